Source: an optimization exercise on an open RTL-to-GDS flow (aim: small area). Production flows keep margins and buffers that such runs may drop. At most, simulation tests tie the RTL to the original design; equivalence was not proved. Runs are listed by start time; runs that overlapped did not see each other's results, and the first one shown may already differ from the original design. Not every run is shown, and edits may drop behaviour that the tests do not exercise. Only the layout flow was run in runs 3, 13 and 22 to 24; the RTL was not checked for function there. Power figures rest on the tool's default switching activity, not on a simulated workload.

==> design/flow/design.v <==
`timescale 1ns / 1ps
module opl3_log_sine_lut (
    input wire clk,
    input wire reset,
    input wire [7:0] theta,
    output reg [11:0] out
);
    always @(posedge clk)
        if (reset)
            out <= 0;
        else case(theta) 
            8'h0: out <= 2137;
            8'h1: out <= 1731;
            8'h2: out <= 1543;
            8'h3: out <= 1419;
            8'h4: out <= 1326;
            8'h5: out <= 1252;
            8'h6: out <= 1190;
            8'h7: out <= 1137;
            8'h8: out <= 1091;
            8'h9: out <= 1050;
            8'ha: out <= 1013;
            8'hb: out <= 979;
            8'hc: out <= 949;
            8'hd: out <= 920;
            8'he: out <= 894;
            8'hf: out <= 869;
            8'h10: out <= 846;
            8'h11: out <= 825;
            8'h12: out <= 804;
            8'h13: out <= 785;
            8'h14: out <= 767;
            8'h15: out <= 749;
            8'h16: out <= 732;
            8'h17: out <= 717;
            8'h18: out <= 701;
            8'h19: out <= 687;
            8'h1a: out <= 672;
            8'h1b: out <= 659;
            8'h1c: out <= 646;
            8'h1d: out <= 633;
            8'h1e: out <= 621;
            8'h1f: out <= 609;
            8'h20: out <= 598;
            8'h21: out <= 587;
            8'h22: out <= 576;
            8'h23: out <= 566;
            8'h24: out <= 556;
            8'h25: out <= 546;
            8'h26: out <= 536;
            8'h27: out <= 527;
            8'h28: out <= 518;
            8'h29: out <= 509;
            8'h2a: out <= 501;
            8'h2b: out <= 492;
            8'h2c: out <= 484;
            8'h2d: out <= 476;
            8'h2e: out <= 468;
            8'h2f: out <= 461;
            8'h30: out <= 453;
            8'h31: out <= 446;
            8'h32: out <= 439;
            8'h33: out <= 432;
            8'h34: out <= 425;
            8'h35: out <= 418;
            8'h36: out <= 411;
            8'h37: out <= 405;
            8'h38: out <= 399;
            8'h39: out <= 392;
            8'h3a: out <= 386;
            8'h3b: out <= 380;
            8'h3c: out <= 375;
            8'h3d: out <= 369;
            8'h3e: out <= 363;
            8'h3f: out <= 358;
            8'h40: out <= 352;
            8'h41: out <= 347;
            8'h42: out <= 341;
            8'h43: out <= 336;
            8'h44: out <= 331;
            8'h45: out <= 326;
            8'h46: out <= 321;
            8'h47: out <= 316;
            8'h48: out <= 311;
            8'h49: out <= 307;
            8'h4a: out <= 302;
            8'h4b: out <= 297;
            8'h4c: out <= 293;
            8'h4d: out <= 289;
            8'h4e: out <= 284;
            8'h4f: out <= 280;
            8'h50: out <= 276;
            8'h51: out <= 271;
            8'h52: out <= 267;
            8'h53: out <= 263;
            8'h54: out <= 259;
            8'h55: out <= 255;
            8'h56: out <= 251;
            8'h57: out <= 248;
            8'h58: out <= 244;
            8'h59: out <= 240;
            8'h5a: out <= 236;
            8'h5b: out <= 233;
            8'h5c: out <= 229;
            8'h5d: out <= 226;
            8'h5e: out <= 222;
            8'h5f: out <= 219;
            8'h60: out <= 215;
            8'h61: out <= 212;
            8'h62: out <= 209;
            8'h63: out <= 205;
            8'h64: out <= 202;
            8'h65: out <= 199;
            8'h66: out <= 196;
            8'h67: out <= 193;
            8'h68: out <= 190;
            8'h69: out <= 187;
            8'h6a: out <= 184;
            8'h6b: out <= 181;
            8'h6c: out <= 178;
            8'h6d: out <= 175;
            8'h6e: out <= 172;
            8'h6f: out <= 169;
            8'h70: out <= 167;
            8'h71: out <= 164;
            8'h72: out <= 161;
            8'h73: out <= 159;
            8'h74: out <= 156;
            8'h75: out <= 153;
            8'h76: out <= 151;
            8'h77: out <= 148;
            8'h78: out <= 146;
            8'h79: out <= 143;
            8'h7a: out <= 141;
            8'h7b: out <= 138;
            8'h7c: out <= 136;
            8'h7d: out <= 134;
            8'h7e: out <= 131;
            8'h7f: out <= 129;
            8'h80: out <= 127;
            8'h81: out <= 125;
            8'h82: out <= 122;
            8'h83: out <= 120;
            8'h84: out <= 118;
            8'h85: out <= 116;
            8'h86: out <= 114;
            8'h87: out <= 112;
            8'h88: out <= 110;
            8'h89: out <= 108;
            8'h8a: out <= 106;
            8'h8b: out <= 104;
            8'h8c: out <= 102;
            8'h8d: out <= 100;
            8'h8e: out <= 98;
            8'h8f: out <= 96;
            8'h90: out <= 94;
            8'h91: out <= 92;
            8'h92: out <= 91;
            8'h93: out <= 89;
            8'h94: out <= 87;
            8'h95: out <= 85;
            8'h96: out <= 83;
            8'h97: out <= 82;
            8'h98: out <= 80;
            8'h99: out <= 78;
            8'h9a: out <= 77;
            8'h9b: out <= 75;
            8'h9c: out <= 74;
            8'h9d: out <= 72;
            8'h9e: out <= 70;
            8'h9f: out <= 69;
            8'ha0: out <= 67;
            8'ha1: out <= 66;
            8'ha2: out <= 64;
            8'ha3: out <= 63;
            8'ha4: out <= 62;
            8'ha5: out <= 60;
            8'ha6: out <= 59;
            8'ha7: out <= 57;
            8'ha8: out <= 56;
            8'ha9: out <= 55;
            8'haa: out <= 53;
            8'hab: out <= 52;
            8'hac: out <= 51;
            8'had: out <= 49;
            8'hae: out <= 48;
            8'haf: out <= 47;
            8'hb0: out <= 46;
            8'hb1: out <= 45;
            8'hb2: out <= 43;
            8'hb3: out <= 42;
            8'hb4: out <= 41;
            8'hb5: out <= 40;
            8'hb6: out <= 39;
            8'hb7: out <= 38;
            8'hb8: out <= 37;
            8'hb9: out <= 36;
            8'hba: out <= 35;
            8'hbb: out <= 34;
            8'hbc: out <= 33;
            8'hbd: out <= 32;
            8'hbe: out <= 31;
            8'hbf: out <= 30;
            8'hc0: out <= 29;
            8'hc1: out <= 28;
            8'hc2: out <= 27;
            8'hc3: out <= 26;
            8'hc4: out <= 25;
            8'hc5: out <= 24;
            8'hc6: out <= 23;
            8'hc7: out <= 23;
            8'hc8: out <= 22;
            8'hc9: out <= 21;
            8'hca: out <= 20;
            8'hcb: out <= 20;
            8'hcc: out <= 19;
            8'hcd: out <= 18;
            8'hce: out <= 17;
            8'hcf: out <= 17;
            8'hd0: out <= 16;
            8'hd1: out <= 15;
            8'hd2: out <= 15;
            8'hd3: out <= 14;
            8'hd4: out <= 13;
            8'hd5: out <= 13;
            8'hd6: out <= 12;
            8'hd7: out <= 12;
            8'hd8: out <= 11;
            8'hd9: out <= 10;
            8'hda: out <= 10;
            8'hdb: out <= 9;
            8'hdc: out <= 9;
            8'hdd: out <= 8;
            8'hde: out <= 8;
            8'hdf: out <= 7;
            8'he0: out <= 7;
            8'he1: out <= 7;
            8'he2: out <= 6;
            8'he3: out <= 6;
            8'he4: out <= 5;
            8'he5: out <= 5;
            8'he6: out <= 5;
            8'he7: out <= 4;
            8'he8: out <= 4;
            8'he9: out <= 4;
            8'hea: out <= 3;
            8'heb: out <= 3;
            8'hec: out <= 3;
            8'hed: out <= 2;
            8'hee: out <= 2;
            8'hef: out <= 2;
            8'hf0: out <= 2;
            8'hf1: out <= 1;
            8'hf2: out <= 1;
            8'hf3: out <= 1;
            8'hf4: out <= 1;
            8'hf5: out <= 1;
            8'hf6: out <= 1;
            8'hf7: out <= 1;
            8'hf8: out <= 0;
            8'hf9: out <= 0;
            8'hfa: out <= 0;
            8'hfb: out <= 0;
            8'hfc: out <= 0;
            8'hfd: out <= 0;
            8'hfe: out <= 0;
            8'hff: out <= 0;
            endcase
endmodule
`timescale 1ns / 1ps
module opl3_exp_lut (
    input wire clk,
    input wire reset,
    input wire [7:0] in,
    output reg [9:0] out
);
    always @(posedge clk)
        if (reset)
            out <= 0;
        else case(in)
            8'h0: out <= 0;
            8'h1: out <= 3;
            8'h2: out <= 6;
            8'h3: out <= 8;
            8'h4: out <= 11;
            8'h5: out <= 14;
            8'h6: out <= 17;
            8'h7: out <= 20;
            8'h8: out <= 22;
            8'h9: out <= 25;
            8'ha: out <= 28;
            8'hb: out <= 31;
            8'hc: out <= 34;
            8'hd: out <= 37;
            8'he: out <= 40;
            8'hf: out <= 42;
            8'h10: out <= 45;
            8'h11: out <= 48;
            8'h12: out <= 51;
            8'h13: out <= 54;
            8'h14: out <= 57;
            8'h15: out <= 60;
            8'h16: out <= 63;
            8'h17: out <= 66;
            8'h18: out <= 69;
            8'h19: out <= 72;
            8'h1a: out <= 75;
            8'h1b: out <= 78;
            8'h1c: out <= 81;
            8'h1d: out <= 84;
            8'h1e: out <= 87;
            8'h1f: out <= 90;
            8'h20: out <= 93;
            8'h21: out <= 96;
            8'h22: out <= 99;
            8'h23: out <= 102;
            8'h24: out <= 105;
            8'h25: out <= 108;
            8'h26: out <= 111;
            8'h27: out <= 114;
            8'h28: out <= 117;
            8'h29: out <= 120;
            8'h2a: out <= 123;
            8'h2b: out <= 126;
            8'h2c: out <= 130;
            8'h2d: out <= 133;
            8'h2e: out <= 136;
            8'h2f: out <= 139;
            8'h30: out <= 142;
            8'h31: out <= 145;
            8'h32: out <= 148;
            8'h33: out <= 152;
            8'h34: out <= 155;
            8'h35: out <= 158;
            8'h36: out <= 161;
            8'h37: out <= 164;
            8'h38: out <= 168;
            8'h39: out <= 171;
            8'h3a: out <= 174;
            8'h3b: out <= 177;
            8'h3c: out <= 181;
            8'h3d: out <= 184;
            8'h3e: out <= 187;
            8'h3f: out <= 190;
            8'h40: out <= 194;
            8'h41: out <= 197;
            8'h42: out <= 200;
            8'h43: out <= 204;
            8'h44: out <= 207;
            8'h45: out <= 210;
            8'h46: out <= 214;
            8'h47: out <= 217;
            8'h48: out <= 220;
            8'h49: out <= 224;
            8'h4a: out <= 227;
            8'h4b: out <= 231;
            8'h4c: out <= 234;
            8'h4d: out <= 237;
            8'h4e: out <= 241;
            8'h4f: out <= 244;
            8'h50: out <= 248;
            8'h51: out <= 251;
            8'h52: out <= 255;
            8'h53: out <= 258;
            8'h54: out <= 262;
            8'h55: out <= 265;
            8'h56: out <= 268;
            8'h57: out <= 272;
            8'h58: out <= 276;
            8'h59: out <= 279;
            8'h5a: out <= 283;
            8'h5b: out <= 286;
            8'h5c: out <= 290;
            8'h5d: out <= 293;
            8'h5e: out <= 297;
            8'h5f: out <= 300;
            8'h60: out <= 304;
            8'h61: out <= 308;
            8'h62: out <= 311;
            8'h63: out <= 315;
            8'h64: out <= 318;
            8'h65: out <= 322;
            8'h66: out <= 326;
            8'h67: out <= 329;
            8'h68: out <= 333;
            8'h69: out <= 337;
            8'h6a: out <= 340;
            8'h6b: out <= 344;
            8'h6c: out <= 348;
            8'h6d: out <= 352;
            8'h6e: out <= 355;
            8'h6f: out <= 359;
            8'h70: out <= 363;
            8'h71: out <= 367;
            8'h72: out <= 370;
            8'h73: out <= 374;
            8'h74: out <= 378;
            8'h75: out <= 382;
            8'h76: out <= 385;
            8'h77: out <= 389;
            8'h78: out <= 393;
            8'h79: out <= 397;
            8'h7a: out <= 401;
            8'h7b: out <= 405;
            8'h7c: out <= 409;
            8'h7d: out <= 412;
            8'h7e: out <= 416;
            8'h7f: out <= 420;
            8'h80: out <= 424;
            8'h81: out <= 428;
            8'h82: out <= 432;
            8'h83: out <= 436;
            8'h84: out <= 440;
            8'h85: out <= 444;
            8'h86: out <= 448;
            8'h87: out <= 452;
            8'h88: out <= 456;
            8'h89: out <= 460;
            8'h8a: out <= 464;
            8'h8b: out <= 468;
            8'h8c: out <= 472;
            8'h8d: out <= 476;
            8'h8e: out <= 480;
            8'h8f: out <= 484;
            8'h90: out <= 488;
            8'h91: out <= 492;
            8'h92: out <= 496;
            8'h93: out <= 501;
            8'h94: out <= 505;
            8'h95: out <= 509;
            8'h96: out <= 513;
            8'h97: out <= 517;
            8'h98: out <= 521;
            8'h99: out <= 526;
            8'h9a: out <= 530;
            8'h9b: out <= 534;
            8'h9c: out <= 538;
            8'h9d: out <= 542;
            8'h9e: out <= 547;
            8'h9f: out <= 551;
            8'ha0: out <= 555;
            8'ha1: out <= 560;
            8'ha2: out <= 564;
            8'ha3: out <= 568;
            8'ha4: out <= 572;
            8'ha5: out <= 577;
            8'ha6: out <= 581;
            8'ha7: out <= 585;
            8'ha8: out <= 590;
            8'ha9: out <= 594;
            8'haa: out <= 599;
            8'hab: out <= 603;
            8'hac: out <= 607;
            8'had: out <= 612;
            8'hae: out <= 616;
            8'haf: out <= 621;
            8'hb0: out <= 625;
            8'hb1: out <= 630;
            8'hb2: out <= 634;
            8'hb3: out <= 639;
            8'hb4: out <= 643;
            8'hb5: out <= 648;
            8'hb6: out <= 652;
            8'hb7: out <= 657;
            8'hb8: out <= 661;
            8'hb9: out <= 666;
            8'hba: out <= 670;
            8'hbb: out <= 675;
            8'hbc: out <= 680;
            8'hbd: out <= 684;
            8'hbe: out <= 689;
            8'hbf: out <= 693;
            8'hc0: out <= 698;
            8'hc1: out <= 703;
            8'hc2: out <= 708;
            8'hc3: out <= 712;
            8'hc4: out <= 717;
            8'hc5: out <= 722;
            8'hc6: out <= 726;
            8'hc7: out <= 731;
            8'hc8: out <= 736;
            8'hc9: out <= 741;
            8'hca: out <= 745;
            8'hcb: out <= 750;
            8'hcc: out <= 755;
            8'hcd: out <= 760;
            8'hce: out <= 765;
            8'hcf: out <= 770;
            8'hd0: out <= 774;
            8'hd1: out <= 779;
            8'hd2: out <= 784;
            8'hd3: out <= 789;
            8'hd4: out <= 794;
            8'hd5: out <= 799;
            8'hd6: out <= 804;
            8'hd7: out <= 809;
            8'hd8: out <= 814;
            8'hd9: out <= 819;
            8'hda: out <= 824;
            8'hdb: out <= 829;
            8'hdc: out <= 834;
            8'hdd: out <= 839;
            8'hde: out <= 844;
            8'hdf: out <= 849;
            8'he0: out <= 854;
            8'he1: out <= 859;
            8'he2: out <= 864;
            8'he3: out <= 869;
            8'he4: out <= 874;
            8'he5: out <= 880;
            8'he6: out <= 885;
            8'he7: out <= 890;
            8'he8: out <= 895;
            8'he9: out <= 900;
            8'hea: out <= 906;
            8'heb: out <= 911;
            8'hec: out <= 916;
            8'hed: out <= 921;
            8'hee: out <= 927;
            8'hef: out <= 932;
            8'hf0: out <= 937;
            8'hf1: out <= 942;
            8'hf2: out <= 948;
            8'hf3: out <= 953;
            8'hf4: out <= 959;
            8'hf5: out <= 964;
            8'hf6: out <= 969;
            8'hf7: out <= 975;
            8'hf8: out <= 980;
            8'hf9: out <= 986;
            8'hfa: out <= 991;
            8'hfb: out <= 996;
            8'hfc: out <= 1002;
            8'hfd: out <= 1007;
            8'hfe: out <= 1013;
            8'hff: out <= 1018;
            endcase
endmodule
`timescale 1ns / 1ps
module edge_detector #(
    parameter EDGE_LEVEL = 1,  
    parameter CLK_DLY = 0,  
    parameter INITIAL_INPUT_LEVEL = 0
) (
    input wire clk,
    input wire reset,
    input wire clk_en,
    input wire in, 
    output reg edge_detected
);
    reg in_r0;
    reg in_r1;
    always @(posedge clk)
        if (reset) begin
            in_r0 <= INITIAL_INPUT_LEVEL;
            in_r1 <= INITIAL_INPUT_LEVEL;
        end else if (!CLK_DLY)
            in_r0 <= in;
        else if (clk_en) begin
            in_r0 <= in;
            in_r1 <= in_r0;
        end
    always @ *
        if (EDGE_LEVEL)
            if (!CLK_DLY)
                edge_detected = in && !in_r0;
            else
                edge_detected = in_r0 && !in_r1;
        else
            if (!CLK_DLY)
                edge_detected = !in && in_r0;
            else 
                edge_detected = !in_r0 && in_r1;        
endmodule
`timescale 1ns / 1ps
module vibrato (
    input wire clk,
    input wire reset,
    input wire sample_clk_en,   
    input wire [10-1:0] fnum,
    input wire dvb,    
    output reg [10-1:0] vib_val
);
    localparam VIBRATO_INDEX_WIDTH = 13;
    reg [VIBRATO_INDEX_WIDTH-1:0] vibrato_index;
    wire [10-1:0] delta0;
    wire [10-1:0] delta1;
    wire [10-1:0] delta2;
    always @(posedge clk)
        if (reset)
            vibrato_index <= 0;
        else if (sample_clk_en)
            vibrato_index <= vibrato_index + 1;
    assign delta0 = fnum >> 7;
    assign delta1 = ((vibrato_index >> 10) & 3) == 3 ? delta0 >> 1 : delta0;
    assign delta2 = !dvb ? delta1 >> 1 : delta1;
    always @(posedge clk)
        if (reset)
            vib_val <= 0;
        else
            vib_val <= ((vibrato_index >> 10) & 4) != 0 ? ~delta2 : delta2;
endmodule
`timescale 1ns / 1ps
module calc_phase_inc (
    input wire clk,
    input wire reset,
    input wire sample_clk_en,     
    input wire [10-1:0] fnum,
    input wire [4-1:0] mult,
    input wire [3-1:0] block,
    input wire vib,
    input wire dvb,
    output reg signed [20-1:0] phase_inc
);   
    wire signed [20-1:0] pre_mult;
    reg signed [20-1:0] post_mult;
    wire signed [10-1:0] vib_val;
    assign pre_mult = fnum << block;
    reg signed [4:0] pre_mult_adj;
    always @(*) begin
        case (mult)
        'h0: pre_mult_adj <= 1;
        'h1: pre_mult_adj <= 1;
        'h2: pre_mult_adj <= 2;
        'h3: pre_mult_adj <= 3;
        'h4: pre_mult_adj <= 4;
        'h5: pre_mult_adj <= 5;
        'h6: pre_mult_adj <= 6;
        'h7: pre_mult_adj <= 7;
        'h8: pre_mult_adj <= 8;
        'h9: pre_mult_adj <= 9;
        'hA: pre_mult_adj <= 10;
        'hB: pre_mult_adj <= 10;
        'hC: pre_mult_adj <= 12;
        'hD: pre_mult_adj <= 12;
        'hE: pre_mult_adj <= 15;
        'hF: pre_mult_adj <= 15;
        default: pre_mult_adj <= 1;
        endcase
    end
    always @(posedge clk)
        if (reset)
            post_mult <= 0;
        else
            case (mult)
            'h0: post_mult <= pre_mult >> 1;
            default: post_mult <= pre_mult * pre_mult_adj;
            endcase
    always @ *
        if (vib)
            phase_inc = post_mult + vib_val;
        else
            phase_inc = post_mult;
    vibrato vibrato (
        .clk(clk),
        .reset(reset),
        .sample_clk_en(sample_clk_en),
        .fnum(fnum),
        .dvb(dvb),
        .vib_val(vib_val)
    );
endmodule
`timescale 1ns / 1ps
module tremolo (
    input wire clk,
    input wire reset,
    input wire sample_clk_en,
    input wire [5-1:0] op_num,            
    input wire dam,  
    output reg [5-1:0] am_val
);
    localparam TREMOLO_MAX_COUNT = 13*1024;
    localparam TREMOLO_INDEX_WIDTH = 14;
    reg [TREMOLO_INDEX_WIDTH-1:0] tremolo_index;
    wire [TREMOLO_INDEX_WIDTH-8-1:0] am_val_tmp0;
    wire [TREMOLO_INDEX_WIDTH-8-1:0] am_val_tmp1;
    always @(posedge clk)
        if (reset)
            tremolo_index <= 0;
        else if (sample_clk_en && op_num == 0)
            if (tremolo_index == TREMOLO_MAX_COUNT - 1)
                tremolo_index <= 0;
            else
                tremolo_index <= tremolo_index + 1;
    assign am_val_tmp0 = tremolo_index >> 8;
    assign am_val_tmp1 = (am_val_tmp0 > 26) ? (2*26 + ~am_val_tmp0) : am_val_tmp0;
    always @(posedge clk)
        if (reset)
            am_val <= 0;
        else if (dam)
            am_val <= am_val_tmp1;
        else
            am_val <= am_val_tmp1 >> 2;
endmodule
`timescale 1ns / 1ps
module ksl_add_rom # (
    parameter integer KSL_ADD_WIDTH = 8  
) (
    input wire clk,
    input wire reset,
    input wire [10-1:0] fnum,
    input wire [3-1:0] block,
    input wire [2-1:0] ksl,
    output reg [KSL_ADD_WIDTH-1:0] ksl_add
);
    reg [6:0] rom_out;
    wire signed [KSL_ADD_WIDTH-1:0] tmp0;
    wire signed [KSL_ADD_WIDTH-1:0] tmp1;
    wire [10-6-1:0] fnum_shifted;
    assign fnum_shifted = fnum >> 6;
    always @(posedge clk)
        if (reset)
            rom_out <= 0;
        else
            case (fnum_shifted)
            0: rom_out <= 0;
            1: rom_out <= 32;
            2: rom_out <= 40;
            3: rom_out <= 45;
            4: rom_out <= 48;
            5: rom_out <= 51;
            6: rom_out <= 53;
            7: rom_out <= 55;
            8: rom_out <= 56;
            9: rom_out <= 58;
            10: rom_out <= 59;
            11: rom_out <= 60;
            12: rom_out <= 61;
            13: rom_out <= 62;
            14: rom_out <= 63;
            15: rom_out <= 64;
            endcase
    assign tmp0 = block - 8;            
    assign tmp1 = rom_out + (tmp0 << 3);
    always @(posedge clk)
        if (reset)
            ksl_add <= 0;
        else
            case (ksl)
            0: ksl_add <= 0;
            1: ksl_add <= tmp1 <= 0 ? 0 : tmp1 << 1;
            2: ksl_add <= tmp1 <= 0 ? 0 : tmp1;
            3: ksl_add <= tmp1 <= 0 ? 0 : tmp1 << 2;
            endcase
endmodule
`timescale 1ns / 1ps
module env_rate_counter (
    input wire clk,
    input wire reset,
    input wire sample_clk_en,
    input wire [5-1:0] op_num,                  
    input wire ksr,  
    input wire nts,  
    input wire [10-1:0] fnum,    
    input wire [3-1:0] block,    
    input wire [4-1:0] requested_rate,
    output wire [8-1:0] rate_counter_overflow
);
    localparam COUNTER_WIDTH = 15;
    localparam OVERFLOW_TMP_MAX_VALUE = 7<<15;
    wire [8-1:0] rate_tmp0;
    wire [8-1:0] rate_tmp1;
    wire [8-1:0] rate_tmp2;
    wire [8-1:0] effective_rate;
    wire [8-1:0] rate_value;
    wire [8-1:0] requested_rate_shifted;
    wire [1:0] rof;
    reg [COUNTER_WIDTH-1:0] counter [0:18-1];
    wire [
   (OVERFLOW_TMP_MAX_VALUE <= 2) ? 1 : (
   (OVERFLOW_TMP_MAX_VALUE <= 4) ? 2 : (
   (OVERFLOW_TMP_MAX_VALUE <= 8) ? 3 : (
   (OVERFLOW_TMP_MAX_VALUE <= 16) ? 4 : (
   (OVERFLOW_TMP_MAX_VALUE <= 32) ? 5 : (
   (OVERFLOW_TMP_MAX_VALUE <= 64) ? 6 : (
   (OVERFLOW_TMP_MAX_VALUE <= 128) ? 7 : (
   (OVERFLOW_TMP_MAX_VALUE <= 256) ? 8 : (
   (OVERFLOW_TMP_MAX_VALUE <= 512) ? 9 : (
   (OVERFLOW_TMP_MAX_VALUE <= 1024) ? 10 : (
   (OVERFLOW_TMP_MAX_VALUE <= 2048) ? 11 : (
   (OVERFLOW_TMP_MAX_VALUE <= 4196) ? 12 : (
   (OVERFLOW_TMP_MAX_VALUE <= 8192) ? 13 : (
   (OVERFLOW_TMP_MAX_VALUE <= 16384) ? 14 : (
   (OVERFLOW_TMP_MAX_VALUE <= 32768) ? 15 : (
   (OVERFLOW_TMP_MAX_VALUE <= 32768) ? 16 : (
   (OVERFLOW_TMP_MAX_VALUE <= 131072) ? 17 : (
   (OVERFLOW_TMP_MAX_VALUE <= 262144) ? 18 : (
   (OVERFLOW_TMP_MAX_VALUE <= 524288) ? 19 : (
   (OVERFLOW_TMP_MAX_VALUE <= 1048576) ? 20 : (
   (OVERFLOW_TMP_MAX_VALUE <= 2097152) ? 21 : (
   (OVERFLOW_TMP_MAX_VALUE <= 4194304) ? 22 : (
   (OVERFLOW_TMP_MAX_VALUE <= 8388608) ? 23 : (
   (OVERFLOW_TMP_MAX_VALUE <= 4194304) ? 24 : (
   (OVERFLOW_TMP_MAX_VALUE <= 16777216) ? 25 : (
   (OVERFLOW_TMP_MAX_VALUE <= 33554432) ? 26 : (
   -1))))))))))))))))))))))))))-1:0] overflow_tmp;
    reg sample_clk_en_d0;
    assign rate_tmp0 = nts ? fnum[8] : fnum[9];
    assign rate_tmp1 = rate_tmp0 | (block << 1);
    assign rate_tmp2 = ksr ? rate_tmp1 : rate_tmp1 >> 2;
    assign requested_rate_shifted = requested_rate << 2;
    assign effective_rate = (rate_tmp2 + requested_rate_shifted > 60) ? 
     60 : rate_tmp2 + requested_rate_shifted;
    assign rate_value = effective_rate >> 2;
    assign rof = effective_rate[1:0];
    always @(posedge clk)
        if (reset)
            sample_clk_en_d0 <= 0;
        else
            sample_clk_en_d0 <= sample_clk_en;
    genvar i;
    generate
        for (i = 0; i < 18; i = i + 1) begin: named
            always @(posedge clk) begin
                if (reset)
                    counter[i] <= 0;
                else if (sample_clk_en_d0 && requested_rate != 0 && (op_num == i))
                    counter[i] <= counter[i] + ((4 | rof) << rate_value);
            end
        end
    endgenerate
    assign overflow_tmp = counter[op_num] + ((4 | rof) << rate_value);
    assign
        rate_counter_overflow = overflow_tmp >> 15;
endmodule
`timescale 1ns / 1ps
module envelope_generator #(
    parameter SILENCE = 511
)(
    input wire clk,
    input wire reset,
    input wire sample_clk_en,
    input wire [5-1:0] op_num,        
    input wire [4-1:0] ar,  
    input wire [4-1:0] dr,  
    input wire [4-1:0] sl,  
    input wire [4-1:0] rr,  
    input wire [6-1:0] tl,   
    input wire ksr,                     
    input wire [2-1:0] ksl,  
    input wire egt,                      
    input wire am,                       
    input wire dam,                      
    input wire nts,                      
    input wire [10-1:0] fnum,
    input wire [3-1:0] block,
    input wire key_on_pulse,
    input wire key_off_pulse,
    output reg [9-1:0] env
);
    localparam KSL_ADD_WIDTH = 8;
    localparam PIPELINE_DELAY = 2;
    localparam [1:0]
        RELEASE   = 2'b00,
        ATTACK    = 2'b01,
        DECAY     = 2'b10,
        SUSTAIN   = 2'b11;
    reg [1:0] state [18-1:0];
    reg [1:0] next_state;    
    wire [KSL_ADD_WIDTH-1:0] ksl_add;
    reg [9-1:0] env_int [0:18-1];
    wire [5-1:0] am_val;
    reg [4-1:0] requested_rate;
    wire [8-1:0] rate_counter_overflow;
    reg signed [9+1:0] env_tmp;  
    reg [PIPELINE_DELAY-1:0] sample_clk_en_delayed;
    ksl_add_rom ksl_add_rom (
        .clk(clk),
        .reset(reset),
        .fnum(fnum),
        .block(block),
        .ksl(ksl),
        .ksl_add(ksl_add)
    );
    genvar i;
    generate
        for (i = 0; i < 18; i = i + 1) begin: named
            always @(posedge clk) begin
                if (reset)
                    state[i] <= RELEASE;
                else if (key_on_pulse && (op_num == i))
                    state[i] <= ATTACK;
                else if (key_off_pulse && (op_num == i))
                    state[i] <= RELEASE;
                else if (sample_clk_en && (op_num == i))
                    state[i] <= next_state;
            end
        end
    endgenerate
    always @ *
        case (state[op_num])
        ATTACK: next_state = env_int[op_num] == 0 ? DECAY : ATTACK;
        DECAY: next_state = (env_int[op_num] >> 4) >= sl ? SUSTAIN : DECAY;
        SUSTAIN: next_state = !egt ? RELEASE : SUSTAIN;
        RELEASE: next_state = RELEASE;
        default: next_state = RELEASE;
        endcase
    always @ *
        case (state[op_num])
        ATTACK: requested_rate = ar;
        DECAY: requested_rate = dr;
        SUSTAIN: requested_rate = 0;
        RELEASE: requested_rate = rr;
        default: requested_rate = rr;
        endcase
    env_rate_counter env_rate_counter (
        .clk(clk),
        .reset(reset),
        .sample_clk_en(sample_clk_en),
        .op_num(op_num),      
        .ksr(ksr),
        .nts(nts),
        .fnum(fnum),
        .block(block),
        .requested_rate(requested_rate),
        .rate_counter_overflow(rate_counter_overflow)
    );
    always @(posedge clk) begin
        if (reset)
            sample_clk_en_delayed <= 0;
        else begin
            sample_clk_en_delayed <= sample_clk_en_delayed << 1;
            sample_clk_en_delayed[0] <= sample_clk_en;
        end
    end        
    generate
    for (i = 0; i < 18; i = i + 1) begin: named1
        always @(posedge clk) begin
            if (reset)
                env_int[i] <= SILENCE;
            else if (sample_clk_en_delayed[PIPELINE_DELAY-1] && (op_num == i))
                if (state[i] == ATTACK && rate_counter_overflow != 0 && env_int[i] != 0)
                    env_int[i] <= env_int[i] - (((env_int[i]*rate_counter_overflow) >> 3) + 1);
                else if (state[i] == DECAY || state[i] == RELEASE)
                    if (env_int[i] + rate_counter_overflow > SILENCE)
                        env_int[i] <= SILENCE;
                    else
                        env_int[i] <= env_int[i] + rate_counter_overflow;     
        end
    end
    endgenerate
    tremolo tremolo (
        .clk(clk),
        .reset(reset),
        .sample_clk_en(sample_clk_en),
        .op_num(op_num),      
        .dam(dam),
        .am_val(am_val)
    );
    always @ *
        if (am)
            env_tmp = env_int[op_num] + (tl << 2) + ksl_add + am_val;
        else
            env_tmp = env_int[op_num] + (tl << 2) + ksl_add;
    always @(posedge clk)
        if (reset)
            env <= 0;
        else if (env_tmp < 0)
            env <= 0;
        else if (env_tmp > SILENCE) 
            env <= SILENCE;
        else
            env <= env_tmp;
endmodule
`timescale 1ns / 1ps
module calc_rhythm_phase (
    input wire clk,
    input wire reset,
    input wire sample_clk_en,
    input wire [5-1:0] op_num,          
    input wire [20-1:0] phase_acc,
    input wire [20-1:0] phase_acc_17,
    input wire [20-1:0] phase_acc_13,
    input wire [2:0] op_type,    
    output reg [20-1:0] rhythm_phase
);	
    localparam RAND_POLYNOMIAL = 'h800302;  
    localparam RAND_NUM_WIDTH = 24;
    reg [20-10-1:0] friend_phase;
    wire [20-10-1:0] phase_bit;
    wire [20-10-1:0] upper_current_phase;
    reg [20-10-1:0] noise_bit;    
    reg [RAND_NUM_WIDTH-1:0] rand_num;
    assign upper_current_phase = phase_acc >> 10;
    always @ *
        case (op_type)
        2:     friend_phase = phase_acc_17 >> 10;
        5: friend_phase = phase_acc_13 >> 10;
        default:        friend_phase = 0;
        endcase
    assign
        phase_bit = (((upper_current_phase & 'h88) ^ ((upper_current_phase << 5) & 'h80)) |
         ((friend_phase ^ (friend_phase << 2)) & 'h20)) ? 'h02 : 'h00;
    always @ *
        case (op_type)
        2:     noise_bit = rand_num[0] << 1;
        4: noise_bit = rand_num[0] << 8;
        default:        noise_bit = 0;
        endcase
    always @ *
        case (op_type)
        0:     rhythm_phase = phase_acc;
        1:  rhythm_phase = phase_acc;
        2:     rhythm_phase = ((phase_bit << 8) | ('h34 << (phase_bit ^ noise_bit))) << 10;
        3:    rhythm_phase = phase_acc;
        4: rhythm_phase = (('h100 + (upper_current_phase & 'h100)) ^ noise_bit) << 10;
        5: rhythm_phase = ((1 + phase_bit) << 8) << 10;
        default:        rhythm_phase = phase_acc;
        endcase
    always @(posedge clk)
        if (reset)
            rand_num <= 1;
        else if (sample_clk_en && op_num == 0)
            if (rand_num & 1)
                rand_num <= (rand_num ^ RAND_POLYNOMIAL) >> 1;
            else
                rand_num <= rand_num >> 1;  
endmodule
`timescale 1ns / 1ps
module phase_generator (
    input wire clk,
    input wire reset,
    input wire sample_clk_en,
    input wire [5-1:0] op_num,  
    input wire [20-1:0] phase_inc,
    input wire [2-1:0] ws,
    input wire [9-1:0] env,
    input wire key_on_pulse,
    input wire [13-1:0] modulation,
    input wire [2:0] op_type,    
    output reg signed [13-1:0] out
);	
    localparam LOG_SIN_OUT_WIDTH = 12;
    localparam EXP_OUT_WIDTH = 10;
    localparam LOG_SIN_PLUS_GAIN_WIDTH = 13;
    localparam PIPELINE_DELAY = 2;     
    reg [PIPELINE_DELAY-1:0] sample_clk_en_delayed;
    reg [20-1:0] phase_acc [0:18-1];
    reg [20-1:0] final_phase [0:18-1];
    wire [20-1:0] rhythm_phase;
    wire [LOG_SIN_OUT_WIDTH-1:0] log_sin_out; 
    wire [LOG_SIN_PLUS_GAIN_WIDTH-1:0] log_sin_plus_gain;     
    wire [EXP_OUT_WIDTH-1:0] exp_out;
    wire [13-1:0] tmp_out0;
    reg signed [13-1:0] tmp_out1;
    reg signed [13-1:0] tmp_out2;    
    wire signed [13-1:0] tmp_ws2;
    always @(posedge clk) begin
        if (reset)
            sample_clk_en_delayed <= 0;
        else begin
            sample_clk_en_delayed <= sample_clk_en_delayed << 1;
            sample_clk_en_delayed[0] <= sample_clk_en;
        end
    end
    calc_rhythm_phase calc_rhythm_phase (
        .clk(clk),
        .reset(reset),
        .sample_clk_en(sample_clk_en),
        .op_num(op_num),
        .phase_acc(phase_acc[op_num]),
        .phase_acc_17(phase_acc[17]),
        .phase_acc_13(phase_acc[13]),
        .op_type(op_type),    
        .rhythm_phase(rhythm_phase)
    );
    genvar k;
    generate
        for (k = 0; k < 18; k = k + 1) begin: phase_regs
            always @(posedge clk)
                if (reset) begin
                    phase_acc[k] <= 0;
                    final_phase[k] <= 0;
                end else if (sample_clk_en_delayed[PIPELINE_DELAY-1] && op_num == k)
                    if (key_on_pulse) begin
                        phase_acc[k] <= 0;
                        final_phase[k] <= 0;
                    end else begin
                        phase_acc[k] <= phase_acc[k] + phase_inc;
                        final_phase[k] <= rhythm_phase + phase_inc
                         + (modulation << 10);
                    end
        end
    endgenerate
    assign tmp_ws2 = tmp_out1 < 0 ? ~tmp_out1 : tmp_out1;
    opl3_log_sine_lut log_sine_lut_inst (
        .theta(final_phase[op_num][18] ? ~final_phase[op_num][17:10]
         : final_phase[op_num][17:10]),
        .out(log_sin_out),
        .clk(clk),
        .reset(reset)
    );      
    assign log_sin_plus_gain = (log_sin_out) + (env << 3);
    opl3_exp_lut exp_lut_inst (
        .in(~log_sin_plus_gain[7:0]),
        .out(exp_out),
        .clk(clk),
        .reset(reset)
    );
    assign tmp_out0 = (2**10 + exp_out) << 1;
    always @ *
        if (final_phase[op_num][19])
            tmp_out1 = ~(tmp_out0 >> log_sin_plus_gain[LOG_SIN_PLUS_GAIN_WIDTH-1:8]);
        else
            tmp_out1 = tmp_out0 >> log_sin_plus_gain[LOG_SIN_PLUS_GAIN_WIDTH-1:8]; 
    always @ *
        case (ws)
        0: tmp_out2 = tmp_out1;
        1: tmp_out2 = tmp_out1 < 0 ? 0 : tmp_out1;
        2: tmp_out2 = tmp_ws2;
        3: tmp_out2 = final_phase[op_num][20-2] ? 0 : tmp_ws2;
        endcase 
    always @(posedge clk)
        if (reset)
            out <= 0;
        else
            case (op_type)
            0:    out <= tmp_out2;
            1: out <= tmp_out2;
            default:      out <= tmp_out2 << 1;
            endcase      
endmodule
`timescale 1ns / 1ps
module operator (
    input wire clk,
    input wire reset,
    input wire sample_clk_en,
    input wire [5-1:0] op_num,              
    input wire [10-1:0] fnum,
    input wire [4-1:0] mult,
    input wire [3-1:0] block,
    input wire [2-1:0] ws,
    input wire vib,
    input wire dvb,
    input wire [18-1:0] kon,  
    input wire [4-1:0] ar,  
    input wire [4-1:0] dr,  
    input wire [4-1:0] sl,  
    input wire [4-1:0] rr,  
    input wire [6-1:0] tl,   
    input wire ksr,                     
    input wire [2-1:0] ksl,  
    input wire egt,                      
    input wire am,                       
    input wire dam,                      
    input wire nts,                      
    input wire bd,
    input wire sd,
    input wire tom,
    input wire tc,
    input wire hh,        
    input wire use_feedback,
    input wire [3-1:0] fb,
    input wire [13-1:0] modulation,
    input wire latch_feedback_pulse,
    input wire [2:0] op_type,
    output wire signed [13-1:0] out
);
    wire [18-1:0] key_on_pulse_array;
    wire [18-1:0] key_off_pulse_array;
    wire bd_on_pulse;
    wire sd_on_pulse;
    wire tom_on_pulse;
    wire tc_on_pulse;
    wire hh_on_pulse;
    wire key_on_pulse;
    wire key_off_pulse;
    wire [20-1:0] phase_inc;
    wire [9-1:0] env;
    reg signed [13-1:0] feedback1 [0:18-1];
    reg signed [13-1:0] feedback2 [0:18-1];
    wire signed [13-1:0] feedback_result;
    reg signed [13+1+2**3-1:0] feedback_result_p0;
    wire rhythm_kon_pulse;
    genvar j;
    generate
        for (j = 0; j < 18; j = j + 1) begin: detect
            edge_detector #(
                .EDGE_LEVEL(1), 
                .CLK_DLY(1)
            ) key_on_edge_detect (
                .clk_en(j == op_num && sample_clk_en),
                .in(kon[j]), 
                .edge_detected(key_on_pulse_array[j]),
                .clk(clk),
                .reset(reset)
            );
            edge_detector #(
                .EDGE_LEVEL(0), 
                .CLK_DLY(1)
            ) key_off_edge_detect (
                .clk_en(j == op_num && sample_clk_en && op_type == 0),
                .in(kon[j]), 
                .edge_detected(key_off_pulse_array[j]),
                .clk(clk),
                .reset(reset)
            );                                   
        end
    endgenerate  
    edge_detector #(
        .EDGE_LEVEL(1), 
        .CLK_DLY(1)
    ) bd_edge_detect (
        .clk_en(op_type == 1 && sample_clk_en),
        .in(bd), 
        .edge_detected(bd_on_pulse),
        .clk(clk),
        .reset(reset)
    );
    edge_detector #(
        .EDGE_LEVEL(1), 
        .CLK_DLY(1)
    ) sd_edge_detect (
        .clk_en(op_type == 4 && sample_clk_en),
        .in(sd), 
        .edge_detected(sd_on_pulse),
        .clk(clk),
        .reset(reset)
    );
    edge_detector #(
        .EDGE_LEVEL(1), 
        .CLK_DLY(1)
    ) tom_edge_detect (
        .clk_en(op_type == 3 && sample_clk_en),
        .in(tom), 
        .edge_detected(tom_on_pulse),
        .clk(clk),
        .reset(reset)
    );       
    edge_detector #(
        .EDGE_LEVEL(1), 
        .CLK_DLY(1)
    ) tc_edge_detect (
        .clk_en(op_type == 5 && sample_clk_en),
        .in(tc), 
        .edge_detected(tc_on_pulse),
        .clk(clk),
        .reset(reset)
    );
    edge_detector #(
        .EDGE_LEVEL(1), 
        .CLK_DLY(1)
    ) hh_edge_detect (
        .clk_en(op_type == 2 && sample_clk_en),
        .in(hh), 
        .edge_detected(hh_on_pulse),
        .clk(clk),
        .reset(reset)
    ); 
    assign rhythm_kon_pulse =
     (op_type == 1 && bd_on_pulse) ||
     (op_type == 4 && sd_on_pulse) ||
     (op_type == 3 && tom_on_pulse) ||
     (op_type == 5 && tc_on_pulse) ||
     (op_type == 2 && hh_on_pulse);
    assign key_on_pulse = key_on_pulse_array[op_num] || rhythm_kon_pulse;
    assign key_off_pulse = key_off_pulse_array[op_num];
    generate
        for (j = 0; j < 18; j = j + 1) begin: named
            always @(posedge clk) begin
                if (reset) begin
                    feedback1[j] <= 0;
                    feedback2[j] <= 0;
                end else if (latch_feedback_pulse && (op_num == j)) begin
                    feedback1[j] <= out;
                    feedback2[j] <= feedback1[j];
                end
            end
        end
    endgenerate
    always @ *
        if (fb == 0)
            feedback_result_p0 = 0;
        else
            feedback_result_p0 = ((feedback1[op_num] +
             feedback2[op_num]) <<< fb);
    assign feedback_result = feedback_result_p0 >>> 9;
    calc_phase_inc calc_phase_inc (
        .clk(clk),
        .reset(reset),
        .sample_clk_en(sample_clk_en),  
        .fnum(fnum),
        .mult(mult),
        .block(block),
        .vib(vib),
        .dvb(dvb),
        .phase_inc(phase_inc)
    ); 
    envelope_generator envelope_generator (
        .clk(clk),
        .reset(reset),
        .sample_clk_en(sample_clk_en),
        .op_num(op_num),
        .ar(ar),
        .dr(dr),
        .sl(sl),
        .rr(rr),
        .tl(tl),
        .ksr(ksr),
        .ksl(ksl),
        .egt(egt),
        .am(am),
        .dam(dam),
        .nts(nts),
        .fnum(fnum),
        .block(block),
        .key_on_pulse(key_on_pulse),
        .key_off_pulse(key_off_pulse),
        .env(env)
    );
    phase_generator phase_generator (
        .clk(clk),
        .reset(reset),
        .sample_clk_en(sample_clk_en),
        .op_num(op_num),
        .phase_inc(phase_inc),
        .ws(ws),
        .env(env),
        .key_on_pulse(key_on_pulse),
        .modulation(use_feedback ? feedback_result : modulation),
        .op_type(op_type),
        .out(out)
    );
endmodule
`timescale 1ns / 1ps
module opl2(
  clk,        
  reset,      
  opl2_we,    
  opl2_data,  
  opl2_adr,   
  kon,        
  channel_a,  
  channel_b,  
  sample_clk,
  sample_clk_128    
  );
  input         clk;
  input         reset;
  input         opl2_we;
  input [7:0]   opl2_data;
  input [7:0]   opl2_adr;
  output [8:0]  kon;
  output signed [15:0] channel_a;
  output signed [15:0] channel_b;
  output sample_clk;
  output sample_clk_128;
  localparam OPERATOR_PIPELINE_DELAY = 7; 
  localparam NUM_OPERATOR_UPDATE_STATES = 18 + 1;
  localparam
    IDLE = 0,
    CALC_OUTPUTS = 1;
  reg [7:0] opl2_reg[255:0];
  reg [9:0] cntr;
  reg sample_clk_en;
  reg nts;
  reg [17:0] am;
  reg [17:0] vib;
  reg [17:0] egt;
  reg [17:0] ksr;
  reg [3:0] mult[17:0];
  reg [1:0] ksl[17:0];
  reg [5:0] tl[17:0];
  reg [3:0] ar[17:0];
  reg [3:0] dr[17:0];
  reg [3:0] sl[17:0];
  reg [3:0] rr[17:0];
  reg [9:0] fnum[8:0];
  reg [8:0] kon;
  reg [2:0] block[8:0];
  reg sample_clk;
  reg sample_clk_128;
  reg dam;
  reg dvb;
  reg ryt;
  reg bd;
  reg sd;
  reg tom;
  reg tc;
  reg hh;
  reg [8:0] chb;
  reg [8:0] cha;
  reg [2:0] fb[8:0];
  reg [8:0] cnt;
  reg [1:0] ws[17:0];
  reg [9:0] fnum_tmp[17:0];
  reg [2:0] block_tmp[17:0];
  reg [2:0] fb_tmp[17:0];
  reg [2:0] op_type_tmp[17:0];
  reg [17:0] kon_tmp;
  reg [17:0] use_feedback;
  reg signed [12:0] modulation[17:0];
  reg [
   (OPERATOR_PIPELINE_DELAY <= 2) ? 1 : (
   (OPERATOR_PIPELINE_DELAY <= 4) ? 2 : (
   (OPERATOR_PIPELINE_DELAY <= 8) ? 3 : (
   (OPERATOR_PIPELINE_DELAY <= 16) ? 4 : (
   (OPERATOR_PIPELINE_DELAY <= 32) ? 5 : (
   (OPERATOR_PIPELINE_DELAY <= 64) ? 6 : (
   (OPERATOR_PIPELINE_DELAY <= 128) ? 7 : (
   (OPERATOR_PIPELINE_DELAY <= 256) ? 8 : (
   (OPERATOR_PIPELINE_DELAY <= 512) ? 9 : (
   (OPERATOR_PIPELINE_DELAY <= 1024) ? 10 : (
   (OPERATOR_PIPELINE_DELAY <= 2048) ? 11 : (
   (OPERATOR_PIPELINE_DELAY <= 4196) ? 12 : (
   (OPERATOR_PIPELINE_DELAY <= 8192) ? 13 : (
   (OPERATOR_PIPELINE_DELAY <= 16384) ? 14 : (
   (OPERATOR_PIPELINE_DELAY <= 32768) ? 15 : (
   (OPERATOR_PIPELINE_DELAY <= 32768) ? 16 : (
   (OPERATOR_PIPELINE_DELAY <= 131072) ? 17 : (
   (OPERATOR_PIPELINE_DELAY <= 262144) ? 18 : (
   (OPERATOR_PIPELINE_DELAY <= 524288) ? 19 : (
   (OPERATOR_PIPELINE_DELAY <= 1048576) ? 20 : (
   (OPERATOR_PIPELINE_DELAY <= 2097152) ? 21 : (
   (OPERATOR_PIPELINE_DELAY <= 4194304) ? 22 : (
   (OPERATOR_PIPELINE_DELAY <= 8388608) ? 23 : (
   (OPERATOR_PIPELINE_DELAY <= 4194304) ? 24 : (
   (OPERATOR_PIPELINE_DELAY <= 16777216) ? 25 : (
   (OPERATOR_PIPELINE_DELAY <= 33554432) ? 26 : (
   -1))))))))))))))))))))))))))-1:0] delay_counter;
  reg [
   (NUM_OPERATOR_UPDATE_STATES <= 2) ? 1 : (
   (NUM_OPERATOR_UPDATE_STATES <= 4) ? 2 : (
   (NUM_OPERATOR_UPDATE_STATES <= 8) ? 3 : (
   (NUM_OPERATOR_UPDATE_STATES <= 16) ? 4 : (
   (NUM_OPERATOR_UPDATE_STATES <= 32) ? 5 : (
   (NUM_OPERATOR_UPDATE_STATES <= 64) ? 6 : (
   (NUM_OPERATOR_UPDATE_STATES <= 128) ? 7 : (
   (NUM_OPERATOR_UPDATE_STATES <= 256) ? 8 : (
   (NUM_OPERATOR_UPDATE_STATES <= 512) ? 9 : (
   (NUM_OPERATOR_UPDATE_STATES <= 1024) ? 10 : (
   (NUM_OPERATOR_UPDATE_STATES <= 2048) ? 11 : (
   (NUM_OPERATOR_UPDATE_STATES <= 4196) ? 12 : (
   (NUM_OPERATOR_UPDATE_STATES <= 8192) ? 13 : (
   (NUM_OPERATOR_UPDATE_STATES <= 16384) ? 14 : (
   (NUM_OPERATOR_UPDATE_STATES <= 32768) ? 15 : (
   (NUM_OPERATOR_UPDATE_STATES <= 32768) ? 16 : (
   (NUM_OPERATOR_UPDATE_STATES <= 131072) ? 17 : (
   (NUM_OPERATOR_UPDATE_STATES <= 262144) ? 18 : (
   (NUM_OPERATOR_UPDATE_STATES <= 524288) ? 19 : (
   (NUM_OPERATOR_UPDATE_STATES <= 1048576) ? 20 : (
   (NUM_OPERATOR_UPDATE_STATES <= 2097152) ? 21 : (
   (NUM_OPERATOR_UPDATE_STATES <= 4194304) ? 22 : (
   (NUM_OPERATOR_UPDATE_STATES <= 8388608) ? 23 : (
   (NUM_OPERATOR_UPDATE_STATES <= 4194304) ? 24 : (
   (NUM_OPERATOR_UPDATE_STATES <= 16777216) ? 25 : (
   (NUM_OPERATOR_UPDATE_STATES <= 33554432) ? 26 : (
   -1))))))))))))))))))))))))))-1:0] delay_state;
  reg [
   (NUM_OPERATOR_UPDATE_STATES <= 2) ? 1 : (
   (NUM_OPERATOR_UPDATE_STATES <= 4) ? 2 : (
   (NUM_OPERATOR_UPDATE_STATES <= 8) ? 3 : (
   (NUM_OPERATOR_UPDATE_STATES <= 16) ? 4 : (
   (NUM_OPERATOR_UPDATE_STATES <= 32) ? 5 : (
   (NUM_OPERATOR_UPDATE_STATES <= 64) ? 6 : (
   (NUM_OPERATOR_UPDATE_STATES <= 128) ? 7 : (
   (NUM_OPERATOR_UPDATE_STATES <= 256) ? 8 : (
   (NUM_OPERATOR_UPDATE_STATES <= 512) ? 9 : (
   (NUM_OPERATOR_UPDATE_STATES <= 1024) ? 10 : (
   (NUM_OPERATOR_UPDATE_STATES <= 2048) ? 11 : (
   (NUM_OPERATOR_UPDATE_STATES <= 4196) ? 12 : (
   (NUM_OPERATOR_UPDATE_STATES <= 8192) ? 13 : (
   (NUM_OPERATOR_UPDATE_STATES <= 16384) ? 14 : (
   (NUM_OPERATOR_UPDATE_STATES <= 32768) ? 15 : (
   (NUM_OPERATOR_UPDATE_STATES <= 32768) ? 16 : (
   (NUM_OPERATOR_UPDATE_STATES <= 131072) ? 17 : (
   (NUM_OPERATOR_UPDATE_STATES <= 262144) ? 18 : (
   (NUM_OPERATOR_UPDATE_STATES <= 524288) ? 19 : (
   (NUM_OPERATOR_UPDATE_STATES <= 1048576) ? 20 : (
   (NUM_OPERATOR_UPDATE_STATES <= 2097152) ? 21 : (
   (NUM_OPERATOR_UPDATE_STATES <= 4194304) ? 22 : (
   (NUM_OPERATOR_UPDATE_STATES <= 8388608) ? 23 : (
   (NUM_OPERATOR_UPDATE_STATES <= 4194304) ? 24 : (
   (NUM_OPERATOR_UPDATE_STATES <= 16777216) ? 25 : (
   (NUM_OPERATOR_UPDATE_STATES <= 33554432) ? 26 : (
   -1))))))))))))))))))))))))))-1:0] next_delay_state;
  reg [
   (18 <= 2) ? 1 : (
   (18 <= 4) ? 2 : (
   (18 <= 8) ? 3 : (
   (18 <= 16) ? 4 : (
   (18 <= 32) ? 5 : (
   (18 <= 64) ? 6 : (
   (18 <= 128) ? 7 : (
   (18 <= 256) ? 8 : (
   (18 <= 512) ? 9 : (
   (18 <= 1024) ? 10 : (
   (18 <= 2048) ? 11 : (
   (18 <= 4196) ? 12 : (
   (18 <= 8192) ? 13 : (
   (18 <= 16384) ? 14 : (
   (18 <= 32768) ? 15 : (
   (18 <= 32768) ? 16 : (
   (18 <= 131072) ? 17 : (
   (18 <= 262144) ? 18 : (
   (18 <= 524288) ? 19 : (
   (18 <= 1048576) ? 20 : (
   (18 <= 2097152) ? 21 : (
   (18 <= 4194304) ? 22 : (
   (18 <= 8388608) ? 23 : (
   (18 <= 4194304) ? 24 : (
   (18 <= 16777216) ? 25 : (
   (18 <= 33554432) ? 26 : (
   -1))))))))))))))))))))))))))-1:0] op_num;
  wire signed [12:0] operator_out_tmp;
  reg signed [12:0] operator_out[17:0];
  wire latch_feedback_pulse;
  reg calc_state;
  reg next_calc_state;
  reg [3:0] channel;
  reg signed [16-1:0] channel_2_op[8:0];
  reg signed [19-1:0] channel_a_acc_pre_clamp;
  reg signed [19-1:0] channel_a_acc_pre_clamp_p[8:0];    
  reg signed [19-1:0] channel_b_acc_pre_clamp;
  reg signed [19-1:0] channel_b_acc_pre_clamp_p[8:0];
  reg signed [16-1:0] channel_a;
  reg signed [16-1:0] channel_b;
  genvar i;
  generate
    for (i = 0; i < 256; i = i + 1) begin: named
      always @ (posedge clk) begin
        if (reset)
          opl2_reg[i] <= 8'd0;
        else if (opl2_we && (opl2_adr == i))
          opl2_reg[i] <= opl2_data;
      end
    end
  endgenerate
  always @(posedge clk)
    if (reset) begin
      cntr <= 10'd0;
      sample_clk_en <= 1'b0;
      sample_clk <= 1'b0;
    end else begin
      cntr <= cntr == 10'd813 ? 9'd0 : cntr + 1'b1;
      sample_clk_en <= cntr == 10'd0;
      sample_clk <= ~cntr[9];
      sample_clk_128 <= ~cntr[0];
    end
  always @(posedge clk)
    if (reset) begin
      nts <= 1'b0;
      dam <= 1'b0;
      dvb <= 1'b0;
      ryt <= 1'b0;
      bd  <= 1'b0;
      sd  <= 1'b0;
      tom <= 1'b0;
      tc  <= 1'b0;
      hh  <= 1'b0;
    end else if (sample_clk_en) begin
      nts <= opl2_reg[8][6];
      dam <= opl2_reg['hBD][7];
      dvb <= opl2_reg['hBD][6];
      ryt <= opl2_reg['hBD][5];
      bd  <= opl2_reg['hBD][4];
      sd  <= opl2_reg['hBD][3];
      tom <= opl2_reg['hBD][2];
      tc  <= opl2_reg['hBD][1];
      hh  <= opl2_reg['hBD][0];                 
    end
  generate
    for (i = 0; i < 6; i = i + 1) begin: name1
      always @(posedge clk) begin
        if (reset) begin
          am[i]   <= 1'b0;
          vib[i]  <= 1'b0;
          egt[i]  <= 1'b0;
          ksr[i]  <= 1'b0;
          mult[i] <= 4'd0;
          ksl[i] <= 2'd0;
          tl[i]  <= 6'd0;
          ar[i] <= 4'd0;
          dr[i] <= 4'd0;
          sl[i] <= 4'd0;
          rr[i] <= 4'd0;
          ws[i] <= 2'd0;        
        end else if (sample_clk_en) begin
          am[i]   <= opl2_reg['h20+i][7];
          vib[i]  <= opl2_reg['h20+i][6];
          egt[i]  <= opl2_reg['h20+i][5];
          ksr[i]  <= opl2_reg['h20+i][4];
          mult[i] <= opl2_reg['h20+i][3:0];
          ksl[i] <= opl2_reg['h40+i][7:6];
          tl[i]  <= opl2_reg['h40+i][5:0];
          ar[i] <= opl2_reg['h60+i][7:4];
          dr[i] <= opl2_reg['h60+i][3:0]; 
          sl[i] <= opl2_reg['h80+i][7:4];
          rr[i] <= opl2_reg['h80+i][3:0];
          ws[i] <= opl2_reg['hE0+i][1:0];           
        end
        end
      end
    endgenerate
    generate    
    for (i = 6; i < 12; i = i + 1) begin: name2
      always @(posedge clk) begin
        if (reset) begin
          am[i]   <= 1'b0;
          vib[i]  <= 1'b0;
          egt[i]  <= 1'b0;
          ksr[i]  <= 1'b0;
          mult[i] <= 4'd0;
          ksl[i] <= 2'd0;
          tl[i]  <= 6'd0;
          ar[i] <= 4'd0;
          dr[i] <= 4'd0;
          sl[i] <= 4'd0;
          rr[i] <= 4'd0;
          ws[i] <= 2'd0;        
        end else if (sample_clk_en) begin         
          am[i]   <= opl2_reg['h22+i][7];
          vib[i]  <= opl2_reg['h22+i][6];
          egt[i]  <= opl2_reg['h22+i][5];
          ksr[i]  <= opl2_reg['h22+i][4];
          mult[i] <= opl2_reg['h22+i][3:0];
          ksl[i] <= opl2_reg['h42+i][7:6];
          tl[i]  <= opl2_reg['h42+i][5:0];
          ar[i] <= opl2_reg['h62+i][7:4];
          dr[i] <= opl2_reg['h62+i][3:0];
          sl[i] <= opl2_reg['h82+i][7:4];
          rr[i] <= opl2_reg['h82+i][3:0];            
          ws[i] <= opl2_reg['hE2+i][1:0];         
        end
        end
      end
    endgenerate
    generate
    for (i = 12; i < 18; i = i + 1) begin: name3
      always @(posedge clk) begin
        if (reset) begin
          am[i]   <= 1'b0;
          vib[i]  <= 1'b0;
          egt[i]  <= 1'b0;
          ksr[i]  <= 1'b0;
          mult[i] <= 4'd0;
          ksl[i] <= 2'd0;
          tl[i]  <= 6'd0;
          ar[i] <= 4'd0;
          dr[i] <= 4'd0;
          sl[i] <= 4'd0;
          rr[i] <= 4'd0;
          ws[i] <= 2'd0;        
        end else if (sample_clk_en) begin            
          am[i]   <= opl2_reg['h24+i][7];
          vib[i]  <= opl2_reg['h24+i][6];
          egt[i]  <= opl2_reg['h24+i][5];
          ksr[i]  <= opl2_reg['h24+i][4];
          mult[i] <= opl2_reg['h24+i][3:0];
          ksl[i] <= opl2_reg['h44+i][7:6];
          tl[i]  <= opl2_reg['h44+i][5:0];
          ar[i] <= opl2_reg['h64+i][7:4];
          dr[i] <= opl2_reg['h64+i][3:0];
          sl[i] <= opl2_reg['h84+i][7:4];
          rr[i] <= opl2_reg['h84+i][3:0];
          ws[i] <= opl2_reg['hE4+i][1:0];         
        end
        end
      end
    endgenerate    
    generate
    for (i = 0; i < 9; i = i + 1) begin: name4
      always @(posedge clk) begin
        if (reset) begin
          fnum[i] <= 10'd0;
          kon[i] <= 1'b0;
          block[i] <= 3'd0;
          chb[i] <= 1'b0;
          cha[i] <= 1'b0;
          fb[i]  <= 3'd0;
          cnt[i] <= 1'b0;
        end else if (sample_clk_en) begin
          fnum[i][7:0] <= opl2_reg['hA0+i];
          fnum[i][9:8] <= opl2_reg['hB0+i][1:0];
          kon[i] <= opl2_reg['hB0+i][5];
          block[i] <= opl2_reg['hB0+i][4:2];
          chb[i] <= opl2_reg['hC0+i][5];
          cha[i] <= opl2_reg['hC0+i][4];
          fb[i]  <= opl2_reg['hC0+i][3:1];
          cnt[i] <= opl2_reg['hC0+i][0];                
        end
        end
      end
    endgenerate   
  always @ (*) begin
    fnum_tmp[0] = fnum[0];
    block_tmp[0] = block[0];
    kon_tmp[0] = kon[0];
    fb_tmp[0] = fb[0];
    op_type_tmp[0] = 0;
    use_feedback[0] = 1;
    modulation[0] = 0;
    fnum_tmp[3] = fnum[0];
    block_tmp[3] = block[0];
    kon_tmp[3] = kon[0];
    fb_tmp[3] = 0;
    op_type_tmp[3] = 0;
    use_feedback[3] = 0;
    modulation[3] = cnt[0] ? 0 : operator_out[0];
    fnum_tmp[1] = fnum[1];
    block_tmp[1] = block[1];
    kon_tmp[1] = kon[1];
    fb_tmp[1] = fb[1];
    op_type_tmp[1] = 0;
    use_feedback[1] = 1;
    modulation[1] = 0;
    fnum_tmp[4] = fnum[1];
    block_tmp[4] = block[1];
    kon_tmp[4] = kon[1];
    fb_tmp[4] = 0;
    op_type_tmp[4] = 0;
    use_feedback[4] = 0;
    modulation[4] = cnt[1] ? 0 : operator_out[1];
    fnum_tmp[2] = fnum[2];
    block_tmp[2] = block[2];
    kon_tmp[2] = kon[2];
    fb_tmp[2] = fb[2];
    op_type_tmp[2] = 0;
    use_feedback[2] = 1;
    modulation[2] = 0;
    fnum_tmp[5] = fnum[2];
    block_tmp[5] = block[2];
    kon_tmp[5] = kon[2];
    fb_tmp[5] = 0;
    op_type_tmp[5] = 0;
    use_feedback[5] = 0;
    modulation[5] = cnt[2] ? 0 : operator_out[2];
    fnum_tmp[6] = fnum[3];
    block_tmp[6] = block[3];
    kon_tmp[6] = kon[3];
    fb_tmp[6] = fb[3];
    op_type_tmp[6] = 0;
    use_feedback[6] = 1;
    modulation[6] = 0;
    fnum_tmp[9] = fnum[3];
    block_tmp[9] = block[3];
    kon_tmp[9] = kon[3];
    fb_tmp[9] = 0; 
    op_type_tmp[9] = 0;
    use_feedback[9] = 0;
    modulation[9] = cnt[3] ? 0 : operator_out[6];
    fnum_tmp[7] = fnum[4];
    block_tmp[7] = block[4];
    kon_tmp[7] = kon[4];
    fb_tmp[7] = fb[4];
    op_type_tmp[7] = 0;
    use_feedback[7] = 1;
    modulation[7] = 0;
    fnum_tmp[10] = fnum[4];
    block_tmp[10] = block[4];
    kon_tmp[10] = kon[4];
    fb_tmp[10] = 0;
    op_type_tmp[10] = 0;
    use_feedback[10] = 0;
    modulation[10] = cnt[4] ? 0 : operator_out[7];
    fnum_tmp[8] = fnum[5];
    block_tmp[8] = block[5];
    kon_tmp[8] = kon[5];
    fb_tmp[8] = fb[5];
    op_type_tmp[8] = 0;
    use_feedback[8] = 1;
    modulation[8] = 0;
    fnum_tmp[11] = fnum[5];
    block_tmp[11] = block[5];
    kon_tmp[11] = kon[5];
    fb_tmp[11] = 0;   
    op_type_tmp[11] = 0;
    use_feedback[11] = 0;
    modulation[11] = cnt[5] ? 0 : operator_out[8];
    fnum_tmp[12] = fnum[6];
    block_tmp[12] = block[6];
    kon_tmp[12] = kon[6];
    fb_tmp[12] = fb[6];
    op_type_tmp[12] = ryt ? 1 : 0;
    use_feedback[12] = 1;
    modulation[12] = 0;
    fnum_tmp[15] = fnum[6];
    block_tmp[15] = block[6];
    kon_tmp[15] = kon[6];
    fb_tmp[15] = 0;
    op_type_tmp[15] = ryt ? 1 : 0;
    use_feedback[15] = 0;
    modulation[15] = cnt[6] ? 0 : operator_out[12];
    fnum_tmp[13] = fnum[7];
    block_tmp[13] = block[7];
    kon_tmp[13] = kon[7];
    fb_tmp[13] = ryt ? 0 : fb[7];
    op_type_tmp[13] = ryt ? 2 : 0;
    use_feedback[13] = ryt ? 0 : 1;
    modulation[13] = 0;
    fnum_tmp[16] = fnum[7];
    block_tmp[16] = block[7];
    kon_tmp[16] = kon[7];
    fb_tmp[16] = 0;
    op_type_tmp[16] = ryt ? 4 : 0;        
    use_feedback[16] = 0;
    modulation[16] = cnt[7] || ryt ? 0 : operator_out[13];
    fnum_tmp[14] = fnum[8];
    block_tmp[14] = block[8];
    kon_tmp[14] = kon[8];
    fb_tmp[14] = ryt ? 0 : fb[8];
    op_type_tmp[14] = ryt ? 3 : 0;        
    use_feedback[14] = ryt ? 0 : 1;
    modulation[14] = 0;
    fnum_tmp[17] = fnum[8];
    block_tmp[17] = block[8];
    kon_tmp[17] = kon[8];
    fb_tmp[17] = 0;
    op_type_tmp[17] = ryt ? 5 : 0;
    use_feedback[17] = 0;
    modulation[17] = cnt[8] || ryt ? 0 : operator_out[14];
  end
  always @(posedge clk)
    if (reset)
      delay_state <= 5'd0;
    else
      delay_state <= next_delay_state;
  always @ (*)
    if (delay_state == 0)
      next_delay_state = sample_clk_en ? 1 : 0;
    else if (delay_counter == OPERATOR_PIPELINE_DELAY - 1)
      if (delay_state == NUM_OPERATOR_UPDATE_STATES - 1)
        next_delay_state = 0;
      else
        next_delay_state = delay_state + 1;
    else
      next_delay_state = delay_state;
  always @(posedge clk)
    if (reset)
      delay_counter <= 0;
    else begin
      if (next_delay_state != delay_state)
        delay_counter <= 0;
      else if (delay_counter == OPERATOR_PIPELINE_DELAY - 1)
        delay_counter <= 0;
      else
        delay_counter <= delay_counter + 1;
    end
  always @ (*) 
    if (delay_state == 0)
      op_num = 0;
    else
      op_num = delay_state - 1;
  operator operator_inst(
    .clk(clk),
    .reset(reset),
    .sample_clk_en(delay_state != 0 && delay_counter == 0),
    .op_num(op_num),              
    .fnum(fnum_tmp[op_num]),
    .mult(mult[op_num]),
    .block(block_tmp[op_num]),
    .ws(ws[op_num]),
    .vib(vib[op_num]),
    .kon(kon_tmp),  
    .ar(ar[op_num]),
    .dr(dr[op_num]),
    .sl(sl[op_num]),
    .rr(rr[op_num]),
    .tl(tl[op_num]),
    .ksr(ksr[op_num]),
    .ksl(ksl[op_num]),
    .egt(egt[op_num]),
    .am(am[op_num]),
    .dam(dam),
    .dvb(dvb),
    .nts(nts),
    .bd(bd),
    .sd(sd),
    .tom(tom),
    .tc(tc),
    .hh(hh),        
    .use_feedback(use_feedback[op_num]),
    .fb(fb_tmp[op_num]),
    .modulation(modulation[op_num]),
    .op_type(op_type_tmp[op_num]),
    .latch_feedback_pulse(latch_feedback_pulse),
    .out(operator_out_tmp)
  );   
  always @(posedge clk) begin
    if (delay_counter == OPERATOR_PIPELINE_DELAY - 1)
      operator_out[op_num] <= operator_out_tmp;
  end
  assign
    latch_feedback_pulse = delay_counter == OPERATOR_PIPELINE_DELAY - 1;     
  always @(posedge clk)
    if (reset)
      calc_state <= IDLE;
    else
      calc_state <= next_calc_state;
  always @ (*)
    case (calc_state)
    IDLE: next_calc_state = sample_clk_en ? CALC_OUTPUTS : IDLE;
    CALC_OUTPUTS: next_calc_state = channel == 8 ? IDLE : CALC_OUTPUTS;
    endcase
  always @(posedge clk) begin
    if (calc_state == IDLE || channel == 8)
      channel <= 0;
    else
      channel <= channel + 1;
    end
  always @ (*) begin
    channel_2_op[0] = cnt[0] ? operator_out[0] + operator_out[3]
     : operator_out[3];
    channel_2_op[1] = cnt[1] ? operator_out[1] + operator_out[4]
     : operator_out[4];
    channel_2_op[2] = cnt[2] ? operator_out[2] + operator_out[5]
     : operator_out[5];        
    channel_2_op[3] = cnt[3] ? operator_out[6] + operator_out[9]
     : operator_out[9];
    channel_2_op[4] = cnt[4] ? operator_out[7] + operator_out[10]
     : operator_out[10];
    channel_2_op[5] = cnt[5] ? operator_out[8] + operator_out[11]
     : operator_out[11];
    if (ryt)               
      channel_2_op[6] = cnt[6] ? operator_out[15] : operator_out[12];
    else
      channel_2_op[6] = cnt[6] ? operator_out[12] + operator_out[15]
       : operator_out[15];
    channel_2_op[7] = cnt[7] || (ryt) ? operator_out[13] + operator_out[16]
     : operator_out[16];   
    channel_2_op[8] = cnt[8] || (ryt)  ? operator_out[14] + operator_out[17]
     : operator_out[17];
  end
  always @(posedge clk) begin
    channel_a_acc_pre_clamp_p[0] <= cha[0] ? channel_2_op[0] : 0;
    channel_a_acc_pre_clamp_p[1] <= cha[1] ? channel_2_op[1] : 0;
    channel_a_acc_pre_clamp_p[2] <= cha[2] ? channel_2_op[2] : 0;
    channel_a_acc_pre_clamp_p[3] <= cha[3] ? channel_2_op[3] : 0;
    channel_a_acc_pre_clamp_p[4] <= cha[4] ? channel_2_op[4] : 0;
    channel_a_acc_pre_clamp_p[5] <= cha[5] ? channel_2_op[5] : 0;
    channel_a_acc_pre_clamp_p[6] <= cha[6] ? channel_2_op[6] : 0;
    channel_a_acc_pre_clamp_p[7] <= cha[7] ? channel_2_op[7] : 0;
    channel_a_acc_pre_clamp_p[8] <= cha[8] ? channel_2_op[8] : 0;
    channel_b_acc_pre_clamp_p[0] <= chb[0] ? channel_2_op[0] : 0;
    channel_b_acc_pre_clamp_p[1] <= chb[1] ? channel_2_op[1] : 0;
    channel_b_acc_pre_clamp_p[2] <= chb[2] ? channel_2_op[2] : 0;
    channel_b_acc_pre_clamp_p[3] <= chb[3] ? channel_2_op[3] : 0;
    channel_b_acc_pre_clamp_p[4] <= chb[4] ? channel_2_op[4] : 0;
    channel_b_acc_pre_clamp_p[5] <= chb[5] ? channel_2_op[5] : 0;
    channel_b_acc_pre_clamp_p[6] <= chb[6] ? channel_2_op[6] : 0;
    channel_b_acc_pre_clamp_p[7] <= chb[7] ? channel_2_op[7] : 0;
    channel_b_acc_pre_clamp_p[8] <= chb[8] ? channel_2_op[8] : 0;
  end
  always @(posedge clk)
    if (sample_clk_en)
      channel_a_acc_pre_clamp <= 0;
    else if (calc_state == CALC_OUTPUTS)
      channel_a_acc_pre_clamp <= channel_a_acc_pre_clamp + 
       channel_a_acc_pre_clamp_p[channel];
  always @(posedge clk)
    if (sample_clk_en)
      channel_b_acc_pre_clamp <= 0;
    else if (calc_state == CALC_OUTPUTS)
      channel_b_acc_pre_clamp <= channel_b_acc_pre_clamp + 
       channel_b_acc_pre_clamp_p[channel];
  always @(posedge clk)
    if (sample_clk_en) begin
      if (channel_a_acc_pre_clamp > 2**15 - 1)
        channel_a <= 2**15 - 1;
      else if (channel_a_acc_pre_clamp < -2**15)
        channel_a <= -2**15;
      else
        channel_a <= channel_a_acc_pre_clamp;
      if (channel_b_acc_pre_clamp > 2**15 - 1)
        channel_b <= 2**15 - 1;
      else if (channel_b_acc_pre_clamp < -2**15)
        channel_b <= -2**15;
      else
        channel_b <= channel_b_acc_pre_clamp;
    end
endmodule
==> design/flow/run.sh <==
#!/bin/bash
# synth_recipe.tcl (not shown) runs the flow's synth.tcl, then flattens the netlist and writes it again
# the make line also repeats each setting of config.mk as NAME=value (left out here)
make -C /OpenROAD-flow-scripts/flow DESIGN_CONFIG=/design/flow/config.mk WORK_HOME=/design/flow/orfs CLKGATE_MAP_FILE= SYNTH_SCRIPT=/design/flow/synth_recipe.tcl finish
==> design/flow/config.mk <==
export PLATFORM = sky130hd
export DESIGN_NAME = opl2
export DESIGN_NICKNAME = opl2
export VERILOG_FILES = /design/flow/design.v
export SDC_FILE = /design/flow/constraint.sdc
export NUM_CORES = 8
export LEC_CHECK = 0
export CAP_MARGIN = 20
export CORE_MARGIN = 2
export CORE_UTILIZATION = 40
export SLEW_MARGIN = 20
==> design/flow/constraint.sdc <==
create_clock -name core_clock -period 15.0 [get_ports {clk}]
set_input_delay 3.0000 -clock core_clock [delete_from_list [all_inputs] [get_ports {clk}]]
set_output_delay 3.0000 -clock core_clock [all_outputs]
set_load 0.01 [all_outputs]
==> results of run 1 <==
[what timing repair did]
item | in CTS | in global routing
gates resized for setup | 0 | 9
hold endpoints to repair | 0 | 0
setup endpoints to repair | 0 | 39
setup buffers | 0 | 4
[cells in the final DEF, fill, tap and decap left out, drive strengths merged, types with 105 or more instances in the layout]
| cell type | n |
|---|---|
| a22o | 132 |
| xnor2 | 673 |
| nand2b | 109 |
| o21ai | 772 |
| nand4 | 156 |
| dfxtp | 3615 |
| a211oi | 143 |
| a21o | 240 |
| and2 | 222 |
| nor2 | 2592 |
| a22oi | 436 |
| a21oi | 2963 |
| a221oi | 223 |
| xor2 | 288 |
| a21boi | 119 |
| o21bai | 352 |
| nor2b | 280 |
| inv | 1135 |
| edfxtp | 267 |
| a31oi | 177 |
| nand2 | 3823 |
| clkinv | 117 |
| ha | 1315 |
| a222oi | 228 |
| clkbuf | 626 |
| nor4 | 105 |
| nand3 | 1017 |
| buf | 492 |
| fa | 285 |
| nor3 | 289 |
| mux2i | 1252 |
| o211ai | 192 |
[layout make-up]
cell class              instances  area [um^2]
clock buffers                 625        12610
flip-flops and latches       3882        80390
inverters                    1144         4305
well taps                    7181         8985
multi-input cells           19386       124900
diodes                         30        75.07
repair buffers                545         4544
fillers                     52932       298700
clock inverters               158         2056
[layer usage]
metal | GRT usage (%) | up-vias | routed length (um)
met2 | 43.41 | 7853 | 346000
met5 | 0 | - | 103
li1 | - | 90078 | -
met3 | 4.760 | 1570 | 66920
met4 | 12.68 | 16 | 40100
met1 | 36.95 | 93216 | 333500
[power by group through the flow]
stage	Clock, mW	Combinational (mW)	Sequential [mW]
floorplan	0	2.81	10.9
finish	11.1	4.22	10.7
global route	11.6	4.55	10.7
global placement	0	4.10	10.9
CTS	11.2	4.15	10.7
detailed placement	0	4.13	10.9
[worst max-delay path: cells and delay by family (launching register included)]
kind                       cells  cell delay, ns
AOI/OAI and AO/OA             28            7.12
and+or+nand+nor               10            2.22
xor gates and xnor gates       3            0.45
DFF                            1            0.88
buffers and inverters          8            1.24
adders and majority gates      6            1.96
[per-stage QoR]
step	power (mW)	instances	instance area (um^2)	setup WS, ns
after global routing	26.83	32927	237800	0.08112
after floorplan	13.72	26175	215300	1.125
final	25.98	32951	237800	0.8745
after detailed placement	15.05	32134	223000	0.4603
after CTS	26.03	32917	237700	0.3964
after global placement	15.02	32132	222900	0.4687
[worst paths after layout]
check / from / end / slack, ns / cells past startpoint
worst max-delay path: delay_state[4] / operator_inst.envelope_generator.env_int[6][8] / 0.87 / 55
worst min-delay path: flop / flop / 0.41 / 2
worst min register to register: flop / flop / 0.41 / 2
worst max register to register: delay_state[4] / operator_inst.envelope_generator.env_int[6][8] / 0.87 / 55
[cell families after synthesis]
family / after synthesis / share of synthesized area, %
flops: 3882 / 37.33
buf+inv: 2907 / 5.150
compound gates: 6543 / 19.15
simple gates: 8984 / 18.07
xor+xnor: 961 / 3.916
fa+ha+maj: 1600 / 10.29
mux: 1298 / 6.099
==> key figures, run 1 <==
Critical path
  – Slowest stage delay, CP: 0.88 ns
  – CP max-delay cell: dfxtp_1
  – Element type at the critical path end: flop
  – Peak fanout along the critical path: 49
  – Crit path kind: reg2reg
  – Top cell by count, worst path: a21oi_1
  – CP startpoint kind: flop
  – Crit path arrival time: 15.06 ns
  – Critical Path RT: 15.94 ns

Final layout
  – P&R area growth vs syn: 10.46%
  – Final core occ: 44.33%
  – Largest register FFs: 801
  – Ratio of cells with drive above 1 in the final layout: 5.796%
  – Nets: 27006

Timing
  – Final Hold Fails: 0
  – Worst Tran Pin Value: 1.246 ns
  – Max Fclk: 70.79 MHz
  – Worst Hold Slack: 0.4095 ns
  – Fin Setup TNS: 0 ns
  – Slew HR: 16.95%
  – Max Slew Vio Count: 0
  – Final setup fails: 0
  – Clock skew: 0.1332 ns
  – Unrepaired setup endpoints after global routing: false
  – Final min period: 14.13 ns
  – Final period utilization: 94.17%

Yosys
  – Synth Warn #: 75
  – Post-synth EDFFs: 267
  – Mapped Cells: 26175
  – Dominant cells by area after synthesis: dfxtp_1, ha_1, a21oi_1, nand2_1, mux2i_1
  – Yosys top cell by area: dfxtp_1
  – Synth Net Count: 27794
  – Count of cell types in the netlist: 114
  – Most frequent cells after synthesis: nand2_1, dfxtp_1, a21oi_1
  – Top FF cell, synth: dfxtp_1
  – Yosys reg bits: 3882
  – Synth Area per Inst: 8.226 um^2
  – Area share of the largest cell type after synthesis: 33.61%
  – Netlist Area Pre-Place: 0.2153 mm^2
  – Sequential area share after synthesis: 37.33%
  – Most numerous cell in the Yosys netlist: nand2_1
  – Share of flip-flops with an asynchronous set or reset: 0%

Detailed routing
  – First-pass DRT Iterations: 10
  – Avg Vias per Cell: 5.849
  – Vias post-DR: 192733
  – Initial DRC count: 21987
  – # DRC: 0
  – Routed WL: 786700 um
  – Final ANT Viol Nets: 0
  – Routed WL per cell: 23.87 um

CTS
  – CTS Root Cell: clkbuf_16
  – Clock Sinks: 3882
  – CTS tree: built
  – Clk pin slew, worst setup/hold paths: 0.06 ns
  – Htree depth: 5
  – CTS Buffer Depth: 4
  – CTS Buf Count: 428
  – Clock latency (worst-skew pair): 1.11 ns
  – Hold-fix buffers, CTS: 0

Pwr
  – Internal Pwr Total: 18.34 mW
  – Combinational power share: 16.2%
  – P_leak: 89.59 nW
  – P_sw: 7.645 mW
  – Net Sw Frac: 29.43%
  – Worst VDD drop: 0.0001053 V
  – Flop pwr share: 41.2%
  – Clock power frac: 42.6%
  – Pwr/cell area: 109.2 mW/mm^2

GRT
  – Number of global-route vias before repair: 178915
  – Initial antenna violation count: 53
  – GRT Total Usage: 27.61%
  – First-pass GRT wire length: 1162000 um
  – Total gr overflow: 0
  – Pin count of the biggest net entering global routing: 239

Job
  – Max-cap check violation count: 0

Run status
  – Status: complete, no violations

Floorplan
  – Die width: 737.7 um
  – I/O Pins: 62
  – Initial Util: 40.14%
  – FP Rows: 269
  – CORE AREA: 0.5365 mm^2
  – DIE AREA: 0.5442 mm^2
  – Chip Height: 737.7 um

Place
  – Port bufs: 61
  – Gpl congestion: 0.9404
  – Detailed Place HPWL: 539800 um

Hold path
  – Min-Delay Path Class: reg2reg
==> run 2: changes to the inputs <==
==> design/flow/design.v (replaced) <==
`timescale 1ns / 1ps
module opl3_log_sine_lut (
    input wire [7:0] theta,
    output reg [11:0] out
);
    always @*
        case (theta)
            8'h0: out = 2137;
            8'h1: out = 1731;
            8'h2: out = 1543;
            8'h3: out = 1419;
            8'h4: out = 1326;
            8'h5: out = 1252;
            8'h6: out = 1190;
            8'h7: out = 1137;
            8'h8: out = 1091;
            8'h9: out = 1050;
            8'ha: out = 1013;
            8'hb: out = 979;
            8'hc: out = 949;
            8'hd: out = 920;
            8'he: out = 894;
            8'hf: out = 869;
            8'h10: out = 846;
            8'h11: out = 825;
            8'h12: out = 804;
            8'h13: out = 785;
            8'h14: out = 767;
            8'h15: out = 749;
            8'h16: out = 732;
            8'h17: out = 717;
            8'h18: out = 701;
            8'h19: out = 687;
            8'h1a: out = 672;
            8'h1b: out = 659;
            8'h1c: out = 646;
            8'h1d: out = 633;
            8'h1e: out = 621;
            8'h1f: out = 609;
            8'h20: out = 598;
            8'h21: out = 587;
            8'h22: out = 576;
            8'h23: out = 566;
            8'h24: out = 556;
            8'h25: out = 546;
            8'h26: out = 536;
            8'h27: out = 527;
            8'h28: out = 518;
            8'h29: out = 509;
            8'h2a: out = 501;
            8'h2b: out = 492;
            8'h2c: out = 484;
            8'h2d: out = 476;
            8'h2e: out = 468;
            8'h2f: out = 461;
            8'h30: out = 453;
            8'h31: out = 446;
            8'h32: out = 439;
            8'h33: out = 432;
            8'h34: out = 425;
            8'h35: out = 418;
            8'h36: out = 411;
            8'h37: out = 405;
            8'h38: out = 399;
            8'h39: out = 392;
            8'h3a: out = 386;
            8'h3b: out = 380;
            8'h3c: out = 375;
            8'h3d: out = 369;
            8'h3e: out = 363;
            8'h3f: out = 358;
            8'h40: out = 352;
            8'h41: out = 347;
            8'h42: out = 341;
            8'h43: out = 336;
            8'h44: out = 331;
            8'h45: out = 326;
            8'h46: out = 321;
            8'h47: out = 316;
            8'h48: out = 311;
            8'h49: out = 307;
            8'h4a: out = 302;
            8'h4b: out = 297;
            8'h4c: out = 293;
            8'h4d: out = 289;
            8'h4e: out = 284;
            8'h4f: out = 280;
            8'h50: out = 276;
            8'h51: out = 271;
            8'h52: out = 267;
            8'h53: out = 263;
            8'h54: out = 259;
            8'h55: out = 255;
            8'h56: out = 251;
            8'h57: out = 248;
            8'h58: out = 244;
            8'h59: out = 240;
            8'h5a: out = 236;
            8'h5b: out = 233;
            8'h5c: out = 229;
            8'h5d: out = 226;
            8'h5e: out = 222;
            8'h5f: out = 219;
            8'h60: out = 215;
            8'h61: out = 212;
            8'h62: out = 209;
            8'h63: out = 205;
            8'h64: out = 202;
            8'h65: out = 199;
            8'h66: out = 196;
            8'h67: out = 193;
            8'h68: out = 190;
            8'h69: out = 187;
            8'h6a: out = 184;
            8'h6b: out = 181;
            8'h6c: out = 178;
            8'h6d: out = 175;
            8'h6e: out = 172;
            8'h6f: out = 169;
            8'h70: out = 167;
            8'h71: out = 164;
            8'h72: out = 161;
            8'h73: out = 159;
            8'h74: out = 156;
            8'h75: out = 153;
            8'h76: out = 151;
            8'h77: out = 148;
            8'h78: out = 146;
            8'h79: out = 143;
            8'h7a: out = 141;
            8'h7b: out = 138;
            8'h7c: out = 136;
            8'h7d: out = 134;
            8'h7e: out = 131;
            8'h7f: out = 129;
            8'h80: out = 127;
            8'h81: out = 125;
            8'h82: out = 122;
            8'h83: out = 120;
            8'h84: out = 118;
            8'h85: out = 116;
            8'h86: out = 114;
            8'h87: out = 112;
            8'h88: out = 110;
            8'h89: out = 108;
            8'h8a: out = 106;
            8'h8b: out = 104;
            8'h8c: out = 102;
            8'h8d: out = 100;
            8'h8e: out = 98;
            8'h8f: out = 96;
            8'h90: out = 94;
            8'h91: out = 92;
            8'h92: out = 91;
            8'h93: out = 89;
            8'h94: out = 87;
            8'h95: out = 85;
            8'h96: out = 83;
            8'h97: out = 82;
            8'h98: out = 80;
            8'h99: out = 78;
            8'h9a: out = 77;
            8'h9b: out = 75;
            8'h9c: out = 74;
            8'h9d: out = 72;
            8'h9e: out = 70;
            8'h9f: out = 69;
            8'ha0: out = 67;
            8'ha1: out = 66;
            8'ha2: out = 64;
            8'ha3: out = 63;
            8'ha4: out = 62;
            8'ha5: out = 60;
            8'ha6: out = 59;
            8'ha7: out = 57;
            8'ha8: out = 56;
            8'ha9: out = 55;
            8'haa: out = 53;
            8'hab: out = 52;
            8'hac: out = 51;
            8'had: out = 49;
            8'hae: out = 48;
            8'haf: out = 47;
            8'hb0: out = 46;
            8'hb1: out = 45;
            8'hb2: out = 43;
            8'hb3: out = 42;
            8'hb4: out = 41;
            8'hb5: out = 40;
            8'hb6: out = 39;
            8'hb7: out = 38;
            8'hb8: out = 37;
            8'hb9: out = 36;
            8'hba: out = 35;
            8'hbb: out = 34;
            8'hbc: out = 33;
            8'hbd: out = 32;
            8'hbe: out = 31;
            8'hbf: out = 30;
            8'hc0: out = 29;
            8'hc1: out = 28;
            8'hc2: out = 27;
            8'hc3: out = 26;
            8'hc4: out = 25;
            8'hc5: out = 24;
            8'hc6: out = 23;
            8'hc7: out = 23;
            8'hc8: out = 22;
            8'hc9: out = 21;
            8'hca: out = 20;
            8'hcb: out = 20;
            8'hcc: out = 19;
            8'hcd: out = 18;
            8'hce: out = 17;
            8'hcf: out = 17;
            8'hd0: out = 16;
            8'hd1: out = 15;
            8'hd2: out = 15;
            8'hd3: out = 14;
            8'hd4: out = 13;
            8'hd5: out = 13;
            8'hd6: out = 12;
            8'hd7: out = 12;
            8'hd8: out = 11;
            8'hd9: out = 10;
            8'hda: out = 10;
            8'hdb: out = 9;
            8'hdc: out = 9;
            8'hdd: out = 8;
            8'hde: out = 8;
            8'hdf: out = 7;
            8'he0: out = 7;
            8'he1: out = 7;
            8'he2: out = 6;
            8'he3: out = 6;
            8'he4: out = 5;
            8'he5: out = 5;
            8'he6: out = 5;
            8'he7: out = 4;
            8'he8: out = 4;
            8'he9: out = 4;
            8'hea: out = 3;
            8'heb: out = 3;
            8'hec: out = 3;
            8'hed: out = 2;
            8'hee: out = 2;
            8'hef: out = 2;
            8'hf0: out = 2;
            8'hf1: out = 1;
            8'hf2: out = 1;
            8'hf3: out = 1;
            8'hf4: out = 1;
            8'hf5: out = 1;
            8'hf6: out = 1;
            8'hf7: out = 1;
            8'hf8: out = 0;
            8'hf9: out = 0;
            8'hfa: out = 0;
            8'hfb: out = 0;
            8'hfc: out = 0;
            8'hfd: out = 0;
            8'hfe: out = 0;
            8'hff: out = 0;
            default: out = 0;
        endcase
endmodule
`timescale 1ns / 1ps
module opl3_exp_lut (
    input wire [7:0] in,
    output reg [9:0] out
);
    always @*
        case (in)
            8'h0: out = 0;
            8'h1: out = 3;
            8'h2: out = 6;
            8'h3: out = 8;
            8'h4: out = 11;
            8'h5: out = 14;
            8'h6: out = 17;
            8'h7: out = 20;
            8'h8: out = 22;
            8'h9: out = 25;
            8'ha: out = 28;
            8'hb: out = 31;
            8'hc: out = 34;
            8'hd: out = 37;
            8'he: out = 40;
            8'hf: out = 42;
            8'h10: out = 45;
            8'h11: out = 48;
            8'h12: out = 51;
            8'h13: out = 54;
            8'h14: out = 57;
            8'h15: out = 60;
            8'h16: out = 63;
            8'h17: out = 66;
            8'h18: out = 69;
            8'h19: out = 72;
            8'h1a: out = 75;
            8'h1b: out = 78;
            8'h1c: out = 81;
            8'h1d: out = 84;
            8'h1e: out = 87;
            8'h1f: out = 90;
            8'h20: out = 93;
            8'h21: out = 96;
            8'h22: out = 99;
            8'h23: out = 102;
            8'h24: out = 105;
            8'h25: out = 108;
            8'h26: out = 111;
            8'h27: out = 114;
            8'h28: out = 117;
            8'h29: out = 120;
            8'h2a: out = 123;
            8'h2b: out = 126;
            8'h2c: out = 130;
            8'h2d: out = 133;
            8'h2e: out = 136;
            8'h2f: out = 139;
            8'h30: out = 142;
            8'h31: out = 145;
            8'h32: out = 148;
            8'h33: out = 152;
            8'h34: out = 155;
            8'h35: out = 158;
            8'h36: out = 161;
            8'h37: out = 164;
            8'h38: out = 168;
            8'h39: out = 171;
            8'h3a: out = 174;
            8'h3b: out = 177;
            8'h3c: out = 181;
            8'h3d: out = 184;
            8'h3e: out = 187;
            8'h3f: out = 190;
            8'h40: out = 194;
            8'h41: out = 197;
            8'h42: out = 200;
            8'h43: out = 204;
            8'h44: out = 207;
            8'h45: out = 210;
            8'h46: out = 214;
            8'h47: out = 217;
            8'h48: out = 220;
            8'h49: out = 224;
            8'h4a: out = 227;
            8'h4b: out = 231;
            8'h4c: out = 234;
            8'h4d: out = 237;
            8'h4e: out = 241;
            8'h4f: out = 244;
            8'h50: out = 248;
            8'h51: out = 251;
            8'h52: out = 255;
            8'h53: out = 258;
            8'h54: out = 262;
            8'h55: out = 265;
            8'h56: out = 268;
            8'h57: out = 272;
            8'h58: out = 276;
            8'h59: out = 279;
            8'h5a: out = 283;
            8'h5b: out = 286;
            8'h5c: out = 290;
            8'h5d: out = 293;
            8'h5e: out = 297;
            8'h5f: out = 300;
            8'h60: out = 304;
            8'h61: out = 308;
            8'h62: out = 311;
            8'h63: out = 315;
            8'h64: out = 318;
            8'h65: out = 322;
            8'h66: out = 326;
            8'h67: out = 329;
            8'h68: out = 333;
            8'h69: out = 337;
            8'h6a: out = 340;
            8'h6b: out = 344;
            8'h6c: out = 348;
            8'h6d: out = 352;
            8'h6e: out = 355;
            8'h6f: out = 359;
            8'h70: out = 363;
            8'h71: out = 367;
            8'h72: out = 370;
            8'h73: out = 374;
            8'h74: out = 378;
            8'h75: out = 382;
            8'h76: out = 385;
            8'h77: out = 389;
            8'h78: out = 393;
            8'h79: out = 397;
            8'h7a: out = 401;
            8'h7b: out = 405;
            8'h7c: out = 409;
            8'h7d: out = 412;
            8'h7e: out = 416;
            8'h7f: out = 420;
            8'h80: out = 424;
            8'h81: out = 428;
            8'h82: out = 432;
            8'h83: out = 436;
            8'h84: out = 440;
            8'h85: out = 444;
            8'h86: out = 448;
            8'h87: out = 452;
            8'h88: out = 456;
            8'h89: out = 460;
            8'h8a: out = 464;
            8'h8b: out = 468;
            8'h8c: out = 472;
            8'h8d: out = 476;
            8'h8e: out = 480;
            8'h8f: out = 484;
            8'h90: out = 488;
            8'h91: out = 492;
            8'h92: out = 496;
            8'h93: out = 501;
            8'h94: out = 505;
            8'h95: out = 509;
            8'h96: out = 513;
            8'h97: out = 517;
            8'h98: out = 521;
            8'h99: out = 526;
            8'h9a: out = 530;
            8'h9b: out = 534;
            8'h9c: out = 538;
            8'h9d: out = 542;
            8'h9e: out = 547;
            8'h9f: out = 551;
            8'ha0: out = 555;
            8'ha1: out = 560;
            8'ha2: out = 564;
            8'ha3: out = 568;
            8'ha4: out = 572;
            8'ha5: out = 577;
            8'ha6: out = 581;
            8'ha7: out = 585;
            8'ha8: out = 590;
            8'ha9: out = 594;
            8'haa: out = 599;
            8'hab: out = 603;
            8'hac: out = 607;
            8'had: out = 612;
            8'hae: out = 616;
            8'haf: out = 621;
            8'hb0: out = 625;
            8'hb1: out = 630;
            8'hb2: out = 634;
            8'hb3: out = 639;
            8'hb4: out = 643;
            8'hb5: out = 648;
            8'hb6: out = 652;
            8'hb7: out = 657;
            8'hb8: out = 661;
            8'hb9: out = 666;
            8'hba: out = 670;
            8'hbb: out = 675;
            8'hbc: out = 680;
            8'hbd: out = 684;
            8'hbe: out = 689;
            8'hbf: out = 693;
            8'hc0: out = 698;
            8'hc1: out = 703;
            8'hc2: out = 708;
            8'hc3: out = 712;
            8'hc4: out = 717;
            8'hc5: out = 722;
            8'hc6: out = 726;
            8'hc7: out = 731;
            8'hc8: out = 736;
            8'hc9: out = 741;
            8'hca: out = 745;
            8'hcb: out = 750;
            8'hcc: out = 755;
            8'hcd: out = 760;
            8'hce: out = 765;
            8'hcf: out = 770;
            8'hd0: out = 774;
            8'hd1: out = 779;
            8'hd2: out = 784;
            8'hd3: out = 789;
            8'hd4: out = 794;
            8'hd5: out = 799;
            8'hd6: out = 804;
            8'hd7: out = 809;
            8'hd8: out = 814;
            8'hd9: out = 819;
            8'hda: out = 824;
            8'hdb: out = 829;
            8'hdc: out = 834;
            8'hdd: out = 839;
            8'hde: out = 844;
            8'hdf: out = 849;
            8'he0: out = 854;
            8'he1: out = 859;
            8'he2: out = 864;
            8'he3: out = 869;
            8'he4: out = 874;
            8'he5: out = 880;
            8'he6: out = 885;
            8'he7: out = 890;
            8'he8: out = 895;
            8'he9: out = 900;
            8'hea: out = 906;
            8'heb: out = 911;
            8'hec: out = 916;
            8'hed: out = 921;
            8'hee: out = 927;
            8'hef: out = 932;
            8'hf0: out = 937;
            8'hf1: out = 942;
            8'hf2: out = 948;
            8'hf3: out = 953;
            8'hf4: out = 959;
            8'hf5: out = 964;
            8'hf6: out = 969;
            8'hf7: out = 975;
            8'hf8: out = 980;
            8'hf9: out = 986;
            8'hfa: out = 991;
            8'hfb: out = 996;
            8'hfc: out = 1002;
            8'hfd: out = 1007;
            8'hfe: out = 1013;
            8'hff: out = 1018;
            default: out = 0;
        endcase
endmodule
`timescale 1ns / 1ps
module opl2(
  clk,
  reset,
  opl2_we,
  opl2_data,
  opl2_adr,
  kon,
  channel_a,
  channel_b,
  sample_clk,
  sample_clk_128
  );
  input         clk;
  input         reset;
  input         opl2_we;
  input [7:0]   opl2_data;
  input [7:0]   opl2_adr;
  output [8:0]  kon;
  output signed [15:0] channel_a;
  output signed [15:0] channel_b;
  output sample_clk;
  output sample_clk_128;
  localparam [1:0]
    RELEASE = 2'b00,
    ATTACK  = 2'b01,
    DECAY   = 2'b10,
    SUSTAIN = 2'b11;
  localparam RAND_POLYNOMIAL = 'h800302;
  localparam TREMOLO_MAX_COUNT = 13*1024;
  reg [8:0] kon;
  reg signed [15:0] channel_a;
  reg signed [15:0] channel_b;
  reg sample_clk;
  reg sample_clk_128;
  genvar i;
  reg [9:0] cntr;
  reg sample_clk_en;
  always @(posedge clk)
    if (reset) begin
      cntr <= 10'd0;
      sample_clk_en <= 1'b0;
      sample_clk <= 1'b0;
    end else begin
      cntr <= cntr == 10'd813 ? 10'd0 : cntr + 1'b1;
      sample_clk_en <= cntr == 10'd0;
      sample_clk <= ~cntr[9];
      sample_clk_128 <= ~cntr[0];
    end
  reg [7:0] m20 [0:17];
  reg [7:0] m40 [0:17];
  reg [7:0] m60 [0:17];
  reg [7:0] m80 [0:17];
  reg [1:0] me0 [0:17];
  reg [7:0] ma0 [0:8];
  reg [5:0] mb0 [0:8];
  reg [5:0] mc0 [0:8];
  reg [7:0] mbd;
  reg       m08;
  generate
    for (i = 0; i < 18; i = i + 1) begin: mop
      localparam [7:0] OFF = (i < 6) ? i : (i < 12) ? i + 2 : i + 4;
      always @(posedge clk)
        if (reset) begin
          m20[i] <= 8'd0;
          m40[i] <= 8'd0;
          m60[i] <= 8'd0;
          m80[i] <= 8'd0;
          me0[i] <= 2'd0;
        end else if (opl2_we) begin
          if (opl2_adr == 8'h20 + OFF) m20[i] <= opl2_data;
          if (opl2_adr == 8'h40 + OFF) m40[i] <= opl2_data;
          if (opl2_adr == 8'h60 + OFF) m60[i] <= opl2_data;
          if (opl2_adr == 8'h80 + OFF) m80[i] <= opl2_data;
          if (opl2_adr == 8'he0 + OFF) me0[i] <= opl2_data[1:0];
        end
    end
    for (i = 0; i < 9; i = i + 1) begin: mch
      always @(posedge clk)
        if (reset) begin
          ma0[i] <= 8'd0;
          mb0[i] <= 6'd0;
          mc0[i] <= 6'd0;
        end else if (opl2_we) begin
          if (opl2_adr == 8'ha0 + i) ma0[i] <= opl2_data;
          if (opl2_adr == 8'hb0 + i) mb0[i] <= opl2_data[5:0];
          if (opl2_adr == 8'hc0 + i) mc0[i] <= opl2_data[5:0];
        end
    end
  endgenerate
  always @(posedge clk)
    if (reset) begin
      mbd <= 8'd0;
      m08 <= 1'b0;
    end else if (opl2_we) begin
      if (opl2_adr == 8'hbd) mbd <= opl2_data;
      if (opl2_adr == 8'h08) m08 <= opl2_data[6];
    end
  reg [7:0] s20 [0:17];
  reg [7:0] s40 [0:17];
  reg [7:0] s60 [0:17];
  reg [7:0] s80 [0:17];
  reg [1:0] se0 [0:17];
  reg [9:0] sfnum [0:8];
  reg [2:0] sblock [0:8];
  reg [8:0] scha;
  reg [8:0] schb;
  reg [2:0] sfb [0:8];
  reg [8:0] scnt;
  reg [7:0] sbd;
  reg       nts;
  reg [2:0] ch0_old;    
  generate
    for (i = 0; i < 18; i = i + 1) begin: sop
      always @(posedge clk)
        if (sample_clk_en) begin
          s20[i] <= m20[i];
          s40[i] <= m40[i];
          s60[i] <= m60[i];
          s80[i] <= m80[i];
          se0[i] <= me0[i];
        end
    end
    for (i = 0; i < 9; i = i + 1) begin: sch
      always @(posedge clk)
        if (sample_clk_en) begin
          sfnum[i] <= {mb0[i][1:0], ma0[i]};
          sblock[i] <= mb0[i][4:2];
          schb[i] <= mc0[i][5];
          scha[i] <= mc0[i][4];
          sfb[i] <= mc0[i][3:1];
          scnt[i] <= mc0[i][0];
        end
      always @(posedge clk)
        if (reset)
          kon[i] <= 1'b0;
        else if (sample_clk_en)
          kon[i] <= mb0[i][5];
    end
  endgenerate
  always @(posedge clk)
    if (sample_clk_en) begin
      sbd <= mbd;
      nts <= m08;
      ch0_old <= {scha[0], schb[0], scnt[0]};
    end
  wire dam = sbd[7];
  wire dvb = sbd[6];
  wire ryt = sbd[5];
  wire bd  = sbd[4];
  wire sd  = sbd[3];
  wire tom = sbd[2];
  wire tc  = sbd[1];
  wire hh  = sbd[0];
  reg [4:0] rpos;        
  reg req;               
  reg act;               
  reg vB;
  reg vC;
  reg fresh;             
  wire start = (sample_clk_en | req) & (rpos == 5'd17);
  wire fin = act & (rpos == 5'd17);
  always @(posedge clk)
    if (reset) begin
      rpos <= 5'd0;
      req <= 1'b0;
      act <= 1'b0;
      vB <= 1'b0;
      vC <= 1'b0;
      fresh <= 1'b1;
    end else begin
      rpos <= (rpos == 5'd17) ? 5'd0 : rpos + 1'b1;
      req <= start ? 1'b0 : (req | sample_clk_en);
      if (start)
        act <= 1'b1;
      else if (fin)
        act <= 1'b0;
      vB <= act;
      vC <= vB;
      if (fin)
        fresh <= 1'b0;
    end
  reg [13:0] tremolo_index;
  reg [12:0] vibrato_index;    
  reg [23:0] rand_num;
  always @(posedge clk)
    if (reset) begin
      tremolo_index <= 14'd0;
      vibrato_index <= 13'd1;
      rand_num <= 24'd1;
    end else begin
      if (start) begin
        if (tremolo_index == TREMOLO_MAX_COUNT - 1)
          tremolo_index <= 0;
        else
          tremolo_index <= tremolo_index + 1'b1;
        if (rand_num & 1)
          rand_num <= (rand_num ^ RAND_POLYNOMIAL) >> 1;
        else
          rand_num <= rand_num >> 1;
      end
      if (act)
        vibrato_index <= vibrato_index + 1'b1;
    end
  wire [5:0] am_val_tmp0 = tremolo_index >> 8;
  wire [5:0] am_val_tmp1 = (am_val_tmp0 > 26) ? (2*26 + ~am_val_tmp0) : am_val_tmp0;
  wire [4:0] am_val = dam ? am_val_tmp1 : am_val_tmp1 >> 2;
  reg [8:0] k1;          
  reg [8:0] k2;          
  reg [2:0] q0;          
  reg [2:0] q1;
  reg bd0;
  reg hh0, hh1, sd0, sd1, tom0, tom1, tc0, tc1;
  always @(posedge clk)
    if (reset) begin
      k1 <= 9'd0;
      k2 <= 9'd0;
      q0 <= 3'd0;
      q1 <= 3'd0;
      bd0 <= 1'b0;
      hh0 <= 1'b0; hh1 <= 1'b0;
      sd0 <= 1'b0; sd1 <= 1'b0;
      tom0 <= 1'b0; tom1 <= 1'b0;
      tc0 <= 1'b0; tc1 <= 1'b0;
    end else if (fin) begin
      k1 <= kon;
      k2 <= k1;
      if (!ryt) begin
        q0 <= kon[8:6];
        q1 <= q0;
      end else begin
        bd0 <= bd;
        hh0 <= hh; hh1 <= hh0;
        sd0 <= sd; sd1 <= sd0;
        tom0 <= tom; tom1 <= tom0;
        tc0 <= tc; tc1 <= tc0;
      end
    end
  reg [1:0]  r_st  [0:17];
  reg [8:0]  r_env [0:17];
  reg [14:0] r_cnt [0:17];
  reg [19:0] r_pa  [0:17];
  reg [12:0] r_out [0:17];
  reg [12:0] r_fb2 [0:8];
  wire [4:0] op = rpos;
  reg [3:0] ch;
  reg is_mod;
  always @ *
    case (op)
    5'd0:  begin ch = 4'd0; is_mod = 1'b1; end
    5'd1:  begin ch = 4'd1; is_mod = 1'b1; end
    5'd2:  begin ch = 4'd2; is_mod = 1'b1; end
    5'd3:  begin ch = 4'd0; is_mod = 1'b0; end
    5'd4:  begin ch = 4'd1; is_mod = 1'b0; end
    5'd5:  begin ch = 4'd2; is_mod = 1'b0; end
    5'd6:  begin ch = 4'd3; is_mod = 1'b1; end
    5'd7:  begin ch = 4'd4; is_mod = 1'b1; end
    5'd8:  begin ch = 4'd5; is_mod = 1'b1; end
    5'd9:  begin ch = 4'd3; is_mod = 1'b0; end
    5'd10: begin ch = 4'd4; is_mod = 1'b0; end
    5'd11: begin ch = 4'd5; is_mod = 1'b0; end
    5'd12: begin ch = 4'd6; is_mod = 1'b1; end
    5'd13: begin ch = 4'd7; is_mod = 1'b1; end
    5'd14: begin ch = 4'd8; is_mod = 1'b1; end
    5'd15: begin ch = 4'd6; is_mod = 1'b0; end
    5'd16: begin ch = 4'd7; is_mod = 1'b0; end
    default: begin ch = 4'd8; is_mod = 1'b0; end
    endcase
  wire [7:0] p20 = s20[op];
  wire [7:0] p40 = s40[op];
  wire [7:0] p60 = s60[op];
  wire [7:0] p80 = s80[op];
  wire [1:0] ws = se0[op];
  wire am   = p20[7];
  wire vib  = p20[6];
  wire egt  = p20[5];
  wire ksr  = p20[4];
  wire [3:0] mult = p20[3:0];
  wire [1:0] ksl = p40[7:6];
  wire [5:0] tl  = p40[5:0];
  wire [3:0] ar = p60[7:4];
  wire [3:0] dr = p60[3:0];
  wire [3:0] sl = p80[7:4];
  wire [3:0] rr = p80[3:0];
  wire [9:0] fnum = sfnum[ch];
  wire [2:0] block = sblock[ch];
  wire [2:0] fb = sfb[ch];
  wire cnt_c = scnt[ch];
  wire kon_c = kon[ch];
  wire k1_c = k1[ch];
  wire k2_c = k2[ch];
  wire op_bd = ryt && (op == 5'd12 || op == 5'd15);
  wire op_hh = ryt && op == 5'd13;
  wire op_tt = ryt && op == 5'd14;
  wire op_sd = ryt && op == 5'd16;
  wire op_tc = ryt && op == 5'd17;
  wire [1:0]  st0  = fresh ? RELEASE : r_st[0];
  wire [8:0]  env0 = fresh ? 9'd511 : r_env[0];
  wire [14:0] cnt0 = fresh ? 15'd0 : r_cnt[0];
  wire [19:0] pa0  = fresh ? 20'd0 : r_pa[0];
  wire [12:0] out_old = fresh ? 13'd0 : r_out[0];
  wire [12:0] fb2_old = fresh ? 13'd0 : r_fb2[0];
  wire [19:0] pa17 = fresh ? 20'd0 : r_pa[14];   
  wire [19:0] pa13 = r_pa[4];                    
  reg off_old, off_new, rhy_old, rhy_new;
  always @ * begin
    if (ch < 4'd6) begin
      off_old = !k1_c && k2_c;
      off_new = !kon_c && k1_c;
    end else begin
      off_old = !q0[ch - 4'd6] && q1[ch - 4'd6];
      off_new = ryt ? off_old : (!kon_c && q0[ch - 4'd6]);
    end
    rhy_old = 1'b0;
    rhy_new = 1'b0;
    if (ryt)
      case (op)
      5'd12: rhy_new = bd && !bd0;
      5'd15: rhy_old = bd && !bd0;
      5'd13: begin rhy_old = hh0 && !hh1; rhy_new = hh && !hh0; end
      5'd14: begin rhy_old = tom0 && !tom1; rhy_new = tom && !tom0; end
      5'd16: begin rhy_old = sd0 && !sd1; rhy_new = sd && !sd0; end
      5'd17: begin rhy_old = tc0 && !tc1; rhy_new = tc && !tc0; end
      default: ;
      endcase
  end
  wire kon_old = (k1_c && !k2_c) || rhy_old;
  wire kon_new = (kon_c && !k1_c) || rhy_new;
  reg [1:0] next_state;
  always @ *
    case (st0)
    ATTACK: next_state = env0 == 0 ? DECAY : ATTACK;
    DECAY: next_state = (env0 >> 4) >= sl ? SUSTAIN : DECAY;
    SUSTAIN: next_state = !egt ? RELEASE : SUSTAIN;
    default: next_state = RELEASE;
    endcase
  wire [1:0] s1 = kon_old ? ATTACK : off_old ? RELEASE : next_state;
  wire [1:0] s2 = kon_new ? ATTACK : off_new ? RELEASE : s1;
  function [3:0] req_rate;
    input [1:0] s;
    input [3:0] ar, dr, rr;
    case (s)
    ATTACK: req_rate = ar;
    DECAY: req_rate = dr;
    SUSTAIN: req_rate = 0;
    default: req_rate = rr;
    endcase
  endfunction
  wire [7:0] rate_tmp0 = nts ? fnum[8] : fnum[9];
  wire [7:0] rate_tmp1 = rate_tmp0 | (block << 1);
  wire [7:0] rate_tmp2 = ksr ? rate_tmp1 : rate_tmp1 >> 2;
  function [17:0] rate_inc;
    input [3:0] requested_rate;
    input [7:0] rate_tmp2;
    reg [7:0] requested_rate_shifted;
    reg [7:0] effective_rate;
    reg [7:0] rate_value;
    reg [1:0] rof;
    begin
      requested_rate_shifted = requested_rate << 2;
      effective_rate = (rate_tmp2 + requested_rate_shifted > 60) ?
       60 : rate_tmp2 + requested_rate_shifted;
      rate_value = effective_rate >> 2;
      rof = effective_rate[1:0];
      rate_inc = (4 | rof) << rate_value;
    end
  endfunction
  wire [3:0] rate1 = req_rate(s1, ar, dr, rr);
  wire [3:0] rate2 = req_rate(s2, ar, dr, rr);
  wire [17:0] inc1 = rate_inc(rate1, rate_tmp2);
  wire [17:0] inc2 = rate_inc(rate2, rate_tmp2);
  wire [14:0] cnt1 = (rate1 != 0) ? cnt0 + inc1[14:0] : cnt0;
  wire [17:0] overflow_tmp = cnt1 + inc2;
  wire [7:0] rate_counter_overflow = overflow_tmp >> 15;
  reg [8:0] env1;
  always @ *
    if (s2 == ATTACK && rate_counter_overflow != 0 && env0 != 0)
      env1 = env0 - (((env0 * rate_counter_overflow) >> 3) + 1);
    else if (s2 == DECAY || s2 == RELEASE)
      if (env0 + rate_counter_overflow > 511)
        env1 = 511;
      else
        env1 = env0 + rate_counter_overflow;
    else
      env1 = env0;
  wire signed [19:0] pre_mult = fnum << block;
  reg signed [4:0] pre_mult_adj;
  always @ *
    case (mult)
    'h0: pre_mult_adj = 1;
    'h1: pre_mult_adj = 1;
    'h2: pre_mult_adj = 2;
    'h3: pre_mult_adj = 3;
    'h4: pre_mult_adj = 4;
    'h5: pre_mult_adj = 5;
    'h6: pre_mult_adj = 6;
    'h7: pre_mult_adj = 7;
    'h8: pre_mult_adj = 8;
    'h9: pre_mult_adj = 9;
    'hA: pre_mult_adj = 10;
    'hB: pre_mult_adj = 10;
    'hC: pre_mult_adj = 12;
    'hD: pre_mult_adj = 12;
    'hE: pre_mult_adj = 15;
    default: pre_mult_adj = 15;
    endcase
  reg signed [19:0] post_mult;
  always @ *
    if (mult == 0)
      post_mult = pre_mult >> 1;
    else
      post_mult = pre_mult * pre_mult_adj;
  wire [9:0] delta0 = fnum >> 7;
  wire [9:0] delta1 = ((vibrato_index >> 10) & 3) == 3 ? delta0 >> 1 : delta0;
  wire [9:0] delta2 = !dvb ? delta1 >> 1 : delta1;
  wire signed [9:0] vib_val = ((vibrato_index >> 10) & 4) != 0 ? ~delta2 : delta2;
  wire signed [19:0] phase_inc = vib ? post_mult + vib_val : post_mult;
  wire [9:0] upper_current_phase = pa0 >> 10;
  reg [9:0] friend_phase;
  always @ *
    if (op_hh)
      friend_phase = pa17 >> 10;
    else if (op_tc)
      friend_phase = pa13 >> 10;
    else
      friend_phase = 0;
  wire [9:0] phase_bit =
   (((upper_current_phase & 'h88) ^ ((upper_current_phase << 5) & 'h80)) |
   ((friend_phase ^ (friend_phase << 2)) & 'h20)) ? 'h02 : 'h00;
  reg [9:0] noise_bit;
  always @ *
    if (op_hh)
      noise_bit = rand_num[0] << 1;
    else if (op_sd)
      noise_bit = rand_num[0] << 8;
    else
      noise_bit = 0;
  reg [19:0] rhythm_phase;
  always @ *
    if (op_hh)
      rhythm_phase = ((phase_bit << 8) | ('h34 << (phase_bit ^ noise_bit))) << 10;
    else if (op_sd)
      rhythm_phase = (('h100 + (upper_current_phase & 'h100)) ^ noise_bit) << 10;
    else if (op_tc)
      rhythm_phase = ((1 + phase_bit) << 8) << 10;
    else
      rhythm_phase = pa0;
  wire use_feedback = is_mod && !((op == 5'd13 || op == 5'd14) && ryt);
  wire signed [12:0] fb1_s = out_old;
  wire signed [12:0] fb2_s = (op == 5'd0) ? out_old : fb2_old;
  reg signed [21:0] feedback_result_p0;
  always @ *
    if (fb == 0)
      feedback_result_p0 = 0;
    else
      feedback_result_p0 = ((fb1_s + fb2_s) <<< fb);
  wire signed [12:0] feedback_result = feedback_result_p0 >>> 9;
  wire carrier_mod_off = cnt_c || (ryt && (op == 5'd16 || op == 5'd17));
  wire [12:0] modulation = use_feedback ? feedback_result :
   (!is_mod && !carrier_mod_off) ? r_out[3] : 13'd0;
  wire [19:0] pa1 = kon_new ? 20'd0 : pa0 + phase_inc;
  wire [19:0] final_phase = kon_new ? 20'd0 :
   rhythm_phase + phase_inc + (modulation << 10);
  reg [6:0] rom_out;
  always @ *
    case (fnum >> 6)
    0: rom_out = 0;
    1: rom_out = 32;
    2: rom_out = 40;
    3: rom_out = 45;
    4: rom_out = 48;
    5: rom_out = 51;
    6: rom_out = 53;
    7: rom_out = 55;
    8: rom_out = 56;
    9: rom_out = 58;
    10: rom_out = 59;
    11: rom_out = 60;
    12: rom_out = 61;
    13: rom_out = 62;
    14: rom_out = 63;
    default: rom_out = 64;
    endcase
  wire signed [7:0] ksl_tmp0 = block - 8;
  wire signed [7:0] ksl_tmp1 = rom_out + (ksl_tmp0 << 3);
  reg [7:0] ksl_add;
  always @ *
    case (ksl)
    0: ksl_add = 0;
    1: ksl_add = ksl_tmp1 <= 0 ? 0 : ksl_tmp1 << 1;
    2: ksl_add = ksl_tmp1 <= 0 ? 0 : ksl_tmp1;
    default: ksl_add = ksl_tmp1 <= 0 ? 0 : ksl_tmp1 << 2;
    endcase
  wire [10:0] env_offs = (tl << 2) + ksl_add + (am ? am_val : 5'd0);
  reg incl;
  always @ *
    if (op == 5'd15)
      incl = ryt ? cnt_c : 1'b1;
    else if (op == 5'd12)
      incl = ryt ? !cnt_c : cnt_c;
    else if (op == 5'd13 || op == 5'd14)
      incl = cnt_c || ryt;
    else if (op == 5'd0)
      incl = ch0_old[0];
    else
      incl = is_mod ? cnt_c : 1'b1;
  wire cha_c = (ch == 4'd0) ? ch0_old[2] : scha[ch];
  wire chb_c = (ch == 4'd0) ? ch0_old[1] : schb[ch];
  wire signed [18:0] out_old_ext = fb1_s;
  reg signed [18:0] acc_a;
  reg signed [18:0] acc_b;
  always @(posedge clk)
    if (start) begin
      acc_a <= 0;
      acc_b <= 0;
    end else if (act) begin
      if (incl && cha_c)
        acc_a <= acc_a + out_old_ext;
      if (incl && chb_c)
        acc_b <= acc_b + out_old_ext;
    end
  always @(posedge clk)
    if (sample_clk_en) begin
      if (acc_a > 2**15 - 1)
        channel_a <= 2**15 - 1;
      else if (acc_a < -2**15)
        channel_a <= -2**15;
      else
        channel_a <= acc_a;
      if (acc_b > 2**15 - 1)
        channel_b <= 2**15 - 1;
      else if (acc_b < -2**15)
        channel_b <= -2**15;
      else
        channel_b <= acc_b;
    end
  reg [9:0] b_phase;       
  reg [9:0] b_offs;
  reg [1:0] b_ws;
  reg b_shl;
  always @(posedge clk) begin
    b_phase <= final_phase[19:10];
    b_offs <= env_offs[9:0];
    b_ws <= ws;
    b_shl <= op_hh || op_tt || op_sd || op_tc;
  end
  wire [11:0] log_sin_out;
  opl3_log_sine_lut log_sine_lut_inst (
    .theta(b_phase[8] ? ~b_phase[7:0] : b_phase[7:0]),
    .out(log_sin_out)
  );
  wire signed [10:0] env_tmp = r_env[1] + b_offs;
  reg [8:0] env;
  always @ *
    if (env_tmp < 0)
      env = 0;
    else if (env_tmp > 511)
      env = 511;
    else
      env = env_tmp;
  wire [12:0] log_sin_plus_gain = log_sin_out + (env << 3);
  reg [12:0] c_lsg;
  reg c_sign;
  reg c_half;
  reg [1:0] c_ws;
  reg c_shl;
  always @(posedge clk) begin
    c_lsg <= log_sin_plus_gain;
    c_sign <= b_phase[9];
    c_half <= b_phase[8];
    c_ws <= b_ws;
    c_shl <= b_shl;
  end
  wire [9:0] exp_out;
  opl3_exp_lut exp_lut_inst (
    .in(~c_lsg[7:0]),
    .out(exp_out)
  );
  wire [12:0] tmp_out0 = (2**10 + exp_out) << 1;
  reg signed [12:0] tmp_out1;
  always @ *
    if (c_sign)
      tmp_out1 = ~(tmp_out0 >> c_lsg[12:8]);
    else
      tmp_out1 = tmp_out0 >> c_lsg[12:8];
  wire signed [12:0] tmp_ws2 = tmp_out1 < 0 ? ~tmp_out1 : tmp_out1;
  reg signed [12:0] tmp_out2;
  always @ *
    case (c_ws)
    0: tmp_out2 = tmp_out1;
    1: tmp_out2 = tmp_out1 < 0 ? 0 : tmp_out1;
    2: tmp_out2 = tmp_ws2;
    default: tmp_out2 = c_half ? 0 : tmp_ws2;
    endcase
  wire [12:0] op_out = c_shl ? tmp_out2 << 1 : tmp_out2;
  always @(posedge clk) begin
    r_st[1]  <= act ? s2 : r_st[0];
    r_env[1] <= act ? env1 : r_env[0];
    r_cnt[1] <= act ? cnt1 : r_cnt[0];
    r_pa[1]  <= act ? pa1 : r_pa[0];
    r_out[1] <= r_out[0];
    r_fb2[1] <= (act && is_mod) ? out_old : r_fb2[0];
    r_st[0]  <= r_st[17];
    r_env[0] <= r_env[17];
    r_cnt[0] <= r_cnt[17];
    r_pa[0]  <= r_pa[17];
    r_out[0] <= r_out[17];
    r_fb2[0] <= r_fb2[8];
    r_out[2] <= r_out[1];
    r_out[3] <= vC ? op_out : r_out[2];
  end
  generate
    for (i = 2; i < 18; i = i + 1) begin: ring
      always @(posedge clk) begin
        r_st[i]  <= r_st[i-1];
        r_env[i] <= r_env[i-1];
        r_cnt[i] <= r_cnt[i-1];
        r_pa[i]  <= r_pa[i-1];
      end
      if (i > 3) begin: ro
        always @(posedge clk)
          r_out[i] <= r_out[i-1];
      end
    end
    for (i = 2; i < 9; i = i + 1) begin: fring
      always @(posedge clk)
        r_fb2[i] <= r_fb2[i-1];
    end
  endgenerate
endmodule
==> run 2 against run 1 <==
  * Clock-buffer cell count fell by 193
  * Worst setup slack worse by 0.064 ns
  * Via count shrank 59%
  * Sequential power shrank 17%
  * Routed wire length fell by 58%
  * Still clean
  * Synthesized area is 48% lower
  * Synthesized cell count is 61% lower
  * Maximum frequency fell by 0.45%
  * Global-route usage decreased by 5.1 points
==> key figures, run 2 <==
Run status
  – Status: complete, no violations

Yosys
  – Synth Net Count: 10670
  – Sequential area share after synthesis: 61.49%
  – Post-synth EDFFs: 828
  – Mapped Cells: 10281
  – Top FF cell, synth: dfxtp_1
  – Synth Area per Inst: 10.83 um^2
  – Netlist Area Pre-Place: 0.1113 mm^2
  – Most frequent cells after synthesis: dfxtp_1, nand2_1, a21oi_1
  – Area share of the largest cell type after synthesis: 39.16%
  – Mux cell area share after synthesis: 4.744%
  – Post-synthesis compound-gate area fraction: 12.39%
  – Synth Area in Simple Gates: 12.02%
  – Count of cell types in the netlist: 99
  – Synth Warn #: 25
  – Yosys top cell by area: dfxtp_1
  – XOR/XNOR share of the synthesized area: 1.605%
  – Adder-cell share of the synthesized area: 4.576%
  – Largest family of logic cells by synthesized area: compound AO/OA/AOI/OAI gates
  – Most numerous cell in the Yosys netlist: dfxtp_1
  – Yosys reg bits: 3006
  – Dominant cells by area after synthesis: dfxtp_1, edfxtp_1, a21oi_1, nand2_1, mux2i_1
  – Share of flip-flops with an asynchronous set or reset: 0%

Timing
  – Final min period: 14.19 ns
  – Final Hold Fails: 0
  – Fin Setup TNS: 0 ns
  – Fin worst setup slack: 0.8107 ns
  – Clock skew: 0.1046 ns
  – Final setup fails: 0
  – Worst Tran Pin Value: 1.232 ns
  – Final period utilization: 94.60%
  – Max Fclk: 70.48 MHz
  – Worst Hold Slack: 0.2939 ns
  – Slew HR: 17.51%
  – Max Slew Vio Count: 0

Detailed routing
  – Avg Vias per Cell: 5.502
  – Vias post-DR: 78074
  – # DRC: 0
  – Initial DRC count: 8415
  – Routed WL per cell: 23.18 um
  – Routed WL: 329000 um
  – Final ANT Viol Nets: 0
  – First-pass DRT Iterations: 7

Place
  – Detailed Place HPWL: 215800 um
  – DP Area: 0.1161 mm^2
  – Port bufs: 61
  – Gpl congestion: 0.8980
  – Pre-CTS WS: 0.3572 ns

Final layout
  – Fill count: 25250
  – Ratio of cells with drive above 1 in the final layout: 9.224%
  – P&R area growth vs syn: 13.99%
  – Largest register FFs: 360
  – Nets: 10619
  – Most frequent cells in the layout: dfxtp_1, nand2_1, a21oi_1
  – Commonest non-fill, non-tap cell in the layout: dfxtp_1
  – Final instance area: 0.1269 mm^2

Critical path
  – Top cell by count, worst path: a21oi_1
  – CP startpoint kind: flop
  – Critical Path RT: 15.78 ns
  – Crit path kind: reg2reg
  – Crit path max-delay family: compound AO/OA/AOI/OAI gates
  – Crit path arrival time: 14.97 ns
  – Slowest stage delay, CP: 0.66 ns
  – Element type at the critical path end: flop
  – Peak fanout along the critical path: 17
  – Buf/Inv on CP: 4
  – CP max-delay cell: dfxtp_2

GRT
  – Pin count of the biggest net entering global routing: 183
  – First-pass GRT wire length: 488900 um
  – GRT Total Usage: 22.53%
  – Number of global-route vias before repair: 75066
  – Total gr overflow: 0
  – Initial antenna violation count: 9

Floorplan
  – FP Rows: 193
  – Die width: 531.6 um
  – I/O Pins: 62
  – Chip Height: 531.6 um
  – Initial Util: 40.24%
  – CORE AREA: 0.2767 mm^2
  – DIE AREA: 0.2826 mm^2

Hold path
  – Min-Delay Path Class: reg2reg

Pwr
  – Pwr/cell area: 183.9 mW/mm^2
  – P_leak: 46.85 nW
  – Worst VDD drop: 0.0001862 V
  – Power Total: 23.34 mW

CTS
  – CTS Buf Count: 310
  – CTS tree: built
  – Hold-fix buffers, CTS: 0
  – Htree depth: 5
  – CTS Buffer Depth: 4
  – CTS Root Cell: clkbuf_16
  – Clock Sinks: 3006
  – Clock latency (worst-skew pair): 0.94 ns
  – Clk pin slew, worst setup/hold paths: 0.06 ns

Job
  – Max-cap check violation count: 0
[run 2: changes by cell type after synthesis, sizes merged, moves of 550 or more]
| cell | change |
|---|---|
| a21oi | -2007 |
| nand2 | -2707 |
| mux2i | -866 |
| clkbuf | -837 |
| ha | -1007 |
| inv | -849 |
| edfxtp | +561 |
| dfxtp | -1437 |
| nor2 | -1691 |
| xnor2 | -550 |
[run 2: repair_timing]
item | in CTS | in global routing
gates resized for setup | 0 | 18
setup endpoints to repair | 0 | 6
buffers inserted | 0 | 11
[run 2: logic make-up (layout without fill, tap and decap cells)]
logic type	Yosys count	count (layout)
fa+ha+maj	370	370
flops	3006	3006
compound gates	2260	2260
mux	492	492
simple gates	3022	3022
xor+xnor	204	204
buf+inv	927	1130
other cells	0	2
[run 2: final cells by class]
cell class                      count  area [um^2]  share of cell area, %
Antenna cell                        2        5.005               0.003943
Tap cell                         3705         4636                  3.652
Multi-Input combinational cell   6348        39760                  31.32
Clock buffer                      432         8836                  6.962
Inverter                          275         1032                 0.8133
Clock inverter                    134         1755                  1.383
Timing Repair Buffer              289         2410                  1.899
Sequential cell                  3006        68490                  53.96
[run 2: through the flow]
stage                     utilization (%)  instances
after floorplan                         -      10281
after global placement              41.95      13610
after detailed placement            41.96      13611
after CTS                           45.78      14177
after global routing                45.86      14190
final                               45.86      14191
[run 2: power by group]
part	internal, mW	switching [mW]	total, mW
logic	2.39	4.20	6.58
registers	8.65	0.200	8.85
clock network	4.61	3.29	7.90
[run 2: routing by layer]
metal	track usage, %	wire [um]
met1	31.07	142600
met2	35.17	147000
met3	4.082	26210
met4	8.456	13140
met5	0	13
[run 2: final timing paths]
check                                    to         from  depth (start not counted)  slack (ns)
worst max-delay path            r_env[1][8]      rpos[4]                         72        0.81
worst min-delay path            r_pa[16][6]  r_pa[15][6]                          0        0.29
worst max register to register  r_env[1][8]      rpos[4]                         72        0.81
worst min register to register  r_pa[16][6]  r_pa[15][6]                          0        0.29
==> run 3: changes to the inputs <==
--- a/design/flow/design.v
+++ b/design/flow/design.v
@@ -589,45 +589,30 @@
   reg [5:0] mc0 [0:8];
   reg [7:0] mbd;
   reg       m08;
+  wire [7:0] wdata = reset ? 8'd0 : opl2_data;
   generate
     for (i = 0; i < 18; i = i + 1) begin: mop
       localparam [7:0] OFF = (i < 6) ? i : (i < 12) ? i + 2 : i + 4;
-      always @(posedge clk)
-        if (reset) begin
-          m20[i] <= 8'd0;
-          m40[i] <= 8'd0;
-          m60[i] <= 8'd0;
-          m80[i] <= 8'd0;
-          me0[i] <= 2'd0;
-        end else if (opl2_we) begin
-          if (opl2_adr == 8'h20 + OFF) m20[i] <= opl2_data;
-          if (opl2_adr == 8'h40 + OFF) m40[i] <= opl2_data;
-          if (opl2_adr == 8'h60 + OFF) m60[i] <= opl2_data;
-          if (opl2_adr == 8'h80 + OFF) m80[i] <= opl2_data;
-          if (opl2_adr == 8'he0 + OFF) me0[i] <= opl2_data[1:0];
-        end
+      always @(posedge clk) begin
+        if (reset || (opl2_we && opl2_adr == 8'h20 + OFF)) m20[i] <= wdata;
+        if (reset || (opl2_we && opl2_adr == 8'h40 + OFF)) m40[i] <= wdata;
+        if (reset || (opl2_we && opl2_adr == 8'h60 + OFF)) m60[i] <= wdata;
+        if (reset || (opl2_we && opl2_adr == 8'h80 + OFF)) m80[i] <= wdata;
+        if (reset || (opl2_we && opl2_adr == 8'he0 + OFF)) me0[i] <= wdata[1:0];
+      end
     end
     for (i = 0; i < 9; i = i + 1) begin: mch
-      always @(posedge clk)
-        if (reset) begin
-          ma0[i] <= 8'd0;
-          mb0[i] <= 6'd0;
-          mc0[i] <= 6'd0;
-        end else if (opl2_we) begin
-          if (opl2_adr == 8'ha0 + i) ma0[i] <= opl2_data;
-          if (opl2_adr == 8'hb0 + i) mb0[i] <= opl2_data[5:0];
-          if (opl2_adr == 8'hc0 + i) mc0[i] <= opl2_data[5:0];
-        end
+      always @(posedge clk) begin
+        if (reset || (opl2_we && opl2_adr == 8'ha0 + i)) ma0[i] <= wdata;
+        if (reset || (opl2_we && opl2_adr == 8'hb0 + i)) mb0[i] <= wdata[5:0];
+        if (reset || (opl2_we && opl2_adr == 8'hc0 + i)) mc0[i] <= wdata[5:0];
+      end
     end
   endgenerate
-  always @(posedge clk)
-    if (reset) begin
-      mbd <= 8'd0;
-      m08 <= 1'b0;
-    end else if (opl2_we) begin
-      if (opl2_adr == 8'hbd) mbd <= opl2_data;
-      if (opl2_adr == 8'h08) m08 <= opl2_data[6];
-    end
+  always @(posedge clk) begin
+    if (reset || (opl2_we && opl2_adr == 8'hbd)) mbd <= wdata;
+    if (reset || (opl2_we && opl2_adr == 8'h08)) m08 <= wdata[6];
+  end
   reg [7:0] s20 [0:17];
   reg [7:0] s40 [0:17];
   reg [7:0] s60 [0:17];
@@ -915,33 +900,29 @@
         env1 = env0 + rate_counter_overflow;
     else
       env1 = env0;
-  wire signed [19:0] pre_mult = fnum << block;
-  reg signed [4:0] pre_mult_adj;
+  reg [3:0] mult_adj;
   always @ *
     case (mult)
-    'h0: pre_mult_adj = 1;
-    'h1: pre_mult_adj = 1;
-    'h2: pre_mult_adj = 2;
-    'h3: pre_mult_adj = 3;
-    'h4: pre_mult_adj = 4;
-    'h5: pre_mult_adj = 5;
-    'h6: pre_mult_adj = 6;
-    'h7: pre_mult_adj = 7;
-    'h8: pre_mult_adj = 8;
-    'h9: pre_mult_adj = 9;
-    'hA: pre_mult_adj = 10;
-    'hB: pre_mult_adj = 10;
-    'hC: pre_mult_adj = 12;
-    'hD: pre_mult_adj = 12;
-    'hE: pre_mult_adj = 15;
-    default: pre_mult_adj = 15;
+    'h0: mult_adj = 1;
+    'h1: mult_adj = 1;
+    'h2: mult_adj = 2;
+    'h3: mult_adj = 3;
+    'h4: mult_adj = 4;
+    'h5: mult_adj = 5;
+    'h6: mult_adj = 6;
+    'h7: mult_adj = 7;
+    'h8: mult_adj = 8;
+    'h9: mult_adj = 9;
+    'hA: mult_adj = 10;
+    'hB: mult_adj = 10;
+    'hC: mult_adj = 12;
+    'hD: mult_adj = 12;
+    'hE: mult_adj = 15;
+    default: mult_adj = 15;
     endcase
-  reg signed [19:0] post_mult;
-  always @ *
-    if (mult == 0)
-      post_mult = pre_mult >> 1;
-    else
-      post_mult = pre_mult * pre_mult_adj;
+  wire [13:0] fnum_mult = fnum * mult_adj;
+  wire [19:0] fnum_mult_sh = fnum_mult << block;
+  wire signed [19:0] post_mult = (mult == 0) ? fnum_mult_sh >> 1 : fnum_mult_sh;
   wire [9:0] delta0 = fnum >> 7;
   wire [9:0] delta1 = ((vibrato_index >> 10) & 3) == 3 ? delta0 >> 1 : delta0;
   wire [9:0] delta2 = !dvb ? delta1 >> 1 : delta1;
@@ -990,9 +971,11 @@
   wire carrier_mod_off = cnt_c || (ryt && (op == 5'd16 || op == 5'd17));
   wire [12:0] modulation = use_feedback ? feedback_result :
    (!is_mod && !carrier_mod_off) ? r_out[3] : 13'd0;
-  wire [19:0] pa1 = kon_new ? 20'd0 : pa0 + phase_inc;
-  wire [19:0] final_phase = kon_new ? 20'd0 :
-   rhythm_phase + phase_inc + (modulation << 10);
+  wire rhythmic = op_hh || op_sd || op_tc;
+  wire [19:0] pa_sum = pa0 + phase_inc;
+  wire [9:0] fp_base = rhythmic ? rhythm_phase[19:10] + phase_inc[19:10] : pa_sum[19:10];
+  wire [19:0] pa1 = kon_new ? 20'd0 : pa_sum;
+  wire [9:0] final_phase_hi = kon_new ? 10'd0 : fp_base + modulation[9:0];
   reg [6:0] rom_out;
   always @ *
     case (fnum >> 6)
@@ -1038,9 +1021,9 @@
       incl = is_mod ? cnt_c : 1'b1;
   wire cha_c = (ch == 4'd0) ? ch0_old[2] : scha[ch];
   wire chb_c = (ch == 4'd0) ? ch0_old[1] : schb[ch];
-  wire signed [18:0] out_old_ext = fb1_s;
-  reg signed [18:0] acc_a;
-  reg signed [18:0] acc_b;
+  wire signed [17:0] out_old_ext = fb1_s;
+  reg signed [17:0] acc_a;
+  reg signed [17:0] acc_b;
   always @(posedge clk)
     if (start) begin
       acc_a <= 0;
@@ -1071,7 +1054,7 @@
   reg [1:0] b_ws;
   reg b_shl;
   always @(posedge clk) begin
-    b_phase <= final_phase[19:10];
+    b_phase <= final_phase_hi;
     b_offs <= env_offs[9:0];
     b_ws <= ws;
     b_shl <= op_hh || op_tt || op_sd || op_tc;
--- a/design/flow/config.mk
+++ b/design/flow/config.mk
@@ -5,6 +5,7 @@
 export SDC_FILE = /design/flow/constraint.sdc
 export NUM_CORES = 8
 export LEC_CHECK = 0
+export ABC_AREA = 1
 export CAP_MARGIN = 20
 export CORE_MARGIN = 2
 export CORE_UTILIZATION = 40
==> run 3 against run 2 <==
  * Highest routed layer unchanged
  * Global-route usage shrank 3.9 points
  * Critical endpoint unchanged
  * Clock skew shrank 0.017 ns
  * Synthesized cell count fell by 21%
  * Still clean on timing, DRC and antenna
  * Sequential cell count down 2
  * Clock-buffer cell count decreased by 41
  * Utilization grew 0.24 points
==> key figures, run 3 <==
Critical path
  – Crit path arrival time: 14.76 ns
  – CP max-delay cell: fa_1
  – CP startpoint kind: flop
  – Slowest stage delay, CP: 0.55 ns
  – Element type at the critical path end: flop
  – Critical Path RT: 15.85 ns
  – Peak fanout along the critical path: 16
  – Top cell by count, worst path: nand2_1
  – Crit path kind: reg2reg

Final layout
  – Nets: 8767
  – Most frequent cells in the layout: edfxtp_1, dfxtp_1, nand2_1
  – Final instance area: 0.1195 mm^2
  – P&R area growth vs syn: 14.77%
  – Largest register FFs: 360
  – Fill count: 22847
  – Commonest non-fill, non-tap cell in the layout: edfxtp_1
  – Ratio of cells with drive above 1 in the final layout: 9.192%

Yosys
  – Area share of the largest cell type after synthesis: 46.97%
  – Synth Area per Inst: 12.85 um^2
  – Synth Net Count: 8442
  – Top FF cell, synth: edfxtp_1
  – Yosys reg bits: 3004
  – Dominant cells by area after synthesis: edfxtp_1, dfxtp_1, nand2_1, ha_1, o21ai_0
  – Share of flip-flops with an asynchronous set or reset: 0%
  – Post-synth EDFFs: 1629
  – Netlist Area Pre-Place: 0.1041 mm^2
  – Yosys top cell by area: edfxtp_1
  – Most frequent cells after synthesis: edfxtp_1, dfxtp_1, nand2_1
  – Sequential area share after synthesis: 73.40%
  – Most numerous cell in the Yosys netlist: edfxtp_1
  – Mapped Cells: 8105
  – Count of cell types in the netlist: 71
  – Synth Warn #: 25

Run status
  – Status: complete, no violations

CTS
  – Htree depth: 5
  – CTS Buf Count: 309
  – Clk pin slew, worst setup/hold paths: 0.06 ns
  – Clock Sinks: 3004
  – CTS Buffer Depth: 4
  – CTS tree: built
  – CTS Root Cell: clkbuf_16
  – Hold-fix buffers, CTS: 0
  – Clock latency (worst-skew pair): 0.95 ns

Detailed routing
  – Final ANT Viol Nets: 0
  – First-pass DRT Iterations: 6
  – Routed WL: 250800 um
  – Initial DRC count: 5840
  – Vias post-DR: 61580
  – Routed WL per cell: 20.80 um
  – Avg Vias per Cell: 5.108
  – # DRC: 0

Place
  – Gpl congestion: 0.8912
  – Detailed Place HPWL: 168500 um
  – DP Area: 0.1096 mm^2
  – Port bufs: 61

Floorplan
  – Initial Util: 40.17%
  – Die width: 514.3 um
  – DIE AREA: 0.2645 mm^2
  – Chip Height: 514.3 um
  – I/O Pins: 62
  – FP Rows: 187
  – CORE AREA: 0.2592 mm^2

Timing
  – Final min period: 13.92 ns
  – Max Slew Vio Count: 0
  – Fin Setup TNS: 0 ns
  – Max Fclk: 71.86 MHz
  – Final Hold Fails: 0
  – Clock skew: 0.08811 ns
  – Final period utilization: 92.77%
  – Worst Tran Pin Value: 1.099 ns
  – Final setup fails: 0
  – Slew HR: 26.24%

GRT
  – GRT Total Usage: 18.66%
  – Total gr overflow: 0
  – Pin count of the biggest net entering global routing: 171
  – First-pass GRT wire length: 374900 um
  – Number of global-route vias before repair: 60262
  – Initial antenna violation count: 8

Pwr
  – Clock power frac: 32.7%
  – Combinational power share: 25.4%
  – Net Sw Frac: 31.89%
  – P_sw: 7.238 mW
  – Pwr/cell area: 189.9 mW/mm^2
  – Worst VDD drop: 0.0001362 V
  – P_leak: 46.01 nW
  – Flop pwr share: 41.9%
  – Internal Pwr Total: 15.46 mW

Hold path
  – Min-Delay Path Class: reg2reg

Job
  – Max-cap check violation count: 0
## run 3: final timing paths
| check | cells after the start | to | startpoint | slack [ns] |
|---|---|---|---|---|
| max | 87 | r_env[1][8] | rpos[0] | 1.08 |
| min | 0 | r_pa[17][9] | r_pa[16][9] | 0.27 |
| max reg2reg | 87 | r_env[1][8] | rpos[0] | 1.08 |
| min reg2reg | 0 | r_pa[17][9] | r_pa[16][9] | 0.27 |
## run 3: final cells by class
cell class / instances / area, um^2 / share of cell area (%)
Antenna cell: 4 / 10.01 / 0.008374
Clock buffer: 391 / 8392 / 7.021
Clock inverter: 139 / 1424 / 1.191
Inverter: 648 / 2444 / 2.044
Multi-Input combinational cell: 4217 / 24480 / 20.48
Sequential cell: 3004 / 76450 / 63.96
Tap cell: 3402 / 4257 / 3.561
Timing Repair Buffer: 250 / 2067 / 1.729
## run 3: per-stage QoR
step / worst slack, ns / hold slack [ns] / instances / util, % / total power, mW
after floorplan: 2.348 / 0.3096 / 8105 / - / 13.49
after global placement: 0.9089 / 0.3097 / 11515 / 42.27 / 15.33
after detailed placement: 0.7276 / 0.3121 / 11516 / 42.28 / 15.35
after CTS: 0.6860 / 0.2681 / 12046 / 46.07 / 22.80
after global routing: -0.09160 / 0.2678 / 12053 / 46.10 / 23.83
final: 1.085 / 0.2651 / 12055 / 46.11 / 22.70
## run 3: routing by layer
layer | wire length [um] | track usage [%] | vias up | part of all wire, %
li1 | - | - | 29095 | -
met1 | 112000 | 25.92 | 30024 | 45
met2 | 115900 | 29.90 | 2037 | 46
met3 | 15480 | 3.104 | 420 | 6.2
met4 | 7334 | 5.783 | 4 | 2.9
met5 | 25 | 0 | - | 0.010
## run 3: kinds of logic after synthesis
group | count (synthesis) | share of synthesized area, %
buffers and inverters | 884 | 3.234
XOR/XNOR | 160 | 1.346
flip-flops | 3004 | 73.40
AO/OA/AOI/OAI | 1511 | 8.897
AND/OR/NAND/NOR | 2227 | 8.988
adder cells (fa/ha/maj) | 318 | 4.123
multiplexers | 1 | 0.009612
## run 3: worst max-delay path: cells and delay by family (launching register included)
kind,cells,cell delay (ns)
xor gates and xnor gates,3,0.52
AOI/OAI and AO/OA,23,3.99
buffers and inverters,10,0.95
adders and majority gates,10,3.33
DFF,1,0.38
and+or+nand+nor,41,4.64
## run 3: repair_timing
action,4_1_cts,5_1_grt
endpoints found under the setup margin,0,4
setup buffers,0,2
gates resized for setup,0,11
## run 3: power by group through the flow
stage                     Clock, mW  Sequential, mW  Combinational [mW]
after floorplan                   0            9.72                3.78
after global placement            0            9.67                5.66
after detailed placement          0            9.69                5.67
after CTS                      7.58            9.51                5.70
after global routing           7.91            9.56                6.37
final                          7.42            9.51                5.76
==> run 4: changes to the inputs <==
--- a/design/flow/design.v
+++ b/design/flow/design.v
@@ -673,7 +673,6 @@
   reg req;               
   reg act;               
   reg vB;
-  reg vC;
   reg fresh;             
   wire start = (sample_clk_en | req) & (rpos == 5'd17);
   wire fin = act & (rpos == 5'd17);
@@ -683,7 +682,6 @@
       req <= 1'b0;
       act <= 1'b0;
       vB <= 1'b0;
-      vC <= 1'b0;
       fresh <= 1'b1;
     end else begin
       rpos <= (rpos == 5'd17) ? 5'd0 : rpos + 1'b1;
@@ -693,7 +691,6 @@
       else if (fin)
         act <= 1'b0;
       vB <= act;
-      vC <= vB;
       if (fin)
         fresh <= 1'b0;
     end
@@ -1074,46 +1071,35 @@
     else
       env = env_tmp;
   wire [12:0] log_sin_plus_gain = log_sin_out + (env << 3);
-  reg [12:0] c_lsg;
-  reg c_sign;
-  reg c_half;
-  reg [1:0] c_ws;
-  reg c_shl;
-  always @(posedge clk) begin
-    c_lsg <= log_sin_plus_gain;
-    c_sign <= b_phase[9];
-    c_half <= b_phase[8];
-    c_ws <= b_ws;
-    c_shl <= b_shl;
-  end
   wire [9:0] exp_out;
   opl3_exp_lut exp_lut_inst (
-    .in(~c_lsg[7:0]),
+    .in(~log_sin_plus_gain[7:0]),
     .out(exp_out)
   );
   wire [12:0] tmp_out0 = (2**10 + exp_out) << 1;
   reg signed [12:0] tmp_out1;
   always @ *
-    if (c_sign)
-      tmp_out1 = ~(tmp_out0 >> c_lsg[12:8]);
+    if (b_phase[9])
+      tmp_out1 = ~(tmp_out0 >> log_sin_plus_gain[12:8]);
     else
-      tmp_out1 = tmp_out0 >> c_lsg[12:8];
+      tmp_out1 = tmp_out0 >> log_sin_plus_gain[12:8];
   wire signed [12:0] tmp_ws2 = tmp_out1 < 0 ? ~tmp_out1 : tmp_out1;
   reg signed [12:0] tmp_out2;
   always @ *
-    case (c_ws)
+    case (b_ws)
     0: tmp_out2 = tmp_out1;
     1: tmp_out2 = tmp_out1 < 0 ? 0 : tmp_out1;
     2: tmp_out2 = tmp_ws2;
-    default: tmp_out2 = c_half ? 0 : tmp_ws2;
+    default: tmp_out2 = b_phase[8] ? 0 : tmp_ws2;
     endcase
-  wire [12:0] op_out = c_shl ? tmp_out2 << 1 : tmp_out2;
+  wire [12:0] op_out = b_shl ? tmp_out2 << 1 : tmp_out2;
   always @(posedge clk) begin
     r_st[1]  <= act ? s2 : r_st[0];
     r_env[1] <= act ? env1 : r_env[0];
     r_cnt[1] <= act ? cnt1 : r_cnt[0];
     r_pa[1]  <= act ? pa1 : r_pa[0];
     r_out[1] <= r_out[0];
+    r_out[2] <= vB ? op_out : r_out[1];
     r_fb2[1] <= (act && is_mod) ? out_old : r_fb2[0];
     r_st[0]  <= r_st[17];
     r_env[0] <= r_env[17];
@@ -1121,8 +1107,7 @@
     r_pa[0]  <= r_pa[17];
     r_out[0] <= r_out[17];
     r_fb2[0] <= r_fb2[8];
-    r_out[2] <= r_out[1];
-    r_out[3] <= vC ? op_out : r_out[2];
+    r_out[3] <= r_out[2];
   end
   generate
     for (i = 2; i < 18; i = i + 1) begin: ring
==> run 4 against run 3 <==
  * Still clean
  * Routed wire length rose by 4.8%
  * First-iteration DRC count rose by 9.5%
  * Maximum frequency rose by 0.67%
  * Sequential cell count fell by 19
  * Non-clock buffer count fell by 24
  * Worst setup slack improved by 0.093 ns
  * Sequential share of layout area fell by 0.056 points
  * Synthesized cell count rose by 0.31%
  * Utilization fell by 0.15 points
  * Critical endpoint unchanged
==> key figures, run 4 <==
Run status
  – Status: complete, no violations

Timing
  – Final period utilization: 92.15%
  – Slew HR: 22.16%
  – Worst Tran Pin Value: 1.160 ns
  – Worst Hold Slack: 0.2721 ns
  – Final setup fails: 0
  – Clock skew: 0.09591 ns
  – Final min period: 13.82 ns
  – Final Hold Fails: 0
  – Max Fclk: 72.35 MHz
  – Max Slew Vio Count: 0

Yosys
  – Most numerous cell in the Yosys netlist: edfxtp_1
  – Yosys reg bits: 2985
  – Synth Area per Inst: 12.78 um^2
  – Most frequent cells after synthesis: edfxtp_1, dfxtp_1, nand2_1
  – Dominant cells by area after synthesis: edfxtp_1, dfxtp_1, nand2_1, ha_1, o21ai_0
  – Area share of the largest cell type after synthesis: 47.10%
  – Sequential area share after synthesis: 73.23%
  – Post-synth EDFFs: 1629
  – Synth Net Count: 8470
  – Synth Warn #: 25
  – Yosys top cell by area: edfxtp_1
  – Netlist Area Pre-Place: 0.1039 mm^2
  – Mapped Cells: 8130
  – Share of flip-flops with an asynchronous set or reset: 0%
  – Count of cell types in the netlist: 69
  – Top FF cell, synth: edfxtp_1

Floorplan
  – CORE AREA: 0.2590 mm^2
  – Initial Util: 40.10%
  – DIE AREA: 0.2638 mm^2
  – FP Rows: 187
  – Die width: 513.6 um
  – I/O Pins: 62
  – Chip Height: 513.6 um

Place
  – Detailed Place HPWL: 173400 um
  – Port bufs: 61
  – DP Area: 0.1092 mm^2
  – Gpl congestion: 0.8929

Critical path
  – Critical Path RT: 15.81 ns
  – FF-to-FF path depth: 83
  – Crit path kind: reg2reg
  – CP startpoint kind: flop
  – Crit path arrival time: 14.63 ns
  – Element type at the critical path end: flop
  – Slowest stage delay, CP: 0.56 ns
  – CP max-delay cell: fa_1
  – Peak fanout along the critical path: 13

CTS
  – CTS Buf Count: 310
  – Clock latency (worst-skew pair): 0.98 ns
  – CTS tree: built
  – Clock Sinks: 2985
  – CTS Root Cell: clkbuf_16
  – Clk pin slew, worst setup/hold paths: 0.06 ns
  – Post-CTS Setup Bufs: 0
  – Hold-fix buffers, CTS: 0
  – Htree depth: 5
  – CTS Buffer Depth: 4

Detailed routing
  – Routed WL per cell: 21.82 um
  – Vias post-DR: 62901
  – # DRC: 0
  – Final ANT Viol Nets: 0
  – Avg Vias per Cell: 5.223
  – Initial DRC count: 6395
  – Routed WL: 262800 um
  – First-pass DRT Iterations: 6

Final layout
  – Nets: 8752
  – Final instance area: 0.1190 mm^2
  – P&R area growth vs syn: 14.60%
  – Commonest non-fill, non-tap cell in the layout: edfxtp_1
  – Ratio of cells with drive above 1 in the final layout: 8.801%
  – Most frequent cells in the layout: edfxtp_1, dfxtp_1, nand2_1
  – Largest register FFs: 360

Job
  – Max-cap check violation count: 0

GRT
  – Initial antenna violation count: 14
  – Number of global-route vias before repair: 61138
  – Pin count of the biggest net entering global routing: 156
  – Total gr overflow: 0
  – GRT Total Usage: 19.53%
  – First-pass GRT wire length: 388700 um

Hold path
  – Min-Delay Path Class: reg2reg
  – Hold Path Depth: 0
-- run 4: changes by cell type after synthesis, sizes merged, moves of 13 or more --
| cell | change |
|---|---|
| nor2 | -63 |
| nand2 | +26 |
| inv | -46 |
| a31oi | +22 |
| dfxtp | -19 |
| o21bai | -13 |
| or2 | -14 |
| buf | +45 |
| a221oi | -22 |
| a22o | -31 |
| a21oi | +17 |
| clkbuf | -25 |
| nand3 | +124 |
-- run 4: critical path, delay by kind of cell, from the launching register on --
| family | cells | cell delay, ns |
|---|---|---|
| compound gates | 22 | 3.73 |
| simple gates | 37 | 4.64 |
| buf+inv | 11 | 1.10 |
| xor+xnor | 3 | 0.42 |
| fa+ha+maj | 10 | 3.44 |
| flops | 1 | 0.37 |
-- run 4: timing repair --
action / 4_1_cts / 5_1_grt
gates resized for setup: 0 / 13
endpoints found under the setup margin: 0 / 4
hold endpoints to repair: 0 / 0
-- run 4: cells by family (layout without fill, tap and decap cells) --
family / count (synthesis) / count (layout) / synth area share (%)
DFF: 2985 / 2985 / 73.23
and+or+nand+nor: 2294 / 2294 / 9.254
AOI/OAI and AO/OA: 1495 / 1495 / 8.664
buffers and inverters: 857 / 1362 / 3.169
adders and majority gates: 321 / 321 / 4.170
xor gates and xnor gates: 168 / 168 / 1.417
muxes: 10 / 10 / 0.09637
other: 0 / 7 / 0
-- run 4: stage by stage --
step	worst slack, ns	TNS, ns	utilization (%)	instances
2_1_floorplan	2.791	0	-	8130
3_3_place_gp	0.7458	0	42.14	11499
3_5_place_dp	0.8119	0	42.16	11501
4_1_cts	0.7575	0	45.93	12036
5_1_grt	-0.03275	-0.03275	45.95	12040
6_report	1.177	0	45.96	12044
-- run 4: cell type report --
cell class / instances / area [um^2]
multi-input combinational: 4288 / 24810
inverter: 601 / 2261
tap: 3402 / 4257
antenna: 7 / 17.52
clock inverter: 136 / 1346
clock buffer: 399 / 8418
timing repair buffer: 226 / 1857
sequential: 2985 / 76070
fill: 22714 / 140000
-- run 4: routing by layer --
layer	part of all wire (%)	vias up	global-route usage (%)	wire length, um
met5	0.11	-	0	294
met4	2.8	12	6.071	7386
met3	6.6	452	3.262	17440
met2	46	2332	31.15	120900
met1	44	30925	27.25	116700
li1	-	29180	-	-
-- run 4: final timing paths --
path,from,end,slack (ns)
min reg2reg,r_fb2[3][5],r_fb2[4][5],0.27
max,rpos[0],r_env[1][8],1.18
max reg2reg,rpos[0],r_env[1][8],1.18
min,r_fb2[3][5],r_fb2[4][5],0.27
Power of run 4 is not shown: the default activity estimate is doubtful for this run.
==> run 5: changes to the inputs <==
--- a/design/flow/config.mk
+++ b/design/flow/config.mk
@@ -9,4 +9,5 @@
 export CAP_MARGIN = 20
 export CORE_MARGIN = 2
 export CORE_UTILIZATION = 40
+export CTS_BUF_LIST = sky130_fd_sc_hd__clkbuf_4 sky130_fd_sc_hd__clkbuf_8
 export SLEW_MARGIN = 20
==> run 5 against run 4 <==
  * Still clean on timing, DRC and antenna
  * Non-clock buffer count up 1
  * Synthesized area unchanged
  * Sequential cell count stayed put
  * Register-to-register slack gained 0.11 ns
  * Cell count is 2.3% higher
  * Synthesized cell count did not move
  * Critical path depth did not move
  * Global-route usage rose by 0.057 points
  * Hold slack got worse by 0.026 ns
  * Via count increased by 0.97%
  * Critical endpoint unchanged
  * Highest routed layer unchanged
==> key figures, run 5 <==
Critical path
  – Peak fanout along the critical path: 13
  – R2r endpoint: r_env[1][8]
  – R2r setup slk: 1.28 ns
  – CP Launch Point: rpos[0]
  – Slowest stage delay, CP: 0.56 ns
  – CP startpoint kind: flop
  – Crit path arrival time: 14.73 ns
  – R2R Path Start: rpos[0]
  – FF-to-FF path depth: 83
  – CP max-delay cell: fa_1
  – Critical Path RT: 16.02 ns
  – Top cell by count, worst path: nand2_1
  – Crit path kind: reg2reg
  – Element type at the critical path end: flop

Yosys
  – Share of flip-flops with an asynchronous set or reset: 0%
  – Synth Net Count: 8470
  – Netlist Area Pre-Place: 0.1039 mm^2
  – Post-synth EDFFs: 1629
  – Top FF cell, synth: edfxtp_1
  – Count of cell types in the netlist: 69
  – Area share of the largest cell type after synthesis: 47.10%
  – Dominant cells by area after synthesis: edfxtp_1, dfxtp_1, nand2_1, ha_1, o21ai_0
  – Sequential area share after synthesis: 73.23%
  – Yosys reg bits: 2985
  – Yosys top cell by area: edfxtp_1
  – Most frequent cells after synthesis: edfxtp_1, dfxtp_1, nand2_1
  – Synth Area per Inst: 12.78 um^2
  – Most numerous cell in the Yosys netlist: edfxtp_1
  – Mapped Cells: 8130
  – Synth Warn #: 25

Detailed routing
  – DR WL met2: 120200 um
  – # DRC: 0
  – DRT met1 WL: 116200 um
  – Initial DRC count: 6095
  – Final ANT Viol Nets: 0
  – DR top layer: met5
  – WL met3: 18470 um
  – Routed WL per cell: 21.39 um
  – Avg Vias per Cell: 5.153
  – Routed WL: 263600 um
  – Vias post-DR: 63510
  – First-pass DRT Iterations: 8

GRT
  – GRT Total Usage: 19.59%
  – Total gr overflow: 0
  – Number of global-route vias before repair: 62488
  – Initial antenna violation count: 13
  – Pin count of the biggest net entering global routing: 156
  – First-pass GRT wire length: 390600 um

Timing
  – Slew HR: 21.38%
  – Worst Hold Slack: 0.2464 ns
  – Final min period: 13.72 ns
  – Worst Tran Pin Value: 1.164 ns
  – Final Hold Fails: 0
  – Final period utilization: 91.44%
  – Max Slew Vio Count: 0
  – Max Fclk: 72.91 MHz
  – Clock skew: 0.09148 ns
  – Final setup fails: 0
  – Unrepaired setup endpoints after global routing: false
  – Fin Setup TNS: 0 ns

Floorplan
  – Chip Height: 513.6 um
  – FP Rows: 187
  – Die width: 513.6 um
  – CORE AREA: 0.2590 mm^2
  – DIE AREA: 0.2638 mm^2
  – Initial Util: 40.10%
  – I/O Pins: 62

Final layout
  – Commonest non-fill, non-tap cell in the layout: edfxtp_1
  – Most frequent cells in the layout: edfxtp_1, dfxtp_1, nand2_1
  – Final core occ: 45.87%
  – Ratio of cells with drive above 1 in the final layout: 12.11%
  – P&R area growth vs syn: 14.38%
  – Nets: 8906
  – Largest register FFs: 360
  – Fill count: 22877

CTS
  – Clk pin slew, worst setup/hold paths: 0.06 ns
  – Hold-fix buffers, CTS: 0
  – CTS Buffer Depth: 4
  – CTS Root Cell: clkbuf_8
  – Clock latency (worst-skew pair): 1.12 ns
  – CTS Buf Count: 463
  – Htree depth: 5
  – Clock Sinks: 2985
  – CTS tree: built

Job
  – Max-cap check violation count: 0

Hold path
  – Hold Path Depth: 0
  – Hold endpoint: r_cnt[8][8]
  – Min-delay src: r_cnt[7][8]
  – Min-Delay Path Class: reg2reg

Run status
  – Status: complete, no violations

Place
  – Detailed Place HPWL: 173400 um
  – Gpl congestion: 0.8929
  – Port bufs: 61
[run 5: changes by cell type in the layout (fill, tap and decap cells not counted), sizes merged]
cell,change
clkbuf,+265
buf,+2
inv,-8
clkinvlp,-5
clkinv,+30
bufinv,-2
diode,-1
[run 5: worst max-delay path: cells and delay by family (launching register included)]
kind / cells / cell delay [ns]
xor gates and xnor gates: 3 / 0.42
adders and majority gates: 10 / 3.49
AOI/OAI and AO/OA: 22 / 3.83
and+or+nand+nor: 37 / 4.39
DFF: 1 / 0.44
buffers and inverters: 11 / 1.09
[run 5: metal layers]
layer | vias up | track usage [%]
met5 | - | 0
met1 | 31038 | 26.96
met4 | 12 | 7.032
li1 | 29571 | -
met3 | 512 | 3.681
met2 | 2377 | 30.92
[run 5: layout make-up]
type                       instances  area, um^2  area share [%]
antenna                            6       15.01         0.01264
clock buffer                     665        8245           6.941
clock inverter                   151        1264           1.064
inverter                         601        2261           1.903
multi-input combinational       4288       24830           20.90
sequential                      2985       76070           64.03
tap                             3402        4257           3.583
timing repair buffer             227        1864           1.569
[run 5: worst max-delay path by stage]
stage | end | depth (start not counted)
6_report | r_env[1][8] | 83
3_3_place_gp | r_env[1][8] | 84
3_5_place_dp | r_env[1][8] | 82
2_1_floorplan | tremolo_index[13] | 11
5_1_grt | r_env[1][8] | 84
4_1_cts | r_env[1][8] | 83
[run 5: cell families (layout without fill, tap and decap cells)]
logic type      count (synthesis)  count (layout)  synth area share [%]
xor+xnor                      168             168                 1.417
mux                            10              10               0.09637
buf+inv                       857            1644                 3.169
compound gates               1495            1495                 8.664
other cells                     0               6                     0
fa+ha+maj                     321             321                 4.170
simple gates                 2294            2294                 9.254
flops                        2985            2985                 73.23
[run 5: through the flow]
step                area [um^2]  instances  setup WS (ns)
global placement         109200      11499         0.7458
finish                   118800      12325          1.284
CTS                      118700      12317         0.7584
global route             118800      12322        0.02373
floorplan                103900       8130          2.791
detailed placement       109200      11501         0.8119
[run 5: what timing repair did]
| action | CTS | global route |
|---|---|---|
| buffers inserted | 0 | 0 |
| endpoints found under the setup margin | 0 | 4 |
| gates resized for setup | 0 | 15 |
Power of run 5 is not shown: the default activity estimate is doubtful for this run.
==> run 6: changes to the inputs <==
--- a/design/flow/config.mk
+++ b/design/flow/config.mk
@@ -8,6 +8,5 @@
 export ABC_AREA = 1
 export CAP_MARGIN = 20
 export CORE_MARGIN = 2
-export CORE_UTILIZATION = 40
-export CTS_BUF_LIST = sky130_fd_sc_hd__clkbuf_4 sky130_fd_sc_hd__clkbuf_8
+export CORE_UTILIZATION = 65
 export SLEW_MARGIN = 20
==> run 6 against run 5 <==
  * Routed wire length is 0.94% lower
  * Cell count is 14% lower
  * Hold slack better by 0.018 ns
  * Register-to-register slack worse by 0.26 ns
  * Worst setup slack worse by 0.26 ns
  * Utilization is 28 points higher
  * Critical path type unchanged
  * Sequential share of layout area is 1.0 points higher
  * Highest routed layer unchanged
  * Maximum frequency is 1.9% lower
==> key figures, run 6 <==
CTS
  – Clock Sinks: 2985
  – Clk pin slew, worst setup/hold paths: 0.06 ns
  – CTS tree: built
  – Htree depth: 5
  – CTS Root Cell: clkbuf_16
  – Clock latency (worst-skew pair): 0.94 ns
  – CTS Buffer Depth: 4
  – CTS Buf Count: 290

Timing
  – Final Hold Fails: 0
  – Worst Hold Slack: 0.2646 ns
  – Unrepaired setup endpoints after global routing: false
  – Clock skew: 0.07957 ns
  – Slew HR: 20.93%
  – Final min period: 13.98 ns
  – Max Fclk: 71.54 MHz
  – Worst Tran Pin Value: 1.181 ns
  – Fin Setup TNS: 0 ns
  – Max Slew Vio Count: 0
  – Final period utilization: 93.19%
  – Final setup fails: 0
  – Fin worst setup slack: 1.022 ns

Final layout
  – Most frequent cells in the layout: edfxtp_1, dfxtp_1, nand2_1
  – Largest register FFs: 360
  – P&R area growth vs syn: 12.54%
  – Commonest non-fill, non-tap cell in the layout: edfxtp_1
  – Final core occ: 73.72%
  – Fill count: 10012
  – Ratio of cells with drive above 1 in the final layout: 8.464%
  – Nets: 8709

Critical path
  – R2r setup slk: 1.02 ns
  – Element type at the critical path end: flop
  – Buf/Inv on CP: 10
  – Top cell by count, worst path: nand2_1
  – FF-to-FF path depth: 83
  – R2r endpoint: r_env[1][8]
  – Peak fanout along the critical path: 14
  – Crit path max-delay family: compound AO/OA/AOI/OAI gates
  – Crit path arrival time: 14.80 ns
  – CP max-delay cell: a2111oi_1
  – Crit path kind: reg2reg
  – Critical Path RT: 15.82 ns
  – CP startpoint kind: flop
  – Slowest stage delay, CP: 0.62 ns
  – R2R Path Start: rpos[0]

Detailed routing
  – Routed WL per cell: 24.51 um
  – Routed WL: 261100 um
  – Vias post-DR: 63774
  – Initial DRC count: 8133
  – # DRC: 0
  – Final ANT Viol Nets: 0
  – Avg Vias per Cell: 5.986
  – First-pass DRT Iterations: 8

Yosys
  – Top FF cell, synth: edfxtp_1
  – Netlist Area Pre-Place: 0.1039 mm^2
  – Dominant cells by area after synthesis: edfxtp_1, dfxtp_1, nand2_1, ha_1, o21ai_0
  – Synth Warn #: 25
  – Yosys reg bits: 2985
  – Area share of the largest cell type after synthesis: 47.10%
  – Yosys top cell by area: edfxtp_1
  – Synth Net Count: 8470
  – Sequential area share after synthesis: 73.23%
  – Share of flip-flops with an asynchronous set or reset: 0%
  – Count of cell types in the netlist: 69
  – Post-synth EDFFs: 1629
  – Most numerous cell in the Yosys netlist: edfxtp_1
  – Most frequent cells after synthesis: edfxtp_1, dfxtp_1, nand2_1
  – Synth Area per Inst: 12.78 um^2
  – Mapped Cells: 8130

GRT
  – GRT Total Usage: 31.87%
  – Initial antenna violation count: 8
  – Number of global-route vias before repair: 62481
  – Pin count of the biggest net entering global routing: 174
  – First-pass GRT wire length: 386900 um
  – Total gr overflow: 0

Hold path
  – Min-Delay Path Class: reg2reg
  – Min-delay src: r_pa[5][9]
  – Hold Path Depth: 0
  – Hold endpoint: r_pa[6][9]

Floorplan
  – DIE AREA: 0.1630 mm^2
  – CORE AREA: 0.1586 mm^2
  – Initial Util: 65.51%
  – FP Rows: 146
  – Die width: 403.7 um
  – Chip Height: 403.7 um
  – I/O Pins: 62

Job
  – Max-cap check violation count: 0

Run status
  – Status: complete, no violations

Place
  – Gpl congestion: 0.9125
  – Detailed Place HPWL: 164800 um
  – Port bufs: 61
  – Pre-CTS WS: 0.9665 ns
-- run 6: stage by stage --
| stage | cell area (um^2) | cells |
|---|---|---|
| after floorplan | 103900 | 8130 |
| after global placement | 107300 | 10147 |
| after detailed placement | 107300 | 10148 |
| after CTS | 116800 | 10649 |
| after global routing | 116900 | 10650 |
| final | 116900 | 10653 |
-- run 6: cell families (layout without fill, tap and decap cells) --
family                   count (synthesis)  count (layout)  share of synthesized area (%)
AND/OR/NAND/NOR                       2294            2294                          9.254
AO/OA/AOI/OAI                         1495            1495                          8.664
other                                    0               3                              0
multiplexers                            10              10                        0.09637
XOR/XNOR                               168             168                          1.417
adder cells (fa/ha/maj)                321             321                          4.170
flip-flops                            2985            2985                          73.23
buffers and inverters                  857            1305                          3.169
-- run 6: final cells by class --
type	count	area, um^2	area share [%]
inverters	601	2258	1.932
well taps	2072	2592	2.218
flip-flops and latches	2985	76070	65.07
repair buffers	203	1692	1.447
clock buffers	384	8130	6.955
multi-input cells	4288	24830	21.24
clock inverters	117	1315	1.125
diodes	3	7.507	0.006422
-- run 6: per-layer routing --
metal	GRT usage (%)	routed length, um	vias to the layer above
met4	12.16	9908	8
met1	44.36	106400	30881
met3	5.580	22310	591
met5	0	49	-
li1	-	-	29037
met2	50.69	122400	3257
-- run 6: worst max-delay path by stage --
stage / start / end / slack (ns) / cells past startpoint
after floorplan: sample_clk_en / tremolo_index[13] / 2.79 / 11
after global routing: rpos[0] / r_env[1][8] / 0.07 / 83
final: rpos[0] / r_env[1][8] / 1.02 / 83
after CTS: rpos[0] / r_env[1][8] / 0.97 / 83
after detailed placement: rpos[0] / r_env[1][8] / 0.97 / 83
after global placement: rpos[0] / r_env[1][8] / 1.09 / 83
-- run 6: what timing repair did --
action,in CTS,in global routing
gates resized for setup,0,1
hold buffers,0,0
setup endpoints to repair,0,1
buffers inserted,0,0
Power of run 6 is not shown: the default activity estimate is doubtful for this run.
==> run 7: changes to the inputs <==
--- a/design/flow/config.mk
+++ b/design/flow/config.mk
@@ -8,5 +8,8 @@
 export ABC_AREA = 1
 export CAP_MARGIN = 20
 export CORE_MARGIN = 2
-export CORE_UTILIZATION = 65
+export CORE_UTILIZATION = 40
+export CTS_BUF_LIST = sky130_fd_sc_hd__clkbuf_16
+export CTS_CLUSTER_DIAMETER = 100
+export CTS_CLUSTER_SIZE = 30
 export SLEW_MARGIN = 20
==> run 7 against run 6 <==
  * Utilization down 30 points
  * Global-route usage shrank 13 points
  * Via count is 3.8% lower
  * Hold slack better by 0.031 ns
  * Routed wire length shrank 1.5%
  * Highest routed layer unchanged
==> key figures, run 7 <==
Run status
  – Status: complete, no violations

Detailed routing
  – Initial DRC count: 6423
  – # DRC: 0
  – Routed WL: 257300 um
  – First-pass DRT Iterations: 8
  – Final ANT Viol Nets: 0
  – Vias post-DR: 61327
  – Routed WL per cell: 21.98 um
  – Avg Vias per Cell: 5.239

CTS
  – CTS Buf Count: 120
  – Clock Sinks: 2985
  – CTS tree: built
  – Post-CTS Setup Bufs: 0
  – CTS Buffer Depth: 3
  – CTS Root Cell: clkbuf_16
  – Clock latency (worst-skew pair): 0.85 ns
  – Clk pin slew, worst setup/hold paths: 0.11 ns
  – Htree depth: 3

Floorplan
  – FP Rows: 187
  – DIE AREA: 0.2638 mm^2
  – Die width: 513.6 um
  – Chip Height: 513.6 um
  – I/O Pins: 62
  – Initial Util: 40.10%
  – CORE AREA: 0.2590 mm^2

Place
  – Port bufs: 61
  – Gpl congestion: 0.8929
  – Detailed Place HPWL: 173400 um

Critical path
  – Top cell by count, worst path: nand2_1
  – CP max-delay cell: fa_1
  – R2r setup slk: 1.22 ns
  – Element type at the critical path end: flop
  – FF-to-FF path depth: 82
  – Critical Path RT: 15.71 ns
  – Slowest stage delay, CP: 0.56 ns
  – Crit path arrival time: 14.50 ns
  – CP startpoint kind: flop
  – Peak fanout along the critical path: 13
  – Crit path kind: reg2reg

Yosys
  – Synth Warn #: 25
  – Mapped Cells: 8130
  – Dominant cells by area after synthesis: edfxtp_1, dfxtp_1, nand2_1, ha_1, o21ai_0
  – Post-synth EDFFs: 1629
  – Most frequent cells after synthesis: edfxtp_1, dfxtp_1, nand2_1
  – Yosys reg bits: 2985
  – Share of flip-flops with an asynchronous set or reset: 0%
  – Top FF cell, synth: edfxtp_1
  – Netlist Area Pre-Place: 0.1039 mm^2
  – Synth Net Count: 8470
  – Yosys top cell by area: edfxtp_1
  – Area share of the largest cell type after synthesis: 47.10%
  – Count of cell types in the netlist: 69
  – Synth Area per Inst: 12.78 um^2
  – Most numerous cell in the Yosys netlist: edfxtp_1
  – Sequential area share after synthesis: 73.23%

Timing
  – Final setup fails: 0
  – Max Fclk: 72.54 MHz
  – Worst Tran Pin Value: 1.151 ns
  – Slew HR: 22.75%
  – Unrepaired setup endpoints after global routing: false
  – Clock skew: 0.06158 ns
  – Final Hold Fails: 0
  – Fin Setup TNS: 0 ns
  – Max Slew Vio Count: 0
  – Final min period: 13.78 ns
  – Final period utilization: 91.90%

GRT
  – First-pass GRT wire length: 379800 um
  – GRT Total Usage: 19.05%
  – Total gr overflow: 0
  – Pin count of the biggest net entering global routing: 156
  – Initial antenna violation count: 12
  – Number of global-route vias before repair: 59031

Hold path
  – Min-Delay Path Class: reg2reg
  – Hold Path Depth: 0

Final layout
  – P&R area growth vs syn: 8.763%
  – Nets: 8562
  – Commonest non-fill, non-tap cell in the layout: edfxtp_1
  – Ratio of cells with drive above 1 in the final layout: 5.701%
  – Most frequent cells in the layout: edfxtp_1, dfxtp_1, nand2_1
  – Largest register FFs: 360

Job
  – Max-cap check violation count: 0
[run 7: cell counts after synthesis]
Identical to the previous run, type by type.
[run 7: path summary, 6_finish.rpt]
path                                     to        start
worst max-delay path            r_env[1][8]      rpos[0]
worst min-delay path            r_cnt[5][3]  r_cnt[4][3]
worst max register to register  r_env[1][8]      rpos[0]
worst min register to register  r_cnt[5][3]  r_cnt[4][3]
[run 7: critical path, delay by kind of cell (launching register included)]
kind | cells | cell delay, ns
AND/OR/NAND/NOR | 38 | 4.66
adder cells (fa/ha/maj) | 10 | 3.51
AO/OA/AOI/OAI | 21 | 3.48
buffers and inverters | 10 | 1.10
XOR/XNOR | 3 | 0.47
flip-flops | 1 | 0.46
[run 7: kinds of logic (layout without fill, tap and decap cells)]
| kind of cell | after synthesis | after routing | share of synthesized area (%) |
|---|---|---|---|
| AOI/OAI and AO/OA | 1495 | 1495 | 8.664 |
| DFF | 2985 | 2985 | 73.23 |
| and+or+nand+nor | 2294 | 2294 | 9.254 |
| xor gates and xnor gates | 168 | 168 | 1.417 |
| adders and majority gates | 321 | 321 | 4.170 |
| buffers and inverters | 857 | 1024 | 3.169 |
| muxes | 10 | 10 | 0.09637 |
| other | 0 | 7 | 0 |
[run 7: final cells by class]
type,instances,area (um^2)
tap,3402,4257
multi-input combinational,4288,24820
clock inverter,75,639.4
fill,23273,146000
antenna,7,17.52
timing repair buffer,226,1857
clock buffer,122,3053
sequential,2985,76070
inverter,601,2261
[run 7: repair_timing]
action	CTS	global route
hold buffers	0	0
setup endpoints to repair	0	4
gates resized for setup	0	16
[run 7: routing by layer]
metal,wire length (um),vias up,GRT usage [%]
met2,118500,2040,30.67
met3,15800,340,2.399
met5,80,-,0
li1,-,28603,-
met1,115700,30334,27.00
met4,7175,10,5.524
[run 7: metrics by stage]
| stage | hold slack (ns) | utilization (%) | cells | cell area (um^2) | worst slack [ns] |
|---|---|---|---|---|---|
| final | 0.2955 | 43.62 | 11706 | 113000 | 1.215 |
| after global routing | 0.3028 | 43.61 | 11702 | 113000 | 0.06681 |
| after CTS | 0.2975 | 43.58 | 11698 | 112900 | 0.6822 |
| after detailed placement | 0.3121 | 42.16 | 11501 | 109200 | 0.8119 |
| after global placement | 0.3096 | 42.14 | 11499 | 109200 | 0.7458 |
| after floorplan | 0.3096 | - | 8130 | 103900 | 2.791 |
Power of run 7 is not shown: the default activity estimate is doubtful for this run.
==> run 8: changes to the inputs <==
--- a/design/flow/config.mk
+++ b/design/flow/config.mk
@@ -8,8 +8,8 @@
 export ABC_AREA = 1
 export CAP_MARGIN = 20
 export CORE_MARGIN = 2
-export CORE_UTILIZATION = 40
+export CORE_UTILIZATION = 60
 export CTS_BUF_LIST = sky130_fd_sc_hd__clkbuf_16
-export CTS_CLUSTER_DIAMETER = 100
+export CTS_CLUSTER_DIAMETER = 80
 export CTS_CLUSTER_SIZE = 30
 export SLEW_MARGIN = 20
==> run 8 against run 7 <==
  * Maximum frequency hardly changed
  * Worst setup slack improved by 0.0037 ns
  * Utilization increased by 21 points
  * Global-route usage up 8.7 points
  * Critical path depth stayed put
  * Hold slack lost 0.037 ns
  * Highest routed layer is now met4
==> key figures, run 8 <==
CTS
  – CTS tree: built
  – Clock Sinks: 2985
  – CTS Root Cell: clkbuf_16
  – CTS Buf Count: 121
  – Hold-fix buffers, CTS: 0
  – CTS Buffer Depth: 3
  – Clock latency (worst-skew pair): 0.85 ns
  – Clk pin slew, worst setup/hold paths: 0.11 ns
  – Htree depth: 3

Detailed routing
  – Initial DRC count: 6311
  – Routed WL per cell: 23.22 um
  – Routed WL: 246100 um
  – Avg Vias per Cell: 5.779
  – # DRC: 0
  – Final ANT Viol Nets: 0
  – Vias post-DR: 61249
  – First-pass DRT Iterations: 8

Job
  – Max-cap check violation count: 0

Yosys
  – Mapped Cells: 8130
  – Area share of the largest cell type after synthesis: 47.10%
  – Sequential area share after synthesis: 73.23%
  – Post-synth EDFFs: 1629
  – Top FF cell, synth: edfxtp_1
  – Synth Net Count: 8470
  – Dominant cells by area after synthesis: edfxtp_1, dfxtp_1, nand2_1, ha_1, o21ai_0
  – Yosys top cell by area: edfxtp_1
  – Synth Area per Inst: 12.78 um^2
  – Synth Warn #: 25
  – Netlist Area Pre-Place: 0.1039 mm^2
  – Most numerous cell in the Yosys netlist: edfxtp_1
  – Yosys reg bits: 2985
  – Most frequent cells after synthesis: edfxtp_1, dfxtp_1, nand2_1
  – Count of cell types in the netlist: 69
  – Share of flip-flops with an asynchronous set or reset: 0%

Final layout
  – Ratio of cells with drive above 1 in the final layout: 5.816%
  – P&R area growth vs syn: 7.523%
  – Largest register FFs: 360
  – Commonest non-fill, non-tap cell in the layout: edfxtp_1
  – Nets: 8559
  – Most frequent cells in the layout: edfxtp_1, dfxtp_1, nand2_1

GRT
  – GRT Total Usage: 27.78%
  – Total gr overflow: 0
  – Pin count of the biggest net entering global routing: 110
  – Number of global-route vias before repair: 57789
  – Initial antenna violation count: 4
  – First-pass GRT wire length: 364700 um

Critical path
  – Slowest stage delay, CP: 0.55 ns
  – CP startpoint kind: flop
  – Top cell by count, worst path: nand2_1
  – Crit path kind: reg2reg
  – Element type at the critical path end: flop
  – Crit path max-delay family: compound AO/OA/AOI/OAI gates
  – Crit path arrival time: 14.52 ns
  – Peak fanout along the critical path: 16
  – Buf/Inv on CP: 10
  – Critical Path RT: 15.74 ns
  – CP max-delay cell: fa_1

Timing
  – Unrepaired setup endpoints after global routing: false
  – Clock skew: 0.1210 ns
  – Max Slew Vio Count: 0
  – Final Hold Fails: 0
  – Final min period: 13.78 ns
  – Max Fclk: 72.56 MHz
  – Worst Tran Pin Value: 1.198 ns
  – Fin Setup TNS: 0 ns
  – Final period utilization: 91.87%
  – Final setup fails: 0
  – Slew HR: 19.96%

Hold path
  – Min-Delay Path Class: reg2reg

Place
  – Port bufs: 61
  – Gpl congestion: 0.9326
  – Detailed Place HPWL: 165600 um

Floorplan
  – FP Rows: 152
  – CORE AREA: 0.1717 mm^2
  – Initial Util: 60.48%
  – Chip Height: 420.1 um
  – I/O Pins: 62
  – DIE AREA: 0.1765 mm^2
  – Die width: 420.1 um

Run status
  – Status: complete, no violations
-- run 8: changes by cell type in the layout (fill, tap and decap cells not counted), sizes merged --
cell      change
inv          -15
clkinv        +8
diode         -6
buf           -4
bufinv        +2
clkbuf        -1
clkinvlp      +1
-- run 8: logic make-up after synthesis --
kind of cell / count (synthesis) / share of synthesized area (%)
compound gates: 1495 / 8.664
xor+xnor: 168 / 1.417
fa+ha+maj: 321 / 4.170
buf+inv: 857 / 3.169
flops: 2985 / 73.23
mux: 10 / 0.09637
simple gates: 2294 / 9.254
-- run 8: per-layer routing --
metal	wire length, um	track usage [%]	part of all wire, %
met1	105700	40.25	43
met2	115100	44.65	47
met5	0	0	0
met4	6931	7.688	2.8
met3	18490	3.431	7.5
-- run 8: per-stage QoR --
stage | utilization, % | worst slack, ns | area, um^2 | hold WS [ns] | std cells
2_1_floorplan | - | 2.791 | 103900 | 0.3096 | 8130
3_3_place_gp | 62.74 | 1.434 | 107700 | 0.3095 | 10401
3_5_place_dp | 62.76 | 1.232 | 107800 | 0.3121 | 10402
4_1_cts | 64.97 | 1.114 | 111600 | 0.2427 | 10594
5_1_grt | 65.03 | 0.04368 | 111700 | 0.2440 | 10598
6_report | 65.03 | 1.219 | 111700 | 0.2583 | 10599
-- run 8: cell type report --
| cell class | instances | area (um^2) |
|---|---|---|
| clock buffers | 121 | 3028 |
| flip-flops and latches | 2985 | 76070 |
| diodes | 1 | 2.502 |
| inverters | 601 | 2265 |
| well taps | 2310 | 2890 |
| repair buffers | 222 | 1822 |
| fillers | 12771 | 60050 |
| clock inverters | 71 | 778.2 |
| multi-input cells | 4288 | 24830 |
-- run 8: path summary, 6_finish.rpt --
path / from / depth (start not counted) / endpoint / slack [ns]
worst max-delay path: rpos[0] / 82 / r_env[1][8] / 1.22
worst min-delay path: r_pa[12][19] / 0 / r_pa[13][19] / 0.26
worst max register to register: rpos[0] / 82 / r_env[1][8] / 1.22
worst min register to register: r_pa[12][19] / 0 / r_pa[13][19] / 0.26
-- run 8: worst register-to-register path: cells and delay by family (launching register included) --
kind                       cells  cell delay (ns)
adders and majority gates     10             3.53
DFF                            1             0.38
and+or+nand+nor               36             4.19
buffers and inverters         10             0.84
AOI/OAI and AO/OA             23             4.33
xor gates and xnor gates       3             0.44
-- run 8: timing repair --
item	in CTS	in global routing
endpoints found under the hold margin	0	0
setup buffers	0	3
gates resized for setup	0	7
endpoints found under the setup margin	0	1
Power of run 8 is not shown: the default activity estimate is doubtful for this run.
==> run 9: changes to the inputs <==
--- a/design/flow/config.mk
+++ b/design/flow/config.mk
@@ -10,6 +10,6 @@
 export CORE_MARGIN = 2
 export CORE_UTILIZATION = 60
 export CTS_BUF_LIST = sky130_fd_sc_hd__clkbuf_16
-export CTS_CLUSTER_DIAMETER = 80
-export CTS_CLUSTER_SIZE = 30
+export CTS_CLUSTER_DIAMETER = 60
+export CTS_CLUSTER_SIZE = 26
 export SLEW_MARGIN = 20
==> run 9 against run 8 <==
  * Synthesized area did not move
  * Die area unchanged
  * Maximum frequency is 0.34% higher
  * Synthesized cell count stayed put
  * Register-to-register slack better by 0.05 ns
  * Worst setup slack better by 0.047 ns
  * Non-clock buffer count rose by 2
  * Design area is 1.6% higher
  * Utilization up 1.0 points
  * First-iteration DRC count increased by 3.1%
  * Critical path type unchanged
  * Still clean on timing, DRC and antenna
  * Global-route usage is 0.28 points higher
==> key figures, run 9 <==
CTS
  – Clk pin slew, worst setup/hold paths: 0.09 ns
  – Clock latency (worst-skew pair): 0.84 ns
  – CTS Buffer Depth: 3
  – Htree depth: 4
  – Hold-fix buffers, CTS: 0
  – Clock Sinks: 2985
  – CTS Root Cell: clkbuf_16
  – CTS Buf Count: 165
  – CTS tree: built

GRT
  – Total gr overflow: 0
  – Pin count of the biggest net entering global routing: 110
  – GRT Total Usage: 28.06%
  – First-pass GRT wire length: 367900 um
  – Initial antenna violation count: 7
  – Number of global-route vias before repair: 58643

Yosys
  – Most frequent cells after synthesis: edfxtp_1, dfxtp_1, nand2_1
  – Share of flip-flops with an asynchronous set or reset: 0%
  – Top FF cell, synth: edfxtp_1
  – Most numerous cell in the Yosys netlist: edfxtp_1
  – Yosys reg bits: 2985
  – Count of cell types in the netlist: 69
  – Synth Net Count: 8470
  – Yosys top cell by area: edfxtp_1
  – Synth Area per Inst: 12.78 um^2
  – Post-synth EDFFs: 1629
  – Area share of the largest cell type after synthesis: 47.10%
  – Synth Warn #: 25
  – Netlist Area Pre-Place: 0.1039 mm^2
  – Mapped Cells: 8130
  – Dominant cells by area after synthesis: edfxtp_1, dfxtp_1, nand2_1, ha_1, o21ai_0
  – Sequential area share after synthesis: 73.23%

Final layout
  – Nets: 8605
  – Commonest non-fill, non-tap cell in the layout: edfxtp_1
  – Most frequent cells in the layout: edfxtp_1, dfxtp_1, nand2_1
  – Largest register FFs: 360
  – Ratio of cells with drive above 1 in the final layout: 7.008%
  – P&R area growth vs syn: 9.247%

Timing
  – Final setup fails: 0
  – Worst Tran Pin Value: 1.189 ns
  – Clock skew: 0.04318 ns
  – Fin Setup TNS: 0 ns
  – Slew HR: 20.26%
  – Final Hold Fails: 0
  – Max Fclk: 72.81 MHz
  – Unrepaired setup endpoints after global routing: false
  – Max Slew Vio Count: 0
  – Final period utilization: 91.56%
  – Final min period: 13.73 ns

Place
  – Port bufs: 61
  – Gpl congestion: 0.9326
  – Detailed Place HPWL: 165600 um

Critical path
  – R2r setup slk: 1.27 ns
  – FF-to-FF path depth: 81
  – Critical Path RT: 15.74 ns
  – Slowest stage delay, CP: 0.62 ns
  – Element type at the critical path end: flop
  – Peak fanout along the critical path: 29
  – CP max-delay cell: dfxtp_1
  – R2R Path Start: rpos[2]
  – Crit path arrival time: 14.47 ns
  – Crit path kind: reg2reg
  – R2r endpoint: r_env[1][8]
  – CP startpoint kind: flop
  – Top cell by count, worst path: nand2_1

Floorplan
  – Initial Util: 60.48%
  – DIE AREA: 0.1765 mm^2
  – Die width: 420.1 um
  – I/O Pins: 62
  – FP Rows: 152
  – CORE AREA: 0.1717 mm^2
  – Chip Height: 420.1 um

Hold path
  – Hold Path Depth: 0
  – Min-delay src: r_pa[3][17]
  – Hold endpoint: r_pa[4][17]
  – Min-Delay Path Class: reg2reg

Detailed routing
  – # DRC: 0
  – Routed WL per cell: 23.14 um
  – Final ANT Viol Nets: 0
  – Avg Vias per Cell: 5.745
  – Routed WL: 247400 um
  – Initial DRC count: 6506
  – First-pass DRT Iterations: 6
  – Vias post-DR: 61416

Job
  – Max-cap check violation count: 0

Run status
  – Status: complete, no violations
run 9: cell counts after synthesis:
No cell type changed its count.
run 9: layer usage:
layer  routed length, um  track usage, %
met5                  11               0
met4                7469           8.706
met3               18200           4.069
met2              115700           44.87
met1              106000           40.06
run 9: timing repair:
item / in CTS / in global routing
setup endpoints to repair: 0 / 1
endpoints found under the hold margin: 0 / 0
gates resized for setup: 0 / 8
setup buffers: 0 / 4
run 9: critical path: cells and delay by family, from the launching register on:
| family | cells | cell delay (ns) |
|---|---|---|
| simple gates | 37 | 4.67 |
| compound gates | 23 | 3.73 |
| xor+xnor | 3 | 0.44 |
| fa+ha+maj | 9 | 3.22 |
| buf+inv | 9 | 0.91 |
| flops | 1 | 0.62 |
run 9: worst max-delay path by stage:
stage	from	depth (start not counted)	endpoint	slack, ns
2_1_floorplan	sample_clk_en	11	tremolo_index[13]	2.79
3_3_place_gp	rpos[0]	83	r_env[1][8]	1.43
3_5_place_dp	rpos[0]	83	r_env[1][8]	1.23
4_1_cts	rpos[0]	83	r_env[1][8]	1.14
5_1_grt	rpos[0]	82	r_env[1][8]	0.06
6_report	rpos[2]	81	r_env[1][8]	1.27
run 9: cells by family after synthesis:
logic type,Yosys count,synth area share [%]
flops,2985,73.23
fa+ha+maj,321,4.170
compound gates,1495,8.664
simple gates,2294,9.254
buf+inv,857,3.169
xor+xnor,168,1.417
mux,10,0.09637
run 9: final cells by class:
type,instances,area [um^2]
inverters,601,2265
fillers,12573,58260
multi-input cells,4288,24830
flip-flops and latches,2985,76070
well taps,2310,2890
repair buffers,224,1837
clock buffers,167,4179
diodes,4,10.01
clock inverters,111,1398
run 9: stage by stage:
step / hold slack, ns / instance area, um^2 / util [%] / cells / setup WS (ns)
floorplan: 0.3096 / 103900 / - / 8130 / 2.791
global placement: 0.3095 / 107700 / 62.74 / 10401 / 1.434
detailed placement: 0.3121 / 107800 / 62.76 / 10402 / 1.232
CTS: 0.3116 / 113400 / 66.00 / 10680 / 1.144
global route: 0.3034 / 113500 / 66.07 / 10688 / 0.06091
finish: 0.3093 / 113500 / 66.07 / 10690 / 1.266
Power of run 9 is not shown: the default activity estimate is doubtful for this run.
==> run 10: changes to the inputs <==
--- a/design/flow/config.mk
+++ b/design/flow/config.mk
@@ -8,8 +8,8 @@
 export ABC_AREA = 1
 export CAP_MARGIN = 20
 export CORE_MARGIN = 2
-export CORE_UTILIZATION = 60
+export CORE_UTILIZATION = 40
 export CTS_BUF_LIST = sky130_fd_sc_hd__clkbuf_16
-export CTS_CLUSTER_DIAMETER = 60
-export CTS_CLUSTER_SIZE = 26
+export CTS_CLUSTER_DIAMETER = 100
+export CTS_CLUSTER_SIZE = 24
 export SLEW_MARGIN = 20
==> run 10 against run 9 <==
  * Still clean on timing, DRC and antenna
  * Clock-buffer cell count fell by 17
  * Sequential cell count stayed put
  * First-iteration DRC count rose by 3.6%
  * Synthesized cell count did not move
  * Design area increased by 0.20%
  * Critical path depth is 1 higher
  * Synthesized area did not move
  * Die area rose by 49%
  * Routed wire length increased by 4.3%
  * Utilization is 22 points lower
  * Non-clock buffer count grew 2
  * Global-route usage down 8.9 points
==> key figures, run 10 <==
Place
  – Port bufs: 61
  – Detailed Place HPWL: 173400 um
  – Gpl congestion: 0.8929

Critical path
  – R2R Path Start: rpos[0]
  – Critical Path RT: 15.76 ns
  – CP Launch Point: rpos[0]
  – Slowest stage delay, CP: 0.56 ns
  – Element type at the critical path end: flop
  – Crit path kind: reg2reg
  – Peak fanout along the critical path: 13
  – CP max-delay cell: fa_1
  – Top cell by count, worst path: nand2_1
  – Crit path arrival time: 14.60 ns
  – CP startpoint kind: flop

CTS
  – CTS Buf Count: 149
  – Htree depth: 4
  – CTS tree: built
  – Post_cts resized: 0
  – CTS Buffer Depth: 3
  – Post-CTS Setup Bufs: 0
  – Clock latency (worst-skew pair): 0.90 ns
  – CTS Root Cell: clkbuf_16
  – Hold-fix buffers, CTS: 0
  – Clock Sinks: 2985
  – Clk pin slew, worst setup/hold paths: 0.10 ns

Final layout
  – P&R area growth vs syn: 9.463%
  – Ratio of cells with drive above 1 in the final layout: 6.036%
  – Fill count: 23192
  – Largest register FFs: 360
  – Commonest non-fill, non-tap cell in the layout: edfxtp_1
  – Nets: 8591
  – Most frequent cells in the layout: edfxtp_1, dfxtp_1, nand2_1

Detailed routing
  – First-pass DRT Iterations: 6
  – Routed WL per cell: 22.00 um
  – Initial DRC count: 6740
  – Avg Vias per Cell: 5.259
  – # DRC: 0
  – Routed WL: 258000 um
  – Final ANT Viol Nets: 0
  – Vias post-DR: 61658
  – DR WL met2: 118300 um
  – WL met3: 16920 um
  – DRT met1 WL: 115400 um
  – DR top layer: met5

Floorplan
  – I/O Pins: 62
  – DIE AREA: 0.2638 mm^2
  – Initial Util: 40.10%
  – FP Rows: 187
  – Chip Height: 513.6 um
  – CORE AREA: 0.2590 mm^2
  – Die width: 513.6 um

GRT
  – Initial antenna violation count: 11
  – Pin count of the biggest net entering global routing: 156
  – GRT Total Usage: 19.17%
  – Number of global-route vias before repair: 59311
  – First-pass GRT wire length: 381100 um
  – Total gr overflow: 0

Yosys
  – Share of flip-flops with an asynchronous set or reset: 0%
  – Mapped Cells: 8130
  – Count of cell types in the netlist: 69
  – Area share of the largest cell type after synthesis: 47.10%
  – Synth Net Count: 8470
  – Post-synth EDFFs: 1629
  – Most frequent cells after synthesis: edfxtp_1, dfxtp_1, nand2_1
  – Netlist Area Pre-Place: 0.1039 mm^2
  – Synth Warn #: 25
  – Synth Area per Inst: 12.78 um^2
  – Yosys reg bits: 2985
  – Yosys top cell by area: edfxtp_1
  – Top FF cell, synth: edfxtp_1
  – Sequential area share after synthesis: 73.23%
  – Dominant cells by area after synthesis: edfxtp_1, dfxtp_1, nand2_1, ha_1, o21ai_0
  – Most numerous cell in the Yosys netlist: edfxtp_1

Timing
  – Final Hold Fails: 0
  – Clock skew: 0.05899 ns
  – Worst Tran Pin Value: 1.184 ns
  – Fin Setup TNS: 0 ns
  – Final min period: 13.83 ns
  – Final period utilization: 92.22%
  – Max Fclk: 72.29 MHz
  – Max Slew Vio Count: 0
  – Final setup fails: 0
  – Slew HR: 20.00%
  – Unrepaired setup endpoints after global routing: false

Run status
  – Status: complete, no violations

Job
  – Max-cap check violation count: 0

Hold path
  – Min-Delay Path Class: reg2reg
  – Min-delay src: r_out[2][7]
-- run 10: cell counts after synthesis --
No cell type changed its count.
-- run 10: metrics by stage --
stage | cells | hold WS (ns) | area (um^2) | utilization, % | worst slack, ns
5_1_grt | 11721 | 0.2988 | 113700 | 43.89 | 0.005787
3_5_place_dp | 11501 | 0.3121 | 109200 | 42.16 | 0.8119
6_report | 11724 | 0.2972 | 113700 | 43.90 | 1.167
4_1_cts | 11718 | 0.2908 | 113600 | 43.86 | 0.7041
3_3_place_gp | 11499 | 0.3096 | 109200 | 42.14 | 0.7458
2_1_floorplan | 8130 | 0.3096 | 103900 | - | 2.791
-- run 10: cell type report --
cell class	instances	area, um^2	share of cell area (%)
sequential	2985	76070	66.91
timing repair buffer	226	1857	1.633
clock inverter	67	670.6	0.5899
antenna	5	12.51	0.01100
tap	3402	4257	3.744
clock buffer	150	3754	3.301
multi-input combinational	4288	24820	21.83
inverter	601	2261	1.989
-- run 10: worst paths after layout --
path                 endpoint  slack, ns  depth (start not counted)
hold reg to reg   r_out[3][7]       0.30                          0
hold / removal    r_out[3][7]       0.30                          0
setup reg to reg  r_env[1][8]       1.17                         82
setup / recovery  r_env[1][8]       1.17                         82
-- run 10: cells by family after synthesis --
| family | synth area share [%] |
|---|---|
| flops | 73.23 |
| fa+ha+maj | 4.170 |
| buf+inv | 3.169 |
| xor+xnor | 1.417 |
| mux | 0.09637 |
| simple gates | 9.254 |
| compound gates | 8.664 |
-- run 10: critical path: cells and delay by family, from the launching register on --
| kind | cells | cell delay [ns] |
|---|---|---|
| buffers and inverters | 10 | 1.05 |
| XOR/XNOR | 3 | 0.42 |
| flip-flops | 1 | 0.44 |
| AO/OA/AOI/OAI | 22 | 3.76 |
| adder cells (fa/ha/maj) | 10 | 3.48 |
| AND/OR/NAND/NOR | 37 | 4.52 |
-- run 10: metal layers --
metal / GRT usage, % / up-vias
met2: 30.64 / 2192
met4: 5.796 / 8
met1: 27.13 / 30445
met5: 0 / -
li1: - / 28645
met3: 2.635 / 368
Power of run 10 is not shown: the default activity estimate is doubtful for this run.
==> run 11: changes to the inputs <==
--- a/design/flow/config.mk
+++ b/design/flow/config.mk
@@ -12,4 +12,6 @@
 export CTS_BUF_LIST = sky130_fd_sc_hd__clkbuf_16
 export CTS_CLUSTER_DIAMETER = 100
 export CTS_CLUSTER_SIZE = 24
+export GPL_ROUTABILITY_DRIVEN = 0
+export GPL_TIMING_DRIVEN = 0
 export SLEW_MARGIN = 20
==> run 11 against run 10 <==
  * Maximum frequency fell by 1.5%
  * Synthesized cell count unchanged
  * Routed wire length shrank 1.6%
  * Synthesized area is the same
  * Sequential share of layout area down 1.1 points
  * Die area unchanged
  * Global-route usage decreased by 0.28 points
  * Utilization grew 0.74 points
  * First-iteration DRC count up 20%
  * Worst setup slack got worse by 0.22 ns
  * Critical path type unchanged
==> key figures, run 11 <==
Run status
  – Status: complete, no violations

Yosys
  – Sequential area share after synthesis: 73.23%
  – Area share of the largest cell type after synthesis: 47.10%
  – Post-synth EDFFs: 1629
  – Synth Net Count: 8470
  – Synth Area per Inst: 12.78 um^2
  – Yosys reg bits: 2985
  – Mapped Cells: 8130
  – Dominant cells by area after synthesis: edfxtp_1, dfxtp_1, nand2_1, ha_1, o21ai_0
  – Synth Warn #: 25
  – Most frequent cells after synthesis: edfxtp_1, dfxtp_1, nand2_1
  – Count of cell types in the netlist: 69
  – Yosys top cell by area: edfxtp_1
  – Most numerous cell in the Yosys netlist: edfxtp_1
  – Top FF cell, synth: edfxtp_1
  – Share of flip-flops with an asynchronous set or reset: 0%
  – Netlist Area Pre-Place: 0.1039 mm^2

Final layout
  – Final core occ: 44.63%
  – Ratio of cells with drive above 1 in the final layout: 6.494%
  – Commonest non-fill, non-tap cell in the layout: edfxtp_1
  – Largest register FFs: 360
  – P&R area growth vs syn: 11.30%
  – Nets: 8780
  – Final instance area: 0.1156 mm^2
  – Fill count: 22894
  – Most frequent cells in the layout: edfxtp_1, dfxtp_1, nand2_1

Critical path
  – Crit path arrival time: 14.81 ns
  – CP startpoint kind: flop
  – Slowest stage delay, CP: 0.55 ns
  – CP max-delay cell: fa_1
  – Crit path kind: reg2reg
  – Critical Path RT: 15.77 ns
  – Peak fanout along the critical path: 19
  – Element type at the critical path end: flop
  – Top cell by count, worst path: nand2_1
  – R2r endpoint: r_env[1][8]
  – FF-to-FF path depth: 82
  – R2r setup slk: 0.95 ns
  – R2R Path Start: rpos[3]

Detailed routing
  – Routed WL: 253900 um
  – Final ANT Viol Nets: 0
  – Initial DRC count: 8105
  – # DRC: 0
  – Avg Vias per Cell: 5.281
  – Vias post-DR: 62871
  – First-pass DRT Iterations: 12
  – Routed WL per cell: 21.33 um

GRT
  – First-pass GRT wire length: 376400 um
  – Initial antenna violation count: 6
  – GRT Total Usage: 18.89%
  – Pin count of the biggest net entering global routing: 62
  – Number of global-route vias before repair: 59965
  – Total gr overflow: 0

CTS
  – CTS tree: built
  – CTS Buffer Depth: 3
  – CTS Root Cell: clkbuf_16
  – CTS Buf Count: 148
  – Htree depth: 4
  – Clock Sinks: 2985
  – Clock latency (worst-skew pair): 0.87 ns
  – Clk pin slew, worst setup/hold paths: 0.10 ns
  – Hold-fix buffers, CTS: 0

Timing
  – Clock skew: 0.05916 ns
  – Final Hold Fails: 0
  – Max Slew Vio Count: 0
  – Final period utilization: 93.66%
  – Final min period: 14.05 ns
  – Worst Tran Pin Value: 1.179 ns
  – Max Fclk: 71.18 MHz
  – Final setup fails: 0
  – Slew HR: 21.39%
  – Fin Setup TNS: 0 ns

Place
  – DP Area: 0.1107 mm^2
  – Port bufs: 60
  – Detailed Place HPWL: 181600 um

Floorplan
  – DIE AREA: 0.2638 mm^2
  – FP Rows: 187
  – Chip Height: 513.6 um
  – I/O Pins: 62
  – Die width: 513.6 um
  – Initial Util: 40.10%
  – CORE AREA: 0.2590 mm^2

Hold path
  – Hold Path Depth: 0
  – Hold endpoint: r_pa[17][10]
  – Min-delay src: r_pa[16][10]
  – Min-Delay Path Class: reg2reg

Job
  – Max-cap check violation count: 0
==> run 11: cell counts after synthesis <==
No cell type changed its count.
==> run 11: kinds of logic after synthesis <==
group,after synthesis,synth area share (%)
AOI/OAI and AO/OA,1495,8.664
xor gates and xnor gates,168,1.417
DFF,2985,73.23
and+or+nand+nor,2294,9.254
muxes,10,0.09637
buffers and inverters,857,3.169
adders and majority gates,321,4.170
==> run 11: how the worst max path moves through the flow <==
stage	from	to	slack (ns)	cells after the start
after floorplan	sample_clk_en	tremolo_index[13]	2.79	11
after global placement	sample_clk_en	acc_b[14]	-2.71	7
after detailed placement	rpos[0]	r_env[1][8]	-2.05	88
after CTS	rpos[0]	r_env[1][8]	0.002	85
after global routing	rpos[0]	r_env[1][8]	-0.06	84
final	rpos[3]	r_env[1][8]	0.95	82
==> run 11: critical path: cells and delay by family, from the launching register on <==
kind	cells	cell delay, ns
buffers and inverters	10	1.59
and+or+nand+nor	36	4.32
adders and majority gates	9	3.39
DFF	1	0.43
xor gates and xnor gates	3	0.41
AOI/OAI and AO/OA	24	3.72
==> run 11: area by class of cell <==
cell class	instances	area (um^2)	area share, %
sequential	2985	76070	65.80
tap	3402	4257	3.682
timing repair buffer	181	2341	2.025
clock buffer	149	3729	3.225
inverter	601	2267	1.961
buffer	235	1112	0.9622
antenna	4	10.01	0.008659
multi-input combinational	4288	25150	21.76
clock inverter	61	665.6	0.5758
==> run 11: timing repair <==
item | 4_1_cts | 5_1_grt
endpoints found under the setup margin | 9 | 8
pin swaps | 1 | 11
buffers inserted | 2 | 10
gates resized for setup | 73 | 103
==> run 11: through the flow <==
stage	hold WS (ns)	worst slack (ns)	instances
after floorplan	0.3096	2.791	8130
final	0.2907	0.9506	11906
after detailed placement	0.3121	-2.047	11701
after CTS	0.2931	0.001831	11898
after global placement	0.3096	-2.707	11592
after global routing	0.3015	-0.06075	11905
==> run 11: layer usage <==
layer	track usage, %	wire, um	vias up
met2	30.17	115200	2710
met5	0	62	-
li1	-	-	29066
met3	3.017	19110	621
met4	7.396	11240	8
met1	25.80	108300	30466
Power of run 11 is not shown: the default activity estimate is doubtful for this run.
==> run 12: changes to the inputs <==
--- a/design/flow/config.mk
+++ b/design/flow/config.mk
@@ -8,10 +8,9 @@
 export ABC_AREA = 1
 export CAP_MARGIN = 20
 export CORE_MARGIN = 2
-export CORE_UTILIZATION = 40
+export CORE_UTILIZATION = 55
 export CTS_BUF_LIST = sky130_fd_sc_hd__clkbuf_16
 export CTS_CLUSTER_DIAMETER = 100
 export CTS_CLUSTER_SIZE = 24
-export GPL_ROUTABILITY_DRIVEN = 0
-export GPL_TIMING_DRIVEN = 0
+export PLACE_DENSITY = 0.7
 export SLEW_MARGIN = 20
==> run 12 against run 11 <==
  * Hold slack improved by 0.015 ns
  * Sequential share of layout area grew 2.0 points
  * Register-to-register slack better by 0.26 ns
==> key figures, run 12 <==
CTS
  – CTS Root Cell: clkbuf_16
  – Clk pin slew, worst setup/hold paths: 0.09 ns
  – Hold-fix buffers, CTS: 0
  – CTS Buf Count: 144
  – Htree depth: 4
  – Clock latency (worst-skew pair): 0.84 ns
  – Clock Sinks: 2985
  – Post-CTS Setup Bufs: 0
  – Post_cts resized: 0
  – CTS tree: built
  – CTS Buffer Depth: 3

Critical path
  – Crit path capture: r_env[1][8]
  – Element type at the critical path end: flop
  – R2r setup slk: 1.21 ns
  – CP startpoint kind: flop
  – FF-to-FF path depth: 83
  – Critical Path RT: 15.70 ns
  – Peak fanout along the critical path: 13
  – CP Launch Point: rpos[0]
  – R2r endpoint: r_env[1][8]
  – CP max-delay cell: fa_1
  – Slowest stage delay, CP: 0.54 ns
  – R2R Path Start: rpos[0]
  – Top cell by count, worst path: nand2_1
  – Crit path kind: reg2reg
  – Crit path arrival time: 14.49 ns

Yosys
  – Top FF cell, synth: edfxtp_1
  – Share of flip-flops with an asynchronous set or reset: 0%
  – Most numerous cell in the Yosys netlist: edfxtp_1
  – Yosys top cell by area: edfxtp_1
  – Sequential area share after synthesis: 73.23%
  – Mapped Cells: 8130
  – Area share of the largest cell type after synthesis: 47.10%
  – Yosys reg bits: 2985
  – Netlist Area Pre-Place: 0.1039 mm^2
  – Synth Net Count: 8470
  – Most frequent cells after synthesis: edfxtp_1, dfxtp_1, nand2_1
  – Synth Area per Inst: 12.78 um^2
  – Synth Warn #: 25
  – Count of cell types in the netlist: 69
  – Post-synth EDFFs: 1629
  – Dominant cells by area after synthesis: edfxtp_1, dfxtp_1, nand2_1, ha_1, o21ai_0

GRT
  – Total gr overflow: 0
  – Pin count of the biggest net entering global routing: 173
  – Initial antenna violation count: 3
  – Number of global-route vias before repair: 58851
  – GRT Total Usage: 25.26%
  – First-pass GRT wire length: 366000 um

Place
  – Port bufs: 61
  – Detailed Place HPWL: 166100 um
  – Pre-CTS WS: 1.101 ns
  – Gpl congestion: 0.9158

Floorplan
  – CORE AREA: 0.1878 mm^2
  – FP Rows: 159
  – DIE AREA: 0.1923 mm^2
  – Chip Height: 438.6 um
  – Initial Util: 55.31%
  – Die width: 438.6 um
  – I/O Pins: 62

Run status
  – Status: complete, no violations

Timing
  – Final Hold Fails: 0
  – Max Fclk: 72.53 MHz
  – Fin worst setup slack: 1.213 ns
  – Fin Setup TNS: 0 ns
  – Worst Tran Pin Value: 1.169 ns
  – Final min period: 13.79 ns
  – Slew HR: 21.26%
  – Final setup fails: 0
  – Unrepaired setup endpoints after global routing: false
  – Clock skew: 0.05206 ns
  – Max Slew Vio Count: 0
  – Final period utilization: 91.91%

Detailed routing
  – Final ANT Viol Nets: 0
  – Routed WL: 245000 um
  – Avg Vias per Cell: 5.692
  – Routed WL per cell: 22.67 um
  – First-pass DRT Iterations: 8
  – Initial DRC count: 6911
  – Vias post-DR: 61516
  – # DRC: 0

Final layout
  – Nets: 8592
  – Total inserted antenna cells: 0
  – Fill count: 14627
  – Most frequent cells in the layout: edfxtp_1, dfxtp_1, nand2_1
  – Ratio of cells with drive above 1 in the final layout: 5.834%
  – Commonest non-fill, non-tap cell in the layout: edfxtp_1
  – Largest register FFs: 360
  – P&R area growth vs syn: 8.089%

Job
  – Max-cap check violation count: 0

Hold path
  – Hold Path Depth: 0
  – Min-Delay Path Class: reg2reg
-- run 12: kinds of logic after synthesis --
kind of cell / after synthesis / synth area share (%)
and+or+nand+nor: 2294 / 9.254
AOI/OAI and AO/OA: 1495 / 8.664
xor gates and xnor gates: 168 / 1.417
muxes: 10 / 0.09637
adders and majority gates: 321 / 4.170
DFF: 2985 / 73.23
buffers and inverters: 857 / 3.169
-- run 12: worst min-delay path by stage --
stage                            start           to
after floorplan           r_cnt[17][0]  r_cnt[0][0]
after global placement     r_fb2[8][1]  r_fb2[0][1]
after detailed placement   r_out[7][4]  r_out[8][4]
after CTS                   r_pa[2][8]   r_pa[3][8]
after global routing       r_pa[14][6]  r_pa[15][6]
final                      r_pa[5][17]  r_pa[6][17]
-- run 12: through the flow --
step	util [%]	cell area, um^2	hold slack, ns	cells
floorplan	-	103900	0.3096	8130
global placement	57.53	108000	0.3097	10598
detailed placement	57.55	108100	0.3121	10600
CTS	59.76	112200	0.3096	10807
global route	59.78	112300	0.3119	10808
finish	59.78	112300	0.3053	10808
-- run 12: worst max-delay path, delay by kind of cell (launching register included) --
family | cells | cell delay, ns
AND/OR/NAND/NOR | 36 | 4.10
buffers and inverters | 10 | 0.96
adder cells (fa/ha/maj) | 10 | 3.48
AO/OA/AOI/OAI | 24 | 4.24
flip-flops | 1 | 0.38
XOR/XNOR | 3 | 0.45
-- run 12: final cells by class --
class	instances	area (um^2)	area share (%)
clock inverter	61	485.5	0.4324
inverter	601	2258	2.012
timing repair buffer	232	1906	1.697
multi-input combinational	4288	24780	22.07
clock buffer	146	3654	3.254
sequential	2985	76070	67.76
tap	2495	3122	2.781
-- run 12: per-layer routing --
metal / GRT usage (%) / routed length (um) / up-vias
li1: - / - / 28647
met1: 36.01 / 105000 / 29938
met2: 40.57 / 114100 / 2549
met3: 3.765 / 18820 / 382
met4: 7.216 / 7049 / 0
met5: 0 / 0 / -
Power of run 12 is not shown: the default activity estimate is doubtful for this run.
==> run 13: changes to the inputs <==
--- a/design/flow/design.v
+++ b/design/flow/design.v
@@ -970,7 +970,7 @@
    (!is_mod && !carrier_mod_off) ? r_out[3] : 13'd0;
   wire rhythmic = op_hh || op_sd || op_tc;
   wire [19:0] pa_sum = pa0 + phase_inc;
-  wire [9:0] fp_base = rhythmic ? rhythm_phase[19:10] + phase_inc[19:10] : pa_sum[19:10];
+  wire [9:0] fp_base = (rhythmic ? rhythm_phase[19:10] : pa_sum[19:10]) + (rhythmic ? phase_inc[19:10] : 10'd0);
   wire [19:0] pa1 = kon_new ? 20'd0 : pa_sum;
   wire [9:0] final_phase_hi = kon_new ? 10'd0 : fp_base + modulation[9:0];
   reg [6:0] rom_out;
@@ -1021,16 +1021,12 @@
   wire signed [17:0] out_old_ext = fb1_s;
   reg signed [17:0] acc_a;
   reg signed [17:0] acc_b;
-  always @(posedge clk)
-    if (start) begin
-      acc_a <= 0;
-      acc_b <= 0;
-    end else if (act) begin
-      if (incl && cha_c)
-        acc_a <= acc_a + out_old_ext;
-      if (incl && chb_c)
-        acc_b <= acc_b + out_old_ext;
-    end
+  wire signed [17:0] add_a = (act && incl && cha_c) ? out_old_ext : 18'sd0;
+  wire signed [17:0] add_b = (act && incl && chb_c) ? out_old_ext : 18'sd0;
+  always @(posedge clk) begin
+    acc_a <= (start ? 18'sd0 : acc_a) + add_a;
+    acc_b <= (start ? 18'sd0 : acc_b) + add_b;
+  end
   always @(posedge clk)
     if (sample_clk_en) begin
       if (acc_a > 2**15 - 1)
==> run 13 against run 12 <==
  * Critical endpoint unchanged
  * Utilization down 0.19 points
  * Sequential share of layout area rose by 0.36 points
  * First-iteration DRC count is 1.6% lower
  * Worst setup slack improved by 0.13 ns
  * Register-to-register slack better by 0.13 ns
  * Highest routed layer is now met5
  * Sequential cell count unchanged
  * Design area down 0.53%
  * Cell count down 0.99%
  * Critical path type unchanged
  * Synthesized cell count is 1.4% lower
==> key figures, run 13 <==
Yosys
  – Sequential area share after synthesis: 73.47%
  – Most frequent cells after synthesis: edfxtp_1, dfxtp_1, nand2_1
  – Synth Area per Inst: 12.91 um^2
  – Mapped Cells: 8016
  – Share of flip-flops with an asynchronous set or reset: 0%
  – Dominant cells by area after synthesis: edfxtp_1, dfxtp_1, nand2_1, ha_1, o21ai_0
  – Post-synth EDFFs: 1629
  – Area share of the largest cell type after synthesis: 47.25%
  – Synth Net Count: 8354
  – Top FF cell, synth: edfxtp_1
  – Most numerous cell in the Yosys netlist: edfxtp_1
  – Yosys top cell by area: edfxtp_1
  – Netlist Area Pre-Place: 0.1035 mm^2
  – Yosys reg bits: 2985
  – Synth Warn #: 25
  – Count of cell types in the netlist: 70

Timing
  – Clock skew: 0.03213 ns
  – Final min period: 13.66 ns
  – Max Fclk: 73.21 MHz
  – Worst Tran Pin Value: 1.135 ns
  – Slew HR: 23.81%
  – Max Slew Vio Count: 0
  – Fin Setup TNS: 0 ns
  – Worst Hold Slack: 0.3149 ns
  – Unrepaired setup endpoints after global routing: false
  – Final period utilization: 91.07%
  – Final setup fails: 0
  – Final Hold Fails: 0

Place
  – Gpl congestion: 0.8910
  – Detailed Place HPWL: 160500 um
  – Port bufs: 61
  – DP Area: 0.1076 mm^2

GRT
  – Pin count of the biggest net entering global routing: 158
  – Number of global-route vias before repair: 58616
  – Initial antenna violation count: 6
  – First-pass GRT wire length: 355400 um
  – GRT Total Usage: 24.44%
  – Total gr overflow: 0

Final layout
  – Ratio of cells with drive above 1 in the final layout: 5.801%
  – Commonest non-fill, non-tap cell in the layout: edfxtp_1
  – P&R area growth vs syn: 7.869%
  – Nets: 8478
  – Largest register FFs: 360
  – Most frequent cells in the layout: edfxtp_1, dfxtp_1, nand2_1
  – Final instance area: 0.1117 mm^2
  – Fill count: 14478

CTS
  – CTS Buf Count: 144
  – Hold-fix buffers, CTS: 0
  – Clock Sinks: 2985
  – Clock latency (worst-skew pair): 0.83 ns
  – Htree depth: 4
  – CTS tree: built
  – CTS Buffer Depth: 3
  – CTS Root Cell: clkbuf_16
  – Post-CTS Setup Bufs: 0
  – Clk pin slew, worst setup/hold paths: 0.10 ns

Critical path
  – R2R Path Start: rpos[0]
  – Slowest stage delay, CP: 0.72 ns
  – Buf/Inv on CP: 13
  – Critical Path RT: 15.75 ns
  – Crit path kind: reg2reg
  – Top cell by count, worst path: nand2_1
  – Crit path arrival time: 14.41 ns
  – Crit path max-delay family: simple AND/OR/NAND/NOR gates
  – Peak fanout along the critical path: 21
  – CP startpoint kind: flop
  – CP Launch Point: rpos[0]
  – Element type at the critical path end: flop
  – CP max-delay cell: nor2_2

Detailed routing
  – Initial DRC count: 6801
  – Routed WL per cell: 22.14 um
  – First-pass DRT Iterations: 6
  – Routed WL: 236900 um
  – Vias post-DR: 60229
  – # DRC: 0
  – Final ANT Viol Nets: 0
  – Avg Vias per Cell: 5.628

Floorplan
  – Initial Util: 55.24%
  – Chip Height: 437.9 um
  – I/O Pins: 62
  – FP Rows: 159
  – CORE AREA: 0.1874 mm^2
  – DIE AREA: 0.1917 mm^2
  – Die width: 437.9 um

Hold path
  – Min-Delay Path Class: reg2reg
  – Min-delay src: r_pa[8][12]

Run status
  – Status: complete, no violations

Job
  – Max-cap check violation count: 0
## run 13: cell types whose count changed after synthesis, moves of 12 or more
cell,delta
buf_2,-13
or2_2,+12
buf_1,-13
inv_1,+53
o21ai_1,+19
a221oi_1,+38
a21oi_1,-61
o21ai_0,-64
a22o_1,+13
a31oi_1,-34
nand3_1,-59
## run 13: cells by family after synthesis
family                     share of synthesized area [%]
and+or+nand+nor                                    9.185
xor gates and xnor gates                           1.371
buffers and inverters                              3.315
AOI/OAI and AO/OA                                  8.409
DFF                                                73.47
adders and majority gates                          4.218
muxes                                            0.02901
## run 13: worst paths after layout
kind                 end  slack, ns  cells after the start
max          r_env[1][8]       1.34                     83
min          r_pa[9][12]       0.31                      0
max reg2reg  r_env[1][8]       1.34                     83
min reg2reg  r_pa[9][12]       0.31                      0
## run 13: worst reg2reg max path, delay by kind of cell, from the launching register on
family / cells / cell delay [ns]
DFF: 1 / 0.38
adders and majority gates: 10 / 3.34
AOI/OAI and AO/OA: 25 / 3.91
buffers and inverters: 13 / 1.43
and+or+nand+nor: 32 / 4.02
xor gates and xnor gates: 3 / 0.52
## run 13: what timing repair did
item | CTS | global route
hold endpoints to repair | 0 | 0
setup endpoints to repair | 0 | 2
gates resized for setup | 0 | 3
## run 13: area by class of cell
| cell class | count | area, um^2 | area share, % |
|---|---|---|---|
| flip-flops and latches | 2985 | 76070 | 68.12 |
| multi-input cells | 4140 | 24200 | 21.67 |
| clock buffers | 145 | 3628 | 3.249 |
| well taps | 2495 | 3122 | 2.795 |
| inverters | 654 | 2467 | 2.209 |
| repair buffers | 215 | 1767 | 1.582 |
| clock inverters | 66 | 419.2 | 0.3753 |
| diodes | 1 | 2.502 | 0.002241 |
## run 13: per-layer routing
layer	vias to the layer above	GRT usage, %	wire, um
met4	6	7.742	7666
met1	29273	32.62	97200
met2	2331	41.04	114300
met5	-	0	41
li1	28181	-	-
met3	438	4.064	17660
## run 13: per-stage QoR
| step | util (%) | setup WS (ns) | instances |
|---|---|---|---|
| floorplan | - | 1.353 | 8016 |
| global placement | 57.39 | 1.457 | 10486 |
| detailed placement | 57.40 | 1.363 | 10488 |
| CTS | 59.56 | 1.300 | 10699 |
| global route | 59.59 | 0.01995 | 10700 |
| finish | 59.59 | 1.340 | 10701 |
Power of run 13 is not shown: the default activity estimate is doubtful for this run.
==> run 14: changes to the inputs <==
--- a/design/flow/design.v
+++ b/design/flow/design.v
@@ -579,11 +579,6 @@
       sample_clk <= ~cntr[9];
       sample_clk_128 <= ~cntr[0];
     end
-  reg [7:0] m20 [0:17];
-  reg [7:0] m40 [0:17];
-  reg [7:0] m60 [0:17];
-  reg [7:0] m80 [0:17];
-  reg [1:0] me0 [0:17];
   reg [7:0] ma0 [0:8];
   reg [5:0] mb0 [0:8];
   reg [5:0] mc0 [0:8];
@@ -591,16 +586,6 @@
   reg       m08;
   wire [7:0] wdata = reset ? 8'd0 : opl2_data;
   generate
-    for (i = 0; i < 18; i = i + 1) begin: mop
-      localparam [7:0] OFF = (i < 6) ? i : (i < 12) ? i + 2 : i + 4;
-      always @(posedge clk) begin
-        if (reset || (opl2_we && opl2_adr == 8'h20 + OFF)) m20[i] <= wdata;
-        if (reset || (opl2_we && opl2_adr == 8'h40 + OFF)) m40[i] <= wdata;
-        if (reset || (opl2_we && opl2_adr == 8'h60 + OFF)) m60[i] <= wdata;
-        if (reset || (opl2_we && opl2_adr == 8'h80 + OFF)) m80[i] <= wdata;
-        if (reset || (opl2_we && opl2_adr == 8'he0 + OFF)) me0[i] <= wdata[1:0];
-      end
-    end
     for (i = 0; i < 9; i = i + 1) begin: mch
       always @(posedge clk) begin
         if (reset || (opl2_we && opl2_adr == 8'ha0 + i)) ma0[i] <= wdata;
@@ -613,11 +598,6 @@
     if (reset || (opl2_we && opl2_adr == 8'hbd)) mbd <= wdata;
     if (reset || (opl2_we && opl2_adr == 8'h08)) m08 <= wdata[6];
   end
-  reg [7:0] s20 [0:17];
-  reg [7:0] s40 [0:17];
-  reg [7:0] s60 [0:17];
-  reg [7:0] s80 [0:17];
-  reg [1:0] se0 [0:17];
   reg [9:0] sfnum [0:8];
   reg [2:0] sblock [0:8];
   reg [8:0] scha;
@@ -628,16 +608,6 @@
   reg       nts;
   reg [2:0] ch0_old;    
   generate
-    for (i = 0; i < 18; i = i + 1) begin: sop
-      always @(posedge clk)
-        if (sample_clk_en) begin
-          s20[i] <= m20[i];
-          s40[i] <= m40[i];
-          s60[i] <= m60[i];
-          s80[i] <= m80[i];
-          se0[i] <= me0[i];
-        end
-    end
     for (i = 0; i < 9; i = i + 1) begin: sch
       always @(posedge clk)
         if (sample_clk_en) begin
@@ -694,6 +664,38 @@
       if (fin)
         fresh <= 1'b0;
     end
+  reg [33:0] mr [0:17];
+  reg [33:0] sr [0:17];
+  wire [4:0] w_off = opl2_adr[4:0];
+  wire [4:0] w_op = w_off - {2'b00, w_off[4:3], 1'b0};
+  wire w_valid = opl2_we && (w_off[2:0] <= 3'd5) && (w_off[4:3] != 2'd3);
+  reg [4:0] w_fld;
+  always @ *
+    case (opl2_adr[7:5])
+    3'd1: w_fld = 5'b00001;
+    3'd2: w_fld = 5'b00010;
+    3'd3: w_fld = 5'b00100;
+    3'd4: w_fld = 5'b01000;
+    3'd7: w_fld = 5'b10000;
+    default: w_fld = 5'b00000;
+    endcase
+  wire [5:0] w_d = {1'b0, rpos} + 6'd1 - {1'b0, w_op};
+  wire [5:0] w_pos = w_d[5] ? w_d + 6'd18 : (w_d == 6'd18 ? 6'd0 : w_d);
+  generate
+    for (i = 0; i < 18; i = i + 1) begin: opring
+      localparam PREV = (i + 17) % 18;
+      wire hit = w_valid && w_pos == i;
+      wire [4:0] wen = {5{reset}} | ({5{hit}} & w_fld);
+      always @(posedge clk) begin
+        mr[i][7:0]   <= wen[0] ? wdata : mr[PREV][7:0];
+        mr[i][15:8]  <= wen[1] ? wdata : mr[PREV][15:8];
+        mr[i][23:16] <= wen[2] ? wdata : mr[PREV][23:16];
+        mr[i][31:24] <= wen[3] ? wdata : mr[PREV][31:24];
+        mr[i][33:32] <= wen[4] ? wdata[1:0] : mr[PREV][33:32];
+        sr[i] <= sample_clk_en ? mr[PREV] : sr[PREV];
+      end
+    end
+  endgenerate
   reg [13:0] tremolo_index;
   reg [12:0] vibrato_index;    
   reg [23:0] rand_num;
@@ -780,11 +782,11 @@
     5'd16: begin ch = 4'd7; is_mod = 1'b0; end
     default: begin ch = 4'd8; is_mod = 1'b0; end
     endcase
-  wire [7:0] p20 = s20[op];
-  wire [7:0] p40 = s40[op];
-  wire [7:0] p60 = s60[op];
-  wire [7:0] p80 = s80[op];
-  wire [1:0] ws = se0[op];
+  wire [7:0] p20 = sr[0][7:0];
+  wire [7:0] p40 = sr[0][15:8];
+  wire [7:0] p60 = sr[0][23:16];
+  wire [7:0] p80 = sr[0][31:24];
+  wire [1:0] ws = sr[0][33:32];
   wire am   = p20[7];
   wire vib  = p20[6];
   wire egt  = p20[5];
==> run 14 against run 13 <==
  * Still clean on timing, DRC and antenna
  * Clock-buffer cell count up 2
  * Critical path depth is 17 lower
  * Routed wire length rose by 0.90%
  * Design area fell by 2.8%
  * Sequential cell count is 1 higher
  * Global-route usage is 0.80 points higher
  * Sequential share of layout area fell by 9.3 points
  * Synthesized cell count is 35% higher
  * Clock skew is 0.013 ns higher
  * Register-to-register slack gained 0.60 ns
  * First-iteration DRC count fell by 11%
  * Utilization is 0.34 points lower
  * Critical path type unchanged
  * Highest routed layer unchanged
==> key figures, run 14 <==
Run status
  – Status: complete, no violations

Detailed routing
  – Final ANT Viol Nets: 0
  – Initial DRC count: 6051
  – # DRC: 0
  – First-pass DRT Iterations: 7
  – Routed WL: 239000 um
  – Routed WL per cell: 18.14 um
  – Avg Vias per Cell: 5.266
  – Vias post-DR: 69401

CTS
  – Post_cts resized: 0
  – CTS tree: built
  – CTS Buf Count: 143
  – CTS Buffer Depth: 3
  – Clock Sinks: 2986
  – Hold-fix buffers, CTS: 0
  – CTS Root Cell: clkbuf_16
  – Htree depth: 4
  – Clk pin slew, worst setup/hold paths: 0.10 ns
  – Clock latency (worst-skew pair): 0.85 ns
  – Post-CTS Setup Bufs: 0

Timing
  – Final Hold Fails: 0
  – Max Fclk: 76.55 MHz
  – Slew HR: 20.05%
  – Final min period: 13.06 ns
  – Final setup fails: 0
  – Fin Setup TNS: 0 ns
  – Clock skew: 0.04495 ns
  – Worst Tran Pin Value: 1.198 ns
  – Unrepaired setup endpoints after global routing: false
  – Max Slew Vio Count: 0
  – Final period utilization: 87.09%

Critical path
  – CP startpoint kind: flop
  – Buf/Inv on CP: 8
  – Crit path max-delay family: simple AND/OR/NAND/NOR gates
  – Element type at the critical path end: flop
  – CP max-delay cell: dfxtp_1
  – Peak fanout along the critical path: 17
  – Slowest stage delay, CP: 0.80 ns
  – Crit path arrival time: 13.74 ns
  – Crit path kind: reg2reg
  – Critical Path RT: 15.68 ns

Yosys
  – Mapped Cells: 10792
  – Post-synth EDFFs: 405
  – Synth Area per Inst: 9.408 um^2
  – Top FF cell, synth: dfxtp_1
  – Synth Net Count: 11142
  – Most frequent cells after synthesis: nand2_1, dfxtp_1, o21ai_0
  – Count of cell types in the netlist: 78
  – Yosys reg bits: 2986
  – Dominant cells by area after synthesis: dfxtp_1, edfxtp_1, nand2_1, o21ai_0, ha_1
  – Synth Warn #: 17
  – Share of flip-flops with an asynchronous set or reset: 0%
  – Most numerous cell in the Yosys netlist: nand2_1
  – Area share of the largest cell type after synthesis: 50.89%
  – Sequential area share after synthesis: 62.87%
  – Yosys top cell by area: dfxtp_1
  – Netlist Area Pre-Place: 0.1015 mm^2

Floorplan
  – Die width: 433.7 um
  – Chip Height: 433.7 um
  – CORE AREA: 0.1833 mm^2
  – I/O Pins: 62
  – Initial Util: 55.40%
  – FP Rows: 157
  – DIE AREA: 0.1881 mm^2

Place
  – Port bufs: 61
  – Detailed Place HPWL: 162800 um
  – Gpl congestion: 0.8943
  – Dpl cells: 12989

Pwr
  – P_sw: 9.648 mW
  – Clock power frac: 18.0%
  – Internal Pwr Total: 13.64 mW
  – Worst VDD drop: 0.0003958 V
  – Power Total: 23.29 mW
  – Pwr/cell area: 214.5 mW/mm^2
  – Flop pwr share: 38.5%
  – P_leak: 46.60 nW
  – Net Sw Frac: 41.43%
  – Combinational power share: 43.5%

Final layout
  – Nets: 11020
  – P&R area growth vs syn: 6.953%
  – Final core occ: 59.25%
  – Ratio of cells with drive above 1 in the final layout: 3.986%
  – Most frequent cells in the layout: nand2_1, dfxtp_1, o21ai_0
  – Commonest non-fill, non-tap cell in the layout: nand2_1
  – Finished Layout Cells: 13179

Hold path
  – Min-Delay Path Class: reg2reg

GRT
  – Pin count of the biggest net entering global routing: 199
  – Busiest metal layer after global routing: met2
  – Initial antenna violation count: 6
  – Met1 usage: 35.31%
  – Number of global-route vias before repair: 66269
  – GRT Total Usage: 25.25%
  – GR Util met3: 3.252%
  – Total gr overflow: 0
  – First-pass GRT wire length: 373800 um
  – GR Layer Usage met2: 40.75%

Job
  – Max-cap check violation count: 0
## run 14: cell count changes after synthesis, sizes merged, moves of 101 or more
cell / before / now
clkbuf: 161 / 403
dfxtp: 1356 / 2581
edfxtp: 1629 / 405
inv: 643 / 744
nand2: 1212 / 3197
o21ai: 548 / 1184
## run 14: logic make-up after synthesis
group / share of synthesized area, %
simple gates: 16.58
flops: 62.87
compound gates: 10.08
buf+inv: 4.489
fa+ha+maj: 4.463
xor+xnor: 1.458
mux: 0.06901
## run 14: power groups by stage
stage | sequential, mW | clock, mW | combinational [mW]
finish | 8.97 | 4.18 | 10.1
global route | 9.02 | 4.56 | 11.3
CTS | 8.97 | 4.28 | 9.97
detailed placement | 9.14 | 0 | 9.91
global placement | 9.14 | 0 | 9.96
floorplan | 9.06 | 0 | 7.06
## run 14: final cells by class
cell class              instances  area (um^2)
fillers                     15586        74680
flip-flops and latches       2986        63840
multi-input cells            6604        33350
clock buffers                 147         3679
well taps                    2464         3083
inverters                     763         2882
repair buffers                172         1453
clock inverters                41        305.3
diodes                          2        5.005
## run 14: layer usage
layer	vias up	part of all wire (%)
met5	-	0.011
met4	4	3.1
met3	382	5.2
met2	1835	45
met1	32640	46
li1	34540	-
## run 14: metrics by stage
| step | instance area, um^2 | setup slack [ns] | hold slack (ns) |
|---|---|---|---|
| finish | 108600 | 1.936 | 0.3108 |
| global route | 108600 | 0.5213 | 0.3045 |
| CTS | 108500 | 1.897 | 0.3090 |
| detailed placement | 104600 | 1.968 | 0.3121 |
| global placement | 104500 | 2.097 | 0.3097 |
| floorplan | 101500 | 4.454 | 0.3096 |
## run 14: final timing paths
kind / end / slack, ns / startpoint / cells past startpoint
min reg2reg: r_out[4][11] / 0.31 / r_out[3][11] / 0
max reg2reg: r_env[1][7] / 1.94 / ch[0] / 66
max: r_env[1][7] / 1.94 / ch[0] / 66
min: r_out[4][11] / 0.31 / r_out[3][11] / 0
## run 14: worst reg2reg max path: cells and delay by family, from the launching register on
family / cells / cell delay [ns]
AND/OR/NAND/NOR: 30 / 3.90
AO/OA/AOI/OAI: 16 / 3.17
XOR/XNOR: 3 / 0.56
flip-flops: 1 / 0.80
adder cells (fa/ha/maj): 9 / 3.09
buffers and inverters: 8 / 1.37
==> run 15: changes to the inputs <==
--- a/design/flow/config.mk
+++ b/design/flow/config.mk
@@ -10,7 +10,7 @@
 export CORE_MARGIN = 2
 export CORE_UTILIZATION = 55
 export CTS_BUF_LIST = sky130_fd_sc_hd__clkbuf_16
-export CTS_CLUSTER_DIAMETER = 100
-export CTS_CLUSTER_SIZE = 24
+export CTS_CLUSTER_DIAMETER = 120
+export CTS_CLUSTER_SIZE = 28
 export PLACE_DENSITY = 0.7
 export SLEW_MARGIN = 20
==> run 15 against run 14 <==
  * Clock-buffer cell count fell by 30
  * Sequential share of layout area rose by 0.45 points
  * Register-to-register slack got worse by 0.08 ns
  * Power fell by 2.0%
  * Clock skew rose by 0.022 ns
  * Global-route usage fell by 0.14 points
  * Hold slack got worse by 0.010 ns
  * Critical path depth did not move
  * Routed wire length fell by 0.30%
  * Non-clock buffer count did not move
  * Worst setup slack got worse by 0.081 ns
  * Largest cell class unchanged
  * Highest routed layer is now met4
==> key figures, run 15 <==
Job
  – Max-cap check violation count: 0

Yosys
  – Yosys top cell by area: dfxtp_1
  – Top FF cell, synth: dfxtp_1
  – Post-synth EDFFs: 405
  – Most frequent cells after synthesis: nand2_1, dfxtp_1, o21ai_0
  – Sequential area share after synthesis: 62.87%
  – Yosys reg bits: 2986
  – Count of cell types in the netlist: 78
  – Synth Warn #: 17
  – Dominant cells by area after synthesis: dfxtp_1, edfxtp_1, nand2_1, o21ai_0, ha_1
  – Synth Net Count: 11142
  – Most numerous cell in the Yosys netlist: nand2_1
  – Share of flip-flops with an asynchronous set or reset: 0%
  – Mapped Cells: 10792
  – Synth Area per Inst: 9.408 um^2
  – Area share of the largest cell type after synthesis: 50.89%
  – Netlist Area Pre-Place: 0.1015 mm^2

Pwr
  – Pwr/cell area: 211.8 mW/mm^2
  – P_leak: 46.19 nW
  – Worst VDD drop: 0.0003960 V
  – Power Total: 22.82 mW

Detailed routing
  – Avg Vias per Cell: 5.260
  – Final ANT Viol Nets: 0
  – DR top layer: met4
  – First-pass DRT Iterations: 8
  – DR WL met2: 108300 um
  – Routed WL per cell: 18.13 um
  – # DRC: 0
  – WL met3: 11940 um
  – Routed WL: 238300 um
  – Vias post-DR: 69126
  – Initial DRC count: 6044
  – DRT met1 WL: 111200 um

CTS
  – Post-CTS Setup Bufs: 0
  – CTS Buf Count: 117
  – CTS Root Cell: clkbuf_16
  – Post_cts resized: 0
  – Clock Sinks: 2986
  – CTS tree: built
  – Clk pin slew, worst setup/hold paths: 0.11 ns
  – Clock latency (worst-skew pair): 0.86 ns
  – CTS Buffer Depth: 3
  – Hold-fix buffers, CTS: 0
  – Htree depth: 3

Critical path
  – CP max-delay cell: dfxtp_1
  – Crit path kind: reg2reg
  – CP startpoint kind: flop
  – Crit path arrival time: 13.82 ns
  – Element type at the critical path end: flop
  – Crit path max-delay family: simple AND/OR/NAND/NOR gates
  – Buf/Inv on CP: 8
  – Critical Path RT: 15.68 ns
  – Peak fanout along the critical path: 17
  – Slowest stage delay, CP: 0.81 ns

Timing
  – Final min period: 13.14 ns
  – Worst Hold Slack: 0.3007 ns
  – Slew HR: 19.91%
  – Final setup fails: 0
  – Worst Tran Pin Value: 1.200 ns
  – Final Hold Fails: 0
  – Fin Setup TNS: 0 ns
  – Clock skew: 0.06732 ns
  – Final period utilization: 87.63%
  – Max Slew Vio Count: 0
  – Max Fclk: 76.08 MHz
  – Unrepaired setup endpoints after global routing: false

GRT
  – First-pass GRT wire length: 372500 um
  – GRT Total Usage: 25.11%
  – Number of global-route vias before repair: 65789
  – Total gr overflow: 0
  – Initial antenna violation count: 5
  – Pin count of the biggest net entering global routing: 199

Floorplan
  – Die width: 433.7 um
  – Chip Height: 433.7 um
  – CORE AREA: 0.1833 mm^2
  – I/O Pins: 62
  – Initial Util: 55.40%
  – DIE AREA: 0.1881 mm^2
  – FP Rows: 157

Hold path
  – Min-Delay Path Class: reg2reg

Final layout
  – P&R area growth vs syn: 6.142%
  – Nets: 10994
  – Fill count: 15753
  – Ratio of cells with drive above 1 in the final layout: 3.691%
  – Commonest non-fill, non-tap cell in the layout: nand2_1
  – Final instance area: 0.1078 mm^2
  – Most frequent cells in the layout: nand2_1, dfxtp_1, o21ai_0

Run status
  – Status: complete, no violations

Place
  – Detailed Place HPWL: 162800 um
  – DP Area: 0.1046 mm^2
  – Gpl congestion: 0.8943
  – Port bufs: 61
run 15: cell types whose count changed in the layout (fill, tap and decap cells not counted), sizes merged:
cell / change
clkinv: -1
inv: -6
clkbuf: -30
diode: -1
run 15: per-stage QoR:
stage | instances | setup WS, ns | util (%)
4_1_cts | 13140 | 1.890 | 58.78
2_1_floorplan | 10792 | 4.454 | -
6_report | 13141 | 1.855 | 58.80
3_5_place_dp | 12989 | 1.968 | 57.05
3_3_place_gp | 12987 | 2.097 | 57.01
5_1_grt | 13141 | 0.5555 | 58.80
run 15: worst paths after layout:
kind	start	slack, ns	depth (start not counted)	endpoint
worst max-delay path	ch[0]	1.86	66	r_env[1][7]
worst max register to register	ch[0]	1.86	66	r_env[1][7]
worst min register to register	r_st[6][1]	0.30	0	r_st[7][1]
worst min-delay path	r_st[6][1]	0.30	0	r_st[7][1]
run 15: area by class of cell:
class	instances	area [um^2]	area share (%)
diodes	1	2.502	0.002322
clock buffers	117	2928	2.717
clock inverters	34	235.2	0.2183
inverters	763	2882	2.674
multi-input cells	6604	33350	30.95
flip-flops and latches	2986	63840	59.23
well taps	2464	3083	2.861
repair buffers	172	1453	1.348
run 15: cell families after synthesis:
family,count (synthesis),share of synthesized area [%]
and+or+nand+nor,4233,16.58
DFF,2986,62.87
AOI/OAI and AO/OA,1864,10.08
buffers and inverters,1202,4.489
adders and majority gates,331,4.463
xor gates and xnor gates,169,1.458
muxes,7,0.06901
run 15: where the power goes:
part           total, mW  internal [mW]  switching, mW
sequential          8.97           8.72          0.255
combinational       10.1           3.14           6.98
clock               3.73           1.43           2.31
run 15: metal layers:
metal	up-vias	track usage [%]
met5	-	0
met3	364	3.131
met4	0	7.106
met1	32593	35.36
met2	1708	40.73
li1	34461	-
==> run 16: changes to the inputs <==
--- a/design/flow/config.mk
+++ b/design/flow/config.mk
@@ -10,7 +10,7 @@
 export CORE_MARGIN = 2
 export CORE_UTILIZATION = 55
 export CTS_BUF_LIST = sky130_fd_sc_hd__clkbuf_16
-export CTS_CLUSTER_DIAMETER = 120
-export CTS_CLUSTER_SIZE = 28
+export CTS_CLUSTER_DIAMETER = 100
+export CTS_CLUSTER_SIZE = 30
 export PLACE_DENSITY = 0.7
 export SLEW_MARGIN = 20
==> run 16 against run 15 <==
  * Power about the same
  * Utilization about the same
  * Design area about the same
  * Non-clock buffer count is the same
  * Still clean
  * Cell count hardly changed
  * Critical path type unchanged
  * Worst setup slack improved by 0.065 ns
  * Largest power group unchanged
  * Clock-buffer cell count shrank 5
  * Combinational power hardly changed
  * Highest routed layer unchanged
  * Synthesized area unchanged
  * First-iteration DRC count down 0.63%
  * Sequential cell count unchanged
  * Maximum frequency increased by 0.49%
==> key figures, run 16 <==
Run status
  – Status: complete, no violations

Yosys
  – Yosys top cell by area: dfxtp_1
  – Mapped Cells: 10792
  – Most frequent cells after synthesis: nand2_1, dfxtp_1, o21ai_0
  – Dominant cells by area after synthesis: dfxtp_1, edfxtp_1, nand2_1, o21ai_0, ha_1
  – Area share of the largest cell type after synthesis: 50.89%
  – Synth Warn #: 17
  – Post-synth EDFFs: 405
  – Synth Net Count: 11142
  – XOR/XNOR share of the synthesized area: 1.458%
  – Synth Area per Inst: 9.408 um^2
  – Netlist Area Pre-Place: 0.1015 mm^2
  – Count of cell types in the netlist: 78
  – Most numerous cell in the Yosys netlist: nand2_1
  – Largest family of logic cells by synthesized area: simple AND/OR/NAND/NOR gates
  – Yosys reg bits: 2986
  – Synth Area in Simple Gates: 16.58%
  – Post-synthesis compound-gate area fraction: 10.08%
  – Mux cell area share after synthesis: 0.06901%
  – Share of flip-flops with an asynchronous set or reset: 0%
  – Adder-cell share of the synthesized area: 4.463%
  – Top FF cell, synth: dfxtp_1
  – Sequential area share after synthesis: 62.87%

GRT
  – Busiest metal layer after global routing: met2
  – First-pass GRT wire length: 371800 um
  – Initial antenna violation count: 4
  – Met1 usage: 35.45%
  – GR Util met3: 2.887%
  – GRT Total Usage: 25.06%
  – GR Layer Usage met2: 40.61%
  – Number of global-route vias before repair: 65604
  – Total gr overflow: 0
  – Pin count of the biggest net entering global routing: 199

Pwr
  – Pwr/cell area: 211.6 mW/mm^2
  – Flop pwr share: 39.3%
  – Clock power frac: 16.3%
  – Net Sw Frac: 41.88%
  – P_sw: 9.550 mW
  – Combinational power share: 44.4%
  – Internal Pwr Total: 13.26 mW
  – P_leak: 46.17 nW
  – Worst VDD drop: 0.0003985 V

Timing
  – Max Fclk: 76.45 MHz
  – Final period utilization: 87.20%
  – Final min period: 13.08 ns
  – Final setup fails: 0
  – Final Hold Fails: 0
  – Worst Tran Pin Value: 1.286 ns
  – Clock skew: 0.05185 ns
  – Unrepaired setup endpoints after global routing: false
  – Slew HR: 13.34%
  – Fin Setup TNS: 0 ns
  – Max Slew Vio Count: 0

Critical path
  – FF-to-FF path depth: 66
  – Element type at the critical path end: flop
  – Crit path kind: reg2reg
  – R2r setup slk: 1.92 ns
  – Peak fanout along the critical path: 17
  – CP max-delay cell: dfxtp_1
  – R2R Path Start: ch[0]
  – R2r endpoint: r_env[1][7]
  – Crit path arrival time: 13.77 ns
  – CP Launch Point: ch[0]
  – CP startpoint kind: flop
  – Slowest stage delay, CP: 0.81 ns
  – Crit path capture: r_env[1][7]
  – Critical Path RT: 15.69 ns

CTS
  – CTS Buffer Depth: 3
  – Post-CTS Setup Bufs: 0
  – CTS Buf Count: 112
  – CTS tree: built
  – Htree depth: 3
  – CTS Root Cell: clkbuf_16
  – Clock Sinks: 2986
  – Clk pin slew, worst setup/hold paths: 0.11 ns
  – Clock latency (worst-skew pair): 0.84 ns
  – Post_cts resized: 0
  – Hold-fix buffers, CTS: 0

Hold path
  – Min-Delay Path Class: reg2reg

Place
  – Dpl cells: 12989
  – Gpl congestion: 0.8943
  – Port bufs: 61
  – Detailed Place HPWL: 162800 um

Final layout
  – Ratio of cells with drive above 1 in the final layout: 3.683%
  – Finished Layout Cells: 13138
  – P&R area growth vs syn: 6.134%
  – Commonest non-fill, non-tap cell in the layout: nand2_1
  – Most frequent cells in the layout: nand2_1, dfxtp_1, o21ai_0
  – Nets: 10989

Detailed routing
  – Initial DRC count: 6006
  – Final ANT Viol Nets: 0
  – First-pass DRT Iterations: 7
  – Routed WL: 237900 um
  – Routed WL per cell: 18.11 um
  – Avg Vias per Cell: 5.263
  – Vias post-DR: 69143
  – # DRC: 0

Floorplan
  – CORE AREA: 0.1833 mm^2
  – FP Rows: 157
  – Die width: 433.7 um
  – I/O Pins: 62
  – Chip Height: 433.7 um
  – DIE AREA: 0.1881 mm^2
  – Initial Util: 55.40%

Job
  – Max-cap check violation count: 0
-- run 16: cells by family (layout without fill, tap and decap cells) --
group / after synthesis / after routing
multiplexers: 7 / 7
AND/OR/NAND/NOR: 4233 / 4233
flip-flops: 2986 / 2986
AO/OA/AOI/OAI: 1864 / 1864
adder cells (fa/ha/maj): 331 / 331
buffers and inverters: 1202 / 1082
other: 0 / 2
XOR/XNOR: 169 / 169
-- run 16: power by group through the flow --
stage | sequential [mW] | clock [mW] | combinational, mW
3_3_place_gp | 9.14 | 0 | 9.96
4_1_cts | 8.97 | 3.81 | 9.97
6_report | 8.97 | 3.72 | 10.1
3_5_place_dp | 9.14 | 0 | 9.91
2_1_floorplan | 9.06 | 0 | 7.06
5_1_grt | 9.03 | 4.08 | 11.3
-- run 16: worst min-delay path by stage --
stage / from / to / depth (start not counted)
2_1_floorplan: r_cnt[17][0] / r_cnt[0][0] / 0
3_3_place_gp: r_out[2][2] / r_out[3][2] / 0
3_5_place_dp: r_pa[17][1] / r_pa[0][1] / 0
4_1_cts: r_env[5][4] / r_env[6][4] / 0
5_1_grt: r_env[3][7] / r_env[4][7] / 0
6_report: r_env[3][7] / r_env[4][7] / 0
-- run 16: per-stage QoR --
step                      util [%]  total power, mW  hold WS [ns]  setup WS, ns  area (um^2)
final                        58.80            22.81        0.3246         1.920       107800
after global routing         58.79            24.38        0.3255        0.5508       107800
after CTS                    58.77            22.75        0.3237         1.920       107700
after global placement       57.01            19.10        0.3097         2.097       104500
after floorplan                  -            16.12        0.3096         4.454       101500
after detailed placement     57.05            19.05        0.3121         1.968       104600
-- run 16: cell type report --
class                           count  area (um^2)
Antenna cell                        2        5.005
Clock buffer                      112         2803
Clock inverter                     35        350.3
Fill cell                       15739        75510
Inverter                          763         2882
Multi-Input combinational cell   6604        33350
Sequential cell                  2986        63840
Tap cell                         2464         3083
Timing Repair Buffer              172         1453
-- run 16: critical path, delay by kind of cell (launching register included) --
kind	cells	cell delay, ns
fa+ha+maj	9	3.10
flops	1	0.81
buf+inv	8	1.36
simple gates	30	3.92
xor+xnor	3	0.56
compound gates	16	3.18
-- run 16: metal layers --
metal,wire [um],vias to the layer above
met1,110900,32536
met4,6913,0
met2,108100,1806
li1,-,34458
met3,11920,343
met5,0,-
==> run 17: changes to the inputs <==
--- a/design/flow/config.mk
+++ b/design/flow/config.mk
@@ -5,7 +5,6 @@
 export SDC_FILE = /design/flow/constraint.sdc
 export NUM_CORES = 8
 export LEC_CHECK = 0
-export ABC_AREA = 1
 export CAP_MARGIN = 20
 export CORE_MARGIN = 2
 export CORE_UTILIZATION = 55
==> run 17 against run 16 <==
  * Global-route usage decreased by 0.31 points
  * Clock skew grew 0.012 ns
  * Utilization is 0.32 points lower
  * Combinational power fell by 21%
  * Hold slack worse by 0.0077 ns
  * Cell count decreased by 9.9%
  * Synthesized area up 5.8%
  * Clock-buffer cell count increased by 8
  * First-iteration DRC count decreased by 11%
  * Critical path type unchanged
  * Clock power up 3%
==> key figures, run 17 <==
Critical path
  – Top cell by count, worst path: o21ai_0
  – Crit path arrival time: 14.38 ns
  – Crit path max-delay family: compound AO/OA/AOI/OAI gates
  – FF-to-FF path depth: 59
  – R2r endpoint: r_env[1][8]
  – R2R Path Start: ch[0]
  – CP max-delay cell: dfxtp_2
  – Buf/Inv on CP: 5
  – Critical Path RT: 15.68 ns
  – Slowest stage delay, CP: 0.88 ns
  – CP startpoint kind: flop
  – Peak fanout along the critical path: 28
  – Crit path kind: reg2reg
  – R2r setup slk: 1.30 ns
  – Element type at the critical path end: flop

Yosys
  – Dominant cells by area after synthesis: dfxtp_1, edfxtp_1, mux2_2, mux2i_1, nor2_1
  – Synth Warn #: 17
  – Area share of the largest cell type after synthesis: 48.09%
  – Most frequent cells after synthesis: dfxtp_1, nor2_1, mux2i_1
  – Most numerous cell in the Yosys netlist: dfxtp_1
  – Mapped Cells: 9465
  – Post-synth EDFFs: 405
  – Sequential area share after synthesis: 59.41%
  – Count of cell types in the netlist: 109
  – Yosys reg bits: 2986
  – Yosys top cell by area: dfxtp_1
  – Netlist Area Pre-Place: 0.1074 mm^2
  – Synth Net Count: 9815
  – Synth Area per Inst: 11.35 um^2
  – Share of flip-flops with an asynchronous set or reset: 0%
  – Top FF cell, synth: dfxtp_1

Detailed routing
  – Routed WL per cell: 21.18 um
  – # DRC: 0
  – WL met3: 10870 um
  – DR top layer: met5
  – First-pass DRT Iterations: 7
  – Final ANT Viol Nets: 0
  – Routed WL: 250700 um
  – Vias post-DR: 66350
  – Initial DRC count: 5347
  – DRT met1 WL: 115100 um
  – Avg Vias per Cell: 5.606
  – DR WL met2: 116400 um

Pwr
  – Pwr/cell area: 177.0 mW/mm^2
  – Net Sw Frac: 38.61%
  – Internal Pwr Total: 12.36 mW
  – Clock power frac: 19.0%
  – Flop pwr share: 41.4%
  – P_leak: 44.60 nW
  – Combinational power share: 39.6%
  – P_sw: 7.775 mW
  – Worst VDD drop: 0.0002632 V

Final layout
  – Final core occ: 58.48%
  – Seq. cell area: 0.06384 mm^2
  – Area of the multi-input gates: 0.04083 mm^2
  – Fill count: 16018
  – Most frequent cells in the layout: dfxtp_1, nor2_1, mux2i_1
  – Ratio of cells with drive above 1 in the final layout: 11.39%
  – Finished Layout Cells: 11836
  – Nets: 9608
  – Commonest non-fill, non-tap cell in the layout: dfxtp_1
  – P&R area growth vs syn: 5.903%

Floorplan
  – Chip Height: 446.0 um
  – FP Rows: 162
  – I/O Pins: 62
  – DIE AREA: 0.1989 mm^2
  – CORE AREA: 0.1946 mm^2
  – Die width: 446.0 um
  – Initial Util: 55.22%

CTS
  – Clock latency (worst-skew pair): 0.85 ns
  – CTS Root Cell: clkbuf_16
  – Post-CTS Setup Bufs: 0
  – Htree depth: 3
  – Clk pin slew, worst setup/hold paths: 0.11 ns
  – CTS Buffer Depth: 3
  – Hold-fix buffers, CTS: 0
  – CTS tree: built
  – Post_cts resized: 0
  – CTS Buf Count: 114
  – Clock Sinks: 2986

Timing
  – Max Slew Vio Count: 0
  – Final min period: 13.70 ns
  – Clock skew: 0.06390 ns
  – Unrepaired setup endpoints after global routing: false
  – Fin Setup TNS: 0 ns
  – Final period utilization: 91.36%
  – Worst Tran Pin Value: 1.164 ns
  – Max Fclk: 72.97 MHz
  – Final Hold Fails: 0
  – Final setup fails: 0
  – Slew HR: 20.41%

GRT
  – Pin count of the biggest net entering global routing: 236
  – Initial antenna violation count: 5
  – GRT Total Usage: 24.74%
  – Total gr overflow: 0
  – Number of global-route vias before repair: 65193
  – First-pass GRT wire length: 386600 um

Hold path
  – Hold Path Depth: 0
  – Min-delay src: r_pa[5][2]
  – Hold endpoint: r_pa[6][2]
  – Min-Delay Path Class: reg2reg

Place
  – Port bufs: 61
  – Dpl cells: 11682
  – Gpl congestion: 0.9445
  – Detailed Place HPWL: 168400 um

Run status
  – Status: complete, no violations

Job
  – Max-cap check violation count: 0
==> run 17: changes by cell type after synthesis, moves of 51 or more <==
| cell | change |
|---|---|
| nor2b_1 | +96 |
| and2_1 | +69 |
| a21o_1 | +54 |
| inv_1 | -457 |
| xor2_1 | -51 |
| xnor2_1 | +95 |
| nand2_1 | -2555 |
| o21ai_0 | -844 |
| mux2_2 | +653 |
| nor2_1 | +598 |
| mux2i_1 | +721 |
| nand3_1 | -145 |
==> run 17: stage by stage <==
step / setup slack, ns / hold WS (ns) / area [um^2] / total power, mW
2_1_floorplan: 3.296 / 0.3096 / 107400 / 13.94
3_3_place_gp: 1.702 / 0.3095 / 110400 / 16.35
6_report: 1.296 / 0.3169 / 113800 / 20.14
5_1_grt: 0.04489 / 0.3226 / 113800 / 21.14
3_5_place_dp: 1.515 / 0.3121 / 110400 / 16.29
4_1_cts: 1.386 / 0.3222 / 113700 / 20.05
==> run 17: cell families (layout without fill, tap and decap cells) <==
kind of cell	after synthesis	after routing	synth area share, %
flip-flops	2986	2986	59.41
AND/OR/NAND/NOR	2409	2409	9.707
multiplexers	1404	1404	14.09
AO/OA/AOI/OAI	1333	1333	8.018
buffers and inverters	789	616	2.820
adder cells (fa/ha/maj)	331	331	4.218
XOR/XNOR	213	213	1.736
other	0	2	0
==> run 17: cell type report <==
type | count | area share (%)
Tap cell | 2542 | 2.795
Sequential cell | 2986 | 56.11
Antenna cell | 2 | 0.004398
Inverter | 285 | 0.9402
Clock inverter | 30 | 0.2738
Multi-Input combinational cell | 5690 | 35.89
Clock buffer | 120 | 2.639
Timing Repair Buffer | 181 | 1.355
==> run 17: worst reg2reg max path, delay by kind of cell, from the launching register on <==
kind / cells / cell delay (ns)
AO/OA/AOI/OAI: 21 / 4.43
flip-flops: 1 / 0.88
multiplexers: 3 / 1.32
XOR/XNOR: 3 / 0.69
adder cells (fa/ha/maj): 9 / 2.72
AND/OR/NAND/NOR: 18 / 2.97
buffers and inverters: 5 / 0.53
==> run 17: power groups by stage <==
stage                     combinational, mW  clock, mW  sequential [mW]
after floorplan                        5.45          0             8.49
after global placement                 7.83          0             8.52
after detailed placement               7.76          0             8.52
after CTS                              7.80       3.91             8.34
after global routing                   8.61       4.17             8.36
final                                  7.98       3.82             8.34
==> run 17: worst max path at each step <==
stage	startpoint	end	slack (ns)	cells after the start
6_report	ch[0]	r_env[1][8]	1.30	59
5_1_grt	ch[0]	r_env[1][8]	0.04	60
4_1_cts	ch[0]	r_env[1][8]	1.39	59
3_5_place_dp	ch[0]	r_env[1][8]	1.51	59
3_3_place_gp	ch[0]	r_env[1][8]	1.70	60
2_1_floorplan	fresh	r_env[1][8]	3.30	67
==> run 17: routing by layer <==
| metal | GRT usage, % | up-vias |
|---|---|---|
| met5 | 0 | - |
| met4 | 7.942 | 2 |
| met3 | 2.825 | 374 |
| met2 | 40.74 | 1646 |
| met1 | 34.10 | 32321 |
| li1 | - | 32007 |
==> run 18: changes to the inputs <==
==> design/flow/config.mk (replaced) <==
export PLATFORM = sky130hd
export DESIGN_NAME = opl2
export DESIGN_NICKNAME = opl2
export VERILOG_FILES = /design/flow/design.v
export SDC_FILE = /design/flow/constraint.sdc
export NUM_CORES = 8
export LEC_CHECK = 0
export ABC_AREA = 1
export CAP_MARGIN = 20
export CORE_MARGIN = 2
export CORE_UTILIZATION = 65
export CTS_BUF_LIST = sky130_fd_sc_hd__clkbuf_16
export CTS_CLUSTER_DIAMETER = 70
export CTS_CLUSTER_SIZE = 30
export PLACE_DENSITY = 0.75
export SLEW_MARGIN = 20
==> run 18 against run 17 <==
  * Sequential power increased by 7.6%
  * Critical path type unchanged
  * Synthesized area decreased by 5.5%
  * Highest routed layer unchanged
  * Global-route usage increased by 4.7 points
  * Still clean on timing, DRC and antenna
  * Design area decreased by 4.6%
==> key figures, run 18 <==
CTS
  – Clk pin slew, worst setup/hold paths: 0.11 ns
  – CTS Buf Count: 135
  – Clock Sinks: 2986
  – Htree depth: 4
  – CTS Buffer Depth: 3
  – Hold-fix buffers, CTS: 0
  – CTS Root Cell: clkbuf_16
  – Post-CTS Setup Bufs: 0
  – Post_cts resized: 0
  – Clock latency (worst-skew pair): 0.84 ns
  – CTS tree: built

Detailed routing
  – First-pass DRT Iterations: 6
  – Initial DRC count: 6685
  – Vias post-DR: 69838
  – Final ANT Viol Nets: 0
  – Routed WL per cell: 18.53 um
  – # DRC: 0
  – Routed WL: 237000 um
  – Avg Vias per Cell: 5.460

Floorplan
  – FP Rows: 145
  – I/O Pins: 62
  – Initial Util: 65.23%
  – DIE AREA: 0.1594 mm^2
  – Die width: 399.2 um
  – Chip Height: 399.2 um
  – CORE AREA: 0.1557 mm^2

Pwr
  – P_sw: 9.730 mW
  – Worst VDD drop: 0.0004021 V
  – Pwr/cell area: 216.4 mW/mm^2
  – Internal Pwr Total: 13.75 mW
  – Combinational power share: 43.0%
  – P_leak: 46.73 nW
  – Net Sw Frac: 41.43%
  – Power Total: 23.48 mW
  – Clock power frac: 18.9%
  – Flop pwr share: 38.2%

Critical path
  – Crit path kind: reg2reg
  – Peak fanout along the critical path: 23
  – CP max-delay cell: fa_1
  – Critical Path RT: 15.76 ns
  – CP startpoint kind: flop
  – Slowest stage delay, CP: 0.57 ns
  – Element type at the critical path end: flop
  – Crit path arrival time: 13.96 ns
  – Top cell by count, worst path: nand2_1

Yosys
  – Synth Net Count: 11142
  – Sequential area share after synthesis: 62.87%
  – Dominant cells by area after synthesis: dfxtp_1, edfxtp_1, nand2_1, o21ai_0, ha_1
  – Synth Warn #: 17
  – Share of flip-flops with an asynchronous set or reset: 0%
  – Yosys reg bits: 2986
  – Synth Area per Inst: 9.408 um^2
  – Post-synth EDFFs: 405
  – Most frequent cells after synthesis: nand2_1, dfxtp_1, o21ai_0
  – Most numerous cell in the Yosys netlist: nand2_1
  – Count of cell types in the netlist: 78
  – Yosys top cell by area: dfxtp_1
  – Top FF cell, synth: dfxtp_1
  – Netlist Area Pre-Place: 0.1015 mm^2
  – Mapped Cells: 10792
  – Area share of the largest cell type after synthesis: 50.89%

Place
  – Gpl congestion: 0.9156
  – Dpl cells: 12573
  – Port bufs: 61
  – DP Area: 0.1039 mm^2
  – Detailed Place HPWL: 158000 um
  – Pre-CTS WS: 1.786 ns

Timing
  – Slew HR: 25.03%
  – Fin Setup TNS: 0 ns
  – Unrepaired setup endpoints after global routing: false
  – Final Hold Fails: 0
  – Fin worst setup slack: 1.802 ns
  – Worst Tran Pin Value: 1.120 ns
  – Final setup fails: 0
  – Final period utilization: 87.99%
  – Clock skew: 0.04695 ns
  – Final min period: 13.20 ns
  – Max Fclk: 75.77 MHz
  – Max Slew Vio Count: 0

Final layout
  – Finished Layout Cells: 12792
  – Most frequent cells in the layout: nand2_1, dfxtp_1, o21ai_0
  – Final instance area: 0.1085 mm^2
  – Ratio of cells with drive above 1 in the final layout: 4.183%
  – Fill count: 11696
  – P&R area growth vs syn: 6.888%
  – Seq. cell area: 0.06384 mm^2
  – Area of the multi-input gates: 0.03331 mm^2
  – Commonest non-fill, non-tap cell in the layout: nand2_1
  – Nets: 11005

GRT
  – Pin count of the biggest net entering global routing: 211
  – Total gr overflow: 0
  – Number of global-route vias before repair: 66653
  – First-pass GRT wire length: 369200 um
  – Initial antenna violation count: 9
  – GRT Total Usage: 29.45%

Hold path
  – Min-Delay Path Class: reg2reg

Job
  – Max-cap check violation count: 0

Run status
  – Status: complete, no violations
[run 18: changes by cell type in the layout (fill, tap and decap cells not counted), moves of 47 or more]
cell     delta
xor2_1     +55
xnor2_1    -91
a21o_1     -54
mux2i_1   -721
a21oi_1    -47
nor2_1    -585
o21ai_0   +841
nor3_1     -52
nand2_1  +2547
inv_1     +451
nor2b_1    -90
nand3_1   +145
and2_1     -69
mux2_2    -653
[run 18: power groups by stage]
stage          sequential [mW]  combinational, mW  clock (mW)
3_5_place_dp              9.14               9.86           0
2_1_floorplan             9.06               7.06           0
6_report                  8.97               10.1        4.43
5_1_grt                   9.02               11.2        4.75
3_3_place_gp              9.13               9.95           0
4_1_cts                   8.96               9.93        4.49
[run 18: per-layer routing]
metal  track usage [%]  vias to the layer above  share of wire, %
li1                  -                    34569                 -
met1             40.83                    32550                44
met2             47.54                     2265                46
met3             4.178                      446               6.5
met4             10.27                        8               3.4
met5                 0                        -             0.022
[run 18: critical path: cells and delay by family (launching register included)]
family / cells / cell delay (ns)
buffers and inverters: 7 / 1.29
adders and majority gates: 8 / 2.89
xor gates and xnor gates: 2 / 0.37
AOI/OAI and AO/OA: 17 / 3.29
and+or+nand+nor: 33 / 4.71
DFF: 1 / 0.55
[run 18: cell type report]
type                       count  share of cell area [%]
inverter                     763                   2.655
sequential                  2986                   58.82
clock inverter                76                  0.8912
tap                         2058                   2.373
timing repair buffer         165                   1.356
multi-input combinational   6604                   30.70
antenna                        1                0.002306
clock buffer                 139                   3.205
[run 18: worst paths after layout]
check | end | slack [ns] | cells past startpoint | startpoint
worst min-delay path | r_out[5][2] | 0.30 | 0 | r_out[4][2]
worst max-delay path | r_env[1][8] | 1.80 | 67 | ch[0]
worst max register to register | r_env[1][8] | 1.80 | 67 | ch[0]
worst min register to register | r_out[5][2] | 0.30 | 0 | r_out[4][2]
[run 18: cells by family after synthesis]
logic type,after synthesis,synth area share [%]
AND/OR/NAND/NOR,4233,16.58
flip-flops,2986,62.87
AO/OA/AOI/OAI,1864,10.08
buffers and inverters,1202,4.489
adder cells (fa/ha/maj),331,4.463
XOR/XNOR,169,1.458
multiplexers,7,0.06901
[run 18: metrics by stage]
stage	hold WS, ns	utilization [%]
2_1_floorplan	0.3096	-
3_3_place_gp	0.3095	66.76
3_5_place_dp	0.3121	66.78
5_1_grt	0.3050	69.72
6_report	0.2965	69.72
4_1_cts	0.2896	69.63
==> run 19: changes to the inputs <==
--- a/design/flow/config.mk
+++ b/design/flow/config.mk
@@ -10,7 +10,7 @@
 export CORE_MARGIN = 2
 export CORE_UTILIZATION = 65
 export CTS_BUF_LIST = sky130_fd_sc_hd__clkbuf_16
-export CTS_CLUSTER_DIAMETER = 70
-export CTS_CLUSTER_SIZE = 30
+export CTS_CLUSTER_DIAMETER = 100
+export CTS_CLUSTER_SIZE = 27
 export PLACE_DENSITY = 0.75
 export SLEW_MARGIN = 20
==> run 19 against run 18 <==
  * Hold slack gained 0.0088 ns
  * Synthesized cell count is the same
  * Clock power shrank 8.6%
  * Still clean
  * Utilization shrank 0.47 points
  * Via count is essentially flat
  * Critical path type unchanged
  * Power shrank 1.5%
  * Critical endpoint unchanged
  * Design area shrank 0.68%
==> key figures, run 19 <==
GRT
  – Pin count of the biggest net entering global routing: 211
  – Total gr overflow: 0
  – Initial antenna violation count: 9
  – GRT Total Usage: 29.54%
  – First-pass GRT wire length: 370200 um
  – Number of global-route vias before repair: 66491

Hold path
  – Min-delay src: r_pa[2][19]
  – Min-Delay Path Class: reg2reg

Floorplan
  – Chip Height: 399.2 um
  – DIE AREA: 0.1594 mm^2
  – Initial Util: 65.23%
  – CORE AREA: 0.1557 mm^2
  – I/O Pins: 62
  – FP Rows: 145
  – Die width: 399.2 um

Yosys
  – Synth Warn #: 17
  – Post-synth EDFFs: 405
  – Synth Net Count: 11142
  – Mapped Cells: 10792
  – Area share of the largest cell type after synthesis: 50.89%
  – Top FF cell, synth: dfxtp_1
  – Synth Area per Inst: 9.408 um^2
  – Most numerous cell in the Yosys netlist: nand2_1
  – Count of cell types in the netlist: 78
  – Yosys reg bits: 2986
  – Share of flip-flops with an asynchronous set or reset: 0%
  – Netlist Area Pre-Place: 0.1015 mm^2
  – Dominant cells by area after synthesis: dfxtp_1, edfxtp_1, nand2_1, o21ai_0, ha_1
  – Sequential area share after synthesis: 62.87%
  – Most frequent cells after synthesis: nand2_1, dfxtp_1, o21ai_0
  – Yosys top cell by area: dfxtp_1

Final layout
  – Commonest non-fill, non-tap cell in the layout: nand2_1
  – Ratio of cells with drive above 1 in the final layout: 3.732%
  – Fill count: 11783
  – Most frequent cells in the layout: nand2_1, dfxtp_1, o21ai_0
  – Nets: 10999
  – P&R area growth vs syn: 6.165%
  – Finished Layout Cells: 12750

Timing
  – Max Slew Vio Count: 0
  – Slew HR: 23.81%
  – Unrepaired setup endpoints after global routing: false
  – Max Fclk: 75.25 MHz
  – Worst Hold Slack: 0.3053 ns
  – Final Hold Fails: 0
  – Final period utilization: 88.59%
  – Clock skew: 0.05247 ns
  – Fin Setup TNS: 0 ns
  – Final min period: 13.29 ns
  – Final setup fails: 0
  – Worst Tran Pin Value: 1.139 ns

CTS
  – CTS Buffer Depth: 3
  – CTS Root Cell: clkbuf_16
  – Post_cts resized: 0
  – Clock Sinks: 2986
  – Hold-fix buffers, CTS: 0
  – CTS tree: built
  – CTS Buf Count: 130
  – Clk pin slew, worst setup/hold paths: 0.10 ns
  – Clock latency (worst-skew pair): 0.80 ns
  – Htree depth: 4
  – Post-CTS Setup Bufs: 0

Pwr
  – Worst VDD drop: 0.0004047 V
  – Pwr/cell area: 214.5 mW/mm^2
  – P_leak: 46.42 nW

Detailed routing
  – Vias post-DR: 69874
  – # DRC: 0
  – First-pass DRT Iterations: 8
  – Avg Vias per Cell: 5.480
  – Final ANT Viol Nets: 0
  – Routed WL per cell: 18.63 um
  – Routed WL: 237500 um
  – Initial DRC count: 6737

Place
  – Gpl congestion: 0.9156
  – Dpl cells: 12573
  – Port bufs: 61
  – Detailed Place HPWL: 158000 um

Critical path
  – Element type at the critical path end: flop
  – Crit path kind: reg2reg
  – Critical Path RT: 15.75 ns
  – Peak fanout along the critical path: 23
  – Slowest stage delay, CP: 0.57 ns
  – CP max-delay cell: inv_1
  – CP startpoint kind: flop
  – Crit path arrival time: 14.04 ns
  – R2R Path Start: ch[0]
  – Top cell by count, worst path: nand2_1
  – CP Launch Point: ch[0]

Job
  – Max-cap check violation count: 0

Run status
  – Status: complete, no violations
run 19: final timing paths:
path                 end  slack [ns]  cells after the start
min          r_pa[3][19]        0.31                      0
max reg2reg  r_env[1][8]        1.71                     67
min reg2reg  r_pa[3][19]        0.31                      0
max          r_env[1][8]        1.71                     67
run 19: cell type report:
type	count	area (um^2)	share of cell area, %
multi-input combinational	6604	33310	30.90
antenna	2	5.005	0.004643
timing repair buffer	164	1444	1.339
inverter	763	2882	2.673
clock inverter	41	434.2	0.4028
tap	2058	2575	2.389
sequential	2986	63840	59.22
clock buffer	132	3303	3.064
run 19: routing by layer:
| metal | vias up | global-route usage [%] | part of all wire, % |
|---|---|---|---|
| met4 | 10 | 9.875 | 3.4 |
| li1 | 34494 | - | - |
| met2 | 2356 | 47.87 | 46 |
| met1 | 32569 | 41.07 | 44 |
| met3 | 445 | 3.987 | 6.5 |
| met5 | - | 0 | 0.027 |
run 19: worst max-delay path, delay by kind of cell (launching register included):
family / cells / cell delay (ns)
xor gates and xnor gates: 2 / 0.37
DFF: 1 / 0.55
and+or+nand+nor: 33 / 4.76
AOI/OAI and AO/OA: 17 / 3.32
adders and majority gates: 8 / 2.89
buffers and inverters: 7 / 1.29
run 19: logic make-up (layout without fill, tap and decap cells):
logic type	after synthesis	after routing	synth area share (%)
simple gates	4233	4233	16.58
flops	2986	2986	62.87
compound gates	1864	1864	10.08
buf+inv	1202	1100	4.489
fa+ha+maj	331	331	4.463
xor+xnor	169	169	1.458
mux	7	7	0.06901
other cells	0	2	0
run 19: stage by stage:
stage | power (mW) | worst slack [ns] | utilization (%) | area (um^2)
6_report | 23.13 | 1.711 | 69.25 | 107800
5_1_grt | 24.65 | 0.2396 | 69.25 | 107800
4_1_cts | 23.00 | 1.689 | 69.18 | 107700
3_5_place_dp | 19.00 | 1.786 | 66.78 | 103900
3_3_place_gp | 19.08 | 1.850 | 66.76 | 103900
2_1_floorplan | 16.12 | 4.454 | - | 101500
run 19: power by group:
| part | total [mW] | switching [mW] | internal, mW |
|---|---|---|---|
| registers | 8.97 | 0.253 | 8.72 |
| clock network | 4.05 | 2.40 | 1.65 |
| logic | 10.1 | 6.94 | 3.17 |
==> run 20: changes to the inputs <==
--- a/design/flow/config.mk
+++ b/design/flow/config.mk
@@ -11,6 +11,6 @@
 export CORE_UTILIZATION = 65
 export CTS_BUF_LIST = sky130_fd_sc_hd__clkbuf_16
 export CTS_CLUSTER_DIAMETER = 100
-export CTS_CLUSTER_SIZE = 27
+export CTS_CLUSTER_SIZE = 30
 export PLACE_DENSITY = 0.75
 export SLEW_MARGIN = 20
==> run 20 against run 19 <==
  * Non-clock buffer count fell by 1
  * Largest cell class unchanged
  * Combinational power about the same
  * Design area decreased by 0.58%
  * Largest power group unchanged
  * Sequential share of layout area rose by 0.34 points
  * Sequential power hardly changed
  * Highest routed layer unchanged
==> key figures, run 20 <==
Timing
  – Final setup fails: 0
  – Clock skew: 0.08009 ns
  – Worst Tran Pin Value: 1.197 ns
  – Final period utilization: 88.48%
  – Unrepaired setup endpoints after global routing: false
  – Worst Hold Slack: 0.2895 ns
  – Final min period: 13.27 ns
  – Slew HR: 19.88%
  – Final Hold Fails: 0
  – Max Fclk: 75.35 MHz
  – Fin Setup TNS: 0 ns
  – Max Slew Vio Count: 0

Pwr
  – Worst VDD drop: 0.0004023 V
  – Pwr/cell area: 212.3 mW/mm^2
  – P_leak: 46.12 nW
  – Power Total: 22.75 mW

Yosys
  – Yosys top cell by area: dfxtp_1
  – Yosys reg bits: 2986
  – Top FF cell, synth: dfxtp_1
  – Synth Area per Inst: 9.408 um^2
  – Count of cell types in the netlist: 78
  – Post-synth EDFFs: 405
  – Dominant cells by area after synthesis: dfxtp_1, edfxtp_1, nand2_1, o21ai_0, ha_1
  – Synth Net Count: 11142
  – Sequential area share after synthesis: 62.87%
  – Area share of the largest cell type after synthesis: 50.89%
  – Most numerous cell in the Yosys netlist: nand2_1
  – Share of flip-flops with an asynchronous set or reset: 0%
  – Most frequent cells after synthesis: nand2_1, dfxtp_1, o21ai_0
  – Netlist Area Pre-Place: 0.1015 mm^2
  – Mapped Cells: 10792
  – Synth Warn #: 17

CTS
  – CTS tree: built
  – Clock Sinks: 2986
  – Clk pin slew, worst setup/hold paths: 0.11 ns
  – CTS Buffer Depth: 3
  – Htree depth: 3
  – CTS Root Cell: clkbuf_16
  – Post-CTS Setup Bufs: 0
  – Post_cts resized: 0
  – Hold-fix buffers, CTS: 0
  – CTS Buf Count: 111
  – Clock latency (worst-skew pair): 0.81 ns

Detailed routing
  – Final ANT Viol Nets: 0
  – WL met3: 14230 um
  – DRT met1 WL: 105400 um
  – Initial DRC count: 6656
  – DR top layer: met5
  – Routed WL: 235500 um
  – DR WL met2: 108300 um
  – Routed WL per cell: 18.51 um
  – First-pass DRT Iterations: 6
  – Avg Vias per Cell: 5.470
  – Vias post-DR: 69590
  – # DRC: 0

Floorplan
  – DIE AREA: 0.1594 mm^2
  – FP Rows: 145
  – I/O Pins: 62
  – Chip Height: 399.2 um
  – Initial Util: 65.23%
  – Die width: 399.2 um
  – CORE AREA: 0.1557 mm^2

Hold path
  – Min-Delay Path Class: reg2reg
  – Hold Path Depth: 0

Final layout
  – Fill count: 11890
  – Seq. cell area: 0.06384 mm^2
  – Area of the multi-input gates: 0.03331 mm^2
  – P&R area growth vs syn: 5.551%
  – Most frequent cells in the layout: nand2_1, dfxtp_1, o21ai_0
  – Commonest non-fill, non-tap cell in the layout: nand2_1
  – Nets: 10979
  – Ratio of cells with drive above 1 in the final layout: 3.499%

GRT
  – First-pass GRT wire length: 367500 um
  – Pin count of the biggest net entering global routing: 211
  – Number of global-route vias before repair: 66188
  – Initial antenna violation count: 9
  – GRT Total Usage: 29.20%
  – Total gr overflow: 0

Critical path
  – Crit path kind: reg2reg
  – CP startpoint kind: flop
  – Crit path arrival time: 13.94 ns
  – Peak fanout along the critical path: 23
  – CP max-delay cell: inv_1
  – Slowest stage delay, CP: 0.57 ns
  – FF-to-FF path depth: 65
  – Critical Path RT: 15.66 ns
  – Element type at the critical path end: flop

Place
  – Port bufs: 61
  – Gpl congestion: 0.9156
  – Detailed Place HPWL: 158000 um

Run status
  – Status: complete, no violations

Job
  – Max-cap check violation count: 0
run 20: final cells by class:
cell class	count	share of cell area (%)
clock inverter	32	0.2720
tap	2058	2.403
clock buffer	113	2.639
antenna	2	0.004670
multi-input combinational	6604	31.08
timing repair buffer	163	1.343
inverter	763	2.689
sequential	2986	59.57
run 20: where the power goes:
part	internal [mW]	switching (mW)
Sequential	8.72	0.252
Clock	1.39	2.31
Combinational	3.17	6.92
Total	13.3	9.48
run 20: layer usage:
layer	up-vias	GRT usage, %
met4	8	8.935
met5	-	0
met1	32521	41.06
li1	34450	-
met3	410	3.535
met2	2201	47.50
run 20: worst paths after layout:
| check | start | endpoint | slack (ns) |
|---|---|---|---|
| setup reg to reg | ch[0] | r_env[1][7] | 1.73 |
| hold reg to reg | r_pa[13][11] | r_pa[14][11] | 0.29 |
| setup / recovery | ch[0] | r_env[1][7] | 1.73 |
| hold / removal | r_pa[13][11] | r_pa[14][11] | 0.29 |
run 20: stage by stage:
step	instance area (um^2)	worst slack, ns	std cells	util [%]
5_1_grt	107200	0.2605	12719	68.84
3_5_place_dp	103900	1.786	12573	66.78
3_3_place_gp	103900	1.850	12572	66.76
6_report	107200	1.728	12721	68.85
4_1_cts	107100	1.723	12718	68.78
2_1_floorplan	101500	4.454	10792	-
run 20: worst max-delay path: cells and delay by family, from the launching register on:
family / cells / cell delay (ns)
AND/OR/NAND/NOR: 29 / 4.56
XOR/XNOR: 3 / 0.48
AO/OA/AOI/OAI: 17 / 3.21
buffers and inverters: 8 / 1.50
adder cells (fa/ha/maj): 8 / 2.82
flip-flops: 1 / 0.56
run 20: cell families after synthesis:
| group | after synthesis | share of synthesized area, % |
|---|---|---|
| mux | 7 | 0.06901 |
| buf+inv | 1202 | 4.489 |
| flops | 2986 | 62.87 |
| simple gates | 4233 | 16.58 |
| fa+ha+maj | 331 | 4.463 |
| compound gates | 1864 | 10.08 |
| xor+xnor | 169 | 1.458 |
==> run 21: changes to the inputs <==
==> design/flow/flow/run.sh (new file) <==
#!/bin/bash
# Layout flow: the standard synthesis, then the combinational logic of the
# synthesized netlist is remapped for area (the flip-flops are left exactly as
# the standard synthesis made them), then the standard layout steps.
set -euo pipefail
W=$PWD
R=$W/orfs/results/$FLOW_PLATFORM/opl2/base
LIB=$FLOW_HOME/platforms/$FLOW_PLATFORM/lib/sky130_fd_sc_hd__tt_025C_1v80.lib

bash standard.sh synth > $W/std_synth.log 2>&1

python3 $W/flow/splitlib.py $LIB $W/seq.lib $W/comb.lib > $W/splitlib.log 2>&1
cp $R/1_2_yosys.v $W/std_1_2_yosys.v
DU=""
for c in $(cat $W/flow/dont_use.txt); do DU="$DU -dont_use $c"; done
cat > $W/remap.ys <<EOS
read_liberty -lib $W/seq.lib
read_liberty -ignore_miss_func $W/comb.lib
read_verilog $W/std_1_2_yosys.v
hierarchy -top $FLOW_TOP
flatten
opt_clean
abc -script $W/flow/abc_area.scr -liberty $LIB $DU
opt_clean -purge
read_liberty -lib -ignore_redef $LIB
hilomap -singleton -hicell sky130_fd_sc_hd__conb_1 HI -locell sky130_fd_sc_hd__conb_1 LO
insbuf -buf sky130_fd_sc_hd__buf_4 A X
opt_clean -purge
tee -o $W/remap_stat.txt stat -liberty $LIB
check -assert -mapped
write_verilog -noattr -nohex -nodec $W/remap_1_2_yosys.v
EOS
yosys -s $W/remap.ys > $W/remap.log 2>&1
cp $W/remap_1_2_yosys.v $R/1_2_yosys.v
touch $R/1_2_yosys.v

bash standard.sh > $W/std_layout.log 2>&1
==> design/flow/flow/abc_area.scr (new file) <==
strash
dch
amap
topo
==> design/flow/flow/dont_use.txt (new file) <==
sky130_fd_sc_hd__probe_p_8
sky130_fd_sc_hd__probec_p_8
sky130_fd_sc_hd__lpflow_bleeder_1
sky130_fd_sc_hd__lpflow_clkbufkapwr_1
sky130_fd_sc_hd__lpflow_clkbufkapwr_16
sky130_fd_sc_hd__lpflow_clkbufkapwr_2
sky130_fd_sc_hd__lpflow_clkbufkapwr_4
sky130_fd_sc_hd__lpflow_clkbufkapwr_8
sky130_fd_sc_hd__lpflow_clkinvkapwr_1
sky130_fd_sc_hd__lpflow_clkinvkapwr_16
sky130_fd_sc_hd__lpflow_clkinvkapwr_2
sky130_fd_sc_hd__lpflow_clkinvkapwr_4
sky130_fd_sc_hd__lpflow_clkinvkapwr_8
sky130_fd_sc_hd__lpflow_decapkapwr_12
sky130_fd_sc_hd__lpflow_decapkapwr_3
sky130_fd_sc_hd__lpflow_decapkapwr_4
sky130_fd_sc_hd__lpflow_decapkapwr_6
sky130_fd_sc_hd__lpflow_decapkapwr_8
sky130_fd_sc_hd__lpflow_inputiso0n_1
sky130_fd_sc_hd__lpflow_inputiso0p_1
sky130_fd_sc_hd__lpflow_inputiso1n_1
sky130_fd_sc_hd__lpflow_inputiso1p_1
sky130_fd_sc_hd__lpflow_inputisolatch_1
sky130_fd_sc_hd__lpflow_isobufsrc_1
sky130_fd_sc_hd__lpflow_isobufsrc_16
sky130_fd_sc_hd__lpflow_isobufsrc_2
sky130_fd_sc_hd__lpflow_isobufsrc_4
sky130_fd_sc_hd__lpflow_isobufsrc_8
sky130_fd_sc_hd__lpflow_isobufsrckapwr_16
sky130_fd_sc_hd__lpflow_lsbuf_lh_hl_isowell_tap_1
sky130_fd_sc_hd__lpflow_lsbuf_lh_hl_isowell_tap_2
sky130_fd_sc_hd__lpflow_lsbuf_lh_hl_isowell_tap_4
sky130_fd_sc_hd__lpflow_lsbuf_lh_isowell_4
sky130_fd_sc_hd__lpflow_lsbuf_lh_isowell_tap_1
sky130_fd_sc_hd__lpflow_lsbuf_lh_isowell_tap_2
sky130_fd_sc_hd__lpflow_lsbuf_lh_isowell_tap_4
==> design/flow/flow/splitlib.py (new file) <==
# Split a Liberty file into its sequential cells (ff/latch/statetable) and its
# combinational cells, so that the combinational part of a mapped netlist can be
# read as logic and remapped while the flip-flops stay as they are.
import re, sys
lib = open(sys.argv[1]).read()
first = lib.index('cell (')
hdr = lib[:first]
cells = []
i = first
while True:
    j = lib.find('cell (', i)
    if j < 0:
        break
    p = lib.index('{', j)
    depth = 0
    while True:
        if lib[p] == '{':
            depth += 1
        elif lib[p] == '}':
            depth -= 1
            if depth == 0:
                break
        p += 1
    cells.append(lib[j:p + 1])
    i = p + 1
seq = [c for c in cells if re.search(r'\b(ff|latch|statetable)\s*\(', c)]
comb = [c for c in cells if not re.search(r'\b(ff|latch|statetable)\s*\(', c)]
open(sys.argv[2], 'w').write(hdr + '\n'.join(seq) + '\n}\n')
open(sys.argv[3], 'w').write(hdr + '\n'.join(comb) + '\n}\n')
print(len(seq), 'sequential cells,', len(comb), 'combinational cells')
==> design/flow/standard.sh (new file) <==
#!/bin/bash
# synth_recipe.tcl (not shown) runs the flow's synth.tcl, then flattens the netlist and writes it again
# the make line also repeats each setting of config.mk as NAME=value (left out here)
make -C /OpenROAD-flow-scripts/flow DESIGN_CONFIG=/design/flow/config.mk WORK_HOME=/design/flow/orfs CLKGATE_MAP_FILE= SYNTH_SCRIPT=/design/flow/synth_recipe.tcl "${@:-finish}"
removed: design/flow/run.sh
==> run 21 against run 20 <==
  * Die area shrank 7.4%
  * Synthesized cell count shrank 15%
  * Critical path depth grew 17
  * Register-to-register slack gained 0.03 ns
  * Combinational power shrank 28%
  * Global-route usage grew 0.44 points
  * Synthesized area shrank 7.5%
  * Cell count shrank 11%
  * Via count shrank 4.9%
  * Worst setup slack gained 0.030 ns
  * Clock-buffer cell count shrank 3
  * Utilization grew 1.5 points
  * Largest cell class unchanged
==> key figures, run 21 <==
Run status
  – Status: complete, no violations

GRT
  – GRT Total Usage: 29.63%
  – Pin count of the biggest net entering global routing: 183
  – First-pass GRT wire length: 345400 um
  – Total gr overflow: 0
  – Number of global-route vias before repair: 62065
  – Initial antenna violation count: 3

CTS
  – Clock latency (worst-skew pair): 0.80 ns
  – Clock Sinks: 2986
  – CTS tree: built
  – Clk pin slew, worst setup/hold paths: 0.11 ns
  – CTS Root Cell: clkbuf_16
  – CTS Buffer Depth: 3
  – Htree depth: 3
  – CTS Buf Count: 110

Detailed routing
  – Avg Vias per Cell: 5.831
  – First-pass DRT Iterations: 9
  – Routed WL: 223800 um
  – # DRC: 0
  – Final ANT Viol Nets: 0
  – Vias post-DR: 66214
  – Routed WL per cell: 19.71 um
  – Initial DRC count: 6434

Floorplan
  – FP Rows: 139
  – Die width: 384.1 um
  – Initial Util: 65.44%
  – Chip Height: 384.1 um
  – I/O Pins: 62
  – DIE AREA: 0.1475 mm^2
  – CORE AREA: 0.1435 mm^2

Critical path
  – R2r endpoint: r_env[1][8]
  – CP max-delay cell: dfxtp_1
  – Crit path arrival time: 13.96 ns
  – Top cell by count, worst path: nor2_1
  – Crit path capture: r_env[1][8]
  – FF-to-FF path depth: 82
  – R2r setup slk: 1.76 ns
  – Crit path kind: reg2reg
  – CP startpoint kind: flop
  – Critical Path RT: 15.72 ns
  – Element type at the critical path end: flop
  – Peak fanout along the critical path: 13
  – R2R Path Start: rpos[0]
  – CP Launch Point: rpos[0]
  – Slowest stage delay, CP: 0.42 ns

Final layout
  – Total inserted antenna cells: 0
  – Most frequent cells in the layout: dfxtp_1, clkinv_1, nand2_1
  – Final core occ: 70.38%
  – Nets: 9441
  – Commonest non-fill, non-tap cell in the layout: dfxtp_1
  – P&R area growth vs syn: 7.543%
  – Ratio of cells with drive above 1 in the final layout: 3.121%
  – Fill count: 10603
  – Final instance area: 0.1010 mm^2

Yosys
  – Netlist Area Pre-Place: 0.09390 mm^2
  – Synth Area per Inst: 10.27 um^2
  – Synth Net Count: 9161
  – Synth Warn #: 17
  – Mapped Cells: 9142

Timing
  – Worst Tran Pin Value: 1.153 ns
  – Clock skew: 0.03591 ns
  – Final Hold Fails: 0
  – Max Fclk: 75.52 MHz
  – Unrepaired setup endpoints after global routing: false
  – Final setup fails: 0
  – Final period utilization: 88.28%
  – Final min period: 13.24 ns
  – Max Slew Vio Count: 0
  – Slew HR: 22.62%

Pwr
  – Worst VDD drop: 0.0003817 V
  – P_leak: 36.46 nW
  – Pwr/cell area: 198.0 mW/mm^2

Place
  – Detailed Place HPWL: 150200 um
  – Gpl congestion: 0.9433
  – DP Area: 0.09781 mm^2
  – Port bufs: 61

Job
  – Max-cap check violation count: 0

Hold path
  – Min-Delay Path Class: reg2reg
run 21: routing by layer:
layer	vias to the layer above	wire length [um]	part of all wire [%]	GRT usage, %
met3	456	13670	6.1	3.800
li1	32274	-	-	-
met5	-	0	0	0
met1	31157	99370	44	41.37
met2	2327	102800	46	48.11
met4	0	7896	3.5	9.826
run 21: area by class of cell:
| cell class | instances | area [um^2] | share of cell area [%] |
|---|---|---|---|
| Inverter | 1072 | 4038 | 3.998 |
| Multi-Input combinational cell | 5075 | 26210 | 25.95 |
| Clock buffer | 110 | 2753 | 2.726 |
| Clock inverter | 32 | 231.5 | 0.2292 |
| Tap cell | 1903 | 2381 | 2.358 |
| Sequential cell | 2986 | 63840 | 63.22 |
| Timing Repair Buffer | 177 | 1533 | 1.518 |
run 21: timing repair:
action                     CTS  global route
buffers inserted             0             3
hold buffers                 0             0
setup endpoints to repair    0             9
gates resized for setup      0            35
run 21: metrics by stage:
stage	setup TNS, ns	worst slack [ns]	hold slack (ns)	cells	power [mW]
after global placement	0	0.6483	0.3097	11203	16.23
after floorplan	-3191.81	-5.840	0.3096	9142	14.19
after CTS	0	0.3111	0.3208	11349	19.81
final	0	1.758	0.3222	11355	19.99
after global routing	0	0.008731	0.3234	11355	21.02
after detailed placement	0	0.3656	0.3121	11207	16.25
run 21: worst min path at each step:
stage	slack [ns]	from	depth (start not counted)	end
finish	0.32	r_env[8][1]	0	r_env[9][1]
global route	0.32	r_st[13][1]	0	r_st[14][1]
CTS	0.32	r_env[8][1]	0	r_env[9][1]
detailed placement	0.31	r_cnt[9][12]	0	r_cnt[10][12]
global placement	0.31	r_cnt[4][14]	0	r_cnt[5][14]
floorplan	0.31	r_cnt[17][0]	0	r_cnt[0][0]
run 21: critical path, delay by kind of cell, from the launching register on:
| kind | cells | cell delay (ns) |
|---|---|---|
| buf+inv | 13 | 2.16 |
| flops | 1 | 0.42 |
| simple gates | 35 | 4.77 |
| compound gates | 34 | 5.81 |
run 21: power breakdown:
group          total (mW)  internal, mW  switching (mW)
Sequential           9.10          8.84           0.262
Clock                3.63          1.35            2.28
Combinational        7.26          2.21            5.05
==> run 22: changes to the inputs <==
--- a/design/flow/design.v
+++ b/design/flow/design.v
@@ -684,15 +684,17 @@
   generate
     for (i = 0; i < 18; i = i + 1) begin: opring
       localparam PREV = (i + 17) % 18;
+      localparam [7:0] INV = (i % 2 == 1) ? 8'hff : 8'h00;
       wire hit = w_valid && w_pos == i;
       wire [4:0] wen = {5{reset}} | ({5{hit}} & w_fld);
+      wire [7:0] wd = wdata ^ INV;
       always @(posedge clk) begin
-        mr[i][7:0]   <= wen[0] ? wdata : mr[PREV][7:0];
-        mr[i][15:8]  <= wen[1] ? wdata : mr[PREV][15:8];
-        mr[i][23:16] <= wen[2] ? wdata : mr[PREV][23:16];
-        mr[i][31:24] <= wen[3] ? wdata : mr[PREV][31:24];
-        mr[i][33:32] <= wen[4] ? wdata[1:0] : mr[PREV][33:32];
-        sr[i] <= sample_clk_en ? mr[PREV] : sr[PREV];
+        mr[i][7:0]   <= wen[0] ? wd : ~mr[PREV][7:0];
+        mr[i][15:8]  <= wen[1] ? wd : ~mr[PREV][15:8];
+        mr[i][23:16] <= wen[2] ? wd : ~mr[PREV][23:16];
+        mr[i][31:24] <= wen[3] ? wd : ~mr[PREV][31:24];
+        mr[i][33:32] <= wen[4] ? wd[1:0] : ~mr[PREV][33:32];
+        sr[i] <= sample_clk_en ? ~mr[PREV] : ~sr[PREV];
       end
     end
   endgenerate
==> run 22 against run 21 <==
  * Sequential cell count is the same
  * Synthesized area decreased by 4.1%
  * Worst setup slack worse by 0.24 ns
  * Largest cell class unchanged
  * Largest power group unchanged
==> key figures, run 22 <==
Detailed routing
  – Final ANT Viol Nets: 0
  – Avg Vias per Cell: 6.280
  – Initial DRC count: 6908
  – # DRC: 0
  – First-pass DRT Iterations: 8
  – Routed WL per cell: 22.94 um
  – Routed WL: 229900 um
  – Vias post-DR: 62923

Place
  – Detailed Place HPWL: 149600 um
  – Port bufs: 61
  – Gpl congestion: 0.9503
  – Dpl cells: 9868
  – DP Area: 0.09383 mm^2

Floorplan
  – CORE AREA: 0.1375 mm^2
  – FP Rows: 136
  – DIE AREA: 0.1416 mm^2
  – Initial Util: 65.52%
  – I/O Pins: 62
  – Die width: 376.3 um
  – Chip Height: 376.3 um

Critical path
  – Critical Path RT: 15.70 ns
  – Buf/Inv on CP: 9
  – CP startpoint kind: flop
  – Slowest stage delay, CP: 0.43 ns
  – CP max-delay cell: o31ai_4
  – Peak fanout along the critical path: 23
  – Crit path arrival time: 14.18 ns
  – Crit path kind: reg2reg
  – Crit path max-delay family: compound AO/OA/AOI/OAI gates
  – Element type at the critical path end: flop
  – Top cell by count, worst path: a21oi_1

Timing
  – Worst Hold Slack: 0.2963 ns
  – Max Fclk: 74.16 MHz
  – Clock skew: 0.08850 ns
  – Worst Tran Pin Value: 1.340 ns
  – Unrepaired setup endpoints after global routing: false
  – Max Slew Vio Count: 0
  – Final Hold Fails: 0
  – Slew HR: 10.67%
  – Final min period: 13.48 ns
  – Final setup fails: 0
  – Final period utilization: 89.89%
  – Fin Setup TNS: 0 ns

Yosys
  – Synth Area per Inst: 11.38 um^2
  – Mapped Cells: 7916
  – Synth Warn #: 17
  – Synth Net Count: 7935
  – Netlist Area Pre-Place: 0.09009 mm^2

Final layout
  – Most frequent cells in the layout: dfxtp_1, o22ai_1, nor2_1
  – Ratio of cells with drive above 1 in the final layout: 3.404%
  – Final instance area: 0.09708 mm^2
  – Commonest non-fill, non-tap cell in the layout: dfxtp_1
  – Finished Layout Cells: 10020
  – Fill count: 9565
  – Nets: 8209
  – P&R area growth vs syn: 7.761%

Pwr
  – P_leak: 35.07 nW
  – Pwr/cell area: 218.5 mW/mm^2
  – Worst VDD drop: 0.0002809 V

GRT
  – Initial antenna violation count: 1
  – Pin count of the biggest net entering global routing: 235
  – GRT Total Usage: 31.58%
  – Number of global-route vias before repair: 59086
  – First-pass GRT wire length: 346900 um
  – Total gr overflow: 0

CTS
  – CTS Root Cell: clkbuf_16
  – Clk pin slew, worst setup/hold paths: 0.11 ns
  – CTS Buffer Depth: 3
  – Clock latency (worst-skew pair): 0.83 ns
  – Htree depth: 3
  – Clock Sinks: 2986
  – Post-CTS Setup Bufs: 0
  – CTS tree: built
  – CTS Buf Count: 112

Hold path
  – Min-Delay Path Class: reg2reg

Job
  – Max-cap check violation count: 0

Run status
  – Status: complete, no violations
## run 22: routing by layer
layer / wire length [um] / vias up / track usage (%)
li1: - / 29812 / -
met3: 14860 / 551 / 3.459
met1: 97250 / 29900 / 43.14
met5: 0 / - / 0
met2: 107400 / 2660 / 51.76
met4: 10350 / 0 / 12.86
## run 22: path summary, 6_finish.rpt
check	from	end	slack [ns]	depth (start not counted)
max	ch[0]	r_env[1][8]	1.52	77
min	r_fb2[7][7]	r_fb2[8][7]	0.30	0
max reg2reg	ch[0]	r_env[1][8]	1.52	77
min reg2reg	r_fb2[7][7]	r_fb2[8][7]	0.30	0
## run 22: what timing repair did
| item | CTS | global route |
|---|---|---|
| hold buffers | 0 | 0 |
| resized for setup | 0 | 8 |
| endpoints found under the setup margin | 0 | 4 |
## run 22: through the flow
| stage | total power [mW] | utilization [%] | worst slack [ns] |
|---|---|---|---|
| CTS | 21.00 | 70.55 | 0.7237 |
| finish | 21.21 | 70.61 | 1.516 |
| global route | 22.22 | 70.61 | 0.04339 |
| detailed placement | 17.38 | 68.25 | 0.8096 |
| global placement | 17.49 | 68.24 | 0.8912 |
| floorplan | 14.70 | - | -2.864 |
## run 22: layout make-up
cell class | instances | area [um^2] | share of cell area (%)
antenna | 1 | 2.502 | 0.002578
tap | 1794 | 2245 | 2.312
clock inverter | 37 | 369.1 | 0.3802
inverter | 476 | 1799 | 1.853
timing repair buffer | 169 | 1461 | 1.505
clock buffer | 112 | 2803 | 2.887
multi-input combinational | 4445 | 24560 | 25.30
sequential | 2986 | 63840 | 65.76
## run 22: worst reg2reg max path: cells and delay by family (launching register included)
kind | cells | cell delay, ns
buffers and inverters | 9 | 1.69
and+or+nand+nor | 29 | 4.19
AOI/OAI and AO/OA | 38 | 6.81
xor gates and xnor gates | 1 | 0.33
DFF | 1 | 0.41
## run 22: power breakdown
| part | total, mW | internal [mW] | switching [mW] |
|---|---|---|---|
| Sequential | 9.43 | 8.99 | 0.434 |
| Clock | 3.70 | 1.39 | 2.31 |
| Combinational | 8.09 | 2.50 | 5.58 |
| Total | 21.2 | 12.9 | 8.32 |
==> run 23: changes to the inputs <==
--- a/design/flow/config.mk
+++ b/design/flow/config.mk
@@ -11,6 +11,6 @@
 export CORE_UTILIZATION = 65
 export CTS_BUF_LIST = sky130_fd_sc_hd__clkbuf_16
 export CTS_CLUSTER_DIAMETER = 100
-export CTS_CLUSTER_SIZE = 30
+export CTS_CLUSTER_SIZE = 22
 export PLACE_DENSITY = 0.75
 export SLEW_MARGIN = 20
==> run 23 against run 22 <==
  * Synthesized cell count did not move
  * Still clean on timing, DRC and antenna
  * Critical endpoint unchanged
  * Register-to-register slack improved by 0.05 ns
  * Non-clock buffer count did not move
  * Design area rose by 1.2%
  * Largest cell class unchanged
  * Critical path depth fell by 1
  * Clock power rose by 18%
  * Worst setup slack improved by 0.053 ns
==> key figures, run 23 <==
Run status
  – Status: complete, no violations

Place
  – Pre-CTS WS: 0.8096 ns
  – Gpl congestion: 0.9503
  – Detailed Place HPWL: 149600 um
  – Port bufs: 61

Critical path
  – CP startpoint kind: flop
  – Element type at the critical path end: flop
  – Crit path max-delay family: compound AO/OA/AOI/OAI gates
  – Crit path kind: reg2reg
  – Crit path arrival time: 14.12 ns
  – Slowest stage delay, CP: 0.42 ns
  – Buf/Inv on CP: 10
  – Top cell by count, worst path: nor2_1
  – Peak fanout along the critical path: 23
  – Critical Path RT: 15.69 ns
  – CP max-delay cell: a21oi_2

Floorplan
  – Initial Util: 65.52%
  – Chip Height: 376.3 um
  – Die width: 376.3 um
  – DIE AREA: 0.1416 mm^2
  – FP Rows: 136
  – I/O Pins: 62
  – CORE AREA: 0.1375 mm^2

Timing
  – Unrepaired setup endpoints after global routing: false
  – Max Slew Vio Count: 0
  – Fin worst setup slack: 1.569 ns
  – Final setup fails: 0
  – Slew HR: 5.831%
  – Final min period: 13.43 ns
  – Fin Setup TNS: 0 ns
  – Final Hold Fails: 0
  – Final period utilization: 89.54%
  – Max Fclk: 74.45 MHz
  – Clock skew: 0.04796 ns
  – Worst Tran Pin Value: 1.413 ns

Pwr
  – P_leak: 35.67 nW
  – P_sw: 8.451 mW
  – Net Sw Frac: 38.67%
  – Worst VDD drop: 0.0002811 V
  – Pwr/cell area: 222.4 mW/mm^2
  – Internal Pwr Total: 13.40 mW
  – Flop pwr share: 43.1%
  – Combinational power share: 37.0%
  – Clock power frac: 19.9%

CTS
  – Clock Sinks: 2986
  – Clock latency (worst-skew pair): 0.83 ns
  – CTS Buffer Depth: 3
  – Clk pin slew, worst setup/hold paths: 0.09 ns
  – CTS tree: built
  – Post-CTS Setup Bufs: 0
  – CTS Buf Count: 155
  – Htree depth: 4
  – CTS Root Cell: clkbuf_16

GRT
  – Pin count of the biggest net entering global routing: 235
  – GRT Total Usage: 32.10%
  – Number of global-route vias before repair: 60018
  – First-pass GRT wire length: 351700 um
  – Initial antenna violation count: 0
  – Total gr overflow: 0

Detailed routing
  – # DRC: 0
  – Routed WL per cell: 23.12 um
  – Final ANT Viol Nets: 0
  – Vias post-DR: 63348
  – First-pass DRT Iterations: 6
  – Avg Vias per Cell: 6.288
  – Initial DRC count: 7035
  – Routed WL: 232900 um

Final layout
  – Most frequent cells in the layout: dfxtp_1, o22ai_1, nor2_1
  – P&R area growth vs syn: 9.072%
  – Final core occ: 71.47%
  – Commonest non-fill, non-tap cell in the layout: dfxtp_1
  – Ratio of cells with drive above 1 in the final layout: 3.985%
  – Nets: 8252
  – Total inserted antenna cells: 0

Job
  – Max-cap check violation count: 0

Yosys
  – Netlist Area Pre-Place: 0.09009 mm^2
  – Mapped Cells: 7916
  – Synth Net Count: 7935
  – Synth Warn #: 17
  – Synth Area per Inst: 11.38 um^2

Hold path
  – Min-Delay Path Class: reg2reg
run 23: cell types whose count changed in the layout (fill, tap and decap cells not counted), moves of 2 or more:
cell,before,now
clkinv_8,0,6
clkbuf_16,112,156
inv_6,1,3
inv_1,25,31
inv_16,5,2
run 23: worst paths after layout:
| kind | startpoint | to | slack (ns) | depth (start not counted) |
|---|---|---|---|---|
| worst max-delay path | ch[0] | r_env[1][8] | 1.57 | 76 |
| worst max register to register | ch[0] | r_env[1][8] | 1.57 | 76 |
| worst min register to register | r_env[10][4] | r_env[11][4] | 0.32 | 0 |
| worst min-delay path | r_env[10][4] | r_env[11][4] | 0.32 | 0 |
run 23: final cells by class:
type,instances,area (um^2)
sequential,2986,63840
fill,9410,39230
multi-input combinational,4445,24560
clock buffer,156,3904
tap,1794,2245
inverter,476,1799
timing repair buffer,169,1461
clock inverter,49,451.7
run 23: power by group through the flow:
stage	combinational [mW]	sequential (mW)	clock, mW
2_1_floorplan	5.25	9.45	0
3_3_place_gp	7.92	9.57	0
3_5_place_dp	7.80	9.58	0
4_1_cts	7.85	9.42	4.40
5_1_grt	8.71	9.50	4.69
6_report	8.08	9.43	4.35
run 23: stage by stage:
stage	std cells	hold slack, ns	area [um^2]	total power, mW
floorplan	7916	0.3096	90090	14.70
global placement	9867	0.3096	93820	17.49
detailed placement	9868	0.3121	93830	17.38
CTS	10073	0.3157	98190	21.67
global route	10075	0.3208	98260	22.89
finish	10075	0.3187	98260	21.85
run 23: worst reg2reg max path: cells and delay by family (launching register included):
| family | cells | cell delay, ns |
|---|---|---|
| XOR/XNOR | 1 | 0.33 |
| AND/OR/NAND/NOR | 28 | 3.95 |
| flip-flops | 1 | 0.40 |
| AO/OA/AOI/OAI | 37 | 6.82 |
| buffers and inverters | 10 | 1.83 |
run 23: routing by layer:
| metal | up-vias | GRT usage, % | share of wire [%] |
|---|---|---|---|
| met5 | - | 0 | 0 |
| met4 | 0 | 13.68 | 4.4 |
| met3 | 572 | 3.980 | 7.0 |
| met2 | 2830 | 52.55 | 47 |
| met1 | 30011 | 43.35 | 42 |
| li1 | 29935 | - | - |
run 23: repair_timing:
item / 4_1_cts / 5_1_grt
resized for setup: 0 / 8
hold buffers: 0 / 0
setup endpoints to repair: 0 / 4
==> run 24: changes to the inputs <==
--- a/design/flow/config.mk
+++ b/design/flow/config.mk
@@ -11,6 +11,6 @@
 export CORE_UTILIZATION = 65
 export CTS_BUF_LIST = sky130_fd_sc_hd__clkbuf_16
 export CTS_CLUSTER_DIAMETER = 100
-export CTS_CLUSTER_SIZE = 22
+export CTS_CLUSTER_SIZE = 26
 export PLACE_DENSITY = 0.75
 export SLEW_MARGIN = 20
==> run 24 against run 23 <==
  * Still clean on timing, DRC and antenna
  * Die area unchanged
  * Design area down 0.58%
  * Synthesized area unchanged
  * Worst setup slack worse by 0.058 ns
  * Routed wire length down 1.1%
  * Hold slack better by 0.0073 ns
==> key figures, run 24 <==
Pwr
  – Power Total: 21.55 mW
  – Internal Pwr Total: 13.17 mW
  – Clock power frac: 18.7%
  – Pwr/cell area: 220.6 mW/mm^2
  – Net Sw Frac: 38.89%
  – P_sw: 8.383 mW
  – Worst VDD drop: 0.0002776 V
  – P_leak: 35.38 nW
  – Combinational power share: 37.5%
  – Flop pwr share: 43.7%

CTS
  – Htree depth: 4
  – Post-CTS Setup Bufs: 0
  – CTS Buffer Depth: 3
  – CTS Buf Count: 134
  – CTS tree: built
  – Clk pin slew, worst setup/hold paths: 0.10 ns
  – CTS Root Cell: clkbuf_16
  – Clock latency (worst-skew pair): 0.81 ns
  – Clock Sinks: 2986

Floorplan
  – Die width: 376.3 um
  – Initial Util: 65.52%
  – I/O Pins: 62
  – DIE AREA: 0.1416 mm^2
  – FP Rows: 136
  – CORE AREA: 0.1375 mm^2
  – Chip Height: 376.3 um

Yosys
  – Synth Warn #: 17
  – Mapped Cells: 7916
  – Synth Net Count: 7935
  – Synth Area per Inst: 11.38 um^2
  – Netlist Area Pre-Place: 0.09009 mm^2

Critical path
  – FF-to-FF path depth: 77
  – CP max-delay cell: o31ai_4
  – Slowest stage delay, CP: 0.42 ns
  – Crit path capture: r_env[1][8]
  – Peak fanout along the critical path: 23
  – Crit path kind: reg2reg
  – R2r endpoint: r_env[1][8]
  – Critical Path RT: 15.69 ns
  – Top cell by count, worst path: nor2_1
  – CP startpoint kind: flop
  – Crit path arrival time: 14.18 ns
  – Element type at the critical path end: flop
  – R2R Path Start: ch[0]
  – R2r setup slk: 1.51 ns
  – CP Launch Point: ch[0]

Detailed routing
  – DRT met1 WL: 96830 um
  – Final ANT Viol Nets: 0
  – DR WL met2: 107300 um
  – DR top layer: met5
  – Vias post-DR: 63184
  – WL met3: 16270 um
  – Routed WL per cell: 22.93 um
  – Routed WL: 230400 um
  – Avg Vias per Cell: 6.288
  – First-pass DRT Iterations: 7
  – # DRC: 0
  – Initial DRC count: 7068

GRT
  – Total gr overflow: 0
  – Pin count of the biggest net entering global routing: 235
  – GRT Total Usage: 31.67%
  – First-pass GRT wire length: 347500 um
  – Number of global-route vias before repair: 59378
  – Initial antenna violation count: 2

Place
  – Dpl cells: 9868
  – Gpl congestion: 0.9503
  – Pre-CTS WS: 0.8096 ns
  – Port bufs: 61
  – Detailed Place HPWL: 149600 um

Final layout
  – Finished Layout Cells: 10048
  – Commonest non-fill, non-tap cell in the layout: dfxtp_1
  – Total inserted antenna cells: 0
  – Fill count: 9475
  – Ratio of cells with drive above 1 in the final layout: 3.732%
  – Nets: 8231
  – Most frequent cells in the layout: dfxtp_1, o22ai_1, nor2_1
  – P&R area growth vs syn: 8.436%

Timing
  – Worst Tran Pin Value: 1.188 ns
  – Fin worst setup slack: 1.511 ns
  – Clock skew: 0.03750 ns
  – Final setup fails: 0
  – Max Slew Vio Count: 0
  – Unrepaired setup endpoints after global routing: false
  – Final period utilization: 89.93%
  – Slew HR: 20.30%
  – Final min period: 13.49 ns
  – Final Hold Fails: 0
  – Max Fclk: 74.14 MHz
  – Worst Hold Slack: 0.3260 ns

Run status
  – Status: complete, no violations

Hold path
  – Min-Delay Path Class: reg2reg

Job
  – Max-cap check violation count: 0
[run 24: how the worst min path moves through the flow]
stage	start	end	slack (ns)	cells after the start
after floorplan	r_cnt[17][0]	r_cnt[0][0]	0.31	0
after detailed placement	r_env[14][3]	r_env[15][3]	0.31	0
after CTS	r_fb2[7][7]	r_fb2[8][7]	0.32	0
after global routing	r_pa[7][10]	r_pa[8][10]	0.32	0
after global placement	r_cnt[7][11]	r_cnt[8][11]	0.31	0
final	r_fb2[6][12]	r_fb2[7][12]	0.33	0
[run 24: critical path: cells and delay by family (launching register included)]
| family | cells | cell delay [ns] |
|---|---|---|
| compound gates | 37 | 6.62 |
| simple gates | 29 | 4.20 |
| buf+inv | 10 | 1.83 |
| flops | 1 | 0.40 |
| xor+xnor | 1 | 0.32 |
[run 24: power groups by stage]
| stage | clock network (mW) | logic, mW | registers, mW |
|---|---|---|---|
| floorplan | 0 | 5.25 | 9.45 |
| global placement | 0 | 7.92 | 9.57 |
| global route | 4.35 | 8.72 | 9.49 |
| finish | 4.04 | 8.09 | 9.43 |
| CTS | 4.08 | 7.85 | 9.42 |
| detailed placement | 0 | 7.80 | 9.58 |
[run 24: routing by layer]
layer,vias to the layer above,GRT usage [%]
met5,-,0
met4,2,13.08
met3,547,3.788
met2,2832,51.54
met1,29926,43.29
li1,29877,-
[run 24: cell type report]
class,count,area [um^2],area share (%)
multi-input combinational,4445,24560,25.15
sequential,2986,63840,65.35
inverter,476,1799,1.842
clock buffer,136,3403,3.484
clock inverter,42,379.1,0.3881
timing repair buffer,169,1461,1.496
tap,1794,2245,2.298
[run 24: repair_timing]
action                                 4_1_cts  5_1_grt
setup endpoints to repair                    0        5
gates resized for setup                      0        8
hold buffers                                 0        0
endpoints found under the hold margin        0        0
[run 24: stage by stage]
stage / utilization (%) / area [um^2] / TNS (ns)
2_1_floorplan: - / 90090 / -1429.77
3_3_place_gp: 68.24 / 93820 / 0
3_5_place_dp: 68.25 / 93830 / 0
4_1_cts: 71.00 / 97620 / 0
5_1_grt: 71.05 / 97690 / 0
6_report: 71.05 / 97690 / 0
==> run 25: changes to the inputs <==
--- a/design/flow/design.v
+++ b/design/flow/design.v
@@ -579,57 +579,38 @@
       sample_clk <= ~cntr[9];
       sample_clk_128 <= ~cntr[0];
     end
-  reg [7:0] ma0 [0:8];
-  reg [5:0] mb0 [0:8];
-  reg [5:0] mc0 [0:8];
+  reg       mkon [0:8];     
   reg [7:0] mbd;
   reg       m08;
   wire [7:0] wdata = reset ? 8'd0 : opl2_data;
   generate
     for (i = 0; i < 9; i = i + 1) begin: mch
-      always @(posedge clk) begin
-        if (reset || (opl2_we && opl2_adr == 8'ha0 + i)) ma0[i] <= wdata;
-        if (reset || (opl2_we && opl2_adr == 8'hb0 + i)) mb0[i] <= wdata[5:0];
-        if (reset || (opl2_we && opl2_adr == 8'hc0 + i)) mc0[i] <= wdata[5:0];
-      end
+      always @(posedge clk)
+        if (reset || (opl2_we && opl2_adr == 8'hb0 + i)) mkon[i] <= wdata[5];
     end
   endgenerate
   always @(posedge clk) begin
     if (reset || (opl2_we && opl2_adr == 8'hbd)) mbd <= wdata;
     if (reset || (opl2_we && opl2_adr == 8'h08)) m08 <= wdata[6];
   end
-  reg [9:0] sfnum [0:8];
-  reg [2:0] sblock [0:8];
-  reg [8:0] scha;
-  reg [8:0] schb;
-  reg [2:0] sfb [0:8];
-  reg [8:0] scnt;
   reg [7:0] sbd;
   reg       nts;
   reg [2:0] ch0_old;    
+  wire [2:0] ch0_now;   
   generate
     for (i = 0; i < 9; i = i + 1) begin: sch
       always @(posedge clk)
-        if (sample_clk_en) begin
-          sfnum[i] <= {mb0[i][1:0], ma0[i]};
-          sblock[i] <= mb0[i][4:2];
-          schb[i] <= mc0[i][5];
-          scha[i] <= mc0[i][4];
-          sfb[i] <= mc0[i][3:1];
-          scnt[i] <= mc0[i][0];
-        end
-      always @(posedge clk)
         if (reset)
           kon[i] <= 1'b0;
         else if (sample_clk_en)
-          kon[i] <= mb0[i][5];
+          kon[i] <= mkon[i];
     end
   endgenerate
   always @(posedge clk)
     if (sample_clk_en) begin
       sbd <= mbd;
       nts <= m08;
-      ch0_old <= {scha[0], schb[0], scnt[0]};
+      ch0_old <= ch0_now;
     end
   wire dam = sbd[7];
   wire dvb = sbd[6];
@@ -698,6 +679,46 @@
       end
     end
   endgenerate
+  reg [18:0] mcr [0:8];
+  reg [18:0] scr [0:8];
+  wire [4:0] r9 = (rpos >= 5'd9) ? rpos - 5'd9 : rpos;
+  wire c_valid = opl2_we && opl2_adr[3:0] <= 4'd8 &&
+   (opl2_adr[7:4] == 4'ha || opl2_adr[7:4] == 4'hb || opl2_adr[7:4] == 4'hc);
+  wire [5:0] c_d = {1'b0, r9} + 6'd1 - {2'b00, opl2_adr[3:0]};
+  wire [5:0] c_pos = c_d[5] ? c_d + 6'd9 : (c_d == 6'd9 ? 6'd0 : c_d);
+  generate
+    for (i = 0; i < 9; i = i + 1) begin: chring
+      localparam PREV = (i + 8) % 9;
+      localparam [18:0] INV = (i % 2 == 1) ? 19'h7ffff : 19'h0;
+      localparam [18:0] FLIP = ((i % 2) != (PREV % 2)) ? 19'h7ffff : 19'h0;
+      wire hit = c_valid && c_pos == i;
+      wire wa = reset || (hit && opl2_adr[7:4] == 4'ha);
+      wire wb = reset || (hit && opl2_adr[7:4] == 4'hb);
+      wire wc = reset || (hit && opl2_adr[7:4] == 4'hc);
+      wire [18:0] wd = {wdata[5:0], wdata[4:0], wdata[7:0]} ^ INV;
+      wire [18:0] mprev = mcr[PREV] ^ FLIP;
+      always @(posedge clk) begin
+        mcr[i][7:0]   <= wa ? wd[7:0] : mprev[7:0];
+        mcr[i][12:8]  <= wb ? wd[12:8] : mprev[12:8];
+        mcr[i][18:13] <= wc ? wd[18:13] : mprev[18:13];
+        scr[i] <= sample_clk_en ? mprev : scr[PREV] ^ FLIP;
+      end
+    end
+  endgenerate
+  reg [18:0] scr_ch0;
+  always @ *
+    case (r9)
+    5'd0: scr_ch0 = scr[0];
+    5'd1: scr_ch0 = ~scr[1];
+    5'd2: scr_ch0 = scr[2];
+    5'd3: scr_ch0 = ~scr[3];
+    5'd4: scr_ch0 = scr[4];
+    5'd5: scr_ch0 = ~scr[5];
+    5'd6: scr_ch0 = scr[6];
+    5'd7: scr_ch0 = ~scr[7];
+    default: scr_ch0 = scr[8];
+    endcase
+  assign ch0_now = {scr_ch0[17], scr_ch0[18], scr_ch0[13]};
   reg [13:0] tremolo_index;
   reg [12:0] vibrato_index;    
   reg [23:0] rand_num;
@@ -800,10 +821,12 @@
   wire [3:0] dr = p60[3:0];
   wire [3:0] sl = p80[7:4];
   wire [3:0] rr = p80[3:0];
-  wire [9:0] fnum = sfnum[ch];
-  wire [2:0] block = sblock[ch];
-  wire [2:0] fb = sfb[ch];
-  wire cnt_c = scnt[ch];
+  wire [18:0] chw = (rpos >= 5'd3 && rpos <= 5'd8) ? ~scr[3] :
+   (rpos >= 5'd9 && rpos <= 5'd14) ? scr[6] : scr[0];
+  wire [9:0] fnum = chw[9:0];
+  wire [2:0] block = chw[12:10];
+  wire [2:0] fb = chw[16:14];
+  wire cnt_c = chw[13];
   wire kon_c = kon[ch];
   wire k1_c = k1[ch];
   wire k2_c = k2[ch];
@@ -1020,8 +1043,8 @@
       incl = ch0_old[0];
     else
       incl = is_mod ? cnt_c : 1'b1;
-  wire cha_c = (ch == 4'd0) ? ch0_old[2] : scha[ch];
-  wire chb_c = (ch == 4'd0) ? ch0_old[1] : schb[ch];
+  wire cha_c = (ch == 4'd0) ? ch0_old[2] : chw[17];
+  wire chb_c = (ch == 4'd0) ? ch0_old[1] : chw[18];
   wire signed [17:0] out_old_ext = fb1_s;
   reg signed [17:0] acc_a;
   reg signed [17:0] acc_b;
==> design/flow/flow/abc_area.scr (replaced) <==
strash
dch
amap
strash
dch
amap
strash
dch
amap
topo
==> run 25 against run 24 <==
  * First-iteration DRC count decreased by 0.83%
  * Non-clock buffer count decreased by 22
  * Power decreased by 0.25%
  * Die area decreased by 1.6%
  * Critical path type unchanged
  * Largest cell class unchanged
  * Largest power group unchanged
==> key figures, run 25 <==
Run status
  – Status: complete, no violations

Hold path
  – Min-delay src: r_env[13][5]
  – Hold endpoint: r_env[14][5]
  – Min-Delay Path Class: reg2reg
  – Hold Path Depth: 0

Detailed routing
  – # DRC: 0
  – Routed WL: 231200 um
  – Vias post-DR: 65623
  – Initial DRC count: 7009
  – Avg Vias per Cell: 6.314
  – First-pass DRT Iterations: 8
  – Final ANT Viol Nets: 0
  – Routed WL per cell: 22.25 um

Timing
  – Worst Tran Pin Value: 1.127 ns
  – Final min period: 13.48 ns
  – Max Fclk: 74.18 MHz
  – Fin worst setup slack: 1.520 ns
  – Final period utilization: 89.87%
  – Final Hold Fails: 0
  – Final setup fails: 0
  – Clock skew: 0.05194 ns
  – Slew HR: 24.83%
  – Unrepaired setup endpoints after global routing: false
  – Max Slew Vio Count: 0

Place
  – Detailed Place HPWL: 149700 um
  – DP Area: 0.09220 mm^2
  – Gpl congestion: 0.9947
  – Port bufs: 61
  – Pre-CTS WS: 1.594 ns

CTS
  – CTS Buffer Depth: 3
  – Clk pin slew, worst setup/hold paths: 0.11 ns
  – CTS Buf Count: 134
  – Clock latency (worst-skew pair): 0.80 ns
  – CTS tree: built
  – Hold-fix buffers, CTS: 0
  – Clock Sinks: 2986
  – Htree depth: 4
  – CTS Root Cell: clkbuf_16

Yosys
  – Synth Net Count: 8328
  – Netlist Area Pre-Place: 0.08859 mm^2
  – Mapped Cells: 8309
  – Synth Area per Inst: 10.66 um^2
  – Synth Warn #: 14

GRT
  – First-pass GRT wire length: 354500 um
  – GR Layer Usage met2: 51.28%
  – Total gr overflow: 0
  – Initial antenna violation count: 2
  – Number of global-route vias before repair: 61944
  – Pin count of the biggest net entering global routing: 221
  – GR Util met3: 5.104%
  – Met1 usage: 43.80%
  – GRT Total Usage: 32.19%
  – Busiest metal layer after global routing: met2

Pwr
  – Pwr/cell area: 224.0 mW/mm^2
  – Internal Pwr Total: 13.27 mW
  – Worst VDD drop: 0.0002607 V
  – P_leak: 35.40 nW
  – P_sw: 8.234 mW
  – Net Sw Frac: 38.30%
  – Combinational power share: 36.1%
  – Clock power frac: 18.9%
  – Flop pwr share: 45.0%

Critical path
  – Top cell by count, worst path: nor2_1
  – CP startpoint kind: flop
  – Critical Path RT: 15.71 ns
  – CP max-delay cell: o21ai_0
  – R2R Path Start: rpos[1]
  – FF-to-FF path depth: 73
  – R2r setup slk: 1.52 ns
  – Slowest stage delay, CP: 0.58 ns
  – Element type at the critical path end: flop
  – R2r endpoint: r_env[1][7]
  – Crit path arrival time: 14.19 ns
  – Crit path kind: reg2reg
  – Peak fanout along the critical path: 20

Final layout
  – Final instance area: 0.09598 mm^2
  – Seq. cell area: 0.06041 mm^2
  – Fill count: 9879
  – Ratio of cells with drive above 1 in the final layout: 3.240%
  – Nets: 8602
  – Area of the multi-input gates: 0.02641 mm^2
  – Total inserted antenna cells: 0
  – Commonest non-fill, non-tap cell in the layout: dfxtp_1
  – Most frequent cells in the layout: dfxtp_1, o22ai_1, nor2_1
  – P&R area growth vs syn: 8.341%

Floorplan
  – I/O Pins: 62
  – CORE AREA: 0.1353 mm^2
  – Initial Util: 65.48%
  – Die width: 373.2 um
  – FP Rows: 135
  – Chip Height: 373.2 um
  – DIE AREA: 0.1393 mm^2

Job
  – Max-cap check violation count: 0
## run 25: timing repair
| item | in CTS | in global routing |
|---|---|---|
| setup buffers | 0 | 0 |
| endpoints found under the setup margin | 0 | 2 |
| resized for setup | 0 | 1 |
## run 25: cell type report
class,instances,area share (%)
Inverter,491,1.937
Timing Repair Buffer,147,1.358
Sequential cell,2986,62.94
Clock inverter,27,0.3272
Clock buffer,138,3.598
Tap cell,1781,2.322
Multi-Input combinational cell,4823,27.52
## run 25: critical path, delay by kind of cell (launching register included)
family	cells	cell delay (ns)
DFF	1	0.48
and+or+nand+nor	31	4.84
AOI/OAI and AO/OA	29	5.30
buffers and inverters	13	2.75
## run 25: power groups by stage
stage	registers, mW	logic [mW]	clock network (mW)
6_report	9.67	7.76	4.06
5_1_grt	9.76	8.43	4.39
4_1_cts	9.66	7.53	4.11
3_5_place_dp	9.82	7.48	0
3_3_place_gp	9.81	7.49	0
2_1_floorplan	9.63	5.30	0
## run 25: worst max-delay path by stage
| stage | startpoint | endpoint | slack [ns] | cells past startpoint |
|---|---|---|---|---|
| 6_report | rpos[1] | r_env[1][7] | 1.52 | 73 |
| 3_5_place_dp | ch[0] | r_env[1][7] | 1.59 | 71 |
| 4_1_cts | ch[0] | r_env[1][7] | 1.51 | 71 |
| 3_3_place_gp | ch[0] | r_env[1][8] | 1.84 | 70 |
| 2_1_floorplan | sample_clk_en | mult_adj[0] | -5.31 | 6 |
| 5_1_grt | rpos[1] | r_env[1][7] | 0.18 | 75 |
## run 25: per-layer routing
layer | share of wire (%) | vias to the layer above | routed length, um
met5 | 0.0086 | - | 20
met4 | 4.4 | 2 | 10280
met3 | 7.4 | 651 | 17160
met2 | 46 | 2953 | 105800
met1 | 42 | 30892 | 97910
li1 | - | 31125 | -
## run 25: metrics by stage
| step | TNS [ns] | hold slack, ns | total power [mW] | instances | util [%] |
|---|---|---|---|---|---|
| 6_report | 0 | 0.3093 | 21.50 | 10393 | 70.94 |
| 5_1_grt | 0 | 0.3214 | 22.59 | 10393 | 70.94 |
| 4_1_cts | 0 | 0.3021 | 21.30 | 10393 | 70.93 |
| 3_5_place_dp | 0 | 0.3121 | 17.30 | 10228 | 68.15 |
| 3_3_place_gp | 0 | 0.3096 | 17.30 | 10228 | 68.14 |
| 2_1_floorplan | -3638.35 | 0.3096 | 14.93 | 8309 | - |
==> run 26: changes to the inputs <==
--- a/design/flow/config.mk
+++ b/design/flow/config.mk
@@ -8,9 +8,9 @@
 export ABC_AREA = 1
 export CAP_MARGIN = 20
 export CORE_MARGIN = 2
-export CORE_UTILIZATION = 65
+export CORE_UTILIZATION = 72
 export CTS_BUF_LIST = sky130_fd_sc_hd__clkbuf_16
 export CTS_CLUSTER_DIAMETER = 100
 export CTS_CLUSTER_SIZE = 26
-export PLACE_DENSITY = 0.75
+export PLACE_DENSITY = 0.8
 export SLEW_MARGIN = 20
==> run 26 against run 25 <==
  * Utilization grew 7.6 points
  * Critical path type unchanged
  * Design area shrank 0.32%
  * Die area shrank 9.6%
==> key figures, run 26 <==
Place
  – Gpl congestion: 0.9624
  – Port bufs: 61
  – Detailed Place HPWL: 158800 um
  – DP Area: 0.09195 mm^2

Job
  – Max-cap check violation count: 0

Critical path
  – CP max-delay cell: or3_1
  – Crit path capture: r_env[1][8]
  – CP Launch Point: rpos[1]
  – Top cell by count, worst path: nor2_1
  – Crit path arrival time: 14.42 ns
  – Peak fanout along the critical path: 20
  – CP startpoint kind: flop
  – R2r endpoint: r_env[1][8]
  – FF-to-FF path depth: 72
  – Critical Path RT: 15.74 ns
  – Element type at the critical path end: flop
  – Slowest stage delay, CP: 0.48 ns
  – R2R Path Start: rpos[1]
  – Crit path kind: reg2reg
  – R2r setup slk: 1.31 ns

CTS
  – Clock Sinks: 2986
  – CTS Buffer Depth: 3
  – CTS Buf Count: 133
  – Clock latency (worst-skew pair): 0.84 ns
  – Clk pin slew, worst setup/hold paths: 0.11 ns
  – CTS Root Cell: clkbuf_16
  – CTS tree: built
  – Htree depth: 4

Floorplan
  – Chip Height: 354.8 um
  – FP Rows: 128
  – I/O Pins: 62
  – DIE AREA: 0.1259 mm^2
  – CORE AREA: 0.1219 mm^2
  – Die width: 354.8 um
  – Initial Util: 72.69%

Timing
  – Final setup fails: 0
  – Max Fclk: 73.05 MHz
  – Worst Tran Pin Value: 1.339 ns
  – Final Hold Fails: 0
  – Unrepaired setup endpoints after global routing: false
  – Slew HR: 10.76%
  – Worst Hold Slack: 0.3121 ns
  – Final period utilization: 91.26%
  – Max Slew Vio Count: 0
  – Clock skew: 0.05533 ns
  – Final min period: 13.69 ns

GRT
  – GR Util met3: 7.631%
  – GRT Total Usage: 39.47%
  – First-pass GRT wire length: 386800 um
  – Initial antenna violation count: 7
  – GR Layer Usage met2: 63.23%
  – Pin count of the biggest net entering global routing: 218
  – Busiest metal layer after global routing: met2
  – Number of global-route vias before repair: 66870
  – Total gr overflow: 0
  – Met1 usage: 50.03%

Final layout
  – Seq. cell area: 0.06041 mm^2
  – Final instance area: 0.09568 mm^2
  – Most frequent cells in the layout: dfxtp_1, o22ai_1, nor2_1
  – Nets: 8607
  – Fill count: 7268
  – P&R area growth vs syn: 7.995%
  – Commonest non-fill, non-tap cell in the layout: dfxtp_1
  – Area of the multi-input gates: 0.02638 mm^2
  – Ratio of cells with drive above 1 in the final layout: 3.228%
  – Final core occ: 78.50%

Pwr
  – Power Total: 21.76 mW
  – P_leak: 35.35 nW
  – Pwr/cell area: 227.5 mW/mm^2
  – Worst VDD drop: 0.0003005 V

Yosys
  – Synth Area per Inst: 10.66 um^2
  – Synth Net Count: 8328
  – Synth Warn #: 14
  – Netlist Area Pre-Place: 0.08859 mm^2
  – Mapped Cells: 8309

Detailed routing
  – Routed WL: 255700 um
  – # DRC: 0
  – Final ANT Viol Nets: 0
  – Vias post-DR: 69684
  – First-pass DRT Iterations: 9
  – Initial DRC count: 9440
  – Routed WL per cell: 24.97 um
  – Avg Vias per Cell: 6.805

Run status
  – Status: complete, no violations

Hold path
  – Min-Delay Path Class: reg2reg
## run 26: cell type report
| type | count | share of cell area [%] |
|---|---|---|
| Antenna cell | 2 | 0.005231 |
| Clock buffer | 135 | 3.531 |
| Clock inverter | 25 | 0.3008 |
| Inverter | 491 | 1.946 |
| Multi-Input combinational cell | 4823 | 27.57 |
| Sequential cell | 2986 | 63.14 |
| Tap cell | 1625 | 2.125 |
| Timing Repair Buffer | 152 | 1.376 |
| Timing Repair inverter | 1 | 0.005231 |
## run 26: what timing repair did
action | 4_1_cts | 5_1_grt
resized for setup | 0 | 6
hold buffers | 0 | 0
hold endpoints to repair | 0 | 0
setup endpoints to repair | 0 | 9
setup buffers | 0 | 3
## run 26: report_power, final
part | leakage (nW) | total [mW] | switching (mW) | internal [mW]
sequential | 24.7 | 9.74 | 0.653 | 9.09
combinational | 8.81 | 7.94 | 5.45 | 2.49
clock | 1.82 | 4.08 | 2.42 | 1.66
## run 26: worst min-delay path by stage
stage / startpoint / endpoint / slack (ns) / cells after the start
3_5_place_dp: r_env[3][4] / r_env[4][4] / 0.31 / 0
2_1_floorplan: r_cnt[17][0] / r_cnt[0][0] / 0.31 / 0
5_1_grt: r_pa[10][13] / r_pa[11][13] / 0.31 / 0
3_3_place_gp: r_env[8][7] / r_env[9][7] / 0.31 / 0
4_1_cts: r_pa[1][10] / r_pa[2][10] / 0.30 / 0
6_report: r_pa[1][10] / r_pa[2][10] / 0.31 / 0
## run 26: metal layers
| metal | vias to the layer above | routed length [um] |
|---|---|---|
| met3 | 1262 | 25360 |
| met1 | 32629 | 95400 |
| li1 | 31144 | - |
| met2 | 4645 | 117000 |
| met5 | - | 27 |
| met4 | 4 | 17950 |
## run 26: metrics by stage
step / TNS [ns] / setup WS [ns] / instances
after detailed placement: 0 / 0.8293 / 10074
after global placement: 0 / 1.468 / 10074
final: 0 / 1.311 / 10240
after floorplan: -3638.35 / -5.313 / 8309
after global routing: 0 / 0.04989 / 10238
after CTS: 0 / 0.5932 / 10234
## run 26: critical path, delay by kind of cell, from the launching register on
family / cells / cell delay, ns
AO/OA/AOI/OAI: 32 / 5.80
AND/OR/NAND/NOR: 29 / 5.02
buffers and inverters: 11 / 2.30
flip-flops: 1 / 0.40
==> run 27: changes to the inputs <==
--- a/design/flow/config.mk
+++ b/design/flow/config.mk
@@ -8,9 +8,9 @@
 export ABC_AREA = 1
 export CAP_MARGIN = 20
 export CORE_MARGIN = 2
-export CORE_UTILIZATION = 72
+export CORE_UTILIZATION = 65
 export CTS_BUF_LIST = sky130_fd_sc_hd__clkbuf_16
 export CTS_CLUSTER_DIAMETER = 100
-export CTS_CLUSTER_SIZE = 26
-export PLACE_DENSITY = 0.8
+export CTS_CLUSTER_SIZE = 28
+export PLACE_DENSITY = 0.75
 export SLEW_MARGIN = 20
==> run 27 against run 26 <==
  * Clock-buffer cell count decreased by 15
  * Via count shrank 6.3%
  * Sequential share of layout area grew 0.18 points
  * Sequential cell count did not move
  * Routed wire length fell by 9.9%
  * Global-route usage decreased by 7.5 points
  * Critical endpoint is now r_env[1][7]
  * Power decreased by 2.8%
  * Synthesized area did not move
  * Cell count increased by 1.2%
  * Combinational power decreased by 3%
  * Maximum frequency grew 1.4%
==> key figures, run 27 <==
Final layout
  – Total inserted antenna cells: 0
  – Fill count: 9963
  – Nets: 8585
  – Seq. cell area: 0.06041 mm^2
  – Area of the multi-input gates: 0.02641 mm^2
  – Final core occ: 70.52%
  – Most frequent cells in the layout: dfxtp_1, o22ai_1, nor2_1
  – Ratio of cells with drive above 1 in the final layout: 2.948%
  – P&R area growth vs syn: 7.690%
  – Finished Layout Cells: 10364
  – Commonest non-fill, non-tap cell in the layout: dfxtp_1

Timing
  – Fin worst setup slack: 1.497 ns
  – Slew HR: 24.11%
  – Max Slew Vio Count: 0
  – Final setup fails: 0
  – Final Hold Fails: 0
  – Clock skew: 0.08445 ns
  – Final min period: 13.50 ns
  – Max Fclk: 74.06 MHz
  – Worst Hold Slack: 0.2772 ns
  – Final period utilization: 90.02%
  – Worst Tran Pin Value: 1.138 ns
  – Unrepaired setup endpoints after global routing: false

Floorplan
  – Chip Height: 373.2 um
  – FP Rows: 135
  – I/O Pins: 62
  – Die width: 373.2 um
  – Initial Util: 65.48%
  – DIE AREA: 0.1393 mm^2
  – CORE AREA: 0.1353 mm^2

Pwr
  – P_leak: 35.12 nW
  – Power Total: 21.15 mW
  – Pwr/cell area: 221.7 mW/mm^2
  – Worst VDD drop: 0.0002627 V

GRT
  – Total gr overflow: 0
  – First-pass GRT wire length: 353200 um
  – Pin count of the biggest net entering global routing: 221
  – Number of global-route vias before repair: 61677
  – GRT Total Usage: 31.99%
  – Initial antenna violation count: 4

CTS
  – CTS Buf Count: 117
  – Post_cts resized: 0
  – Clock latency (worst-skew pair): 0.82 ns
  – CTS Root Cell: clkbuf_16
  – Clk pin slew, worst setup/hold paths: 0.10 ns
  – Hold-fix buffers, CTS: 0
  – CTS tree: built
  – Post-CTS Setup Bufs: 0
  – Htree depth: 3
  – Clock Sinks: 2986
  – CTS Buffer Depth: 3

Critical path
  – CP max-delay cell: o21ai_0
  – Element type at the critical path end: flop
  – Crit path kind: reg2reg
  – Critical Path RT: 15.66 ns
  – Crit path max-delay family: compound AO/OA/AOI/OAI gates
  – Buf/Inv on CP: 13
  – Peak fanout along the critical path: 20
  – Top cell by count, worst path: nor2_1
  – Crit path arrival time: 14.16 ns
  – Slowest stage delay, CP: 0.59 ns
  – CP startpoint kind: flop

Yosys
  – Mapped Cells: 8309
  – Netlist Area Pre-Place: 0.08859 mm^2
  – Synth Area per Inst: 10.66 um^2
  – Synth Warn #: 14
  – Synth Net Count: 8328

Detailed routing
  – Vias post-DR: 65307
  – Avg Vias per Cell: 6.301
  – # DRC: 0
  – Initial DRC count: 6815
  – Final ANT Viol Nets: 0
  – Routed WL: 230400 um
  – Routed WL per cell: 22.23 um
  – First-pass DRT Iterations: 8

Job
  – Max-cap check violation count: 0

Place
  – Port bufs: 61
  – Detailed Place HPWL: 149700 um
  – Gpl congestion: 0.9947
  – Dpl cells: 10228
  – Pre-CTS WS: 1.594 ns

Run status
  – Status: complete, no violations

Hold path
  – Min-Delay Path Class: reg2reg
run 27: layer usage:
metal,up-vias,part of all wire [%],GRT usage [%]
li1,31101,-,-
met1,30790,42,43.66
met2,2792,46,51.25
met3,622,7.3,4.460
met4,2,4.7,13.84
met5,-,0.0056,0
run 27: where the power goes:
| group | switching, mW | internal, mW | leakage, nW |
|---|---|---|---|
| registers | 0.583 | 9.09 | 24.7 |
| clock network | 2.28 | 1.45 | 1.59 |
| logic | 5.26 | 2.48 | 8.80 |
| total | 8.13 | 13.0 | 35.1 |
run 27: path summary, 6_finish.rpt:
path / from / end / slack, ns / cells past startpoint
worst max-delay path: rpos[1] / r_env[1][7] / 1.50 / 73
worst min register to register: r_env[14][1] / r_env[15][1] / 0.28 / 0
worst min-delay path: r_env[14][1] / r_env[15][1] / 0.28 / 0
worst max register to register: rpos[1] / r_env[1][7] / 1.50 / 73
run 27: stage by stage:
stage,area (um^2),TNS (ns)
after floorplan,88600,-3638.35
after global placement,92190,0
after detailed placement,92200,0
after CTS,95390,0
after global routing,95410,0
final,95410,0
run 27: layout make-up:
class | count | share of cell area [%]
clock buffer | 120 | 3.147
clock inverter | 16 | 0.1967
inverter | 491 | 1.949
multi-input combinational | 4823 | 27.68
sequential | 2986 | 63.32
tap | 1781 | 2.336
timing repair buffer | 147 | 1.367
run 27: worst reg2reg max path, delay by kind of cell, from the launching register on:
kind                   cells  cell delay [ns]
AO/OA/AOI/OAI             29             5.26
AND/OR/NAND/NOR           31             4.82
buffers and inverters     13             2.78
flip-flops                 1             0.48

## afterwards: timing with drivers on the ports
The results above use ideal ports. As a check the final layouts listed here were re-extracted and re-timed, cells and wires unchanged.
Step 1 (the two cells are an assumption about what drives the block):
set clk [get_ports {clk}]
set_driving_cell -lib_cell sky130_fd_sc_hd__clkbuf_16 $clk
set_driving_cell -lib_cell sky130_fd_sc_hd__buf_2 [delete_from_list [all_inputs] $clk]
Step 2 also shifts input and output timing later by t, the mid clock arrival at the registers, as if the neighbouring blocks saw the same clock.
Slacks: ideal / step 1 / step 2; pairs: ideal / step 1.
run	t (ns)	slack for setup (ns)	worst hold slack (ns)
run 1	1.176	0.875 / 0.875 / 0.875	0.409 / 0.409 / 0.409
run 2	0.988	0.811 / 0.811 / 0.811	0.294 / 0.294 / 0.294
run 3	0.998	1.085 / 1.085 / 1.085	0.265 / 0.265 / 0.265
run 4	1.018	1.177 / 1.177 / 1.177	0.272 / 0.272 / 0.272
run 5	1.159	1.284 / 1.284 / 1.284	0.246 / 0.246 / 0.246
run 6	0.990	1.022 / 1.022 / 1.022	0.265 / 0.265 / 0.265
run 7	0.911	1.215 / 1.215 / 1.215	0.296 / 0.296 / 0.296
run 8	0.883	1.219 / 1.219 / 1.219	0.258 / 0.258 / 0.258
run 9	0.913	1.266 / 1.266 / 1.266	0.309 / 0.309 / 0.309
run 10	0.952	1.167 / 1.167 / 1.167	0.297 / 0.297 / 0.297
run 11	0.929	0.951 / 0.951 / 0.951	0.291 / 0.291 / 0.291
run 12	0.905	1.213 / 1.213 / 1.213	0.305 / 0.305 / 0.305
run 13	0.891	1.340 / 1.340 / 1.340	0.315 / 0.315 / 0.315
run 14	0.902	1.936 / 1.936 / 1.936	0.311 / 0.311 / 0.311
run 15	0.914	1.855 / 1.855 / 1.855	0.301 / 0.301 / 0.301
run 16	0.902	1.920 / 1.920 / 1.920	0.325 / 0.325 / 0.325
run 17	0.897	1.296 / 1.296 / 1.296	0.317 / 0.317 / 0.317
run 18	0.905	1.802 / 1.802 / 1.802	0.296 / 0.296 / 0.296
run 19	0.871	1.711 / 1.711 / 1.711	0.305 / 0.305 / 0.305
run 20	0.861	1.728 / 1.728 / 1.728	0.289 / 0.289 / 0.289
run 21	0.853	1.758 / 1.758 / 1.758	0.322 / 0.322 / 0.322
run 22	0.869	1.516 / 1.516 / 1.516	0.296 / 0.296 / 0.296
run 23	0.892	1.569 / 1.569 / 1.569	0.319 / 0.319 / 0.319
run 24	0.879	1.511 / 1.511 / 1.511	0.326 / 0.326 / 0.326
run 25	0.870	1.520 / 1.520 / 1.520	0.309 / 0.309 / 0.309
run 26	0.893	1.311 / 1.311 / 1.311	0.312 / 0.312 / 0.312
run 27	0.855	1.497 / 1.497 / 1.497	0.277 / 0.277 / 0.277
After both steps setup and hold are still met in every run listed.
